Source: an optimization exercise on an open RTL-to-GDS flow (aim: small area and a short achievable clock period). Production flows keep margins and buffers that such runs may drop. RTL that was checked went through simulation tests only; none was proved equivalent to the original. Runs are listed by start time; runs that overlapped did not see each other's results, and the first one shown may already differ from the original design. The series may have gaps, and a smaller design here may also do less where the tests do not look. Only the layout flow was run in runs 2 to 5, 8, 9, 12 to 24, 26, 27, 29, 31, 38 to 40, 42, 43, 46, 47 and 52 to 54; the RTL was not checked for function there. No driver is modelled on the clock port, so clocking that relies on it looks cheaper here than on a real chip. No activity file was given, so power comes from the tool's default toggle rates.

==> run.sh <==
#!/bin/bash
# synth_recipe.tcl (not shown) runs the flow's synth.tcl, then flattens the netlist and writes it again
# the make line also repeats each setting of config.mk as NAME=value (left out here)
make -C /OpenROAD-flow-scripts/flow DESIGN_CONFIG=/design/flow/config.mk WORK_HOME=/design/flow/orfs CLKGATE_MAP_FILE= SYNTH_SCRIPT=/design/flow/synth_recipe.tcl finish
==> config.mk <==
export PLATFORM = sky130hd
export DESIGN_NAME = rrc_filter
export DESIGN_NICKNAME = rrc_filter
export VERILOG_FILES = /design/flow/design.v
export SDC_FILE = /design/flow/constraint.sdc
export NUM_CORES = 4
export LEC_CHECK = 0
export CAP_MARGIN = 20
export CORE_MARGIN = 2
export CORE_UTILIZATION = 40
export SLEW_MARGIN = 20
==> constraint.sdc <==
create_clock -name core_clock -period 10.5 [get_ports {clk}]
set_input_delay 2.1000 -clock core_clock [delete_from_list [all_inputs] [get_ports {clk}]]
set_output_delay 2.1000 -clock core_clock [all_outputs]
set_load 0.01 [all_outputs]
==> design.v <==
`timescale 1ns / 1ps
module rrc_filter #(
	parameter WIDTH = 9
)(
	input logic clk,
	input logic rst,
	input logic signed [WIDTH-1:0] filter_in,
	output logic signed [WIDTH-1:0] filter_out
);
	logic signed [WIDTH-1:0] shift_reg_out [0:31];
	logic signed [2*WIDTH-1:0] mul_sum [0:32];
	logic signed [23:0] acc_sum;
	integer i;
	always @(posedge clk or posedge rst) begin
		if(rst) begin
			for(i = 0; i < 32; i=i+1) begin
				shift_reg_out[i] <= 9'b0;
			end
		end
		else begin
			shift_reg_out[0] <= filter_in;
			for(i = 0; i < 31; i=i+1) begin
				shift_reg_out[i+1] <= shift_reg_out[i];
			end
		end
	end
	multiplier_9b #(.WIDTH(9)) MUL0(.mul_in(filter_in), .coefficient(9'd0), .mul_out(mul_sum[0]));
	multiplier_9b #(.WIDTH(9)) MUL1(.mul_in(shift_reg_out[0]), .coefficient(-9'd1), .mul_out(mul_sum[1]));
	multiplier_9b #(.WIDTH(9)) MUL2(.mul_in(shift_reg_out[1]), .coefficient(9'd1),.mul_out(mul_sum[2]));
	multiplier_9b #(.WIDTH(9)) MUL3(.mul_in(shift_reg_out[2]), .coefficient(9'd0),.mul_out(mul_sum[3]));
	multiplier_9b #(.WIDTH(9)) MUL4(.mul_in(shift_reg_out[3]), .coefficient(-9'd1),.mul_out(mul_sum[4]));
	multiplier_9b #(.WIDTH(9)) MUL5(.mul_in(shift_reg_out[4]), .coefficient(9'd2),.mul_out(mul_sum[5]));
	multiplier_9b #(.WIDTH(9)) MUL6(.mul_in(shift_reg_out[5]), .coefficient(9'd0),.mul_out(mul_sum[6]));
	multiplier_9b #(.WIDTH(9)) MUL7(.mul_in(shift_reg_out[6]), .coefficient(-9'd2),.mul_out(mul_sum[7]));
	multiplier_9b #(.WIDTH(9)) MUL8(.mul_in(shift_reg_out[7]), .coefficient(9'd2),.mul_out(mul_sum[8]));
	multiplier_9b #(.WIDTH(9)) MUL9(.mul_in(shift_reg_out[8]), .coefficient(9'd0),.mul_out(mul_sum[9]));
	multiplier_9b #(.WIDTH(9)) MUL10(.mul_in(shift_reg_out[9]), .coefficient(-9'd6),.mul_out(mul_sum[10]));
	multiplier_9b #(.WIDTH(9)) MUL11(.mul_in(shift_reg_out[10]), .coefficient(9'd8),.mul_out(mul_sum[11]));
	multiplier_9b #(.WIDTH(9)) MUL12(.mul_in(shift_reg_out[11]), .coefficient(9'd10),.mul_out(mul_sum[12]));
	multiplier_9b #(.WIDTH(9)) MUL13(.mul_in(shift_reg_out[12]), .coefficient(-9'd28),.mul_out(mul_sum[13]));
	multiplier_9b #(.WIDTH(9)) MUL14(.mul_in(shift_reg_out[13]), .coefficient(-9'd14),.mul_out(mul_sum[14]));
	multiplier_9b #(.WIDTH(9)) MUL15(.mul_in(shift_reg_out[14]), .coefficient(9'd111),.mul_out(mul_sum[15]));
	multiplier_9b #(.WIDTH(9)) MUL16(.mul_in(shift_reg_out[15]), .coefficient(9'd196),.mul_out(mul_sum[16]));
	multiplier_9b #(.WIDTH(9)) MUL17(.mul_in(shift_reg_out[16]), .coefficient(9'd111),.mul_out(mul_sum[17]));
	multiplier_9b #(.WIDTH(9)) MUL18(.mul_in(shift_reg_out[17]), .coefficient(-9'd14),.mul_out(mul_sum[18]));
	multiplier_9b #(.WIDTH(9)) MUL19(.mul_in(shift_reg_out[18]), .coefficient(-9'd28),.mul_out(mul_sum[19]));
	multiplier_9b #(.WIDTH(9)) MUL20(.mul_in(shift_reg_out[19]), .coefficient(9'd10),.mul_out(mul_sum[20]));
	multiplier_9b #(.WIDTH(9)) MUL21(.mul_in(shift_reg_out[20]), .coefficient(9'd8),.mul_out(mul_sum[21]));
	multiplier_9b #(.WIDTH(9)) MUL22(.mul_in(shift_reg_out[21]), .coefficient(-9'd6),.mul_out(mul_sum[22]));
	multiplier_9b #(.WIDTH(9)) MUL23(.mul_in(shift_reg_out[22]), .coefficient(9'd0),.mul_out(mul_sum[23]));
	multiplier_9b #(.WIDTH(9)) MUL24(.mul_in(shift_reg_out[23]), .coefficient(9'd2),.mul_out(mul_sum[24]));
	multiplier_9b #(.WIDTH(9)) MUL25(.mul_in(shift_reg_out[24]), .coefficient(-9'd2),.mul_out(mul_sum[25]));
	multiplier_9b #(.WIDTH(9)) MUL26(.mul_in(shift_reg_out[25]), .coefficient(9'd0),.mul_out(mul_sum[26]));
	multiplier_9b #(.WIDTH(9)) MUL27(.mul_in(shift_reg_out[26]), .coefficient(9'd2),.mul_out(mul_sum[27]));
	multiplier_9b #(.WIDTH(9)) MUL28(.mul_in(shift_reg_out[27]), .coefficient(-9'd1),.mul_out(mul_sum[28]));
	multiplier_9b #(.WIDTH(9)) MUL29(.mul_in(shift_reg_out[28]), .coefficient(9'd0),.mul_out(mul_sum[29]));
	multiplier_9b #(.WIDTH(9)) MUL30(.mul_in(shift_reg_out[29]), .coefficient(9'd1),.mul_out(mul_sum[30]));
	multiplier_9b #(.WIDTH(9)) MUL31(.mul_in(shift_reg_out[30]), .coefficient(-9'd1),.mul_out(mul_sum[31]));
	multiplier_9b #(.WIDTH(9)) MUL32(.mul_in(shift_reg_out[31]), .coefficient(9'd0),.mul_out(mul_sum[32]));
	always_comb begin : accumulate_sum
		acc_sum = mul_sum[0] + mul_sum[1] + mul_sum[2] + mul_sum[3] + mul_sum[4] + 
		mul_sum[5] + mul_sum[6] + mul_sum[7] + mul_sum[8] + mul_sum[9] + 
		mul_sum[10] + mul_sum[11] + mul_sum[12] + mul_sum[13] + mul_sum[14] + 
		mul_sum[15] + mul_sum[16] + mul_sum[17] + mul_sum[18] + mul_sum[19] + 
		mul_sum[20] + mul_sum[21] + mul_sum[22] + mul_sum[23] + mul_sum[24] + 
		mul_sum[25] + mul_sum[26] + mul_sum[27] + mul_sum[28] + mul_sum[29] + 
		mul_sum[30] + mul_sum[31] + mul_sum[32];  
	end
	logic signed [15:0] trunc_frac_sum;
	assign trunc_frac_sum = acc_sum[23:8];
	always_ff @( posedge clk or posedge rst ) begin : blockName
		if(rst) begin
			filter_out <= 0;
		end
		else if(trunc_frac_sum > 255) begin
			filter_out <= 255;
		end
		else if(trunc_frac_sum < -256) begin
			filter_out <= -256;
		end
		else begin
			filter_out <= trunc_frac_sum;
		end
	end
endmodule
module multiplier_9b #(
	parameter WIDTH = 9
)(
	input logic signed [WIDTH-1:0] mul_in,
	input logic signed [WIDTH-1:0] coefficient,
	output logic signed [2*WIDTH-1:0] mul_out
);
	assign mul_out = mul_in * coefficient;
endmodule
==> impl_metrics.tcl, run 1 <==
set metrics [dict create \
    clk_pin_slew_ns 0.06 \
    postSynthAreaPerCell_um2 11.7 \
    worstHoldPathType "reg2reg" \
    syn_inst 2181 \
    tritoncts "built" \
    vias 14600 \
    start_util 0.404 \
    wl_per_cell_um 17.2 \
    drt.antenna.violating_nets 0 \
    syn-cell-area_um2 25400 \
    hold_viol 0 \
    crit_family "adder cells" \
    timing.hold.ws_ns 0.335 \
    drt-total-wl_um 53800 \
    die-area_um2 65700 \
    cts_buffer_depth 3 \
    ys_top_cells_by_count "inv_1 (607), fa_1 (409), ha_1 (330)" \
    crit_slowest_cell "fa_1" \
    nNetsFinal 3000 \
    slowest_delay_ns 0.54 \
    synth_cell_types 54 \
    final_cells 3123 \
    crit_type "reg2reg" \
    clock_latency_ns 0.55 \
    track_usage 0.174 \
    synth_compound_area_frac 0.0599 \
    rows 92 \
    synthAdderAreaFrac 0.484 \
    finalMaxSlewViolations 0 \
    dieWidth_um 256 \
    synthArstFlopShare 1.00 \
    fin_crit_sh 0.960 \
    io_buffers 19 \
    yosysMostFrequentCell "inv_1" \
    rsz0062_at_grt "no" \
    place_inst 3055 \
    r2r_slack_ns 0.42 \
    ys_dominant_reg_cell "dfrtp_1" \
    critPathLaunch "shift_reg_out[16][4]" \
    hold_depth 0 \
    synth_top_family_by_area "adder cells" \
    setup_tns_ns 0 \
    r2r-start "shift_reg_out[16][4]" \
    maxSlewHeadroom 0.387 \
    crit_top_cell "fa_1" \
    grt_max_degree 157 \
    cp-start-kind "register" \
    synth_area_leader_cell "fa_1" \
    synth_top_area_frac 0.322 \
    holdPathEnd "shift_reg_out[23][5]" \
    cp-end-kind "register" \
    critPathBufInv 7 \
    drt-vias-per-instance 4.66 \
    timing.fmax_mhz 99.2 \
    timing.rr.end "filter_out[5]" \
    skew_ns 0.0227 \
    clock_sinks 288 \
    synthXorXnorAreaFrac 0.0471 \
    pin_count 20 \
    gp_congestion 0.846 \
    worst_slew_pin_slew_ns 0.913 \
    finalSetupViolCount 0 \
    layout-drive-gt1-share 0.0558 \
    numCtsBuffers 35 \
    yosys_warnings 4 \
    dr.pass1.iters 5 \
    worstPathMaxFanout 8 \
    drv_cap 0 \
    cp.required_ns 10.92 \
    hp-start "shift_reg_out[22][5]" \
    yosysSeqAreaShare 0.283 \
    status "complete, no violations" \
    dp_hpwl_um 45400 \
    drt_iter0_drc 837 \
    htreeDepth 2 \
    ys_ff_latch 288 \
    grt_pass1_wl_um 89500 \
    area_growth_pct 10.9 \
    root_buffer "clkbuf_16" \
    drcViolationCount 0 \
    yosys-top-cells-area "fa_1 (32%), dfrtp_1 (28%), ha_1 (16%)" \
    synth_simple_gate_area_share 0.0344 \
    finalCriticalPeriod_ns 10.08 \
    die-height_um 256 \
    grt_pass1_vias 16400 \
    grt_antenna_before_repair 0 \
    grt_overflow 0 \
    diodes 0 \
    core-area_um2 63000 \
    crit_arrival_ns 10.50 \
    synth_edf_count 0 \
    ff2ff_path_depth 34 \
    synthMuxAreaShare 0.000393 \
]
-- worst max-delay path by stage --
stage                          endpoint  cells past startpoint  slack [ns]
final                     filter_out[5]                     34        0.42
after global routing      filter_out[5]                     37       0.005
after CTS                 filter_out[5]                     35        0.02
after detailed placement  filter_out[5]                     36        0.09
after global placement    filter_out[3]                     35        0.31
after floorplan           filter_out[0]                     35        0.37
-- final cells by class --
cell class	instances	area, µm²
timing repair buffer	38	345
inverter	607	2290
tap	846	1060
sequential	288	7220
clock buffer	52	1060
fill	5829	34700
multi-input combinational	1280	16100
clock inverter	12	139
-- layer usage --
| metal | GRT usage | up-vias | share of wire |
|---|---|---|---|
| li1 | - | 6800 | - |
| met3 | 0.0202 | 59 | 0.033 |
| met5 | 0 | - | 0 |
| met4 | 0.0396 | 0 | 0.020 |
| met1 | 0.247 | 7501 | 0.46 |
| met2 | 0.289 | 190 | 0.49 |
-- cell usage in the layout, fill, tap and decap left out, types with 4 or more instances in the layout --
| master | Yosys | final |
|---|---|---|
| a211o_1 | 5 | 5 |
| a211oi_1 | 6 | 4 |
| a21boi_1 | 6 | 6 |
| a21o_1 | 41 | 41 |
| a21oi_1 | 69 | 65 |
| a21oi_2 | 1 | 5 |
| a31oi_1 | 5 | 5 |
| and2_1 | 6 | 5 |
| and3_1 | 8 | 7 |
| buf_4 | 0 | 18 |
| clkbuf_1 | 4 | 6 |
| clkbuf_16 | 0 | 36 |
| clkbuf_8 | 0 | 10 |
| clkdlybuf4s50_1 | 0 | 19 |
| clkinv_2 | 0 | 4 |
| dfrtp_1 | 288 | 281 |
| dfrtp_2 | 0 | 7 |
| fa_1 | 409 | 406 |
| ha_1 | 330 | 326 |
| inv_1 | 607 | 605 |
| nand2_1 | 36 | 36 |
| nand2b_1 | 15 | 15 |
| nand3_1 | 14 | 14 |
| nor2_1 | 33 | 33 |
| nor2b_1 | 15 | 15 |
| nor3_1 | 15 | 13 |
| nor4_1 | 4 | 4 |
| o21a_1 | 12 | 12 |
| o21ai_0 | 23 | 23 |
| o21ai_1 | 27 | 26 |
| o21bai_1 | 14 | 14 |
| or2_2 | 9 | 9 |
| or3_1 | 5 | 5 |
| xnor2_1 | 90 | 87 |
| xor2_1 | 47 | 46 |
-- registers in the layout, summed over array words and instances (netlist names) --
| register | count |
|---|---|
| filter_out | 9 |
| shift_reg_out | 279 |
-- per-stage QoR --
stage                      util  instance area, µm²  worst slack [ns]
after floorplan               -               25400             0.368
after global placement    0.426               26800             0.310
after detailed placement  0.426               26800            0.0919
after CTS                 0.445               28000            0.0179
after global routing      0.448               28200           0.00477
final                     0.448               28200             0.424
-- kinds of logic (layout without fill, tap and decap cells) --
| kind of cell | after synthesis | after routing |
|---|---|---|
| fa+ha+maj | 739 | 739 |
| buf+inv | 613 | 709 |
| flops | 288 | 288 |
| compound gates | 232 | 232 |
| simple gates | 171 | 171 |
| xor+xnor | 137 | 137 |
| mux | 1 | 1 |
-- timing repair --
action / CTS / global route
setup endpoints to repair: 0 / 9
resized for setup: 0 / 40
hold buffers: 0 / 0
setup buffers: 0 / 4
Power of run 1 is left out: the tool's default activity adds up to more than one toggle a clock period on the data nets, which glitch-free logic cannot reach.
--- run 2: outline of the changes from run 1 ---
design.v: 94 -> 952 lines; modules unchanged: 0
  rrc_filter: edited, 84 -> 952 lines, not shown
  removed: multiplier_9b
  code outside the modules changed too, not shown
==> impl_metrics.tcl, run 2 <==
set metrics [dict create \
    timing.rr.end "filter_out[1]" \
    drv_cap 0 \
    synth_area_leader_cell "dfrtp_1" \
    clock_sinks 341 \
    skew_ns 0.0195 \
    die-area_um2 47300 \
    status "complete, no violations" \
    dieWidth_um 218 \
    synth_cell_types 42 \
    ys_ff_latch 341 \
    grt_pass1_wl_um 53800 \
    cts_hold_buf 0 \
    grt_antenna_before_repair 0 \
    final_common_cell "inv_1" \
    maxSlewHeadroom 0.346 \
    cts_setup_buffers 0 \
    final_cell_mix "inv_1 (460), fa_1 (318), dfrtp_1 (307)" \
    numCtsBuffers 38 \
    drt-total-wl_um 32700 \
    yosys_warnings 1 \
    reg.largest.list "cs1: 36 flops, cs2: 35 flops" \
    cp-end-kind "register" \
    drcViolationCount 0 \
    hold_viol 0 \
    track_usage 0.152 \
    wl_per_cell_um 16.5 \
    fin_crit_sh 0.418 \
    dp_hpwl_um 25800 \
    cp.required_ns 10.90 \
    holdPathEnd "sr27[5]" \
    core-area_um2 45200 \
    top_register "cs1" \
    finalMaxSlewViolations 0 \
    critPathLaunch "cs1[4]" \
    tritoncts "built" \
    finalSetupViolCount 0 \
    synth_edf_count 0 \
    worstPathMaxFanout 8 \
    syn_inst 1296 \
    grt_max_degree 178 \
    root_buffer "clkbuf_16" \
    drt_iter0_drc 507 \
    synthArstFlopShare 1.00 \
    post_cts_resized 0 \
    synth_top_area_frac 0.421 \
    clock_latency_ns 0.53 \
    clk_pin_slew_ns 0.06 \
    rsz0062_at_grt "no" \
    drt-vias-per-instance 4.34 \
    setup_tns_ns 0 \
    ys_top_cells_by_count "inv_1 (461), fa_1 (318), dfrtp_1 (307)" \
    io_buffers 19 \
    nNetsFinal 1761 \
    worst_slew_pin_slew_ns 0.981 \
    finalCriticalPeriod_ns 4.39 \
    syn-cell-area_um2 18200 \
    die-height_um 218 \
    cp-start-kind "register" \
    yosysSeqAreaShare 0.470 \
    dr.pass1.iters 4 \
    r2r-start "cs1[4]" \
    hp-start "sr26[5]" \
    drt.antenna.violating_nets 0 \
    ys_dominant_reg_cell "dfrtp_1" \
    htreeDepth 2 \
    cts_buffer_depth 3 \
    grt_overflow 0 \
    postSynthAreaPerCell_um2 14.1 \
    area_growth_pct 12.5 \
    layout-drive-gt1-share 0.0757 \
    r2r_slack_ns 6.11 \
    crit_arrival_ns 4.79 \
    diodes 0 \
    crit_type "reg2reg" \
    rows 78 \
    start_util 0.404 \
    largest_reg_flops 36 \
    worstHoldPathType "reg2reg" \
    vias 8614 \
    timing.fmax_mhz 228 \
    pin_count 20 \
    gp_congestion 0.914 \
    grt_pass1_vias 9932 \
    ff2ff_path_depth 16 \
    yosysMostFrequentCell "inv_1" \
    yosys-top-cells-area "dfrtp_1 (42%), fa_1 (35%), inv_1 (9.5%)" \
    hold_depth 0 \
]
[run 2: metrics by stage]
step / std cells / worst slack (ns) / util / cell area, µm² / hold slack, ns
floorplan: 1296 / 3.87 / - / 18200 / 0.331
global placement: 1917 / 5.96 / 0.425 / 19200 / 0.331
detailed placement: 1917 / 5.92 / 0.425 / 19200 / 0.335
CTS: 1987 / 6.12 / 0.454 / 20500 / 0.341
global route: 1987 / 5.86 / 0.454 / 20500 / 0.348
finish: 1987 / 6.11 / 0.454 / 20500 / 0.346
[run 2: worst max-delay path by stage]
stage                     to  cells after the start
6_report       filter_out[1]                     16
5_1_grt        filter_out[1]                     16
4_1_cts        filter_out[1]                     16
3_5_place_dp          sr4[0]                      4
3_3_place_gp          sr3[0]                      4
2_1_floorplan        cs1[11]                      1
[run 2: cell type report]
class,count,area [µm²]
timing repair buffer,23,236
multi-input combinational,492,7920
sequential,341,8580
tap,600,751
clock inverter,11,118
inverter,461,1730
fill,4036,24700
clock buffer,59,1170
[run 2: metal layers]
layer | track usage | vias up | wire [µm]
met2 | 0.246 | 105 | 16300
met4 | 0.0434 | 0 | 800
met3 | 0.0300 | 54 | 1300
met1 | 0.209 | 4679 | 14300
li1 | - | 3776 | -
met5 | 0 | - | 0
[run 2: cells by family after synthesis]
group                      Yosys count  share of synthesized area
buffers and inverters              463                     0.0954
adders and majority gates          393                      0.401
DFF                                341                      0.470
AOI/OAI and AO/OA                   53                     0.0196
and+or+nand+nor                     38                     0.0104
xor gates and xnor gates             8                    0.00384
[run 2: worst max-delay path, cell delays in order, from the launching register on]
cell and delay, ns:
dfstp_2 0.51, inv_1 0.04, fa_1 0.49, inv_1 0.05
fa_1 0.47, inv_1 0.06, fa_1 0.53, inv_1 0.04
ha_1 0.29, ha_1 0.27, nand4_1 0.11, a211oi_2 0.35
o311ai_0 0.28, o21ai_1 0.23, o211ai_2 0.17, a21oi_4 0.24
o21ai_1 0.11
Power of run 2 is not shown: the default activity estimate is doubtful for this run.
--- run 3: outline of the changes from run 2 ---
design.v: 952 -> 892 lines; modules unchanged: 0
  rrc_filter: edited, 952 -> 884 lines, shown in part
  rrc_fa: new, 4 lines, not shown
  rrc_ha: new, 4 lines
==> module rrc_filter as of run 3, first 8 of 884 lines <==
module rrc_filter #(
	parameter WIDTH = 9
)(
	input logic clk,
	input logic rst,
	input logic signed [WIDTH-1:0] filter_in,
	output logic signed [WIDTH-1:0] filter_out
);
==> module rrc_ha as of run 3 <==
module rrc_ha (input logic a, input logic b, output logic s, output logic co);
  assign s = a ^ b;
  assign co = a & b;
endmodule
removed: run.sh
==> flow/run.sh (new file) <==
#!/bin/bash
# Own layout flow: the standard ORFS flow (standard.sh, unchanged synthesis), with
#  - timing repair aimed below the design's period (SETUP_SLACK_MARGIN; the SDC is unchanged),
#  - port buffers of a normal buffer cell rather than the smallest one.
# Each step's full log is kept by ORFS under orfs/logs/; make's own output goes to flow.log.
set -uo pipefail
bash standard.sh SETUP_SLACK_MARGIN=7.3 "BUFFER_PORTS_ARGS=-buffer_cell sky130_fd_sc_hd__buf_4" finish > flow.log 2>&1
==> standard.sh (new file) <==
#!/bin/bash
# synth_recipe.tcl (not shown) runs the flow's synth.tcl, then flattens the netlist and writes it again
# the make line also repeats each setting of config.mk as NAME=value (left out here)
make -C /OpenROAD-flow-scripts/flow DESIGN_CONFIG=/design/flow/config.mk WORK_HOME=/design/flow/orfs CLKGATE_MAP_FILE= SYNTH_SCRIPT=/design/flow/synth_recipe.tcl "${@:-finish}"
--- a/config.mk
+++ b/config.mk
@@ -5,7 +5,9 @@
 export SDC_FILE = /design/flow/constraint.sdc
 export NUM_CORES = 4
 export LEC_CHECK = 0
+export ABC_CLOCK_PERIOD_IN_PS = 2500
 export CAP_MARGIN = 20
 export CORE_MARGIN = 2
-export CORE_UTILIZATION = 40
+export CORE_UTILIZATION = 55
 export SLEW_MARGIN = 20
+export SYNTH_HIERARCHICAL = 1
==> impl_metrics.tcl, run 3 <==
set metrics [dict create \
    status "complete, no violations" \
    largest_reg_flops 36 \
    diodes 0 \
    cp-end-kind "register" \
    cp-start-kind "register" \
    clk_pin_slew_ns 0.06 \
    root_buffer "clkbuf_16" \
    synth_edf_count 0 \
    rows 65 \
    track_usage 0.194 \
    worst_slew_pin_slew_ns 0.933 \
    wl_met3_um 768 \
    timing.hold.ws_ns 0.337 \
    grt_max_degree 189 \
    worstPathMaxFanout 8 \
    hold_viol 0 \
    timing.fmax_mhz 315 \
    synth_compound_area_frac 0.0236 \
    top_register "cs1" \
    die-height_um 183 \
    finalMaxSlewViolations 0 \
    drt_iter0_drc 285 \
    dr.pass1.iters 4 \
    cp.required_ns 10.93 \
    grt_pass1_wl_um 48700 \
    drcViolationCount 0 \
    pin_count 20 \
    start_util 0.559 \
    postSynthAreaPerCell_um2 17.2 \
    synth_simple_gate_area_share 0.0114 \
    vias 7605 \
    ys_dominant_reg_cell "dfrtp_1" \
    synth_area_leader_cell "dfrtp_1" \
    nNetsFinal 1491 \
    crit_arrival_ns 3.60 \
    wl_met2_um 14800 \
    grt_overflow 0 \
    drt-vias-per-instance 4.94 \
    dp_hpwl_um 22100 \
    skew_ns 0.0122 \
    reg.largest.list "cs1: 36 flops, cs2: 35 flops, cs3: 28 flops" \
    cts_buffer_depth 3 \
    finalCriticalPeriod_ns 3.17 \
    layout-drive-gt1-share 0.170 \
    crit_type "reg2reg" \
    synthArstFlopShare 1.00 \
    core-area_um2 31600 \
    maxSlewHeadroom 0.378 \
    io_buffers 19 \
    final_cell_mix "dfrtp_1 (313), fa_1 (291), inv_1 (156)" \
    area_growth_pct 13.4 \
    grt_pass1_vias 9027 \
    drt.antenna.violating_nets 0 \
    ys_ff_latch 370 \
    crit_path_cell_trace "fa_1 > inv_1 > ha_1 > inv_2 > ha_4 > and4b_2 > o311a_4 > o211ai_4 > mux2i_1 > and3_4 > a21oi_4 > o31ai_2" \
    clock_sinks 370 \
    yosysSeqAreaShare 0.528 \
    tritoncts "built" \
    syn_inst 1027 \
    rsz0062_at_grt "yes" \
    final_common_cell "dfrtp_1" \
    synthXorXnorAreaFrac 0.00944 \
    synthAdderAreaFrac 0.391 \
    htreeDepth 2 \
    yosys_warnings 7 \
    finalSetupViolCount 0 \
    final_core_util 0.634 \
    synth_top_family_by_area "adder cells" \
    numCtsBuffers 41 \
    yosysMostFrequentCell "dfrtp_1" \
    top_layer_used "met4" \
    worstHoldPathType "reg2reg" \
    gp_congestion 0.784 \
    wl_met1_um 13100 \
    slowest_delay_ns 0.53 \
    grt_antenna_before_repair 0 \
    setup_tns_ns 0 \
    ys_top_cells_by_count "dfrtp_1 (329), fa_1 (291), inv_1 (161)" \
    dieWidth_um 183 \
    drv_cap 0 \
    drt-total-wl_um 29400 \
    clock_latency_ns 0.52 \
    crit_slowest_cell "fa_1" \
    synth_cell_types 44 \
    die-area_um2 33500 \
    yosys-top-cells-area "dfrtp_1 (47%), fa_1 (33%), dfstp_2 (6.1%)" \
    synth_top_area_frac 0.467 \
    wl_per_cell_um 19.1 \
    cts_hold_buf 0 \
    synthMuxAreaShare 0.00114 \
    fin_crit_sh 0.302 \
    syn-cell-area_um2 17600 \
]
run 3: path summary, 6_finish.rpt:
path	from	to	slack (ns)	cells past startpoint
worst max-delay path	cs1[5]	filter_out[1]	7.33	12
worst min-delay path	sr12[6]	sr13[6]	0.34	0
worst max register to register	cs1[5]	filter_out[1]	7.33	12
worst min register to register	sr12[6]	sr13[6]	0.34	0
max in group asynchronous	rst	sr15[0]	7.75	3
min in group asynchronous	rst	sr17[8]	1.56	2
run 3: per-module statistics from Yosys (local to each module, per instance):
module      flip-flops and latches  times used
rrc_fa                           0         290
rrc_filter                     370           1
rrc_ha                           0          44
run 3: repair_timing:
item,CTS,global route
cloned,0,0
buffers inserted,3,10
pin swaps,10,11
resized for setup,22,35
setup endpoints to repair,307,23
run 3: cell type report:
cell class              instances  area, µm²
clock buffers                  61       1180
clock inverters                15        195
fillers                      2275      11600
inverters                     161        608
multi-input cells             493       7870
flip-flops and latches        370       9330
well taps                     402        503
repair buffers                 36        310
run 3: metal layers:
metal / vias to the layer above / global-route usage
met1: 4154 / 0.278
li1: 3311 / -
met4: 0 / 0.0470
met3: 51 / 0.0284
met5: - / 0
met2: 89 / 0.322
run 3: cells by family (layout without fill, tap and decap cells):
kind of cell,Yosys count,after routing
XOR/XNOR,16,16
multiplexers,2,2
flip-flops,370,370
adder cells (fa/ha/maj),377,377
AND/OR/NAND/NOR,39,39
buffers and inverters,164,273
AO/OA/AOI/OAI,59,59
run 3: critical path, delay by kind of cell, from the launching register on:
kind	cells	cell delay, ns
fa+ha+maj	3	1.01
compound gates	4	0.86
simple gates	2	0.49
flops	1	0.38
mux	1	0.22
buf+inv	2	0.11
run 3: metrics by stage:
stage          instances  cell area [µm²]  setup slack [ns]
6_report            1538            20000              7.33
5_1_grt             1538            20000              7.19
4_1_cts             1527            19800              7.26
3_5_place_dp        1448            18300              6.66
3_3_place_gp        1448            18300              6.68
2_1_floorplan       1027            17600              3.47
Power of run 3 is not shown: the default activity estimate is doubtful for this run.
==> run 4: changes to the inputs <==
==> run.sh (new file) <==
#!/bin/bash
# synth_recipe.tcl (not shown) runs the flow's synth.tcl, then flattens the netlist and writes it again
# the make line also repeats each setting of config.mk as NAME=value (left out here)
make -C /OpenROAD-flow-scripts/flow DESIGN_CONFIG=/design/flow/config.mk WORK_HOME=/design/flow/orfs CLKGATE_MAP_FILE= SYNTH_SCRIPT=/design/flow/synth_recipe.tcl finish
--- a/config.mk
+++ b/config.mk
@@ -9,5 +9,6 @@
 export CAP_MARGIN = 20
 export CORE_MARGIN = 2
 export CORE_UTILIZATION = 55
+export SETUP_SLACK_MARGIN = 5
 export SLEW_MARGIN = 20
 export SYNTH_HIERARCHICAL = 1
removed: flow/run.sh
removed: standard.sh
==> impl_metrics.tcl, run 4 <==
set metrics [dict create \
    yosysMostFrequentCell "dfrtp_1" \
    synthArstFlopShare 1.00 \
    grt.met1_usage 0.279 \
    dr.pass1.iters 4 \
    clk_pin_slew_ns 0.06 \
    maxSlewHeadroom 0.409 \
    synth_edf_count 0 \
    timing.fmax_mhz 283 \
    start_util 0.559 \
    crit_arrival_ns 4.07 \
    finalWorstSetupSlack_ns 6.97 \
    cp.required_ns 11.03 \
    grt_use_met3 0.0294 \
    drt-total-wl_um 28900 \
    yosys_warnings 7 \
    largest_reg_flops 36 \
    vias 7495 \
    synth_area_leader_cell "dfrtp_1" \
    tritoncts "built" \
    numCtsBuffers 41 \
    final_cell_mix "dfrtp_1 (329), fa_1 (291), inv_1 (160)" \
    cts_setup_buffers 0 \
    grt_pass1_vias 8886 \
    htreeDepth 2 \
    wl_met3_um 777 \
    reg.largest.list "cs1: 36 flops, cs2: 35 flops, cs3: 28 flops" \
    cts_buffer_depth 3 \
    rsz0062_at_grt "no" \
    drt.antenna.violating_nets 0 \
    cts_hold_buf 0 \
    ys_dominant_reg_cell "dfrtp_1" \
    synth_top_area_frac 0.467 \
    pin_count 20 \
    post_cts_resized 0 \
    synth_cell_types 44 \
    skew_ns 0.0133 \
    final_common_cell "dfrtp_1" \
    rows 65 \
    grt_overflow 0 \
    track_usage 0.193 \
    layout-drive-gt1-share 0.113 \
    yosysSeqAreaShare 0.528 \
    root_buffer "clkbuf_16" \
    gp_congestion 0.798 \
    dp_hpwl_um 22100 \
    worstHoldPathType "reg2reg" \
    crit_type "in2async" \
    top_register "cs1" \
    area_growth_pct 12.0 \
    finalCriticalPeriod_ns 3.53 \
    drt-vias-per-instance 4.92 \
    clock_latency_ns 0.52 \
    grt_use_met2 0.316 \
    diodes 0 \
    yosys-top-cells-area "dfrtp_1 (47%), fa_1 (33%), dfstp_2 (6.1%)" \
    drt_iter0_drc 305 \
    hold_viol 0 \
    wl_met2_um 14400 \
    io_buffers 19 \
    wl_met1_um 13100 \
    drcViolationCount 0 \
    nNetsFinal 1478 \
    cp-end-kind "async pin" \
    die-height_um 183 \
    ys_ff_latch 370 \
    finalMaxSlewViolations 0 \
    postSynthAreaPerCell_um2 17.2 \
    core-area_um2 31600 \
    syn-cell-area_um2 17600 \
    place_ws_ns 6.18 \
    top_layer_used "met4" \
    top_usage_layer "met2" \
    setup_tns_ns 0 \
    status "complete, no violations" \
    fin_crit_sh 0.337 \
    final_core_util 0.626 \
    dieWidth_um 183 \
    nFillCells 2282 \
    drv_cap 0 \
    wl_per_cell_um 19.0 \
    finalSetupViolCount 0 \
    die-area_um2 33500 \
    ys_top_cells_by_count "dfrtp_1 (329), fa_1 (291), inv_1 (161)" \
    worst_slew_pin_slew_ns 0.886 \
    grt_max_degree 154 \
    worstPathMaxFanout 77 \
    cp-start-kind "input pin" \
    clock_sinks 370 \
    syn_inst 1027 \
    grt_pass1_wl_um 48300 \
    grt_antenna_before_repair 0 \
]
==> run 4: worst paths after layout <==
kind / startpoint / end / slack [ns] / cells after the start
max: rst / sr23[2] / 6.97 / 4
min: sr25[5] / sr26[5] / 0.34 / 0
max reg2reg: sr0[4] / filter_out[4] / 7.19 / 13
min reg2reg: sr25[5] / sr26[5] / 0.34 / 0
max in group core_clock: filter_out[7] / filter_out[7] / 7.03 / 1
min in group asynchronous: rst / sr18[7] / 2.14 / 3
==> run 4: layout make-up <==
cell class	count	area, µm²	share of cell area
sequential	370	9310	0.471
multi-input combinational	493	7710	0.390
clock buffer	56	1180	0.0599
inverter	161	608	0.0308
tap	402	503	0.0255
timing repair buffer	23	236	0.0120
clock inverter	17	208	0.0105
==> run 4: kinds of logic (layout without fill, tap and decap cells) <==
kind of cell / Yosys count / after routing / synth area share
buffers and inverters: 164 / 257 / 0.0350
AO/OA/AOI/OAI: 59 / 59 / 0.0236
flip-flops: 370 / 370 / 0.528
adder cells (fa/ha/maj): 377 / 377 / 0.391
XOR/XNOR: 16 / 16 / 0.00944
AND/OR/NAND/NOR: 39 / 39 / 0.0114
multiplexers: 2 / 2 / 0.00114
==> run 4: critical path, cell delays in order <==
cell and delay (ns):
clkdlybuf4s50_1 0.44, clkinvlp_4 0.07, buf_4 0.56, buf_4 0.82
==> run 4: Yosys stat by module, one instance, submodules excluded <==
module | times used | cell area (µm²) | flops+latches | cells
rrc_filter | 1 | 11300 | 370 | 693
rrc_fa | 290 | 20.0 | 0 | 1
rrc_ha | 44 | 12.5 | 0 | 1
==> run 4: per-stage QoR <==
| stage | hold WS (ns) | instance area (µm²) | cells |
|---|---|---|---|
| 6_report | 0.343 | 19800 | 1522 |
| 3_5_place_dp | 0.335 | 18400 | 1449 |
| 3_3_place_gp | 0.331 | 18400 | 1449 |
| 5_1_grt | 0.349 | 19800 | 1522 |
| 2_1_floorplan | 0.331 | 17600 | 1027 |
| 4_1_cts | 0.345 | 19800 | 1522 |
Power of run 4 is not shown: the default activity estimate is doubtful for this run.
==> run 5: changes to the inputs <==
--- a/design.v
+++ b/design.v
@@ -824,42 +824,58 @@
   wire n746 = ~sr0[5];
   wire n747 = ~sr0[6];
   wire n748 = ~sr0[7];
-  wire s749, c750;
-  rrc_ha u750 (.a(cs1[0]), .b(n739), .s(s749), .co(c750));
-  wire s751, c752;
-  rrc_fa u752 (.a(cs1[2]), .b(n741), .ci(n742), .s(s751), .co(c752));
-  wire s753, c754;
-  rrc_fa u754 (.a(cs1[4]), .b(cs1[5]), .ci(n743), .s(s753), .co(c754));
-  wire s755, c756;
-  rrc_fa u756 (.a(cs1[6]), .b(cs1[7]), .ci(n744), .s(s755), .co(c756));
-  wire s757, c758;
-  rrc_fa u758 (.a(cs1[8]), .b(cs1[9]), .ci(n745), .s(s757), .co(c758));
-  wire s759, c760;
-  rrc_fa u760 (.a(cs1[10]), .b(cs1[11]), .ci(n746), .s(s759), .co(c760));
-  wire s761, c762;
-  rrc_fa u762 (.a(cs1[12]), .b(cs1[13]), .ci(n747), .s(s761), .co(c762));
-  wire s763, c764;
-  rrc_fa u764 (.a(cs1[14]), .b(cs1[15]), .ci(n748), .s(s763), .co(c764));
+  wire n749 = ~cs1[4];
+  wire s750, c751;
+  rrc_ha u751 (.a(cs1[6]), .b(cs1[7]), .s(s750), .co(c751));
+  wire s752, c753;
+  rrc_fa1 u753 (.a(cs1[8]), .b(cs1[9]), .s(s752), .co(c753));
+  wire s754, c755;
+  rrc_fa1 u755 (.a(cs1[10]), .b(cs1[11]), .s(s754), .co(c755));
+  wire s756, c757;
+  rrc_fa1 u757 (.a(cs1[12]), .b(cs1[13]), .s(s756), .co(c757));
+  wire s758, c759;
+  rrc_ha u759 (.a(cs1[14]), .b(cs1[15]), .s(s758), .co(c759));
+  wire s760, c761;
+  rrc_ha u761 (.a(cs1[16]), .b(cs1[17]), .s(s760), .co(c761));
+  wire n762 = ~cs1[18];
+  wire n763 = ~cs1[20];
+  wire n764 = ~cs1[22];
   wire s765, c766;
-  rrc_fa u766 (.a(cs1[16]), .b(cs1[17]), .ci(sr0[8]), .s(s765), .co(c766));
+  rrc_ha u766 (.a(cs1[0]), .b(n739), .s(s765), .co(c766));
   wire s767, c768;
-  rrc_ha u768 (.a(cs1[18]), .b(cs1[19]), .s(s767), .co(c768));
+  rrc_fa u768 (.a(cs1[2]), .b(n741), .ci(n742), .s(s767), .co(c768));
   wire s769, c770;
-  rrc_ha u770 (.a(cs1[20]), .b(cs1[21]), .s(s769), .co(c770));
+  rrc_fa u770 (.a(cs1[5]), .b(n743), .ci(n749), .s(s769), .co(c770));
   wire s771, c772;
-  rrc_ha u772 (.a(cs1[22]), .b(cs1[23]), .s(s771), .co(c772));
+  rrc_fa u772 (.a(cs1[4]), .b(n744), .ci(s750), .s(s771), .co(c772));
   wire s773, c774;
-  rrc_ha u774 (.a(cs1[24]), .b(cs1[25]), .s(s773), .co(c774));
+  rrc_fa u774 (.a(n745), .b(c751), .ci(s752), .s(s773), .co(c774));
   wire s775, c776;
-  rrc_ha u776 (.a(cs1[26]), .b(cs1[27]), .s(s775), .co(c776));
+  rrc_fa u776 (.a(n746), .b(c753), .ci(s754), .s(s775), .co(c776));
   wire s777, c778;
-  rrc_ha u778 (.a(cs1[28]), .b(cs1[29]), .s(s777), .co(c778));
+  rrc_fa u778 (.a(n747), .b(c755), .ci(s756), .s(s777), .co(c778));
   wire s779, c780;
-  rrc_ha u780 (.a(cs1[30]), .b(cs1[31]), .s(s779), .co(c780));
+  rrc_fa u780 (.a(n748), .b(c757), .ci(s758), .s(s779), .co(c780));
   wire s781, c782;
-  rrc_ha u782 (.a(cs1[32]), .b(cs1[33]), .s(s781), .co(c782));
+  rrc_fa u782 (.a(sr0[8]), .b(c759), .ci(s760), .s(s781), .co(c782));
   wire s783, c784;
-  rrc_ha u784 (.a(cs1[34]), .b(cs1[35]), .s(s783), .co(c784));
+  rrc_fa u784 (.a(cs1[19]), .b(n762), .ci(c761), .s(s783), .co(c784));
+  wire s785, c786;
+  rrc_fa u786 (.a(cs1[21]), .b(cs1[18]), .ci(n763), .s(s785), .co(c786));
+  wire s787, c788;
+  rrc_fa u788 (.a(cs1[23]), .b(cs1[20]), .ci(n764), .s(s787), .co(c788));
+  wire s789, c790;
+  rrc_fa u790 (.a(cs1[24]), .b(cs1[25]), .ci(cs1[22]), .s(s789), .co(c790));
+  wire s791, c792;
+  rrc_ha u792 (.a(cs1[26]), .b(cs1[27]), .s(s791), .co(c792));
+  wire s793, c794;
+  rrc_fa1 u794 (.a(cs1[28]), .b(cs1[29]), .s(s793), .co(c794));
+  wire s795, c796;
+  rrc_ha u796 (.a(cs1[30]), .b(cs1[31]), .s(s795), .co(c796));
+  wire s797, c798;
+  rrc_fa1 u798 (.a(cs1[32]), .b(cs1[33]), .s(s797), .co(c798));
+  wire s799, c800;
+  rrc_ha u800 (.a(cs1[34]), .b(cs1[35]), .s(s799), .co(c800));
   always_ff @(posedge clk or posedge rst) begin
     if (rst) cs3 <= 29'b01100111000111010000111000100;
     else cs3 <= {c233, c230, s232, c227, s229, c224, s226, c221, s223, c218, s220, c215, s217, c212, s214, c209, s211, c206, s208, c203, s205, c200, s202, c197, s199, c194, s196, s193, sr26[0]};
@@ -872,9 +888,9 @@
     if (rst) cs1 <= 36'b100000110011010101110011000001000100;
     else cs1 <= {c738, cs2[34], c736, s737, c734, s735, c732, s733, c730, s731, c727, s729, c724, s726, c721, s723, c718, s720, c715, s717, c712, s714, c709, s711, c706, s708, c703, s705, c700, s702, c697, s699, c694, s696, s693, s655};
   end
-  wire [18:0] fa_ = {c784, s783, s781, s779, s777, s775, s773, s771, s769, s767, s765, s763, s761, s759, s757, s755, s753, s751, n740};
-  wire [18:0] fb_ = {1'b0, c782, c780, c778, c776, c774, c772, c770, c768, c766, c764, c762, c760, c758, c756, c754, c752, c750, s749};
-  wire [18:0] sum_ = fa_ + fb_ + 19'd347764;
+  wire [18:0] fa_ = {c800, s799, s797, s795, s793, s791, s789, s787, s785, s783, s781, s779, s777, s775, s773, s771, s769, s767, n740};
+  wire [18:0] fb_ = {1'b0, c798, c796, c794, c792, c790, c788, c786, c784, c782, c780, c778, c776, c774, c772, c770, c768, c766, s765};
+  wire [18:0] sum_ = fa_ + fb_ + 19'd262144;
   wire ovf_ = (sum_[18] != sum_[16]) || (sum_[17] != sum_[16]);
   wire [8:0] y_ = ovf_ ? (sum_[18] ? 9'h100 : 9'h0ff) : sum_[16:8];
   always_ff @(posedge clk or posedge rst) begin
@@ -886,6 +902,10 @@
   assign s = a ^ b ^ ci;
   assign co = (a & b) | (a & ci) | (b & ci);
 endmodule
+module rrc_fa1 (input logic a, input logic b, output logic s, output logic co);
+  assign s = ~(a ^ b);
+  assign co = a | b;
+endmodule
 module rrc_ha (input logic a, input logic b, output logic s, output logic co);
   assign s = a ^ b;
   assign co = a & b;
==> flow/run.sh (new file) <==
#!/bin/bash
# Own layout flow: the standard ORFS flow (standard.sh, unchanged synthesis), with
#  - timing repair aimed below the design's period (SETUP_SLACK_MARGIN; the SDC is unchanged),
#  - port buffers of a normal buffer cell rather than the smallest one.
# Each step's full log is kept by ORFS under orfs/logs/; make's own output goes to flow.log.
set -uo pipefail
bash standard.sh SETUP_SLACK_MARGIN=7.3 "BUFFER_PORTS_ARGS=-buffer_cell sky130_fd_sc_hd__buf_4" finish > flow.log 2>&1
==> standard.sh (new file) <==
#!/bin/bash
# synth_recipe.tcl (not shown) runs the flow's synth.tcl, then flattens the netlist and writes it again
# the make line also repeats each setting of config.mk as NAME=value (left out here)
make -C /OpenROAD-flow-scripts/flow DESIGN_CONFIG=/design/flow/config.mk WORK_HOME=/design/flow/orfs CLKGATE_MAP_FILE= SYNTH_SCRIPT=/design/flow/synth_recipe.tcl "${@:-finish}"
--- a/config.mk
+++ b/config.mk
@@ -9,6 +9,8 @@
 export CAP_MARGIN = 20
 export CORE_MARGIN = 2
 export CORE_UTILIZATION = 55
-export SETUP_SLACK_MARGIN = 5
+export CTS_BUF_LIST = sky130_fd_sc_hd__clkbuf_4 sky130_fd_sc_hd__clkbuf_8
+export CTS_CLUSTER_DIAMETER = 60
+export CTS_CLUSTER_SIZE = 20
 export SLEW_MARGIN = 20
 export SYNTH_HIERARCHICAL = 1
removed: run.sh
==> impl_metrics.tcl, run 5 <==
set metrics [dict create \
    top_register "cs1" \
    nFillCells 2393 \
    htreeDepth 2 \
    timing.hold.ws_ns 0.346 \
    rows 65 \
    setup_tns_ns 0 \
    yosysMostFrequentCell "dfrtp_1" \
    synth_cell_types 40 \
    synthMuxAreaShare 0 \
    synth_top_family_by_area "adder cells" \
    yosysSeqAreaShare 0.533 \
    synthArstFlopShare 1.00 \
    rsz0062_at_grt "yes" \
    drt.antenna.violating_nets 0 \
    cp-end-kind "register" \
    die-height_um 182 \
    synthXorXnorAreaFrac 0.00753 \
    core-area_um2 31400 \
    reg.largest.list "cs1: 36 flops, cs2: 35 flops, cs3: 28 flops" \
    root_buffer "clkbuf_8" \
    dp_hpwl_um 22800 \
    final_common_cell "dfrtp_1" \
    cts_buffer_depth 3 \
    start_util 0.556 \
    yosys-top-cells-area "dfrtp_1 (47%), fa_1 (34%), dfstp_2 (6.2%)" \
    worstPathMaxFanout 8 \
    synth_area_leader_cell "dfrtp_1" \
    diodes 0 \
    grt_max_degree 154 \
    skew_ns 0.0175 \
    crit_type "reg2reg" \
    cp.required_ns 10.96 \
    crit_path_cell_trace "inv_1 > fa_1 > ha_1 > and4_4 > and3_1 > o211ai_1 > a21o_1 > a311oi_4 > o21ai_2 > buf_6 > o21ai_1" \
    clock_sinks 370 \
    cts_hold_buf 0 \
    timing.fmax_mhz 311 \
    dieWidth_um 182 \
    crit_slowest_cell "dfstp_2" \
    area_growth_pct 9.68 \
    finalSetupViolCount 0 \
    numCtsBuffers 34 \
    grt_pass1_vias 8739 \
    die-area_um2 33200 \
    ys_top_cells_by_count "dfrtp_1 (329), fa_1 (295), inv_1 (147)" \
    slowest_delay_ns 0.55 \
    track_usage 0.201 \
    dr.pass1.iters 4 \
    tritoncts "built" \
    drt_iter0_drc 276 \
    synthAdderAreaFrac 0.390 \
    ys_dominant_reg_cell "dfrtp_1" \
    clk_pin_slew_ns 0.09 \
    ys_ff_latch 370 \
    synth_edf_count 0 \
    nNetsFinal 1445 \
    grt_overflow 0 \
    layout-drive-gt1-share 0.157 \
    wl_per_cell_um 19.7 \
    cp-start-kind "register" \
    drt-total-wl_um 29500 \
    finalCriticalPeriod_ns 3.21 \
    syn-cell-area_um2 17500 \
    finalMaxSlewViolations 0 \
    synth_top_area_frac 0.472 \
    maxSlewHeadroom 0.423 \
    pin_count 20 \
    clock_latency_ns 0.55 \
    drcViolationCount 0 \
    grt_antenna_before_repair 0 \
    synth_compound_area_frac 0.0267 \
    yosys_warnings 7 \
    drt-vias-per-instance 5.02 \
    vias 7509 \
    postSynthAreaPerCell_um2 17.4 \
    drv_cap 0 \
    worstHoldPathType "reg2reg" \
    io_buffers 19 \
    final_cell_mix "dfrtp_1 (314), fa_1 (295), inv_1 (143)" \
    critPathBufInv 2 \
    fin_crit_sh 0.306 \
    hold_viol 0 \
    crit_family "compound AO/OA/AOI/OAI gates" \
    synth_simple_gate_area_share 0.0108 \
    worst_slew_pin_slew_ns 0.865 \
    largest_reg_flops 36 \
    syn_inst 1003 \
    crit_arrival_ns 3.67 \
    status "complete, no violations" \
    grt_pass1_wl_um 49600 \
    gp_congestion 0.779 \
]
[run 5: cell types whose count changed after synthesis, moves of 3 or more]
cell and delta:
a211o_1 +3, a21oi_1 -6, o21ai_1 +7, fa_1 +4, o211ai_1 +3, inv_1 -14
a211oi_1 +3, nor2_1 +3, nand3_1 +3, ha_1 -14
[run 5: cell type report]
class                   count  area (µm²)  area share
flip-flops and latches    370        9330       0.487
multi-input cells         485        7700       0.402
inverters                 147         556      0.0290
clock buffers              41         552      0.0288
well taps                 402         503      0.0263
repair buffers             29         282      0.0147
clock inverters            21         229      0.0120
[run 5: metrics by stage]
stage / instance area [µm²] / cells / setup WS (ns) / util
2_1_floorplan: 17500 / 1003 / 3.47 / -
3_3_place_gp: 18100 / 1427 / 6.38 / 0.578
3_5_place_dp: 18100 / 1427 / 6.35 / 0.578
4_1_cts: 19000 / 1491 / 7.30 / 0.607
5_1_grt: 19100 / 1495 / 7.18 / 0.610
6_report: 19100 / 1495 / 7.29 / 0.610
[run 5: modules after synthesis (local to each module, per instance)]
module,copies in the design,flip-flops and latches,cell area [µm²],cells inside
rrc_filter,1,370,10900,643
rrc_fa1,5,0,27.5,5
rrc_fa,294,0,20.0,1
rrc_ha,41,0,12.5,1
[run 5: routing by layer]
metal  track usage  share of wire  routed length, µm
met1         0.293           0.43              12700
met3        0.0319          0.032                938
met4        0.0426          0.016                484
met5             0              0                  0
met2         0.330           0.52              15300
[run 5: final timing paths]
check	slack [ns]	end	depth (start not counted)	from
worst max-delay path	7.29	filter_out[2]	11	cs1[20]
worst min-delay path	0.35	sr2[7]	0	sr1[7]
worst max register to register	7.29	filter_out[2]	11	cs1[20]
worst min register to register	0.35	sr2[7]	0	sr1[7]
max in group asynchronous	7.59	sr15[0]	4	rst
min in group asynchronous	1.50	cs2[34]	2	rst
[run 5: what timing repair did]
item                                   CTS  global route
pin swaps                                8             0
setup buffers                            2             3
setup endpoints to repair              235           105
gates cloned                             0             1
endpoints found under the hold margin    0             0
gates resized for setup                 25            18
Power of run 5 is not shown: the default activity estimate is doubtful for this run.
==> run 6: changes to the inputs <==
--- a/design.v
+++ b/design.v
@@ -888,9 +888,9 @@
     if (rst) cs1 <= 36'b100000110011010101110011000001000100;
     else cs1 <= {c738, cs2[34], c736, s737, c734, s735, c732, s733, c730, s731, c727, s729, c724, s726, c721, s723, c718, s720, c715, s717, c712, s714, c709, s711, c706, s708, c703, s705, c700, s702, c697, s699, c694, s696, s693, s655};
   end
-  wire [18:0] fa_ = {c800, s799, s797, s795, s793, s791, s789, s787, s785, s783, s781, s779, s777, s775, s773, s771, s769, s767, n740};
-  wire [18:0] fb_ = {1'b0, c798, c796, c794, c792, c790, c788, c786, c784, c782, c780, c778, c776, c774, c772, c770, c768, c766, s765};
-  wire [18:0] sum_ = fa_ + fb_ + 19'd262144;
+  wire [18:0] fa_ = {1'b1, s799, s797, s795, s793, s791, s789, s787, s785, s783, s781, s779, s777, s775, s773, s771, s769, s767, n740};
+  wire [18:0] fb_ = {c800, c798, c796, c794, c792, c790, c788, c786, c784, c782, c780, c778, c776, c774, c772, c770, c768, c766, s765};
+  wire [18:0] sum_ = fa_ + fb_;
   wire ovf_ = (sum_[18] != sum_[16]) || (sum_[17] != sum_[16]);
   wire [8:0] y_ = ovf_ ? (sum_[18] ? 9'h100 : 9'h0ff) : sum_[16:8];
   always_ff @(posedge clk or posedge rst) begin
--- a/config.mk
+++ b/config.mk
@@ -5,7 +5,7 @@
 export SDC_FILE = /design/flow/constraint.sdc
 export NUM_CORES = 4
 export LEC_CHECK = 0
-export ABC_CLOCK_PERIOD_IN_PS = 2500
+export ABC_CLOCK_PERIOD_IN_PS = 800
 export CAP_MARGIN = 20
 export CORE_MARGIN = 2
 export CORE_UTILIZATION = 55
==> impl_metrics.tcl, run 6 <==
set metrics [dict create \
    tritoncts "built" \
    grt_pass1_wl_um 49600 \
    grt_max_degree 154 \
    yosys-top-cells-area "dfrtp_1 (47%), fa_1 (34%), dfstp_2 (6.2%)" \
    vias 7509 \
    rows 65 \
    crit_slowest_cell "dfstp_2" \
    dp_hpwl_um 22800 \
    die-height_um 182 \
    synthAdderAreaFrac 0.390 \
    hold_viol 0 \
    syn-cell-area_um2 17500 \
    grt_use_met2 0.330 \
    yosys_warnings 7 \
    pin_count 20 \
    drt-vias-per-instance 5.02 \
    drt.antenna.violating_nets 0 \
    yosysSeqAreaShare 0.533 \
    dr.pass1.iters 4 \
    layout-drive-gt1-share 0.157 \
    wl_met1_um 12700 \
    start_util 0.556 \
    clock_sinks 370 \
    wl_met2_um 15300 \
    drv_cap 0 \
    rsz0062_at_grt "yes" \
    area_growth_pct 9.68 \
    clk_pin_slew_ns 0.09 \
    ys_dominant_reg_cell "dfrtp_1" \
    final_cell_mix "dfrtp_1 (314), fa_1 (295), inv_1 (143)" \
    synthMuxAreaShare 0 \
    io_buffers 19 \
    drt_iter0_drc 276 \
    worstPathMaxFanout 8 \
    finalMaxSlewViolations 0 \
    syn_inst 1003 \
    worst_slew_pin_slew_ns 0.865 \
    critPathBufInv 2 \
    cp.required_ns 10.96 \
    clock_latency_ns 0.55 \
    crit_arrival_ns 3.67 \
    grt_use_met3 0.0319 \
    wl_per_cell_um 19.7 \
    worstHoldPathType "reg2reg" \
    synth_edf_count 0 \
    cts_buffer_depth 3 \
    top_layer_used "met4" \
    cp-end-kind "register" \
    setup_tns_ns 0 \
    diodes 0 \
    synthXorXnorAreaFrac 0.00753 \
    htreeDepth 2 \
    synth_top_area_frac 0.472 \
    core-area_um2 31400 \
    root_buffer "clkbuf_8" \
    grt_pass1_vias 8739 \
    ys_top_cells_by_count "dfrtp_1 (329), fa_1 (295), inv_1 (147)" \
    grt_antenna_before_repair 0 \
    slowest_delay_ns 0.55 \
    yosysMostFrequentCell "dfrtp_1" \
    maxSlewHeadroom 0.423 \
    status "complete, no violations" \
    crit_path_cell_trace "inv_1 > fa_1 > ha_1 > and4_4 > and3_1 > o211ai_1 > a21o_1 > a311oi_4 > o21ai_2 > buf_6 > o21ai_1" \
    cp-start-kind "register" \
    die-area_um2 33200 \
    fin_crit_sh 0.306 \
    synthArstFlopShare 1.00 \
    postSynthAreaPerCell_um2 17.4 \
    top_register "cs1" \
    drt-total-wl_um 29500 \
    synth_area_leader_cell "dfrtp_1" \
    finalCriticalPeriod_ns 3.21 \
    reg.largest.list "cs1: 36 flops, cs2: 35 flops, cs3: 28 flops" \
    synth_simple_gate_area_share 0.0108 \
    track_usage 0.201 \
    dieWidth_um 182 \
    final_core_util 0.610 \
    grt.met1_usage 0.293 \
    crit_type "reg2reg" \
    numCtsBuffers 34 \
    ys_ff_latch 370 \
    wl_met3_um 938 \
    grt_overflow 0 \
    nNetsFinal 1445 \
    synth_compound_area_frac 0.0267 \
    nFillCells 2393 \
    skew_ns 0.0175 \
    drcViolationCount 0 \
    finalSetupViolCount 0 \
    largest_reg_flops 36 \
    final_common_cell "dfrtp_1" \
    synth_cell_types 40 \
    synth_top_family_by_area "adder cells" \
    crit_family "compound AO/OA/AOI/OAI gates" \
    timing.fmax_mhz 311 \
    gp_congestion 0.779 \
    top_usage_layer "met2" \
]
run 6: cell counts in the layout (fill, tap and decap cells not counted):
No cell type changed its count.
run 6: per-stage QoR:
stage | std cells | hold WS, ns | cell area [µm²] | worst slack [ns]
2_1_floorplan | 1003 | 0.331 | 17500 | 3.47
4_1_cts | 1491 | 0.352 | 19000 | 7.30
6_report | 1495 | 0.346 | 19100 | 7.29
5_1_grt | 1495 | 0.358 | 19100 | 7.18
3_5_place_dp | 1427 | 0.335 | 18100 | 6.35
3_3_place_gp | 1427 | 0.331 | 18100 | 6.38
run 6: cell families (layout without fill, tap and decap cells):
group                    after synthesis  count (layout)
XOR/XNOR                              15              15
adder cells (fa/ha/maj)              367             367
AND/OR/NAND/NOR                       37              37
buffers and inverters                148             238
AO/OA/AOI/OAI                         66              66
flip-flops                           370             370
run 6: final cells by class:
class                   instances  area, µm²  share of cell area
inverters                     147        556              0.0290
flip-flops and latches        370       9330               0.487
clock buffers                  41        552              0.0288
well taps                     402        503              0.0263
repair buffers                 29        282              0.0147
multi-input cells             485       7700               0.402
clock inverters                21        229              0.0120
run 6: repair_timing:
action | 4_1_cts | 5_1_grt
buffers inserted | 2 | 3
pin swaps | 8 | 0
cloned | 0 | 1
hold buffers | 0 | 0
setup endpoints to repair | 235 | 105
endpoints found under the hold margin | 0 | 0
gates resized for setup | 25 | 18
run 6: path summary, 6_finish.rpt:
| check | endpoint | from | slack (ns) | cells after the start |
|---|---|---|---|---|
| worst max-delay path | filter_out[2] | cs1[20] | 7.29 | 11 |
| worst min-delay path | sr2[7] | sr1[7] | 0.35 | 0 |
| worst max register to register | filter_out[2] | cs1[20] | 7.29 | 11 |
| worst min register to register | sr2[7] | sr1[7] | 0.35 | 0 |
| max in group asynchronous | sr15[0] | rst | 7.59 | 4 |
| min in group asynchronous | cs2[34] | rst | 1.50 | 2 |
Power of run 6 is not shown: the default activity estimate is doubtful for this run.
==> run 7: changes to the inputs <==
--- a/config.mk
+++ b/config.mk
@@ -8,9 +8,9 @@
 export ABC_CLOCK_PERIOD_IN_PS = 800
 export CAP_MARGIN = 20
 export CORE_MARGIN = 2
-export CORE_UTILIZATION = 55
+export CORE_UTILIZATION = 68
 export CTS_BUF_LIST = sky130_fd_sc_hd__clkbuf_4 sky130_fd_sc_hd__clkbuf_8
-export CTS_CLUSTER_DIAMETER = 60
-export CTS_CLUSTER_SIZE = 20
+export CTS_CLUSTER_DIAMETER = 50
+export CTS_CLUSTER_SIZE = 24
 export SLEW_MARGIN = 20
 export SYNTH_HIERARCHICAL = 1
==> impl_metrics.tcl, run 7 <==
set metrics [dict create \
    worstPathMaxFanout 6 \
    finalWorstSetupSlack_ns 7.29 \
    maxSlewHeadroom 0.627 \
    drt_iter0_drc 351 \
    ys_ff_latch 370 \
    synth_area_leader_cell "dfrtp_1" \
    worst_slew_pin_slew_ns 0.559 \
    fin_crit_sh 0.306 \
    dieWidth_um 164 \
    clk_pin_slew_ns 0.10 \
    tritoncts "built" \
    grt_antenna_before_repair 0 \
    die-height_um 164 \
    crit_family "compound AO/OA/AOI/OAI gates" \
    grt_pass1_vias 8723 \
    grt_pass1_wl_um 46300 \
    dpl_cell_area_um2 18000 \
    drcViolationCount 0 \
    htreeDepth 2 \
    rsz0062_at_grt "yes" \
    synth_cell_types 40 \
    crit_type "reg2reg" \
    clock_latency_ns 0.56 \
    syn-cell-area_um2 17500 \
    diodes 0 \
    worstHoldPathType "reg2reg" \
    core-area_um2 25200 \
    place_ws_ns 6.33 \
    crit_slowest_cell "dfstp_2" \
    yosys-top-cells-area "dfrtp_1 (47%), fa_1 (34%), dfstp_2 (6.2%)" \
    grt_max_degree 81 \
    yosysMostFrequentCell "dfrtp_1" \
    io_buffers 19 \
    rows 58 \
    yosysSeqAreaShare 0.533 \
    gp_congestion 0.790 \
    finalSetupViolCount 0 \
    dr.pass1.iters 4 \
    nNetsFinal 1450 \
    top_register "cs1" \
    critPathBufInv 1 \
    start_util 0.693 \
    numCtsBuffers 36 \
    status "complete, no violations" \
    cp-end-kind "register" \
    vias 7439 \
    finalMaxSlewViolations 0 \
    pin_count 20 \
    layout-drive-gt1-share 0.167 \
    wl_per_cell_um 19.6 \
    final_core_util 0.760 \
    fin_area_um2 19100 \
    hold_viol 0 \
    grt_overflow 0 \
    track_usage 0.234 \
    dp_hpwl_um 21500 \
    cp.required_ns 10.94 \
    final_cell_mix "dfrtp_1 (315), fa_1 (295), inv_1 (146)" \
    synthArstFlopShare 1.00 \
    setup_tns_ns 0 \
    crit_arrival_ns 3.65 \
    syn_inst 1003 \
    ys_dominant_reg_cell "dfrtp_1" \
    final_common_cell "dfrtp_1" \
    die-area_um2 27000 \
    crit_path_cell_trace "ha_1 > fa_1 > ha_2 > a211o_1 > o211ai_1 > a211oi_2 > a311oi_4 > a21oi_2 > buf_6 > o21ai_1" \
    root_buffer "clkbuf_8" \
    yosys_warnings 7 \
    timing.fmax_mhz 312 \
    postSynthAreaPerCell_um2 17.4 \
    drv_cap 0 \
    skew_ns 0.0399 \
    cts_buffer_depth 3 \
    ff2ff_path_depth 10 \
    cp-start-kind "register" \
    drt-total-wl_um 27900 \
    cp.depth 10 \
    clock_sinks 370 \
    hold_depth 0 \
    nFillCells 1480 \
    area_growth_pct 9.58 \
    drt-vias-per-instance 5.21 \
    largest_reg_flops 36 \
    drt.antenna.violating_nets 0 \
    reg.largest.list "cs1: 36 flops, cs2: 35 flops, cs3: 28 flops" \
    ys_top_cells_by_count "dfrtp_1 (329), fa_1 (295), inv_1 (147)" \
    synth_top_area_frac 0.472 \
    slowest_delay_ns 0.53 \
    finalCriticalPeriod_ns 3.21 \
    cts_hold_buf 0 \
    synth_edf_count 0 \
]
run 7: layer usage:
metal	vias to the layer above	track usage	share of wire
met5	-	0	0
met4	0	0.0618	0.021
met3	42	0.0293	0.025
met2	81	0.382	0.51
met1	4074	0.347	0.45
li1	3242	-	-
run 7: worst reg2reg max path, stage by stage (launching register included):
cell and delay, ns:
dfstp_2 0.53, ha_1 0.24, fa_1 0.42, ha_2 0.24, a211o_1 0.32, o211ai_1 0.43, a211oi_2 0.16, a311oi_4 0.39
a21oi_2 0.09, buf_6 0.15, o21ai_1 0.14
run 7: final timing paths:
| kind | end | startpoint | slack (ns) |
|---|---|---|---|
| hold reg to reg | sr5[8] | sr4[8] | 0.33 |
| setup reg to reg | filter_out[1] | cs1[6] | 7.29 |
| setup / recovery | filter_out[1] | cs1[6] | 7.29 |
| min in group asynchronous | cs3[24] | rst | 1.51 |
| max in group asynchronous | sr11[6] | rst | 7.55 |
| hold / removal | sr5[8] | sr4[8] | 0.33 |
run 7: through the flow:
stage | hold slack, ns | instances
detailed placement | 0.335 | 1356
global route | 0.341 | 1428
floorplan | 0.331 | 1003
CTS | 0.333 | 1423
global placement | 0.331 | 1356
finish | 0.334 | 1428
run 7: kinds of logic (layout without fill, tap and decap cells):
family / after synthesis / after routing / synth area share
flip-flops: 370 / 370 / 0.533
adder cells (fa/ha/maj): 367 / 367 / 0.390
buffers and inverters: 148 / 243 / 0.0318
AO/OA/AOI/OAI: 66 / 66 / 0.0267
AND/OR/NAND/NOR: 37 / 37 / 0.0108
XOR/XNOR: 15 / 15 / 0.00753
run 7: area by class of cell:
class                           instances  area [µm²]  share of cell area
Sequential cell                       370        9330               0.488
Tap cell                              330         413              0.0216
Timing Repair Buffer                   32         274              0.0143
Inverter                              147         556              0.0290
Clock inverter                         23         284              0.0148
Clock buffer                           41         552              0.0288
Multi-Input combinational cell        485        7720               0.404
run 7: timing repair:
item	4_1_cts	5_1_grt
gates resized for setup	15	39
buffers inserted	3	5
endpoints found under the setup margin	249	263
pin swaps	3	15
Power of run 7 is not shown: the default activity estimate is doubtful for this run.
==> run 8: changes to the inputs <==
--- a/design.v
+++ b/design.v
@@ -890,9 +890,12 @@
   end
   wire [18:0] fa_ = {1'b1, s799, s797, s795, s793, s791, s789, s787, s785, s783, s781, s779, s777, s775, s773, s771, s769, s767, n740};
   wire [18:0] fb_ = {c800, c798, c796, c794, c792, c790, c788, c786, c784, c782, c780, c778, c776, c774, c772, c770, c768, c766, s765};
-  wire [18:0] sum_ = fa_ + fb_;
-  wire ovf_ = (sum_[18] != sum_[16]) || (sum_[17] != sum_[16]);
-  wire [8:0] y_ = ovf_ ? (sum_[18] ? 9'h100 : 9'h0ff) : sum_[16:8];
+  wire c8_;
+  wire [8:0] y0_, y1_;
+  rrc_carry8 u_c8 (.a(fa_[7:0]), .b(fb_[7:0]), .co(c8_));
+  rrc_hsat u_h0 (.a(fa_[18:8]), .b(fb_[18:8]), .ci(1'b0), .y(y0_));
+  rrc_hsat u_h1 (.a(fa_[18:8]), .b(fb_[18:8]), .ci(1'b1), .y(y1_));
+  wire [8:0] y_ = c8_ ? y1_ : y0_;
   always_ff @(posedge clk or posedge rst) begin
     if (rst) filter_out <= 9'd0;
     else filter_out <= y_;
@@ -902,6 +905,15 @@
   assign s = a ^ b ^ ci;
   assign co = (a & b) | (a & ci) | (b & ci);
 endmodule
+module rrc_carry8 (input logic [7:0] a, input logic [7:0] b, output logic co);
+  wire [8:0] t = {1'b0, a} + {1'b0, b};
+  assign co = t[8];
+endmodule
+module rrc_hsat (input logic [10:0] a, input logic [10:0] b, input logic ci, output logic [8:0] y);
+  wire [10:0] t = a + b + {10'd0, ci};
+  wire ovf = (t[10] != t[8]) || (t[9] != t[8]);
+  assign y = ovf ? (t[10] ? 9'h100 : 9'h0ff) : t[8:0];
+endmodule
 module rrc_fa1 (input logic a, input logic b, output logic s, output logic co);
   assign s = ~(a ^ b);
   assign co = a | b;
--- a/config.mk
+++ b/config.mk
@@ -8,9 +8,9 @@
 export ABC_CLOCK_PERIOD_IN_PS = 800
 export CAP_MARGIN = 20
 export CORE_MARGIN = 2
-export CORE_UTILIZATION = 68
+export CORE_UTILIZATION = 55
 export CTS_BUF_LIST = sky130_fd_sc_hd__clkbuf_4 sky130_fd_sc_hd__clkbuf_8
-export CTS_CLUSTER_DIAMETER = 50
-export CTS_CLUSTER_SIZE = 24
+export CTS_CLUSTER_DIAMETER = 60
+export CTS_CLUSTER_SIZE = 20
 export SLEW_MARGIN = 20
 export SYNTH_HIERARCHICAL = 1
==> impl_metrics.tcl, run 8 <==
set metrics [dict create \
    yosysMostFrequentCell "dfrtp_1" \
    synth_edf_count 0 \
    dr.pass1.iters 4 \
    top_register "cs1" \
    syn_inst 1074 \
    core-area_um2 32500 \
    holdPathEnd "sr5[3]" \
    final_cells 1609 \
    dieWidth_um 186 \
    nNetsFinal 1533 \
    dpl_cell_area_um2 18900 \
    timing.fmax_mhz 281 \
    cp-end-kind "register" \
    track_usage 0.193 \
    start_util 0.558 \
    io_buffers 19 \
    ys_dominant_reg_cell "dfrtp_1" \
    final_core_util 0.611 \
    layout-drive-gt1-share 0.173 \
    ff2ff_path_depth 13 \
    grt_antenna_before_repair 0 \
    hp-start "sr4[3]" \
    crit_slowest_cell "fa_2" \
    final_cell_mix "dfrtp_1 (316), fa_1 (292), inv_1 (154)" \
    skew_ns 0.0309 \
    cp.required_ns 10.98 \
    grt_overflow 0 \
    crit_arrival_ns 4.05 \
    grt_pass1_wl_um 49600 \
    drt_iter0_drc 301 \
    cp-start-kind "register" \
    drv_cap 0 \
    drt-total-wl_um 30000 \
    numCtsBuffers 30 \
    maxSlewHeadroom 0.344 \
    gp_congestion 0.805 \
    synth_cell_types 45 \
    drt-vias-per-instance 4.89 \
    r2r_slack_ns 6.94 \
    crit_top_cell "fa_2" \
    crit_type "reg2reg" \
    fin_area_um2 19900 \
    slowest_delay_ns 0.57 \
    htreeDepth 1 \
    timing.hold.ws_ns 0.335 \
    r2r-start "cs1[16]" \
    synth_top_area_frac 0.453 \
    worstHoldPathType "reg2reg" \
    pin_count 20 \
    finalCriticalPeriod_ns 3.56 \
    drcViolationCount 0 \
    cts_buffer_depth 3 \
    yosys-top-cells-area "dfrtp_1 (45%), fa_1 (33%), dfstp_2 (5.9%)" \
    ys_ff_latch 370 \
    largest_reg_flops 36 \
    grt_pass1_vias 9074 \
    die-area_um2 34500 \
    dp_hpwl_um 23300 \
    worst_slew_pin_slew_ns 0.985 \
    grt_max_degree 179 \
    hold_depth 0 \
    synthArstFlopShare 1.00 \
    fin_crit_sh 0.339 \
    place_inst 1540 \
    rows 66 \
    finalWorstSetupSlack_ns 6.94 \
    place_ws_ns 6.37 \
    ys_top_cells_by_count "dfrtp_1 (329), fa_1 (299), inv_1 (157)" \
    clock_latency_ns 0.62 \
    vias 7863 \
    wl_per_cell_um 18.7 \
    root_buffer "clkbuf_8" \
    setup_tns_ns 0 \
    worstPathMaxFanout 7 \
    crit_path_cell_trace "ha_4 > fa_2 > fa_2 > inv_2 > fa_2 > nor2b_4 > o31a_4 > o21ai_4 > a21o_2 > a211oi_4 > a21boi_4 > a21oi_1 > mux2_2" \
    yosysSeqAreaShare 0.513 \
    diodes 0 \
    area_growth_pct 9.52 \
    syn-cell-area_um2 18200 \
    status "complete, no violations" \
    hold_viol 0 \
    nFillCells 2482 \
    drt.antenna.violating_nets 0 \
    yosys_warnings 7 \
    rsz0062_at_grt "yes" \
    die-height_um 186 \
    clock_sinks 370 \
    final_common_cell "dfrtp_1" \
    reg.largest.list "cs1: 36 flops, cs2: 35 flops, cs3: 28 flops" \
    clk_pin_slew_ns 0.12 \
    timing.rr.end "filter_out[7]" \
    tritoncts "built" \
    postSynthAreaPerCell_um2 16.9 \
    finalSetupViolCount 0 \
    finalMaxSlewViolations 0 \
    synth_area_leader_cell "dfrtp_1" \
]
## run 8: how the worst max path moves through the flow
stage,start,end,slack [ns],cells past startpoint
2_1_floorplan,rst,cs1[0],3.47,1
3_3_place_gp,rst,sr15[4],6.41,4
3_5_place_dp,rst,cs3[19],6.37,4
4_1_cts,cs1[16],filter_out[7],6.91,13
5_1_grt,cs1[16],filter_out[6],6.77,13
6_report,cs1[16],filter_out[7],6.94,13
## run 8: repair_timing
action,CTS,global route
hold buffers,0,0
resized for setup,22,16
pin swaps,13,2
endpoints found under the setup margin,116,203
buffers inserted,3,9
## run 8: kinds of logic after synthesis
| family | Yosys count | share of synthesized area |
|---|---|---|
| fa+ha+maj | 379 | 0.385 |
| flops | 370 | 0.513 |
| simple gates | 54 | 0.0151 |
| compound gates | 81 | 0.0367 |
| xor+xnor | 21 | 0.0118 |
| buf+inv | 158 | 0.0327 |
| other cells | 2 | 0.000414 |
| mux | 9 | 0.00558 |
## run 8: cell type report
cell class	instances	area, µm²	area share
clock buffer	34	455	0.0229
clock inverter	22	290	0.0146
tap	442	553	0.0278
sequential	370	9330	0.469
timing repair buffer	36	343	0.0172
multi-input combinational	548	8320	0.419
inverter	157	593	0.0298
## run 8: metal layers
| metal | part of all wire | wire [µm] | up-vias | global-route usage |
|---|---|---|---|---|
| met5 | 0 | 0 | - | 0 |
| met4 | 0.019 | 558 | 0 | 0.0387 |
| met3 | 0.021 | 638 | 35 | 0.0245 |
| met2 | 0.50 | 14900 | 62 | 0.316 |
| met1 | 0.46 | 14000 | 4283 | 0.286 |
| li1 | - | - | 3483 | - |
## run 8: critical path, delay by kind of cell (launching register included)
family / cells / cell delay [ns]
and+or+nand+nor: 1 / 0.13
AOI/OAI and AO/OA: 6 / 1.10
muxes: 1 / 0.27
adders and majority gates: 4 / 1.35
DFF: 1 / 0.55
buffers and inverters: 1 / 0.04
Power of run 8 is not shown: the default activity estimate is doubtful for this run.
==> run 9: changes to the inputs <==
--- a/flow/run.sh
+++ b/flow/run.sh
@@ -4,4 +4,4 @@
 #  - port buffers of a normal buffer cell rather than the smallest one.
 # Each step's full log is kept by ORFS under orfs/logs/; make's own output goes to flow.log.
 set -uo pipefail
-bash standard.sh SETUP_SLACK_MARGIN=7.3 "BUFFER_PORTS_ARGS=-buffer_cell sky130_fd_sc_hd__buf_4" finish > flow.log 2>&1
+bash standard.sh SETUP_SLACK_MARGIN=7.45 "BUFFER_PORTS_ARGS=-buffer_cell sky130_fd_sc_hd__buf_4" finish > flow.log 2>&1
==> impl_metrics.tcl, run 9 <==
set metrics [dict create \
    yosys_warnings 7 \
    cp-end-kind "register" \
    hold_viol 0 \
    clock_latency_ns 0.62 \
    maxSlewHeadroom 0.470 \
    syn-cell-area_um2 18200 \
    track_usage 0.196 \
    diodes 0 \
    htreeDepth 1 \
    r2r_slack_ns 6.95 \
    postSynthAreaPerCell_um2 16.9 \
    timing.fmax_mhz 282 \
    fin_area_um2 20100 \
    nNetsFinal 1555 \
    cp-start-kind "register" \
    syn_inst 1074 \
    finalSetupViolCount 0 \
    cts_hold_buf 0 \
    tritoncts "built" \
    ys_dominant_reg_cell "dfrtp_1" \
    clk_pin_slew_ns 0.12 \
    finalMaxSlewViolations 0 \
    pin_count 20 \
    wl_met3_um 689 \
    largest_reg_flops 36 \
    vias 7963 \
    synthArstFlopShare 1.00 \
    worst_slew_pin_slew_ns 0.795 \
    worstHoldPathType "reg2reg" \
    crit_type "reg2reg" \
    regArea_um2 9360 \
    cp.required_ns 10.98 \
    holdPathEnd "sr10[2]" \
    critPathLaunch "cs1[16]" \
    multi_input_area_um2 8400 \
    layout-drive-gt1-share 0.247 \
    final_cells 1630 \
    yosysMostFrequentCell "dfrtp_1" \
    ff2ff_path_depth 13 \
    start_util 0.558 \
    rows 66 \
    numCtsBuffers 29 \
    hold_depth 0 \
    r2r-start "cs1[16]" \
    grt_pass1_wl_um 50400 \
    wl_per_cell_um 18.8 \
    worstPathMaxFanout 7 \
    yosysSeqAreaShare 0.513 \
    grt_antenna_before_repair 0 \
    drt-total-wl_um 30700 \
    ys_ff_latch 370 \
    area_growth_pct 11.0 \
    endpoint "filter_out[7]" \
    rsz0062_at_grt "yes" \
    synth_top_area_frac 0.453 \
    crit_arrival_ns 4.03 \
    place_inst 1540 \
    synth_edf_count 0 \
    drcViolationCount 0 \
    skew_ns 0.0314 \
    io_buffers 19 \
    drv_cap 0 \
    dp_hpwl_um 23500 \
    dpl_cell_area_um2 18900 \
    wl_met1_um 14200 \
    fin_crit_sh 0.338 \
    final_cell_mix "dfrtp_1 (293), fa_1 (254), inv_1 (140)" \
    status "complete, no violations" \
    yosys-top-cells-area "dfrtp_1 (45%), fa_1 (33%), dfstp_2 (5.9%)" \
    die-area_um2 34500 \
    final_core_util 0.619 \
    hp-start "sr9[2]" \
    die-height_um 186 \
    clock_sinks 370 \
    drt-vias-per-instance 4.89 \
    synth_area_leader_cell "dfrtp_1" \
    dieWidth_um 186 \
    final_common_cell "dfrtp_1" \
    drt.antenna.violating_nets 0 \
    gp_congestion 0.793 \
    top_layer_used "met4" \
    ys_top_cells_by_count "dfrtp_1 (329), fa_1 (299), inv_1 (157)" \
    grt_pass1_vias 9230 \
    finalCriticalPeriod_ns 3.55 \
    top_register "cs1" \
    synth_cell_types 45 \
    setup_tns_ns 0 \
    cts_setup_buffers 22 \
    wl_met2_um 15300 \
    grt_max_degree 144 \
    nFillCells 2433 \
    core-area_um2 32500 \
    cts_buffer_depth 3 \
    reg.largest.list "cs1: 36 flops, cs2: 35 flops, cs3: 28 flops" \
    post_cts_resized 54 \
    timing.rr.end "filter_out[7]" \
    grt_overflow 0 \
    root_buffer "clkbuf_8" \
    drt_iter0_drc 347 \
    dr.pass1.iters 4 \
]
[run 9: cell count changes in the layout (fill, tap and decap cells not counted), moves of 6 or more]
cell,before,now
clkinvlp_4,8,2
buf_4,21,44
inv_2,2,16
fa_1,292,254
inv_1,154,140
fa_2,7,45
dfrtp_2,13,36
dfrtp_1,316,293
[run 9: metrics by stage]
step	setup slack (ns)	hold slack, ns
after global placement	6.33	0.331
after CTS	6.91	0.353
after global routing	6.80	0.344
after detailed placement	6.29	0.335
final	6.95	0.349
after floorplan	3.47	0.331
[run 9: cell families after synthesis]
logic type / count (synthesis) / share of synthesized area
mux: 9 / 0.00558
buf+inv: 158 / 0.0327
fa+ha+maj: 379 / 0.385
flops: 370 / 0.513
other cells: 2 / 0.000414
simple gates: 54 / 0.0151
compound gates: 81 / 0.0367
xor+xnor: 21 / 0.0118
[run 9: modules after synthesis (local to each module, per instance)]
module,cells inside,times used,flops+latches,area [µm²]
rrc_hsat,76,2,0,612
rrc_carry8,16,1,0,141
rrc_filter,546,1,370,10300
rrc_ha,1,41,0,12.5
rrc_fa1,5,5,0,27.5
rrc_fa,1,294,0,20.0
[run 9: final cells by class]
class / instances / area share
flip-flops and latches: 370 / 0.464
multi-input cells: 548 / 0.417
clock buffers: 36 / 0.0237
inverters: 157 / 0.0294
clock inverters: 18 / 0.0117
repair buffers: 59 / 0.0261
well taps: 442 / 0.0275
[run 9: routing by layer]
layer	up-vias	global-route usage
met3	32	0.0209
met2	62	0.323
met5	-	0
met1	4362	0.292
met4	0	0.0384
li1	3507	-
[run 9: worst max-delay path, stage by stage, from the launching register on]
cell and delay, ns:
dfstp_2 0.56, ha_4 0.20, fa_2 0.57, fa_2 0.23, inv_2 0.04, fa_2 0.36
nor2b_4 0.13, o31a_4 0.14, o21ai_4 0.07, a21o_2 0.21, a211oi_4 0.28, a21boi_4 0.31
a21oi_1 0.07, mux2_2 0.27
Power of run 9 is not shown: the default activity estimate is doubtful for this run.
==> run 10: changes to the inputs <==
--- a/design.v
+++ b/design.v
@@ -890,12 +890,9 @@
   end
   wire [18:0] fa_ = {1'b1, s799, s797, s795, s793, s791, s789, s787, s785, s783, s781, s779, s777, s775, s773, s771, s769, s767, n740};
   wire [18:0] fb_ = {c800, c798, c796, c794, c792, c790, c788, c786, c784, c782, c780, c778, c776, c774, c772, c770, c768, c766, s765};
-  wire c8_;
-  wire [8:0] y0_, y1_;
-  rrc_carry8 u_c8 (.a(fa_[7:0]), .b(fb_[7:0]), .co(c8_));
-  rrc_hsat u_h0 (.a(fa_[18:8]), .b(fb_[18:8]), .ci(1'b0), .y(y0_));
-  rrc_hsat u_h1 (.a(fa_[18:8]), .b(fb_[18:8]), .ci(1'b1), .y(y1_));
-  wire [8:0] y_ = c8_ ? y1_ : y0_;
+  wire [18:0] sum_ = fa_ + fb_;
+  wire ovf_ = (sum_[18] != sum_[16]) || (sum_[17] != sum_[16]);
+  wire [8:0] y_ = ovf_ ? (sum_[18] ? 9'h100 : 9'h0ff) : sum_[16:8];
   always_ff @(posedge clk or posedge rst) begin
     if (rst) filter_out <= 9'd0;
     else filter_out <= y_;
@@ -905,15 +902,6 @@
   assign s = a ^ b ^ ci;
   assign co = (a & b) | (a & ci) | (b & ci);
 endmodule
-module rrc_carry8 (input logic [7:0] a, input logic [7:0] b, output logic co);
-  wire [8:0] t = {1'b0, a} + {1'b0, b};
-  assign co = t[8];
-endmodule
-module rrc_hsat (input logic [10:0] a, input logic [10:0] b, input logic ci, output logic [8:0] y);
-  wire [10:0] t = a + b + {10'd0, ci};
-  wire ovf = (t[10] != t[8]) || (t[9] != t[8]);
-  assign y = ovf ? (t[10] ? 9'h100 : 9'h0ff) : t[8:0];
-endmodule
 module rrc_fa1 (input logic a, input logic b, output logic s, output logic co);
   assign s = ~(a ^ b);
   assign co = a | b;
--- a/flow/run.sh
+++ b/flow/run.sh
@@ -4,4 +4,4 @@
 #  - port buffers of a normal buffer cell rather than the smallest one.
 # Each step's full log is kept by ORFS under orfs/logs/; make's own output goes to flow.log.
 set -uo pipefail
-bash standard.sh SETUP_SLACK_MARGIN=7.45 "BUFFER_PORTS_ARGS=-buffer_cell sky130_fd_sc_hd__buf_4" finish > flow.log 2>&1
+bash standard.sh SETUP_SLACK_MARGIN=7.3 "BUFFER_PORTS_ARGS=-buffer_cell sky130_fd_sc_hd__buf_4" finish > flow.log 2>&1
--- a/config.mk
+++ b/config.mk
@@ -8,9 +8,10 @@
 export ABC_CLOCK_PERIOD_IN_PS = 800
 export CAP_MARGIN = 20
 export CORE_MARGIN = 2
-export CORE_UTILIZATION = 55
-export CTS_BUF_LIST = sky130_fd_sc_hd__clkbuf_4 sky130_fd_sc_hd__clkbuf_8
+export CORE_UTILIZATION = 70
+export CTS_BUF_LIST = sky130_fd_sc_hd__clkbuf_8 sky130_fd_sc_hd__clkbuf_16
 export CTS_CLUSTER_DIAMETER = 60
-export CTS_CLUSTER_SIZE = 20
+export CTS_CLUSTER_SIZE = 25
+export PLACE_DENSITY = 0.75
 export SLEW_MARGIN = 20
 export SYNTH_HIERARCHICAL = 1
==> impl_metrics.tcl, run 10 <==
set metrics [dict create \
    status "complete, no violations" \
    crit_family "adder cells" \
    grt_pass1_wl_um 49900 \
    finalSetupViolCount 0 \
    yosysSeqAreaShare 0.533 \
    grt_overflow 0 \
    cp.depth 13 \
    fin_crit_sh 0.308 \
    clk_pin_slew_ns 0.09 \
    yosys-top-cells-area "dfrtp_1 (47%), fa_1 (34%), dfstp_2 (6.2%)" \
    root_buffer "clkbuf_16" \
    maxSlewHeadroom 0.448 \
    final_common_cell "dfrtp_1" \
    drt-total-wl_um 30000 \
    ys_ff_latch 370 \
    nNetsFinal 1446 \
    largest_reg_flops 36 \
    ys_dominant_reg_cell "dfrtp_1" \
    ys_top_cells_by_count "dfrtp_1 (329), fa_1 (295), inv_1 (147)" \
    pin_count 20 \
    layout-drive-gt1-share 0.165 \
    htreeDepth 1 \
    vias 7630 \
    cp-start-kind "register" \
    final_cell_mix "dfrtp_1 (316), fa_1 (294), inv_1 (143)" \
    crit_type "reg2reg" \
    grt_max_degree 176 \
    place_inst 1349 \
    area_growth_pct 11.5 \
    core-area_um2 24400 \
    finalMaxSlewViolations 0 \
    crit_slowest_cell "dfstp_2" \
    wl_per_cell_um 21.2 \
    die-area_um2 26200 \
    synth_area_leader_cell "dfrtp_1" \
    worst_slew_pin_slew_ns 0.829 \
    worstPathMaxFanout 6 \
    clock_latency_ns 0.57 \
    worstHoldPathType "reg2reg" \
    top_register "cs1" \
    die-height_um 162 \
    yosysMostFrequentCell "dfrtp_1" \
    ff2ff_path_depth 13 \
    yosys_warnings 7 \
    drcViolationCount 0 \
    cp.required_ns 10.94 \
    final_cells 1415 \
    drv_cap 0 \
    rsz0062_at_grt "yes" \
    dp_hpwl_um 22100 \
    synthArstFlopShare 1.00 \
    track_usage 0.258 \
    cts_buffer_depth 3 \
    slowest_delay_ns 0.54 \
    grt.met1_usage 0.393 \
    crit_path_cell_trace "inv_2 > ha_4 > inv_2 > fa_2 > ha_4 > nand3_4 > a211oi_4 > o31ai_4 > o211ai_1 > xor2_2 > a21oi_2 > buf_6 > o21ai_2" \
    reg.largest.list "cs1: 36 flops, cs2: 35 flops, cs3: 28 flops" \
    drt.antenna.violating_nets 0 \
    cp-end-kind "register" \
    synth_cell_types 40 \
    grt_use_met3 0.0375 \
    gp_congestion 0.828 \
    timing.fmax_mhz 309 \
    dr.pass1.iters 4 \
    syn-cell-area_um2 17500 \
    io_buffers 19 \
    synth_top_area_frac 0.472 \
    start_util 0.716 \
    grt_pass1_vias 9041 \
    syn_inst 1003 \
    synth_edf_count 0 \
    grt_antenna_before_repair 0 \
    rows 57 \
    dieWidth_um 162 \
    diodes 0 \
    hold_depth 0 \
    drt-vias-per-instance 5.39 \
    finalCriticalPeriod_ns 3.24 \
    postSynthAreaPerCell_um2 17.4 \
    grt_use_met2 0.415 \
    drt_iter0_drc 565 \
    top_usage_layer "met2" \
    tritoncts "built" \
    skew_ns 0.0177 \
    setup_tns_ns 0 \
    clock_sinks 370 \
    numCtsBuffers 29 \
    hold_viol 0 \
    critPathBufInv 3 \
    crit_arrival_ns 3.68 \
]
[run 10: per-layer routing]
metal	vias to the layer above	wire, µm
li1	3239	-
met1	4249	12800
met2	95	15500
met3	47	910
met4	0	738
met5	-	0
[run 10: final timing paths]
kind,slack [ns],start,endpoint
worst min-delay path,0.34,sr9[8],sr10[8]
min in group asynchronous,1.64,rst,filter_out[8]
worst max-delay path,7.26,cs1[13],filter_out[2]
max in group asynchronous,7.60,rst,cs3[16]
worst max register to register,7.26,cs1[13],filter_out[2]
worst min register to register,0.34,sr9[8],sr10[8]
[run 10: cell families after synthesis]
family,after synthesis,synth area share
AO/OA/AOI/OAI,66,0.0267
XOR/XNOR,15,0.00753
adder cells (fa/ha/maj),367,0.390
buffers and inverters,148,0.0318
flip-flops,370,0.533
AND/OR/NAND/NOR,37,0.0108
[run 10: through the flow]
step	cell area [µm²]	worst slack (ns)	hold slack [ns]	util
after floorplan	17500	3.47	0.331	-
final	19500	7.26	0.344	0.798
after global placement	18000	5.88	0.331	0.740
after global routing	19500	7.11	0.336	0.798
after detailed placement	18000	5.84	0.335	0.740
after CTS	19200	7.30	0.346	0.788
[run 10: cell type report]
cell class	count	area, µm²
clock buffers	29	726
clock inverters	25	328
fillers	1313	4930
inverters	147	556
multi-input cells	485	7790
flip-flops and latches	370	9330
well taps	324	405
repair buffers	35	325
[run 10: timing repair]
| item | 4_1_cts | 5_1_grt |
|---|---|---|
| setup endpoints to repair | 98 | 264 |
| hold buffers | 0 | 0 |
| setup buffers | 4 | 8 |
| pin swaps | 8 | 23 |
| gates resized for setup | 20 | 45 |
[run 10: Yosys stat by module, one instance, submodules excluded]
module / flops+latches / cell area, µm² / times used / cells inside
rrc_fa: 0 / 20.0 / 294 / 1
rrc_ha: 0 / 12.5 / 41 / 1
rrc_filter: 370 / 10900 / 1 / 643
rrc_fa1: 0 / 27.5 / 5 / 5
Power of run 10 is not shown: the default activity estimate is doubtful for this run.
==> run 11: changes to the inputs <==
--- a/config.mk
+++ b/config.mk
@@ -9,9 +9,9 @@
 export CAP_MARGIN = 20
 export CORE_MARGIN = 2
 export CORE_UTILIZATION = 70
-export CTS_BUF_LIST = sky130_fd_sc_hd__clkbuf_8 sky130_fd_sc_hd__clkbuf_16
-export CTS_CLUSTER_DIAMETER = 60
-export CTS_CLUSTER_SIZE = 25
+export CTS_BUF_LIST = sky130_fd_sc_hd__clkbuf_16
+export CTS_CLUSTER_DIAMETER = 80
+export CTS_CLUSTER_SIZE = 30
 export PLACE_DENSITY = 0.75
 export SLEW_MARGIN = 20
 export SYNTH_HIERARCHICAL = 1
==> impl_metrics.tcl, run 11 <==
set metrics [dict create \
    cts_buffer_depth 3 \
    status "complete, no violations" \
    grt_pass1_vias 8902 \
    r2r_slack_ns 7.28 \
    timing.fmax_mhz 311 \
    gp_congestion 0.828 \
    dieWidth_um 162 \
    syn_inst 1003 \
    die-area_um2 26200 \
    dr.pass1.iters 4 \
    skew_ns 0.0271 \
    cts_hold_buf 0 \
    drt-vias-per-instance 5.43 \
    synthMuxAreaShare 0 \
    final_cell_mix "dfrtp_1 (314), fa_1 (292), inv_1 (147)" \
    synth_edf_count 0 \
    vias 7611 \
    die-height_um 162 \
    yosysMostFrequentCell "dfrtp_1" \
    finalSetupViolCount 0 \
    cp-start-kind "register" \
    clock_sinks 370 \
    drt-total-wl_um 29800 \
    place_inst 1349 \
    setup_tns_ns 0 \
    clk_pin_slew_ns 0.10 \
    drcViolationCount 0 \
    pin_count 20 \
    regArea_um2 9330 \
    fin_crit_sh 0.306 \
    rsz0062_at_grt "yes" \
    finalMaxSlewViolations 0 \
    wl_per_cell_um 21.2 \
    nNetsFinal 1445 \
    drt_iter0_drc 611 \
    io_buffers 19 \
    hold_viol 0 \
    final_core_util 0.781 \
    synth_top_family_by_area "adder cells" \
    cp.required_ns 10.95 \
    synth_simple_gate_area_share 0.0108 \
    diodes 0 \
    final_cells 1401 \
    ys_ff_latch 370 \
    area_growth_pct 9.14 \
    yosysSeqAreaShare 0.533 \
    yosys_warnings 7 \
    clock_latency_ns 0.53 \
    finalCriticalPeriod_ns 3.22 \
    synth_compound_area_frac 0.0267 \
    synthXorXnorAreaFrac 0.00753 \
    worstHoldPathType "reg2reg" \
    worstPathMaxFanout 8 \
    track_usage 0.254 \
    rows 57 \
    syn-cell-area_um2 17500 \
    synth_cell_types 40 \
    cp-end-kind "register" \
    dpl_cell_area_um2 18000 \
    htreeDepth 1 \
    reg.largest.list "cs1: 36 flops, cs2: 35 flops, cs3: 28 flops" \
    worst_slew_pin_slew_ns 0.814 \
    synth_top_area_frac 0.472 \
    start_util 0.716 \
    drt.antenna.violating_nets 0 \
    top_register "cs1" \
    postSynthAreaPerCell_um2 17.4 \
    maxSlewHeadroom 0.457 \
    synthArstFlopShare 1.00 \
    multi_input_area_um2 7840 \
    grt_pass1_wl_um 49000 \
    yosys-top-cells-area "dfrtp_1 (47%), fa_1 (34%), dfstp_2 (6.2%)" \
    ys_top_cells_by_count "dfrtp_1 (329), fa_1 (295), inv_1 (147)" \
    core-area_um2 24400 \
    grt_max_degree 176 \
    drv_cap 0 \
    dp_hpwl_um 22100 \
    crit_arrival_ns 3.67 \
    final_common_cell "dfrtp_1" \
    fin_area_um2 19100 \
    ys_dominant_reg_cell "dfrtp_1" \
    layout-drive-gt1-share 0.160 \
    largest_reg_flops 36 \
    nFillCells 1375 \
    crit_type "reg2reg" \
    numCtsBuffers 17 \
    synthAdderAreaFrac 0.390 \
    synth_area_leader_cell "dfrtp_1" \
    tritoncts "built" \
    grt_antenna_before_repair 0 \
    root_buffer "clkbuf_16" \
    grt_overflow 0 \
]
-- run 11: logic make-up (layout without fill, tap and decap cells) --
family / after synthesis / count (layout)
AOI/OAI and AO/OA: 66 / 66
and+or+nand+nor: 37 / 37
DFF: 370 / 370
xor gates and xnor gates: 15 / 15
adders and majority gates: 367 / 367
buffers and inverters: 148 / 222
-- run 11: area by class of cell --
class                   count  share of cell area
clock buffers              17              0.0223
multi-input cells         485               0.412
well taps                 324              0.0213
clock inverters            12             0.00519
inverters                 147              0.0292
flip-flops and latches    370               0.490
repair buffers             46              0.0208
-- run 11: through the flow --
step,hold WS [ns],setup slack (ns)
after floorplan,0.331,3.47
after global placement,0.331,5.88
after detailed placement,0.335,5.84
after CTS,0.339,7.30
after global routing,0.344,7.17
final,0.342,7.28
-- run 11: timing repair --
| item | 4_1_cts | 5_1_grt |
|---|---|---|
| pin swaps | 11 | 30 |
| buffers inserted | 5 | 18 |
| gates resized for setup | 22 | 54 |
| setup endpoints to repair | 100 | 264 |
-- run 11: metal layers --
metal	wire length, µm	vias up	track usage
met4	798	0	0.0628
met5	0	-	0
li1	-	3212	-
met1	12700	4235	0.386
met2	15300	118	0.409
met3	966	46	0.0352
-- run 11: worst max-delay path: stages, from the launching register on --
cell,delay [ns]
dfrtp_1,0.38
inv_2,0.05
ha_4,0.26
inv_2,0.03
fa_1,0.56
ha_4,0.23
a211o_1,0.33
o211ai_1,0.40
a211oi_2,0.16
a311oi_4,0.34
buf_4,0.18
o21ai_4,0.10
o21ai_1,0.10
-- run 11: path summary, 6_finish.rpt --
| check | from | end | cells past startpoint |
|---|---|---|---|
| max in group asynchronous | rst | cs3[17] | 5 |
| min in group asynchronous | rst | filter_out[8] | 3 |
| setup / recovery | cs1[10] | filter_out[7] | 12 |
| setup reg to reg | cs1[10] | filter_out[7] | 12 |
| hold / removal | sr12[8] | sr13[8] | 0 |
| hold reg to reg | sr12[8] | sr13[8] | 0 |
Power of run 11 is not shown: the default activity estimate is doubtful for this run.
==> run 12: changes to the inputs <==
--- a/design.v
+++ b/design.v
@@ -9,34 +9,34 @@
   logic [8:0] sr0, sr1, sr2, sr3, sr4, sr5, sr6, sr7, sr8, sr9, sr10, sr11, sr12, sr13, sr14, sr15, sr16, sr17, sr18, sr19, sr20, sr21, sr22, sr23, sr24, sr25, sr26, sr27;
   always_ff @(posedge clk or posedge rst) begin
     if (rst) begin
-      sr0 <= 9'd0;
-      sr1 <= 9'd0;
-      sr2 <= 9'd0;
-      sr3 <= 9'd0;
-      sr4 <= 9'd0;
-      sr5 <= 9'd0;
-      sr6 <= 9'd0;
-      sr7 <= 9'd0;
-      sr8 <= 9'd0;
-      sr9 <= 9'd0;
-      sr10 <= 9'd0;
-      sr11 <= 9'd0;
-      sr12 <= 9'd0;
-      sr13 <= 9'd0;
-      sr14 <= 9'd0;
-      sr15 <= 9'd0;
-      sr16 <= 9'd0;
-      sr17 <= 9'd0;
-      sr18 <= 9'd0;
-      sr19 <= 9'd0;
-      sr20 <= 9'd0;
-      sr21 <= 9'd0;
-      sr22 <= 9'd0;
-      sr23 <= 9'd0;
-      sr24 <= 9'd0;
-      sr25 <= 9'd0;
-      sr26 <= 9'd0;
-      sr27 <= 9'd0;
+      sr0 <= 9'h000;
+      sr1 <= 9'h000;
+      sr2 <= 9'h000;
+      sr3 <= 9'h000;
+      sr4 <= 9'h000;
+      sr5 <= 9'h000;
+      sr6 <= 9'h000;
+      sr7 <= 9'h000;
+      sr8 <= 9'h000;
+      sr9 <= 9'h000;
+      sr10 <= 9'h000;
+      sr11 <= 9'h000;
+      sr12 <= 9'h000;
+      sr13 <= 9'h000;
+      sr14 <= 9'h000;
+      sr15 <= 9'h000;
+      sr16 <= 9'h000;
+      sr17 <= 9'h000;
+      sr18 <= 9'h000;
+      sr19 <= 9'h000;
+      sr20 <= 9'h000;
+      sr21 <= 9'h000;
+      sr22 <= 9'h000;
+      sr23 <= 9'h000;
+      sr24 <= 9'h000;
+      sr25 <= 9'h000;
+      sr26 <= 9'h000;
+      sr27 <= 9'h000;
     end else begin
       sr0 <= filter_in;
       sr1 <= sr0;
@@ -68,6 +68,11 @@
       sr27 <= sr26;
     end
   end
+  logic [12:0] t0;
+  always_ff @(posedge clk or posedge rst) begin
+    if (rst) t0 <= 13'd3955;
+    else t0 <= 13'd3955 - {{4{filter_in[8]}}, filter_in};
+  end
   logic [9:0] pv0;
   always_ff @(posedge clk or posedge rst) begin
     if (rst) pv0 <= 10'd0;
@@ -815,67 +820,43 @@
   wire s737, c738;
   rrc_ha u738 (.a(cs2[32]), .b(cs2[33]), .s(s737), .co(c738));
   wire n739 = ~cs1[1];
-  wire n740 = ~sr0[0];
-  wire n741 = ~cs1[3];
-  wire n742 = ~sr0[1];
-  wire n743 = ~sr0[2];
-  wire n744 = ~sr0[3];
-  wire n745 = ~sr0[4];
-  wire n746 = ~sr0[5];
-  wire n747 = ~sr0[6];
-  wire n748 = ~sr0[7];
-  wire n749 = ~cs1[4];
-  wire s750, c751;
-  rrc_ha u751 (.a(cs1[6]), .b(cs1[7]), .s(s750), .co(c751));
-  wire s752, c753;
-  rrc_fa1 u753 (.a(cs1[8]), .b(cs1[9]), .s(s752), .co(c753));
-  wire s754, c755;
-  rrc_fa1 u755 (.a(cs1[10]), .b(cs1[11]), .s(s754), .co(c755));
-  wire s756, c757;
-  rrc_fa1 u757 (.a(cs1[12]), .b(cs1[13]), .s(s756), .co(c757));
-  wire s758, c759;
-  rrc_ha u759 (.a(cs1[14]), .b(cs1[15]), .s(s758), .co(c759));
-  wire s760, c761;
-  rrc_ha u761 (.a(cs1[16]), .b(cs1[17]), .s(s760), .co(c761));
-  wire n762 = ~cs1[18];
-  wire n763 = ~cs1[20];
-  wire n764 = ~cs1[22];
+  wire n740 = ~cs1[3];
+  wire s741, c742;
+  rrc_ha u742 (.a(cs1[0]), .b(t0[0]), .s(s741), .co(c742));
+  wire s743, c744;
+  rrc_fa u744 (.a(cs1[2]), .b(t0[1]), .ci(n740), .s(s743), .co(c744));
+  wire s745, c746;
+  rrc_fa u746 (.a(cs1[4]), .b(cs1[5]), .ci(t0[2]), .s(s745), .co(c746));
+  wire s747, c748;
+  rrc_fa u748 (.a(cs1[6]), .b(cs1[7]), .ci(t0[3]), .s(s747), .co(c748));
+  wire s749, c750;
+  rrc_fa u750 (.a(cs1[8]), .b(cs1[9]), .ci(t0[4]), .s(s749), .co(c750));
+  wire s751, c752;
+  rrc_fa u752 (.a(cs1[10]), .b(cs1[11]), .ci(t0[5]), .s(s751), .co(c752));
+  wire s753, c754;
+  rrc_fa u754 (.a(cs1[12]), .b(cs1[13]), .ci(t0[6]), .s(s753), .co(c754));
+  wire s755, c756;
+  rrc_fa u756 (.a(cs1[14]), .b(cs1[15]), .ci(t0[7]), .s(s755), .co(c756));
+  wire s757, c758;
+  rrc_fa u758 (.a(cs1[16]), .b(cs1[17]), .ci(t0[8]), .s(s757), .co(c758));
+  wire s759, c760;
+  rrc_fa u760 (.a(cs1[18]), .b(cs1[19]), .ci(t0[9]), .s(s759), .co(c760));
+  wire s761, c762;
+  rrc_fa u762 (.a(cs1[20]), .b(cs1[21]), .ci(t0[10]), .s(s761), .co(c762));
+  wire s763, c764;
+  rrc_fa u764 (.a(cs1[22]), .b(cs1[23]), .ci(t0[11]), .s(s763), .co(c764));
   wire s765, c766;
-  rrc_ha u766 (.a(cs1[0]), .b(n739), .s(s765), .co(c766));
+  rrc_fa u766 (.a(cs1[24]), .b(cs1[25]), .ci(t0[12]), .s(s765), .co(c766));
   wire s767, c768;
-  rrc_fa u768 (.a(cs1[2]), .b(n741), .ci(n742), .s(s767), .co(c768));
+  rrc_ha u768 (.a(cs1[26]), .b(cs1[27]), .s(s767), .co(c768));
   wire s769, c770;
-  rrc_fa u770 (.a(cs1[5]), .b(n743), .ci(n749), .s(s769), .co(c770));
+  rrc_fa1 u770 (.a(cs1[28]), .b(cs1[29]), .s(s769), .co(c770));
   wire s771, c772;
-  rrc_fa u772 (.a(cs1[4]), .b(n744), .ci(s750), .s(s771), .co(c772));
+  rrc_ha u772 (.a(cs1[30]), .b(cs1[31]), .s(s771), .co(c772));
   wire s773, c774;
-  rrc_fa u774 (.a(n745), .b(c751), .ci(s752), .s(s773), .co(c774));
+  rrc_fa1 u774 (.a(cs1[32]), .b(cs1[33]), .s(s773), .co(c774));
   wire s775, c776;
-  rrc_fa u776 (.a(n746), .b(c753), .ci(s754), .s(s775), .co(c776));
-  wire s777, c778;
-  rrc_fa u778 (.a(n747), .b(c755), .ci(s756), .s(s777), .co(c778));
-  wire s779, c780;
-  rrc_fa u780 (.a(n748), .b(c757), .ci(s758), .s(s779), .co(c780));
-  wire s781, c782;
-  rrc_fa u782 (.a(sr0[8]), .b(c759), .ci(s760), .s(s781), .co(c782));
-  wire s783, c784;
-  rrc_fa u784 (.a(cs1[19]), .b(n762), .ci(c761), .s(s783), .co(c784));
-  wire s785, c786;
-  rrc_fa u786 (.a(cs1[21]), .b(cs1[18]), .ci(n763), .s(s785), .co(c786));
-  wire s787, c788;
-  rrc_fa u788 (.a(cs1[23]), .b(cs1[20]), .ci(n764), .s(s787), .co(c788));
-  wire s789, c790;
-  rrc_fa u790 (.a(cs1[24]), .b(cs1[25]), .ci(cs1[22]), .s(s789), .co(c790));
-  wire s791, c792;
-  rrc_ha u792 (.a(cs1[26]), .b(cs1[27]), .s(s791), .co(c792));
-  wire s793, c794;
-  rrc_fa1 u794 (.a(cs1[28]), .b(cs1[29]), .s(s793), .co(c794));
-  wire s795, c796;
-  rrc_ha u796 (.a(cs1[30]), .b(cs1[31]), .s(s795), .co(c796));
-  wire s797, c798;
-  rrc_fa1 u798 (.a(cs1[32]), .b(cs1[33]), .s(s797), .co(c798));
-  wire s799, c800;
-  rrc_ha u800 (.a(cs1[34]), .b(cs1[35]), .s(s799), .co(c800));
+  rrc_ha u776 (.a(cs1[34]), .b(cs1[35]), .s(s775), .co(c776));
   always_ff @(posedge clk or posedge rst) begin
     if (rst) cs3 <= 29'b01100111000111010000111000100;
     else cs3 <= {c233, c230, s232, c227, s229, c224, s226, c221, s223, c218, s220, c215, s217, c212, s214, c209, s211, c206, s208, c203, s205, c200, s202, c197, s199, c194, s196, s193, sr26[0]};
@@ -888,11 +869,14 @@
     if (rst) cs1 <= 36'b100000110011010101110011000001000100;
     else cs1 <= {c738, cs2[34], c736, s737, c734, s735, c732, s733, c730, s731, c727, s729, c724, s726, c721, s723, c718, s720, c715, s717, c712, s714, c709, s711, c706, s708, c703, s705, c700, s702, c697, s699, c694, s696, s693, s655};
   end
-  wire [18:0] fa_ = {1'b1, s799, s797, s795, s793, s791, s789, s787, s785, s783, s781, s779, s777, s775, s773, s771, s769, s767, n740};
-  wire [18:0] fb_ = {c800, c798, c796, c794, c792, c790, c788, c786, c784, c782, c780, c778, c776, c774, c772, c770, c768, c766, s765};
-  wire [18:0] sum_ = fa_ + fb_;
-  wire ovf_ = (sum_[18] != sum_[16]) || (sum_[17] != sum_[16]);
-  wire [8:0] y_ = ovf_ ? (sum_[18] ? 9'h100 : 9'h0ff) : sum_[16:8];
+  wire [18:0] fa_ = {1'b1, s775, s773, s771, s769, s767, s765, s763, s761, s759, s757, s755, s753, s751, s749, s747, s745, s743, n739};
+  wire [18:0] fb_ = {c776, c774, c772, c770, c768, c766, c764, c762, c760, c758, c756, c754, c752, c750, c748, c746, c744, c742, s741};
+  wire c8_;
+  wire [8:0] y0_, y1_;
+  rrc_carry8 u_c8 (.a(fa_[7:0]), .b(fb_[7:0]), .co(c8_));
+  rrc_hsat u_h0 (.a(fa_[18:8]), .b(fb_[18:8]), .ci(1'b0), .y(y0_));
+  rrc_hsat u_h1 (.a(fa_[18:8]), .b(fb_[18:8]), .ci(1'b1), .y(y1_));
+  wire [8:0] y_ = c8_ ? y1_ : y0_;
   always_ff @(posedge clk or posedge rst) begin
     if (rst) filter_out <= 9'd0;
     else filter_out <= y_;
@@ -902,6 +886,16 @@
   assign s = a ^ b ^ ci;
   assign co = (a & b) | (a & ci) | (b & ci);
 endmodule
+module rrc_carry8 (input logic [7:0] a, input logic [7:0] b, output logic co);
+  wire [8:0] t = {1'b0, a} + {1'b0, b};
+  assign co = t[8];
+endmodule
+module rrc_hsat (input logic [10:0] a, input logic [10:0] b, input logic ci, output logic [8:0] y);
+  wire [11:0] t2 = {a, ci} + {b, ci};
+  wire [10:0] t = t2[11:1];
+  wire ovf = (t[10] != t[8]) || (t[9] != t[8]);
+  assign y = ovf ? (t[10] ? 9'h100 : 9'h0ff) : t[8:0];
+endmodule
 module rrc_fa1 (input logic a, input logic b, output logic s, output logic co);
   assign s = ~(a ^ b);
   assign co = a | b;
==> impl_metrics.tcl, run 12 <==
set metrics [dict create \
    status "complete, no violations" \
    top_usage_layer "met2" \
    yosysSeqAreaShare 0.506 \
    rsz0062_at_grt "yes" \
    synthArstFlopShare 1.00 \
    reg.largest.list "cs1: 36 flops, cs2: 35 flops, cs3: 28 flops" \
    setup_tns_ns 0 \
    worstPathMaxFanout 4 \
    drv_cap 0 \
    postSynthAreaPerCell_um2 15.8 \
    root_buffer "clkbuf_16" \
    ys_ff_latch 382 \
    ff2ff_path_depth 10 \
    track_usage 0.255 \
    largest_reg_flops 36 \
    final_common_cell "dfrtp_1" \
    syn_inst 1201 \
    cp-start-kind "register" \
    hp-start "sr12[6]" \
    finalSetupViolCount 0 \
    finalCriticalPeriod_ns 3.32 \
    cp-end-kind "register" \
    core-area_um2 26800 \
    grt_pass1_vias 10300 \
    maxSlewHeadroom 0.521 \
    dr.pass1.iters 5 \
    pin_count 20 \
    clock_latency_ns 0.54 \
    place_inst 1559 \
    fin_crit_sh 0.316 \
    synth_compound_area_frac 0.0526 \
    synth_simple_gate_area_share 0.0226 \
    area_growth_pct 9.75 \
    ys_top_cells_by_count "dfrtp_1 (332), fa_1 (297), inv_1 (146)" \
    synth_top_family_by_area "adder cells" \
    skew_ns 0.0302 \
    drt_iter0_drc 549 \
    timing.hold.ws_ns 0.345 \
    grt_overflow 0 \
    drt-vias-per-instance 5.59 \
    final_cells 1634 \
    nNetsFinal 1666 \
    top_register "cs1" \
    gp_congestion 0.870 \
    yosys_warnings 7 \
    fin_area_um2 20900 \
    drcViolationCount 0 \
    wl_per_cell_um 20.5 \
    drt-total-wl_um 33500 \
    die-height_um 169 \
    drt.antenna.violating_nets 0 \
    slowest_delay_ns 0.55 \
    clock_sinks 382 \
    crit_path_cell_trace "fa_2 > fa_2 > a211oi_2 > o21ai_0 > a21oi_2 > mux2i_1 > and4b_1 > or4b_1 > nor2_2 > mux2_2" \
    timing.rr.end "filter_out[7]" \
    cts_buffer_depth 3 \
    yosysMostFrequentCell "dfrtp_1" \
    layout-drive-gt1-share 0.179 \
    regArea_um2 9640 \
    grt_pass1_wl_um 54500 \
    synthXorXnorAreaFrac 0.0166 \
    timing.fmax_mhz 301 \
    syn-cell-area_um2 19000 \
    grt.met1_usage 0.372 \
    start_util 0.710 \
    cp.required_ns 10.96 \
    worst_slew_pin_slew_ns 0.719 \
    hold_depth 0 \
    crit_top_cell "fa_2" \
    finalWorstSetupSlack_ns 7.18 \
    synth_cell_types 49 \
    dp_hpwl_um 25100 \
    htreeDepth 1 \
    crit_type "reg2reg" \
    crit_arrival_ns 3.77 \
    synth_area_leader_cell "dfrtp_1" \
    die-area_um2 28500 \
    grt_antenna_before_repair 0 \
    synth_top_area_frac 0.437 \
    nFillCells 1500 \
    clk_pin_slew_ns 0.11 \
    synthMuxAreaShare 0.00638 \
    holdPathEnd "sr13[6]" \
    final_cell_mix "dfrtp_1 (315), fa_1 (290), inv_1 (153)" \
    crit_slowest_cell "dfstp_2" \
    grt_use_met2 0.423 \
    multi_input_area_um2 9090 \
    diodes 0 \
    grt_use_met3 0.0341 \
    rows 60 \
    tritoncts "built" \
    synthAdderAreaFrac 0.363 \
    ys_dominant_reg_cell "dfrtp_1" \
    r2r_slack_ns 7.18 \
    vias 9137 \
    synth_edf_count 0 \
    dieWidth_um 169 \
    finalMaxSlewViolations 0 \
    worstHoldPathType "reg2reg" \
    r2r-start "cs1[17]" \
    cts_hold_buf 0 \
    hold_viol 0 \
    dpl_cell_area_um2 19600 \
    final_core_util 0.779 \
    grt_max_degree 85 \
    yosys-top-cells-area "dfrtp_1 (44%), fa_1 (31%), dfstp_2 (6.9%)" \
    numCtsBuffers 18 \
    place_ws_ns 6.25 \
    io_buffers 19 \
]
run 12: cell count changes in the layout (fill, tap and decap cells not counted), sizes merged, moves of 6 or more:
cell,previous run,this run
nor2,7,25
buf,46,67
a21oi,16,53
mux2,0,9
conb,0,8
nor3,2,8
o21ai,19,31
dfstp,41,50
xnor2,7,25
o211ai,3,18
nand2,12,21
run 12: repair_timing:
action / CTS / global route
buffers inserted: 19 / 23
gates resized for setup: 40 / 52
pin swaps: 18 / 30
setup endpoints to repair: 241 / 227
run 12: cell type report:
type,instances,share of cell area
inverters,148,0.0269
repair buffers,67,0.0271
clock inverters,13,0.00563
clock buffers,19,0.0228
flip-flops and latches,382,0.462
well taps,341,0.0204
multi-input cells,664,0.435
run 12: kinds of logic after synthesis:
logic type | after synthesis
xor+xnor | 36
buf+inv | 161
other cells | 2
fa+ha+maj | 374
simple gates | 87
mux | 11
flops | 382
compound gates | 148
run 12: how the worst max path moves through the flow:
stage | startpoint | endpoint | slack, ns | cells past startpoint
CTS | cs1[17] | filter_out[7] | 7.24 | 10
global placement | rst | cs1[1] | 6.32 | 4
detailed placement | rst | cs1[3] | 6.25 | 4
finish | cs1[17] | filter_out[7] | 7.18 | 10
global route | cs1[16] | filter_out[7] | 7.00 | 10
floorplan | rst | cs1[0] | 3.31 | 1
run 12: routing by layer:
layer,vias up,routed length [µm],share of wire
li1,3968,-,-
met1,4937,14400,0.43
met2,186,17000,0.51
met3,46,1300,0.039
met4,0,773,0.023
met5,-,0,0
run 12: Yosys stat by module (local to each module, per instance):
| module | cells | times used |
|---|---|---|
| rrc_filter | 567 | 1 |
| rrc_hsat | 138 | 2 |
| rrc_carry8 | 16 | 1 |
| rrc_fa1 | 5 | 2 |
| rrc_fa | 1 | 294 |
| rrc_ha | 1 | 38 |
run 12: worst max-delay path, delay by kind of cell, from the launching register on:
family | cells | cell delay, ns
flops | 1 | 0.55
compound gates | 3 | 0.76
mux | 2 | 0.26
simple gates | 3 | 0.80
fa+ha+maj | 2 | 0.87
Power of run 12 is not shown: default switching activity piles up to over one toggle a cycle in this logic, so the estimate is an artifact.
==> run 13: changes to the inputs <==
--- a/design.v
+++ b/design.v
@@ -871,12 +871,9 @@
   end
   wire [18:0] fa_ = {1'b1, s775, s773, s771, s769, s767, s765, s763, s761, s759, s757, s755, s753, s751, s749, s747, s745, s743, n739};
   wire [18:0] fb_ = {c776, c774, c772, c770, c768, c766, c764, c762, c760, c758, c756, c754, c752, c750, c748, c746, c744, c742, s741};
-  wire c8_;
-  wire [8:0] y0_, y1_;
-  rrc_carry8 u_c8 (.a(fa_[7:0]), .b(fb_[7:0]), .co(c8_));
-  rrc_hsat u_h0 (.a(fa_[18:8]), .b(fb_[18:8]), .ci(1'b0), .y(y0_));
-  rrc_hsat u_h1 (.a(fa_[18:8]), .b(fb_[18:8]), .ci(1'b1), .y(y1_));
-  wire [8:0] y_ = c8_ ? y1_ : y0_;
+  wire [18:0] sum_ = fa_ + fb_;
+  wire ovf_ = (sum_[18] != sum_[16]) || (sum_[17] != sum_[16]);
+  wire [8:0] y_ = ovf_ ? (sum_[18] ? 9'h100 : 9'h0ff) : sum_[16:8];
   always_ff @(posedge clk or posedge rst) begin
     if (rst) filter_out <= 9'd0;
     else filter_out <= y_;
==> impl_metrics.tcl, run 13 <==
set metrics [dict create \
    status "complete, no violations" \
    synthArstFlopShare 1.00 \
    cp-start-kind "register" \
    endpoint "filter_out[0]" \
    multi_input_area_um2 7750 \
    largest_reg_flops 36 \
    diodes 0 \
    nNetsFinal 1451 \
    synth_edf_count 0 \
    yosys-top-cells-area "dfrtp_1 (47%), fa_1 (33%), dfstp_2 (7.4%)" \
    slowest_delay_ns 0.38 \
    tritoncts "built" \
    layout-drive-gt1-share 0.129 \
    htreeDepth 1 \
    hp-start "sr25[6]" \
    hold_viol 0 \
    synth_top_area_frac 0.466 \
    syn_inst 1024 \
    cp.depth 1 \
    dp_hpwl_um 22700 \
    core-area_um2 25100 \
    dr.pass1.iters 4 \
    area_growth_pct 7.37 \
    crit_slowest_cell "dfrtp_1" \
    ys_ff_latch 382 \
    synthAdderAreaFrac 0.379 \
    root_buffer "clkbuf_16" \
    crit_path_cell_trace "buf_4" \
    synthXorXnorAreaFrac 0.0107 \
    finalSetupViolCount 0 \
    dieWidth_um 164 \
    ys_dominant_reg_cell "dfrtp_1" \
    setup_tns_ns 0 \
    yosys_warnings 7 \
    track_usage 0.252 \
    r2r_slack_ns 7.38 \
    grt_antenna_before_repair 0 \
    yosysSeqAreaShare 0.540 \
    cp-end-kind "output port" \
    hold_depth 0 \
    syn-cell-area_um2 17800 \
    reg.largest.list "cs1: 36 flops, cs2: 35 flops, cs3: 28 flops" \
    clk_pin_slew_ns 0.11 \
    cp.required_ns 8.40 \
    drt.antenna.violating_nets 0 \
    cts_hold_buf 0 \
    finalCriticalPeriod_ns 3.13 \
    final_common_cell "dfrtp_1" \
    worstPathMaxFanout 1 \
    synthMuxAreaShare 0 \
    worstHoldPathType "reg2reg" \
    cts_buffer_depth 3 \
    ys_top_cells_by_count "dfrtp_1 (332), fa_1 (295), inv_1 (133)" \
    nFillCells 1516 \
    maxSlewHeadroom 0.515 \
    grt_pass1_vias 8942 \
    critPathBufInv 1 \
    gp_congestion 0.875 \
    fin_crit_sh 0.298 \
    holdPathEnd "sr26[6]" \
    grt_pass1_wl_um 49400 \
    grt_overflow 0 \
    crit_arrival_ns 1.03 \
    drt-total-wl_um 29600 \
    die-height_um 164 \
    vias 7673 \
    wl_per_cell_um 20.8 \
    die-area_um2 26700 \
    numCtsBuffers 17 \
    final_cell_mix "dfrtp_1 (318), fa_1 (295), inv_1 (138)" \
    synth_area_leader_cell "dfrtp_1" \
    crit_family "flip-flops" \
    rsz0062_at_grt "yes" \
    start_util 0.710 \
    clock_latency_ns 0.51 \
    timing.fmax_mhz 320 \
    top_register "cs1" \
    io_buffers 19 \
    regArea_um2 9640 \
    synth_simple_gate_area_share 0.0148 \
    ff2ff_path_depth 10 \
    synth_compound_area_frac 0.0278 \
    place_ws_ns 6.40 \
    drt-vias-per-instance 5.41 \
    synth_cell_types 44 \
    critPathLaunch "filter_out[0]" \
    finalMaxSlewViolations 0 \
    timing.rr.end "filter_out[4]" \
    worst_slew_pin_slew_ns 0.728 \
    yosysMostFrequentCell "dfrtp_1" \
    finalWorstSetupSlack_ns 7.37 \
    crit_type "reg2out" \
    skew_ns 0.0212 \
    r2r-start "t0[6]" \
    drv_cap 0 \
    drcViolationCount 0 \
    pin_count 20 \
    drt_iter0_drc 618 \
    synth_top_family_by_area "adder cells" \
    grt_max_degree 157 \
    postSynthAreaPerCell_um2 17.4 \
    rows 58 \
    clock_sinks 382 \
]
-- run 13: cell count changes in the layout (fill, tap and decap cells not counted), moves of 8 or more --
cell      change
buf_4        -28
nor2_1       -11
o21ai_0      -13
ha_4          -8
o211ai_1     -14
a21oi_1      -25
conb_1        -8
xnor2_1      -13
inv_1        -15
-- run 13: kinds of logic after synthesis --
family	Yosys count
compound gates	70
xor+xnor	21
fa+ha+maj	362
buf+inv	133
flops	382
simple gates	56
-- run 13: cell type report --
| type | count | area share |
|---|---|---|
| flip-flops and latches | 382 | 0.504 |
| multi-input cells | 509 | 0.405 |
| inverters | 133 | 0.0263 |
| clock buffers | 17 | 0.0222 |
| well taps | 330 | 0.0216 |
| repair buffers | 35 | 0.0167 |
| clock inverters | 12 | 0.00399 |
-- run 13: metrics by stage --
step                utilization  instance area, µm²  hold WS [ns]  std cells
CTS                       0.754               18900         0.350       1406
floorplan                     -               17800         0.331       1024
global route              0.762               19100         0.361       1418
finish                    0.762               19100         0.346       1418
detailed placement        0.734               18400         0.335       1377
global placement          0.734               18400         0.331       1377
-- run 13: routing by layer --
layer / up-vias / routed length, µm / GRT usage
met3: 34 / 1270 / 0.0462
met2: 129 / 14800 / 0.389
met5: - / 0 / 0
met4: 0 / 559 / 0.0423
met1: 4250 / 12900 / 0.397
li1: 3260 / - / -
-- run 13: worst register-to-register path, stage by stage, from the launching register on --
cell,delay [ns]
dfstp_2,0.55
fa_1,0.44
ha_2,0.40
a21oi_1,0.08
o21ai_0,0.37
a21oi_2,0.16
o41ai_4,0.36
xor2_2,0.10
buf_4,0.17
a21oi_4,0.25
o21ai_1,0.11
-- run 13: timing repair --
action | 4_1_cts | 5_1_grt
pin swaps | 0 | 15
gates resized for setup | 10 | 22
buffers inserted | 0 | 11
endpoints found under the setup margin | 247 | 111
cloned | 0 | 1
Power of run 13 is not shown: the default activity estimate is doubtful for this run.
==> run 14: changes to the inputs <==
==> flow/run.sh (replaced) <==
#!/bin/bash
# Own layout flow: the standard ORFS flow (standard.sh, unchanged synthesis), with
#  - timing repair aimed below the design's period (SETUP_SLACK_MARGIN; the SDC is unchanged),
#  - port buffers of a normal buffer cell rather than the smallest one,
#  - a flatter clock tree (fewer buffer levels between the clock port and the registers).
# Each step's full log is kept by ORFS under orfs/logs/; make's own output goes to flow.log.
set -uo pipefail
bash standard.sh SETUP_SLACK_MARGIN=7.3 "BUFFER_PORTS_ARGS=-buffer_cell sky130_fd_sc_hd__buf_4" \
  "CTS_ARGS=-sink_clustering_enable -sink_clustering_size 30 -sink_clustering_max_diameter 80 -buf_list sky130_fd_sc_hd__clkbuf_16 -root_buf sky130_fd_sc_hd__clkbuf_16 -distance_between_buffers 2000 -branching_point_buffers_distance 2000 -repair_clock_nets" \
  finish > flow.log 2>&1
==> impl_metrics.tcl, run 14 <==
set metrics [dict create \
    cts_buffer_depth 3 \
    postSynthAreaPerCell_um2 17.4 \
    dp_hpwl_um 22700 \
    ff2ff_path_depth 10 \
    reg.largest.list "cs1: 36 flops, cs2: 35 flops, cs3: 28 flops" \
    numCtsBuffers 17 \
    dieWidth_um 164 \
    ys_ff_latch 382 \
    worstHoldPathType "reg2reg" \
    critPathBufInv 1 \
    grt_pass1_wl_um 49400 \
    cp-end-kind "output port" \
    die-area_um2 26700 \
    drt.antenna.violating_nets 0 \
    rsz0062_at_grt "yes" \
    crit_family "flip-flops" \
    crit_slowest_cell "dfrtp_1" \
    finalSetupViolCount 0 \
    die-height_um 164 \
    io_buffers 19 \
    root_buffer "clkbuf_16" \
    final_core_util 0.762 \
    slowest_delay_ns 0.38 \
    syn-cell-area_um2 17800 \
    place_ws_ns 6.40 \
    setup_tns_ns 0 \
    finalCriticalPeriod_ns 3.13 \
    tritoncts "built" \
    pin_count 20 \
    final_common_cell "dfrtp_1" \
    crit_type "reg2out" \
    status "complete, no violations" \
    start_util 0.710 \
    cp.required_ns 8.40 \
    track_usage 0.252 \
    place_inst 1377 \
    gp_congestion 0.875 \
    final_cells 1418 \
    drt_iter0_drc 618 \
    yosysSeqAreaShare 0.540 \
    timing.hold.ws_ns 0.346 \
    grt_max_degree 157 \
    finalMaxSlewViolations 0 \
    fin_crit_sh 0.298 \
    final_cell_mix "dfrtp_1 (318), fa_1 (295), inv_1 (138)" \
    top_register "cs1" \
    yosysMostFrequentCell "dfrtp_1" \
    yosys-top-cells-area "dfrtp_1 (47%), fa_1 (33%), dfstp_2 (7.4%)" \
    drt-total-wl_um 29600 \
    hold_depth 0 \
    htreeDepth 1 \
    grt_pass1_vias 8942 \
    ys_dominant_reg_cell "dfrtp_1" \
    drt-vias-per-instance 5.41 \
    cp.depth 1 \
    synth_top_area_frac 0.466 \
    grt_overflow 0 \
    crit_path_cell_trace "buf_4" \
    cp-start-kind "register" \
    timing.fmax_mhz 320 \
    area_growth_pct 7.37 \
    clock_latency_ns 0.51 \
    nNetsFinal 1451 \
    wl_per_cell_um 20.8 \
    yosys_warnings 7 \
    ys_top_cells_by_count "dfrtp_1 (332), fa_1 (295), inv_1 (133)" \
    synth_area_leader_cell "dfrtp_1" \
    dpl_cell_area_um2 18400 \
    crit_arrival_ns 1.03 \
    largest_reg_flops 36 \
    fin_area_um2 19100 \
    grt_antenna_before_repair 0 \
    rows 58 \
    clk_pin_slew_ns 0.11 \
    synth_cell_types 44 \
    finalWorstSetupSlack_ns 7.37 \
    maxSlewHeadroom 0.515 \
    synthArstFlopShare 1.00 \
    drv_cap 0 \
    layout-drive-gt1-share 0.129 \
    dr.pass1.iters 4 \
    hold_viol 0 \
    worst_slew_pin_slew_ns 0.728 \
    worstPathMaxFanout 1 \
    drcViolationCount 0 \
    vias 7673 \
    skew_ns 0.0212 \
    diodes 0 \
    clock_sinks 382 \
    core-area_um2 25100 \
    synth_edf_count 0 \
    syn_inst 1024 \
]
-- run 14: path summary, 6_finish.rpt --
check / startpoint / slack [ns] / end
max: filter_out[0] / 7.37 / filter_out[0]
min: sr25[6] / 0.35 / sr26[6]
max reg2reg: t0[6] / 7.38 / filter_out[4]
min reg2reg: sr25[6] / 0.35 / sr26[6]
max in group asynchronous: rst / 7.63 / filter_out[7]
min in group asynchronous: rst / 1.79 / cs1[34]
-- run 14: timing repair --
item,4_1_cts,5_1_grt
cloned,0,1
buffers inserted,0,11
hold buffers,0,0
setup endpoints to repair,247,111
gates resized for setup,10,22
pin swaps,0,15
-- run 14: layout make-up --
class / count / area, µm²
inverter: 133 / 503
clock inverter: 12 / 76.3
tap: 330 / 413
timing repair buffer: 35 / 319
clock buffer: 17 / 425
multi-input combinational: 509 / 7750
fill: 1516 / 5980
sequential: 382 / 9640
-- run 14: kinds of logic after synthesis --
family | synth area share
AOI/OAI and AO/OA | 0.0278
and+or+nand+nor | 0.0148
adders and majority gates | 0.379
DFF | 0.540
buffers and inverters | 0.0280
xor gates and xnor gates | 0.0107
-- run 14: metal layers --
| layer | wire length (µm) | GRT usage | up-vias |
|---|---|---|---|
| li1 | - | - | 3260 |
| met4 | 559 | 0.0423 | 0 |
| met5 | 0 | 0 | - |
| met2 | 14800 | 0.389 | 129 |
| met3 | 1270 | 0.0462 | 34 |
| met1 | 12900 | 0.397 | 4250 |
-- run 14: modules after synthesis (local to each module, per instance) --
| module | flip-flops and latches | area [µm²] | cells inside |
|---|---|---|---|
| rrc_fa | 0 | 20.0 | 1 |
| rrc_fa1 | 0 | 27.5 | 5 |
| rrc_filter | 382 | 11400 | 682 |
| rrc_ha | 0 | 12.5 | 1 |
Power of run 14 is not shown: the default activity estimate is doubtful for this run.
==> run 15: too many edits to list; what changed since run 14 <==
design.v: 903 -> 830 lines; modules unchanged: 5
  rrc_filter: edited, 881 -> 808 lines, not shown
==> flow/run.sh (replaced) <==
#!/bin/bash
# Own layout flow: the standard ORFS flow (standard.sh, unchanged synthesis), with
#  - timing repair aimed below the design's period (SETUP_SLACK_MARGIN; the SDC is unchanged),
#  - port buffers of a normal buffer cell rather than the smallest one.
# Each step's full log is kept by ORFS under orfs/logs/; make's own output goes to flow.log.
set -uo pipefail
bash standard.sh SETUP_SLACK_MARGIN=7.3 "BUFFER_PORTS_ARGS=-buffer_cell sky130_fd_sc_hd__buf_4" finish > flow.log 2>&1
==> impl_metrics.tcl, run 15 <==
set metrics [dict create \
    status "complete, no violations" \
    gp_congestion 0.859 \
    cts_buffer_depth 3 \
    synth_top_family_by_area "adder cells" \
    cp-start-kind "register" \
    crit_path_cell_trace "buf_4" \
    drt_iter0_drc 480 \
    place_ws_ns 6.47 \
    yosysMostFrequentCell "dfrtp_1" \
    tritoncts "built" \
    critPathBufInv 1 \
    synth_compound_area_frac 0.0319 \
    ys_top_cells_by_count "dfrtp_1 (328), fa_1 (296), inv_1 (119)" \
    die-height_um 161 \
    synth_top_area_frac 0.475 \
    dr.pass1.iters 4 \
    numCtsBuffers 16 \
    postSynthAreaPerCell_um2 17.8 \
    root_buffer "clkbuf_16" \
    drt-total-wl_um 28900 \
    vias 7392 \
    dp_hpwl_um 22300 \
    io_buffers 19 \
    nNetsFinal 1357 \
    place_inst 1315 \
    grt_max_degree 90 \
    yosys-top-cells-area "dfrtp_1 (48%), fa_1 (34%), dfstp_2 (7.2%)" \
    area_growth_pct 6.81 \
    crit_type "reg2out" \
    die-area_um2 25900 \
    synthMuxAreaShare 0.000580 \
    timing.hold.ws_ns 0.339 \
    synth_area_leader_cell "dfrtp_1" \
    synth_simple_gate_area_share 0.0159 \
    rows 57 \
    final_cells 1351 \
    setup_tns_ns 0 \
    final_common_cell "dfrtp_1" \
    yosys_warnings 7 \
    finalSetupViolCount 0 \
    drt.antenna.violating_nets 0 \
    pin_count 20 \
    reg.largest.list "cs1: 34 flops, cs2: 34 flops, cs3: 28 flops" \
    crit_slowest_cell "dfrtp_1" \
    finalMaxSlewViolations 0 \
    grt_overflow 0 \
    cts_hold_buf 0 \
    syn_inst 969 \
    layout-drive-gt1-share 0.133 \
    wl_per_cell_um 21.4 \
    htreeDepth 1 \
    synthXorXnorAreaFrac 0.0117 \
    dieWidth_um 161 \
    worstPathMaxFanout 1 \
    cp-end-kind "output port" \
    track_usage 0.248 \
    ys_ff_latch 375 \
    skew_ns 0.0231 \
    start_util 0.712 \
    fin_crit_sh 0.298 \
    worst_slew_pin_slew_ns 0.915 \
    maxSlewHeadroom 0.390 \
    finalCriticalPeriod_ns 3.13 \
    nFillCells 1394 \
    synth_cell_types 50 \
    final_cell_mix "dfrtp_1 (317), fa_1 (296), inv_1 (124)" \
    clk_pin_slew_ns 0.11 \
    crit_family "flip-flops" \
    rsz0062_at_grt "no" \
    clock_sinks 375 \
    timing.fmax_mhz 320 \
    grt_pass1_vias 8822 \
    clock_latency_ns 0.51 \
    slowest_delay_ns 0.39 \
    synthArstFlopShare 1.00 \
    ys_dominant_reg_cell "dfrtp_1" \
    synthAdderAreaFrac 0.366 \
    core-area_um2 24200 \
    grt_pass1_wl_um 48300 \
    crit_arrival_ns 1.03 \
    synth_edf_count 0 \
    drt-vias-per-instance 5.47 \
    syn-cell-area_um2 17300 \
    diodes 0 \
    drcViolationCount 0 \
    yosysSeqAreaShare 0.547 \
    cp.required_ns 8.40 \
    worstHoldPathType "reg2reg" \
    finalWorstSetupSlack_ns 7.37 \
    drv_cap 0 \
    grt_antenna_before_repair 0 \
    hold_viol 0 \
]
[run 15: cell count changes in the layout (fill, tap and decap cells not counted), moves of 3 or more]
cell / delta
a21oi_2: +3
clkinvlp_4: -3
dfrtp_2: -3
dfstp_2: -3
ha_1: -35
inv_1: -14
nand2_1: -3
o21a_1: +3
o21ai_0: -7
[run 15: cell type report]
| class | count | area (µm²) | area share |
|---|---|---|---|
| clock buffers | 17 | 425 | 0.0231 |
| flip-flops and latches | 375 | 9460 | 0.513 |
| well taps | 324 | 405 | 0.0220 |
| clock inverters | 10 | 45.0 | 0.00244 |
| multi-input cells | 474 | 7400 | 0.401 |
| inverters | 119 | 450 | 0.0244 |
| repair buffers | 32 | 255 | 0.0138 |
[run 15: per-layer routing]
layer,share of wire,GRT usage,vias up
li1,-,-,3088
met1,0.44,0.375,4148
met2,0.51,0.408,106
met3,0.025,0.0280,50
met4,0.025,0.0597,0
met5,0,0,-
[run 15: cell families after synthesis]
logic type | Yosys count
mux | 1
xor+xnor | 21
buf+inv | 121
fa+ha+maj | 328
simple gates | 51
compound gates | 72
flops | 375
[run 15: metrics by stage]
step           instance area, µm²  utilization
6_report                    18400        0.760
5_1_grt                     18400        0.760
4_1_cts                     18300        0.756
3_5_place_dp                17800        0.736
3_3_place_gp                17800        0.736
2_1_floorplan               17300            -
[run 15: path summary, 6_finish.rpt]
path,slack [ns],depth (start not counted),start,endpoint
setup / recovery,7.37,1,filter_out[2],filter_out[2]
hold / removal,0.34,0,sr4[7],sr5[7]
setup reg to reg,7.38,5,sr15[3],cs3[15]
hold reg to reg,0.34,0,sr4[7],sr5[7]
max in group asynchronous,7.55,4,rst,sr1[0]
min in group asynchronous,1.83,3,rst,pv0[6]
[run 15: repair_timing]
item,in CTS,in global routing
setup buffers,0,8
gates cloned,0,1
pin swaps,0,4
gates resized for setup,3,16
setup endpoints to repair,151,167
endpoints found under the hold margin,0,0
Power of run 15 is not shown: the default activity estimate is doubtful for this run.
--- run 16: outline of the changes from run 15 ---
design.v: 830 -> 877 lines; modules unchanged: 5
  rrc_filter: edited, 808 -> 855 lines, shown in part
==> module rrc_filter, changes in run 16, first 44 of 993 lines <==
@@ -79,7 +79,7 @@
     else pv0 <= {sr11[8], sr11} + {sr13[8], sr13};
   end
   logic [27:0] cs3;
-  logic [33:0] cs2;
+  logic [34:0] cs2;
   logic [34:0] cs1;
   wire n1 = ~sr26[0];
   wire s2, c3;
@@ -287,517 +287,564 @@
   rrc_fa u204 (.a(c188), .b(n202), .ci(c191), .s(s203), .co(c204));
   wire s205, c206;
   rrc_fa u206 (.a(sr15[7]), .b(c195), .ci(c198), .s(s205), .co(c206));
-  wire n207 = ~cs3[1];
-  wire s208, c209;
-  rrc_fa u209 (.a(sr11[0]), .b(sr15[0]), .ci(n207), .s(s208), .co(c209));
-  wire s210, c211;
-  rrc_fa u211 (.a(sr11[1]), .b(sr13[0]), .ci(sr15[1]), .s(s210), .co(c211));
-  wire n212 = ~c209;
-  wire s213, c214;
-  rrc_fa u214 (.a(cs3[2]), .b(pv0[2]), .ci(n212), .s(s213), .co(c214));
-  wire s215, c216;
-  rrc_fa u216 (.a(sr8[0]), .b(sr11[2]), .ci(sr13[1]), .s(s215), .co(c216));
-  wire s217, c218;
-  rrc_fa u218 (.a(cs3[3]), .b(cs3[4]), .ci(pv0[3]), .s(s217), .co(c218));
-  wire s219, c220;
-  rrc_fa u220 (.a(sr15[2]), .b(c211), .ci(s215), .s(s219), .co(c220));
-  wire n221 = ~s219;
+  wire n207 = ~s2;
+  wire n208 = ~s11;
+  wire n209 = ~c26;
+  wire n210 = ~s44;
+  wire n211 = ~s86;
+  wire n212 = ~s109;
+  wire n213 = ~s132;
+  wire n214 = ~s157;
+  wire n215 = ~s178;
+  wire n216 = ~c179;
+  wire n217 = ~c193;
+  wire n218 = ~s203;
+  wire n219 = ~c201;
+  wire s220, c221;
+  rrc_fa u221 (.a(cs3[1]), .b(sr11[0]), .ci(sr15[0]), .s(s220), .co(c221));
   wire s222, c223;
==> impl_metrics.tcl, run 16 <==
set metrics [dict create \
    cp-end-kind "output port" \
    cts_buffer_depth 3 \
    final_core_util 0.760 \
    grt_antenna_before_repair 0 \
    dr.pass1.iters 4 \
    grt_pass1_vias 8524 \
    synthXorXnorAreaFrac 0.0113 \
    dp_hpwl_um 21100 \
    vias 7167 \
    gp_congestion 0.804 \
    final_cell_mix "dfrtp_1 (364), fa_1 (297), inv_1 (162)" \
    io_buffers 19 \
    nNetsFinal 1362 \
    clock_sinks 376 \
    core-area_um2 24100 \
    drt.antenna.violating_nets 0 \
    root_buffer "clkbuf_16" \
    largest_reg_flops 35 \
    setup_tns_ns 0 \
    crit_family "flip-flops" \
    yosysMostFrequentCell "dfrtp_1" \
    synth_simple_gate_area_share 0.00953 \
    ys_ff_latch 376 \
    area_growth_pct 7.34 \
    rows 57 \
    synth_top_area_frac 0.547 \
    finalCriticalPeriod_ns 3.15 \
    critPathBufInv 1 \
    rsz0062_at_grt "yes" \
    cp.required_ns 8.40 \
    ys_dominant_reg_cell "dfrtp_1" \
    finalMaxSlewViolations 0 \
    yosys-top-cells-area "dfrtp_1 (55%), fa_1 (35%), inv_1 (3.6%)" \
    worstHoldPathType "reg2reg" \
    crit_slowest_cell "dfrtp_1" \
    slowest_delay_ns 0.39 \
    synth_compound_area_frac 0.0226 \
    synthMuxAreaShare 0 \
    synth_cell_types 40 \
    grt_max_degree 95 \
    hp-start "sr12[7]" \
    ys_top_cells_by_count "dfrtp_1 (373), fa_1 (297), inv_1 (163)" \
    grt_overflow 0 \
    place_inst 1326 \
    yosysSeqAreaShare 0.551 \
    drv_cap 0 \
    worst_slew_pin_slew_ns 0.557 \
    cts_hold_buf 0 \
    drt-total-wl_um 27900 \
    reg.largest.list "cs2: 35 flops, cs1: 34 flops, cs3: 28 flops" \
    track_usage 0.247 \
    die-area_um2 25700 \
    final_common_cell "dfrtp_1" \
    drt-vias-per-instance 5.30 \
    fin_crit_sh 0.300 \
    numCtsBuffers 17 \
    synth_area_leader_cell "dfrtp_1" \
    hold_viol 0 \
    finalSetupViolCount 0 \
    layout-drive-gt1-share 0.0817 \
    pin_count 20 \
    start_util 0.708 \
    skew_ns 0.0206 \
    syn_inst 979 \
    grt_pass1_wl_um 47000 \
    tritoncts "built" \
    crit_path_cell_trace "buf_4" \
    final_cells 1352 \
    diodes 0 \
    worstPathMaxFanout 1 \
    crit_type "reg2out" \
    r2r-start "sr11[3]" \
    top_register "cs2" \
    clock_latency_ns 0.52 \
    synthArstFlopShare 1.00 \
    synth_top_family_by_area "adder cells" \
    synth_edf_count 0 \
    crit_arrival_ns 1.05 \
    htreeDepth 1 \
    critPathLaunch "filter_out[5]" \
    drt_iter0_drc 351 \
    clk_pin_slew_ns 0.11 \
    cp-start-kind "register" \
    timing.fmax_mhz 318 \
    syn-cell-area_um2 17100 \
    maxSlewHeadroom 0.628 \
    drcViolationCount 0 \
    dieWidth_um 160 \
    synthAdderAreaFrac 0.369 \
    wl_per_cell_um 20.6 \
    postSynthAreaPerCell_um2 17.4 \
    yosys_warnings 7 \
    die-height_um 160 \
    status "complete, no violations" \
]
run 16: changes by cell type after synthesis, sizes merged, moves of 4 or more:
cell,change
xor2,-4
nor2,-5
xnor2,+5
nand2,-7
inv,+44
dfstp,-44
dfrtp,+45
a21oi,-9
run 16: metal layers:
metal	routed length [µm]	vias to the layer above	GRT usage
met5	0	-	0
met4	472	0	0.0414
met3	920	39	0.0392
met2	14800	80	0.408
met1	11700	4013	0.373
li1	-	3035	-
run 16: kinds of logic after synthesis:
family          Yosys count
xor+xnor                 22
flops                   376
compound gates           58
buf+inv                 163
fa+ha+maj               326
simple gates             34
run 16: per-stage QoR:
stage               setup WS [ns]  cell area [µm²]  hold WS, ns
finish                       7.35            18300        0.341
floorplan                    3.35            17100        0.331
CTS                          7.27            18200        0.342
detailed placement           6.19            17700        0.335
global route                 7.24            18300        0.338
global placement             6.26            17700        0.331
run 16: final timing paths:
check	endpoint	slack (ns)	cells after the start
setup reg to reg	cs2[16]	7.36	7
min in group asynchronous	cs2[34]	1.55	2
setup / recovery	filter_out[5]	7.35	1
hold / removal	sr13[7]	0.34	0
max in group asynchronous	sr11[2]	7.57	4
hold reg to reg	sr13[7]	0.34	0
run 16: per-module statistics from Yosys, one instance, submodules excluded:
module      flops+latches  cells inside  times used
rrc_fa                  0             1         296
rrc_filter            376           681           1
rrc_ha                  0             1           2
run 16: timing repair:
item                                    CTS  global route
setup buffers                             2             1
gates cloned                              1             0
pin swaps                                 2            10
resized for setup                         5            30
endpoints found under the setup margin   87           157
run 16: layout make-up:
| cell class | count | area (µm²) |
|---|---|---|
| clock buffer | 17 | 425 |
| clock inverter | 5 | 57.6 |
| timing repair buffer | 27 | 267 |
| multi-input combinational | 440 | 7130 |
| inverter | 163 | 616 |
| fill | 1418 | 5780 |
| sequential | 376 | 9420 |
| tap | 324 | 405 |
Power of run 16 is not shown: the default activity estimate is doubtful for this run.
==> run 17: changes to the inputs <==
==> design.v: back to that of run 15 <==
--- a/flow/run.sh
+++ b/flow/run.sh
@@ -4,4 +4,4 @@
 #  - port buffers of a normal buffer cell rather than the smallest one.
 # Each step's full log is kept by ORFS under orfs/logs/; make's own output goes to flow.log.
 set -uo pipefail
-bash standard.sh SETUP_SLACK_MARGIN=7.3 "BUFFER_PORTS_ARGS=-buffer_cell sky130_fd_sc_hd__buf_4" finish > flow.log 2>&1
+bash standard.sh SETUP_SLACK_MARGIN=7.55 "BUFFER_PORTS_ARGS=-buffer_cell sky130_fd_sc_hd__buf_4" finish > flow.log 2>&1
==> impl_metrics.tcl, run 17 <==
set metrics [dict create \
    status "complete, no violations" \
    finalSetupViolCount 0 \
    ys_top_cells_by_count "dfrtp_1 (328), fa_1 (296), inv_1 (119)" \
    htreeDepth 1 \
    maxSlewHeadroom 0.637 \
    timing.fmax_mhz 322 \
    cp.required_ns 8.40 \
    synthArstFlopShare 1.00 \
    synthXorXnorAreaFrac 0.0117 \
    grt_overflow 0 \
    drt.antenna.violating_nets 0 \
    final_common_cell "dfrtp_1" \
    ff2ff_path_depth 7 \
    drv_cap 0 \
    pin_count 20 \
    syn-cell-area_um2 17300 \
    io_buffers 19 \
    synth_compound_area_frac 0.0319 \
    wl_per_cell_um 21.6 \
    timing.hold.ws_ns 0.342 \
    synth_edf_count 0 \
    track_usage 0.258 \
    synth_area_leader_cell "dfrtp_1" \
    syn_inst 969 \
    vias 7634 \
    worstPathMaxFanout 1 \
    worst_slew_pin_slew_ns 0.545 \
    yosysMostFrequentCell "dfrtp_1" \
    numCtsBuffers 17 \
    final_cell_mix "dfrtp_1 (284), fa_1 (240), inv_1 (115)" \
    drcViolationCount 0 \
    drt_iter0_drc 357 \
    rows 57 \
    synth_top_family_by_area "adder cells" \
    yosys-top-cells-area "dfrtp_1 (48%), fa_1 (34%), dfstp_2 (7.2%)" \
    fin_crit_sh 0.296 \
    cts_buffer_depth 3 \
    skew_ns 0.0233 \
    core-area_um2 24200 \
    crit_path_cell_trace "buf_6" \
    final_cells 1400 \
    diodes 0 \
    nFillCells 1258 \
    grt_max_degree 102 \
    postSynthAreaPerCell_um2 17.8 \
    die-height_um 161 \
    synth_cell_types 50 \
    clock_sinks 375 \
    critPathBufInv 1 \
    dr.pass1.iters 4 \
    gp_congestion 0.851 \
    clk_pin_slew_ns 0.11 \
    synthAdderAreaFrac 0.366 \
    root_buffer "clkbuf_16" \
    yosysSeqAreaShare 0.547 \
    place_inst 1313 \
    grt_pass1_wl_um 50300 \
    rsz0062_at_grt "yes" \
    layout-drive-gt1-share 0.284 \
    cp-start-kind "register" \
    drt-vias-per-instance 5.45 \
    synth_simple_gate_area_share 0.0159 \
    crit_arrival_ns 1.01 \
    crit_type "reg2out" \
    worstHoldPathType "reg2reg" \
    area_growth_pct 12.2 \
    cp-end-kind "output port" \
    hold_depth 0 \
    finalMaxSlewViolations 0 \
    start_util 0.712 \
    multi_input_area_um2 7770 \
    clock_latency_ns 0.53 \
    dp_hpwl_um 22100 \
    crit_family "flip-flops" \
    grt_antenna_before_repair 0 \
    cp.depth 1 \
    crit_slowest_cell "dfrtp_1" \
    tritoncts "built" \
    regArea_um2 9500 \
    drt-total-wl_um 30300 \
    synth_top_area_frac 0.475 \
    slowest_delay_ns 0.39 \
    reg.largest.list "cs1: 34 flops, cs2: 34 flops, cs3: 28 flops" \
    grt_pass1_vias 9288 \
    hold_viol 0 \
    ys_dominant_reg_cell "dfrtp_1" \
    ys_ff_latch 375 \
    dieWidth_um 161 \
    nNetsFinal 1406 \
    finalCriticalPeriod_ns 3.11 \
    synthMuxAreaShare 0.000580 \
    setup_tns_ns 0 \
    final_core_util 0.799 \
    die-area_um2 25900 \
    yosys_warnings 7 \
]
run 17: cell count changes in the layout (fill, tap and decap cells not counted), sizes merged, moves of 3 or more:
cell    previous run  this run
nand2             10        17
ha                29        32
nor2               7        12
inv              165       127
xnor2             14         9
xor2               8        13
o211ai             0         3
dfrtp            373       328
o21bai             0         3
a21oi             19        28
buf               26        78
dfstp              3        47
run 17: what timing repair did:
item / CTS / global route
buffers inserted: 36 / 20
gates cloned: 3 / 0
hold buffers: 0 / 0
endpoints found under the setup margin: 225 / 210
pin swaps: 28 / 49
gates resized for setup: 101 / 64
run 17: logic make-up (layout without fill, tap and decap cells):
family                     after synthesis  after routing
buffers and inverters                  121            226
xor gates and xnor gates                21             22
adders and majority gates              328            328
AOI/OAI and AO/OA                       72             73
muxes                                    1              1
DFF                                    375            375
and+or+nand+nor                         51             51
run 17: layer usage:
layer,up-vias,share of wire,track usage
met5,-,0,0
met4,0,0.021,0.0593
met3,48,0.027,0.0267
met2,123,0.54,0.441
met1,4276,0.42,0.376
li1,3187,-,-
run 17: worst paths after layout:
kind,start,to,slack [ns]
min reg2reg,sr25[8],sr26[8],0.34
max in group asynchronous,rst,cs3[4],7.83
max reg2reg,sr13[5],cs2[32],7.45
max,filter_out[1],filter_out[1],7.39
min,sr25[8],sr26[8],0.34
min in group asynchronous,rst,sr11[8],1.78
run 17: final cells by class:
type | count | area share
Inverter | 119 | 0.0233
Clock inverter | 11 | 0.00420
Sequential cell | 375 | 0.490
Tap cell | 324 | 0.0209
Clock buffer | 17 | 0.0220
Multi-Input combinational cell | 475 | 0.401
Timing Repair Buffer | 79 | 0.0383
run 17: stage by stage:
step	worst slack (ns)	cell area (µm²)
3_3_place_gp	6.36	17800
2_1_floorplan	3.40	17300
6_report	7.39	19400
4_1_cts	7.37	19000
5_1_grt	7.35	19400
3_5_place_dp	6.29	17800
Power of run 17 is not shown: the default activity estimate is doubtful for this run.
==> run 18: changes to the inputs <==
==> design.v: back to that of run 16 <==
==> impl_metrics.tcl, run 18 <==
set metrics [dict create \
    status "complete, no violations" \
    grt_pass1_vias 8570 \
    cts_hold_buf 0 \
    clk_pin_slew_ns 0.11 \
    root_buffer "clkbuf_16" \
    synthArstFlopShare 1.00 \
    worstHoldPathType "reg2reg" \
    crit_slowest_cell "dfrtp_1" \
    gp_congestion 0.816 \
    die-area_um2 25700 \
    timing.hold.ws_ns 0.348 \
    yosysMostFrequentCell "dfrtp_1" \
    place_ws_ns 6.56 \
    nFillCells 1320 \
    finalMaxSlewViolations 0 \
    yosysSeqAreaShare 0.551 \
    cp-end-kind "output port" \
    drv_cap 0 \
    synth_area_leader_cell "dfrtp_1" \
    layout-drive-gt1-share 0.227 \
    tritoncts "built" \
    clock_sinks 376 \
    finalWorstSetupSlack_ns 7.38 \
    grt_overflow 0 \
    crit_arrival_ns 1.02 \
    drt_iter0_drc 457 \
    maxSlewHeadroom 0.536 \
    largest_reg_flops 35 \
    place_inst 1326 \
    numCtsBuffers 17 \
    io_buffers 19 \
    timing.fmax_mhz 321 \
    ys_top_cells_by_count "dfrtp_1 (373), fa_1 (297), inv_1 (163)" \
    reg.largest.list "cs2: 35 flops, cs1: 34 flops, cs3: 28 flops" \
    clock_latency_ns 0.51 \
    drt.antenna.violating_nets 0 \
    htreeDepth 1 \
    drcViolationCount 0 \
    crit_family "flip-flops" \
    drt-total-wl_um 29200 \
    cp.required_ns 8.40 \
    area_growth_pct 11.6 \
    vias 7425 \
    syn-cell-area_um2 17100 \
    synth_edf_count 0 \
    worst_slew_pin_slew_ns 0.697 \
    grt_antenna_before_repair 0 \
    final_core_util 0.791 \
    fin_crit_sh 0.297 \
    critPathBufInv 1 \
    ys_ff_latch 376 \
    wl_per_cell_um 20.7 \
    postSynthAreaPerCell_um2 17.4 \
    crit_path_cell_trace "buf_6" \
    final_cell_mix "dfrtp_1 (328), fa_1 (230), inv_1 (158)" \
    core-area_um2 24100 \
    finalCriticalPeriod_ns 3.12 \
    rows 57 \
    final_common_cell "dfrtp_1" \
    dpl_cell_area_um2 17700 \
    track_usage 0.255 \
    cp-start-kind "register" \
    syn_inst 979 \
    ys_dominant_reg_cell "dfrtp_1" \
    top_register "cs2" \
    setup_tns_ns 0 \
    dp_hpwl_um 21400 \
    grt_pass1_wl_um 48300 \
    start_util 0.708 \
    synth_top_area_frac 0.547 \
    grt_max_degree 87 \
    die-height_um 160 \
    hold_viol 0 \
    yosys_warnings 7 \
    crit_type "reg2out" \
    synth_cell_types 40 \
    drt-vias-per-instance 5.28 \
    diodes 0 \
    slowest_delay_ns 0.39 \
    nNetsFinal 1416 \
    dieWidth_um 160 \
    dr.pass1.iters 5 \
    final_cells 1407 \
    cts_buffer_depth 3 \
    pin_count 20 \
    rsz0062_at_grt "yes" \
    worstPathMaxFanout 1 \
    skew_ns 0.0158 \
    yosys-top-cells-area "dfrtp_1 (55%), fa_1 (35%), inv_1 (3.6%)" \
    fin_area_um2 19100 \
    finalSetupViolCount 0 \
]
## run 18: changes by cell type after synthesis, moves of 4 or more
cell	change
a21oi_2	-6
inv_1	+44
dfrtp_1	+45
dfstp_2	-44
nand2_1	-7
o21ai_0	+4
xnor2_1	+5
nor2_1	-5
## run 18: kinds of logic after synthesis
family          count (synthesis)  share of synthesized area
compound gates                 58                     0.0226
xor+xnor                       22                     0.0113
fa+ha+maj                     326                      0.369
buf+inv                       163                     0.0358
flops                         376                      0.551
simple gates                   34                    0.00953
## run 18: timing repair
action | CTS | global route
cloned | 1 | 0
endpoints found under the setup margin | 300 | 199
buffers inserted | 44 | 13
pin swaps | 28 | 26
gates resized for setup | 117 | 36
## run 18: final timing paths
| path | startpoint | end | slack (ns) | cells past startpoint |
|---|---|---|---|---|
| worst min-delay path | sr9[8] | sr10[8] | 0.35 | 0 |
| min in group asynchronous | rst | cs2[30] | 1.59 | 2 |
| worst min register to register | sr9[8] | sr10[8] | 0.35 | 0 |
| worst max register to register | cs1[19] | filter_out[6] | 7.39 | 12 |
| worst max-delay path | filter_out[2] | filter_out[2] | 7.38 | 1 |
| max in group asynchronous | rst | sr15[2] | 7.77 | 4 |
## run 18: cell type report
type | count | area [µm²] | area share
Clock inverter | 6 | 57.6 | 0.00302
Timing Repair Buffer | 81 | 785 | 0.0412
Clock buffer | 17 | 425 | 0.0223
Sequential cell | 376 | 9470 | 0.497
Inverter | 163 | 616 | 0.0323
Tap cell | 324 | 405 | 0.0213
Multi-Input combinational cell | 440 | 7300 | 0.383
## run 18: metal layers
metal  wire length [µm]  GRT usage  vias up
li1                   -          -     3126
met4                330     0.0410        0
met5                  0          0        -
met2              15600      0.419       97
met3               1050     0.0301       29
met1              12200      0.396     4173
## run 18: per-module statistics from Yosys (local to each module, per instance)
module | copies in the design | cells inside | flip-flops and latches
rrc_filter | 1 | 681 | 376
rrc_ha | 2 | 1 | 0
rrc_fa | 296 | 1 | 0
Power of run 18 is not shown: the default activity estimate is doubtful for this run.
==> run 19: changes to the inputs <==
==> design.v: back to that of run 15 <==
--- a/flow/run.sh
+++ b/flow/run.sh
@@ -4,4 +4,4 @@
 #  - port buffers of a normal buffer cell rather than the smallest one.
 # Each step's full log is kept by ORFS under orfs/logs/; make's own output goes to flow.log.
 set -uo pipefail
-bash standard.sh SETUP_SLACK_MARGIN=7.55 "BUFFER_PORTS_ARGS=-buffer_cell sky130_fd_sc_hd__buf_4" finish > flow.log 2>&1
+bash standard.sh SETUP_SLACK_MARGIN=6.9 "BUFFER_PORTS_ARGS=-buffer_cell sky130_fd_sc_hd__buf_4" finish > flow.log 2>&1
==> impl_metrics.tcl, run 19 <==
set metrics [dict create \
    grt_max_degree 90 \
    ys_dominant_reg_cell "dfrtp_1" \
    ys_top_cells_by_count "dfrtp_1 (328), fa_1 (296), inv_1 (119)" \
    drt_iter0_drc 510 \
    yosysSeqAreaShare 0.547 \
    cp-start-kind "register" \
    drt-vias-per-instance 5.45 \
    status "complete, no violations" \
    dpl_cell_area_um2 17800 \
    worst_slew_pin_slew_ns 0.916 \
    diodes 0 \
    synth_edf_count 0 \
    die-height_um 161 \
    synth_area_leader_cell "dfrtp_1" \
    slowest_delay_ns 0.62 \
    start_util 0.712 \
    clk_pin_slew_ns 0.11 \
    ys_ff_latch 375 \
    gp_congestion 0.859 \
    crit_path_cell_trace "fa_1 > fa_1 > fa_1 > fa_1 > fa_1 > fa_1" \
    area_growth_pct 6.12 \
    clock_sinks 375 \
    dr.pass1.iters 4 \
    postSynthAreaPerCell_um2 17.8 \
    root_buffer "clkbuf_16" \
    clock_latency_ns 0.51 \
    critPathBufInv 0 \
    core-area_um2 24200 \
    yosysMostFrequentCell "dfrtp_1" \
    track_usage 0.248 \
    worstPathMaxFanout 6 \
    setup_tns_ns 0 \
    synthMuxAreaShare 0.000580 \
    io_buffers 19 \
    finalSetupViolCount 0 \
    drcViolationCount 0 \
    synth_compound_area_frac 0.0319 \
    rsz0062_at_grt "no" \
    cp-end-kind "register" \
    synthAdderAreaFrac 0.366 \
    cts_hold_buf 0 \
    die-area_um2 25900 \
    fin_area_um2 18300 \
    fin_crit_sh 0.311 \
    drt-total-wl_um 28500 \
    finalMaxSlewViolations 0 \
    crit_arrival_ns 3.66 \
    vias 7308 \
    cts_buffer_depth 3 \
    cts_setup_buffers 0 \
    finalCriticalPeriod_ns 3.27 \
    drt.antenna.violating_nets 0 \
    skew_ns 0.0237 \
    wl_per_cell_um 21.3 \
    grt_pass1_wl_um 48300 \
    syn-cell-area_um2 17300 \
    reg.largest.list "cs1: 34 flops, cs2: 34 flops, cs3: 28 flops" \
    grt_pass1_vias 8831 \
    cp.required_ns 10.89 \
    synth_simple_gate_area_share 0.0159 \
    hold_viol 0 \
    crit_family "adder cells" \
    htreeDepth 1 \
    layout-drive-gt1-share 0.114 \
    worstHoldPathType "reg2reg" \
    numCtsBuffers 16 \
    dp_hpwl_um 22300 \
    timing.fmax_mhz 306 \
    yosys_warnings 7 \
    synth_cell_types 50 \
    yosys-top-cells-area "dfrtp_1 (48%), fa_1 (34%), dfstp_2 (7.2%)" \
    maxSlewHeadroom 0.389 \
    crit_type "reg2reg" \
    tritoncts "built" \
    crit_top_cell "fa_1" \
    timing.hold.ws_ns 0.338 \
    pin_count 20 \
    post_cts_resized 0 \
    synth_top_area_frac 0.475 \
    nNetsFinal 1348 \
    rows 57 \
    drv_cap 0 \
    syn_inst 969 \
    crit_slowest_cell "dfrtp_1" \
    synth_top_family_by_area "adder cells" \
    synthArstFlopShare 1.00 \
    final_cell_mix "dfrtp_1 (328), fa_1 (296), inv_1 (124)" \
    final_common_cell "dfrtp_1" \
    grt_antenna_before_repair 0 \
    dieWidth_um 161 \
    grt_overflow 0 \
    synthXorXnorAreaFrac 0.0117 \
]
==> run 19: path summary, 6_finish.rpt <==
check / depth (start not counted) / to / start / slack, ns
max in group asynchronous: 4 / sr11[8] / rst / 7.42
min in group asynchronous: 3 / pv0[6] / rst / 1.86
worst min-delay path: 0 / sr5[7] / sr4[7] / 0.34
worst max register to register: 6 / cs2[32] / sr11[8] / 7.23
worst max-delay path: 6 / cs2[32] / sr11[8] / 7.23
worst min register to register: 0 / sr5[7] / sr4[7] / 0.34
==> run 19: per-layer routing <==
| metal | track usage | part of all wire |
|---|---|---|
| met1 | 0.375 | 0.43 |
| met2 | 0.408 | 0.51 |
| met3 | 0.0280 | 0.028 |
| met4 | 0.0609 | 0.025 |
| met5 | 0 | 0 |
==> run 19: layout make-up <==
type | instances | area (µm²)
sequential | 375 | 9440
tap | 324 | 405
clock buffer | 17 | 425
fill | 1403 | 5930
clock inverter | 10 | 45.0
timing repair buffer | 24 | 188
inverter | 119 | 450
multi-input combinational | 473 | 7360
==> run 19: cells by family (layout without fill, tap and decap cells) <==
logic type | after synthesis | count (layout)
mux | 1 | 1
compound gates | 72 | 72
simple gates | 51 | 51
xor+xnor | 21 | 21
flops | 375 | 375
buf+inv | 121 | 170
fa+ha+maj | 328 | 328
==> run 19: stage by stage <==
stage	utilization	setup slack [ns]	instances
3_3_place_gp	0.736	6.56	1315
3_5_place_dp	0.736	6.47	1315
4_1_cts	0.755	7.03	1342
6_report	0.756	7.23	1342
5_1_grt	0.756	7.13	1342
2_1_floorplan	-	3.40	969
==> run 19: Yosys stat by module, one instance, submodules excluded <==
module / cells / times used
rrc_fa: 1 / 295
rrc_ha: 1 / 4
rrc_fa1: 5 / 1
rrc_filter: 665 / 1
Power of run 19 is not shown: the default activity estimate is doubtful for this run.
==> run 20: changes to the inputs <==
--- a/flow/run.sh
+++ b/flow/run.sh
@@ -4,4 +4,4 @@
 #  - port buffers of a normal buffer cell rather than the smallest one.
 # Each step's full log is kept by ORFS under orfs/logs/; make's own output goes to flow.log.
 set -uo pipefail
-bash standard.sh SETUP_SLACK_MARGIN=6.9 "BUFFER_PORTS_ARGS=-buffer_cell sky130_fd_sc_hd__buf_4" finish > flow.log 2>&1
+bash standard.sh SETUP_SLACK_MARGIN=7.1 "BUFFER_PORTS_ARGS=-buffer_cell sky130_fd_sc_hd__buf_4" finish > flow.log 2>&1
==> impl_metrics.tcl, run 20 <==
set metrics [dict create \
    layout-drive-gt1-share 0.114 \
    clock_sinks 375 \
    synthXorXnorAreaFrac 0.0117 \
    crit_top_cell "fa_1" \
    synth_top_family_by_area "adder cells" \
    cp-end-kind "register" \
    clock_latency_ns 0.51 \
    ys_dominant_reg_cell "dfrtp_1" \
    slowest_delay_ns 0.61 \
    track_usage 0.248 \
    dieWidth_um 161 \
    cts_buffer_depth 3 \
    gp_congestion 0.859 \
    ys_top_cells_by_count "dfrtp_1 (328), fa_1 (296), inv_1 (119)" \
    crit_arrival_ns 3.65 \
    drv_cap 0 \
    synth_top_area_frac 0.475 \
    reg.largest.list "cs1: 34 flops, cs2: 34 flops, cs3: 28 flops" \
    synth_compound_area_frac 0.0319 \
    diodes 0 \
    rows 57 \
    synth_cell_types 50 \
    synth_edf_count 0 \
    root_buffer "clkbuf_16" \
    ys_ff_latch 375 \
    dpl_cell_area_um2 17800 \
    nNetsFinal 1348 \
    fin_area_um2 18300 \
    drcViolationCount 0 \
    final_cell_mix "dfrtp_1 (328), fa_1 (296), inv_1 (124)" \
    cts_setup_buffers 0 \
    r2r_slack_ns 7.24 \
    finalMaxSlewViolations 0 \
    wl_per_cell_um 21.3 \
    postSynthAreaPerCell_um2 17.8 \
    setup_tns_ns 0 \
    tritoncts "built" \
    io_buffers 19 \
    crit_slowest_cell "dfrtp_1" \
    cp-start-kind "register" \
    yosysSeqAreaShare 0.547 \
    drt-vias-per-instance 5.45 \
    syn_inst 969 \
    worstHoldPathType "reg2reg" \
    cts_hold_buf 0 \
    fin_crit_sh 0.311 \
    dr.pass1.iters 4 \
    finalCriticalPeriod_ns 3.26 \
    synthMuxAreaShare 0.000580 \
    grt_overflow 0 \
    start_util 0.712 \
    htreeDepth 1 \
    core-area_um2 24200 \
    yosysMostFrequentCell "dfrtp_1" \
    drt-total-wl_um 28500 \
    drt.antenna.violating_nets 0 \
    yosys-top-cells-area "dfrtp_1 (48%), fa_1 (34%), dfstp_2 (7.2%)" \
    worst_slew_pin_slew_ns 0.916 \
    maxSlewHeadroom 0.389 \
    grt_pass1_vias 8831 \
    pin_count 20 \
    synthArstFlopShare 1.00 \
    vias 7314 \
    final_common_cell "dfrtp_1" \
    yosys_warnings 7 \
    numCtsBuffers 16 \
    grt_antenna_before_repair 0 \
    area_growth_pct 6.12 \
    timing.fmax_mhz 306 \
    final_cells 1342 \
    die-height_um 161 \
    place_inst 1315 \
    grt_max_degree 90 \
    status "complete, no violations" \
    rsz0062_at_grt "no" \
    drt_iter0_drc 509 \
    skew_ns 0.0250 \
    post_cts_resized 1 \
    crit_type "reg2reg" \
    die-area_um2 25900 \
    cp.required_ns 10.89 \
    clk_pin_slew_ns 0.11 \
    synth_area_leader_cell "dfrtp_1" \
    finalSetupViolCount 0 \
    dp_hpwl_um 22300 \
    crit_path_cell_trace "fa_1 > fa_1 > fa_1 > fa_1 > fa_1 > fa_1" \
    synthAdderAreaFrac 0.366 \
    grt_pass1_wl_um 48300 \
    hold_viol 0 \
    worstPathMaxFanout 6 \
    syn-cell-area_um2 17300 \
    synth_simple_gate_area_share 0.0159 \
]
run 20: cell counts in the layout (fill, tap and decap cells not counted):
No cell type changed its count.
run 20: modules after synthesis (local to each module, per instance):
module      area, µm²  times used
rrc_fa1          27.5           1
rrc_fa           20.0         295
rrc_ha           12.5           4
rrc_filter      11300           1
run 20: final timing paths:
path / cells past startpoint / to / from
worst max-delay path: 6 / cs2[32] / sr11[8]
worst min-delay path: 0 / sr5[7] / sr4[7]
worst max register to register: 6 / cs2[32] / sr11[8]
worst min register to register: 0 / sr5[7] / sr4[7]
max in group asynchronous: 4 / sr2[0] / rst
min in group asynchronous: 3 / sr13[8] / rst
run 20: kinds of logic (layout without fill, tap and decap cells):
group | after synthesis | in the layout
AOI/OAI and AO/OA | 72 | 72
xor gates and xnor gates | 21 | 21
adders and majority gates | 328 | 328
buffers and inverters | 121 | 170
DFF | 375 | 375
muxes | 1 | 1
and+or+nand+nor | 51 | 51
run 20: layout make-up:
class,count,area (µm²)
Inverter,119,450
Multi-Input combinational cell,473,7360
Fill cell,1403,5930
Sequential cell,375,9440
Tap cell,324,405
Timing Repair Buffer,24,188
Clock buffer,17,425
Clock inverter,10,45.0
run 20: layer usage:
layer,share of wire,GRT usage
met1,0.43,0.374
met2,0.51,0.408
met3,0.030,0.0280
met4,0.025,0.0609
met5,0,0
run 20: metrics by stage:
| stage | setup WS [ns] | hold slack (ns) | util |
|---|---|---|---|
| finish | 7.24 | 0.339 | 0.756 |
| global route | 7.13 | 0.363 | 0.756 |
| global placement | 6.56 | 0.331 | 0.736 |
| detailed placement | 6.47 | 0.335 | 0.736 |
| floorplan | 3.40 | 0.331 | - |
| CTS | 7.11 | 0.343 | 0.755 |
run 20: critical path, delay by kind of cell (launching register included):
family	cells	cell delay [ns]
DFF	1	0.61
adders and majority gates	6	2.53
Power of run 20 is not shown: the default activity estimate is doubtful for this run.
==> run 21: changes to the inputs <==
==> flow/run.sh (replaced) <==
#!/bin/bash
# Own layout flow: the standard ORFS flow (standard.sh, unchanged synthesis), with
#  - timing repair aimed below the design's period (SETUP_SLACK_MARGIN; the SDC is unchanged),
#  - port buffers of a normal buffer cell rather than the smallest one,
#  - after CTS, the clock port drives the tree's second level directly (flow/flatten_clock_root.tcl).
# Each step's full log is kept by ORFS under orfs/logs/; make's own output goes to flow.log.
set -uo pipefail
here=$(pwd)
bash standard.sh SETUP_SLACK_MARGIN=7.3 "BUFFER_PORTS_ARGS=-buffer_cell sky130_fd_sc_hd__buf_4" \
  "POST_CTS_TCL=$here/flow/flatten_clock_root.tcl" finish > flow.log 2>&1
==> flow/flatten_clock_root.tcl (new file) <==
set block [ord::get_db_block]
set clknet [$block findNet clk]
set roots {}
foreach it [$clknet getITerms] {
  if {[$it isInputSignal]} { lappend roots [$it getInst] }
}
puts "flatten_clock_root: clock port feeds [llength $roots] cell(s)"
if {[llength $roots] == 1} {
  set root [lindex $roots 0]
  set master [[$root getMaster] getName]
  set out {}
  foreach it [$root getITerms] {
    if {[$it isOutputSignal]} { set out [$it getNet] }
  }
  set loads {}
  foreach it [$out getITerms] {
    if {[$it isInputSignal]} { lappend loads $it }
  }
  puts "flatten_clock_root: root [$root getName] ($master) drives [llength $loads] cell(s)"
  if {[llength $loads] <= 4 && [llength $loads] > 0} {
    foreach it $loads {
      set inst [$it getInst]
      set pin [$it getMTerm]
      set pname "[$inst getName]/[$pin getName]"
      disconnect_pin [$out getName] $pname
      connect_pin clk $pname
    }
    set rname [$root getName]
    set oname [$out getName]
    delete_instance $rname
    delete_net $oname
    puts "flatten_clock_root: removed $rname"
    estimate_parasitics -placement
    report_clock_latency
  }
}
==> impl_metrics.tcl, run 21 <==
set metrics [dict create \
    wl_per_cell_um 21.3 \
    clock_latency_ns 0.38 \
    drv_cap 0 \
    die-area_um2 25900 \
    diodes 0 \
    synth_area_leader_cell "dfrtp_1" \
    final_core_util 0.760 \
    fin_crit_sh 0.297 \
    synth_simple_gate_area_share 0.0159 \
    gp_congestion 0.859 \
    vias 7386 \
    hold_viol 0 \
    final_common_cell "dfrtp_1" \
    clk_pin_slew_ns 0.11 \
    core-area_um2 24200 \
    crit_arrival_ns 3.45 \
    pin_count 20 \
    drt_iter0_drc 518 \
    grt_pass1_wl_um 48300 \
    synthAdderAreaFrac 0.366 \
    slowest_delay_ns 0.64 \
    crit_top_cell "fa_1" \
    tritoncts "built" \
    ys_ff_latch 375 \
    ys_top_cells_by_count "dfrtp_1 (328), fa_1 (296), inv_1 (119)" \
    io_buffers 19 \
    area_growth_pct 6.70 \
    timing.rr.end "cs3[15]" \
    rsz0062_at_grt "no" \
    clock_sinks 375 \
    maxSlewHeadroom 0.390 \
    worst_slew_pin_slew_ns 0.915 \
    yosys_warnings 7 \
    drt.antenna.violating_nets 0 \
    finalCriticalPeriod_ns 3.12 \
    reg.largest.list "cs1: 34 flops, cs2: 34 flops, cs3: 28 flops" \
    cp-start-kind "register" \
    hp-start "sr4[7]" \
    grt_overflow 0 \
    syn-cell-area_um2 17300 \
    synth_cell_types 50 \
    worstPathMaxFanout 5 \
    worstHoldPathType "reg2reg" \
    final_cell_mix "dfrtp_1 (317), fa_1 (296), inv_1 (124)" \
    layout-drive-gt1-share 0.133 \
    skew_ns 0.0236 \
    synthMuxAreaShare 0.000580 \
    grt_max_degree 90 \
    postSynthAreaPerCell_um2 17.8 \
    synth_top_family_by_area "adder cells" \
    critPathBufInv 0 \
    r2r_slack_ns 7.38 \
    synthXorXnorAreaFrac 0.0117 \
    die-height_um 161 \
    crit_slowest_cell "dfrtp_1" \
    ys_dominant_reg_cell "dfrtp_1" \
    crit_family "adder cells" \
    holdPathEnd "sr5[7]" \
    finalMaxSlewViolations 0 \
    dp_hpwl_um 22300 \
    ff2ff_path_depth 5 \
    nNetsFinal 1356 \
    crit_type "reg2reg" \
    dieWidth_um 161 \
    yosys-top-cells-area "dfrtp_1 (48%), fa_1 (34%), dfstp_2 (7.2%)" \
    cp.required_ns 10.83 \
    cp-end-kind "register" \
    synth_top_area_frac 0.475 \
    finalSetupViolCount 0 \
    yosysMostFrequentCell "dfrtp_1" \
    track_usage 0.248 \
    r2r-start "sr15[3]" \
    drcViolationCount 0 \
    drt-vias-per-instance 5.47 \
    synth_compound_area_frac 0.0319 \
    grt_pass1_vias 8814 \
    grt_antenna_before_repair 0 \
    start_util 0.712 \
    rows 57 \
    synth_edf_count 0 \
    dr.pass1.iters 4 \
    yosysSeqAreaShare 0.547 \
    hold_depth 0 \
    drt-total-wl_um 28800 \
    syn_inst 969 \
    setup_tns_ns 0 \
    timing.fmax_mhz 321 \
    status "complete, no violations" \
    synthArstFlopShare 1.00 \
    crit_path_cell_trace "fa_1 > fa_1 > fa_1 > fa_1 > fa_1" \
]
==> run 21: kinds of logic after synthesis <==
logic type               count (synthesis)
flip-flops                             375
multiplexers                             1
XOR/XNOR                                21
AO/OA/AOI/OAI                           72
buffers and inverters                  121
adder cells (fa/ha/maj)                328
AND/OR/NAND/NOR                         51
==> run 21: metal layers <==
| metal | vias up | share of wire | GRT usage |
|---|---|---|---|
| li1 | 3085 | - | - |
| met1 | 4139 | 0.44 | 0.375 |
| met2 | 116 | 0.51 | 0.408 |
| met3 | 46 | 0.029 | 0.0280 |
| met4 | 0 | 0.025 | 0.0572 |
| met5 | - | 0 | 0 |
==> run 21: how the worst max path moves through the flow <==
stage | endpoint | from | cells past startpoint
5_1_grt | filter_out[3] | cs1[19] | 11
6_report | cs3[15] | sr15[3] | 5
3_5_place_dp | sr2[0] | rst | 4
2_1_floorplan | cs1[10] | rst | 1
3_3_place_gp | sr1[0] | rst | 4
==> run 21: stage by stage <==
stage	hold slack [ns]	area (µm²)	setup WS (ns)	cells
floorplan	0.331	17300	3.40	969
global placement	0.331	17800	6.56	1315
detailed placement	0.335	17800	6.47	1315
global route	0.363	18400	7.29	1350
finish	0.339	18400	7.38	1350
==> run 21: Yosys stat by module, one instance, submodules excluded <==
module,area [µm²],times used,flops+latches,cells
rrc_ha,12.5,4,0,1
rrc_fa,20.0,295,0,1
rrc_fa1,27.5,1,0,5
rrc_filter,11300,1,375,665
==> run 21: cell type report <==
| class | instances | area, µm² |
|---|---|---|
| Clock buffer | 16 | 400 |
| Clock inverter | 10 | 45.0 |
| Fill cell | 1396 | 5830 |
| Inverter | 119 | 450 |
| Multi-Input combinational cell | 474 | 7400 |
| Sequential cell | 375 | 9460 |
| Tap cell | 324 | 405 |
| Timing Repair Buffer | 32 | 262 |
==> run 21: worst reg2reg max path, cell delays in order (launching register included) <==
cell,delay [ns]
dfrtp_1,0.64
fa_1,0.51
fa_1,0.47
fa_1,0.46
fa_1,0.48
fa_1,0.52
Power of run 21 is not shown: the default activity estimate is doubtful for this run.
==> run 22: changes to the inputs <==
--- a/flow/run.sh
+++ b/flow/run.sh
@@ -6,5 +6,5 @@
 # Each step's full log is kept by ORFS under orfs/logs/; make's own output goes to flow.log.
 set -uo pipefail
 here=$(pwd)
-bash standard.sh SETUP_SLACK_MARGIN=7.3 "BUFFER_PORTS_ARGS=-buffer_cell sky130_fd_sc_hd__buf_4" \
+bash standard.sh SETUP_SLACK_MARGIN=7.4 "BUFFER_PORTS_ARGS=-buffer_cell sky130_fd_sc_hd__buf_4" \
   "POST_CTS_TCL=$here/flow/flatten_clock_root.tcl" finish > flow.log 2>&1
==> impl_metrics.tcl, run 22 <==
set metrics [dict create \
    status "complete, no violations" \
    r2r_slack_ns 7.45 \
    crit_slowest_cell "fa_1" \
    core-area_um2 24200 \
    clk_pin_slew_ns 0.11 \
    syn_inst 969 \
    finalSetupViolCount 0 \
    finalCriticalPeriod_ns 3.05 \
    worst_slew_pin_slew_ns 0.915 \
    drt-total-wl_um 29300 \
    rsz0062_at_grt "yes" \
    pin_count 20 \
    timing.fmax_mhz 328 \
    reg.largest.list "cs1: 34 flops, cs2: 34 flops, cs3: 28 flops" \
    hold_viol 0 \
    rows 57 \
    clock_latency_ns 0.38 \
    worstHoldPathType "reg2reg" \
    yosysMostFrequentCell "dfrtp_1" \
    synth_top_area_frac 0.475 \
    ys_ff_latch 375 \
    yosys-top-cells-area "dfrtp_1 (48%), fa_1 (34%), dfstp_2 (7.2%)" \
    layout-drive-gt1-share 0.169 \
    tritoncts "built" \
    timing.rr.end "cs2[18]" \
    postSynthAreaPerCell_um2 17.8 \
    drt.antenna.violating_nets 0 \
    synthArstFlopShare 1.00 \
    drcViolationCount 0 \
    diodes 0 \
    skew_ns 0.0223 \
    nNetsFinal 1371 \
    nFillCells 1357 \
    maxSlewHeadroom 0.390 \
    cp.required_ns 10.83 \
    crit_path_cell_trace "buf_12 > fa_1 > fa_2 > fa_1 > fa_1 > inv_1 > fa_1" \
    final_cell_mix "dfrtp_1 (301), fa_1 (291), inv_1 (124)" \
    drt_iter0_drc 489 \
    setup_tns_ns 0 \
    worstPathMaxFanout 3 \
    grt_pass1_wl_um 48500 \
    ff2ff_path_depth 7 \
    area_growth_pct 8.39 \
    critPathBufInv 2 \
    ys_dominant_reg_cell "dfrtp_1" \
    finalMaxSlewViolations 0 \
    yosysSeqAreaShare 0.547 \
    synth_cell_types 50 \
    dp_hpwl_um 22300 \
    start_util 0.712 \
    cp-start-kind "register" \
    drv_cap 0 \
    dieWidth_um 161 \
    hold_depth 0 \
    grt_antenna_before_repair 0 \
    die-height_um 161 \
    synth_edf_count 0 \
    synth_area_leader_cell "dfrtp_1" \
    yosys_warnings 7 \
    io_buffers 19 \
    crit_arrival_ns 3.38 \
    grt_pass1_vias 8817 \
    cp-end-kind "register" \
    clock_sinks 375 \
    drt-vias-per-instance 5.45 \
    holdPathEnd "sr5[7]" \
    fin_crit_sh 0.290 \
    dr.pass1.iters 6 \
    track_usage 0.249 \
    crit_family "adder cells" \
    vias 7438 \
    wl_per_cell_um 21.5 \
    grt_max_degree 90 \
    crit_top_cell "fa_1" \
    hp-start "sr4[7]" \
    slowest_delay_ns 0.52 \
    gp_congestion 0.859 \
    grt_overflow 0 \
    r2r-start "sr13[5]" \
    ys_top_cells_by_count "dfrtp_1 (328), fa_1 (296), inv_1 (119)" \
    final_common_cell "dfrtp_1" \
    die-area_um2 25900 \
    syn-cell-area_um2 17300 \
    crit_type "reg2reg" \
]
## run 22: through the flow
stage	hold WS, ns	cell area (µm²)	setup WS (ns)	cells	utilization
floorplan	0.331	17300	3.40	969	-
global placement	0.331	17800	6.56	1315	0.736
detailed placement	0.335	17800	6.47	1315	0.736
global route	0.363	18700	7.38	1365	0.772
finish	0.342	18700	7.45	1365	0.772
## run 22: Yosys stat by module (local to each module, per instance)
module      area [µm²]  flip-flops and latches  cells
rrc_fa            20.0                       0      1
rrc_fa1           27.5                       0      5
rrc_filter       11300                     375    665
rrc_ha            12.5                       0      1
## run 22: worst max-delay path by stage
stage	slack [ns]	end	cells after the start	start
floorplan	3.40	cs1[10]	1	rst
global placement	6.56	sr1[0]	4	rst
detailed placement	6.47	sr2[0]	4	rst
global route	7.38	filter_out[2]	13	cs1[22]
finish	7.45	cs2[18]	7	sr13[5]
## run 22: final cells by class
| class | count | area [µm²] | share of cell area |
|---|---|---|---|
| clock buffer | 16 | 400 | 0.0214 |
| clock inverter | 10 | 45.0 | 0.00241 |
| inverter | 119 | 450 | 0.0241 |
| multi-input combinational | 475 | 7510 | 0.401 |
| sequential | 375 | 9480 | 0.506 |
| tap | 324 | 405 | 0.0217 |
| timing repair buffer | 46 | 423 | 0.0226 |
## run 22: layer usage
| layer | track usage | share of wire | vias to the layer above |
|---|---|---|---|
| met5 | 0 | 0 | - |
| met4 | 0.0548 | 0.020 | 0 |
| met3 | 0.0272 | 0.027 | 39 |
| met2 | 0.412 | 0.52 | 106 |
| met1 | 0.377 | 0.44 | 4180 |
| li1 | - | - | 3113 |
## run 22: logic make-up (layout without fill, tap and decap cells)
family,count (synthesis),in the layout,share of synthesized area
xor+xnor,21,22,0.0117
flops,375,375,0.547
mux,1,1,0.000580
compound gates,72,73,0.0319
fa+ha+maj,328,328,0.366
simple gates,51,51,0.0159
buf+inv,121,191,0.0265
Power of run 22 is not shown: the default activity estimate is doubtful for this run.
==> run 23: changes to the inputs <==
--- a/flow/run.sh
+++ b/flow/run.sh
@@ -6,5 +6,5 @@
 # Each step's full log is kept by ORFS under orfs/logs/; make's own output goes to flow.log.
 set -uo pipefail
 here=$(pwd)
-bash standard.sh SETUP_SLACK_MARGIN=7.4 "BUFFER_PORTS_ARGS=-buffer_cell sky130_fd_sc_hd__buf_4" \
+bash standard.sh SETUP_SLACK_MARGIN=7.5 "BUFFER_PORTS_ARGS=-buffer_cell sky130_fd_sc_hd__buf_4" \
   "POST_CTS_TCL=$here/flow/flatten_clock_root.tcl" finish > flow.log 2>&1
==> impl_metrics.tcl, run 23 <==
set metrics [dict create \
    final_cell_mix "dfrtp_1 (286), fa_1 (265), inv_1 (119)" \
    grt_antenna_before_repair 0 \
    fin_crit_sh 0.288 \
    timing.fmax_mhz 330 \
    cp.depth 15 \
    ys_dominant_reg_cell "dfrtp_1" \
    synth_area_leader_cell "dfrtp_1" \
    grt_overflow 0 \
    hold_depth 0 \
    layout-drive-gt1-share 0.240 \
    status "complete, no violations" \
    synthArstFlopShare 1.00 \
    rows 57 \
    r2r_slack_ns 7.47 \
    drv_cap 0 \
    ys_ff_latch 375 \
    synth_edf_count 0 \
    worst_slew_pin_slew_ns 0.914 \
    finalWorstSetupSlack_ns 7.47 \
    tritoncts "built" \
    crit_arrival_ns 3.28 \
    synth_cell_types 50 \
    synth_top_area_frac 0.475 \
    setup_tns_ns 0 \
    gp_congestion 0.859 \
    die-area_um2 25900 \
    ff2ff_path_depth 15 \
    core-area_um2 24200 \
    wl_per_cell_um 21.5 \
    finalSetupViolCount 0 \
    worstHoldPathType "reg2reg" \
    area_growth_pct 10.5 \
    crit_type "reg2reg" \
    die-height_um 161 \
    clock_sinks 375 \
    drt_iter0_drc 547 \
    hold_viol 0 \
    clk_pin_slew_ns 0.11 \
    syn_inst 969 \
    vias 7533 \
    postSynthAreaPerCell_um2 17.8 \
    dr.pass1.iters 4 \
    nFillCells 1309 \
    drt.antenna.violating_nets 0 \
    grt_pass1_vias 8839 \
    yosysMostFrequentCell "dfrtp_1" \
    worstPathMaxFanout 5 \
    skew_ns 0.0241 \
    crit_family "adder cells" \
    place_ws_ns 6.47 \
    critPathBufInv 5 \
    finalCriticalPeriod_ns 3.03 \
    drcViolationCount 0 \
    track_usage 0.252 \
    drt-total-wl_um 29800 \
    slowest_delay_ns 0.49 \
    finalMaxSlewViolations 0 \
    clock_latency_ns 0.38 \
    syn-cell-area_um2 17300 \
    dp_hpwl_um 22300 \
    grt_pass1_wl_um 48900 \
    start_util 0.712 \
    pin_count 20 \
    io_buffers 19 \
    reg.largest.list "cs1: 34 flops, cs2: 34 flops, cs3: 28 flops" \
    crit_slowest_cell "fa_1" \
    cp.required_ns 10.76 \
    yosys-top-cells-area "dfrtp_1 (48%), fa_1 (34%), dfstp_2 (7.2%)" \
    nNetsFinal 1394 \
    rsz0062_at_grt "yes" \
    crit_path_cell_trace "inv_1 > inv_2 > ha_4 > inv_2 > fa_1 > ha_4 > nand4_1 > nor2_2 > nand2_2 > o211ai_1 > buf_4 > nor3_4 > buf_6 > a21oi_4 > a21oi_1" \
    maxSlewHeadroom 0.391 \
    ys_top_cells_by_count "dfrtp_1 (328), fa_1 (296), inv_1 (119)" \
    yosys_warnings 7 \
    drt-vias-per-instance 5.43 \
    yosysSeqAreaShare 0.547 \
    diodes 0 \
    cp-start-kind "register" \
    cp-end-kind "register" \
    grt_max_degree 90 \
    dieWidth_um 161 \
    final_common_cell "dfrtp_1" \
]
==> run 23: cell counts after synthesis <==
Identical to the previous run, type by type.
==> run 23: through the flow <==
step	instances	instance area (µm²)	utilization	hold WS [ns]
global route	1388	19100	0.787	0.363
detailed placement	1315	17800	0.736	0.335
global placement	1315	17800	0.736	0.331
floorplan	969	17300	-	0.331
finish	1388	19100	0.787	0.340
==> run 23: routing by layer <==
layer,part of all wire,vias to the layer above,track usage
li1,-,3148,-
met1,0.44,4209,0.383
met2,0.51,130,0.417
met3,0.028,46,0.0280
met4,0.020,0,0.0491
met5,0,-,0
==> run 23: final cells by class <==
cell class                      count  area (µm²)  area share
Tap cell                          324         405      0.0212
Inverter                          119         450      0.0236
Clock inverter                     10        45.0     0.00236
Clock buffer                       16         400      0.0210
Multi-Input combinational cell    473        7620       0.399
Sequential cell                   375        9500       0.498
Timing Repair Buffer               71         668      0.0350
==> run 23: cells by family (layout without fill, tap and decap cells) <==
family                     after synthesis  after routing  share of synthesized area
DFF                                    375            375                      0.547
buffers and inverters                  121            216                     0.0265
adders and majority gates              328            328                      0.366
AOI/OAI and AO/OA                       72             72                     0.0319
xor gates and xnor gates                21             21                     0.0117
muxes                                    1              1                   0.000580
and+or+nand+nor                         51             51                     0.0159
==> run 23: final timing paths <==
kind / from / to
min in group asynchronous: rst / pv0[6]
hold reg to reg: sr4[7] / sr5[7]
max in group asynchronous: rst / t0[3]
setup / recovery: cs1[22] / filter_out[0]
setup reg to reg: cs1[22] / filter_out[0]
hold / removal: sr4[7] / sr5[7]
==> run 23: Yosys stat by module (local to each module, per instance) <==
module	copies in the design	flops+latches	area [µm²]
rrc_fa	295	0	20.0
rrc_fa1	1	0	27.5
rrc_filter	1	375	11300
rrc_ha	4	0	12.5
Power of run 23 is not shown: the default activity estimate is doubtful for this run.
## Run 24: large edit since run 23, in outline
design.v: 830 -> 904 lines; modules unchanged: 5
  rrc_filter: edited, 808 -> 882 lines, shown in part
==> module rrc_filter as of run 24, first 40 of 882 lines <==
module rrc_filter #(
	parameter WIDTH = 9
)(
	input logic clk,
	input logic rst,
	input logic signed [WIDTH-1:0] filter_in,
	output logic signed [WIDTH-1:0] filter_out
);
  logic [8:0] sr0, sr1, sr2, sr3, sr4, sr5, sr6, sr7, sr8, sr9, sr10, sr11, sr12, sr13, sr14, sr15, sr16, sr17, sr18, sr19, sr20, sr21, sr22, sr23, sr24, sr25, sr26, sr27;
  always_ff @(posedge clk or posedge rst) begin
    if (rst) begin
      sr0 <= 9'h000;
      sr1 <= 9'h000;
      sr2 <= 9'h000;
      sr3 <= 9'h000;
      sr4 <= 9'h000;
      sr5 <= 9'h000;
      sr6 <= 9'h000;
      sr7 <= 9'h000;
      sr8 <= 9'h000;
      sr9 <= 9'h000;
      sr10 <= 9'h000;
      sr11 <= 9'h000;
      sr12 <= 9'h000;
      sr13 <= 9'h000;
      sr14 <= 9'h000;
      sr15 <= 9'h000;
      sr16 <= 9'h000;
      sr17 <= 9'h000;
      sr18 <= 9'h000;
      sr19 <= 9'h000;
      sr20 <= 9'h000;
      sr21 <= 9'h000;
      sr22 <= 9'h000;
      sr23 <= 9'h000;
      sr24 <= 9'h000;
      sr25 <= 9'h000;
      sr26 <= 9'h000;
      sr27 <= 9'h000;
    end else begin
--- a/flow/run.sh
+++ b/flow/run.sh
@@ -6,5 +6,5 @@
 # Each step's full log is kept by ORFS under orfs/logs/; make's own output goes to flow.log.
 set -uo pipefail
 here=$(pwd)
-bash standard.sh SETUP_SLACK_MARGIN=7.5 "BUFFER_PORTS_ARGS=-buffer_cell sky130_fd_sc_hd__buf_4" \
+bash standard.sh SETUP_SLACK_MARGIN=7.45 "BUFFER_PORTS_ARGS=-buffer_cell sky130_fd_sc_hd__buf_4" \
   "POST_CTS_TCL=$here/flow/flatten_clock_root.tcl" finish > flow.log 2>&1
==> impl_metrics.tcl, run 24 <==
set metrics [dict create \
    status "complete, no violations" \
    slowest_delay_ns 0.57 \
    crit_type "reg2reg" \
    taps 330 \
    die-height_um 163 \
    crit_slowest_cell "fa_1" \
    reg.largest.list "cs1: 36 flops, cs2: 35 flops, cs3: 29 flops" \
    maxSlewHeadroom 0.472 \
    nFillCells 1430 \
    hp-start "sr4[6]" \
    ys_top_cells_by_count "dfrtp_1 (376), fa_1 (296), inv_1 (191)" \
    crit_top_cell "fa_1" \
    dr.pass1.iters 4 \
    skew_ns 0.0147 \
    drv_cap 0 \
    synth_cell_types 57 \
    tritoncts "built" \
    worstHoldPathType "reg2reg" \
    timing.hold.ws_ns 0.357 \
    ff2ff_path_depth 10 \
    dpl_cell_area_um2 18200 \
    synth_edf_count 0 \
    layout.nonclk_buf_frac 0.0301 \
    yosysSeqAreaShare 0.537 \
    finalCriticalPeriod_ns 3.21 \
    wl_per_cell_um 20.8 \
    final_cell_mix "dfrtp_1 (350), fa_1 (287), inv_1 (190)" \
    timing.rr.end "filter_out[4]" \
    grt_pass1_vias 9181 \
    io_buffers 19 \
    yosys_warnings 7 \
    dieWidth_um 163 \
    finalMaxSlewViolations 0 \
    seq_share 0.494 \
    pin_count 20 \
    crit_path_cell_trace "fa_1 > fa_1 > ha_4 > nand4_1 > o211ai_2 > nand3_2 > o21ai_4 > xor2_4 > nand2_1 > o211ai_1" \
    synth_top_area_frac 0.532 \
    syn_inst 1063 \
    clock_sinks 379 \
    fin_area_um2 19300 \
    ys_dominant_reg_cell "dfrtp_1" \
    drt-vias-per-instance 5.34 \
    r2r_slack_ns 7.29 \
    multi_input_area_share 0.391 \
    die-area_um2 26500 \
    worstPathMaxFanout 7 \
    nNetsFinal 1479 \
    finalSetupViolCount 0 \
    regArea_um2 9520 \
    largest_reg_flops 36 \
    grt_max_degree 177 \
    hold_depth 0 \
    critPathBufInv 0 \
    ys_ff_latch 379 \
    cp-end-kind "register" \
    diodes 0 \
    holdPathEnd "sr5[6]" \
    area_growth_pct 8.93 \
    area_dominant_class "sequential cells" \
    start_util 0.708 \
    drt.antenna.violating_nets 0 \
    clk_pin_slew_ns 0.10 \
    nMultiInputCombCells 487 \
    grt_antenna_before_repair 0 \
    vias 7863 \
    worst_slew_pin_slew_ns 0.787 \
    r2r-start "t0[9]" \
    top_register "cs1" \
    hold_viol 0 \
    nClkBuffers 16 \
    rsz0062_at_grt "yes" \
    drt_iter0_drc 542 \
    final_common_cell "dfrtp_1" \
    gp_congestion 0.820 \
    grt_pass1_wl_um 49100 \
    crit_family "adder cells" \
    postSynthAreaPerCell_um2 16.6 \
    synthArstFlopShare 1.00 \
    clock_latency_ns 0.39 \
    multi_input_area_um2 7530 \
    core-area_um2 25000 \
    fin_crit_sh 0.305 \
    timing.fmax_mhz 312 \
    grt_overflow 0 \
    drcViolationCount 0 \
    syn-cell-area_um2 17700 \
    synth_area_leader_cell "dfrtp_1" \
    nNonClkBuffers 61 \
    num-nonclk-inverters 193 \
    dp_hpwl_um 22000 \
    cp.required_ns 10.80 \
    rows 58 \
    clock_cell_area_share 0.0250 \
    drt-total-wl_um 30600 \
    layout-drive-gt1-share 0.134 \
    crit_arrival_ns 3.51 \
    yosys-top-cells-area "dfrtp_1 (53%), fa_1 (34%), inv_1 (4.1%)" \
    track_usage 0.249 \
    cp-start-kind "register" \
    yosysMostFrequentCell "dfrtp_1" \
    setup_tns_ns 0 \
    seq_cell_count 379 \
]
run 24: changes by cell type after synthesis, sizes merged, moves of 3 or more:
cell	change
dfstp	-44
o21ai	+6
buf	+3
a21oi	+3
nor3	+4
inv	+72
a31oi	+4
dfrtp	+48
o211ai	+5
run 24: worst max path at each step:
stage | startpoint | endpoint | slack, ns | cells past startpoint
after global placement | rst | sr19[1] | 6.88 | 3
after global routing | t0[9] | filter_out[4] | 7.20 | 10
after detailed placement | rst | sr19[1] | 6.81 | 3
after floorplan | rst | cs1[10] | 3.31 | 1
final | t0[9] | filter_out[4] | 7.29 | 10
run 24: logic make-up (layout without fill, tap and decap cells):
kind of cell    Yosys count  after routing  synth area share
flops                   379            379             0.537
fa+ha+maj               330            330             0.359
buf+inv                 197            277            0.0436
simple gates             57             57            0.0171
xor+xnor                 19             19            0.0105
compound gates           81             81            0.0330
run 24: per-stage QoR:
stage | setup slack, ns | std cells | util
final | 7.29 | 1473 | 0.772
after global routing | 7.20 | 1473 | 0.772
after detailed placement | 6.81 | 1409 | 0.730
after floorplan | 3.31 | 1063 | -
after global placement | 6.88 | 1409 | 0.730
run 24: worst register-to-register path: cells and delay by family, from the launching register on:
kind,cells,cell delay [ns]
adders and majority gates,3,1.36
DFF,1,0.41
AOI/OAI and AO/OA,3,0.58
and+or+nand+nor,3,0.44
xor gates and xnor gates,1,0.32
run 24: modules after synthesis (local to each module, per instance):
module / area, µm² / copies in the design
rrc_fa: 20.0 / 295
rrc_filter: 11700 / 1
rrc_ha: 12.5 / 6
rrc_fa1: 27.5 / 1
run 24: per-layer routing:
metal,vias to the layer above,global-route usage,routed length (µm)
met4,0,0.0575,877
li1,3348,-,-
met2,106,0.426,15900
met1,4361,0.359,13100
met3,48,0.0265,682
met5,-,0,0
Power of run 24 is not shown: the default activity estimate is doubtful for this run.
--- run 25: outline of the changes from run 24 ---
design.v: 904 -> 843 lines; modules unchanged: 5
  rrc_filter: edited, 882 -> 821 lines, shown in part
==> module rrc_filter, changes in run 25, first 43 of 1028 lines <==
@@ -80,7 +80,7 @@
   end
   logic [28:0] cs3;
   logic [34:0] cs2;
-  logic [36:0] cs1;
+  logic [35:0] cs1;
   wire n1 = ~sr26[0];
   wire s2, c3;
   rrc_fa u3 (.a(sr24[0]), .b(sr27[0]), .ci(n1), .s(s2), .co(c3));
@@ -289,589 +289,528 @@
   rrc_fa u206 (.a(n204), .b(s202), .ci(c192), .s(s205), .co(c206));
   wire s207, c208;
   rrc_fa u208 (.a(sr15[7]), .b(c197), .ci(c200), .s(s207), .co(c208));
-  wire n209 = ~s2;
-  wire n210 = ~s26;
-  wire n211 = ~c27;
-  wire n212 = ~s45;
-  wire n213 = ~c67;
-  wire n214 = ~s89;
-  wire n215 = ~s112;
-  wire n216 = ~s135;
-  wire n217 = ~s154;
-  wire n218 = ~s157;
-  wire n219 = ~s177;
-  wire n220 = ~c181;
-  wire n221 = ~s205;
-  wire n222 = ~c203;
+  wire s209, c210;
+  rrc_fa u210 (.a(cs3[1]), .b(sr11[0]), .ci(sr15[0]), .s(s209), .co(c210));
+  wire s211, c212;
+  rrc_fa u212 (.a(cs3[2]), .b(sr11[1]), .ci(sr13[0]), .s(s211), .co(c212));
+  wire n213 = ~pv0[2];
+  wire s214, c215;
+  rrc_fa u215 (.a(sr15[1]), .b(n213), .ci(c210), .s(s214), .co(c215));
+  wire s216, c217;
+  rrc_fa u217 (.a(cs3[3]), .b(cs3[4]), .ci(sr8[0]), .s(s216), .co(c217));
+  wire s218, c219;
+  rrc_fa u219 (.a(sr11[2]), .b(sr13[1]), .ci(sr15[2]), .s(s218), .co(c219));
+  wire n220 = ~pv0[3];
+  wire s221, c222;
+  rrc_fa u222 (.a(n220), .b(c212), .ci(s216), .s(s221), .co(c222));
   wire s223, c224;
-  rrc_fa u224 (.a(cs3[1]), .b(sr11[0]), .ci(sr15[0]), .s(s223), .co(c224));
==> impl_metrics.tcl, run 25 <==
set metrics [dict create \
    timing.fmax_mhz 333 \
    diodes 0 \
    synth_top_area_frac 0.481 \
    ff2ff_path_depth 5 \
    core-area_um2 24200 \
    postSynthAreaPerCell_um2 17.8 \
    hold_depth 0 \
    finalMaxSlewViolations 0 \
    start_util 0.710 \
    finalCriticalPeriod_ns 3.00 \
    die-area_um2 25900 \
    drt-vias-per-instance 5.44 \
    cp-start-kind "register" \
    regArea_um2 9550 \
    crit_path_cell_trace "fa_1 > fa_1 > fa_1 > fa_1 > fa_1" \
    crit_type "reg2reg" \
    ys_ff_latch 378 \
    synthArstFlopShare 1.00 \
    die-height_um 161 \
    layout-drive-gt1-share 0.167 \
    rsz0062_at_grt "yes" \
    multi_input_area_um2 7310 \
    synth_area_leader_cell "dfrtp_1" \
    final_common_cell "dfrtp_1" \
    worstPathMaxFanout 1 \
    dr.pass1.iters 4 \
    track_usage 0.243 \
    reg.largest.list "cs1: 35 flops, cs2: 35 flops, cs3: 29 flops" \
    clock_sinks 378 \
    grt_use_met2 0.401 \
    drt_iter0_drc 518 \
    drt-total-wl_um 29000 \
    dieWidth_um 161 \
    pin_count 20 \
    clock_latency_ns 0.38 \
    grt_pass1_wl_um 47100 \
    fin_crit_sh 0.286 \
    crit_arrival_ns 3.26 \
    grt_use_met3 0.0261 \
    vias 7423 \
    cp.required_ns 10.76 \
    io_buffers 19 \
    place_inst 1313 \
    maxSlewHeadroom 0.518 \
    grt_antenna_before_repair 0 \
    clk_pin_slew_ns 0.11 \
    hold_viol 0 \
    drv_cap 0 \
    setup_tns_ns 0 \
    synth_edf_count 0 \
    cp.depth 5 \
    final_cell_mix "dfrtp_1 (304), fa_1 (290), inv_1 (132)" \
    synth_cell_types 45 \
    final_cells 1365 \
    nFillCells 1318 \
    grt_overflow 0 \
    yosys-top-cells-area "dfrtp_1 (48%), fa_1 (34%), dfstp_2 (7.2%)" \
    gp_congestion 0.869 \
    grt_pass1_vias 8709 \
    crit_family "adder cells" \
    area_growth_pct 8.32 \
    syn-cell-area_um2 17200 \
    finalWorstSetupSlack_ns 7.50 \
    grt.met1_usage 0.368 \
    finalSetupViolCount 0 \
    cp-end-kind "register" \
    ys_top_cells_by_count "dfrtp_1 (331), fa_1 (296), inv_1 (128)" \
    drcViolationCount 0 \
    syn_inst 967 \
    crit_top_cell "fa_1" \
    skew_ns 0.0132 \
    top_usage_layer "met2" \
    fin_area_um2 18700 \
    dp_hpwl_um 21800 \
    drt.antenna.violating_nets 0 \
    tritoncts "built" \
    yosysMostFrequentCell "dfrtp_1" \
    dpl_cell_area_um2 17800 \
    ys_dominant_reg_cell "dfrtp_1" \
    yosysSeqAreaShare 0.553 \
    nNetsFinal 1371 \
    rows 57 \
    status "complete, no violations" \
    grt_max_degree 83 \
    place_ws_ns 6.33 \
    slowest_delay_ns 0.57 \
    crit_slowest_cell "dfstp_2" \
    yosys_warnings 7 \
    wl_per_cell_um 21.3 \
    worstHoldPathType "reg2reg" \
    critPathBufInv 0 \
    worst_slew_pin_slew_ns 0.719 \
]
## run 25: changes by cell type in the layout (fill, tap and decap cells not counted), sizes merged, moves of 3 or more
cell	before	now
nor3	8	4
nand3	4	8
dfrtp	376	331
inv	194	135
dfstp	3	47
buf	59	48
o211ai	8	2
a21oi	31	17
xnor2	7	10
## run 25: cell type report
type                    count  share of cell area
repair inverters            1            0.000268
flip-flops and latches    378               0.512
multi-input cells         460               0.392
clock buffers              16              0.0215
well taps                 324              0.0217
repair buffers             48              0.0245
inverters                 128              0.0260
clock inverters            10             0.00235
## run 25: cell families (layout without fill, tap and decap cells)
kind of cell	count (synthesis)	in the layout	share of synthesized area
simple gates	49	49	0.0131
mux	1	1	0.000581
compound gates	60	60	0.0267
fa+ha+maj	328	328	0.367
flops	378	378	0.553
buf+inv	129	203	0.0282
xor+xnor	22	22	0.0116
## run 25: per-stage QoR
step	utilization	hold WS [ns]
floorplan	-	0.331
global placement	0.735	0.331
detailed placement	0.735	0.335
global route	0.770	0.362
finish	0.770	0.359
## run 25: final timing paths
path | startpoint | endpoint | slack [ns]
max in group asynchronous | rst | sr8[4] | 7.69
setup reg to reg | cs3[17] | cs2[18] | 7.50
min in group asynchronous | rst | sr20[7] | 1.72
setup / recovery | cs3[17] | cs2[18] | 7.50
hold reg to reg | sr4[5] | sr5[5] | 0.36
hold / removal | sr4[5] | sr5[5] | 0.36
## run 25: layer usage
layer	routed length (µm)	vias to the layer above	part of all wire
met2	14900	135	0.51
met1	12500	4164	0.43
met4	697	0	0.024
met5	0	-	0
met3	971	45	0.033
li1	-	3079	-
## run 25: Yosys stat by module, one instance, submodules excluded
module,area (µm²),cells inside,flip-flops and latches,times used
rrc_fa1,27.5,5,0,1
rrc_fa,20.0,1,0,295
rrc_ha,12.5,1,0,4
rrc_filter,11200,663,378,1
Power of run 25 is not shown: the default activity estimate is doubtful for this run.
--- run 26: outline of the changes from run 25 ---
design.v: 843 -> 849 lines; modules unchanged: 5
  rrc_filter: edited, 821 -> 827 lines, shown in part
==> module rrc_filter, changes in run 26, first 29 of 1017 lines <==
@@ -78,9 +78,9 @@
     if (rst) pv0 <= 10'd0;
     else pv0 <= {sr11[8], sr11} + {sr13[8], sr13};
   end
-  logic [28:0] cs3;
-  logic [34:0] cs2;
-  logic [35:0] cs1;
+  logic [30:0] cs3;
+  logic [36:0] cs2;
+  logic [37:0] cs1;
   wire n1 = ~sr26[0];
   wire s2, c3;
   rrc_fa u3 (.a(sr24[0]), .b(sr27[0]), .ci(n1), .s(s2), .co(c3));
@@ -259,558 +259,564 @@
   wire n176 = ~s171;
   wire s177, c178;
   rrc_fa u178 (.a(s168), .b(c152), .ci(n176), .s(s177), .co(c178));
-  wire n179 = ~c155;
-  wire s180, c181;
-  rrc_fa u181 (.a(s174), .b(n179), .ci(c158), .s(s180), .co(c181));
-  wire s182, c183;
-  rrc_fa u183 (.a(sr15[5]), .b(sr15[8]), .ci(sr18[7]), .s(s182), .co(c183));
-  wire s184, c185;
-  rrc_fa u185 (.a(sr16[7]), .b(sr17[7]), .ci(c160), .s(s184), .co(c185));
-  wire s186, c187;
-  rrc_fa u187 (.a(c162), .b(c164), .ci(s182), .s(s186), .co(c187));
+  wire s179, c180;
+  rrc_fa u180 (.a(sr15[5]), .b(sr15[8]), .ci(sr18[7]), .s(s179), .co(c180));
+  wire s181, c182;
--- a/flow/run.sh
+++ b/flow/run.sh
@@ -6,5 +6,5 @@
 # Each step's full log is kept by ORFS under orfs/logs/; make's own output goes to flow.log.
 set -uo pipefail
 here=$(pwd)
-bash standard.sh SETUP_SLACK_MARGIN=7.45 "BUFFER_PORTS_ARGS=-buffer_cell sky130_fd_sc_hd__buf_4" \
+bash standard.sh SETUP_SLACK_MARGIN=7.5 "BUFFER_PORTS_ARGS=-buffer_cell sky130_fd_sc_hd__buf_4" \
   "POST_CTS_TCL=$here/flow/flatten_clock_root.tcl" finish > flow.log 2>&1
==> impl_metrics.tcl, run 26 <==
set metrics [dict create \
    r2r-start "cs1[16]" \
    vias 7536 \
    crit_path_cell_trace "ha_4 > fa_1 > fa_2 > ha_4 > buf_12 > a21oi_1 > nor2_1 > a211oi_1 > o21ai_1 > xnor2_1 > o21ai_2 > a21o_1" \
    drt-total-wl_um 30100 \
    io_buffers 19 \
    drt.antenna.violating_nets 0 \
    grt_pass1_vias 9093 \
    cp.required_ns 10.77 \
    finalCriticalPeriod_ns 3.28 \
    clock_latency_ns 0.39 \
    dr.pass1.iters 4 \
    drv_cap 0 \
    pin_count 20 \
    synth_area_leader_cell "dfrtp_1" \
    gp_congestion 0.875 \
    synthArstFlopShare 1.00 \
    hold_viol 0 \
    drcViolationCount 0 \
    die-area_um2 26400 \
    finalSetupViolCount 0 \
    slowest_delay_ns 0.57 \
    layout-drive-gt1-share 0.197 \
    dp_hpwl_um 22600 \
    grt_antenna_before_repair 0 \
    hp-start "sr9[6]" \
    synth_top_area_frac 0.472 \
    start_util 0.718 \
    grt_overflow 0 \
    clk_pin_slew_ns 0.10 \
    crit_arrival_ns 3.55 \
    skew_ns 0.0251 \
    timing.rr.end "filter_out[4]" \
    postSynthAreaPerCell_um2 17.9 \
    place_inst 1328 \
    drt_iter0_drc 501 \
    ys_ff_latch 384 \
    clock_sinks 384 \
    status "complete, no violations" \
    timing.fmax_mhz 305 \
    crit_family "adder cells" \
    ff2ff_path_depth 12 \
    crit_type "reg2reg" \
    synth_edf_count 0 \
    ys_dominant_reg_cell "dfrtp_1" \
    crit_slowest_cell "fa_2" \
    grt_max_degree 99 \
    drt-vias-per-instance 5.43 \
    final_cell_mix "dfrtp_1 (307), fa_1 (283), inv_1 (136)" \
    holdPathEnd "sr10[6]" \
    die-height_um 162 \
    diodes 0 \
    fin_crit_sh 0.313 \
    maxSlewHeadroom 0.671 \
    worst_slew_pin_slew_ns 0.489 \
    reg.largest.list "cs1: 37 flops, cs2: 37 flops, cs3: 31 flops" \
    syn_inst 983 \
    cp-start-kind "register" \
    final_cells 1387 \
    critPathLaunch "cs1[16]" \
    worstPathMaxFanout 4 \
    yosys_warnings 7 \
    rows 57 \
    syn-cell-area_um2 17600 \
    setup_tns_ns 0 \
    ys_top_cells_by_count "dfrtp_1 (331), fa_1 (296), inv_1 (131)" \
    cp-end-kind "register" \
    final_core_util 0.785 \
    critPathBufInv 1 \
    synth_cell_types 51 \
    tritoncts "built" \
    wl_per_cell_um 21.7 \
    cp.depth 12 \
    grt_pass1_wl_um 49500 \
    dieWidth_um 162 \
    r2r_slack_ns 7.22 \
    worstHoldPathType "reg2reg" \
    final_common_cell "dfrtp_1" \
    rsz0062_at_grt "yes" \
    finalMaxSlewViolations 0 \
    regArea_um2 9710 \
    crit_top_cell "ha_4" \
    nNetsFinal 1396 \
    nFillCells 1287 \
    yosys-top-cells-area "dfrtp_1 (47%), fa_1 (34%), dfstp_2 (7.9%)" \
    area_growth_pct 9.34 \
    core-area_um2 24500 \
    multi_input_area_um2 7570 \
    yosysSeqAreaShare 0.551 \
    track_usage 0.252 \
    hold_depth 0 \
    endpoint "filter_out[4]" \
    yosysMostFrequentCell "dfrtp_1" \
]
-- run 26: cell types whose count changed in the layout (fill, tap and decap cells not counted), moves of 4 or more --
cell and delta:
nor2_1 -6, fa_2 +7, nand2_1 -9, a21o_1 +4
buf_12 +5, o21ai_1 -4, nand3_1 -8, a21oi_1 +7
inv_1 +4, dfstp_2 +6, fa_1 -7
-- run 26: cell families after synthesis --
family	count (synthesis)	share of synthesized area
AOI/OAI and AO/OA	75	0.0338
xor gates and xnor gates	22	0.0120
adders and majority gates	331	0.363
buffers and inverters	135	0.0297
DFF	384	0.551
and+or+nand+nor	36	0.0108
-- run 26: per-layer routing --
metal	part of all wire	vias to the layer above	wire length (µm)	track usage
li1	-	3150	-	-
met1	0.42	4194	12800	0.376
met2	0.52	146	15700	0.426
met3	0.038	46	1140	0.0275
met4	0.019	0	579	0.0495
met5	0	-	0	0
-- run 26: worst register-to-register path, cell delays in order, from the launching register on --
cell and delay, ns:
dfstp_2 0.56, ha_4 0.12, fa_1 0.43, fa_2 0.57
ha_4 0.22, buf_12 0.13, a21oi_1 0.14, nor2_1 0.07
a211oi_1 0.17, o21ai_1 0.11, xnor2_1 0.35, o21ai_2 0.11
a21o_1 0.20
-- run 26: final cells by class --
type / count / area share
Clock buffer: 16 / 0.0209
Clock inverter: 11 / 0.00345
Inverter: 132 / 0.0263
Multi-Input combinational cell: 464 / 0.394
Sequential cell: 384 / 0.506
Tap cell: 324 / 0.0211
Timing Repair Buffer: 56 / 0.0284
-- run 26: through the flow --
stage | setup slack [ns] | hold WS, ns | cell area, µm²
2_1_floorplan | 3.28 | 0.331 | 17600
3_3_place_gp | 6.29 | 0.332 | 18200
3_5_place_dp | 6.18 | 0.335 | 18200
5_1_grt | 7.15 | 0.350 | 19200
6_report | 7.22 | 0.347 | 19200
Power of run 26 is not shown: the default activity estimate is doubtful for this run.
--- run 27: outline of the changes from run 26 ---
design.v: 849 -> 840 lines; modules unchanged: 5
  rrc_filter: edited, 827 -> 818 lines, shown in part
==> module rrc_filter, changes in run 27, first 30 of 1016 lines <==
@@ -78,9 +78,9 @@
     if (rst) pv0 <= 10'd0;
     else pv0 <= {sr11[8], sr11} + {sr13[8], sr13};
   end
-  logic [30:0] cs3;
-  logic [36:0] cs2;
-  logic [37:0] cs1;
+  logic [28:0] cs3;
+  logic [34:0] cs2;
+  logic [33:0] cs1;
   wire n1 = ~sr26[0];
   wire s2, c3;
   rrc_fa u3 (.a(sr24[0]), .b(sr27[0]), .ci(n1), .s(s2), .co(c3));
@@ -259,564 +259,555 @@
   wire n176 = ~s171;
   wire s177, c178;
   rrc_fa u178 (.a(s168), .b(c152), .ci(n176), .s(s177), .co(c178));
-  wire s179, c180;
-  rrc_fa u180 (.a(sr15[5]), .b(sr15[8]), .ci(sr18[7]), .s(s179), .co(c180));
-  wire s181, c182;
-  rrc_fa u182 (.a(sr16[7]), .b(sr17[7]), .ci(c160), .s(s181), .co(c182));
-  wire s183, c184;
-  rrc_fa u184 (.a(c162), .b(c164), .ci(s179), .s(s183), .co(c184));
-  wire s185, c186;
-  rrc_fa u186 (.a(c166), .b(c169), .ci(s181), .s(s185), .co(c186));
-  wire n187 = ~c175;
+  wire n179 = ~c155;
+  wire s180, c181;
+  rrc_fa u181 (.a(s174), .b(n179), .ci(c158), .s(s180), .co(c181));
+  wire s182, c183;
--- a/flow/run.sh
+++ b/flow/run.sh
@@ -6,5 +6,5 @@
 # Each step's full log is kept by ORFS under orfs/logs/; make's own output goes to flow.log.
 set -uo pipefail
 here=$(pwd)
-bash standard.sh SETUP_SLACK_MARGIN=7.5 "BUFFER_PORTS_ARGS=-buffer_cell sky130_fd_sc_hd__buf_4" \
+bash standard.sh SETUP_SLACK_MARGIN=7.42 "BUFFER_PORTS_ARGS=-buffer_cell sky130_fd_sc_hd__buf_4" \
   "POST_CTS_TCL=$here/flow/flatten_clock_root.tcl" finish > flow.log 2>&1
==> impl_metrics.tcl, run 27 <==
set metrics [dict create \
    nFillCells 1397 \
    vias 7357 \
    yosysSeqAreaShare 0.549 \
    setup_tns_ns 0 \
    worst_slew_pin_slew_ns 0.600 \
    grt_pass1_vias 8619 \
    synth_edf_count 0 \
    clock_sinks 376 \
    timing.rr.end "cs2[16]" \
    wl_per_cell_um 20.9 \
    grt_max_degree 161 \
    finalWorstSetupSlack_ns 7.48 \
    fin_area_um2 18600 \
    dr.pass1.iters 4 \
    place_inst 1324 \
    ys_top_cells_by_count "dfrtp_1 (329), fa_1 (297), inv_1 (127)" \
    drt-total-wl_um 28600 \
    drcViolationCount 0 \
    worstHoldPathType "reg2reg" \
    yosys_warnings 7 \
    reg.largest.list "cs2: 35 flops, cs1: 33 flops, cs3: 29 flops" \
    grt_overflow 0 \
    finalSetupViolCount 0 \
    regArea_um2 9500 \
    grt_pass1_wl_um 47000 \
    crit_arrival_ns 3.29 \
    tritoncts "built" \
    endpoint "cs2[16]" \
    dieWidth_um 161 \
    layout-drive-gt1-share 0.143 \
    taps 324 \
    top_register "cs2" \
    ys_ff_latch 376 \
    maxSlewHeadroom 0.596 \
    io_buffers 19 \
    status "complete, no violations" \
    dp_hpwl_um 21000 \
    cp-start-kind "register" \
    final_cell_mix "dfrtp_1 (307), fa_1 (293), inv_1 (134)" \
    yosys-top-cells-area "dfrtp_1 (48%), fa_1 (34%), dfstp_2 (7.2%)" \
    drt.antenna.violating_nets 0 \
    area_dominant_class "sequential cells" \
    grt_antenna_before_repair 0 \
    track_usage 0.242 \
    syn_inst 982 \
    synth_area_leader_cell "dfrtp_1" \
    core-area_um2 24200 \
    num-nonclk-inverters 128 \
    postSynthAreaPerCell_um2 17.6 \
    ff2ff_path_depth 6 \
    cp-end-kind "register" \
    fin_crit_sh 0.288 \
    hold_viol 0 \
    seq_share 0.511 \
    clock_cell_area_share 0.0243 \
    drt-vias-per-instance 5.39 \
    drv_cap 0 \
    drt_iter0_drc 500 \
    rows 57 \
    layout.nonclk_buf_frac 0.0207 \
    final_cells 1366 \
    r2r-start "sr11[2]" \
    nClkBuffers 16 \
    synthArstFlopShare 1.00 \
    largest_reg_flops 35 \
    ys_dominant_reg_cell "dfrtp_1" \
    rsz0062_at_grt "no" \
    multi_input_area_um2 7350 \
    finalCriticalPeriod_ns 3.02 \
    die-area_um2 25900 \
    crit_type "reg2reg" \
    area_growth_pct 7.72 \
    start_util 0.711 \
    nNonClkBuffers 38 \
    finalMaxSlewViolations 0 \
    multi_input_area_share 0.396 \
    clock_latency_ns 0.38 \
    place_ws_ns 6.46 \
    final_core_util 0.766 \
    clk_pin_slew_ns 0.11 \
    final_common_cell "dfrtp_1" \
    timing.hold.ws_ns 0.349 \
    nNetsFinal 1369 \
    synth_top_area_frac 0.478 \
    pin_count 20 \
    yosysMostFrequentCell "dfrtp_1" \
    worstPathMaxFanout 6 \
    syn-cell-area_um2 17200 \
    skew_ns 0.0129 \
    r2r_slack_ns 7.48 \
    cp.required_ns 10.76 \
    synth_cell_types 48 \
    die-height_um 161 \
    gp_congestion 0.837 \
    timing.fmax_mhz 331 \
    diodes 0 \
    seq_cell_count 376 \
    critPathLaunch "sr11[2]" \
    dpl_cell_area_um2 17800 \
    nMultiInputCombCells 473 \
]
[run 27: changes by cell type in the layout (fill, tap and decap cells not counted), moves of 5 or more]
cell / before / now
a21oi_1: 17 / 25
fa_2: 13 / 4
nand2_1: 8 / 17
o21ai_1: 3 / 8
dfstp_2: 53 / 47
fa_1: 283 / 293
buf_4: 37 / 24
[run 27: worst max-delay path: stages, from the launching register on]
cell,delay (ns)
dfrtp_2,0.51
fa_1,0.48
fa_1,0.49
fa_1,0.53
inv_1,0.06
fa_1,0.40
fa_1,0.43
[run 27: per-module statistics from Yosys, one instance, submodules excluded]
| module | area [µm²] | cells |
|---|---|---|
| rrc_filter | 11300 | 684 |
| rrc_ha | 12.5 | 1 |
| rrc_fa | 20.0 | 1 |
[run 27: cell families (layout without fill, tap and decap cells)]
| group | Yosys count | after routing | share of synthesized area |
|---|---|---|---|
| xor gates and xnor gates | 20 | 20 | 0.0102 |
| buffers and inverters | 133 | 193 | 0.0292 |
| adders and majority gates | 326 | 326 | 0.366 |
| DFF | 376 | 376 | 0.549 |
| and+or+nand+nor | 47 | 47 | 0.0133 |
| AOI/OAI and AO/OA | 80 | 80 | 0.0323 |
[run 27: worst min-delay path by stage]
stage             from       to  slack (ns)  cells past startpoint
2_1_floorplan  cs2[31]  cs1[29]        0.33                      0
3_3_place_gp   sr14[0]  sr15[0]        0.33                      0
3_5_place_dp    sr9[5]  sr10[5]        0.33                      0
5_1_grt        sr22[7]  sr23[7]        0.36                      0
6_report       sr25[8]  sr26[8]        0.35                      0
[run 27: layer usage]
| metal | routed length [µm] | GRT usage | vias to the layer above |
|---|---|---|---|
| li1 | - | - | 3122 |
| met1 | 12700 | 0.374 | 4101 |
| met2 | 14400 | 0.395 | 91 |
| met3 | 884 | 0.0292 | 43 |
| met4 | 573 | 0.0434 | 0 |
| met5 | 0 | 0 | - |
Power of run 27 is not shown: the default activity estimate is doubtful for this run.
==> run 28: changes to the inputs <==
==> design.v: back to that of run 25 <==
--- a/flow/run.sh
+++ b/flow/run.sh
@@ -6,5 +6,5 @@
 # Each step's full log is kept by ORFS under orfs/logs/; make's own output goes to flow.log.
 set -uo pipefail
 here=$(pwd)
-bash standard.sh SETUP_SLACK_MARGIN=7.42 "BUFFER_PORTS_ARGS=-buffer_cell sky130_fd_sc_hd__buf_4" \
+bash standard.sh SETUP_SLACK_MARGIN=7.45 "BUFFER_PORTS_ARGS=-buffer_cell sky130_fd_sc_hd__buf_2" \
   "POST_CTS_TCL=$here/flow/flatten_clock_root.tcl" finish > flow.log 2>&1
==> impl_metrics.tcl, run 28 <==
set metrics [dict create \
    rows 57 \
    timing.fmax_mhz 333 \
    dr.pass1.iters 4 \
    top_layer_used "met4" \
    wl_met1_um 12600 \
    die-area_um2 25900 \
    nNetsFinal 1371 \
    synth_cell_types 45 \
    cp-end-kind "register" \
    clock_latency_ns 0.39 \
    finalMaxSlewViolations 0 \
    yosysMostFrequentCell "dfrtp_1" \
    tritoncts "built" \
    synthArstFlopShare 1.00 \
    die-height_um 161 \
    drt-vias-per-instance 5.40 \
    grt_use_met3 0.0261 \
    ys_dominant_reg_cell "dfrtp_1" \
    crit_path_cell_trace "fa_1 > fa_1 > fa_1 > fa_1 > fa_1" \
    start_util 0.710 \
    finalCriticalPeriod_ns 3.01 \
    clock_sinks 378 \
    wl_met3_um 790 \
    drcViolationCount 0 \
    nFillCells 1341 \
    crit_type "reg2reg" \
    ys_top_cells_by_count "dfrtp_1 (331), fa_1 (296), inv_1 (128)" \
    ys_ff_latch 378 \
    place_inst 1312 \
    crit_slowest_cell "dfstp_2" \
    critPathBufInv 0 \
    grt_overflow 0 \
    fin_crit_sh 0.286 \
    dp_hpwl_um 21900 \
    vias 7373 \
    worstPathMaxFanout 1 \
    rsz0062_at_grt "yes" \
    layout-drive-gt1-share 0.169 \
    yosysSeqAreaShare 0.553 \
    pin_count 20 \
    final_core_util 0.768 \
    grt_pass1_vias 9009 \
    grt_antenna_before_repair 0 \
    wl_per_cell_um 21.6 \
    syn-cell-area_um2 17200 \
    yosys_warnings 7 \
    worst_slew_pin_slew_ns 0.741 \
    drt.antenna.violating_nets 0 \
    top_usage_layer "met2" \
    final_common_cell "dfrtp_1" \
    crit_top_cell "fa_1" \
    grt.met1_usage 0.367 \
    clk_pin_slew_ns 0.11 \
    hold_viol 0 \
    worstHoldPathType "reg2reg" \
    crit_arrival_ns 3.33 \
    reg.largest.list "cs1: 35 flops, cs2: 35 flops, cs3: 29 flops" \
    postSynthAreaPerCell_um2 17.8 \
    grt_use_met2 0.426 \
    wl_met2_um 15500 \
    final_cells 1365 \
    area_growth_pct 8.06 \
    syn_inst 967 \
    slowest_delay_ns 0.54 \
    cp.required_ns 10.83 \
    core-area_um2 24200 \
    gp_congestion 0.902 \
    grt_pass1_wl_um 48500 \
    skew_ns 0.0172 \
    finalSetupViolCount 0 \
    dieWidth_um 161 \
    synth_area_leader_cell "dfrtp_1" \
    io_buffers 19 \
    grt_max_degree 97 \
    drt_iter0_drc 497 \
    final_cell_mix "dfrtp_1 (304), fa_1 (290), inv_1 (130)" \
    crit_family "adder cells" \
    track_usage 0.250 \
    synth_top_area_frac 0.481 \
    synth_edf_count 0 \
    status "complete, no violations" \
    setup_tns_ns 0 \
    diodes 0 \
    drt-total-wl_um 29500 \
    maxSlewHeadroom 0.506 \
    cp-start-kind "register" \
    yosys-top-cells-area "dfrtp_1 (48%), fa_1 (34%), dfstp_2 (7.2%)" \
    drv_cap 0 \
]
[run 28: cell count changes in the layout (fill, tap and decap cells not counted), moves of 3 or more]
cell and delta:
buf_6 -9, dfrtp_1 -3, a21o_1 -4, a21oi_1 -15, inv_1 -4, nand4_1 -4
xor2_1 +3, fa_1 -3, buf_2 +19, dfrtp_2 +5, nand3_1 +4
[run 28: cells by family after synthesis]
| group | after synthesis | share of synthesized area |
|---|---|---|
| DFF | 378 | 0.553 |
| adders and majority gates | 328 | 0.367 |
| buffers and inverters | 129 | 0.0282 |
| AOI/OAI and AO/OA | 60 | 0.0267 |
| and+or+nand+nor | 49 | 0.0131 |
| xor gates and xnor gates | 22 | 0.0116 |
| muxes | 1 | 0.000581 |
[run 28: modules after synthesis, one instance, submodules excluded]
module,area [µm²],cells,flops+latches,times used
rrc_fa1,27.5,5,0,1
rrc_ha,12.5,1,0,4
rrc_fa,20.0,1,0,295
rrc_filter,11200,663,378,1
[run 28: worst paths after layout]
path	from	to	slack (ns)	depth (start not counted)
max in group asynchronous	rst	sr27[0]	7.67	3
min in group asynchronous	rst	sr18[8]	1.76	2
min	sr12[2]	sr13[2]	0.34	0
min reg2reg	sr12[2]	sr13[2]	0.34	0
max reg2reg	cs2[14]	cs1[16]	7.49	5
max	cs2[14]	cs1[16]	7.49	5
[run 28: metrics by stage]
stage	hold WS [ns]	setup slack, ns	cell area, µm²
finish	0.343	7.49	18600
floorplan	0.331	3.36	17200
detailed placement	0.335	6.12	17800
global placement	0.331	6.21	17800
global route	0.358	7.35	18600
[run 28: final cells by class]
cell class,count,area (µm²),share of cell area
clock buffers,16,400,0.0215
multi-input cells,460,7320,0.394
clock inverters,10,42.5,0.00229
inverters,128,484,0.0260
well taps,324,405,0.0218
flip-flops and latches,378,9550,0.513
repair buffers,48,399,0.0214
repair inverters,1,5.00,0.000269
Power of run 28 is not shown: the default activity estimate is doubtful for this run.
==> run 29: too many edits to list; what changed since run 28 <==
design.v: 843 -> 840 lines; modules unchanged: 5
  rrc_filter: edited, 821 -> 818 lines, not shown
==> impl_metrics.tcl, run 29 <==
set metrics [dict create \
    status "complete, no violations" \
    grt_overflow 0 \
    crit_type "reg2reg" \
    timing.hold.ws_ns 0.354 \
    layout-drive-gt1-share 0.151 \
    syn_inst 958 \
    pin_count 20 \
    finalSetupViolCount 0 \
    yosysSeqAreaShare 0.552 \
    area_growth_pct 7.14 \
    grt_pass1_wl_um 46700 \
    grt_max_degree 90 \
    postSynthAreaPerCell_um2 18.0 \
    ys_dominant_reg_cell "dfrtp_1" \
    crit_arrival_ns 3.27 \
    synth_area_leader_cell "dfrtp_1" \
    clock_latency_ns 0.38 \
    wl_per_cell_um 21.0 \
    yosys_warnings 7 \
    final_cell_mix "dfrtp_1 (309), fa_1 (293), inv_1 (134)" \
    grt_antenna_before_repair 0 \
    track_usage 0.240 \
    drt.antenna.violating_nets 0 \
    io_buffers 19 \
    top_register "cs2" \
    hold_viol 0 \
    reg.largest.list "cs2: 36 flops, cs1: 34 flops, cs3: 29 flops" \
    grt_pass1_vias 8661 \
    ys_top_cells_by_count "dfrtp_1 (327), fa_1 (297), inv_1 (128)" \
    r2r_slack_ns 7.48 \
    yosys-top-cells-area "dfrtp_1 (47%), fa_1 (34%), dfstp_2 (7.8%)" \
    vias 7292 \
    final_common_cell "dfrtp_1" \
    skew_ns 0.00911 \
    syn-cell-area_um2 17200 \
    drt-total-wl_um 28400 \
    clock_sinks 378 \
    cp.required_ns 10.76 \
    maxSlewHeadroom 0.518 \
    drv_cap 0 \
    worstPathMaxFanout 6 \
    finalWorstSetupSlack_ns 7.48 \
    cp-start-kind "register" \
    rsz0062_at_grt "no" \
    dieWidth_um 161 \
    fin_area_um2 18500 \
    timing.fmax_mhz 331 \
    drcViolationCount 0 \
    clk_pin_slew_ns 0.11 \
    yosysMostFrequentCell "dfrtp_1" \
    largest_reg_flops 36 \
    cp-end-kind "register" \
    dpl_cell_area_um2 17800 \
    dp_hpwl_um 21800 \
    diodes 0 \
    synth_edf_count 0 \
    fin_crit_sh 0.287 \
    place_ws_ns 6.06 \
    finalCriticalPeriod_ns 3.02 \
    ys_ff_latch 378 \
    synth_cell_types 51 \
    worstHoldPathType "reg2reg" \
    synthArstFlopShare 1.00 \
    gp_congestion 0.886 \
    setup_tns_ns 0 \
    die-area_um2 25900 \
    start_util 0.711 \
    nNetsFinal 1352 \
    dr.pass1.iters 5 \
    synth_top_area_frac 0.475 \
    core-area_um2 24200 \
    die-height_um 161 \
    finalMaxSlewViolations 0 \
    drt_iter0_drc 456 \
    drt-vias-per-instance 5.41 \
    tritoncts "built" \
    rows 57 \
    worst_slew_pin_slew_ns 0.724 \
]
run 29: changes by cell type after synthesis, sizes merged, moves of 4 or more:
cell	change
nor2	-7
nand2	-7
o21ai	-8
a21o	+5
a21oi	+7
dfrtp	-4
xnor2	+4
nand3	-7
dfstp	+4
run 29: Yosys stat by module, one instance, submodules excluded:
module / copies in the design / flops+latches / area (µm²)
rrc_filter: 1 / 378 / 11300
rrc_ha: 2 / 0 / 12.5
rrc_fa: 296 / 0 / 20.0
run 29: final timing paths:
check,depth (start not counted),start,end
max in group asynchronous,4,rst,cs2[22]
setup / recovery,9,cs1[11],filter_out[2]
setup reg to reg,9,cs1[11],filter_out[2]
hold reg to reg,0,sr12[4],sr13[4]
hold / removal,0,sr12[4],sr13[4]
min in group asynchronous,2,rst,sr19[8]
run 29: worst max-delay path: stages (launching register included):
cell and delay [ns]:
dfstp_2 0.56, fa_1 0.40, ha_1 0.36, and2_1 0.21
a31o_2 0.30, nor3b_4 0.32, o221a_4 0.25, xnor2_1 0.10
o21ai_2 0.28, a21oi_1 0.12
run 29: layout make-up:
class                      count  area (µm²)
clock buffer                  16         400
clock inverter                10        45.0
fill                        1343        5780
inverter                     128         484
multi-input combinational    451        7270
sequential                   378        9550
tap                          324         405
timing repair buffer          40         308
timing repair inverter         1        5.00
run 29: per-layer routing:
metal | GRT usage | up-vias | part of all wire
met5 | 0 | - | 0
met4 | 0.0499 | 0 | 0.019
met3 | 0.0227 | 38 | 0.027
met2 | 0.401 | 119 | 0.53
met1 | 0.364 | 4089 | 0.43
li1 | - | 3046 | -
run 29: cells by family after synthesis:
kind of cell	share of synthesized area
xor+xnor	0.0121
flops	0.552
buf+inv	0.0283
compound gates	0.0279
simple gates	0.0132
fa+ha+maj	0.366
run 29: metrics by stage:
stage | utilization | cells
finish | 0.762 | 1348
detailed placement | 0.733 | 1305
global placement | 0.733 | 1305
floorplan | - | 958
global route | 0.762 | 1348
Power of run 29 is not shown: the default activity estimate is doubtful for this run.
==> run 30: changes to the inputs <==
==> design.v: back to that of run 25 <==
--- a/config.mk
+++ b/config.mk
@@ -8,10 +8,10 @@
 export ABC_CLOCK_PERIOD_IN_PS = 800
 export CAP_MARGIN = 20
 export CORE_MARGIN = 2
-export CORE_UTILIZATION = 70
+export CORE_UTILIZATION = 80
 export CTS_BUF_LIST = sky130_fd_sc_hd__clkbuf_16
 export CTS_CLUSTER_DIAMETER = 80
 export CTS_CLUSTER_SIZE = 30
-export PLACE_DENSITY = 0.75
+export PLACE_DENSITY = 0.85
 export SLEW_MARGIN = 20
 export SYNTH_HIERARCHICAL = 1
==> impl_metrics.tcl, run 30 <==
set metrics [dict create \
    fin_area_um2 18700 \
    pin_count 20 \
    layout-drive-gt1-share 0.189 \
    dp_hpwl_um 22600 \
    place_ws_ns 6.07 \
    synth_edf_count 0 \
    reg.largest.list "cs1: 35 flops, cs2: 35 flops, cs3: 29 flops" \
    synth_compound_area_frac 0.0267 \
    worstPathMaxFanout 5 \
    hold_viol 0 \
    grt_antenna_before_repair 0 \
    dpl_cell_area_um2 17700 \
    crit_type "reg2reg" \
    yosysSeqAreaShare 0.553 \
    start_util 0.817 \
    finalWorstSetupSlack_ns 7.41 \
    dieWidth_um 151 \
    track_usage 0.309 \
    die-height_um 151 \
    worst_slew_pin_slew_ns 0.785 \
    area_growth_pct 8.41 \
    yosys-top-cells-area "dfrtp_1 (48%), fa_1 (34%), dfstp_2 (7.2%)" \
    finalSetupViolCount 0 \
    final_cell_mix "dfrtp_1 (299), fa_1 (284), inv_1 (131)" \
    die-area_um2 22700 \
    gp_congestion 0.942 \
    ys_ff_latch 378 \
    drt-total-wl_um 34100 \
    yosys_warnings 7 \
    synth_top_area_frac 0.481 \
    drt-vias-per-instance 5.87 \
    synthAdderAreaFrac 0.367 \
    yosysMostFrequentCell "dfrtp_1" \
    clk_pin_slew_ns 0.12 \
    synth_cell_types 45 \
    fin_crit_sh 0.294 \
    syn-cell-area_um2 17200 \
    timing.fmax_mhz 324 \
    nNetsFinal 1382 \
    drt_iter0_drc 534 \
    clock_sinks 378 \
    ys_dominant_reg_cell "dfrtp_1" \
    grt_max_degree 93 \
    postSynthAreaPerCell_um2 17.8 \
    synthXorXnorAreaFrac 0.0116 \
    cp.required_ns 10.76 \
    vias 7786 \
    finalMaxSlewViolations 0 \
    synth_simple_gate_area_share 0.0131 \
    worstHoldPathType "reg2reg" \
    syn_inst 967 \
    tritoncts "built" \
    core-area_um2 21100 \
    cp-start-kind "register" \
    grt_pass1_vias 9101 \
    place_inst 1263 \
    diodes 0 \
    drt.antenna.violating_nets 0 \
    drcViolationCount 0 \
    synthArstFlopShare 1.00 \
    status "complete, no violations" \
    cp-end-kind "register" \
    maxSlewHeadroom 0.477 \
    io_buffers 19 \
    crit_arrival_ns 3.35 \
    ys_top_cells_by_count "dfrtp_1 (331), fa_1 (296), inv_1 (128)" \
    wl_per_cell_um 25.7 \
    finalCriticalPeriod_ns 3.09 \
    grt_pass1_wl_um 50400 \
    rows 53 \
    synth_area_leader_cell "dfrtp_1" \
    skew_ns 0.0224 \
    synthMuxAreaShare 0.000581 \
    grt_overflow 0 \
    drv_cap 0 \
    rsz0062_at_grt "yes" \
    clock_latency_ns 0.38 \
    synth_top_family_by_area "adder cells" \
    setup_tns_ns 0 \
    final_common_cell "dfrtp_1" \
    final_cells 1327 \
    dr.pass1.iters 5 \
]
==> run 30: final cells by class <==
cell class	count	area, µm²
multi-input cells	460	7350
well taps	275	344
clock inverters	10	50.0
repair buffers	59	482
fillers	753	2410
clock buffers	16	400
repair inverters	1	5.00
inverters	128	484
flip-flops and latches	378	9560
==> run 30: per-stage QoR <==
| stage | hold slack [ns] | util |
|---|---|---|
| floorplan | 0.331 | - |
| global placement | 0.331 | 0.839 |
| detailed placement | 0.335 | 0.839 |
| global route | 0.357 | 0.886 |
| finish | 0.350 | 0.886 |
==> run 30: cells by family after synthesis <==
family | Yosys count
flip-flops | 378
adder cells (fa/ha/maj) | 328
buffers and inverters | 129
AO/OA/AOI/OAI | 60
AND/OR/NAND/NOR | 49
XOR/XNOR | 22
multiplexers | 1
==> run 30: critical path: stages (launching register included) <==
cell and delay (ns):
dfrtp_2 0.49, buf_4 0.17, fa_1 0.45, fa_1 0.42
fa_1 0.51, fa_1 0.43, fa_1 0.49
==> run 30: final timing paths <==
kind / startpoint / cells after the start / slack (ns) / end
min in group asynchronous: rst / 2 / 1.71 / sr17[8]
worst min-delay path: sr9[7] / 0 / 0.35 / sr10[7]
max in group asynchronous: rst / 4 / 7.70 / sr8[2]
worst max register to register: sr11[2] / 6 / 7.41 / cs2[11]
worst min register to register: sr9[7] / 0 / 0.35 / sr10[7]
worst max-delay path: sr11[2] / 6 / 7.41 / cs2[11]
==> run 30: metal layers <==
metal,GRT usage,up-vias,part of all wire
met1,0.444,4373,0.39
met4,0.0668,0,0.029
li1,-,3095,-
met3,0.0439,77,0.043
met2,0.528,241,0.54
met5,0,-,0
==> run 30: per-module statistics from Yosys, one instance, submodules excluded <==
module      cells  times used
rrc_filter    663           1
rrc_fa1         5           1
rrc_fa          1         295
rrc_ha          1           4
Power of run 30 is not shown: the default activity estimate is doubtful for this run.
==> run 31: too many edits to list; what changed since run 30 <==
design.v: 843 -> 844 lines; modules unchanged: 5
  rrc_filter: edited, 821 -> 822 lines, not shown
--- a/flow/run.sh
+++ b/flow/run.sh
@@ -6,5 +6,5 @@
 # Each step's full log is kept by ORFS under orfs/logs/; make's own output goes to flow.log.
 set -uo pipefail
 here=$(pwd)
-bash standard.sh SETUP_SLACK_MARGIN=7.45 "BUFFER_PORTS_ARGS=-buffer_cell sky130_fd_sc_hd__buf_2" \
+bash standard.sh SETUP_SLACK_MARGIN=7.55 "BUFFER_PORTS_ARGS=-buffer_cell sky130_fd_sc_hd__buf_2" \
   "POST_CTS_TCL=$here/flow/flatten_clock_root.tcl" finish > flow.log 2>&1
--- a/config.mk
+++ b/config.mk
@@ -8,10 +8,10 @@
 export ABC_CLOCK_PERIOD_IN_PS = 800
 export CAP_MARGIN = 20
 export CORE_MARGIN = 2
-export CORE_UTILIZATION = 80
+export CORE_UTILIZATION = 70
 export CTS_BUF_LIST = sky130_fd_sc_hd__clkbuf_16
 export CTS_CLUSTER_DIAMETER = 80
 export CTS_CLUSTER_SIZE = 30
-export PLACE_DENSITY = 0.85
+export PLACE_DENSITY = 0.75
 export SLEW_MARGIN = 20
 export SYNTH_HIERARCHICAL = 1
==> impl_metrics.tcl, run 31 <==
set metrics [dict create \
    r2r-start "cs1[22]" \
    yosys-top-cells-area "dfrtp_1 (48%), fa_1 (34%), dfstp_2 (8.1%)" \
    rsz0062_at_grt "yes" \
    start_util 0.717 \
    synth_cell_types 51 \
    synth_edf_count 0 \
    cp-start-kind "register" \
    crit_arrival_ns 3.59 \
    dr.pass1.iters 4 \
    die-height_um 162 \
    synth_top_family_by_area "adder cells" \
    place_inst 1317 \
    diodes 0 \
    crit_slowest_cell "dfstp_2" \
    grt_pass1_wl_um 49800 \
    grt_pass1_vias 8993 \
    nFillCells 1296 \
    timing.fmax_mhz 299 \
    endpoint "filter_out[2]" \
    nNetsFinal 1369 \
    ys_ff_latch 388 \
    rows 57 \
    layout-drive-gt1-share 0.173 \
    dieWidth_um 162 \
    drt_iter0_drc 420 \
    finalMaxSlewViolations 0 \
    grt_overflow 0 \
    cp-end-kind "register" \
    wl_met1_um 12900 \
    wl_per_cell_um 22.4 \
    clock_latency_ns 0.40 \
    core-area_um2 24500 \
    regArea_um2 9810 \
    yosysMostFrequentCell "dfrtp_1" \
    fin_area_um2 19000 \
    clk_pin_slew_ns 0.11 \
    wl_met3_um 889 \
    grt_antenna_before_repair 0 \
    pin_count 20 \
    tritoncts "built" \
    dp_hpwl_um 22600 \
    synthArstFlopShare 1.00 \
    synthXorXnorAreaFrac 0.0119 \
    skew_ns 0.0280 \
    yosys_warnings 7 \
    dpl_cell_area_um2 18100 \
    reg.largest.list "cs1: 39 flops, cs2: 39 flops, cs3: 31 flops" \
    hold_viol 0 \
    finalSetupViolCount 0 \
    final_cell_mix "dfrtp_1 (311), fa_1 (290), inv_1 (132)" \
    die-area_um2 26300 \
    track_usage 0.257 \
    area_growth_pct 8.22 \
    cp.depth 11 \
    r2r_slack_ns 7.16 \
    synthAdderAreaFrac 0.362 \
    synthMuxAreaShare 0 \
    drt-vias-per-instance 5.47 \
    postSynthAreaPerCell_um2 18.0 \
    io_buffers 19 \
    maxSlewHeadroom 0.645 \
    timing.rr.end "filter_out[2]" \
    drt-total-wl_um 30600 \
    cp.required_ns 10.75 \
    final_common_cell "dfrtp_1" \
    critPathBufInv 0 \
    slowest_delay_ns 0.56 \
    worst_slew_pin_slew_ns 0.529 \
    yosysSeqAreaShare 0.558 \
    drcViolationCount 0 \
    ys_top_cells_by_count "dfrtp_1 (334), fa_1 (296), inv_1 (128)" \
    syn-cell-area_um2 17500 \
    fin_crit_sh 0.319 \
    synth_simple_gate_area_share 0.0130 \
    synth_top_area_frac 0.477 \
    crit_family "adder cells" \
    synth_area_leader_cell "dfrtp_1" \
    status "complete, no violations" \
    ys_dominant_reg_cell "dfrtp_1" \
    grt_max_degree 95 \
    multi_input_area_um2 7460 \
    vias 7448 \
    crit_type "reg2reg" \
    clock_sinks 388 \
    setup_tns_ns 0 \
    drt.antenna.violating_nets 0 \
    gp_congestion 0.911 \
    ff2ff_path_depth 11 \
    worstHoldPathType "reg2reg" \
    crit_path_cell_trace "ha_4 > fa_2 > fa_2 > ha_4 > and4_4 > nand2b_4 > and2b_4 > nor3_4 > xnor2_4 > o21ai_4 > a21oi_1" \
    wl_met2_um 16100 \
    top_layer_used "met4" \
    drv_cap 0 \
    syn_inst 972 \
    finalCriticalPeriod_ns 3.34 \
    synth_compound_area_frac 0.0275 \
    critPathLaunch "cs1[22]" \
    worstPathMaxFanout 6 \
    final_cells 1362 \
]
run 31: changes by cell type after synthesis, sizes merged, moves of 5 or more:
cell / change
dfstp: +7
a21oi: +7
nor2: -7
o21ai: -8
a21o: +5
nand2: -7
nand3: -7
run 31: per-module statistics from Yosys, one instance, submodules excluded:
| module | cells inside | area [µm²] |
|---|---|---|
| rrc_fa | 1 | 20.0 |
| rrc_fa1 | 5 | 27.5 |
| rrc_filter | 666 | 11500 |
| rrc_ha | 1 | 12.5 |
run 31: logic make-up after synthesis:
| logic type | after synthesis |
|---|---|
| compound gates | 66 |
| xor+xnor | 23 |
| fa+ha+maj | 330 |
| buf+inv | 129 |
| flops | 388 |
| simple gates | 36 |
run 31: how the worst min path moves through the flow:
stage | startpoint | to | slack (ns) | depth (start not counted)
floorplan | sr9[0] | sr10[0] | 0.33 | 0
global placement | sr9[5] | sr10[5] | 0.33 | 0
detailed placement | sr9[4] | sr10[4] | 0.33 | 0
global route | sr12[4] | sr13[4] | 0.37 | 0
finish | sr14[4] | sr15[4] | 0.35 | 0
run 31: metal layers:
metal  track usage  vias to the layer above
li1              -                     3087
met1         0.376                     4180
met2         0.438                      130
met3        0.0268                       51
met4        0.0555                        0
met5             0                        -
run 31: cell type report:
class | instances | area share
clock buffers | 16 | 0.0211
clock inverters | 12 | 0.00382
inverters | 128 | 0.0255
multi-input cells | 455 | 0.393
flip-flops and latches | 388 | 0.517
well taps | 324 | 0.0214
repair buffers | 38 | 0.0181
repair inverters | 1 | 0.000264
run 31: per-stage QoR:
stage                     utilization  hold WS (ns)  setup WS, ns
after floorplan                     -         0.331          3.23
after global placement          0.740         0.331          6.06
after detailed placement        0.740         0.335          5.98
after global routing            0.776         0.366          7.07
final                           0.776         0.350          7.16
Power of run 31 is not shown: the default activity estimate is doubtful for this run.
==> run 32: changes to the inputs <==
==> design.v: back to that of run 25 <==
==> impl_metrics.tcl, run 32 <==
set metrics [dict create \
    worstPathMaxFanout 7 \
    io_buffers 19 \
    regArea_um2 9560 \
    start_util 0.710 \
    drcViolationCount 0 \
    core-area_um2 24200 \
    drt-total-wl_um 30500 \
    clock_latency_ns 0.39 \
    final_cell_mix "dfrtp_1 (299), fa_1 (240), inv_1 (123)" \
    finalMaxSlewViolations 0 \
    synth_top_area_frac 0.481 \
    crit_family "adder cells" \
    grt_antenna_before_repair 0 \
    finalCriticalPeriod_ns 3.05 \
    wl_per_cell_um 21.9 \
    finalWorstSetupSlack_ns 7.45 \
    ys_ff_latch 378 \
    track_usage 0.254 \
    grt_overflow 0 \
    setup_tns_ns 0 \
    crit_path_cell_trace "inv_1 > inv_2 > ha_4 > inv_2 > fa_1 > ha_4 > nand4_1 > o221ai_2 > or3_1 > o211ai_2 > a31oi_4 > a21oi_4 > a31oi_1" \
    postSynthAreaPerCell_um2 17.8 \
    area_growth_pct 10.5 \
    drv_cap 0 \
    die-height_um 161 \
    cp-end-kind "register" \
    fin_crit_sh 0.291 \
    crit_slowest_cell "fa_1" \
    ys_dominant_reg_cell "dfrtp_1" \
    die-area_um2 25900 \
    hold_viol 0 \
    critPathBufInv 3 \
    place_ws_ns 5.96 \
    dieWidth_um 161 \
    clock_sinks 378 \
    reg.largest.list "cs1: 35 flops, cs2: 35 flops, cs3: 29 flops" \
    drt-vias-per-instance 5.40 \
    yosysSeqAreaShare 0.553 \
    synth_cell_types 45 \
    worstHoldPathType "reg2reg" \
    nNetsFinal 1397 \
    drt.antenna.violating_nets 0 \
    grt_pass1_vias 8962 \
    tritoncts "built" \
    diodes 0 \
    syn-cell-area_um2 17200 \
    r2r_slack_ns 7.45 \
    synth_edf_count 0 \
    gp_congestion 0.867 \
    ys_top_cells_by_count "dfrtp_1 (331), fa_1 (296), inv_1 (128)" \
    worst_slew_pin_slew_ns 0.663 \
    dp_hpwl_um 22000 \
    yosys-top-cells-area "dfrtp_1 (48%), fa_1 (34%), dfstp_2 (7.2%)" \
    slowest_delay_ns 0.47 \
    drt_iter0_drc 514 \
    layout-drive-gt1-share 0.257 \
    final_common_cell "dfrtp_1" \
    finalSetupViolCount 0 \
    status "complete, no violations" \
    dr.pass1.iters 4 \
    maxSlewHeadroom 0.556 \
    pin_count 20 \
    synthArstFlopShare 1.00 \
    yosysMostFrequentCell "dfrtp_1" \
    skew_ns 0.0151 \
    vias 7519 \
    timing.fmax_mhz 328 \
    crit_arrival_ns 3.35 \
    yosys_warnings 7 \
    multi_input_area_um2 7510 \
    cp-start-kind "register" \
    rows 57 \
    clk_pin_slew_ns 0.11 \
    synth_area_leader_cell "dfrtp_1" \
    nFillCells 1286 \
    cp.required_ns 10.80 \
    grt_pass1_wl_um 49100 \
    grt_max_degree 87 \
    syn_inst 967 \
    rsz0062_at_grt "yes" \
    crit_type "reg2reg" \
]
-- run 32: cells by family after synthesis --
family	after synthesis	synth area share
flops	378	0.553
fa+ha+maj	328	0.367
buf+inv	129	0.0282
compound gates	60	0.0267
simple gates	49	0.0131
xor+xnor	22	0.0116
mux	1	0.000581
-- run 32: metrics by stage --
stage / hold WS, ns / instance area (µm²) / utilization / std cells
3_3_place_gp: 0.331 / 17800 / 0.733 / 1314
2_1_floorplan: 0.331 / 17200 / - / 967
3_5_place_dp: 0.335 / 17800 / 0.733 / 1314
6_report: 0.354 / 19000 / 0.785 / 1392
5_1_grt: 0.365 / 19000 / 0.785 / 1392
-- run 32: cell type report --
class,instances,share of cell area
Clock inverter,12,0.00434
Multi-Input combinational cell,460,0.395
Timing Repair Buffer,72,0.0303
Tap cell,324,0.0213
Sequential cell,378,0.502
Clock buffer,16,0.0210
Timing Repair inverter,2,0.000658
Inverter,128,0.0254
-- run 32: layer usage --
metal  up-vias  GRT usage  wire length, µm  share of wire
met5         -          0                0              0
met4         0     0.0528              657          0.022
met3        48     0.0302              981          0.032
met2       149      0.425            15800           0.52
met1      4180      0.380            13100           0.43
li1       3142          -                -              -
-- run 32: final timing paths --
check                           cells past startpoint  startpoint             to
max in group asynchronous                           4         rst          t0[3]
worst min register to register                      0      sr1[7]         sr2[7]
worst max-delay path                               13     cs1[22]  filter_out[0]
min in group asynchronous                           2         rst        cs3[25]
worst min-delay path                                0      sr1[7]         sr2[7]
worst max register to register                     13     cs1[22]  filter_out[0]
-- run 32: Yosys stat by module (local to each module, per instance) --
module | flip-flops and latches | times used
rrc_ha | 0 | 4
rrc_fa | 0 | 295
rrc_fa1 | 0 | 1
rrc_filter | 378 | 1
Power of run 32 is not shown: the default activity estimate is doubtful for this run.
==> run 33: too many edits to list; what changed since run 32 <==
design.v: 843 -> 841 lines; modules unchanged: 5
  rrc_filter: edited, 821 -> 819 lines, not shown
--- a/flow/run.sh
+++ b/flow/run.sh
@@ -6,5 +6,5 @@
 # Each step's full log is kept by ORFS under orfs/logs/; make's own output goes to flow.log.
 set -uo pipefail
 here=$(pwd)
-bash standard.sh SETUP_SLACK_MARGIN=7.55 "BUFFER_PORTS_ARGS=-buffer_cell sky130_fd_sc_hd__buf_2" \
+bash standard.sh SETUP_SLACK_MARGIN=7.58 "BUFFER_PORTS_ARGS=-buffer_cell sky130_fd_sc_hd__buf_2" \
   "POST_CTS_TCL=$here/flow/flatten_clock_root.tcl" finish > flow.log 2>&1
==> impl_metrics.tcl, run 33 <==
set metrics [dict create \
    status "complete, no violations" \
    ys_dominant_reg_cell "dfrtp_1" \
    grt_antenna_before_repair 0 \
    clock_sinks 378 \
    largest_reg_flops 36 \
    diodes 0 \
    top_register "cs2" \
    synthArstFlopShare 1.00 \
    drcViolationCount 0 \
    track_usage 0.256 \
    layout-drive-gt1-share 0.252 \
    place_inst 1311 \
    maxSlewHeadroom 0.543 \
    worstPathMaxFanout 1 \
    final_common_cell "dfrtp_1" \
    ys_ff_latch 378 \
    drv_cap 0 \
    nNetsFinal 1381 \
    hold_viol 0 \
    grt_pass1_vias 8926 \
    worst_slew_pin_slew_ns 0.682 \
    yosys-top-cells-area "dfrtp_1 (47%), fa_1 (34%), dfstp_2 (7.9%)" \
    synth_edf_count 0 \
    drt_iter0_drc 437 \
    grt_pass1_wl_um 49600 \
    worstHoldPathType "reg2reg" \
    final_cells 1378 \
    nFillCells 1285 \
    cp.required_ns 8.40 \
    skew_ns 0.0165 \
    final_cell_mix "dfrtp_1 (289), fa_1 (243), inv_1 (131)" \
    drt.antenna.violating_nets 0 \
    dr.pass1.iters 4 \
    finalMaxSlewViolations 0 \
    crit_family "flip-flops" \
    yosys_warnings 7 \
    finalCriticalPeriod_ns 2.99 \
    yosysSeqAreaShare 0.550 \
    pin_count 20 \
    critPathBufInv 1 \
    tritoncts "built" \
    setup_tns_ns 0 \
    synth_area_leader_cell "dfrtp_1" \
    synth_cell_types 51 \
    core-area_um2 24300 \
    syn-cell-area_um2 17300 \
    synth_top_area_frac 0.471 \
    crit_slowest_cell "dfrtp_1" \
    vias 7501 \
    dpl_cell_area_um2 17900 \
    dieWidth_um 161 \
    crit_type "reg2out" \
    die-height_um 161 \
    crit_path_cell_trace "buf_2" \
    timing.hold.ws_ns 0.342 \
    fin_crit_sh 0.284 \
    clock_latency_ns 0.39 \
    finalSetupViolCount 0 \
    ys_top_cells_by_count "dfrtp_1 (326), fa_1 (297), inv_1 (127)" \
    postSynthAreaPerCell_um2 17.9 \
    fin_area_um2 19100 \
    drt-vias-per-instance 5.44 \
    start_util 0.713 \
    reg.largest.list "cs2: 36 flops, cs1: 34 flops, cs3: 29 flops" \
    gp_congestion 0.885 \
    area_growth_pct 9.94 \
    place_ws_ns 5.74 \
    yosysMostFrequentCell "dfrtp_1" \
    grt_overflow 0 \
    dp_hpwl_um 21900 \
    io_buffers 19 \
    grt_max_degree 87 \
    cp-start-kind "register" \
    finalWorstSetupSlack_ns 7.51 \
    crit_arrival_ns 0.89 \
    rows 57 \
    die-area_um2 26000 \
    cp-end-kind "output port" \
    syn_inst 968 \
    rsz0062_at_grt "yes" \
    timing.fmax_mhz 335 \
    clk_pin_slew_ns 0.11 \
    wl_per_cell_um 22.4 \
    final_core_util 0.783 \
    slowest_delay_ns 0.38 \
    drt-total-wl_um 30900 \
]
==> run 33: changes by cell type in the layout (fill, tap and decap cells not counted), moves of 6 or more <==
cell,delta
a21oi_1,+12
buf_4,-13
dfrtp_1,-10
inv_1,+8
inv_2,-9
nand2_1,-8
nand3_1,-7
nor2_1,-6
==> run 33: path summary, 6_finish.rpt <==
check                         startpoint  slack, ns             to  depth (start not counted)
min reg2reg                       sr9[5]       0.34        sr10[5]                          0
min                               sr9[5]       0.34        sr10[5]                          0
max reg2reg                      cs1[16]       7.56  filter_out[7]                          9
max                        filter_out[6]       7.51  filter_out[6]                          1
min in group asynchronous            rst       1.81        sr17[7]                          2
max in group asynchronous            rst       7.65         cs1[7]                          4
==> run 33: area by class of cell <==
type | count | area (µm²) | share of cell area
Clock buffer | 17 | 425 | 0.0223
Timing Repair Buffer | 59 | 520 | 0.0273
Multi-Input combinational cell | 459 | 7560 | 0.397
Sequential cell | 378 | 9570 | 0.502
Tap cell | 324 | 405 | 0.0213
Clock inverter | 11 | 73.8 | 0.00387
Timing Repair inverter | 2 | 12.5 | 0.000657
Inverter | 128 | 489 | 0.0257
==> run 33: cell families after synthesis <==
family	count (synthesis)	synth area share
flops	378	0.550
fa+ha+maj	326	0.364
buf+inv	131	0.0292
compound gates	75	0.0341
simple gates	36	0.0110
xor+xnor	22	0.0122
==> run 33: modules after synthesis (local to each module, per instance) <==
module / flops+latches / times used
rrc_filter: 378 / 1
rrc_fa: 0 / 296
rrc_ha: 0 / 2
==> run 33: routing by layer <==
metal	wire (µm)	GRT usage
met1	12900	0.385
met2	16400	0.430
met3	940	0.0231
met4	713	0.0532
met5	0	0
Power of run 33 is not shown: the default activity estimate is doubtful for this run.
==> run 34: changes to the inputs <==
==> flow/run.sh (replaced) <==
#!/bin/bash
# Own layout flow: the standard ORFS flow (standard.sh, unchanged synthesis), with
#  - timing repair aimed below the design's period (SETUP_SLACK_MARGIN; the SDC is unchanged),
#  - port buffers of a normal buffer cell rather than the smallest one,
#  - after CTS, the clock port drives the tree's branch buffers directly, split in two (flow/flatten_clock_root.tcl).
# Each step's full log is kept by ORFS under orfs/logs/; make's own output goes to flow.log.
set -uo pipefail
here=$(pwd)
bash standard.sh SETUP_SLACK_MARGIN=7.45 "BUFFER_PORTS_ARGS=-buffer_cell sky130_fd_sc_hd__buf_2" \
  "POST_CTS_TCL=$here/flow/flatten_clock_root.tcl" finish > flow.log 2>&1
==> flow/flatten_clock_root.tcl (replaced) <==
# POST_CTS hook. CTS builds root buffer -> branch buffers -> leaf buffers -> registers.
# 1. Drop the root buffer: the clock port then feeds the branch buffers directly.
set block [ord::get_db_block]
set clknet [$block findNet clk]

proc loads_of {net} {
  set l {}
  foreach it [$net getITerms] { if {[$it isInputSignal]} { lappend l $it } }
  return $l
}
proc out_net {inst} {
  foreach it [$inst getITerms] { if {[$it isOutputSignal]} { return [$it getNet] } }
  return ""
}

set roots [loads_of $clknet]
puts "clock hook: clock port feeds [llength $roots] cell(s)"
if {[llength $roots] == 1} {
  set root [[lindex $roots 0] getInst]
  set out [out_net $root]
  set loads [loads_of $out]
  if {[llength $loads] <= 4 && [llength $loads] > 0} {
    foreach it $loads {
      set pname "[[$it getInst] getName]/[[$it getMTerm] getName]"
      disconnect_pin [$out getName] $pname
      connect_pin clk $pname
    }
    set rname [$root getName]
    set oname [$out getName]
    delete_instance $rname
    delete_net $oname
    puts "clock hook: removed root $rname"
  }
}

set branches [loads_of $clknet]
set nsplit [expr {4 / max(1, [llength $branches])}]
if {[llength $branches] <= 2} {
  set k 0
  foreach bit $branches {
    set b [$bit getInst]
    set bnet [out_net $b]
    set leaves [loads_of $bnet]
    if {[llength $leaves] < 4} continue
    # split the leaves in two halves along the wider spread of their positions
    set pts {}
    foreach it $leaves {
      set li [$it getInst]
      set loc [$li getLocation]
      lappend pts [list $it [lindex $loc 0] [lindex $loc 1]]
    }
    set xs [lmap p $pts {lindex $p 1}]
    set ys [lmap p $pts {lindex $p 2}]
    set dx [expr {[tcl::mathfunc::max {*}$xs] - [tcl::mathfunc::min {*}$xs]}]
    set dy [expr {[tcl::mathfunc::max {*}$ys] - [tcl::mathfunc::min {*}$ys]}]
    set idx [expr {$dx >= $dy ? 1 : 2}]
    set pts [lsort -integer -index $idx $pts]
    set half [expr {[llength $pts] / 2}]
    set moved [lrange $pts $half end]
    set master [[$b getMaster] getName]
    set nname "clkhook_split_${k}"
    set netname "clkhook_net_${k}"
    incr k
    make_net $netname
    make_instance $nname $master
    set inst [$block findInst $nname]
    set sx 0; set sy 0
    foreach p $moved { set sx [expr {$sx + [lindex $p 1]}]; set sy [expr {$sy + [lindex $p 2]}] }
    set n [llength $moved]
    $inst setLocation [expr {$sx / $n}] [expr {$sy / $n}]
    $inst setPlacementStatus PLACED
    connect_pin clk "$nname/A"
    connect_pin $netname "$nname/X"
    [$block findNet $netname] setSigType CLOCK
    foreach p $moved {
      set it [lindex $p 0]
      set pname "[[$it getInst] getName]/[[$it getMTerm] getName]"
      disconnect_pin [$bnet getName] $pname
      connect_pin $netname $pname
    }
    # move the original branch buffer to the centroid of the leaves it keeps
    set sx 0; set sy 0
    set kept [lrange $pts 0 [expr {$half - 1}]]
    foreach p $kept { set sx [expr {$sx + [lindex $p 1]}]; set sy [expr {$sy + [lindex $p 2]}] }
    set n [llength $kept]
    $b setLocation [expr {$sx / $n}] [expr {$sy / $n}]
    puts "clock hook: split [$b getName] ([llength $leaves] leaves) into two"
  }
  detailed_placement
  check_placement -verbose
}
estimate_parasitics -placement
report_clock_latency
==> impl_metrics.tcl, run 34 <==
set metrics [dict create \
    dieWidth_um 161 \
    yosys-top-cells-area "dfrtp_1 (47%), fa_1 (34%), dfstp_2 (7.9%)" \
    synth_cell_types 51 \
    synth_top_area_frac 0.471 \
    pin_count 20 \
    stop_stage "clock tree synthesis" \
    gp_congestion 0.899 \
    synth_area_leader_cell "dfrtp_1" \
    rows 57 \
    yosysSeqAreaShare 0.550 \
    dpl_cell_area_um2 17800 \
    yosys_warnings 7 \
    die-height_um 161 \
    postSynthAreaPerCell_um2 17.9 \
    dp_hpwl_um 22100 \
    yosysMostFrequentCell "dfrtp_1" \
    ys_dominant_reg_cell "dfrtp_1" \
    ys_top_cells_by_count "dfrtp_1 (326), fa_1 (297), inv_1 (127)" \
    clock_sinks 378 \
    synthArstFlopShare 1.00 \
    ys_ff_latch 378 \
    syn-cell-area_um2 17300 \
    syn_inst 968 \
    start_util 0.713 \
    status "aborted with a tool error" \
    synth_edf_count 0 \
    io_buffers 19 \
    stop_error "Error: cts.tcl, 90 invalid command name \"NULL\"" \
]
## run 34: Yosys stat by module, one instance, submodules excluded
module / area (µm²) / flip-flops and latches / cells inside
rrc_fa: 20.0 / 0 / 1
rrc_filter: 11400 / 378 / 670
rrc_ha: 12.5 / 0 / 1
## run 34: how the worst min path moves through the flow
stage	end	cells after the start
after floorplan	sr10[0]	0
after global placement	sr10[8]	0
after detailed placement	sr10[0]	0
## run 34: logic make-up after synthesis
| group | count (synthesis) | synth area share |
|---|---|---|
| flip-flops | 378 | 0.550 |
| adder cells (fa/ha/maj) | 326 | 0.364 |
| AO/OA/AOI/OAI | 75 | 0.0341 |
| AND/OR/NAND/NOR | 36 | 0.0110 |
| XOR/XNOR | 22 | 0.0122 |
| buffers and inverters | 131 | 0.0292 |
## run 34: through the flow
stage / setup WS (ns) / instances
after global placement: 5.87 / 1311
after detailed placement: 5.77 / 1311
after floorplan: 3.36 / 968
==> run 35: changes to the inputs <==
--- a/flow/run.sh
+++ b/flow/run.sh
@@ -2,7 +2,7 @@
 # Own layout flow: the standard ORFS flow (standard.sh, unchanged synthesis), with
 #  - timing repair aimed below the design's period (SETUP_SLACK_MARGIN; the SDC is unchanged),
 #  - port buffers of a normal buffer cell rather than the smallest one,
-#  - after CTS, the clock port drives the tree's branch buffers directly, split in two (flow/flatten_clock_root.tcl).
+#  - after CTS, the clock port drives the tree's second level directly (flow/flatten_clock_root.tcl).
 # Each step's full log is kept by ORFS under orfs/logs/; make's own output goes to flow.log.
 set -uo pipefail
 here=$(pwd)
==> flow/flatten_clock_root.tcl (replaced) <==
set block [ord::get_db_block]
set clknet [$block findNet clk]
set roots {}
foreach it [$clknet getITerms] {
  if {[$it isInputSignal]} { lappend roots [$it getInst] }
}
puts "flatten_clock_root: clock port feeds [llength $roots] cell(s)"
if {[llength $roots] == 1} {
  set root [lindex $roots 0]
  set master [[$root getMaster] getName]
  set out {}
  foreach it [$root getITerms] {
    if {[$it isOutputSignal]} { set out [$it getNet] }
  }
  set loads {}
  foreach it [$out getITerms] {
    if {[$it isInputSignal]} { lappend loads $it }
  }
  puts "flatten_clock_root: root [$root getName] ($master) drives [llength $loads] cell(s)"
  if {[llength $loads] <= 4 && [llength $loads] > 0} {
    foreach it $loads {
      set inst [$it getInst]
      set pin [$it getMTerm]
      set pname "[$inst getName]/[$pin getName]"
      disconnect_pin [$out getName] $pname
      connect_pin clk $pname
    }
    set rname [$root getName]
    set oname [$out getName]
    delete_instance $rname
    delete_net $oname
    puts "flatten_clock_root: removed $rname"
    estimate_parasitics -placement
    report_clock_latency
  }
}
==> impl_metrics.tcl, run 35 <==
set metrics [dict create \
    dr.pass1.iters 4 \
    grt_pass1_vias 8845 \
    yosys_warnings 7 \
    pin_count 20 \
    nNetsFinal 1367 \
    dp_hpwl_um 22100 \
    clock_latency_ns 0.38 \
    yosysMostFrequentCell "dfrtp_1" \
    finalSetupViolCount 0 \
    largest_reg_flops 36 \
    die-area_um2 26000 \
    top_register "cs2" \
    diodes 0 \
    cp-end-kind "register" \
    cp.required_ns 10.76 \
    postSynthAreaPerCell_um2 17.9 \
    dpl_cell_area_um2 17800 \
    final_cell_mix "dfrtp_1 (305), fa_1 (295), inv_1 (132)" \
    clk_pin_slew_ns 0.10 \
    crit_arrival_ns 3.25 \
    core-area_um2 24300 \
    synth_cell_types 51 \
    drt-total-wl_um 29500 \
    worstPathMaxFanout 4 \
    drt-vias-per-instance 5.39 \
    maxSlewHeadroom 0.539 \
    syn_inst 968 \
    vias 7346 \
    hold_viol 0 \
    io_buffers 19 \
    finalCriticalPeriod_ns 2.99 \
    drt_iter0_drc 392 \
    fin_crit_sh 0.285 \
    final_common_cell "dfrtp_1" \
    rows 57 \
    gp_congestion 0.899 \
    area_growth_pct 7.56 \
    start_util 0.713 \
    status "complete, no violations" \
    die-height_um 161 \
    wl_per_cell_um 21.7 \
    r2r_slack_ns 7.51 \
    ys_top_cells_by_count "dfrtp_1 (326), fa_1 (297), inv_1 (127)" \
    ys_dominant_reg_cell "dfrtp_1" \
    drv_cap 0 \
    finalWorstSetupSlack_ns 7.51 \
    setup_tns_ns 0 \
    rsz0062_at_grt "no" \
    skew_ns 0.0242 \
    worst_slew_pin_slew_ns 0.692 \
    crit_type "reg2reg" \
    drt.antenna.violating_nets 0 \
    place_ws_ns 5.77 \
    drcViolationCount 0 \
    fin_area_um2 18600 \
    dieWidth_um 161 \
    layout-drive-gt1-share 0.157 \
    clock_sinks 378 \
    track_usage 0.251 \
    nFillCells 1367 \
    yosysSeqAreaShare 0.550 \
    timing.fmax_mhz 334 \
    synth_edf_count 0 \
    synth_area_leader_cell "dfrtp_1" \
    grt_pass1_wl_um 48900 \
    synthArstFlopShare 1.00 \
    final_core_util 0.766 \
    syn-cell-area_um2 17300 \
    yosys-top-cells-area "dfrtp_1 (47%), fa_1 (34%), dfstp_2 (7.9%)" \
    grt_max_degree 85 \
    timing.hold.ws_ns 0.339 \
    final_cells 1362 \
    ys_ff_latch 378 \
    worstHoldPathType "reg2reg" \
    reg.largest.list "cs2: 36 flops, cs1: 34 flops, cs3: 29 flops" \
    tritoncts "built" \
    finalMaxSlewViolations 0 \
    synth_top_area_frac 0.471 \
    cp-start-kind "register" \
    grt_antenna_before_repair 0 \
    grt_overflow 0 \
    place_inst 1311 \
]
## run 35: cell counts after synthesis
Identical to the previous run, type by type.
## run 35: critical path, stage by stage, from the launching register on
cell	delay, ns
dfrtp_2	0.52
fa_1	0.54
inv_1	0.07
fa_1	0.42
fa_1	0.41
fa_1	0.51
fa_1	0.40
## run 35: path summary, 6_finish.rpt
| path | start | to | cells after the start |
|---|---|---|---|
| max | sr8[2] | cs1[14] | 6 |
| min | sr19[7] | sr20[7] | 0 |
| max reg2reg | sr8[2] | cs1[14] | 6 |
| min reg2reg | sr19[7] | sr20[7] | 0 |
| max in group asynchronous | rst | cs3[23] | 4 |
| min in group asynchronous | rst | cs3[9] | 2 |
## run 35: cells by family after synthesis
kind of cell | after synthesis | synth area share
simple gates | 36 | 0.0110
buf+inv | 131 | 0.0292
xor+xnor | 22 | 0.0122
flops | 378 | 0.550
fa+ha+maj | 326 | 0.364
compound gates | 75 | 0.0341
## run 35: per-layer routing
metal  vias to the layer above  share of wire  GRT usage
met5                         -              0          0
met1                      4105           0.43      0.373
met4                         0          0.030     0.0641
met3                        51          0.023     0.0257
li1                       3088              -          -
met2                       102           0.51      0.419
## run 35: modules after synthesis, one instance, submodules excluded
module	cells inside	cell area [µm²]	times used	flops+latches
rrc_filter	670	11400	1	378
rrc_fa	1	20.0	296	0
rrc_ha	1	12.5	2	0
## run 35: final cells by class
type                       instances  area (µm²)  share of cell area
tap                              324         405              0.0217
clock buffer                      16         400              0.0215
timing repair buffer              45         372              0.0199
clock inverter                    10         101             0.00544
inverter                         128         489              0.0262
multi-input combinational        459        7310               0.392
sequential                       378        9550               0.512
timing repair inverter             2        12.5            0.000671
Power of run 35 is not shown: the default activity estimate is doubtful for this run.
==> run 36: changes to the inputs <==
--- a/flow/run.sh
+++ b/flow/run.sh
@@ -2,7 +2,7 @@
 # Own layout flow: the standard ORFS flow (standard.sh, unchanged synthesis), with
 #  - timing repair aimed below the design's period (SETUP_SLACK_MARGIN; the SDC is unchanged),
 #  - port buffers of a normal buffer cell rather than the smallest one,
-#  - after CTS, the clock port drives the tree's second level directly (flow/flatten_clock_root.tcl).
+#  - after CTS, the clock port drives the tree's branch buffers directly, split in two (flow/flatten_clock_root.tcl).
 # Each step's full log is kept by ORFS under orfs/logs/; make's own output goes to flow.log.
 set -uo pipefail
 here=$(pwd)
==> flow/flatten_clock_root.tcl (replaced) <==
# POST_CTS hook. CTS builds root buffer -> branch buffers -> leaf buffers -> registers.
# 1. Drop the root buffer: the clock port then feeds the branch buffers directly.
set block [ord::get_db_block]
set clknet [$block findNet clk]

proc loads_of {net} {
  set l {}
  foreach it [$net getITerms] { if {[$it isInputSignal]} { lappend l $it } }
  return $l
}
proc out_net {inst} {
  foreach it [$inst getITerms] { if {[$it isOutputSignal]} { return [$it getNet] } }
  return ""
}

set roots [loads_of $clknet]
puts "clock hook: clock port feeds [llength $roots] cell(s)"
if {[llength $roots] == 1} {
  set root [[lindex $roots 0] getInst]
  set out [out_net $root]
  set loads [loads_of $out]
  if {[llength $loads] <= 4 && [llength $loads] > 0} {
    foreach it $loads {
      set pname "[[$it getInst] getName]/[[$it getMTerm] getName]"
      disconnect_pin [$out getName] $pname
      connect_pin clk $pname
    }
    set rname [$root getName]
    set oname [$out getName]
    delete_instance $rname
    delete_net $oname
    puts "clock hook: removed root $rname"
  }
}

set branches [loads_of $clknet]
set nsplit [expr {4 / max(1, [llength $branches])}]
if {[llength $branches] <= 2} {
  set k 0
  foreach bit $branches {
    set b [$bit getInst]
    set bnet [out_net $b]
    set leaves [loads_of $bnet]
    if {[llength $leaves] < 4} continue
    # split the leaves in two halves along the wider spread of their positions
    set pts {}
    foreach it $leaves {
      set li [$it getInst]
      set loc [$li getLocation]
      lappend pts [list $it [lindex $loc 0] [lindex $loc 1]]
    }
    set xs [lmap p $pts {lindex $p 1}]
    set ys [lmap p $pts {lindex $p 2}]
    set dx [expr {[tcl::mathfunc::max {*}$xs] - [tcl::mathfunc::min {*}$xs]}]
    set dy [expr {[tcl::mathfunc::max {*}$ys] - [tcl::mathfunc::min {*}$ys]}]
    set idx [expr {$dx >= $dy ? 1 : 2}]
    set pts [lsort -integer -index $idx $pts]
    set half [expr {[llength $pts] / 2}]
    set moved [lrange $pts $half end]
    set master [[$b getMaster] getName]
    set nname "clkhook_split_${k}"
    set netname "clkhook_net_${k}"
    incr k
    set newnet [odb::dbNet_create $block $netname]
    $newnet setSigType CLOCK
    set inst [odb::dbInst_create $block [[ord::get_db] findMaster $master] $nname]
    set sx 0; set sy 0
    foreach p $moved { set sx [expr {$sx + [lindex $p 1]}]; set sy [expr {$sy + [lindex $p 2]}] }
    set n [llength $moved]
    $inst setLocation [expr {$sx / $n}] [expr {$sy / $n}]
    $inst setPlacementStatus PLACED
    [$inst findITerm A] connect $clknet
    [$inst findITerm X] connect $newnet
    foreach p $moved {
      set it [lindex $p 0]
      $it disconnect
      $it connect $newnet
    }
    # move the original branch buffer to the centroid of the leaves it keeps
    set sx 0; set sy 0
    set kept [lrange $pts 0 [expr {$half - 1}]]
    foreach p $kept { set sx [expr {$sx + [lindex $p 1]}]; set sy [expr {$sy + [lindex $p 2]}] }
    set n [llength $kept]
    $b setLocation [expr {$sx / $n}] [expr {$sy / $n}]
    puts "clock hook: split [$b getName] ([llength $leaves] leaves) into two"
  }
  detailed_placement
  check_placement -verbose
}
estimate_parasitics -placement
report_clock_latency
==> impl_metrics.tcl, run 36 <==
set metrics [dict create \
    worst_slew_pin_slew_ns 0.698 \
    drt-vias-per-instance 5.40 \
    fin_crit_sh 0.284 \
    crit_top_cell "fa_1" \
    layout-drive-gt1-share 0.165 \
    synth_edf_count 0 \
    yosysSeqAreaShare 0.550 \
    maxSlewHeadroom 0.534 \
    cp-end-kind "register" \
    grt_pass1_vias 8906 \
    synth_area_leader_cell "dfrtp_1" \
    crit_family "adder cells" \
    nFillCells 1354 \
    drcViolationCount 0 \
    finalMaxSlewViolations 0 \
    dieWidth_um 161 \
    drt_iter0_drc 451 \
    dp_hpwl_um 22100 \
    crit_arrival_ns 3.18 \
    pin_count 20 \
    largest_reg_flops 36 \
    ys_dominant_reg_cell "dfrtp_1" \
    final_cell_mix "dfrtp_1 (303), fa_1 (293), inv_1 (132)" \
    io_buffers 19 \
    worstHoldPathType "reg2reg" \
    gp_congestion 0.899 \
    synth_top_area_frac 0.471 \
    reg.largest.list "cs2: 36 flops, cs1: 34 flops, cs3: 29 flops" \
    ys_ff_latch 378 \
    rsz0062_at_grt "no" \
    timing.fmax_mhz 335 \
    skew_ns 0.0397 \
    final_core_util 0.770 \
    synthArstFlopShare 1.00 \
    postSynthAreaPerCell_um2 17.9 \
    drt-total-wl_um 29600 \
    cp-start-kind "register" \
    syn-cell-area_um2 17300 \
    yosys-top-cells-area "dfrtp_1 (47%), fa_1 (34%), dfstp_2 (7.9%)" \
    crit_type "reg2reg" \
    critPathBufInv 0 \
    ys_top_cells_by_count "dfrtp_1 (326), fa_1 (297), inv_1 (127)" \
    start_util 0.713 \
    cp.required_ns 10.69 \
    crit_path_cell_trace "fa_1 > fa_1 > fa_1 > fa_1 > fa_1" \
    final_common_cell "dfrtp_1" \
    slowest_delay_ns 0.53 \
    clock_latency_ns 0.33 \
    worstPathMaxFanout 4 \
    synth_cell_types 51 \
    drv_cap 0 \
    area_growth_pct 8.02 \
    top_register "cs2" \
    grt_overflow 0 \
    yosysMostFrequentCell "dfrtp_1" \
    die-height_um 161 \
    vias 7376 \
    crit_slowest_cell "fa_1" \
    track_usage 0.255 \
    clock_sinks 378 \
    diodes 0 \
    timing.hold.ws_ns 0.338 \
    yosys_warnings 7 \
    nNetsFinal 1371 \
    dr.pass1.iters 4 \
    grt_pass1_wl_um 49100 \
    rows 57 \
    finalSetupViolCount 0 \
    drt.antenna.violating_nets 0 \
    tritoncts "built" \
    hold_viol 0 \
    clk_pin_slew_ns 0.11 \
    core-area_um2 24300 \
    die-area_um2 26000 \
    grt_max_degree 85 \
    wl_per_cell_um 21.7 \
    setup_tns_ns 0 \
    grt_antenna_before_repair 0 \
    syn_inst 968 \
    status "complete, no violations" \
    finalCriticalPeriod_ns 2.98 \
]
## run 36: cell counts after synthesis
No cell type changed its count.
## run 36: modules after synthesis, one instance, submodules excluded
module / copies in the design / flops+latches / cells inside / area [µm²]
rrc_ha: 2 / 0 / 1 / 12.5
rrc_filter: 1 / 378 / 670 / 11400
rrc_fa: 296 / 0 / 1 / 20.0
## run 36: stage by stage
stage | instance area [µm²] | setup slack (ns) | instances
6_report | 18700 | 7.52 | 1366
5_1_grt | 18700 | 7.45 | 1366
3_5_place_dp | 17800 | 5.77 | 1311
3_3_place_gp | 17800 | 5.87 | 1311
2_1_floorplan | 17300 | 3.36 | 968
## run 36: path summary, 6_finish.rpt
check                         from       to  cells past startpoint  slack (ns)
setup / recovery            sr8[4]  cs1[14]                      5        7.52
hold / removal             sr14[5]  sr15[5]                      0        0.34
setup reg to reg            sr8[4]  cs1[14]                      5        7.52
hold reg to reg            sr14[5]  sr15[5]                      0        0.34
max in group asynchronous      rst  sr15[4]                      4        7.69
min in group asynchronous      rst  cs3[16]                      2        1.89
## run 36: cell families after synthesis
kind of cell / Yosys count / synth area share
AND/OR/NAND/NOR: 36 / 0.0110
AO/OA/AOI/OAI: 75 / 0.0341
adder cells (fa/ha/maj): 326 / 0.364
flip-flops: 378 / 0.550
XOR/XNOR: 22 / 0.0122
buffers and inverters: 131 / 0.0292
## run 36: cell type report, without the clock buffers
cell class	instances	area [µm²]	share of cell area
Tap cell	324	405	0.0217
Multi-Input combinational cell	459	7320	0.391
Timing Repair Buffer	47	387	0.0207
Inverter	128	489	0.0261
Sequential cell	378	9550	0.510
Buffer	2	50.0	0.00267
Clock inverter	10	101	0.00541
Timing Repair inverter	2	12.5	0.000668
## run 36: metal layers
| metal | up-vias | share of wire | global-route usage |
|---|---|---|---|
| li1 | 3091 | - | - |
| met1 | 4109 | 0.42 | 0.373 |
| met2 | 122 | 0.52 | 0.419 |
| met3 | 54 | 0.030 | 0.0277 |
| met4 | 0 | 0.030 | 0.0844 |
| met5 | - | 0 | 0 |
Power of run 36 is not shown: the default activity estimate is doubtful for this run.
==> run 37: changes to the inputs <==
--- a/flow/run.sh
+++ b/flow/run.sh
@@ -6,5 +6,5 @@
 # Each step's full log is kept by ORFS under orfs/logs/; make's own output goes to flow.log.
 set -uo pipefail
 here=$(pwd)
-bash standard.sh SETUP_SLACK_MARGIN=7.45 "BUFFER_PORTS_ARGS=-buffer_cell sky130_fd_sc_hd__buf_2" \
+bash standard.sh SETUP_SLACK_MARGIN=7.58 "BUFFER_PORTS_ARGS=-buffer_cell sky130_fd_sc_hd__buf_2" \
   "POST_CTS_TCL=$here/flow/flatten_clock_root.tcl" finish > flow.log 2>&1
==> impl_metrics.tcl, run 37 <==
set metrics [dict create \
    dr.pass1.iters 6 \
    hold_viol 0 \
    syn_inst 968 \
    synth_area_leader_cell "dfrtp_1" \
    ys_dominant_reg_cell "dfrtp_1" \
    crit_arrival_ns 3.23 \
    timing.hold.ws_ns 0.326 \
    die-height_um 161 \
    vias 7579 \
    finalMaxSlewViolations 0 \
    diodes 0 \
    area_growth_pct 10.6 \
    drt.antenna.violating_nets 0 \
    crit_path_cell_trace "fa_1 > fa_2 > fa_2 > fa_2 > fa_1" \
    setup_tns_ns 0 \
    place_inst 1311 \
    top_register "cs2" \
    synth_edf_count 0 \
    fin_crit_sh 0.283 \
    gp_congestion 0.885 \
    postSynthAreaPerCell_um2 17.9 \
    synthArstFlopShare 1.00 \
    grt_antenna_before_repair 0 \
    grt_max_degree 87 \
    core-area_um2 24300 \
    ys_top_cells_by_count "dfrtp_1 (326), fa_1 (297), inv_1 (127)" \
    clock_latency_ns 0.34 \
    worstHoldPathType "reg2reg" \
    finalWorstSetupSlack_ns 7.53 \
    dieWidth_um 161 \
    finalSetupViolCount 0 \
    final_cell_mix "dfrtp_1 (290), fa_1 (239), inv_1 (130)" \
    drt-vias-per-instance 5.46 \
    crit_family "adder cells" \
    clock_sinks 378 \
    wl_per_cell_um 22.5 \
    cp-end-kind "register" \
    drt_iter0_drc 464 \
    cp-start-kind "register" \
    crit_slowest_cell "fa_2" \
    syn-cell-area_um2 17300 \
    nNetsFinal 1391 \
    slowest_delay_ns 0.55 \
    clk_pin_slew_ns 0.12 \
    maxSlewHeadroom 0.528 \
    synth_cell_types 51 \
    drcViolationCount 0 \
    skew_ns 0.0357 \
    finalCriticalPeriod_ns 2.97 \
    status "complete, no violations" \
    final_common_cell "dfrtp_1" \
    top_usage_layer "met2" \
    largest_reg_flops 36 \
    start_util 0.713 \
    yosys-top-cells-area "dfrtp_1 (47%), fa_1 (34%), dfstp_2 (7.9%)" \
    grt_pass1_wl_um 50100 \
    grt_use_met2 0.433 \
    worst_slew_pin_slew_ns 0.704 \
    crit_type "reg2reg" \
    reg.largest.list "cs2: 36 flops, cs1: 34 flops, cs3: 29 flops" \
    rsz0062_at_grt "yes" \
    die-area_um2 26000 \
    dpl_cell_area_um2 17900 \
    pin_count 20 \
    drt-total-wl_um 31200 \
    io_buffers 19 \
    dp_hpwl_um 21900 \
    final_core_util 0.788 \
    final_cells 1388 \
    rows 57 \
    ys_ff_latch 378 \
    synth_top_area_frac 0.471 \
    yosys_warnings 7 \
    cp.required_ns 10.76 \
    crit_top_cell "fa_2" \
    yosysSeqAreaShare 0.550 \
    nFillCells 1274 \
    layout-drive-gt1-share 0.257 \
    grt.met1_usage 0.389 \
    timing.fmax_mhz 337 \
    grt_pass1_vias 8988 \
    place_ws_ns 5.74 \
    fin_area_um2 19200 \
    track_usage 0.261 \
    grt_overflow 0 \
    worstPathMaxFanout 4 \
    drv_cap 0 \
    tritoncts "built" \
    yosysMostFrequentCell "dfrtp_1" \
    grt_use_met3 0.0339 \
    critPathBufInv 0 \
]
run 37: kinds of logic (layout without fill, tap and decap cells):
kind of cell	count (synthesis)	count (layout)	share of synthesized area
AO/OA/AOI/OAI	75	75	0.0341
XOR/XNOR	22	22	0.0122
adder cells (fa/ha/maj)	326	326	0.364
buffers and inverters	131	227	0.0292
flip-flops	378	378	0.550
AND/OR/NAND/NOR	36	36	0.0110
run 37: worst paths after layout:
kind	depth (start not counted)	to	start	slack (ns)
hold / removal	0	sr13[5]	sr12[5]	0.33
max in group asynchronous	5	t0[3]	rst	7.82
setup / recovery	5	cs2[18]	sr8[5]	7.53
hold reg to reg	0	sr13[5]	sr12[5]	0.33
setup reg to reg	5	cs2[18]	sr8[5]	7.53
min in group asynchronous	2	cs3[16]	rst	1.87
run 37: area by class of cell, without the clock buffers:
| cell class | instances | area, µm² | area share |
|---|---|---|---|
| Timing Repair inverter | 2 | 12.5 | 0.000653 |
| Sequential cell | 378 | 9570 | 0.499 |
| Tap cell | 324 | 405 | 0.0211 |
| Multi-Input combinational cell | 459 | 7540 | 0.393 |
| Timing Repair Buffer | 67 | 611 | 0.0318 |
| Clock inverter | 11 | 73.8 | 0.00385 |
| Inverter | 128 | 489 | 0.0255 |
| Buffer | 2 | 50.0 | 0.00261 |
run 37: per-module statistics from Yosys, one instance, submodules excluded:
module,flops+latches,area [µm²],cells
rrc_filter,378,11400,670
rrc_ha,0,12.5,1
rrc_fa,0,20.0,1
run 37: metal layers:
layer / part of all wire / wire length, µm
met1: 0.42 / 13000
met2: 0.53 / 16700
met3: 0.030 / 924
met4: 0.020 / 631
met5: 0 / 0
run 37: worst reg2reg max path, delay by kind of cell (launching register included):
family / cells / cell delay (ns)
flip-flops: 1 / 0.51
adder cells (fa/ha/maj): 5 / 2.39
Power of run 37 is not shown: the default activity estimate is doubtful for this run.
## Run 38: large edit since run 37, in outline
design.v: 841 -> 785 lines; modules unchanged: 5
  rrc_filter: edited, 819 -> 763 lines, shown in part
==> module rrc_filter, changes in run 38, first 32 of 1300 lines <==
@@ -70,745 +70,689 @@
   end
   logic [9:0] t0;
   always_ff @(posedge clk or posedge rst) begin
-    if (rst) t0 <= 10'd904;
-    else t0 <= 10'd904 - {{1{filter_in[8]}}, filter_in};
+    if (rst) t0 <= 10'd888;
+    else t0 <= 10'd888 - {{1{filter_in[8]}}, filter_in};
+  end
+  logic [9:0] pv1;
+  always_ff @(posedge clk or posedge rst) begin
+    if (rst) pv1 <= 10'd0;
+    else pv1 <= {sr10[8], sr10} + {sr14[8], sr14};
+  end
+  logic [9:0] pv2;
+  always_ff @(posedge clk or posedge rst) begin
+    if (rst) pv2 <= 10'd0;
+    else pv2 <= {sr8[8], sr8} + {sr16[8], sr16};
   end
   logic [9:0] pv0;
   always_ff @(posedge clk or posedge rst) begin
     if (rst) pv0 <= 10'd0;
-    else pv0 <= {sr11[8], sr11} + {sr13[8], sr13};
+    else pv0 <= {sr12[8], sr12} + {sr14[8], sr14};
   end
-  logic [28:0] cs3;
-  logic [35:0] cs2;
-  logic [34:0] cs1;
-  wire n1 = ~sr26[0];
-  wire s2, c3;
-  rrc_fa u3 (.a(sr24[0]), .b(sr27[0]), .ci(n1), .s(s2), .co(c3));
-  wire s4, c5;
--- a/flow/run.sh
+++ b/flow/run.sh
@@ -6,5 +6,5 @@
 # Each step's full log is kept by ORFS under orfs/logs/; make's own output goes to flow.log.
 set -uo pipefail
 here=$(pwd)
-bash standard.sh SETUP_SLACK_MARGIN=7.58 "BUFFER_PORTS_ARGS=-buffer_cell sky130_fd_sc_hd__buf_2" \
+bash standard.sh SETUP_SLACK_MARGIN=7.45 "BUFFER_PORTS_ARGS=-buffer_cell sky130_fd_sc_hd__buf_2" \
   "POST_CTS_TCL=$here/flow/flatten_clock_root.tcl" finish > flow.log 2>&1
==> impl_metrics.tcl, run 38 <==
set metrics [dict create \
    drt_iter0_drc 612 \
    finalCriticalPeriod_ns 3.25 \
    r2r_slack_ns 7.25 \
    postSynthAreaPerCell_um2 17.0 \
    grt_pass1_wl_um 52000 \
    endpoint "filter_out[2]" \
    clock_sinks 383 \
    ys_dominant_reg_cell "dfrtp_1" \
    largest_reg_flops 36 \
    yosysMostFrequentCell "dfrtp_1" \
    drt.antenna.violating_nets 0 \
    drt-total-wl_um 32800 \
    cp-start-kind "register" \
    worst_slew_pin_slew_ns 0.822 \
    nNetsFinal 1416 \
    final_common_cell "dfrtp_1" \
    rsz0062_at_grt "yes" \
    vias 7806 \
    cp.required_ns 10.71 \
    diodes 0 \
    layout-drive-gt1-share 0.165 \
    finalMaxSlewViolations 0 \
    synth_cell_types 49 \
    dr.pass1.iters 4 \
    crit_arrival_ns 3.47 \
    setup_tns_ns 0 \
    crit_path_cell_trace "inv_2 > fa_1 > fa_1 > ha_4 > nand4_1 > o221ai_2 > a21oi_4 > a31oi_4 > a311o_4 > a21oi_4 > o21ai_1" \
    dieWidth_um 162 \
    finalWorstSetupSlack_ns 7.25 \
    nFillCells 1385 \
    synth_top_area_frac 0.486 \
    ys_top_cells_by_count "dfrtp_1 (339), fa_1 (266), inv_1 (133)" \
    io_buffers 19 \
    yosys-top-cells-area "dfrtp_1 (49%), fa_1 (31%), dfstp_2 (6.6%)" \
    grt_pass1_vias 9064 \
    ff2ff_path_depth 11 \
    fin_area_um2 18900 \
    tritoncts "built" \
    wl_per_cell_um 23.1 \
    place_ws_ns 6.44 \
    syn_inst 1024 \
    maxSlewHeadroom 0.452 \
    dp_hpwl_um 24900 \
    pin_count 20 \
    core-area_um2 24400 \
    skew_ns 0.0441 \
    die-area_um2 26200 \
    crit_type "reg2reg" \
    track_usage 0.275 \
    crit_slowest_cell "fa_1" \
    status "complete, no violations" \
    die-height_um 162 \
    reg.largest.list "cs1: 36 flops, cs2: 25 flops, cs3: 22 flops" \
    clock_latency_ns 0.34 \
    critPathBufInv 1 \
    area_growth_pct 8.21 \
    worstHoldPathType "reg2reg" \
    drt-vias-per-instance 5.50 \
    timing.rr.end "filter_out[2]" \
    grt_overflow 0 \
    yosysSeqAreaShare 0.552 \
    hold_viol 0 \
    grt_antenna_before_repair 2 \
    worstPathMaxFanout 7 \
    r2r-start "t0[9]" \
    critPathLaunch "t0[9]" \
    syn-cell-area_um2 17500 \
    drv_cap 0 \
    finalSetupViolCount 0 \
    drcViolationCount 0 \
    synth_area_leader_cell "dfrtp_1" \
    synth_edf_count 0 \
    rows 57 \
    start_util 0.716 \
    dpl_cell_area_um2 18000 \
    gp_congestion 0.839 \
    timing.hold.ws_ns 0.332 \
    clk_pin_slew_ns 0.10 \
    synthArstFlopShare 1.00 \
    fin_crit_sh 0.310 \
    ys_ff_latch 383 \
    timing.fmax_mhz 307 \
    cp.depth 11 \
    crit_family "adder cells" \
    cp-end-kind "register" \
    top_register "cs1" \
    grt_max_degree 164 \
    slowest_delay_ns 0.55 \
    yosys_warnings 7 \
    final_cell_mix "dfrtp_1 (312), fa_1 (261), inv_1 (138)" \
]
[run 38: changes by cell type after synthesis, moves of 4 or more]
cell      previous run  this run
o21bai_1             3         7
dfrtp_1            326       339
nand2_1              9        17
nand3_1              0         7
a21oi_1             24        38
ha_1                29        54
xnor2_1             12        19
inv_1              127       133
nor3_1               7         1
o21ai_1              4        10
xor2_1               9        17
dfstp_2             52        44
fa_1               297       266
[run 38: logic make-up after synthesis]
family          Yosys count  synth area share
buf+inv                 138            0.0310
mux                       2           0.00129
flops                   383             0.552
compound gates           95            0.0373
fa+ha+maj               320             0.344
xor+xnor                 38            0.0206
simple gates             48            0.0139
[run 38: layer usage]
metal / GRT usage / share of wire / up-vias
li1: - / - / 3288
met1: 0.407 / 0.43 / 4341
met2: 0.459 / 0.52 / 146
met3: 0.0289 / 0.037 / 31
met4: 0.0652 / 0.018 / 0
met5: 0 / 0 / -
[run 38: stage by stage]
step / cells / utilization
global route: 1419 / 0.774
detailed placement: 1367 / 0.737
floorplan: 1024 / -
finish: 1419 / 0.774
global placement: 1367 / 0.737
[run 38: worst min-delay path by stage]
stage / start / endpoint / slack (ns) / depth (start not counted)
6_report: sr2[7] / sr3[7] / 0.33 / 0
3_5_place_dp: sr11[1] / sr12[1] / 0.33 / 0
3_3_place_gp: sr11[3] / sr12[3] / 0.33 / 0
5_1_grt: sr2[7] / sr3[7] / 0.35 / 0
2_1_floorplan: cs3[1] / cs2[1] / 0.33 / 0
[run 38: per-module statistics from Yosys, one instance, submodules excluded]
module	flip-flops and latches	cell area [µm²]
rrc_fa1	0	27.5
rrc_filter	383	12100
rrc_fa	0	20.0
rrc_ha	0	12.5
[run 38: final cells by class, without the clock buffers]
class	count	area [µm²]	share of cell area
Sequential cell	383	9670	0.512
Multi-Input combinational cell	503	7400	0.392
Inverter	134	507	0.0268
Tap cell	324	405	0.0215
Timing Repair Buffer	45	348	0.0184
Clock inverter	12	103	0.00543
Buffer	2	50.0	0.00265
Power of run 38 is not shown: the default activity estimate is doubtful for this run.
==> run 39: too many edits to list; what changed since run 38 <==
design.v: 785 -> 786 lines; modules unchanged: 5
  rrc_filter: edited, 763 -> 764 lines, shown in part
==> module rrc_filter, changes in run 39, first 46 of 1246 lines <==
@@ -70,8 +70,13 @@
   end
   logic [9:0] t0;
   always_ff @(posedge clk or posedge rst) begin
-    if (rst) t0 <= 10'd888;
-    else t0 <= 10'd888 - {{1{filter_in[8]}}, filter_in};
+    if (rst) t0 <= 10'd880;
+    else t0 <= 10'd880 - {{1{filter_in[8]}}, filter_in};
+  end
+  logic [9:0] pv0;
+  always_ff @(posedge clk or posedge rst) begin
+    if (rst) pv0 <= 10'd0;
+    else pv0 <= {sr11[8], sr11} + {sr13[8], sr13};
   end
   logic [9:0] pv1;
   always_ff @(posedge clk or posedge rst) begin
@@ -81,678 +86,674 @@
   logic [9:0] pv2;
   always_ff @(posedge clk or posedge rst) begin
     if (rst) pv2 <= 10'd0;
-    else pv2 <= {sr8[8], sr8} + {sr16[8], sr16};
-  end
-  logic [9:0] pv0;
-  always_ff @(posedge clk or posedge rst) begin
-    if (rst) pv0 <= 10'd0;
-    else pv0 <= {sr12[8], sr12} + {sr14[8], sr14};
+    else pv2 <= {sr6[8], sr6} + {sr18[8], sr18};
   end
-  logic [22:0] cs3;
-  logic [24:0] cs2;
-  logic [35:0] cs1;
-  wire s1, c2;
-  rrc_fa u2 (.a(sr0[0]), .b(sr24[0]), .ci(sr27[0]), .s(s1), .co(c2));
-  wire s3, c4;
-  rrc_fa u4 (.a(sr1[0]), .b(sr6[0]), .ci(sr18[0]), .s(s3), .co(c4));
-  wire s5, c6;
-  rrc_fa u6 (.a(sr0[1]), .b(sr3[0]), .ci(sr24[1]), .s(s5), .co(c6));
-  wire n7 = ~sr27[1];
-  wire s8, c9;
-  rrc_fa u9 (.a(sr23[0]), .b(sr26[1]), .ci(n7), .s(s8), .co(c9));
-  wire n10 = ~s3;
+  logic [24:0] cs3;
+  logic [31:0] cs2;
+  logic [30:0] cs1;
+  wire n1 = ~sr26[0];
+  wire s2, c3;
==> impl_metrics.tcl, run 39 <==
set metrics [dict create \
    crit_family "compound AO/OA/AOI/OAI gates" \
    io_buffers 19 \
    tritoncts "built" \
    postSynthAreaPerCell_um2 17.1 \
    core-area_um2 24400 \
    slowest_delay_ns 0.55 \
    grt_pass1_wl_um 47700 \
    finalMaxSlewViolations 0 \
    cp.required_ns 10.68 \
    grt_overflow 0 \
    crit_top_cell "ha_4" \
    rsz0062_at_grt "yes" \
    wl_per_cell_um 21.2 \
    yosys_warnings 7 \
    track_usage 0.249 \
    nNetsFinal 1413 \
    timing.fmax_mhz 324 \
    worstPathMaxFanout 6 \
    maxSlewHeadroom 0.606 \
    yosysMostFrequentCell "dfrtp_1" \
    crit_slowest_cell "dfstp_2" \
    worst_slew_pin_slew_ns 0.588 \
    synth_edf_count 0 \
    drt-total-wl_um 30000 \
    drt-vias-per-instance 5.41 \
    drv_cap 0 \
    dieWidth_um 162 \
    finalSetupViolCount 0 \
    die-height_um 162 \
    status "complete, no violations" \
    final_cell_mix "dfrtp_1 (319), fa_1 (256), inv_1 (133)" \
    clock_sinks 386 \
    regArea_um2 9740 \
    finalCriticalPeriod_ns 3.08 \
    reg.largest.list "cs2: 32 flops, cs1: 30 flops, cs3: 25 flops" \
    layout-drive-gt1-share 0.159 \
    syn_inst 1021 \
    crit_arrival_ns 3.27 \
    critPathBufInv 0 \
    skew_ns 0.0362 \
    multi_input_area_um2 7400 \
    cp-start-kind "register" \
    gp_congestion 0.824 \
    area_growth_pct 8.07 \
    drt.antenna.violating_nets 0 \
    pin_count 20 \
    fin_crit_sh 0.294 \
    crit_path_cell_trace "ha_4 > fa_1 > ha_4 > a211o_4 > o32ai_4 > o41ai_4 > xor2_2 > o21ai_4 > o311ai_1" \
    ys_top_cells_by_count "dfrtp_1 (337), fa_1 (266), inv_1 (128)" \
    hold_viol 0 \
    crit_type "reg2reg" \
    dr.pass1.iters 4 \
    largest_reg_flops 32 \
    ys_dominant_reg_cell "dfrtp_1" \
    rows 57 \
    diodes 0 \
    cp-end-kind "register" \
    worstHoldPathType "reg2reg" \
    die-area_um2 26300 \
    synthArstFlopShare 1.00 \
    grt_antenna_before_repair 0 \
    syn-cell-area_um2 17500 \
    drt_iter0_drc 463 \
    nFillCells 1355 \
    top_register "cs2" \
    drcViolationCount 0 \
    synth_top_area_frac 0.482 \
    setup_tns_ns 0 \
    ys_ff_latch 386 \
    clock_latency_ns 0.34 \
    dp_hpwl_um 22800 \
    vias 7659 \
    yosysSeqAreaShare 0.556 \
    clk_pin_slew_ns 0.11 \
    yosys-top-cells-area "dfrtp_1 (48%), fa_1 (30%), dfstp_2 (7.4%)" \
    grt_pass1_vias 8753 \
    final_common_cell "dfrtp_1" \
    synth_area_leader_cell "dfrtp_1" \
    synth_cell_types 46 \
    start_util 0.717 \
    grt_max_degree 79 \
]
## run 39: cell types whose count changed in the layout (fill, tap and decap cells not counted), moves of 5 or more
| cell | before | now |
|---|---|---|
| o21ai_1 | 8 | 3 |
| fa_1 | 261 | 256 |
| dfrtp_1 | 312 | 319 |
| fa_2 | 5 | 10 |
| a21oi_1 | 35 | 29 |
| inv_1 | 138 | 133 |
| dfrtp_2 | 27 | 18 |
| dfstp_2 | 44 | 49 |
## run 39: final cells by class, without the clock buffers
cell class,count,share of cell area
timing repair inverter,1,0.000265
sequential,386,0.516
multi-input combinational,504,0.392
clock inverter,11,0.00344
inverter,128,0.0256
timing repair buffer,43,0.0177
tap,324,0.0215
buffer,2,0.00265
## run 39: worst paths after layout
path / start / endpoint / slack (ns) / depth (start not counted)
max in group asynchronous: rst / cs1[1] / 7.60 / 4
min in group asynchronous: rst / pv1[6] / 1.83 / 2
worst max register to register: cs1[14] / filter_out[4] / 7.42 / 9
worst min register to register: sr12[3] / sr13[3] / 0.35 / 0
worst max-delay path: cs1[14] / filter_out[4] / 7.42 / 9
worst min-delay path: sr12[3] / sr13[3] / 0.35 / 0
## run 39: cell families (layout without fill, tap and decap cells)
family	count (synthesis)	after routing	synth area share
compound gates	93	93	0.0356
xor+xnor	38	38	0.0199
fa+ha+maj	320	320	0.343
buf+inv	131	201	0.0290
flops	386	386	0.556
mux	4	4	0.00243
simple gates	49	49	0.0137
## run 39: per-layer routing
metal	GRT usage	routed length, µm	vias up
met3	0.0370	1210	44
met5	0	0	-
met2	0.408	15100	127
met1	0.370	12900	4185
li1	-	-	3303
met4	0.0567	710	0
## run 39: through the flow
stage	setup WS (ns)	hold WS (ns)	utilization	instances	cell area (µm²)
2_1_floorplan	3.25	0.331	-	1021	17500
3_3_place_gp	6.20	0.331	0.738	1366	18000
3_5_place_dp	6.15	0.335	0.738	1366	18000
5_1_grt	7.33	0.358	0.774	1415	18900
6_report	7.42	0.351	0.774	1415	18900
Power of run 39 is not shown: the default activity estimate is doubtful for this run.
--- run 40: outline of the changes from run 39 ---
design.v: 786 -> 844 lines; modules unchanged: 5
  rrc_filter: edited, 764 -> 822 lines, shown in part
==> module rrc_filter, changes in run 40, first 44 of 1301 lines <==
@@ -70,693 +70,751 @@
   end
   logic [9:0] t0;
   always_ff @(posedge clk or posedge rst) begin
-    if (rst) t0 <= 10'd880;
-    else t0 <= 10'd880 - {{1{filter_in[8]}}, filter_in};
+    if (rst) t0 <= 10'd904;
+    else t0 <= 10'd904 - {{1{filter_in[8]}}, filter_in};
   end
   logic [9:0] pv0;
   always_ff @(posedge clk or posedge rst) begin
     if (rst) pv0 <= 10'd0;
     else pv0 <= {sr11[8], sr11} + {sr13[8], sr13};
   end
-  logic [9:0] pv1;
-  always_ff @(posedge clk or posedge rst) begin
-    if (rst) pv1 <= 10'd0;
-    else pv1 <= {sr10[8], sr10} + {sr14[8], sr14};
-  end
-  logic [9:0] pv2;
-  always_ff @(posedge clk or posedge rst) begin
-    if (rst) pv2 <= 10'd0;
-    else pv2 <= {sr6[8], sr6} + {sr18[8], sr18};
-  end
-  logic [24:0] cs3;
-  logic [31:0] cs2;
-  logic [30:0] cs1;
+  logic [28:0] cs3;
+  logic [35:0] cs2;
+  logic [34:0] cs1;
   wire n1 = ~sr26[0];
   wire s2, c3;
   rrc_fa u3 (.a(sr24[0]), .b(sr27[0]), .ci(n1), .s(s2), .co(c3));
   wire s4, c5;
-  rrc_fa u5 (.a(sr16[0]), .b(sr20[0]), .ci(sr23[0]), .s(s4), .co(c5));
+  rrc_fa u5 (.a(sr16[0]), .b(sr18[0]), .ci(sr20[0]), .s(s4), .co(c5));
   wire s6, c7;
   rrc_fa u7 (.a(sr21[0]), .b(sr24[1]), .ci(sr27[1]), .s(s6), .co(c7));
   wire n8 = ~c3;
   wire s9, c10;
-  rrc_fa u10 (.a(sr26[1]), .b(n8), .ci(s4), .s(s9), .co(c10));
-  wire s11, c12;
-  rrc_fa u12 (.a(sr15[0]), .b(sr16[1]), .ci(sr20[1]), .s(s11), .co(c12));
-  wire s13, c14;
==> impl_metrics.tcl, run 40 <==
set metrics [dict create \
    status "complete, no violations" \
    vias 7902 \
    cp-end-kind "register" \
    diodes 0 \
    finalCriticalPeriod_ns 3.46 \
    io_buffers 19 \
    rows 58 \
    synth_top_area_frac 0.457 \
    regArea_um2 9550 \
    gp_congestion 0.841 \
    postSynthAreaPerCell_um2 17.2 \
    worstPathMaxFanout 8 \
    critPathLaunch "cs1[16]" \
    seq_cell_count 378 \
    drt-vias-per-instance 5.45 \
    worst_slew_pin_slew_ns 0.789 \
    num-nonclk-inverters 129 \
    multi_input_area_share 0.418 \
    synthAdderAreaFrac 0.363 \
    clock_sinks 378 \
    drt.antenna.violating_nets 0 \
    drcViolationCount 0 \
    crit_arrival_ns 3.71 \
    yosysMostFrequentCell "dfrtp_1" \
    nNetsFinal 1459 \
    slowest_delay_ns 0.55 \
    dr.pass1.iters 4 \
    die-height_um 164 \
    crit_slowest_cell "dfstp_2" \
    endpoint "filter_out[7]" \
    maxSlewHeadroom 0.471 \
    ys_top_cells_by_count "dfrtp_1 (326), fa_1 (299), inv_1 (128)" \
    yosys_warnings 7 \
    r2r_slack_ns 7.04 \
    grt_pass1_vias 9044 \
    timing.fmax_mhz 289 \
    area_dominant_class "sequential cells" \
    dpl_cell_area_um2 18500 \
    finalMaxSlewViolations 0 \
    grt_antenna_before_repair 1 \
    synthXorXnorAreaFrac 0.0152 \
    track_usage 0.247 \
    top_register "cs2" \
    drt_iter0_drc 436 \
    seq_share 0.487 \
    synth_top_family_by_area "adder cells" \
    crit_type "reg2reg" \
    area_growth_pct 9.74 \
    clk_pin_slew_ns 0.11 \
    largest_reg_flops 36 \
    synth_simple_gate_area_share 0.0151 \
    ys_dominant_reg_cell "dfrtp_1" \
    pin_count 20 \
    grt_overflow 0 \
    cp.required_ns 10.75 \
    synthMuxAreaShare 0.00568 \
    ys_ff_latch 378 \
    finalWorstSetupSlack_ns 7.04 \
    syn-cell-area_um2 17900 \
    ff2ff_path_depth 11 \
    finalSetupViolCount 0 \
    skew_ns 0.0370 \
    tritoncts "built" \
    setup_tns_ns 0 \
    nMultiInputCombCells 535 \
    grt_max_degree 181 \
    yosys-top-cells-area "dfrtp_1 (46%), fa_1 (34%), dfstp_2 (7.7%)" \
    fin_crit_sh 0.329 \
    crit_top_cell "fa_2" \
    hold_viol 0 \
    wl_per_cell_um 20.8 \
    core-area_um2 25100 \
    synthArstFlopShare 1.00 \
    crit_path_cell_trace "fa_2 > fa_2 > a211oi_4 > o21bai_1 > a311o_1 > or4b_4 > o311ai_2 > a21oi_2 > buf_6 > a21oi_1 > mux2_2" \
    final_common_cell "dfrtp_1" \
    r2r-start "cs1[16]" \
    start_util 0.711 \
    dp_hpwl_um 22200 \
    clock_latency_ns 0.34 \
    final_cell_mix "dfrtp_1 (303), fa_1 (287), inv_1 (133)" \
    drv_cap 0 \
    rsz0062_at_grt "yes" \
    drt-total-wl_um 30100 \
    multi_input_area_um2 8180 \
    synth_compound_area_frac 0.0402 \
    timing.rr.end "filter_out[7]" \
    yosysSeqAreaShare 0.533 \
    worstHoldPathType "reg2reg" \
    place_ws_ns 6.75 \
    die-area_um2 26800 \
    cp-start-kind "register" \
    nFillCells 1402 \
    synth_area_leader_cell "dfrtp_1" \
    syn_inst 1038 \
    reg.largest.list "cs2: 36 flops, cs1: 34 flops, cs3: 29 flops" \
    synth_edf_count 0 \
    grt_pass1_wl_um 48600 \
    layout-drive-gt1-share 0.193 \
    fin_area_um2 19600 \
    dieWidth_um 164 \
    taps 330 \
    synth_cell_types 48 \
]
## run 40: cell count changes after synthesis, moves of 9 or more
cell     before  now
fa_1        266  299
ha_1         54   39
dfrtp_1     337  326
xor2_1       18    9
## run 40: metrics by stage
step | utilization | std cells | hold WS [ns]
floorplan | - | 1044 | 0.331
global placement | 0.737 | 1393 | 0.331
detailed placement | 0.737 | 1393 | 0.335
global route | 0.780 | 1451 | 0.347
finish | 0.780 | 1451 | 0.339
## run 40: metal layers
layer | wire length, µm | share of wire | track usage | vias to the layer above
met5 | 0 | 0 | 0 | -
met4 | 563 | 0.019 | 0.0606 | 0
met3 | 984 | 0.033 | 0.0270 | 38
met2 | 15300 | 0.51 | 0.401 | 107
met1 | 13300 | 0.44 | 0.374 | 4370
li1 | - | - | - | 3387
## run 40: critical path: cells and delay by family, from the launching register on
kind / cells / cell delay (ns)
flops: 1 / 0.55
simple gates: 1 / 0.48
compound gates: 6 / 1.09
buf+inv: 1 / 0.15
fa+ha+maj: 2 / 0.95
mux: 1 / 0.18
## run 40: how the worst min path moves through the flow
stage / start / to / slack [ns] / cells after the start
after detailed placement: sr9[0] / sr10[0] / 0.33 / 0
after global routing: sr1[8] / sr2[8] / 0.35 / 0
after global placement: sr12[1] / sr13[1] / 0.33 / 0
final: sr1[8] / sr2[8] / 0.34 / 0
after floorplan: sr9[0] / sr10[0] / 0.33 / 0
## run 40: Yosys stat by module, one instance, submodules excluded
| module | copies in the design | cell area, µm² | cells inside | flops+latches |
|---|---|---|---|---|
| rrc_filter | 1 | 10600 | 566 | 378 |
| rrc_fa | 296 | 20.0 | 1 | 0 |
| rrc_hsat | 2 | 606 | 79 | 0 |
| rrc_carry8 | 1 | 141 | 16 | 0 |
| rrc_ha | 2 | 12.5 | 1 | 0 |
Power of run 40 is not shown: the default activity estimate is doubtful for this run.
==> run 41: changes to the inputs <==
--- a/design.v
+++ b/design.v
@@ -809,12 +809,9 @@
   end
   wire [18:0] fa_ = {1'b1, cs1[34], n714, s712, s710, n709, s707, s705, s703, s701, s699, s697, s695, s693, s691, s689, s687, s685, n674};
   wire [18:0] fb_ = {1'b0, cs1[33], c713, c711, cs1[27], c708, c706, c704, c702, c700, c698, c696, c694, c692, c690, c688, c686, c684, s683};
-  wire c8_;
-  wire [8:0] y0_, y1_;
-  rrc_carry8 u_c8 (.a(fa_[7:0]), .b(fb_[7:0]), .co(c8_));
-  rrc_hsat u_h0 (.a(fa_[18:8]), .b(fb_[18:8]), .ci(1'b0), .y(y0_));
-  rrc_hsat u_h1 (.a(fa_[18:8]), .b(fb_[18:8]), .ci(1'b1), .y(y1_));
-  wire [8:0] y_ = c8_ ? y1_ : y0_;
+  wire [18:0] sum_ = fa_ + fb_;
+  wire ovf_ = (sum_[18] != sum_[16]) || (sum_[17] != sum_[16]);
+  wire [8:0] y_ = ovf_ ? (sum_[18] ? 9'h100 : 9'h0ff) : sum_[16:8];
   always_ff @(posedge clk or posedge rst) begin
     if (rst) filter_out <= 9'd0;
     else filter_out <= y_;
--- a/flow/run.sh
+++ b/flow/run.sh
@@ -6,5 +6,5 @@
 # Each step's full log is kept by ORFS under orfs/logs/; make's own output goes to flow.log.
 set -uo pipefail
 here=$(pwd)
-bash standard.sh SETUP_SLACK_MARGIN=7.45 "BUFFER_PORTS_ARGS=-buffer_cell sky130_fd_sc_hd__buf_2" \
+bash standard.sh SETUP_SLACK_MARGIN=7.5 "BUFFER_PORTS_ARGS=-buffer_cell sky130_fd_sc_hd__buf_2" \
   "POST_CTS_TCL=$here/flow/flatten_clock_root.tcl" finish > flow.log 2>&1
==> impl_metrics.tcl, run 41 <==
set metrics [dict create \
    synth_edf_count 0 \
    r2r-start "sr8[6]" \
    fin_crit_sh 0.282 \
    dp_hpwl_um 22100 \
    yosysMostFrequentCell "dfrtp_1" \
    crit_slowest_cell "dfrtp_2" \
    final_core_util 0.775 \
    drt_iter0_drc 401 \
    fin_area_um2 18800 \
    drt.antenna.violating_nets 0 \
    rows 57 \
    gp_congestion 0.899 \
    finalSetupViolCount 0 \
    finalWorstSetupSlack_ns 7.53 \
    tritoncts "built" \
    top_register "cs2" \
    grt_antenna_before_repair 0 \
    yosys_warnings 7 \
    synth_top_area_frac 0.471 \
    dr.pass1.iters 4 \
    pin_count 20 \
    die-height_um 161 \
    finalCriticalPeriod_ns 2.97 \
    crit_top_cell "fa_1" \
    area_growth_pct 8.71 \
    cp-start-kind "register" \
    clock_latency_ns 0.33 \
    cp-end-kind "register" \
    syn-cell-area_um2 17300 \
    endpoint "cs1[23]" \
    grt_pass1_vias 8910 \
    final_cell_mix "dfrtp_1 (295), fa_1 (283), inv_1 (131)" \
    clk_pin_slew_ns 0.11 \
    crit_family "adder cells" \
    final_common_cell "dfrtp_1" \
    grt_pass1_wl_um 49100 \
    cp.depth 8 \
    synth_cell_types 51 \
    synthArstFlopShare 1.00 \
    drcViolationCount 0 \
    start_util 0.713 \
    timing.hold.ws_ns 0.336 \
    synth_area_leader_cell "dfrtp_1" \
    grt_overflow 0 \
    timing.fmax_mhz 337 \
    dpl_cell_area_um2 17800 \
    grt_max_degree 85 \
    crit_type "reg2reg" \
    crit_path_cell_trace "buf_4 > fa_1 > inv_1 > fa_1 > fa_1 > inv_1 > fa_1 > fa_1" \
    r2r_slack_ns 7.53 \
    die-area_um2 26000 \
    ys_top_cells_by_count "dfrtp_1 (326), fa_1 (297), inv_1 (127)" \
    core-area_um2 24300 \
    slowest_delay_ns 0.47 \
    worst_slew_pin_slew_ns 0.698 \
    syn_inst 968 \
    drt-total-wl_um 30000 \
    place_inst 1311 \
    status "complete, no violations" \
    wl_per_cell_um 21.9 \
    ff2ff_path_depth 8 \
    hold_viol 0 \
    maxSlewHeadroom 0.534 \
    crit_arrival_ns 3.16 \
    yosysSeqAreaShare 0.550 \
    diodes 0 \
    drv_cap 0 \
    final_cells 1373 \
    dieWidth_um 161 \
    clock_sinks 378 \
    setup_tns_ns 0 \
    layout-drive-gt1-share 0.194 \
    skew_ns 0.0392 \
    cp.required_ns 10.70 \
    critPathLaunch "sr8[6]" \
    worstPathMaxFanout 3 \
    track_usage 0.255 \
    reg.largest.list "cs2: 36 flops, cs1: 34 flops, cs3: 29 flops" \
    largest_reg_flops 36 \
    place_ws_ns 5.77 \
    postSynthAreaPerCell_um2 17.9 \
    rsz0062_at_grt "yes" \
    ys_dominant_reg_cell "dfrtp_1" \
    nNetsFinal 1378 \
    vias 7409 \
    finalMaxSlewViolations 0 \
    ys_ff_latch 378 \
    drt-vias-per-instance 5.40 \
    yosys-top-cells-area "dfrtp_1 (47%), fa_1 (34%), dfstp_2 (7.9%)" \
    critPathBufInv 3 \
    timing.rr.end "cs1[23]" \
    io_buffers 19 \
    worstHoldPathType "reg2reg" \
]
==> run 41: changes by cell type in the layout (fill, tap and decap cells not counted), sizes merged, moves of 5 or more <==
| cell | change |
|---|---|
| a31oi | +5 |
| buf | +7 |
| conb | -8 |
| ha | -10 |
| inv | -5 |
| mux2 | -9 |
| nor2 | -10 |
| nor3 | +5 |
| o31a | -5 |
| xnor2 | -10 |
==> run 41: worst register-to-register path, stage by stage (launching register included) <==
cell     delay, ns
dfrtp_2       0.47
buf_4         0.16
fa_1          0.34
inv_1         0.07
fa_1          0.44
fa_1          0.40
inv_1         0.09
fa_1          0.43
fa_1          0.44
==> run 41: final cells by class, without the clock buffers <==
type	count	area [µm²]
buffer	2	50.0
clock inverter	10	101
fill	1342	5480
inverter	128	489
multi-input combinational	459	7370
sequential	378	9560
tap	324	405
timing repair buffer	54	452
timing repair inverter	2	12.5
==> run 41: routing by layer <==
metal,vias up,GRT usage,wire length (µm)
li1,3111,-,-
met1,4142,0.374,12900
met2,105,0.421,15500
met3,51,0.0288,750
met4,0,0.0808,823
met5,-,0,0
==> run 41: logic make-up after synthesis <==
kind of cell | share of synthesized area
AOI/OAI and AO/OA | 0.0341
xor gates and xnor gates | 0.0122
adders and majority gates | 0.364
buffers and inverters | 0.0292
DFF | 0.550
and+or+nand+nor | 0.0110
==> run 41: how the worst min path moves through the flow <==
stage / startpoint / to / cells after the start
floorplan: sr9[0] / sr10[0] / 0
global placement: sr9[8] / sr10[8] / 0
detailed placement: sr9[0] / sr10[0] / 0
global route: sr19[7] / sr20[7] / 0
finish: sr14[5] / sr15[5] / 0
==> run 41: per-module statistics from Yosys, one instance, submodules excluded <==
module / cells / flops+latches / times used
rrc_fa: 1 / 0 / 296
rrc_ha: 1 / 0 / 2
rrc_filter: 670 / 378 / 1
Power of run 41 is not shown: the default activity estimate is doubtful for this run.
==> run 42: too many edits to list; what changed since run 41 <==
design.v: 841 -> 841 lines; modules unchanged: 5
  rrc_filter: edited, 819 -> 819 lines, not shown
--- a/flow/run.sh
+++ b/flow/run.sh
@@ -6,5 +6,5 @@
 # Each step's full log is kept by ORFS under orfs/logs/; make's own output goes to flow.log.
 set -uo pipefail
 here=$(pwd)
-bash standard.sh SETUP_SLACK_MARGIN=7.5 "BUFFER_PORTS_ARGS=-buffer_cell sky130_fd_sc_hd__buf_2" \
+bash standard.sh SETUP_SLACK_MARGIN=7.45 "BUFFER_PORTS_ARGS=-buffer_cell sky130_fd_sc_hd__buf_2" \
   "POST_CTS_TCL=$here/flow/flatten_clock_root.tcl" finish > flow.log 2>&1
--- a/config.mk
+++ b/config.mk
@@ -10,8 +10,8 @@
 export CORE_MARGIN = 2
 export CORE_UTILIZATION = 70
 export CTS_BUF_LIST = sky130_fd_sc_hd__clkbuf_16
-export CTS_CLUSTER_DIAMETER = 80
-export CTS_CLUSTER_SIZE = 30
+export CTS_CLUSTER_DIAMETER = 90
+export CTS_CLUSTER_SIZE = 32
 export PLACE_DENSITY = 0.75
 export SLEW_MARGIN = 20
 export SYNTH_HIERARCHICAL = 1
==> impl_metrics.tcl, run 42 <==
set metrics [dict create \
    cp-start-kind "register" \
    hp-start "sr7[6]" \
    synthMuxAreaShare 0 \
    synthAdderAreaFrac 0.366 \
    endpoint "filter_out[3]" \
    yosysMostFrequentCell "dfrtp_1" \
    synth_simple_gate_area_share 0.0133 \
    layout-drive-gt1-share 0.182 \
    nFillCells 1359 \
    hold_viol 0 \
    crit_arrival_ns 3.32 \
    status "complete, no violations" \
    synthArstFlopShare 1.00 \
    syn_inst 982 \
    clk_pin_slew_ns 0.11 \
    worstPathMaxFanout 6 \
    timing.rr.end "filter_out[3]" \
    tritoncts "built" \
    crit_top_cell "buf_6" \
    final_cell_mix "dfrtp_1 (298), fa_1 (290), inv_1 (131)" \
    finalSetupViolCount 0 \
    track_usage 0.254 \
    cp.required_ns 10.73 \
    setup_tns_ns 0 \
    yosys_warnings 7 \
    worstHoldPathType "reg2reg" \
    yosys-top-cells-area "dfrtp_1 (47%), fa_1 (34%), dfstp_2 (7.8%)" \
    drt.antenna.violating_nets 0 \
    grt_overflow 0 \
    rows 57 \
    die-height_um 161 \
    start_util 0.711 \
    synth_edf_count 0 \
    ys_ff_latch 376 \
    r2r_slack_ns 7.42 \
    critPathLaunch "t0[7]" \
    rsz0062_at_grt "yes" \
    yosysSeqAreaShare 0.549 \
    drt_iter0_drc 572 \
    vias 7477 \
    crit_type "reg2reg" \
    synthXorXnorAreaFrac 0.0102 \
    grt_antenna_before_repair 0 \
    ys_top_cells_by_count "dfrtp_1 (325), fa_1 (297), inv_1 (127)" \
    drcViolationCount 0 \
    grt_max_degree 95 \
    skew_ns 0.0253 \
    ff2ff_path_depth 11 \
    grt_pass1_wl_um 48700 \
    cp-end-kind "register" \
    synth_compound_area_frac 0.0321 \
    area_growth_pct 9.24 \
    clock_latency_ns 0.33 \
    slowest_delay_ns 0.56 \
    grt_pass1_vias 8945 \
    holdPathEnd "sr8[6]" \
    drv_cap 0 \
    crit_path_cell_trace "fa_1 > ha_4 > nand4_1 > a211oi_2 > a311oi_4 > buf_6 > a2111o_1 > o211ai_4 > buf_6 > o21ai_2 > a21oi_1" \
    drt-total-wl_um 30200 \
    drt-vias-per-instance 5.41 \
    finalCriticalPeriod_ns 3.08 \
    core-area_um2 24200 \
    io_buffers 19 \
    maxSlewHeadroom 0.603 \
    ys_dominant_reg_cell "dfrtp_1" \
    top_register "cs2" \
    worst_slew_pin_slew_ns 0.595 \
    finalMaxSlewViolations 0 \
    fin_crit_sh 0.294 \
    postSynthAreaPerCell_um2 17.6 \
    nNetsFinal 1385 \
    clock_sinks 376 \
    dieWidth_um 161 \
    diodes 0 \
    synth_top_family_by_area "adder cells" \
    largest_reg_flops 35 \
    syn-cell-area_um2 17200 \
    dp_hpwl_um 21600 \
    gp_congestion 0.837 \
    hold_depth 0 \
    reg.largest.list "cs2: 35 flops, cs1: 33 flops, cs3: 29 flops" \
    wl_per_cell_um 21.8 \
    synth_top_area_frac 0.472 \
    final_common_cell "dfrtp_1" \
    synth_cell_types 48 \
    r2r-start "t0[7]" \
    crit_slowest_cell "dfstp_2" \
    dr.pass1.iters 4 \
    synth_area_leader_cell "dfrtp_1" \
    timing.fmax_mhz 324 \
    die-area_um2 25900 \
    pin_count 20 \
]
run 42: changes by cell type in the layout (fill, tap and decap cells not counted), sizes merged, moves of 4 or more:
| cell | delta |
|---|---|
| nand2 | +8 |
| buf | -5 |
| o21ai | +5 |
| a31oi | -4 |
run 42: cell families (layout without fill, tap and decap cells):
| family | after synthesis | count (layout) |
|---|---|---|
| DFF | 376 | 376 |
| adders and majority gates | 326 | 326 |
| buffers and inverters | 133 | 208 |
| AOI/OAI and AO/OA | 80 | 81 |
| and+or+nand+nor | 47 | 47 |
| xor gates and xnor gates | 20 | 20 |
run 42: final cells by class, without the clock buffers:
class / count / area [µm²] / area share
Multi-Input combinational cell: 474 / 7470 / 0.397
Inverter: 128 / 484 / 0.0257
Clock inverter: 11 / 70.1 / 0.00372
Sequential cell: 376 / 9510 / 0.505
Buffer: 2 / 50.0 / 0.00266
Timing Repair Buffer: 51 / 448 / 0.0238
Tap cell: 324 / 405 / 0.0215
run 42: through the flow:
step | hold WS (ns) | cell area, µm² | setup WS [ns] | instances | util
global placement | 0.332 | 17800 | 6.12 | 1324 | 0.733
global route | 0.352 | 18800 | 7.33 | 1382 | 0.777
finish | 0.345 | 18800 | 7.42 | 1382 | 0.777
floorplan | 0.331 | 17200 | 3.39 | 982 | -
detailed placement | 0.335 | 17800 | 6.07 | 1324 | 0.733
run 42: per-module statistics from Yosys (local to each module, per instance):
module      cells inside  flops+latches  cell area, µm²
rrc_fa                 1              0            20.0
rrc_filter           684            376           11300
rrc_ha                 1              0            12.5
run 42: metal layers:
layer | wire, µm | GRT usage
met1 | 13000 | 0.375
met2 | 15700 | 0.427
met3 | 779 | 0.0271
met4 | 663 | 0.0621
met5 | 0 | 0
run 42: critical path, delay by kind of cell (launching register included):
kind | cells | cell delay, ns
compound gates | 6 | 1.18
fa+ha+maj | 2 | 0.79
buf+inv | 2 | 0.32
flops | 1 | 0.56
simple gates | 1 | 0.15
Power of run 42 is not shown: the default activity estimate is doubtful for this run.
## Run 43: large edit since run 42, in outline
design.v: 841 -> 842 lines; modules unchanged: 5
  rrc_filter: edited, 819 -> 820 lines, shown in part
==> module rrc_filter, changes in run 43, first 29 of 1011 lines <==
@@ -78,9 +78,9 @@
     if (rst) pv0 <= 10'd0;
     else pv0 <= {sr11[8], sr11} + {sr13[8], sr13};
   end
-  logic [28:0] cs3;
-  logic [34:0] cs2;
-  logic [33:0] cs1;
+  logic [30:0] cs3;
+  logic [36:0] cs2;
+  logic [37:0] cs1;
   wire n1 = ~sr26[0];
   wire s2, c3;
   rrc_fa u3 (.a(sr24[0]), .b(sr27[0]), .ci(n1), .s(s2), .co(c3));
@@ -259,515 +259,515 @@
   wire n176 = ~s171;
   wire s177, c178;
   rrc_fa u178 (.a(s168), .b(c152), .ci(n176), .s(s177), .co(c178));
-  wire n179 = ~c155;
-  wire s180, c181;
-  rrc_fa u181 (.a(s174), .b(n179), .ci(c158), .s(s180), .co(c181));
-  wire s182, c183;
-  rrc_fa u183 (.a(sr15[5]), .b(sr15[8]), .ci(sr18[7]), .s(s182), .co(c183));
-  wire s184, c185;
-  rrc_fa u185 (.a(sr16[7]), .b(sr17[7]), .ci(c160), .s(s184), .co(c185));
-  wire s186, c187;
-  rrc_fa u187 (.a(c162), .b(c164), .ci(s182), .s(s186), .co(c187));
+  wire s179, c180;
+  rrc_fa u180 (.a(sr15[5]), .b(sr15[8]), .ci(sr18[7]), .s(s179), .co(c180));
+  wire s181, c182;
--- a/flow/run.sh
+++ b/flow/run.sh
@@ -6,5 +6,5 @@
 # Each step's full log is kept by ORFS under orfs/logs/; make's own output goes to flow.log.
 set -uo pipefail
 here=$(pwd)
-bash standard.sh SETUP_SLACK_MARGIN=7.45 "BUFFER_PORTS_ARGS=-buffer_cell sky130_fd_sc_hd__buf_2" \
+bash standard.sh SETUP_SLACK_MARGIN=7.5 "BUFFER_PORTS_ARGS=-buffer_cell sky130_fd_sc_hd__buf_2" \
   "POST_CTS_TCL=$here/flow/flatten_clock_root.tcl" finish > flow.log 2>&1
==> impl_metrics.tcl, run 43 <==
set metrics [dict create \
    maxSlewHeadroom 0.505 \
    grt_pass1_wl_um 48800 \
    finalWorstSetupSlack_ns 7.16 \
    reg.largest.list "cs1: 37 flops, cs2: 37 flops, cs3: 31 flops" \
    regArea_um2 9710 \
    grt_overflow 0 \
    synth_area_leader_cell "dfrtp_1" \
    hp-start "sr22[8]" \
    drt-vias-per-instance 5.48 \
    timing.fmax_mhz 299 \
    ys_ff_latch 384 \
    rows 57 \
    yosysSeqAreaShare 0.554 \
    worst_slew_pin_slew_ns 0.739 \
    start_util 0.716 \
    grt_max_degree 147 \
    drt-total-wl_um 30400 \
    tritoncts "built" \
    yosys-top-cells-area "dfrtp_1 (47%), fa_1 (34%), dfstp_2 (8.7%)" \
    r2r_slack_ns 7.16 \
    ys_dominant_reg_cell "dfrtp_1" \
    synth_edf_count 0 \
    cp.depth 11 \
    drt_iter0_drc 482 \
    finalMaxSlewViolations 0 \
    pin_count 20 \
    grt_pass1_vias 9006 \
    yosysMostFrequentCell "dfrtp_1" \
    wl_per_cell_um 22.2 \
    hold_depth 0 \
    dp_hpwl_um 22400 \
    clock_sinks 384 \
    place_ws_ns 6.44 \
    finalCriticalPeriod_ns 3.34 \
    worstPathMaxFanout 6 \
    io_buffers 19 \
    multi_input_area_um2 7530 \
    crit_family "adder cells" \
    hold_viol 0 \
    setup_tns_ns 0 \
    finalSetupViolCount 0 \
    grt_antenna_before_repair 1 \
    holdPathEnd "sr23[8]" \
    nFillCells 1348 \
    die-height_um 162 \
    die-area_um2 26200 \
    worstHoldPathType "reg2reg" \
    postSynthAreaPerCell_um2 17.8 \
    drcViolationCount 0 \
    cp-end-kind "register" \
    wl_met2_um 16000 \
    rsz0062_at_grt "yes" \
    timing.rr.end "filter_out[6]" \
    crit_slowest_cell "dfstp_2" \
    dr.pass1.iters 4 \
    wl_met3_um 835 \
    crit_arrival_ns 3.56 \
    status "complete, no violations" \
    drv_cap 0 \
    crit_path_cell_trace "ha_4 > fa_1 > fa_1 > ha_4 > a21oi_4 > nand2b_1 > o31ai_4 > a21oi_2 > o21ba_4 > o21ai_4 > a21oi_2" \
    ff2ff_path_depth 11 \
    grt_use_met3 0.0314 \
    track_usage 0.250 \
    area_growth_pct 8.89 \
    ys_top_cells_by_count "dfrtp_1 (326), fa_1 (296), inv_1 (126)" \
    fin_crit_sh 0.318 \
    top_usage_layer "met2" \
    slowest_delay_ns 0.58 \
    critPathBufInv 0 \
    final_common_cell "dfrtp_1" \
    r2r-start "cs1[13]" \
    clk_pin_slew_ns 0.12 \
    final_core_util 0.780 \
    drt.antenna.violating_nets 0 \
    synth_top_area_frac 0.467 \
    cp.required_ns 10.71 \
    final_cell_mix "dfrtp_1 (305), fa_1 (292), inv_1 (134)" \
    cp-start-kind "register" \
    dieWidth_um 162 \
    gp_congestion 0.865 \
    syn-cell-area_um2 17500 \
    core-area_um2 24400 \
    vias 7523 \
    syn_inst 979 \
    synthArstFlopShare 1.00 \
    grt.met1_usage 0.361 \
    crit_type "reg2reg" \
    top_layer_used "met4" \
    layout-drive-gt1-share 0.182 \
    diodes 0 \
    yosys_warnings 7 \
    skew_ns 0.0321 \
    clock_latency_ns 0.33 \
    synth_cell_types 47 \
    nNetsFinal 1379 \
    grt_use_met2 0.430 \
    wl_met1_um 13000 \
]
-- run 43: cell types whose count changed after synthesis, moves of 3 or more --
cell and change:
dfstp_2 +7, buf_2 -4, nand2_1 -8, ha_1 +5, nor3_1 +4, o21ai_1 -3
-- run 43: cell type report, without the clock buffers --
type	instances	share of cell area
well taps	324	0.0213
repair buffers	43	0.0191
multi-input cells	465	0.396
clock inverters	11	0.00368
inverters	127	0.0255
plain buffers	2	0.00263
flip-flops and latches	384	0.511
-- run 43: stage by stage --
step	area (µm²)	cells	hold slack [ns]
after global routing	19000	1372	0.360
after detailed placement	18100	1323	0.335
final	19000	1372	0.345
after global placement	18100	1323	0.331
after floorplan	17600	979	0.331
-- run 43: cells by family (layout without fill, tap and decap cells) --
logic type / after synthesis / in the layout / synth area share
and+or+nand+nor: 38 / 38 / 0.0109
AOI/OAI and AO/OA: 75 / 75 / 0.0301
xor gates and xnor gates: 22 / 22 / 0.0121
adders and majority gates: 330 / 330 / 0.364
buffers and inverters: 130 / 199 / 0.0287
DFF: 384 / 384 / 0.554
-- run 43: worst max path at each step --
stage / slack, ns / start / to
2_1_floorplan: 3.29 / rst / cs1[10]
3_3_place_gp: 6.55 / rst / sr23[1]
3_5_place_dp: 6.44 / rst / sr26[0]
5_1_grt: 7.00 / cs1[22] / filter_out[4]
6_report: 7.16 / cs1[13] / filter_out[6]
-- run 43: per-module statistics from Yosys, one instance, submodules excluded --
| module | cells inside | cell area (µm²) | flops+latches |
|---|---|---|---|
| rrc_filter | 673 | 11500 | 384 |
| rrc_ha | 1 | 12.5 | 0 |
| rrc_fa | 1 | 20.0 | 0 |
| rrc_fa1 | 5 | 27.5 | 0 |
-- run 43: worst register-to-register path, cell delays in order, from the launching register on --
cell and delay, ns:
dfstp_2 0.58, ha_4 0.14, fa_1 0.42, fa_1 0.54, ha_4 0.24, a21oi_4 0.16, nand2b_1 0.11, o31ai_4 0.33
a21oi_2 0.14, o21ba_4 0.26, o21ai_4 0.24, a21oi_2 0.09
Power of run 43 is not shown: the default activity estimate is doubtful for this run.
==> run 44: changes to the inputs <==
==> design.v: back to that of run 33 <==
--- a/flow/run.sh
+++ b/flow/run.sh
@@ -6,5 +6,5 @@
 # Each step's full log is kept by ORFS under orfs/logs/; make's own output goes to flow.log.
 set -uo pipefail
 here=$(pwd)
-bash standard.sh SETUP_SLACK_MARGIN=7.5 "BUFFER_PORTS_ARGS=-buffer_cell sky130_fd_sc_hd__buf_2" \
+bash standard.sh SETUP_SLACK_MARGIN=7.45 "BUFFER_PORTS_ARGS=-buffer_cell sky130_fd_sc_hd__buf_2" \
   "POST_CTS_TCL=$here/flow/flatten_clock_root.tcl" finish > flow.log 2>&1
==> impl_metrics.tcl, run 44 <==
set metrics [dict create \
    status "complete, no violations" \
    ys_dominant_reg_cell "dfrtp_1" \
    drt_iter0_drc 406 \
    wl_per_cell_um 22.0 \
    synth_area_leader_cell "dfrtp_1" \
    clock_latency_ns 0.34 \
    drt-vias-per-instance 5.39 \
    drt.antenna.violating_nets 0 \
    vias 7329 \
    yosys-top-cells-area "dfrtp_1 (47%), fa_1 (34%), dfstp_2 (7.9%)" \
    crit_arrival_ns 3.26 \
    top_register "cs2" \
    synth_compound_area_frac 0.0341 \
    area_growth_pct 7.13 \
    tritoncts "built" \
    diodes 0 \
    skew_ns 0.0277 \
    dr.pass1.iters 4 \
    drt-total-wl_um 29900 \
    core-area_um2 24300 \
    layout-drive-gt1-share 0.153 \
    synth_top_family_by_area "adder cells" \
    fin_crit_sh 0.285 \
    hold_viol 0 \
    postSynthAreaPerCell_um2 17.9 \
    nFillCells 1385 \
    cp-end-kind "register" \
    dp_hpwl_um 22100 \
    nNetsFinal 1364 \
    start_util 0.713 \
    finalSetupViolCount 0 \
    grt_antenna_before_repair 0 \
    gp_congestion 0.899 \
    syn_inst 968 \
    track_usage 0.258 \
    worstPathMaxFanout 6 \
    synthXorXnorAreaFrac 0.0122 \
    final_cells 1360 \
    worst_slew_pin_slew_ns 0.692 \
    cp.required_ns 10.77 \
    setup_tns_ns 0 \
    drv_cap 0 \
    timing.fmax_mhz 335 \
    synth_simple_gate_area_share 0.0110 \
    clk_pin_slew_ns 0.12 \
    finalMaxSlewViolations 0 \
    synthMuxAreaShare 0 \
    die-height_um 161 \
    yosysMostFrequentCell "dfrtp_1" \
    cp-start-kind "register" \
    reg.largest.list "cs2: 36 flops, cs1: 34 flops, cs3: 29 flops" \
    final_common_cell "dfrtp_1" \
    grt_pass1_vias 9003 \
    dieWidth_um 161 \
    grt_pass1_wl_um 49500 \
    die-area_um2 26000 \
    ys_ff_latch 378 \
    drcViolationCount 0 \
    worstHoldPathType "reg2reg" \
    pin_count 20 \
    synthAdderAreaFrac 0.364 \
    largest_reg_flops 36 \
    finalCriticalPeriod_ns 2.99 \
    grt_overflow 0 \
    ys_top_cells_by_count "dfrtp_1 (326), fa_1 (297), inv_1 (127)" \
    rows 57 \
    clock_sinks 378 \
    place_inst 1311 \
    synth_edf_count 0 \
    yosys_warnings 7 \
    crit_type "reg2reg" \
    yosysSeqAreaShare 0.550 \
    rsz0062_at_grt "no" \
    synth_cell_types 51 \
    synthArstFlopShare 1.00 \
    grt_max_degree 85 \
    timing.hold.ws_ns 0.346 \
    maxSlewHeadroom 0.538 \
    final_cell_mix "dfrtp_1 (305), fa_1 (295), inv_1 (134)" \
    io_buffers 19 \
    synth_top_area_frac 0.471 \
    syn-cell-area_um2 17300 \
]
run 44: routing by layer:
metal  vias to the layer above  routed length (µm)  track usage
met5                         -                   0            0
met4                         0                 698       0.0576
met3                        45                 920       0.0331
met2                       111               15800        0.439
met1                      4093               12500        0.372
li1                       3080                   -            -
run 44: final cells by class, without the clock buffers:
class	instances	area, µm²	area share
tap	324	405	0.0218
inverter	128	489	0.0264
timing repair buffer	42	349	0.0188
sequential	378	9550	0.514
clock inverter	11	48.8	0.00263
multi-input combinational	459	7310	0.394
timing repair inverter	2	12.5	0.000674
buffer	2	50.0	0.00270
run 44: cells by family (layout without fill, tap and decap cells):
family,Yosys count,in the layout
buf+inv,131,199
simple gates,36,36
xor+xnor,22,22
compound gates,75,75
fa+ha+maj,326,326
flops,378,378
run 44: path summary, 6_finish.rpt:
kind | from | to | slack [ns] | cells after the start
max in group asynchronous | rst | cs3[20] | 7.73 | 4
min | sr25[1] | sr26[1] | 0.35 | 0
max reg2reg | sr11[7] | cs2[18] | 7.51 | 5
min in group asynchronous | rst | sr23[7] | 1.87 | 2
max | sr11[7] | cs2[18] | 7.51 | 5
min reg2reg | sr25[1] | sr26[1] | 0.35 | 0
run 44: stage by stage:
stage	worst slack, ns	utilization	cell area (µm²)
floorplan	3.36	-	17300
global placement	5.87	0.734	17800
detailed placement	5.77	0.734	17800
global route	7.44	0.763	18600
finish	7.51	0.763	18600
run 44: worst max-delay path: stages (launching register included):
cell     delay [ns]
dfrtp_2        0.54
fa_1           0.49
fa_1           0.46
fa_1           0.52
fa_1           0.43
fa_1           0.49
run 44: Yosys stat by module (local to each module, per instance):
module,area (µm²),cells,flip-flops and latches
rrc_ha,12.5,1,0
rrc_fa,20.0,1,0
rrc_filter,11400,670,378
Power of run 44 is not shown: the default activity estimate is doubtful for this run.
==> run 45: changes to the inputs <==
--- a/config.mk
+++ b/config.mk
@@ -5,7 +5,7 @@
 export SDC_FILE = /design/flow/constraint.sdc
 export NUM_CORES = 4
 export LEC_CHECK = 0
-export ABC_CLOCK_PERIOD_IN_PS = 800
+export ABC_CLOCK_PERIOD_IN_PS = 1500
 export CAP_MARGIN = 20
 export CORE_MARGIN = 2
 export CORE_UTILIZATION = 70
==> impl_metrics.tcl, run 45 <==
set metrics [dict create \
    ys_dominant_reg_cell "dfrtp_1" \
    grt_pass1_wl_um 49500 \
    top_register "cs2" \
    yosysSeqAreaShare 0.550 \
    rsz0062_at_grt "no" \
    reg.largest.list "cs2: 36 flops, cs1: 34 flops, cs3: 29 flops" \
    clk_pin_slew_ns 0.12 \
    grt_use_met2 0.439 \
    vias 7329 \
    final_cell_mix "dfrtp_1 (305), fa_1 (295), inv_1 (134)" \
    drt_iter0_drc 406 \
    dp_hpwl_um 22100 \
    finalMaxSlewViolations 0 \
    grt_overflow 0 \
    clock_latency_ns 0.34 \
    wl_per_cell_um 22.0 \
    skew_ns 0.0277 \
    clock_sinks 378 \
    drcViolationCount 0 \
    worst_slew_pin_slew_ns 0.692 \
    setup_tns_ns 0 \
    crit_type "reg2reg" \
    dr.pass1.iters 4 \
    rows 57 \
    status "complete, no violations" \
    yosysMostFrequentCell "dfrtp_1" \
    yosys_warnings 7 \
    worstHoldPathType "reg2reg" \
    grt_max_degree 85 \
    synth_top_area_frac 0.471 \
    gp_congestion 0.899 \
    core-area_um2 24300 \
    synthArstFlopShare 1.00 \
    die-height_um 161 \
    maxSlewHeadroom 0.538 \
    finalSetupViolCount 0 \
    finalCriticalPeriod_ns 2.99 \
    cp-start-kind "register" \
    drt-total-wl_um 29900 \
    ys_top_cells_by_count "dfrtp_1 (326), fa_1 (297), inv_1 (127)" \
    grt_pass1_vias 9003 \
    fin_crit_sh 0.285 \
    final_common_cell "dfrtp_1" \
    drv_cap 0 \
    top_usage_layer "met2" \
    timing.fmax_mhz 335 \
    grt_antenna_before_repair 0 \
    nNetsFinal 1364 \
    largest_reg_flops 36 \
    ys_ff_latch 378 \
    die-area_um2 26000 \
    io_buffers 19 \
    drt.antenna.violating_nets 0 \
    cp-end-kind "register" \
    synth_cell_types 51 \
    pin_count 20 \
    postSynthAreaPerCell_um2 17.9 \
    cp.required_ns 10.77 \
    drt-vias-per-instance 5.39 \
    track_usage 0.258 \
    grt.met1_usage 0.372 \
    synth_edf_count 0 \
    worstPathMaxFanout 6 \
    dieWidth_um 161 \
    diodes 0 \
    syn_inst 968 \
    hold_viol 0 \
    timing.hold.ws_ns 0.346 \
    grt_use_met3 0.0331 \
    synth_area_leader_cell "dfrtp_1" \
    layout-drive-gt1-share 0.153 \
    crit_arrival_ns 3.26 \
    yosys-top-cells-area "dfrtp_1 (47%), fa_1 (34%), dfstp_2 (7.9%)" \
    syn-cell-area_um2 17300 \
    area_growth_pct 7.13 \
    tritoncts "built" \
    start_util 0.713 \
]
[run 45: final timing paths]
path,start,end,slack (ns),depth (start not counted)
min in group asynchronous,rst,sr23[7],1.87,2
min,sr25[1],sr26[1],0.35,0
max reg2reg,sr11[7],cs2[18],7.51,5
max in group asynchronous,rst,cs3[20],7.73,4
min reg2reg,sr25[1],sr26[1],0.35,0
max,sr11[7],cs2[18],7.51,5
[run 45: final cells by class, without the clock buffers]
type / count / area, µm²
Multi-Input combinational cell: 459 / 7310
Sequential cell: 378 / 9550
Clock inverter: 11 / 48.8
Buffer: 2 / 50.0
Tap cell: 324 / 405
Timing Repair inverter: 2 / 12.5
Fill cell: 1385 / 5750
Inverter: 128 / 489
Timing Repair Buffer: 42 / 349
[run 45: critical path: stages (launching register included)]
cell     delay, ns
dfrtp_2       0.54
fa_1          0.49
fa_1          0.46
fa_1          0.52
fa_1          0.43
fa_1          0.49
[run 45: per-layer routing]
layer / vias to the layer above / part of all wire
li1: 3080 / -
met1: 4093 / 0.42
met2: 111 / 0.53
met3: 45 / 0.031
met4: 0 / 0.023
met5: - / 0
[run 45: cell families after synthesis]
logic type                 Yosys count  synth area share
and+or+nand+nor                     36            0.0110
DFF                                378             0.550
adders and majority gates          326             0.364
buffers and inverters              131            0.0292
xor gates and xnor gates            22            0.0122
AOI/OAI and AO/OA                   75            0.0341
[run 45: per-module statistics from Yosys, one instance, submodules excluded]
module | cell area (µm²) | copies in the design | flip-flops and latches
rrc_ha | 12.5 | 2 | 0
rrc_fa | 20.0 | 296 | 0
rrc_filter | 11400 | 1 | 378
[run 45: through the flow]
step           std cells   util  worst slack (ns)  area [µm²]
5_1_grt             1360  0.763              7.44       18600
3_3_place_gp        1311  0.734              5.87       17800
2_1_floorplan        968      -              3.36       17300
3_5_place_dp        1311  0.734              5.77       17800
6_report            1360  0.763              7.51       18600
Power of run 45 is not shown: the default activity estimate is doubtful for this run.
==> run 46: too many edits to list; what changed since run 45 <==
design.v: 841 -> 871 lines; modules unchanged: 5
  rrc_filter: edited, 819 -> 849 lines, not shown
--- a/config.mk
+++ b/config.mk
@@ -5,7 +5,7 @@
 export SDC_FILE = /design/flow/constraint.sdc
 export NUM_CORES = 4
 export LEC_CHECK = 0
-export ABC_CLOCK_PERIOD_IN_PS = 1500
+export ABC_CLOCK_PERIOD_IN_PS = 800
 export CAP_MARGIN = 20
 export CORE_MARGIN = 2
 export CORE_UTILIZATION = 70
==> impl_metrics.tcl, run 46 <==
set metrics [dict create \
    status "complete, no violations" \
    wl_met2_um 14900 \
    synth_cell_types 50 \
    slowest_delay_ns 0.56 \
    ys_dominant_reg_cell "dfrtp_1" \
    cp-end-kind "register" \
    nNetsFinal 1386 \
    rows 57 \
    clock_sinks 374 \
    drt.antenna.violating_nets 0 \
    tritoncts "built" \
    worst_slew_pin_slew_ns 0.643 \
    crit_arrival_ns 3.27 \
    top_layer_used "met4" \
    syn-cell-area_um2 17200 \
    yosys_warnings 7 \
    grt_use_met3 0.0315 \
    nFillCells 1383 \
    postSynthAreaPerCell_um2 17.6 \
    grt_overflow 0 \
    reg.largest.list "cs1: 34 flops, cs2: 34 flops, cs3: 27 flops" \
    gp_congestion 0.825 \
    yosys-top-cells-area "dfrtp_1 (47%), fa_1 (34%), dfstp_2 (7.5%)" \
    diodes 0 \
    wl_met1_um 12400 \
    clk_pin_slew_ns 0.11 \
    wl_met3_um 797 \
    grt_pass1_wl_um 47900 \
    start_util 0.711 \
    final_cell_mix "dfrtp_1 (293), fa_1 (282), inv_1 (158)" \
    cp.required_ns 10.70 \
    core-area_um2 24200 \
    drcViolationCount 0 \
    cp-start-kind "register" \
    die-height_um 161 \
    finalSetupViolCount 0 \
    yosysMostFrequentCell "dfrtp_1" \
    syn_inst 982 \
    track_usage 0.252 \
    yosysSeqAreaShare 0.546 \
    grt_max_degree 83 \
    skew_ns 0.0280 \
    io_buffers 19 \
    finalCriticalPeriod_ns 3.07 \
    drt_iter0_drc 472 \
    place_ws_ns 6.19 \
    dpl_cell_area_um2 17800 \
    layout-drive-gt1-share 0.185 \
    vias 7298 \
    dieWidth_um 161 \
    pin_count 20 \
    final_cells 1382 \
    maxSlewHeadroom 0.572 \
    crit_path_cell_trace "fa_1 > fa_1 > inv_1 > fa_1 > fa_1 > fa_1" \
    ys_top_cells_by_count "dfrtp_1 (325), fa_1 (297), inv_1 (156)" \
    worstPathMaxFanout 1 \
    area_growth_pct 8.15 \
    final_core_util 0.769 \
    setup_tns_ns 0 \
    dr.pass1.iters 4 \
    grt_use_met2 0.428 \
    worstHoldPathType "reg2reg" \
    top_usage_layer "met2" \
    synth_top_area_frac 0.472 \
    crit_top_cell "fa_1" \
    crit_type "reg2reg" \
    grt_pass1_vias 8780 \
    grt_antenna_before_repair 0 \
    fin_area_um2 18600 \
    dp_hpwl_um 21600 \
    ys_ff_latch 374 \
    final_common_cell "dfrtp_1" \
    drv_cap 0 \
    grt.met1_usage 0.374 \
    drt-vias-per-instance 5.28 \
    wl_per_cell_um 20.6 \
    finalMaxSlewViolations 0 \
    crit_slowest_cell "fa_1" \
    hold_viol 0 \
    clock_latency_ns 0.34 \
    synth_area_leader_cell "dfrtp_1" \
    die-area_um2 25900 \
    finalWorstSetupSlack_ns 7.43 \
    rsz0062_at_grt "yes" \
    synth_edf_count 0 \
    place_inst 1329 \
    synthArstFlopShare 1.00 \
    drt-total-wl_um 28500 \
    timing.fmax_mhz 326 \
    timing.hold.ws_ns 0.345 \
    fin_crit_sh 0.293 \
]
==> run 46: changes by cell type in the layout (fill, tap and decap cells not counted), moves of 3 or more <==
| cell | previous run | this run |
|---|---|---|
| dfstp_2 | 52 | 49 |
| a21o_2 | 0 | 3 |
| a21oi_2 | 3 | 0 |
| buf_12 | 0 | 4 |
| inv_1 | 134 | 158 |
| buf_4 | 18 | 25 |
| inv_2 | 0 | 5 |
| nor3_1 | 7 | 2 |
| buf_16 | 3 | 0 |
| fa_2 | 2 | 15 |
| dfrtp_1 | 305 | 293 |
| fa_1 | 295 | 282 |
| dfrtp_2 | 21 | 32 |
==> run 46: cell type report, without the clock buffers <==
cell class                      instances  area (µm²)  share of cell area
Buffer                                  2        50.0             0.00268
Clock inverter                         11        76.3             0.00409
Inverter                              156         589              0.0316
Multi-Input combinational cell        451        7330               0.393
Sequential cell                       374        9460               0.507
Tap cell                              324         405              0.0217
Timing Repair Buffer                   49         374              0.0201
Timing Repair inverter                  1        5.00            0.000268
==> run 46: path summary, 6_finish.rpt <==
kind	start	cells past startpoint	slack, ns	to
setup / recovery	cs2[17]	6	7.43	cs1[18]
hold / removal	sr25[3]	0	0.35	sr26[3]
setup reg to reg	cs2[17]	6	7.43	cs1[18]
hold reg to reg	sr25[3]	0	0.35	sr26[3]
max in group asynchronous	rst	4	7.64	cs2[34]
min in group asynchronous	rst	2	1.74	sr23[0]
==> run 46: worst max-delay path, delay by kind of cell, from the launching register on <==
| family | cells | cell delay [ns] |
|---|---|---|
| adder cells (fa/ha/maj) | 5 | 2.34 |
| flip-flops | 1 | 0.55 |
| buffers and inverters | 1 | 0.06 |
==> run 46: cells by family (layout without fill, tap and decap cells) <==
group | count (synthesis) | after routing | share of synthesized area
buf+inv | 157 | 233 | 0.0344
compound gates | 66 | 66 | 0.0278
flops | 374 | 374 | 0.546
xor+xnor | 23 | 23 | 0.0121
simple gates | 36 | 36 | 0.0132
fa+ha+maj | 326 | 326 | 0.366
Power of run 46 is not shown: the default activity estimate is doubtful for this run.
==> run 47: too many edits to list; what changed since run 46 <==
design.v: 871 -> 842 lines; modules unchanged: 5
  rrc_filter: edited, 849 -> 820 lines, not shown
==> impl_metrics.tcl, run 47 <==
set metrics [dict create \
    clock_latency_ns 0.34 \
    r2r-start "cs1[3]" \
    crit_family "compound AO/OA/AOI/OAI gates" \
    timing.rr.end "filter_out[1]" \
    nNetsFinal 1388 \
    yosys_warnings 7 \
    grt_max_degree 196 \
    cp-start-kind "register" \
    diodes 0 \
    finalSetupViolCount 0 \
    synth_compound_area_frac 0.0237 \
    synth_simple_gate_area_share 0.0156 \
    finalMaxSlewViolations 0 \
    timing.fmax_mhz 319 \
    final_cell_mix "dfrtp_1 (290), fa_1 (281), inv_1 (134)" \
    crit_arrival_ns 3.33 \
    drt_iter0_drc 558 \
    ff2ff_path_depth 10 \
    setup_tns_ns 0 \
    synth_cell_types 46 \
    largest_reg_flops 35 \
    die-height_um 160 \
    synth_area_leader_cell "dfrtp_1" \
    cp.required_ns 10.70 \
    worstHoldPathType "reg2reg" \
    pin_count 20 \
    dieWidth_um 160 \
    holdPathEnd "sr13[7]" \
    syn_inst 966 \
    yosys-top-cells-area "dfrtp_1 (48%), fa_1 (35%), dfstp_2 (7.2%)" \
    drcViolationCount 0 \
    synthXorXnorAreaFrac 0.0112 \
    grt_antenna_before_repair 0 \
    status "complete, no violations" \
    synth_top_family_by_area "adder cells" \
    hp-start "sr12[7]" \
    drt.antenna.violating_nets 0 \
    ys_top_cells_by_count "dfrtp_1 (329), fa_1 (297), inv_1 (128)" \
    core-area_um2 24200 \
    synthMuxAreaShare 0 \
    crit_type "reg2reg" \
    rows 57 \
    io_buffers 19 \
    ys_ff_latch 376 \
    clk_pin_slew_ns 0.12 \
    synthArstFlopShare 1.00 \
    maxSlewHeadroom 0.609 \
    dr.pass1.iters 4 \
    gp_congestion 0.845 \
    synth_edf_count 0 \
    hold_depth 0 \
    rsz0062_at_grt "yes" \
    syn-cell-area_um2 17100 \
    top_register "cs2" \
    drv_cap 0 \
    worstPathMaxFanout 7 \
    reg.largest.list "cs2: 35 flops, cs1: 34 flops, cs3: 28 flops" \
    crit_slowest_cell "dfstp_2" \
    yosysMostFrequentCell "dfrtp_1" \
    die-area_um2 25700 \
    synthAdderAreaFrac 0.368 \
    layout-drive-gt1-share 0.211 \
    cp-end-kind "register" \
    start_util 0.709 \
    postSynthAreaPerCell_um2 17.7 \
    drt-vias-per-instance 5.45 \
    worst_slew_pin_slew_ns 0.584 \
    yosysSeqAreaShare 0.553 \
    grt_pass1_vias 9002 \
    fin_crit_sh 0.299 \
    grt_pass1_wl_um 49000 \
    nFillCells 1283 \
    tritoncts "built" \
    ys_dominant_reg_cell "dfrtp_1" \
    dp_hpwl_um 22400 \
    slowest_delay_ns 0.56 \
    crit_path_cell_trace "fa_1 > ha_1 > and3b_2 > o311a_4 > o41ai_4 > o211ai_1 > xor2_2 > buf_6 > o21ai_4 > a21oi_1" \
    finalCriticalPeriod_ns 3.14 \
    track_usage 0.258 \
    synth_top_area_frac 0.481 \
    final_common_cell "dfrtp_1" \
    skew_ns 0.0261 \
    vias 7547 \
    clock_sinks 376 \
    critPathBufInv 1 \
    drt-total-wl_um 30700 \
    area_growth_pct 9.87 \
    grt_overflow 0 \
    r2r_slack_ns 7.36 \
    hold_viol 0 \
    wl_per_cell_um 22.2 \
]
-- run 47: layer usage --
metal	GRT usage	wire length, µm	vias up
met5	0	0	-
met4	0.0573	631	0
met3	0.0418	964	47
met2	0.438	16600	123
met1	0.369	12500	4257
li1	-	-	3120
-- run 47: cells by family after synthesis --
| family | count (synthesis) |
|---|---|
| xor+xnor | 22 |
| fa+ha+maj | 326 |
| flops | 376 |
| buf+inv | 130 |
| simple gates | 50 |
| compound gates | 62 |
-- run 47: worst max-delay path by stage --
stage / cells after the start / start / to / slack (ns)
floorplan: 1 / rst / cs1[11] / 3.39
global placement: 4 / rst / sr18[2] / 6.03
detailed placement: 4 / rst / sr22[5] / 5.87
global route: 10 / cs1[3] / filter_out[1] / 7.30
finish: 10 / cs1[3] / filter_out[1] / 7.36
-- run 47: per-module statistics from Yosys (local to each module, per instance) --
module | flip-flops and latches | cells | cell area (µm²) | times used
rrc_filter | 376 | 668 | 11200 | 1
rrc_fa | 0 | 1 | 20.0 | 296
rrc_ha | 0 | 1 | 12.5 | 2
-- run 47: metrics by stage --
| step | instances | util | area, µm² | setup slack, ns | hold slack (ns) |
|---|---|---|---|---|---|
| after floorplan | 966 | - | 17100 | 3.39 | 0.331 |
| after detailed placement | 1310 | 0.731 | 17700 | 5.87 | 0.335 |
| after global routing | 1384 | 0.779 | 18800 | 7.30 | 0.366 |
| after global placement | 1310 | 0.731 | 17700 | 6.03 | 0.332 |
| final | 1384 | 0.779 | 18800 | 7.36 | 0.350 |
-- run 47: final cells by class, without the clock buffers --
class,instances,area [µm²],area share
plain buffers,2,50.0,0.00266
clock inverters,11,51.3,0.00273
inverters,128,484,0.0257
multi-input cells,460,7430,0.395
flip-flops and latches,376,9520,0.506
well taps,324,405,0.0215
repair buffers,67,522,0.0277
repair inverters,2,12.5,0.000665
Power of run 47 is not shown: the default activity estimate is doubtful for this run.
==> run 48: changes to the inputs <==
==> design.v: back to that of run 33 <==
--- a/config.mk
+++ b/config.mk
@@ -12,6 +12,7 @@
 export CTS_BUF_LIST = sky130_fd_sc_hd__clkbuf_16
 export CTS_CLUSTER_DIAMETER = 90
 export CTS_CLUSTER_SIZE = 32
+export GPL_TIMING_DRIVEN = 1
 export PLACE_DENSITY = 0.75
 export SLEW_MARGIN = 20
 export SYNTH_HIERARCHICAL = 1
==> impl_metrics.tcl, run 48 <==
set metrics [dict create \
    crit_arrival_ns 3.26 \
    maxSlewHeadroom 0.538 \
    worst_slew_pin_slew_ns 0.692 \
    cp-start-kind "register" \
    synth_area_leader_cell "dfrtp_1" \
    yosys-top-cells-area "dfrtp_1 (47%), fa_1 (34%), dfstp_2 (7.9%)" \
    rows 57 \
    synth_edf_count 0 \
    largest_reg_flops 36 \
    clock_latency_ns 0.34 \
    finalMaxSlewViolations 0 \
    layout-drive-gt1-share 0.153 \
    postSynthAreaPerCell_um2 17.9 \
    nNetsFinal 1364 \
    dp_hpwl_um 22100 \
    reg.largest.list "cs2: 36 flops, cs1: 34 flops, cs3: 29 flops" \
    final_cells 1360 \
    die-height_um 161 \
    grt_pass1_vias 9003 \
    holdPathEnd "sr26[1]" \
    syn_inst 968 \
    status "complete, no violations" \
    drv_cap 0 \
    drt-total-wl_um 29900 \
    finalSetupViolCount 0 \
    cp.required_ns 10.77 \
    finalCriticalPeriod_ns 2.99 \
    hold_viol 0 \
    ys_dominant_reg_cell "dfrtp_1" \
    pin_count 20 \
    place_inst 1311 \
    start_util 0.713 \
    drcViolationCount 0 \
    timing.fmax_mhz 335 \
    grt_max_degree 85 \
    ys_top_cells_by_count "dfrtp_1 (326), fa_1 (297), inv_1 (127)" \
    synth_cell_types 51 \
    ff2ff_path_depth 5 \
    track_usage 0.258 \
    skew_ns 0.0277 \
    crit_type "reg2reg" \
    final_core_util 0.763 \
    hold_depth 0 \
    wl_per_cell_um 22.0 \
    top_register "cs2" \
    io_buffers 19 \
    grt_overflow 0 \
    yosys_warnings 7 \
    critPathLaunch "sr11[7]" \
    worstPathMaxFanout 6 \
    drt.antenna.violating_nets 0 \
    worstHoldPathType "reg2reg" \
    grt_pass1_wl_um 49500 \
    gp_congestion 0.899 \
    synth_top_area_frac 0.471 \
    die-area_um2 26000 \
    synthArstFlopShare 1.00 \
    ys_ff_latch 378 \
    final_cell_mix "dfrtp_1 (305), fa_1 (295), inv_1 (134)" \
    rsz0062_at_grt "no" \
    fin_crit_sh 0.285 \
    vias 7329 \
    core-area_um2 24300 \
    drt_iter0_drc 406 \
    fin_area_um2 18600 \
    dpl_cell_area_um2 17800 \
    r2r-start "sr11[7]" \
    clk_pin_slew_ns 0.12 \
    timing.rr.end "cs2[18]" \
    final_common_cell "dfrtp_1" \
    dieWidth_um 161 \
    grt_antenna_before_repair 0 \
    setup_tns_ns 0 \
    r2r_slack_ns 7.51 \
    diodes 0 \
    hp-start "sr25[1]" \
    yosysMostFrequentCell "dfrtp_1" \
    tritoncts "built" \
    dr.pass1.iters 4 \
    syn-cell-area_um2 17300 \
    drt-vias-per-instance 5.39 \
    yosysSeqAreaShare 0.550 \
    cp-end-kind "register" \
    area_growth_pct 7.13 \
    clock_sinks 378 \
]
-- run 48: changes by cell type after synthesis, moves of 4 or more --
cell and change:
nand3_1 -5, nand2_1 -8, nor2_1 -4, nor3_1 +4, dfstp_2 +5
-- run 48: cell type report, without the clock buffers --
cell class	count	area, µm²
Buffer	2	50.0
Clock inverter	11	48.8
Fill cell	1385	5750
Inverter	128	489
Multi-Input combinational cell	459	7310
Sequential cell	378	9550
Tap cell	324	405
Timing Repair Buffer	42	349
Timing Repair inverter	2	12.5
-- run 48: how the worst max path moves through the flow --
stage | endpoint | slack (ns) | cells past startpoint
2_1_floorplan | cs1[10] | 3.36 | 1
3_3_place_gp | cs3[22] | 5.87 | 4
3_5_place_dp | cs3[21] | 5.77 | 4
5_1_grt | cs2[18] | 7.44 | 5
6_report | cs2[18] | 7.51 | 5
-- run 48: cells by family after synthesis --
logic type	synth area share
AOI/OAI and AO/OA	0.0341
xor gates and xnor gates	0.0122
adders and majority gates	0.364
buffers and inverters	0.0292
DFF	0.550
and+or+nand+nor	0.0110
-- run 48: worst max-delay path, cell delays in order, from the launching register on --
cell     delay (ns)
dfrtp_2        0.54
fa_1           0.49
fa_1           0.46
fa_1           0.52
fa_1           0.43
fa_1           0.49
-- run 48: stage by stage --
| stage | hold WS (ns) | worst slack (ns) |
|---|---|---|
| finish | 0.346 | 7.51 |
| global route | 0.355 | 7.44 |
| detailed placement | 0.335 | 5.77 |
| global placement | 0.332 | 5.87 |
| floorplan | 0.331 | 3.36 |
-- run 48: metal layers --
metal / wire, µm / track usage / vias up
li1: - / - / 3080
met1: 12500 / 0.372 / 4093
met2: 15800 / 0.439 / 111
met3: 920 / 0.0331 / 45
met4: 698 / 0.0576 / 0
met5: 0 / 0 / -
-- run 48: per-module statistics from Yosys, one instance, submodules excluded --
module      area, µm²  flops+latches  cells
rrc_fa           20.0              0      1
rrc_filter      11400            378    670
rrc_ha           12.5              0      1
Power of run 48 is not shown: the default activity estimate is doubtful for this run.
==> run 49: changes to the inputs <==
--- a/config.mk
+++ b/config.mk
@@ -12,6 +12,7 @@
 export CTS_BUF_LIST = sky130_fd_sc_hd__clkbuf_16
 export CTS_CLUSTER_DIAMETER = 90
 export CTS_CLUSTER_SIZE = 32
+export GPL_ROUTABILITY_DRIVEN = 0
 export GPL_TIMING_DRIVEN = 1
 export PLACE_DENSITY = 0.75
 export SLEW_MARGIN = 20
==> impl_metrics.tcl, run 49 <==
set metrics [dict create \
    status "complete, no violations" \
    grt_pass1_wl_um 49500 \
    final_common_cell "dfrtp_1" \
    synth_top_area_frac 0.471 \
    critPathBufInv 0 \
    cp-end-kind "register" \
    r2r_slack_ns 7.51 \
    synth_area_leader_cell "dfrtp_1" \
    critPathLaunch "sr11[7]" \
    dpl_cell_area_um2 17800 \
    drt-vias-per-instance 5.39 \
    grt_pass1_vias 9003 \
    fin_crit_sh 0.285 \
    io_buffers 19 \
    worstPathMaxFanout 6 \
    yosys-top-cells-area "dfrtp_1 (47%), fa_1 (34%), dfstp_2 (7.9%)" \
    drv_cap 0 \
    final_core_util 0.763 \
    top_register "cs2" \
    crit_family "adder cells" \
    ys_ff_latch 378 \
    start_util 0.713 \
    yosysMostFrequentCell "dfrtp_1" \
    finalSetupViolCount 0 \
    wl_per_cell_um 22.0 \
    crit_arrival_ns 3.26 \
    die-area_um2 26000 \
    cp-start-kind "register" \
    grt_overflow 0 \
    drt.antenna.violating_nets 0 \
    nNetsFinal 1364 \
    drt-total-wl_um 29900 \
    core-area_um2 24300 \
    diodes 0 \
    crit_top_cell "fa_1" \
    finalMaxSlewViolations 0 \
    maxSlewHeadroom 0.538 \
    crit_type "reg2reg" \
    timing.fmax_mhz 335 \
    hold_viol 0 \
    area_growth_pct 7.13 \
    worstHoldPathType "reg2reg" \
    vias 7329 \
    yosys_warnings 7 \
    r2r-start "sr11[7]" \
    largest_reg_flops 36 \
    nFillCells 1385 \
    worst_slew_pin_slew_ns 0.692 \
    timing.rr.end "cs2[18]" \
    regArea_um2 9550 \
    postSynthAreaPerCell_um2 17.9 \
    hp-start "sr25[1]" \
    synthArstFlopShare 1.00 \
    yosysSeqAreaShare 0.550 \
    hold_depth 0 \
    skew_ns 0.0277 \
    rsz0062_at_grt "no" \
    multi_input_area_um2 7310 \
    clock_latency_ns 0.34 \
    clock_sinks 378 \
    synth_cell_types 51 \
    holdPathEnd "sr26[1]" \
    clk_pin_slew_ns 0.12 \
    ys_dominant_reg_cell "dfrtp_1" \
    dp_hpwl_um 22100 \
    die-height_um 161 \
    fin_area_um2 18600 \
    tritoncts "built" \
    drcViolationCount 0 \
    ys_top_cells_by_count "dfrtp_1 (326), fa_1 (297), inv_1 (127)" \
    crit_slowest_cell "dfrtp_2" \
    dieWidth_um 161 \
    finalCriticalPeriod_ns 2.99 \
    drt_iter0_drc 406 \
    ff2ff_path_depth 5 \
    syn-cell-area_um2 17300 \
    track_usage 0.258 \
    slowest_delay_ns 0.54 \
    pin_count 20 \
    dr.pass1.iters 4 \
    layout-drive-gt1-share 0.153 \
    setup_tns_ns 0 \
    final_cell_mix "dfrtp_1 (305), fa_1 (295), inv_1 (134)" \
    grt_max_degree 85 \
    grt_antenna_before_repair 0 \
    syn_inst 968 \
    synth_edf_count 0 \
    rows 57 \
    cp.required_ns 10.77 \
    reg.largest.list "cs2: 36 flops, cs1: 34 flops, cs3: 29 flops" \
    crit_path_cell_trace "fa_1 > fa_1 > fa_1 > fa_1 > fa_1" \
]
## run 49: cell counts after synthesis
Identical to the previous run, type by type.
## run 49: logic make-up after synthesis
group,count (synthesis),share of synthesized area
DFF,378,0.550
and+or+nand+nor,36,0.0110
buffers and inverters,131,0.0292
adders and majority gates,326,0.364
AOI/OAI and AO/OA,75,0.0341
xor gates and xnor gates,22,0.0122
## run 49: how the worst max path moves through the flow
stage	end	slack, ns	cells after the start
floorplan	cs1[10]	3.36	1
global placement	cs3[22]	5.87	4
detailed placement	cs3[21]	5.77	4
global route	cs2[18]	7.44	5
finish	cs2[18]	7.51	5
## run 49: final cells by class, without the clock buffers
cell class / count / area share
Inverter: 128 / 0.0264
Tap cell: 324 / 0.0218
Timing Repair Buffer: 42 / 0.0188
Clock inverter: 11 / 0.00263
Sequential cell: 378 / 0.514
Timing Repair inverter: 2 / 0.000674
Multi-Input combinational cell: 459 / 0.394
Buffer: 2 / 0.00270
## run 49: metal layers
layer | GRT usage | wire, µm | up-vias
met5 | 0 | 0 | -
met4 | 0.0576 | 698 | 0
met3 | 0.0331 | 920 | 45
met2 | 0.439 | 15800 | 111
met1 | 0.372 | 12500 | 4093
li1 | - | - | 3080
## run 49: through the flow
stage,setup slack [ns],hold WS (ns),instances
after detailed placement,5.77,0.335,1311
after global routing,7.44,0.355,1360
after floorplan,3.36,0.331,968
after global placement,5.87,0.332,1311
final,7.51,0.346,1360
## run 49: per-module statistics from Yosys (local to each module, per instance)
module	flip-flops and latches	times used
rrc_filter	378	1
rrc_fa	0	296
rrc_ha	0	2
Power of run 49 is not shown: the default activity estimate is doubtful for this run.
==> run 50: changes to the inputs <==
--- a/flow/run.sh
+++ b/flow/run.sh
@@ -6,5 +6,5 @@
 # Each step's full log is kept by ORFS under orfs/logs/; make's own output goes to flow.log.
 set -uo pipefail
 here=$(pwd)
-bash standard.sh SETUP_SLACK_MARGIN=7.45 "BUFFER_PORTS_ARGS=-buffer_cell sky130_fd_sc_hd__buf_2" \
+bash standard.sh SETUP_SLACK_MARGIN=7.4 "BUFFER_PORTS_ARGS=-buffer_cell sky130_fd_sc_hd__buf_2" \
   "POST_CTS_TCL=$here/flow/flatten_clock_root.tcl" finish > flow.log 2>&1
--- a/config.mk
+++ b/config.mk
@@ -12,8 +12,6 @@
 export CTS_BUF_LIST = sky130_fd_sc_hd__clkbuf_16
 export CTS_CLUSTER_DIAMETER = 90
 export CTS_CLUSTER_SIZE = 32
-export GPL_ROUTABILITY_DRIVEN = 0
-export GPL_TIMING_DRIVEN = 1
 export PLACE_DENSITY = 0.75
 export SLEW_MARGIN = 20
 export SYNTH_HIERARCHICAL = 1
==> impl_metrics.tcl, run 50 <==
set metrics [dict create \
    gp_congestion 0.899 \
    critPathBufInv 0 \
    grt_antenna_before_repair 0 \
    synth_cell_types 51 \
    wl_per_cell_um 22.0 \
    maxSlewHeadroom 0.538 \
    nNetsFinal 1359 \
    worstHoldPathType "reg2reg" \
    postSynthAreaPerCell_um2 17.9 \
    syn_inst 968 \
    yosys-top-cells-area "dfrtp_1 (47%), fa_1 (34%), dfstp_2 (7.9%)" \
    drcViolationCount 0 \
    skew_ns 0.0252 \
    holdPathEnd "sr26[1]" \
    r2r_slack_ns 7.50 \
    cp.required_ns 10.72 \
    grt_pass1_wl_um 49500 \
    yosysMostFrequentCell "dfrtp_1" \
    start_util 0.713 \
    top_register "cs2" \
    final_common_cell "dfrtp_1" \
    setup_tns_ns 0 \
    synthAdderAreaFrac 0.364 \
    largest_reg_flops 36 \
    crit_family "adder cells" \
    drt-vias-per-instance 5.43 \
    finalMaxSlewViolations 0 \
    hold_viol 0 \
    ys_ff_latch 378 \
    tritoncts "built" \
    fin_crit_sh 0.286 \
    drv_cap 0 \
    rows 57 \
    io_buffers 19 \
    yosysSeqAreaShare 0.550 \
    clk_pin_slew_ns 0.11 \
    vias 7351 \
    finalSetupViolCount 0 \
    synth_top_area_frac 0.471 \
    crit_path_cell_trace "fa_1 > fa_1 > fa_1 > fa_1 > fa_1" \
    timing.hold.ws_ns 0.347 \
    critPathLaunch "sr11[3]" \
    area_growth_pct 6.83 \
    track_usage 0.257 \
    dp_hpwl_um 22100 \
    cp-start-kind "register" \
    cp-end-kind "register" \
    synth_simple_gate_area_share 0.0110 \
    core-area_um2 24300 \
    final_cell_mix "dfrtp_1 (309), fa_1 (297), inv_1 (134)" \
    dieWidth_um 161 \
    die-area_um2 26000 \
    dr.pass1.iters 4 \
    grt_pass1_vias 8970 \
    synthXorXnorAreaFrac 0.0122 \
    ys_dominant_reg_cell "dfrtp_1" \
    crit_arrival_ns 3.22 \
    timing.rr.end "cs2[11]" \
    hp-start "sr25[1]" \
    ys_top_cells_by_count "dfrtp_1 (326), fa_1 (297), inv_1 (127)" \
    finalWorstSetupSlack_ns 7.50 \
    clock_latency_ns 0.33 \
    synthArstFlopShare 1.00 \
    clock_sinks 378 \
    layout-drive-gt1-share 0.143 \
    synth_compound_area_frac 0.0341 \
    hold_depth 0 \
    syn-cell-area_um2 17300 \
    synthMuxAreaShare 0 \
    timing.fmax_mhz 333 \
    crit_type "reg2reg" \
    grt_overflow 0 \
    drt.antenna.violating_nets 0 \
    status "complete, no violations" \
    worstPathMaxFanout 6 \
    synth_area_leader_cell "dfrtp_1" \
    drt_iter0_drc 474 \
    reg.largest.list "cs2: 36 flops, cs1: 34 flops, cs3: 29 flops" \
    ff2ff_path_depth 5 \
    crit_slowest_cell "dfrtp_2" \
    crit_top_cell "fa_1" \
    die-height_um 161 \
    synth_top_family_by_area "adder cells" \
    synth_edf_count 0 \
    worst_slew_pin_slew_ns 0.692 \
    diodes 0 \
    rsz0062_at_grt "no" \
    finalCriticalPeriod_ns 3.00 \
    grt_max_degree 85 \
    place_ws_ns 5.77 \
    r2r-start "sr11[3]" \
    drt-total-wl_um 29800 \
    slowest_delay_ns 0.54 \
    yosys_warnings 7 \
    pin_count 20 \
]
==> run 50: area by class of cell, without the clock buffers <==
| class | count | area [µm²] |
|---|---|---|
| multi-input combinational | 459 | 7300 |
| buffer | 2 | 50.0 |
| tap | 324 | 405 |
| inverter | 128 | 489 |
| fill | 1380 | 5810 |
| sequential | 378 | 9550 |
| clock inverter | 11 | 48.8 |
| timing repair inverter | 2 | 12.5 |
| timing repair buffer | 37 | 312 |
==> run 50: per-layer routing <==
metal | routed length (µm) | track usage | vias up
li1 | - | - | 3067
met4 | 678 | 0.0593 | 0
met3 | 876 | 0.0339 | 41
met2 | 15800 | 0.437 | 128
met1 | 12400 | 0.372 | 4115
met5 | 0 | 0 | -
==> run 50: modules after synthesis, one instance, submodules excluded <==
module	flip-flops and latches	area, µm²
rrc_fa	0	20.0
rrc_filter	378	11400
rrc_ha	0	12.5
==> run 50: worst max path at each step <==
stage | slack, ns | cells after the start | endpoint
floorplan | 3.36 | 1 | cs1[10]
detailed placement | 5.77 | 4 | cs3[21]
global placement | 5.87 | 4 | cs3[22]
global route | 7.42 | 5 | cs1[16]
finish | 7.50 | 5 | cs2[11]
==> run 50: per-stage QoR <==
stage	util	area, µm²	cells
2_1_floorplan	-	17300	968
3_3_place_gp	0.734	17800	1311
3_5_place_dp	0.734	17800	1311
5_1_grt	0.761	18500	1355
6_report	0.761	18500	1355
==> run 50: cell families (layout without fill, tap and decap cells) <==
kind of cell    after synthesis  in the layout
compound gates               75             75
xor+xnor                     22             22
fa+ha+maj                   326            326
buf+inv                     131            194
flops                       378            378
simple gates                 36             36
Power of run 50 is not shown: the default activity estimate is doubtful for this run.
==> run 51: changes to the inputs <==
--- a/flow/run.sh
+++ b/flow/run.sh
@@ -6,5 +6,5 @@
 # Each step's full log is kept by ORFS under orfs/logs/; make's own output goes to flow.log.
 set -uo pipefail
 here=$(pwd)
-bash standard.sh SETUP_SLACK_MARGIN=7.4 "BUFFER_PORTS_ARGS=-buffer_cell sky130_fd_sc_hd__buf_2" \
+bash standard.sh SETUP_SLACK_MARGIN=7.48 "BUFFER_PORTS_ARGS=-buffer_cell sky130_fd_sc_hd__buf_2" \
   "POST_CTS_TCL=$here/flow/flatten_clock_root.tcl" finish > flow.log 2>&1
==> impl_metrics.tcl, run 51 <==
set metrics [dict create \
    grt_antenna_before_repair 0 \
    synthArstFlopShare 1.00 \
    yosysSeqAreaShare 0.550 \
    track_usage 0.259 \
    synth_cell_types 51 \
    diodes 0 \
    maxSlewHeadroom 0.599 \
    ys_ff_latch 378 \
    final_core_util 0.767 \
    finalCriticalPeriod_ns 3.02 \
    drt_iter0_drc 443 \
    layout-drive-gt1-share 0.170 \
    worstHoldPathType "reg2reg" \
    io_buffers 19 \
    tritoncts "built" \
    final_common_cell "dfrtp_1" \
    crit_slowest_cell "fa_1" \
    dr.pass1.iters 4 \
    grt_pass1_vias 9001 \
    drt-vias-per-instance 5.44 \
    wl_per_cell_um 22.4 \
    grt_overflow 0 \
    crit_top_cell "fa_1" \
    critPathLaunch "sr8[1]" \
    top_layer_used "met4" \
    ys_dominant_reg_cell "dfrtp_1" \
    wl_met2_um 16200 \
    cp-end-kind "register" \
    synth_area_leader_cell "dfrtp_1" \
    drcViolationCount 0 \
    rsz0062_at_grt "no" \
    rows 57 \
    setup_tns_ns 0 \
    finalMaxSlewViolations 0 \
    core-area_um2 24300 \
    yosys-top-cells-area "dfrtp_1 (47%), fa_1 (34%), dfstp_2 (7.9%)" \
    final_cells 1360 \
    drv_cap 0 \
    clock_sinks 378 \
    drt-total-wl_um 30500 \
    grt_max_degree 85 \
    worstPathMaxFanout 4 \
    area_growth_pct 7.60 \
    pin_count 20 \
    die-area_um2 26000 \
    top_register "cs2" \
    postSynthAreaPerCell_um2 17.9 \
    slowest_delay_ns 0.55 \
    finalWorstSetupSlack_ns 7.48 \
    r2r-start "sr8[1]" \
    crit_arrival_ns 3.24 \
    clock_latency_ns 0.33 \
    place_ws_ns 5.77 \
    synth_top_area_frac 0.471 \
    start_util 0.713 \
    yosys_warnings 7 \
    reg.largest.list "cs2: 36 flops, cs1: 34 flops, cs3: 29 flops" \
    wl_met3_um 865 \
    synth_edf_count 0 \
    crit_path_cell_trace "fa_1 > fa_1 > fa_1 > fa_1 > fa_1" \
    syn_inst 968 \
    drt.antenna.violating_nets 0 \
    crit_family "adder cells" \
    status "complete, no violations" \
    yosysMostFrequentCell "dfrtp_1" \
    critPathBufInv 0 \
    wl_met1_um 12800 \
    final_cell_mix "dfrtp_1 (302), fa_1 (284), inv_1 (134)" \
    nNetsFinal 1364 \
    cp-start-kind "register" \
    gp_congestion 0.899 \
    die-height_um 161 \
    dieWidth_um 161 \
    vias 7402 \
    largest_reg_flops 36 \
    grt_pass1_wl_um 49700 \
    dp_hpwl_um 22100 \
    hold_viol 0 \
    syn-cell-area_um2 17300 \
    skew_ns 0.0276 \
    timing.fmax_mhz 331 \
    ys_top_cells_by_count "dfrtp_1 (326), fa_1 (297), inv_1 (127)" \
    crit_type "reg2reg" \
    cp.required_ns 10.72 \
    worst_slew_pin_slew_ns 0.599 \
    clk_pin_slew_ns 0.12 \
    finalSetupViolCount 0 \
    fin_crit_sh 0.288 \
    place_inst 1311 \
    hp-start "sr25[1]" \
]
==> run 51: cell counts after synthesis <==
No cell type changed its count.
==> run 51: final cells by class, without the clock buffers <==
type / count / area, µm²
well taps: 324 / 405
flip-flops and latches: 378 / 9550
fillers: 1358 / 5670
repair inverters: 2 / 12.5
repair buffers: 42 / 388
plain buffers: 2 / 50.0
clock inverters: 11 / 48.8
inverters: 128 / 489
multi-input cells: 459 / 7350
==> run 51: stage by stage <==
| stage | instance area, µm² | hold slack (ns) |
|---|---|---|
| finish | 18600 | 0.346 |
| global route | 18600 | 0.357 |
| detailed placement | 17800 | 0.335 |
| global placement | 17800 | 0.332 |
| floorplan | 17300 | 0.331 |
==> run 51: final timing paths <==
path	depth (start not counted)	to	slack, ns
setup reg to reg	5	cs1[10]	7.48
min in group asynchronous	2	sr26[8]	1.86
max in group asynchronous	4	cs3[20]	7.67
setup / recovery	5	cs1[10]	7.48
hold / removal	0	sr26[1]	0.35
hold reg to reg	0	sr26[1]	0.35
==> run 51: cell families after synthesis <==
family                     share of synthesized area
buffers and inverters                         0.0292
AOI/OAI and AO/OA                             0.0341
adders and majority gates                      0.364
and+or+nand+nor                               0.0110
DFF                                            0.550
xor gates and xnor gates                      0.0122
==> run 51: per-module statistics from Yosys (local to each module, per instance) <==
module / copies in the design / flip-flops and latches / area (µm²) / cells inside
rrc_filter: 1 / 378 / 11400 / 670
rrc_fa: 296 / 0 / 20.0 / 1
rrc_ha: 2 / 0 / 12.5 / 1
==> run 51: layer usage <==
layer / vias up / track usage
li1: 3089 / -
met3: 40 / 0.0342
met2: 113 / 0.439
met1: 4160 / 0.375
met5: - / 0
met4: 0 / 0.0572
Power of run 51 is not shown: the default activity estimate is doubtful for this run.
--- run 52: outline of the changes from run 51 ---
design.v: 841 -> 870 lines; modules unchanged: 5
  rrc_filter: edited, 819 -> 848 lines, not shown
--- a/flow/run.sh
+++ b/flow/run.sh
@@ -6,5 +6,5 @@
 # Each step's full log is kept by ORFS under orfs/logs/; make's own output goes to flow.log.
 set -uo pipefail
 here=$(pwd)
-bash standard.sh SETUP_SLACK_MARGIN=7.48 "BUFFER_PORTS_ARGS=-buffer_cell sky130_fd_sc_hd__buf_2" \
+bash standard.sh SETUP_SLACK_MARGIN=7.45 "BUFFER_PORTS_ARGS=-buffer_cell sky130_fd_sc_hd__buf_2" \
   "POST_CTS_TCL=$here/flow/flatten_clock_root.tcl" finish > flow.log 2>&1
==> impl_metrics.tcl, run 52 <==
set metrics [dict create \
    drt-total-wl_um 30000 \
    final_cells 1415 \
    clock_sinks 382 \
    place_inst 1368 \
    final_core_util 0.763 \
    syn-cell-area_um2 17600 \
    dr.pass1.iters 4 \
    timing.fmax_mhz 285 \
    drv_cap 0 \
    ys_dominant_reg_cell "dfrtp_1" \
    grt_max_degree 99 \
    yosys_warnings 7 \
    reg.largest.list "cs1: 37 flops, cs2: 37 flops, cs3: 29 flops" \
    timing.hold.ws_ns 0.345 \
    yosysMostFrequentCell "dfrtp_1" \
    ys_ff_latch 382 \
    nNetsFinal 1416 \
    layout-drive-gt1-share 0.150 \
    dpl_cell_area_um2 18100 \
    io_buffers 19 \
    die-area_um2 26400 \
    rows 58 \
    grt_pass1_wl_um 49300 \
    finalWorstSetupSlack_ns 7.00 \
    vias 7655 \
    fin_crit_sh 0.334 \
    drt_iter0_drc 512 \
    pin_count 20 \
    start_util 0.707 \
    place_ws_ns 6.46 \
    dieWidth_um 163 \
    die-height_um 163 \
    syn_inst 1021 \
    postSynthAreaPerCell_um2 17.2 \
    cp.required_ns 10.72 \
    grt_overflow 0 \
    worstHoldPathType "reg2reg" \
    skew_ns 0.0280 \
    track_usage 0.255 \
    finalSetupViolCount 0 \
    synth_area_leader_cell "dfrtp_1" \
    crit_arrival_ns 3.72 \
    final_common_cell "dfrtp_1" \
    maxSlewHeadroom 0.638 \
    finalMaxSlewViolations 0 \
    clk_pin_slew_ns 0.12 \
    fin_area_um2 19000 \
    final_cell_mix "dfrtp_1 (312), fa_1 (295), inv_1 (155)" \
    synth_cell_types 44 \
    grt_pass1_vias 9071 \
    status "complete, no violations" \
    crit_type "reg2reg" \
    slowest_delay_ns 0.61 \
    clock_latency_ns 0.34 \
    grt_antenna_before_repair 0 \
    cp-start-kind "register" \
    tritoncts "built" \
    drt-vias-per-instance 5.41 \
    ys_top_cells_by_count "dfrtp_1 (324), fa_1 (296), inv_1 (151)" \
    wl_per_cell_um 21.2 \
    yosys-top-cells-area "dfrtp_1 (46%), fa_1 (34%), dfstp_2 (8.7%)" \
    hold_viol 0 \
    yosysSeqAreaShare 0.548 \
    synth_top_area_frac 0.461 \
    cp-end-kind "register" \
    diodes 0 \
    synth_edf_count 0 \
    area_growth_pct 8.04 \
    worstPathMaxFanout 5 \
    setup_tns_ns 0 \
    crit_path_cell_trace "inv_2 > fa_1 > fa_1 > ha_4 > buf_4 > nand4_1 > or2_1 > o221ai_2 > o31a_4 > or2_4 > clkinv_8 > o21ai_2 > a22o_1" \
    drt.antenna.violating_nets 0 \
    drcViolationCount 0 \
    core-area_um2 24900 \
    synthArstFlopShare 1.00 \
    crit_top_cell "fa_1" \
    crit_slowest_cell "fa_1" \
    gp_congestion 0.835 \
    worst_slew_pin_slew_ns 0.542 \
    dp_hpwl_um 21900 \
    finalCriticalPeriod_ns 3.50 \
    rsz0062_at_grt "yes" \
]
-- run 52: cell families (layout without fill, tap and decap cells) --
family | after synthesis | in the layout | synth area share
AOI/OAI and AO/OA | 84 | 84 | 0.0322
DFF | 382 | 382 | 0.548
adders and majority gates | 330 | 330 | 0.361
buffers and inverters | 156 | 219 | 0.0346
xor gates and xnor gates | 23 | 23 | 0.0115
and+or+nand+nor | 46 | 47 | 0.0131
-- run 52: layout make-up, without the clock buffers --
type / instances / area [µm²]
multi-input combinational: 484 / 7490
clock inverter: 12 / 88.8
tap: 330 / 413
fill: 1366 / 5890
buffer: 2 / 50.0
timing repair buffer: 37 / 339
sequential: 382 / 9650
inverter: 152 / 587
timing repair inverter: 1 / 8.76
-- run 52: worst max-delay path: cells and delay by family, from the launching register on --
family | cells | cell delay [ns]
and+or+nand+nor | 3 | 0.56
DFF | 1 | 0.54
buffers and inverters | 3 | 0.25
adders and majority gates | 3 | 1.33
AOI/OAI and AO/OA | 4 | 0.71
-- run 52: layer usage --
layer,vias up,routed length (µm),global-route usage
li1,3217,-,-
met1,4245,12900,0.379
met2,139,15300,0.425
met3,54,1060,0.0247
met4,0,779,0.0700
met5,-,0,0
-- run 52: final timing paths --
check	startpoint	to	slack, ns	cells after the start
worst max-delay path	t0[9]	filter_out[0]	7.00	13
worst max register to register	t0[9]	filter_out[0]	7.00	13
worst min-delay path	sr4[5]	sr5[5]	0.35	0
min in group asynchronous	rst	sr23[0]	1.99	3
max in group asynchronous	rst	cs2[28]	7.64	4
worst min register to register	sr4[5]	sr5[5]	0.35	0
-- run 52: modules after synthesis (local to each module, per instance) --
module      times used  area (µm²)
rrc_fa             295        20.0
rrc_fa1              1        27.5
rrc_filter           1       11600
rrc_ha               6        12.5
Power of run 52 is not shown: the default activity estimate is doubtful for this run.
==> run 53: too many edits to list; what changed since run 52 <==
design.v: 870 -> 885 lines; modules unchanged: 5
  rrc_filter: edited, 848 -> 863 lines, not shown
==> impl_metrics.tcl, run 53 <==
set metrics [dict create \
    status "complete, no violations" \
    synth_area_leader_cell "dfrtp_1" \
    cp-start-kind "register" \
    tritoncts "built" \
    critPathBufInv 2 \
    ys_ff_latch 385 \
    core-area_um2 25000 \
    yosys_warnings 7 \
    final_cell_mix "dfrtp_1 (330), fa_1 (293), inv_1 (173)" \
    timing.rr.end "filter_out[5]" \
    fin_area_um2 19100 \
    skew_ns 0.0272 \
    finalCriticalPeriod_ns 3.38 \
    nNetsFinal 1420 \
    pin_count 20 \
    cp.required_ns 10.75 \
    crit_type "reg2reg" \
    setup_tns_ns 0 \
    hold_viol 0 \
    yosysSeqAreaShare 0.548 \
    grt_pass1_wl_um 50300 \
    synth_top_area_frac 0.468 \
    worstHoldPathType "reg2reg" \
    drt_iter0_drc 558 \
    finalSetupViolCount 0 \
    clock_sinks 385 \
    vias 7636 \
    grt_antenna_before_repair 0 \
    largest_reg_flops 40 \
    track_usage 0.261 \
    slowest_delay_ns 0.54 \
    dp_hpwl_um 22300 \
    r2r_slack_ns 7.12 \
    syn_inst 1031 \
    dieWidth_um 163 \
    postSynthAreaPerCell_um2 17.2 \
    grt_overflow 0 \
    synth_edf_count 0 \
    yosysMostFrequentCell "dfrtp_1" \
    yosys-top-cells-area "dfrtp_1 (47%), fa_1 (34%), dfstp_2 (8.0%)" \
    worstPathMaxFanout 5 \
    drt.antenna.violating_nets 0 \
    drcViolationCount 0 \
    endpoint "filter_out[5]" \
    top_register "cs2" \
    clock_latency_ns 0.34 \
    fin_crit_sh 0.322 \
    ys_top_cells_by_count "dfrtp_1 (331), fa_1 (296), inv_1 (168)" \
    layout-drive-gt1-share 0.140 \
    finalMaxSlewViolations 0 \
    r2r-start "cs1[19]" \
    clk_pin_slew_ns 0.12 \
    drt-vias-per-instance 5.38 \
    io_buffers 19 \
    syn-cell-area_um2 17700 \
    dr.pass1.iters 4 \
    synth_cell_types 53 \
    reg.largest.list "cs2: 40 flops, cs1: 37 flops, cs3: 29 flops" \
    crit_family "adder cells" \
    ys_dominant_reg_cell "dfrtp_1" \
    final_common_cell "dfrtp_1" \
    drv_cap 0 \
    dpl_cell_area_um2 18300 \
    start_util 0.709 \
    timing.fmax_mhz 296 \
    area_growth_pct 7.92 \
    synthArstFlopShare 1.00 \
    crit_arrival_ns 3.63 \
    ff2ff_path_depth 11 \
    hp-start "sr9[0]" \
    rows 58 \
    gp_congestion 0.778 \
    rsz0062_at_grt "yes" \
    die-height_um 163 \
    cp-end-kind "register" \
    timing.hold.ws_ns 0.355 \
    grt_max_degree 102 \
    worst_slew_pin_slew_ns 0.708 \
    crit_slowest_cell "dfstp_2" \
    critPathLaunch "cs1[19]" \
    drt-total-wl_um 30400 \
    wl_per_cell_um 21.4 \
    final_core_util 0.765 \
    maxSlewHeadroom 0.522 \
    cp.depth 11 \
    grt_pass1_vias 9147 \
    diodes 0 \
    crit_path_cell_trace "inv_2 > ha_4 > fa_2 > fa_2 > ha_4 > nand2_4 > or4_4 > a41oi_4 > buf_4 > o21ai_1 > a21oi_1" \
    die-area_um2 26600 \
]
-- run 53: changes by cell type after synthesis, moves of 6 or more --
cell	before	now
inv_1	151	168
a22o_1	8	0
dfrtp_1	324	331
xnor2_1	15	9
o21ai_0	19	9
o21ai_1	9	3
-- run 53: through the flow --
step           instances  setup slack [ns]
2_1_floorplan       1031              3.27
3_3_place_gp        1378              6.50
3_5_place_dp        1378              6.45
5_1_grt             1419              7.02
6_report            1419              7.12
-- run 53: metal layers --
layer | up-vias | global-route usage | wire, µm
li1 | 3237 | - | -
met4 | 0 | 0.0527 | 598
met5 | - | 0 | 0
met2 | 129 | 0.446 | 15900
met3 | 35 | 0.0303 | 887
met1 | 4235 | 0.378 | 13000
-- run 53: logic make-up after synthesis --
family | Yosys count | share of synthesized area
buffers and inverters | 172 | 0.0379
multiplexers | 2 | 0.00113
AND/OR/NAND/NOR | 48 | 0.0142
XOR/XNOR | 19 | 0.00941
adder cells (fa/ha/maj) | 330 | 0.359
AO/OA/AOI/OAI | 75 | 0.0298
flip-flops | 385 | 0.548
-- run 53: how the worst min path moves through the flow --
stage,endpoint,slack (ns),depth (start not counted)
2_1_floorplan,cs1[34],0.33,0
3_3_place_gp,sr26[6],0.33,0
6_report,sr10[0],0.36,0
3_5_place_dp,sr10[4],0.33,0
5_1_grt,sr15[3],0.37,0
-- run 53: area by class of cell, without the clock buffers --
cell class	instances	area (µm²)
fill	1420	5880
timing repair buffer	32	285
inverter	168	634
buffer	2	50.0
clock inverter	12	83.8
multi-input combinational	475	7540
sequential	385	9700
tap	330	413
-- run 53: modules after synthesis (local to each module, per instance) --
module,cells,cell area (µm²)
rrc_fa1,5,27.5
rrc_fa,1,20.0
rrc_filter,725,11700
rrc_ha,1,12.5
Power of run 53 is not shown: the default activity estimate is doubtful for this run.
--- run 54: outline of the changes from run 53 ---
design.v: 885 -> 837 lines; modules unchanged: 5
  rrc_filter: edited, 863 -> 815 lines, not shown
==> impl_metrics.tcl, run 54 <==
set metrics [dict create \
    slowest_delay_ns 0.54 \
    cp.required_ns 10.68 \
    top_register "cs2" \
    pin_count 20 \
    core-area_um2 24200 \
    top_layer_used "met4" \
    r2r-start "cs1[5]" \
    die-area_um2 25900 \
    dp_hpwl_um 22700 \
    syn-cell-area_um2 17300 \
    place_ws_ns 6.04 \
    final_common_cell "dfrtp_1" \
    hp-start "sr25[7]" \
    gp_congestion 0.851 \
    worstPathMaxFanout 8 \
    grt_overflow 0 \
    rsz0062_at_grt "yes" \
    drt-total-wl_um 30000 \
    drv_cap 0 \
    yosysSeqAreaShare 0.549 \
    finalMaxSlewViolations 0 \
    final_cells 1362 \
    grt_use_met2 0.449 \
    rows 57 \
    vias 7461 \
    setup_tns_ns 0 \
    wl_met1_um 12500 \
    ys_dominant_reg_cell "dfrtp_1" \
    start_util 0.711 \
    final_core_util 0.767 \
    yosys_warnings 7 \
    fin_crit_sh 0.297 \
    place_inst 1310 \
    crit_slowest_cell "dfstp_2" \
    synth_cell_types 52 \
    grt_pass1_vias 9262 \
    tritoncts "built" \
    timing.fmax_mhz 320 \
    nNetsFinal 1367 \
    yosys-top-cells-area "dfrtp_1 (47%), fa_1 (34%), dfstp_2 (8.2%)" \
    crit_type "reg2reg" \
    synth_top_area_frac 0.467 \
    timing.hold.ws_ns 0.340 \
    hold_viol 0 \
    fin_area_um2 18600 \
    timing.rr.end "filter_out[7]" \
    drt_iter0_drc 514 \
    drt.antenna.violating_nets 0 \
    grt_pass1_wl_um 50100 \
    largest_reg_flops 38 \
    area_growth_pct 7.78 \
    wl_per_cell_um 22.0 \
    clock_latency_ns 0.34 \
    synth_area_leader_cell "dfrtp_1" \
    cp-start-kind "register" \
    dr.pass1.iters 4 \
    r2r_slack_ns 7.38 \
    ff2ff_path_depth 11 \
    wl_met2_um 15900 \
    nFillCells 1348 \
    final_cell_mix "dfrtp_1 (292), fa_1 (284), inv_1 (128)" \
    synthArstFlopShare 1.00 \
    yosysMostFrequentCell "dfrtp_1" \
    drt-vias-per-instance 5.48 \
    reg.largest.list "cs2: 38 flops, cs1: 34 flops, cs3: 24 flops" \
    die-height_um 161 \
    clk_pin_slew_ns 0.12 \
    skew_ns 0.0269 \
    cp-end-kind "register" \
    diodes 0 \
    wl_met3_um 866 \
    io_buffers 19 \
    grt.met1_usage 0.370 \
    grt_max_degree 90 \
    maxSlewHeadroom 0.559 \
    grt_antenna_before_repair 0 \
    synth_edf_count 0 \
    crit_path_cell_trace "fa_1 > ha_4 > o21ai_2 > a22oi_2 > buf_6 > buf_6 > a211o_1 > a211o_1 > a211oi_4 > buf_6 > o22ai_2" \
    worstHoldPathType "reg2reg" \
    crit_top_cell "buf_6" \
    layout-drive-gt1-share 0.188 \
    grt_use_met3 0.0259 \
    postSynthAreaPerCell_um2 17.8 \
    top_usage_layer "met2" \
    status "complete, no violations" \
    ys_top_cells_by_count "dfrtp_1 (322), fa_1 (297), inv_1 (123)" \
    track_usage 0.261 \
    holdPathEnd "sr26[7]" \
    drcViolationCount 0 \
    crit_arrival_ns 3.30 \
    finalCriticalPeriod_ns 3.12 \
    dieWidth_um 161 \
    hold_depth 0 \
    finalSetupViolCount 0 \
    worst_slew_pin_slew_ns 0.661 \
    clock_sinks 376 \
    syn_inst 968 \
    dpl_cell_area_um2 17700 \
    ys_ff_latch 376 \
    finalWorstSetupSlack_ns 7.38 \
]
==> run 54: logic make-up (layout without fill, tap and decap cells) <==
| logic type | count (synthesis) | in the layout | synth area share |
|---|---|---|---|
| AO/OA/AOI/OAI | 70 | 70 | 0.0290 |
| adder cells (fa/ha/maj) | 326 | 326 | 0.366 |
| multiplexers | 1 | 1 | 0.000580 |
| XOR/XNOR | 22 | 22 | 0.0116 |
| flip-flops | 376 | 376 | 0.549 |
| AND/OR/NAND/NOR | 44 | 44 | 0.0135 |
| buffers and inverters | 129 | 199 | 0.0303 |
==> run 54: Yosys stat by module (local to each module, per instance) <==
| module | area (µm²) | cells inside | times used | flops+latches |
|---|---|---|---|---|
| rrc_ha | 12.5 | 1 | 2 | 0 |
| rrc_fa | 20.0 | 1 | 296 | 0 |
| rrc_filter | 11300 | 670 | 1 | 376 |
==> run 54: final cells by class, without the clock buffers <==
| cell class | count | area, µm² | share of cell area |
|---|---|---|---|
| timing repair inverter | 2 | 12.5 | 0.000673 |
| timing repair buffer | 48 | 397 | 0.0213 |
| buffer | 2 | 50.0 | 0.00269 |
| clock inverter | 10 | 47.5 | 0.00256 |
| tap | 324 | 405 | 0.0218 |
| inverter | 123 | 465 | 0.0250 |
| sequential | 376 | 9510 | 0.512 |
| multi-input combinational | 463 | 7350 | 0.395 |
==> run 54: worst max-delay path: cells and delay by family, from the launching register on <==
family                     cells  cell delay, ns
AOI/OAI and AO/OA              6            1.27
adders and majority gates      2            0.72
DFF                            1            0.54
buffers and inverters          3            0.43
==> run 54: worst max-delay path by stage <==
stage / cells after the start / slack, ns / end / from
floorplan: 1 / 3.39 / cs1[10] / rst
global placement: 4 / 6.13 / sr13[8] / rst
detailed placement: 4 / 6.04 / sr17[8] / rst
global route: 10 / 7.27 / filter_out[7] / cs1[5]
finish: 11 / 7.38 / filter_out[7] / cs1[5]
Power of run 54 is not shown: the default activity estimate is doubtful for this run.
## Run 55: large edit since run 54, in outline
design.v: 837 -> 851 lines; modules unchanged: 5
  rrc_filter: edited, 815 -> 829 lines, not shown
==> impl_metrics.tcl, run 55 <==
set metrics [dict create \
    postSynthAreaPerCell_um2 17.7 \
    cp-start-kind "register" \
    nNetsFinal 1366 \
    layout-drive-gt1-share 0.176 \
    grt_pass1_wl_um 46300 \
    clkPwrFrac 0.123 \
    die-height_um 161 \
    synthMuxAreaShare 0 \
    synthXorXnorAreaFrac 0.0117 \
    start_util 0.711 \
    grt_overflow 0 \
    grt_pass1_vias 8498 \
    ys_ff_latch 372 \
    critPathLaunch "sr11[8]" \
    drv_cap 0 \
    diodes 0 \
    finalSetupViolCount 0 \
    dpl_cell_area_um2 17700 \
    regArea_um2 9410 \
    clock_latency_ns 0.32 \
    syn_inst 973 \
    synthArstFlopShare 1.00 \
    p_sw_mw 2.15 \
    finalMaxSlewViolations 0 \
    drt.antenna.violating_nets 0 \
    r2r-start "sr11[8]" \
    dp_hpwl_um 21200 \
    worst_slew_pin_slew_ns 0.524 \
    tritoncts "built" \
    yosysMostFrequentCell "dfrtp_1" \
    reg.largest.list "cs1: 32 flops, cs2: 32 flops, cs3: 28 flops" \
    worstHoldPathType "reg2reg" \
    worstPathMaxFanout 4 \
    slowest_delay_ns 0.53 \
    synth_compound_area_frac 0.0339 \
    timing.fmax_mhz 334 \
    place_ws_ns 6.37 \
    cp-end-kind "register" \
    pwr-share-comb 0.518 \
    ys_top_cells_by_count "dfrtp_1 (323), fa_1 (297), inv_1 (138)" \
    track_usage 0.243 \
    synth_simple_gate_area_share 0.00990 \
    p_per_area_nw_per_um2 303 \
    dr.pass1.iters 4 \
    multi_input_area_share 0.397 \
    yosys_warnings 7 \
    status "complete, no violations" \
    area_growth_pct 7.36 \
    crit_type "reg2reg" \
    core-area_um2 24200 \
    synth_area_leader_cell "dfrtp_1" \
    synthAdderAreaFrac 0.367 \
    die-area_um2 25800 \
    gp_congestion 0.854 \
    leakagePower_nw 8.18 \
    final_cell_mix "dfrtp_1 (291), fa_1 (281), inv_1 (145)" \
    pin_count 20 \
    nMultiInputCombCells 459 \
    final_common_cell "dfrtp_1" \
    final_core_util 0.763 \
    crit_slowest_cell "fa_1" \
    crit_path_cell_trace "fa_1 > inv_1 > fa_1 > fa_1 > fa_1 > fa_1" \
    seq_cell_count 372 \
    swShare 0.385 \
    drt-vias-per-instance 5.32 \
    internal-power_mw 3.44 \
    rsz0062_at_grt "yes" \
    ys_dominant_reg_cell "dfrtp_1" \
    crit_arrival_ns 3.20 \
    clk_pin_slew_ns 0.12 \
    rows 57 \
    area_dominant_class "sequential cells" \
    wl_per_cell_um 20.7 \
    yosysSeqAreaShare 0.545 \
    yosys-top-cells-area "dfrtp_1 (47%), fa_1 (35%), dfstp_2 (7.5%)" \
    nFillCells 1359 \
    power_mw 5.60 \
    grt_max_degree 105 \
    finalCriticalPeriod_ns 3.00 \
    setup_tns_ns 0 \
    synth_edf_count 0 \
    io_buffers 19 \
    drt_iter0_drc 405 \
    dieWidth_um 161 \
    synth_top_family_by_area "adder cells" \
    skew_ns 0.0135 \
    drcViolationCount 0 \
    hp-start "sr25[7]" \
    hold_viol 0 \
    fin_area_um2 18400 \
    p_seq_frac 0.359 \
    grt_antenna_before_repair 0 \
    syn-cell-area_um2 17200 \
    fin_crit_sh 0.285 \
    vias 7241 \
    synth_cell_types 50 \
    synth_top_area_frac 0.470 \
    crit_top_cell "fa_1" \
    cp.required_ns 10.71 \
    seq_share 0.510 \
    multi_input_area_um2 7320 \
    num-nonclk-inverters 139 \
    taps 324 \
    drt-total-wl_um 28100 \
    clock_sinks 372 \
    finalWorstSetupSlack_ns 7.50 \
    ir_drop_v 0.000311 \
    maxSlewHeadroom 0.650 \
]
==> run 55: changes by cell type after synthesis, sizes merged, moves of 4 or more <==
cell   change
a21oi      +6
nand2      -6
dfstp      -5
o21ai      +5
inv       +15
and3       -4
a31oi      +4
o22ai      -5
==> run 55: power groups by stage <==
stage / combinational (mW) / clock, mW / sequential [mW]
3_5_place_dp: 2.87 / 0 / 2.04
6_report: 2.90 / 0.689 / 2.01
3_3_place_gp: 2.77 / 0 / 2.03
2_1_floorplan: 2.20 / 0 / 2.00
5_1_grt: 3.35 / 0.763 / 2.04
==> run 55: final timing paths <==
path / cells past startpoint / slack [ns] / end
max reg2reg: 6 / 7.50 / cs2[18]
min in group asynchronous: 3 / 1.90 / cs2[21]
max: 6 / 7.50 / cs2[18]
min: 0 / 0.36 / sr26[7]
min reg2reg: 0 / 0.36 / sr26[7]
max in group asynchronous: 4 / 7.71 / sr10[0]
==> run 55: per-stage QoR <==
step | cells | hold slack, ns
after detailed placement | 1316 | 0.335
after floorplan | 973 | 0.331
final | 1361 | 0.358
after global placement | 1316 | 0.331
after global routing | 1361 | 0.366
==> run 55: per-module statistics from Yosys, one instance, submodules excluded <==
module | times used | flip-flops and latches | area, µm² | cells
rrc_ha | 2 | 0 | 12.5 | 1
rrc_filter | 1 | 372 | 11200 | 675
rrc_fa | 296 | 0 | 20.0 | 1
==> run 55: routing by layer <==
layer	global-route usage	up-vias	share of wire
li1	-	3086	-
met2	0.394	82	0.51
met3	0.0207	36	0.022
met1	0.378	4037	0.45
met5	0	-	0
met4	0.0561	0	0.020
==> run 55: critical path: cells and delay by family (launching register included) <==
family / cells / cell delay [ns]
flops: 1 / 0.51
fa+ha+maj: 5 / 2.33
buf+inv: 1 / 0.05
==> run 56: changes to the inputs <==
--- a/config.mk
+++ b/config.mk
@@ -8,10 +8,10 @@
 export ABC_CLOCK_PERIOD_IN_PS = 800
 export CAP_MARGIN = 20
 export CORE_MARGIN = 2
-export CORE_UTILIZATION = 70
+export CORE_UTILIZATION = 76
 export CTS_BUF_LIST = sky130_fd_sc_hd__clkbuf_16
 export CTS_CLUSTER_DIAMETER = 90
 export CTS_CLUSTER_SIZE = 32
-export PLACE_DENSITY = 0.75
+export PLACE_DENSITY = 0.81
 export SLEW_MARGIN = 20
 export SYNTH_HIERARCHICAL = 1
==> impl_metrics.tcl, run 56 <==
set metrics [dict create \
    tritoncts "built" \
    syn-cell-area_um2 17200 \
    synth_area_leader_cell "dfrtp_1" \
    syn_inst 973 \
    clk_pin_slew_ns 0.11 \
    finalMaxSlewViolations 0 \
    die-area_um2 23800 \
    r2r-start "cs2[6]" \
    area_growth_pct 7.29 \
    cp-start-kind "register" \
    grt_antenna_before_repair 0 \
    synth_cell_types 50 \
    die-height_um 154 \
    layout-drive-gt1-share 0.172 \
    hold_viol 0 \
    wl_per_cell_um 23.0 \
    worst_slew_pin_slew_ns 0.762 \
    ys_dominant_reg_cell "dfrtp_1" \
    crit_top_cell "fa_1" \
    drv_cap 0 \
    final_cell_mix "dfrtp_1 (291), fa_1 (288), inv_1 (140)" \
    cp-end-kind "register" \
    holdPathEnd "sr5[0]" \
    finalCriticalPeriod_ns 3.02 \
    drt_iter0_drc 447 \
    grt_max_degree 186 \
    core-area_um2 22400 \
    hp-start "sr4[0]" \
    slowest_delay_ns 0.55 \
    dp_hpwl_um 22200 \
    drt.antenna.violating_nets 0 \
    ff2ff_path_depth 5 \
    grt_pass1_vias 8781 \
    ys_ff_latch 372 \
    io_buffers 19 \
    drt-total-wl_um 30400 \
    track_usage 0.276 \
    synthArstFlopShare 1.00 \
    dieWidth_um 154 \
    fin_crit_sh 0.287 \
    critPathBufInv 0 \
    nNetsFinal 1367 \
    diodes 0 \
    crit_arrival_ns 3.23 \
    cp.required_ns 10.71 \
    setup_tns_ns 0 \
    crit_family "adder cells" \
    crit_path_cell_trace "fa_1 > fa_1 > fa_1 > fa_1 > fa_1" \
    gp_congestion 0.868 \
    synth_edf_count 0 \
    status "complete, no violations" \
    rows 55 \
    postSynthAreaPerCell_um2 17.7 \
    yosys_warnings 7 \
    pin_count 20 \
    reg.largest.list "cs1: 32 flops, cs2: 32 flops, cs3: 28 flops" \
    start_util 0.766 \
    yosys-top-cells-area "dfrtp_1 (47%), fa_1 (35%), dfstp_2 (7.5%)" \
    yosysMostFrequentCell "dfrtp_1" \
    finalSetupViolCount 0 \
    clock_sinks 372 \
    rsz0062_at_grt "yes" \
    worstPathMaxFanout 1 \
    timing.fmax_mhz 331 \
    timing.rr.end "cs1[12]" \
    grt_pass1_wl_um 48000 \
    vias 7465 \
    crit_slowest_cell "dfstp_2" \
    worstHoldPathType "reg2reg" \
    maxSlewHeadroom 0.489 \
    yosysSeqAreaShare 0.545 \
    grt_overflow 0 \
    hold_depth 0 \
    drcViolationCount 0 \
    r2r_slack_ns 7.48 \
    drt-vias-per-instance 5.65 \
    skew_ns 0.0291 \
    final_common_cell "dfrtp_1" \
    crit_type "reg2reg" \
    synth_top_area_frac 0.470 \
    clock_latency_ns 0.33 \
    ys_top_cells_by_count "dfrtp_1 (323), fa_1 (297), inv_1 (138)" \
    dr.pass1.iters 4 \
]
-- run 56: metrics by stage --
step	utilization	std cells	setup WS, ns	hold WS [ns]	cell area (µm²)
finish	0.822	1322	7.48	0.341	18400
global route	0.822	1322	7.41	0.353	18400
detailed placement	0.787	1277	6.40	0.335	17600
global placement	0.787	1277	6.48	0.331	17600
floorplan	-	973	3.45	0.331	17200
-- run 56: how the worst max path moves through the flow --
stage	from	to	slack [ns]	cells past startpoint
floorplan	rst	cs1[10]	3.45	1
global placement	rst	sr1[0]	6.48	3
detailed placement	rst	sr1[0]	6.40	3
global route	sr14[3]	cs3[7]	7.41	5
finish	cs2[6]	cs1[12]	7.48	5
-- run 56: layout make-up, without the clock buffers --
class	instances	area (µm²)
well taps	285	357
multi-input cells	459	7320
inverters	139	531
plain buffers	2	50.0
flip-flops and latches	372	9410
clock inverters	9	91.3
fillers	1079	4000
repair inverters	2	12.5
repair buffers	40	310
-- run 56: cell families after synthesis --
kind of cell | count (synthesis) | synth area share
AOI/OAI and AO/OA | 81 | 0.0339
xor gates and xnor gates | 22 | 0.0117
adders and majority gates | 326 | 0.367
buffers and inverters | 142 | 0.0319
DFF | 372 | 0.545
and+or+nand+nor | 30 | 0.00991
-- run 56: worst register-to-register path, delay by kind of cell, from the launching register on --
family	cells	cell delay (ns)
flops	1	0.55
fa+ha+maj	5	2.32
-- run 56: routing by layer --
metal / GRT usage / wire (µm) / vias to the layer above
met5: 0 / 0 / -
met4: 0.0617 / 534 / 0
met3: 0.0364 / 892 / 38
met2: 0.465 / 16200 / 146
met1: 0.406 / 12700 / 4189
li1: - / - / 3092
-- run 56: Yosys stat by module, one instance, submodules excluded --
module | cell area (µm²) | cells inside
rrc_ha | 12.5 | 1
rrc_filter | 11200 | 675
rrc_fa | 20.0 | 1
Power of run 56 is not shown: the default activity estimate is doubtful for this run.
==> run 57: changes to the inputs <==
--- a/config.mk
+++ b/config.mk
@@ -8,10 +8,10 @@
 export ABC_CLOCK_PERIOD_IN_PS = 800
 export CAP_MARGIN = 20
 export CORE_MARGIN = 2
-export CORE_UTILIZATION = 76
+export CORE_UTILIZATION = 52
 export CTS_BUF_LIST = sky130_fd_sc_hd__clkbuf_16
 export CTS_CLUSTER_DIAMETER = 90
 export CTS_CLUSTER_SIZE = 32
-export PLACE_DENSITY = 0.81
+export PLACE_DENSITY = 0.57
 export SLEW_MARGIN = 20
 export SYNTH_HIERARCHICAL = 1
==> impl_metrics.tcl, run 57 <==
set metrics [dict create \
    setup_tns_ns 0 \
    r2r-start "cs1[3]" \
    wl_per_cell_um 19.6 \
    syn-cell-area_um2 17200 \
    place_ws_ns 6.67 \
    nFillCells 2551 \
    worstPathMaxFanout 5 \
    vias 7167 \
    critPathLaunch "cs1[3]" \
    drt-total-wl_um 28900 \
    final_common_cell "dfrtp_1" \
    ys_top_cells_by_count "dfrtp_1 (323), fa_1 (297), inv_1 (138)" \
    postSynthAreaPerCell_um2 17.7 \
    die-area_um2 34500 \
    maxSlewHeadroom 0.647 \
    drv_cap 0 \
    timing.fmax_mhz 333 \
    clock_latency_ns 0.32 \
    layout-drive-gt1-share 0.170 \
    synth_cell_types 50 \
    worstHoldPathType "reg2reg" \
    timing.hold.ws_ns 0.349 \
    rsz0062_at_grt "yes" \
    gp_congestion 0.814 \
    io_buffers 19 \
    grt_pass1_vias 8386 \
    crit_type "reg2reg" \
    skew_ns 0.0248 \
    drt.antenna.violating_nets 0 \
    synth_edf_count 0 \
    clk_pin_slew_ns 0.12 \
    grt_overflow 0 \
    track_usage 0.187 \
    core-area_um2 32500 \
    dp_hpwl_um 22500 \
    cp.required_ns 10.71 \
    crit_arrival_ns 3.21 \
    drt-vias-per-instance 4.86 \
    grt_max_degree 87 \
    finalSetupViolCount 0 \
    clock_sinks 372 \
    tritoncts "built" \
    area_growth_pct 8.46 \
    synth_top_area_frac 0.470 \
    finalWorstSetupSlack_ns 7.50 \
    reg.largest.list "cs1: 32 flops, cs2: 32 flops, cs3: 28 flops" \
    dieWidth_um 186 \
    grt_antenna_before_repair 0 \
    final_cell_mix "dfrtp_1 (297), fa_1 (284), inv_1 (141)" \
    fin_area_um2 18600 \
    rows 66 \
    die-height_um 186 \
    grt_pass1_wl_um 47300 \
    start_util 0.528 \
    finalMaxSlewViolations 0 \
    hold_viol 0 \
    finalCriticalPeriod_ns 3.00 \
    worst_slew_pin_slew_ns 0.530 \
    cp-end-kind "register" \
    r2r_slack_ns 7.50 \
    nNetsFinal 1361 \
    synthArstFlopShare 1.00 \
    yosys_warnings 7 \
    yosysSeqAreaShare 0.545 \
    ys_ff_latch 372 \
    ys_dominant_reg_cell "dfrtp_1" \
    synth_area_leader_cell "dfrtp_1" \
    drcViolationCount 0 \
    drt_iter0_drc 340 \
    status "complete, no violations" \
    yosys-top-cells-area "dfrtp_1 (47%), fa_1 (35%), dfstp_2 (7.5%)" \
    pin_count 20 \
    hp-start "sr22[2]" \
    diodes 0 \
    syn_inst 973 \
    cp-start-kind "register" \
    dpl_cell_area_um2 17900 \
    dr.pass1.iters 4 \
    fin_crit_sh 0.286 \
    yosysMostFrequentCell "dfrtp_1" \
]
run 57: cell counts after synthesis:
Identical to the previous run, type by type.
run 57: critical path, stage by stage (launching register included):
cell and delay, ns:
dfstp_2 0.55, inv_2 0.04, fa_1 0.43, ha_1 0.27
and3b_2 0.22, o311a_4 0.35, o311a_1 0.33, o21ai_2 0.15
a22oi_2 0.14, o21ai_2 0.29, a21oi_1 0.10
run 57: kinds of logic (layout without fill, tap and decap cells):
| group | after synthesis | in the layout | synth area share |
|---|---|---|---|
| flip-flops | 372 | 372 | 0.545 |
| adder cells (fa/ha/maj) | 326 | 326 | 0.367 |
| buffers and inverters | 142 | 202 | 0.0319 |
| AO/OA/AOI/OAI | 81 | 81 | 0.0339 |
| AND/OR/NAND/NOR | 30 | 30 | 0.00991 |
| XOR/XNOR | 22 | 22 | 0.0117 |
run 57: per-module statistics from Yosys (local to each module, per instance):
module / flops+latches / times used
rrc_ha: 0 / 2
rrc_fa: 0 / 296
rrc_filter: 372 / 1
run 57: final timing paths:
path | to | cells after the start
max in group asynchronous | cs1[3] | 4
worst min register to register | sr23[2] | 0
worst max register to register | filter_out[6] | 10
worst max-delay path | filter_out[6] | 10
worst min-delay path | sr23[2] | 0
min in group asynchronous | sr15[5] | 3
run 57: routing by layer:
metal  global-route usage  wire, µm  vias to the layer above
li1                     -         -                     3077
met1                0.281     13600                     4000
met2                0.302     14300                       64
met3               0.0248       642                       26
met4               0.0340       435                        0
met5                    0         0                        -
run 57: through the flow:
| step | util | cells |
|---|---|---|
| after floorplan | - | 973 |
| after global placement | 0.549 | 1435 |
| after detailed placement | 0.549 | 1435 |
| after global routing | 0.573 | 1475 |
| final | 0.573 | 1475 |
run 57: final cells by class, without the clock buffers:
type	count	area [µm²]	area share
plain buffers	2	50.0	0.00269
clock inverters	10	78.8	0.00423
inverters	139	531	0.0285
multi-input cells	459	7330	0.393
flip-flops and latches	372	9400	0.505
well taps	442	553	0.0297
repair buffers	35	289	0.0155
Power of run 57 is not shown: the default activity estimate is doubtful for this run.
==> run 58: changes to the inputs <==
--- a/config.mk
+++ b/config.mk
@@ -8,10 +8,10 @@
 export ABC_CLOCK_PERIOD_IN_PS = 800
 export CAP_MARGIN = 20
 export CORE_MARGIN = 2
-export CORE_UTILIZATION = 52
+export CORE_UTILIZATION = 57
 export CTS_BUF_LIST = sky130_fd_sc_hd__clkbuf_16
 export CTS_CLUSTER_DIAMETER = 90
 export CTS_CLUSTER_SIZE = 32
-export PLACE_DENSITY = 0.57
+export PLACE_DENSITY = 0.62
 export SLEW_MARGIN = 20
 export SYNTH_HIERARCHICAL = 1
==> impl_metrics.tcl, run 58 <==
set metrics [dict create \
    p_sw_mw 2.15 \
    gp_congestion 0.805 \
    place_ws_ns 5.91 \
    drt-total-wl_um 28700 \
    drt-vias-per-instance 5.09 \
    synth_top_area_frac 0.470 \
    grt_max_degree 87 \
    start_util 0.580 \
    clock_latency_ns 0.33 \
    dr.pass1.iters 4 \
    clk-power_mw 0.683 \
    worst_slew_pin_slew_ns 0.843 \
    dpl_cell_area_um2 17800 \
    nNetsFinal 1364 \
    reg.largest.list "cs1: 32 flops, cs2: 32 flops, cs3: 28 flops" \
    nFillCells 2211 \
    crit_path_cell_trace "buf_12 > fa_1 > inv_1 > fa_1 > fa_2 > fa_1 > fa_1" \
    tritoncts "built" \
    dieWidth_um 178 \
    yosys_warnings 7 \
    syn-cell-area_um2 17200 \
    die-area_um2 31500 \
    slowest_delay_ns 0.52 \
    dp_hpwl_um 22500 \
    diodes 0 \
    leakagePower_nw 8.15 \
    pg_seq_mw 2.01 \
    timing.fmax_mhz 329 \
    p_per_area_nw_per_um2 302 \
    finalSetupViolCount 0 \
    final_core_util 0.624 \
    maxSlewHeadroom 0.435 \
    ys_dominant_reg_cell "dfrtp_1" \
    drt.antenna.violating_nets 0 \
    syn_inst 973 \
    crit_arrival_ns 3.24 \
    fin_crit_sh 0.289 \
    cp-end-kind "register" \
    layout-drive-gt1-share 0.170 \
    final_common_cell "dfrtp_1" \
    timing.hold.ws_ns 0.354 \
    place_inst 1384 \
    p_seq_frac 0.361 \
    grt_antenna_before_repair 0 \
    yosys-top-cells-area "dfrtp_1 (47%), fa_1 (35%), dfstp_2 (7.5%)" \
    synthArstFlopShare 1.00 \
    drv_cap 0 \
    synth_cell_types 50 \
    status "complete, no violations" \
    finalWorstSetupSlack_ns 7.46 \
    wl_per_cell_um 20.2 \
    io_buffers 19 \
    final_cell_mix "dfrtp_1 (290), fa_1 (285), inv_1 (142)" \
    clk_pin_slew_ns 0.12 \
    setup_tns_ns 0 \
    crit_family "adder cells" \
    postSynthAreaPerCell_um2 17.7 \
    fin_area_um2 18500 \
    track_usage 0.204 \
    finalMaxSlewViolations 0 \
    hold_viol 0 \
    internal-power_mw 3.42 \
    clkPwrFrac 0.123 \
    drt_iter0_drc 362 \
    rows 63 \
    pin_count 20 \
    pwr-share-comb 0.516 \
    yosysSeqAreaShare 0.545 \
    synth_area_leader_cell "dfrtp_1" \
    power-top-group "combinational logic" \
    p_comb_mw 2.88 \
    cp.required_ns 10.70 \
    drcViolationCount 0 \
    grt_pass1_vias 8561 \
    crit_slowest_cell "fa_1" \
    ir_drop_v 0.000201 \
    worstPathMaxFanout 3 \
    swShare 0.386 \
    synth_edf_count 0 \
    yosysMostFrequentCell "dfrtp_1" \
    die-height_um 178 \
    ys_top_cells_by_count "dfrtp_1 (323), fa_1 (297), inv_1 (138)" \
    grt_pass1_wl_um 47200 \
    skew_ns 0.0149 \
    crit_top_cell "fa_1" \
    ys_ff_latch 372 \
    area_growth_pct 7.62 \
    power_mw 5.58 \
    finalCriticalPeriod_ns 3.04 \
    grt_overflow 0 \
    crit_type "reg2reg" \
    cp-start-kind "register" \
    vias 7244 \
    clock_sinks 372 \
    worstHoldPathType "reg2reg" \
    critPathBufInv 2 \
    final_cells 1424 \
    rsz0062_at_grt "yes" \
    core-area_um2 29600 \
]
run 58: cell counts after synthesis:
No cell type changed its count.
run 58: worst reg2reg max path, delay by kind of cell (launching register included):
family	cells	cell delay, ns
DFF	1	0.47
buffers and inverters	2	0.20
adders and majority gates	5	2.25
run 58: area by class of cell, without the clock buffers:
cell class	count	area [µm²]	area share
Inverter	139	531	0.0287
Buffer	2	50.0	0.00271
Timing Repair inverter	2	10.0	0.000541
Sequential cell	372	9410	0.509
Timing Repair Buffer	37	303	0.0164
Tap cell	390	488	0.0264
Multi-Input combinational cell	459	7310	0.395
Clock inverter	9	40.0	0.00217
run 58: metal layers:
layer | global-route usage | wire length (µm) | vias up
met3 | 0.0289 | 685 | 24
met1 | 0.307 | 13100 | 4082
met2 | 0.330 | 14500 | 62
li1 | - | - | 3076
met5 | 0 | 0 | -
met4 | 0.0345 | 417 | 0
run 58: cells by family (layout without fill, tap and decap cells):
family / Yosys count / after routing / share of synthesized area
flops: 372 / 372 / 0.545
fa+ha+maj: 326 / 326 / 0.367
buf+inv: 142 / 203 / 0.0319
compound gates: 81 / 81 / 0.0339
simple gates: 30 / 30 / 0.00991
xor+xnor: 22 / 22 / 0.0117
run 58: worst paths after layout:
| kind | from | end | slack (ns) | depth (start not counted) |
|---|---|---|---|---|
| max | sr10[4] | cs2[18] | 7.46 | 7 |
| min | sr7[3] | sr8[3] | 0.35 | 0 |
| max reg2reg | sr10[4] | cs2[18] | 7.46 | 7 |
| min reg2reg | sr7[3] | sr8[3] | 0.35 | 0 |
| max in group asynchronous | rst | cs1[7] | 7.65 | 4 |
| min in group asynchronous | rst | sr17[5] | 1.78 | 2 |
run 58: modules after synthesis (local to each module, per instance):
module / area, µm² / flip-flops and latches / copies in the design
rrc_fa: 20.0 / 0 / 296
rrc_filter: 11200 / 372 / 1
rrc_ha: 12.5 / 0 / 2
==> run 59: changes to the inputs <==
--- a/config.mk
+++ b/config.mk
@@ -8,10 +8,10 @@
 export ABC_CLOCK_PERIOD_IN_PS = 800
 export CAP_MARGIN = 20
 export CORE_MARGIN = 2
-export CORE_UTILIZATION = 57
+export CORE_UTILIZATION = 62
 export CTS_BUF_LIST = sky130_fd_sc_hd__clkbuf_16
 export CTS_CLUSTER_DIAMETER = 90
 export CTS_CLUSTER_SIZE = 32
-export PLACE_DENSITY = 0.62
+export PLACE_DENSITY = 0.67
 export SLEW_MARGIN = 20
 export SYNTH_HIERARCHICAL = 1
==> impl_metrics.tcl, run 59 <==
set metrics [dict create \
    final_cell_mix "dfrtp_1 (296), fa_1 (282), inv_1 (143)" \
    grt_overflow 0 \
    diodes 0 \
    pwr-share-comb 0.514 \
    yosysMostFrequentCell "dfrtp_1" \
    final_common_cell "dfrtp_1" \
    drt_iter0_drc 284 \
    skew_ns 0.0338 \
    postSynthAreaPerCell_um2 17.7 \
    setup_tns_ns 0 \
    synthArstFlopShare 1.00 \
    grt_max_degree 150 \
    maxSlewHeadroom 0.609 \
    wl_per_cell_um 19.8 \
    start_util 0.634 \
    finalWorstSetupSlack_ns 7.52 \
    synth_top_family_by_area "adder cells" \
    synth_cell_types 50 \
    pin_count 20 \
    synthMuxAreaShare 0 \
    worst_slew_pin_slew_ns 0.587 \
    place_inst 1365 \
    dieWidth_um 170 \
    nNetsFinal 1360 \
    cp-start-kind "register" \
    finalMaxSlewViolations 0 \
    p_per_area_nw_per_um2 301 \
    ys_top_cells_by_count "dfrtp_1 (323), fa_1 (297), inv_1 (138)" \
    io_buffers 19 \
    worstHoldPathType "reg2reg" \
    internal-power_mw 3.41 \
    finalSetupViolCount 0 \
    final_cells 1404 \
    worstPathMaxFanout 6 \
    place_ws_ns 6.55 \
    fin_crit_sh 0.284 \
    drv_cap 0 \
    power_mw 5.55 \
    p_sw_mw 2.14 \
    drt-vias-per-instance 5.10 \
    nFillCells 1847 \
    synth_edf_count 0 \
    gp_congestion 0.828 \
    rows 60 \
    grt_antenna_before_repair 0 \
    dr.pass1.iters 4 \
    synthXorXnorAreaFrac 0.0117 \
    track_usage 0.214 \
    layout-drive-gt1-share 0.163 \
    crit_type "reg2reg" \
    rsz0062_at_grt "yes" \
    dp_hpwl_um 21700 \
    drt.antenna.violating_nets 0 \
    leakagePower_nw 8.14 \
    tritoncts "built" \
    drt-total-wl_um 27900 \
    core-area_um2 27100 \
    synth_top_area_frac 0.470 \
    area_growth_pct 7.38 \
    die-height_um 170 \
    yosys_warnings 7 \
    grt_pass1_vias 8324 \
    ys_ff_latch 372 \
    clock_sinks 372 \
    crit_arrival_ns 3.26 \
    die-area_um2 29100 \
    reg.largest.list "cs1: 32 flops, cs2: 32 flops, cs3: 28 flops" \
    clk_pin_slew_ns 0.12 \
    clock_latency_ns 0.34 \
    synth_simple_gate_area_share 0.00990 \
    hold_viol 0 \
    synth_area_leader_cell "dfrtp_1" \
    ys_dominant_reg_cell "dfrtp_1" \
    cp-end-kind "register" \
    synthAdderAreaFrac 0.367 \
    timing.fmax_mhz 335 \
    yosys-top-cells-area "dfrtp_1 (47%), fa_1 (35%), dfstp_2 (7.5%)" \
    cp.required_ns 10.77 \
    ir_drop_v 0.000191 \
    swShare 0.385 \
    clkPwrFrac 0.124 \
    drcViolationCount 0 \
    vias 7154 \
    p_seq_frac 0.362 \
    status "complete, no violations" \
    finalCriticalPeriod_ns 2.98 \
    yosysSeqAreaShare 0.545 \
    syn_inst 973 \
    grt_pass1_wl_um 45700 \
    syn-cell-area_um2 17200 \
    synth_compound_area_frac 0.0339 \
]
## run 59: cell counts after synthesis
Identical to the previous run, type by type.
## run 59: power by group through the flow
stage | logic (mW) | clock network (mW) | registers [mW]
after floorplan | 2.20 | 0 | 2.00
after detailed placement | 2.88 | 0 | 2.04
final | 2.86 | 0.689 | 2.01
after global routing | 3.31 | 0.765 | 2.05
after global placement | 2.80 | 0 | 2.04
## run 59: final timing paths
path                       startpoint       to  slack (ns)  depth (start not counted)
max in group asynchronous         rst   cs3[8]        7.70                          4
setup reg to reg              sr13[1]  cs2[16]        7.52                          5
hold reg to reg               sr12[3]  sr13[3]        0.33                          0
hold / removal                sr12[3]  sr13[3]        0.33                          0
setup / recovery              sr13[1]  cs2[16]        7.52                          5
min in group asynchronous         rst  sr16[8]        1.93                          3
## run 59: metrics by stage
stage	utilization	hold WS, ns	cell area, µm²
2_1_floorplan	-	0.331	17200
3_3_place_gp	0.656	0.331	17800
3_5_place_dp	0.656	0.335	17800
5_1_grt	0.681	0.348	18400
6_report	0.681	0.331	18400
## run 59: modules after synthesis, one instance, submodules excluded
module / cells / times used / cell area (µm²)
rrc_fa: 1 / 296 / 20.0
rrc_filter: 675 / 1 / 11200
rrc_ha: 1 / 2 / 12.5
## run 59: routing by layer
layer  GRT usage  vias to the layer above  wire length, µm
met1       0.317                     3978            12400
met4      0.0383                        0              430
met3      0.0349                       27              866
met2       0.352                       69            14200
li1            -                     3080                -
met5           0                        -                0
## run 59: area by class of cell, without the clock buffers
class	instances	area [µm²]	share of cell area
tap	372	465	0.0252
timing repair buffer	35	282	0.0153
inverter	139	531	0.0288
multi-input combinational	459	7310	0.397
sequential	372	9400	0.510
clock inverter	11	51.3	0.00278
buffer	2	50.0	0.00271
## run 59: critical path: stages (launching register included)
cell,delay (ns)
dfrtp_2,0.51
fa_1,0.52
fa_1,0.42
fa_2,0.54
fa_2,0.45
fa_1,0.49
==> run 60: changes to the inputs <==
--- a/flow/run.sh
+++ b/flow/run.sh
@@ -6,5 +6,5 @@
 # Each step's full log is kept by ORFS under orfs/logs/; make's own output goes to flow.log.
 set -uo pipefail
 here=$(pwd)
-bash standard.sh SETUP_SLACK_MARGIN=7.45 "BUFFER_PORTS_ARGS=-buffer_cell sky130_fd_sc_hd__buf_2" \
+bash standard.sh SETUP_SLACK_MARGIN=7.42 "BUFFER_PORTS_ARGS=-buffer_cell sky130_fd_sc_hd__buf_2" \
   "POST_CTS_TCL=$here/flow/flatten_clock_root.tcl" finish > flow.log 2>&1
==> impl_metrics.tcl, run 60 <==
set metrics [dict create \
    maxSlewHeadroom 0.608 \
    dp_hpwl_um 21700 \
    vias 7151 \
    p_seq_frac 0.363 \
    internal-power_mw 3.40 \
    worstPathMaxFanout 3 \
    core-area_um2 27100 \
    dieWidth_um 170 \
    r2r_slack_ns 7.50 \
    drt_iter0_drc 306 \
    timing.rr.end "cs2[18]" \
    pin_count 20 \
    yosysMostFrequentCell "dfrtp_1" \
    crit_arrival_ns 3.21 \
    start_util 0.634 \
    hold_depth 0 \
    track_usage 0.214 \
    place_inst 1365 \
    synth_edf_count 0 \
    r2r-start "sr13[2]" \
    worst_slew_pin_slew_ns 0.588 \
    die-height_um 170 \
    grt_pass1_vias 8323 \
    clk_pin_slew_ns 0.12 \
    cp-end-kind "register" \
    final_common_cell "dfrtp_1" \
    reg.largest.list "cs1: 32 flops, cs2: 32 flops, cs3: 28 flops" \
    p_comb_mw 2.84 \
    crit_type "reg2reg" \
    grt_overflow 0 \
    swShare 0.386 \
    dr.pass1.iters 4 \
    hp-start "sr12[3]" \
    grt_antenna_before_repair 0 \
    yosysSeqAreaShare 0.545 \
    ys_ff_latch 372 \
    leakagePower_nw 8.14 \
    postSynthAreaPerCell_um2 17.7 \
    drt-vias-per-instance 5.11 \
    power-top-group "combinational logic" \
    cp-start-kind "register" \
    ir_drop_v 0.000191 \
    holdPathEnd "sr13[3]" \
    grt_pass1_wl_um 45700 \
    wl_per_cell_um 19.8 \
    clk-power_mw 0.688 \
    io_buffers 19 \
    clkPwrFrac 0.124 \
    die-area_um2 29100 \
    gp_congestion 0.828 \
    finalCriticalPeriod_ns 3.00 \
    synth_cell_types 50 \
    yosys-top-cells-area "dfrtp_1 (47%), fa_1 (35%), dfstp_2 (7.5%)" \
    syn_inst 973 \
    timing.fmax_mhz 333 \
    syn-cell-area_um2 17200 \
    area_growth_pct 6.97 \
    yosys_warnings 7 \
    clock_sinks 372 \
    rsz0062_at_grt "no" \
    setup_tns_ns 0 \
    drv_cap 0 \
    tritoncts "built" \
    rows 60 \
    skew_ns 0.0340 \
    nNetsFinal 1356 \
    p_per_area_nw_per_um2 301 \
    hold_viol 0 \
    fin_crit_sh 0.286 \
    final_cell_mix "dfrtp_1 (307), fa_1 (290), inv_1 (143)" \
    ys_top_cells_by_count "dfrtp_1 (323), fa_1 (297), inv_1 (138)" \
    grt_max_degree 150 \
    timing.hold.ws_ns 0.331 \
    drt.antenna.violating_nets 0 \
    pwr-share-comb 0.513 \
    synth_top_area_frac 0.470 \
    finalMaxSlewViolations 0 \
    ys_dominant_reg_cell "dfrtp_1" \
    status "complete, no violations" \
    synthArstFlopShare 1.00 \
    synth_area_leader_cell "dfrtp_1" \
    ff2ff_path_depth 5 \
    final_cells 1400 \
    finalSetupViolCount 0 \
    diodes 0 \
    p_sw_mw 2.13 \
    final_core_util 0.678 \
    drcViolationCount 0 \
    pg_seq_mw 2.01 \
    cp.required_ns 10.71 \
    worstHoldPathType "reg2reg" \
    layout-drive-gt1-share 0.140 \
    clock_latency_ns 0.34 \
    drt-total-wl_um 27800 \
]
==> run 60: cell families (layout without fill, tap and decap cells) <==
group	count (synthesis)	in the layout	share of synthesized area
AO/OA/AOI/OAI	81	81	0.0339
XOR/XNOR	22	22	0.0117
adder cells (fa/ha/maj)	326	326	0.367
buffers and inverters	142	197	0.0319
flip-flops	372	372	0.545
AND/OR/NAND/NOR	30	30	0.00991
==> run 60: critical path: stages, from the launching register on <==
cell and delay (ns):
dfrtp_2 0.48, fa_1 0.47, fa_1 0.46, fa_1 0.50, fa_1 0.55, fa_1 0.41
==> run 60: area by class of cell, without the clock buffers <==
cell class | count | area (µm²)
Multi-Input combinational cell | 459 | 7290
Inverter | 139 | 531
Tap cell | 372 | 465
Buffer | 2 | 50.0
Sequential cell | 372 | 9390
Fill cell | 1851 | 8720
Timing Repair Buffer | 31 | 251
Clock inverter | 11 | 51.3
==> run 60: how the worst max path moves through the flow <==
stage / from / to / slack, ns / cells after the start
2_1_floorplan: rst / cs1[10] / 3.45 / 1
3_3_place_gp: rst / sr0[8] / 6.58 / 4
3_5_place_dp: rst / cs1[12] / 6.55 / 4
5_1_grt: sr13[5] / cs2[18] / 7.42 / 5
6_report: sr13[2] / cs2[18] / 7.50 / 5
==> run 60: routing by layer <==
metal / GRT usage / routed length, µm
met5: 0 / 0
met4: 0.0383 / 430
met3: 0.0349 / 855
met2: 0.352 / 14100
met1: 0.316 / 12400
==> run 60: Yosys stat by module, one instance, submodules excluded <==
module | cells inside | area, µm² | times used
rrc_ha | 1 | 12.5 | 2
rrc_fa | 1 | 20.0 | 296
rrc_filter | 675 | 11200 | 1
==> run 60: through the flow <==
stage                     worst slack, ns  instance area [µm²]  power (mW)
final                                7.50                18400        5.53
after global routing                 7.42                18400        6.10
after floorplan                      3.45                17200        4.20
after global placement               6.58                17800        4.84
after detailed placement             6.55                17800        4.93
==> run 61: changes to the inputs <==
--- a/flow/run.sh
+++ b/flow/run.sh
@@ -6,5 +6,5 @@
 # Each step's full log is kept by ORFS under orfs/logs/; make's own output goes to flow.log.
 set -uo pipefail
 here=$(pwd)
-bash standard.sh SETUP_SLACK_MARGIN=7.42 "BUFFER_PORTS_ARGS=-buffer_cell sky130_fd_sc_hd__buf_2" \
+bash standard.sh SETUP_SLACK_MARGIN=7.48 "BUFFER_PORTS_ARGS=-buffer_cell sky130_fd_sc_hd__buf_2" \
   "POST_CTS_TCL=$here/flow/flatten_clock_root.tcl" finish > flow.log 2>&1
==> impl_metrics.tcl, run 61 <==
set metrics [dict create \
    status "complete, no violations" \
    nNetsFinal 1362 \
    drt-total-wl_um 28000 \
    p_sw_mw 2.15 \
    regArea_um2 9410 \
    dieWidth_um 170 \
    drt_iter0_drc 274 \
    yosys-top-cells-area "dfrtp_1 (47%), fa_1 (35%), dfstp_2 (7.5%)" \
    critPathLaunch "pv0[2]" \
    clock_sinks 372 \
    synth_area_leader_cell "dfrtp_1" \
    diodes 0 \
    grt_pass1_wl_um 46100 \
    maxSlewHeadroom 0.666 \
    leakagePower_nw 8.15 \
    clock_latency_ns 0.34 \
    pin_count 20 \
    final_cell_mix "dfrtp_1 (291), fa_1 (273), inv_1 (143)" \
    grt_antenna_before_repair 0 \
    top_layer_used "met4" \
    worstPathMaxFanout 3 \
    pwr-share-comb 0.516 \
    hp-start "sr12[3]" \
    ys_ff_latch 372 \
    syn_inst 973 \
    finalWorstSetupSlack_ns 7.52 \
    nFillCells 1832 \
    dp_hpwl_um 21700 \
    finalCriticalPeriod_ns 2.98 \
    yosysMostFrequentCell "dfrtp_1" \
    ir_drop_v 0.000191 \
    place_ws_ns 6.55 \
    drt.antenna.violating_nets 0 \
    wl_per_cell_um 19.9 \
    synth_top_area_frac 0.470 \
    worstHoldPathType "reg2reg" \
    timing.fmax_mhz 336 \
    wl_met3_um 920 \
    rsz0062_at_grt "yes" \
    endpoint "cs2[18]" \
    tritoncts "built" \
    drt-vias-per-instance 5.10 \
    syn-cell-area_um2 17200 \
    crit_type "reg2reg" \
    vias 7166 \
    swShare 0.385 \
    ff2ff_path_depth 5 \
    grt_overflow 0 \
    cp-start-kind "register" \
    place_inst 1365 \
    clkPwrFrac 0.124 \
    p_seq_frac 0.360 \
    postSynthAreaPerCell_um2 17.7 \
    start_util 0.634 \
    clk_pin_slew_ns 0.12 \
    timing.rr.end "cs2[18]" \
    die-height_um 170 \
    yosysSeqAreaShare 0.545 \
    yosys_warnings 7 \
    dr.pass1.iters 4 \
    finalSetupViolCount 0 \
    drv_cap 0 \
    synth_edf_count 0 \
    drcViolationCount 0 \
    layout-drive-gt1-share 0.179 \
    wl_met2_um 14200 \
    internal-power_mw 3.42 \
    finalMaxSlewViolations 0 \
    core-area_um2 27100 \
    rows 60 \
    synth_cell_types 50 \
    wl_met1_um 12400 \
    final_common_cell "dfrtp_1" \
    io_buffers 19 \
    ys_dominant_reg_cell "dfrtp_1" \
    reg.largest.list "cs1: 32 flops, cs2: 32 flops, cs3: 28 flops" \
    die-area_um2 29100 \
    p_per_area_nw_per_um2 301 \
    timing.hold.ws_ns 0.332 \
    r2r-start "pv0[2]" \
    fin_crit_sh 0.284 \
    hold_viol 0 \
    setup_tns_ns 0 \
    ys_top_cells_by_count "dfrtp_1 (323), fa_1 (297), inv_1 (138)" \
    final_core_util 0.683 \
    area_growth_pct 7.73 \
    cp-end-kind "register" \
    skew_ns 0.0350 \
    track_usage 0.217 \
    gp_congestion 0.828 \
    crit_arrival_ns 3.19 \
    final_cells 1406 \
    cp.required_ns 10.71 \
    multi_input_area_um2 7340 \
    grt_pass1_vias 8382 \
    synthArstFlopShare 1.00 \
    r2r_slack_ns 7.52 \
    grt_max_degree 87 \
    worst_slew_pin_slew_ns 0.501 \
]
[run 61: cell counts after synthesis]
No cell type changed its count.
[run 61: cell families (layout without fill, tap and decap cells)]
kind of cell / after synthesis / after routing / share of synthesized area
flops: 372 / 372 / 0.545
fa+ha+maj: 326 / 326 / 0.367
buf+inv: 142 / 203 / 0.0319
compound gates: 81 / 81 / 0.0339
simple gates: 30 / 30 / 0.00991
xor+xnor: 22 / 22 / 0.0117
[run 61: final cells by class, without the clock buffers]
cell class                      instances  area share
Inverter                              139      0.0287
Timing Repair Buffer                   37      0.0166
Clock inverter                         11     0.00277
Buffer                                  2     0.00270
Multi-Input combinational cell        459       0.397
Sequential cell                       372       0.508
Tap cell                              372      0.0251
[run 61: through the flow]
stage	power [mW]	area, µm²
after floorplan	4.20	17200
after global placement	4.84	17800
after detailed placement	4.93	17800
after global routing	6.13	18500
final	5.57	18500
[run 61: worst min-delay path by stage]
stage | to | slack, ns | cells after the start
floorplan | cs1[29] | 0.33 | 0
global placement | sr10[7] | 0.33 | 0
detailed placement | sr26[2] | 0.33 | 0
global route | sr22[0] | 0.35 | 0
finish | sr13[3] | 0.33 | 0
[run 61: power by group through the flow]
stage / clock (mW) / sequential (mW) / combinational, mW
global placement: 0 / 2.04 / 2.80
global route: 0.766 / 2.05 / 3.32
floorplan: 0 / 2.00 / 2.20
finish: 0.689 / 2.01 / 2.87
detailed placement: 0 / 2.04 / 2.88
[run 61: modules after synthesis, one instance, submodules excluded]
module | area [µm²] | cells
rrc_ha | 12.5 | 1
rrc_fa | 20.0 | 1
rrc_filter | 11200 | 675
[run 61: critical path, stage by stage (launching register included)]
cell and delay, ns:
dfrtp_1 0.49, fa_1 0.59, fa_1 0.44, fa_1 0.39, fa_1 0.52, fa_1 0.41
[run 61: per-layer routing]
metal | GRT usage | up-vias
met5 | 0 | -
met4 | 0.0383 | 0
met3 | 0.0360 | 28
met2 | 0.358 | 77
met1 | 0.318 | 3979
li1 | - | 3082
==> run 62: changes to the inputs <==
--- a/flow/run.sh
+++ b/flow/run.sh
@@ -6,5 +6,5 @@
 # Each step's full log is kept by ORFS under orfs/logs/; make's own output goes to flow.log.
 set -uo pipefail
 here=$(pwd)
-bash standard.sh SETUP_SLACK_MARGIN=7.48 "BUFFER_PORTS_ARGS=-buffer_cell sky130_fd_sc_hd__buf_2" \
+bash standard.sh SETUP_SLACK_MARGIN=7.45 "BUFFER_PORTS_ARGS=-buffer_cell sky130_fd_sc_hd__buf_2" \
   "POST_CTS_TCL=$here/flow/flatten_clock_root.tcl" finish > flow.log 2>&1
--- a/config.mk
+++ b/config.mk
@@ -9,9 +9,9 @@
 export CAP_MARGIN = 20
 export CORE_MARGIN = 2
 export CORE_UTILIZATION = 62
-export CTS_BUF_LIST = sky130_fd_sc_hd__clkbuf_16
-export CTS_CLUSTER_DIAMETER = 90
-export CTS_CLUSTER_SIZE = 32
+export CTS_BUF_LIST = sky130_fd_sc_hd__clkbuf_8
+export CTS_CLUSTER_DIAMETER = 60
+export CTS_CLUSTER_SIZE = 18
 export PLACE_DENSITY = 0.67
 export SLEW_MARGIN = 20
 export SYNTH_HIERARCHICAL = 1
==> impl_metrics.tcl, run 62 <==
set metrics [dict create \
    pin_count 20 \
    reg.largest.list "cs1: 32 flops, cs2: 32 flops, cs3: 28 flops" \
    rows 60 \
    skew_ns 0.0244 \
    nFillCells 1828 \
    drcViolationCount 0 \
    multi_input_area_um2 7340 \
    synthArstFlopShare 1.00 \
    nNetsFinal 1370 \
    crit_type "reg2reg" \
    synth_top_family_by_area "adder cells" \
    regArea_um2 9400 \
    die-area_um2 29100 \
    synth_area_leader_cell "dfrtp_1" \
    die-height_um 170 \
    crit_slowest_cell "dfstp_2" \
    critPathLaunch "cs1[3]" \
    layout-drive-gt1-share 0.173 \
    crit_family "compound AO/OA/AOI/OAI gates" \
    drt.antenna.violating_nets 0 \
    track_usage 0.218 \
    finalSetupViolCount 0 \
    finalCriticalPeriod_ns 3.04 \
    crit_arrival_ns 3.28 \
    setup_tns_ns 0 \
    critPathBufInv 2 \
    hp-start "sr1[8]" \
    start_util 0.634 \
    area_growth_pct 7.87 \
    gp_congestion 0.828 \
    grt_antenna_before_repair 0 \
    drt-vias-per-instance 5.03 \
    drt-total-wl_um 28100 \
    syn-cell-area_um2 17200 \
    final_common_cell "dfrtp_1" \
    vias 7183 \
    ys_dominant_reg_cell "dfrtp_1" \
    cp-start-kind "register" \
    worst_slew_pin_slew_ns 0.674 \
    timing.hold.ws_ns 0.340 \
    finalWorstSetupSlack_ns 7.46 \
    hold_viol 0 \
    final_cell_mix "dfrtp_1 (301), fa_1 (287), inv_1 (148)" \
    grt_overflow 0 \
    cp-end-kind "register" \
    clk_pin_slew_ns 0.11 \
    yosys-top-cells-area "dfrtp_1 (47%), fa_1 (35%), dfstp_2 (7.5%)" \
    dieWidth_um 170 \
    rsz0062_at_grt "yes" \
    tritoncts "built" \
    final_cells 1427 \
    ys_top_cells_by_count "dfrtp_1 (323), fa_1 (297), inv_1 (138)" \
    crit_path_cell_trace "inv_2 > fa_1 > ha_1 > and3b_2 > o311a_4 > o311a_1 > o21ai_2 > a22oi_2 > buf_6 > o21ai_4 > a21oi_1" \
    ys_ff_latch 372 \
    grt_pass1_wl_um 46300 \
    yosysMostFrequentCell "dfrtp_1" \
    synthAdderAreaFrac 0.367 \
    grt_pass1_vias 8442 \
    place_ws_ns 6.55 \
    synthMuxAreaShare 0 \
    r2r-start "cs1[3]" \
    io_buffers 19 \
    timing.fmax_mhz 329 \
    dr.pass1.iters 4 \
    maxSlewHeadroom 0.551 \
    fin_crit_sh 0.289 \
    wl_per_cell_um 19.7 \
    cp.required_ns 10.74 \
    postSynthAreaPerCell_um2 17.7 \
    synthXorXnorAreaFrac 0.0117 \
    diodes 0 \
    synth_compound_area_frac 0.0339 \
    drt_iter0_drc 321 \
    place_inst 1365 \
    core-area_um2 27100 \
    yosys_warnings 7 \
    worstHoldPathType "reg2reg" \
    syn_inst 973 \
    synth_edf_count 0 \
    slowest_delay_ns 0.55 \
    finalMaxSlewViolations 0 \
    grt_max_degree 150 \
    yosysSeqAreaShare 0.545 \
    synth_simple_gate_area_share 0.00990 \
    synth_top_area_frac 0.470 \
    status "complete, no violations" \
    worstPathMaxFanout 6 \
    clock_sinks 372 \
    clock_latency_ns 0.37 \
    synth_cell_types 50 \
    drv_cap 0 \
    dp_hpwl_um 21700 \
]
-- run 62: cell counts after synthesis --
No cell type changed its count.
-- run 62: cell families after synthesis --
group,after synthesis
compound gates,81
xor+xnor,22
fa+ha+maj,326
buf+inv,142
flops,372
simple gates,30
-- run 62: cell type report, without the clock buffers --
class,count,share of cell area
clock inverter,23,0.00797
multi-input combinational,459,0.396
sequential,372,0.507
timing repair buffer,32,0.0126
buffer,2,0.00149
tap,372,0.0251
inverter,139,0.0286
-- run 62: modules after synthesis (local to each module, per instance) --
module / cells inside / flops+latches / copies in the design
rrc_filter: 675 / 372 / 1
rrc_fa: 1 / 0 / 296
rrc_ha: 1 / 0 / 2
-- run 62: per-layer routing --
layer | up-vias | share of wire | track usage
met5 | - | 0 | 0
met4 | 0 | 0.015 | 0.0394
met3 | 37 | 0.031 | 0.0386
met2 | 86 | 0.51 | 0.356
met1 | 3945 | 0.45 | 0.321
li1 | 3115 | - | -
-- run 62: metrics by stage --
stage,util,cell area [µm²]
after floorplan,-,17200
after global placement,0.656,17800
after detailed placement,0.656,17800
after global routing,0.684,18500
final,0.684,18500
-- run 62: final timing paths --
path | endpoint | slack, ns | cells past startpoint
worst max register to register | filter_out[6] | 7.46 | 11
min in group asynchronous | sr13[8] | 1.88 | 3
worst max-delay path | filter_out[6] | 7.46 | 11
worst min-delay path | sr2[8] | 0.34 | 0
max in group asynchronous | sr15[2] | 7.54 | 4
worst min register to register | sr2[8] | 0.34 | 0
Power of run 62 is not shown: the default activity estimate is doubtful for this run.

re-timing with driven ports:
The flow's constraints put no driver on any port. The routed layouts listed below were extracted and timed again, unchanged, in two steps.
Step 1 sets driving cells, clkbuf_16 on the clock port and buf_2 on the other inputs (assumed; they add their load-dependent delay and slew).
Step 2 also shifts input and output timing later by t, the mid clock arrival at the registers, as if the neighbouring blocks saw the same clock.
Three values: no drivers, after step 1, after step 2; two values: the first two.
run | t (ns) | setup WS [ns] | clock arrival spread, ns | slew at the worst register clock pin (ns) | worst data-port slew with drivers (ns)
run 1 | 0.595 | 0.424 / 0.424 / 0.424 | 0.026 / 0.027 | 0.07 / 0.07 | 0.03
run 2 | 0.580 | 6.107 / 6.107 / 6.107 | 0.020 / 0.020 | 0.07 / 0.07 | 0.04
run 3 | 0.567 | 7.330 / 7.330 / 7.210 | 0.013 / 0.013 | 0.06 / 0.06 | 0.03
run 4 | 0.568 | 6.966 / 6.980 / 6.431 | 0.015 / 0.015 | 0.06 / 0.06 | 0.03
run 5 | 0.588 | 7.290 / 7.290 / 7.025 | 0.024 / 0.024 | 0.11 / 0.11 | 0.04
run 6 | 0.588 | 7.290 / 7.290 / 7.025 | 0.024 / 0.024 | 0.11 / 0.11 | 0.04
run 7 | 0.587 | 7.291 / 7.291 / 6.983 | 0.048 / 0.047 | 0.12 / 0.12 | 0.04
run 8 | 0.657 | 6.937 / 6.937 / 6.901 | 0.037 / 0.037 | 0.12 / 0.12 | 0.04
run 9 | 0.655 | 6.954 / 6.954 / 6.954 | 0.033 / 0.033 | 0.12 / 0.12 | 0.03
run 10 | 0.612 | 7.263 / 7.263 / 7.010 | 0.020 / 0.020 | 0.09 / 0.09 | 0.03
run 11 | 0.566 | 7.282 / 7.282 / 6.999 | 0.029 / 0.028 | 0.11 / 0.11 | 0.03
run 12 | 0.575 | 7.181 / 7.181 / 7.035 | 0.033 / 0.033 | 0.11 / 0.11 | 0.04
run 13 | 0.552 | 7.371 / 7.323 / 7.102 | 0.024 / 0.024 | 0.11 / 0.11 | 0.04
run 14 | 0.552 | 7.371 / 7.323 / 7.102 | 0.024 / 0.024 | 0.11 / 0.11 | 0.04
run 15 | 0.553 | 7.371 / 7.321 / 7.022 | 0.030 / 0.030 | 0.11 / 0.11 | 0.03
run 16 | 0.553 | 7.351 / 7.306 / 7.039 | 0.021 / 0.021 | 0.11 / 0.11 | 0.04
run 17 | 0.563 | 7.395 / 7.346 / 7.200 | 0.026 / 0.026 | 0.11 / 0.11 | 0.04
run 18 | 0.555 | 7.380 / 7.332 / 7.230 | 0.016 / 0.016 | 0.11 / 0.11 | 0.03
run 19 | 0.553 | 7.231 / 7.231 / 6.894 | 0.030 / 0.030 | 0.11 / 0.11 | 0.03
run 20 | 0.552 | 7.237 / 7.237 / 6.884 | 0.032 / 0.032 | 0.11 / 0.11 | 0.03
run 21 | 0.437 | 7.382 / 7.382 / 7.114 | 0.030 / 0.030 | 0.11 / 0.11 | 0.03
run 22 | 0.436 | 7.450 / 7.450 / 7.138 | 0.028 / 0.029 | 0.11 / 0.11 | 0.03
run 23 | 0.437 | 7.474 / 7.438 / 7.217 | 0.031 / 0.030 | 0.11 / 0.11 | 0.03
run 24 | 0.442 | 7.292 / 7.292 / 7.205 | 0.016 / 0.016 | 0.11 / 0.11 | 0.03
run 25 | 0.436 | 7.496 / 7.464 / 7.139 | 0.014 / 0.015 | 0.11 / 0.11 | 0.04
run 26 | 0.442 | 7.218 / 7.218 / 7.210 | 0.025 / 0.026 | 0.12 / 0.12 | 0.03
run 27 | 0.443 | 7.476 / 7.452 / 7.153 | 0.013 / 0.013 | 0.11 / 0.11 | 0.03
run 28 | 0.443 | 7.493 / 7.448 / 7.147 | 0.018 / 0.018 | 0.11 / 0.11 | 0.03
run 29 | 0.434 | 7.482 / 7.450 / 7.140 | 0.011 / 0.011 | 0.11 / 0.11 | 0.03
run 30 | 0.435 | 7.413 / 7.413 / 7.192 | 0.022 / 0.023 | 0.12 / 0.12 | 0.03
run 31 | 0.448 | 7.155 / 7.155 / 7.155 | 0.035 / 0.034 | 0.11 / 0.11 | 0.03
run 32 | 0.447 | 7.449 / 7.445 / 7.232 | 0.020 / 0.020 | 0.11 / 0.11 | 0.03
run 33 | 0.443 | 7.514 / 7.453 / 7.245 | 0.017 / 0.017 | 0.12 / 0.12 | 0.03
run 35 | 0.428 | 7.508 / 7.458 / 7.213 | 0.024 / 0.025 | 0.11 / 0.11 | 0.03
run 36 | 0.413 | 7.516 / 7.477 / 7.214 | 0.043 / 0.042 | 0.11 / 0.11 | 0.03
run 37 | 0.423 | 7.533 / 7.481 / 7.332 | 0.036 / 0.036 | 0.12 / 0.12 | 0.03
run 38 | 0.430 | 7.246 / 7.246 / 7.190 | 0.046 / 0.046 | 0.12 / 0.12 | 0.03
run 39 | 0.421 | 7.418 / 7.418 / 7.260 | 0.036 / 0.037 | 0.11 / 0.11 | 0.03
run 40 | 0.423 | 7.041 / 7.041 / 7.041 | 0.039 / 0.039 | 0.11 / 0.11 | 0.03
run 41 | 0.412 | 7.534 / 7.473 / 7.222 | 0.043 / 0.043 | 0.11 / 0.11 | 0.04
run 42 | 0.419 | 7.417 / 7.417 / 7.128 | 0.025 / 0.026 | 0.11 / 0.11 | 0.03
run 43 | 0.416 | 7.158 / 7.158 / 7.158 | 0.035 / 0.036 | 0.12 / 0.12 | 0.04
run 44 | 0.425 | 7.512 / 7.470 / 7.235 | 0.034 / 0.034 | 0.12 / 0.12 | 0.04
run 45 | 0.425 | 7.512 / 7.470 / 7.235 | 0.034 / 0.034 | 0.12 / 0.12 | 0.04
run 46 | 0.423 | 7.429 / 7.429 / 7.237 | 0.028 / 0.028 | 0.12 / 0.12 | 0.03
run 47 | 0.419 | 7.365 / 7.365 / 7.154 | 0.026 / 0.026 | 0.12 / 0.12 | 0.03
run 48 | 0.425 | 7.512 / 7.470 / 7.235 | 0.034 / 0.034 | 0.12 / 0.12 | 0.04
run 49 | 0.425 | 7.512 / 7.470 / 7.235 | 0.034 / 0.034 | 0.12 / 0.12 | 0.04
run 50 | 0.423 | 7.496 / 7.466 / 7.254 | 0.030 / 0.030 | 0.12 / 0.12 | 0.04
run 51 | 0.424 | 7.477 / 7.467 / 7.179 | 0.034 / 0.033 | 0.12 / 0.12 | 0.05
run 52 | 0.420 | 6.997 / 6.997 / 6.997 | 0.028 / 0.028 | 0.12 / 0.12 | 0.03
run 53 | 0.423 | 7.120 / 7.120 / 7.120 | 0.031 / 0.031 | 0.12 / 0.12 | 0.03
run 54 | 0.422 | 7.377 / 7.377 / 7.170 | 0.031 / 0.031 | 0.12 / 0.12 | 0.04
run 55 | 0.420 | 7.504 / 7.483 / 7.264 | 0.018 / 0.018 | 0.12 / 0.12 | 0.03
run 56 | 0.415 | 7.482 / 7.479 / 7.171 | 0.029 / 0.029 | 0.12 / 0.12 | 0.03
run 57 | 0.417 | 7.500 / 7.467 / 7.270 | 0.035 / 0.034 | 0.12 / 0.12 | 0.03
run 58 | 0.419 | 7.461 / 7.460 / 7.285 | 0.019 / 0.019 | 0.12 / 0.12 | 0.03
run 59 | 0.426 | 7.518 / 7.473 / 7.274 | 0.034 / 0.034 | 0.12 / 0.12 | 0.03
run 60 | 0.426 | 7.496 / 7.474 / 7.277 | 0.034 / 0.034 | 0.12 / 0.12 | 0.03
run 61 | 0.424 | 7.521 / 7.475 / 7.286 | 0.035 / 0.035 | 0.12 / 0.12 | 0.03
run 62 | 0.443 | 7.465 / 7.442 / 7.160 | 0.027 / 0.027 | 0.11 / 0.11 | 0.03
After both steps every run listed still meets setup and hold. For run 4, which loses most, drivers alone change the setup slack by +0.014 ns; drivers and shift together by -0.535 ns. The worst setup slack also covers recovery checks on asynchronous resets.
